This design comes from an exercise in tuning for small area and a short achievable clock period on the open sky130 flow, not from production work. Where RTL was checked, it was by simulation tests only, not by an equivalence proof against the original. Runs are listed by start time; runs that overlapped did not see each other's results, and the first one shown may already differ from the original design. Not every run is shown, and edits may drop behaviour that the tests do not exercise. Function not checked in runs 2, 3 and 6: the RTL went through the layout flow alone.

--- run.sh ---
#!/bin/bash
# synth_recipe.tcl (not shown) runs the flow's synth.tcl, then flattens the netlist and writes it again
# the make line also repeats each setting of config.mk as NAME=value (left out here)
make -C /OpenROAD-flow-scripts/flow DESIGN_CONFIG=/design/flow/config.mk WORK_HOME=/design/flow/orfs CLKGATE_MAP_FILE= SYNTH_SCRIPT=/design/flow/synth_recipe.tcl finish
--- config.mk ---
export PLATFORM = sky130hd
export DESIGN_NAME = mul64_multi
export DESIGN_NICKNAME = mul64_multi
export VERILOG_FILES = /design/flow/design.v
export SDC_FILE = /design/flow/constraint.sdc
export NUM_CORES = 4
export LEC_CHECK = 0
export CAP_MARGIN = 20
export CORE_MARGIN = 2
export CORE_UTILIZATION = 40
export SETUP_SLACK_MARGIN = 0.4
export SLEW_MARGIN = 20
--- constraint.sdc ---
create_clock -name core_clock -period 12.0 [get_ports {clk}]
set_input_delay 2.4000 -clock core_clock [delete_from_list [all_inputs] [get_ports {clk}]]
set_output_delay 2.4000 -clock core_clock [all_outputs]
set_load 0.01 [all_outputs]
--- design.v ---
`timescale 1ns/100ps
module mul64_multi(input clk,input [63:0] A,B,output reg [127:0] Y,output done)
 ;
reg [4:0] enabler;
always@(posedge clk)
begin
	Y<=A*B;
end
reg [63:0] A_r,B_r;
always@(posedge clk)
begin
	A_r<=A;
	B_r<=B;
end
wire	changed;
assign changed = (A_r!=A) | (B_r!=B);
always@(posedge clk)
begin
	if(changed)
		enabler<=5'b10000;	
	else
		enabler<=(enabler>>1);
end
assign done=enabler[0];
endmodule
==> flow_metrics.tcl, run 1 <==
set metrics [dict create \
    fin_tns_setup_ns 0 \
    tightest_slew_ns 1.13 \
    worstPathRequired_ns 12.56 \
    cp_data_arrival_time_ns 11.98 \
    reg2reg_depth 8 \
    cts_buffers 44 \
    avgRoutedWirePerCell_um 23.2 \
    synth.distinct_cells 72 \
    die_area_um2 343000 \
    synth_ff_type "dfxtp_1" \
    drive_gt1_share_pct 6.48 \
    critPathMaxFanout 27 \
    cp-end-kind "flop" \
    die_w_um 586 \
    setup_violations 0 \
    firstDrtPassIters 7 \
    synth_edf_count 0 \
    synth_common_cells "fa_1, inv_1, nand2_1" \
    grt_usage_pct 27.0 \
    start_util_pct 40.2 \
    ant_nets 0 \
    hold_depth 1 \
    ios 258 \
    drc 0 \
    yosys-top-cells-area "fa_1, inv_1, and2_1" \
    relSlewSlack_pct 23.9 \
    yosysTopAreaCell "fa_1" \
    rows 213 \
    path_clk_slew_ns 0.05 \
    die_h_um 586 \
    rsz0062_at_grt "yes" \
    grt_pass1_wl_um 684000 \
    timing.fmax_mhz 87.6 \
    worst-setup-path-type "input pin to flop" \
    drt_iter0_markers 6770 \
    nFillCells 32800 \
    finClkSkew_ns 0.0481 \
    cts_setup_buffers 0 \
    status "no timing/DRC/antenna violations" \
    syn_area_um2 135000 \
    antenna_found_initial 50 \
    hold_path_class "flop to flop" \
    synth_most_common_cell "fa_1" \
    wl_um 448000 \
    overflow 0 \
    dpl-instance-area_um2 146000 \
    ys_ff_latch 261 \
    route.vias.total 98600 \
    syn_area_per_cell_um2 9.25 \
    cts_max_path_buffers 3 \
    cts_root_buf "clkbuf_16" \
    clk_latency_ns 0.71 \
    fin_util_pct 43.9 \
    ys_async_sr_fraction_pct 0 \
    maxSlewViolCount 0 \
    cap_violations 0 \
    crit_path_start_kind "input pin" \
    gp_congestion 0.960 \
    ys_seq_area_share_pct 3.86 \
    fin_area_um2 148000 \
    dp_hpwl_um 382000 \
    clock-sinks 261 \
    post-route-min-period_ns 11.42 \
    cts_tree "yes" \
    grt_pass1_vias 108000 \
    synth_warnings 1 \
    syn_inst 14600 \
    final_hold_viol_count 0 \
    post-route-period-util_pct 95.2 \
    viasPerCell 5.12 \
    layout.nets 19300 \
    cts.htree.levels 2 \
    cts_hold_buffers 0 \
    synth.top_cell.area_share_pct 56.8 \
    core_area_um2 337000 \
    area_growth_pct 9.25 \
    grt_max_degree 65 \
    io_buffers 257 \
]
-- critical path, stage by stage --
cell and delay (ns):
buf_2 0.40, buf_4 0.49, and2_1 0.22, fa_1 0.41, inv_1 0.08, fa_1 0.47, fa_1 0.58, fa_1 0.52
fa_1 0.55, fa_1 0.52, inv_1 0.08, fa_1 0.75, fa_1 0.51, fa_1 0.38, ha_1 0.31, ha_1 0.26
a21oi_1 0.16, o21ai_0 0.21, a221oi_1 0.35, buf_4 0.22, o211ai_1 0.13, a211o_1 0.28, o21ai_2 0.44, o311a_1 0.36
o31ai_2 0.08, buf_4 0.15, a21boi_0 0.31, xnor2_1 0.23
-- state kept, by name, summed over array words and instances (netlist names) --
register and count:
B_r 64, enabler 5, Y 128, A_r 64
-- cell usage in the layout (no fill, tap or decap), drive strengths merged, types with 4 or more instances in the layout --
master,n
fa,3837
inv,3560
nand2,2312
and2,1946
buf,839
ha,654
dfxtp,261
a21oi,211
xnor2,164
clkdlybuf4s50,129
nor2,103
o21ai,103
nand4,100
xor2,88
a21o,69
clkbuf,68
o21bai,45
nor4,25
diode,22
nor3,20
o21a,19
a31oi,11
nand3,11
o31ai,11
clkinv,10
o211ai,9
nor2b,9
nand2b,8
clkinvlp,8
a211oi,7
and3,7
or3,7
a21boi,7
and4,6
o31a,6
a221oi,5
o22ai,4
a41oi,4
-- path summary, 6_finish.rpt --
path | startpoint | slack [ns] | endpoint
hold reg to reg | enabler[3] | 0.43 | enabler[2]
hold / removal | enabler[3] | 0.43 | enabler[2]
setup reg to reg | B_r[15] | 8.85 | enabler[1]
setup / recovery | A[53] | 0.58 | Y[115]
-- per-layer routing --
metal	GRT usage (%)	vias to the layer above	wire length, um
met5	0	-	89
met4	15.8	14	31600
met3	5.12	1118	33800
met2	45.5	3668	219000
met1	32.3	52400	163000
li1	-	41300	-
-- per-stage QoR --
stage | cells | worst slack [ns] | hold WS [ns]
2_1_floorplan | 14600 | 1.09 | 0.406
3_3_place_gp | 19200 | -0.379 | 0.411
3_5_place_dp | 19200 | -0.327 | 0.420
4_1_cts | 19200 | 0.535 | 0.434
5_1_grt | 19300 | 0.349 | 0.443
6_report | 19300 | 0.581 | 0.426
-- cell families after synthesis --
family	Yosys count	synth area share [%]
simple gates	4562	16.6
buf+inv	4526	12.6
fa+ha+maj	4491	62.8
compound gates	543	2.53
flops	261	3.86
xor+xnor	252	1.63
-- area by class of cell --
cell class              count  area, um2  share of cell area, %
clock buffers              57       1240                  0.839
well taps                4515       5650                   3.82
diodes                     22       55.1                 0.0372
inverters                3556      13300                   9.03
repair buffers            979       8930                   6.04
clock inverters            24        250                  0.169
multi-input cells        9848     113000                   76.5
flip-flops and latches    261       5230                   3.53
-- what timing repair did --
| item | CTS | global route |
|---|---|---|
| hold endpoints to repair | 0 | 0 |
| gates resized for setup | 2 | 18 |
| setup endpoints to repair | 2 | 19 |
Power of run 1 is not shown: default switching activity piles up to over one toggle a cycle in this logic, so the estimate is an artifact.
==> run 2: changes to the inputs <==
==> design.v (replaced) <==
`timescale 1ns/100ps
module mul64_multi(input clk, input [63:0] A, B, output reg [127:0] Y, output done);
reg [63:0] A_r, B_r;
reg [4:0]  st;    
wire changed = (A_r != A) | (B_r != B);
always @(posedge clk) begin
	A_r <= A;
	B_r <= B;
	if (changed)
		st <= 5'b00001;
	else
		st <= {st[3:0], 1'b0};
end
assign done = st[4];
function [24:0] benc;    
	input [15:0] c;
	reg [16:0] x;
	integer k;
	begin
		x = {c, 1'b0};
		for (k = 0; k < 8; k = k + 1) begin
			benc[k]      = x[2*k+1] ^ x[2*k];
			benc[8+k]    = (x[2*k+2] & ~x[2*k+1] & ~x[2*k]) | (~x[2*k+2] & x[2*k+1] & x[2*k]);
			benc[16+k]   = x[2*k+2] & ~(x[2*k+1] & x[2*k]);
		end
		benc[24] = c[15];
	end
endfunction
wire [15:0] bnx = ({16{st[0]}} & B_r[31:16]) | ({16{st[1]}} & B_r[47:32]) | ({16{st[2]}} & B_r[63:48]);
reg  [24:0] ctl;
always @(posedge clk)
	ctl <= changed ? benc(B[15:0]) : benc(bnx);
wire [7:0] one  = ctl[7:0];
wire [7:0] two  = ctl[15:8];
wire [7:0] neg  = ctl[23:16];
wire [7:0] nneg = ~neg;
wire [16:0] bc  = {ctl[24], 16'b0};
genvar j, i;
wire [64:0] ax = {1'b0, A_r};
wire [64:0] ax2 = {A_r, 1'b0};
wire [64:0] pp0, pp1, pp2, pp3, pp4, pp5, pp6, pp7;
wire [64:0] ppa [0:7];
generate for (j = 0; j < 8; j = j + 1) begin : bsel
	assign ppa[j] = (({65{one[j]}} & ax) | ({65{two[j]}} & ax2)) ^ {65{neg[j]}};
end endgenerate
assign pp0 = ppa[0]; assign pp1 = ppa[1]; assign pp2 = ppa[2]; assign pp3 = ppa[3];
assign pp4 = ppa[4]; assign pp5 = ppa[5]; assign pp6 = ppa[6]; assign pp7 = ppa[7];
wire [63:0] pr8 = A_r & {64{bc[16]}};
wire [63:0] acc = {64{~st[0]}} & Y[127:64];
wire s1, c2;
ha us1(.a(acc[14]), .b(neg[7]), .s(s1), .co(c2));
wire s3, c4;
ha us3(.a(acc[15]), .b(pp0[15]), .s(s3), .co(c4));
wire s5, c6;
fa us5(.a(acc[16]), .b(pr8[0]), .c(pp0[16]), .s(s5), .co(c6));
wire s7, c8;
fa us7(.a(acc[17]), .b(pr8[1]), .c(pp0[17]), .s(s7), .co(c8));
wire s9, c10;
fa us9(.a(acc[18]), .b(pr8[2]), .c(pp0[18]), .s(s9), .co(c10));
wire s11, c12;
fa us11(.a(acc[19]), .b(pr8[3]), .c(pp0[19]), .s(s11), .co(c12));
wire s13, c14;
fa us13(.a(acc[20]), .b(pr8[4]), .c(pp0[20]), .s(s13), .co(c14));
wire s15, c16;
fa us15(.a(acc[21]), .b(pr8[5]), .c(pp0[21]), .s(s15), .co(c16));
wire s17, c18;
fa us17(.a(acc[22]), .b(pr8[6]), .c(pp0[22]), .s(s17), .co(c18));
wire s19, c20;
fa us19(.a(acc[23]), .b(pr8[7]), .c(pp0[23]), .s(s19), .co(c20));
wire s21, c22;
fa us21(.a(acc[24]), .b(pr8[8]), .c(pp0[24]), .s(s21), .co(c22));
wire s23, c24;
fa us23(.a(acc[25]), .b(pr8[9]), .c(pp0[25]), .s(s23), .co(c24));
wire s25, c26;
fa us25(.a(acc[26]), .b(pr8[10]), .c(pp0[26]), .s(s25), .co(c26));
wire s27, c28;
fa us27(.a(acc[27]), .b(pr8[11]), .c(pp0[27]), .s(s27), .co(c28));
wire s29, c30;
fa us29(.a(acc[28]), .b(pr8[12]), .c(pp0[28]), .s(s29), .co(c30));
wire s31, c32;
fa us31(.a(acc[29]), .b(pr8[13]), .c(pp0[29]), .s(s31), .co(c32));
wire s33, c34;
fa us33(.a(acc[30]), .b(pr8[14]), .c(pp0[30]), .s(s33), .co(c34));
wire s35, c36;
fa us35(.a(acc[31]), .b(pr8[15]), .c(pp0[31]), .s(s35), .co(c36));
wire s37, c38;
fa us37(.a(acc[32]), .b(pr8[16]), .c(pp0[32]), .s(s37), .co(c38));
wire s39, c40;
fa us39(.a(acc[33]), .b(pr8[17]), .c(pp0[33]), .s(s39), .co(c40));
wire s41, c42;
fa us41(.a(acc[34]), .b(pr8[18]), .c(pp0[34]), .s(s41), .co(c42));
wire s43, c44;
fa us43(.a(acc[35]), .b(pr8[19]), .c(pp0[35]), .s(s43), .co(c44));
wire s45, c46;
fa us45(.a(acc[36]), .b(pr8[20]), .c(pp0[36]), .s(s45), .co(c46));
wire s47, c48;
fa us47(.a(acc[37]), .b(pr8[21]), .c(pp0[37]), .s(s47), .co(c48));
wire s49, c50;
fa us49(.a(acc[38]), .b(pr8[22]), .c(pp0[38]), .s(s49), .co(c50));
wire s51, c52;
fa us51(.a(acc[39]), .b(pr8[23]), .c(pp0[39]), .s(s51), .co(c52));
wire s53, c54;
fa us53(.a(acc[40]), .b(pr8[24]), .c(pp0[40]), .s(s53), .co(c54));
wire s55, c56;
fa us55(.a(acc[41]), .b(pr8[25]), .c(pp0[41]), .s(s55), .co(c56));
wire s57, c58;
fa us57(.a(acc[42]), .b(pr8[26]), .c(pp0[42]), .s(s57), .co(c58));
wire s59, c60;
fa us59(.a(acc[43]), .b(pr8[27]), .c(pp0[43]), .s(s59), .co(c60));
wire s61, c62;
fa us61(.a(acc[44]), .b(pr8[28]), .c(pp0[44]), .s(s61), .co(c62));
wire s63, c64;
fa us63(.a(acc[45]), .b(pr8[29]), .c(pp0[45]), .s(s63), .co(c64));
wire s65, c66;
fa us65(.a(acc[46]), .b(pr8[30]), .c(pp0[46]), .s(s65), .co(c66));
wire s67, c68;
fa us67(.a(acc[47]), .b(pr8[31]), .c(pp0[47]), .s(s67), .co(c68));
wire s69, c70;
fa us69(.a(acc[48]), .b(pr8[32]), .c(pp0[48]), .s(s69), .co(c70));
wire s71, c72;
fa us71(.a(acc[49]), .b(pr8[33]), .c(pp0[49]), .s(s71), .co(c72));
wire s73, c74;
fa us73(.a(acc[50]), .b(pr8[34]), .c(pp0[50]), .s(s73), .co(c74));
wire s75, c76;
fa us75(.a(acc[51]), .b(pr8[35]), .c(pp0[51]), .s(s75), .co(c76));
wire s77, c78;
fa us77(.a(acc[52]), .b(pr8[36]), .c(pp0[52]), .s(s77), .co(c78));
wire s79, c80;
fa us79(.a(acc[53]), .b(pr8[37]), .c(pp0[53]), .s(s79), .co(c80));
wire s81, c82;
fa us81(.a(acc[54]), .b(pr8[38]), .c(pp0[54]), .s(s81), .co(c82));
wire s83, c84;
fa us83(.a(acc[55]), .b(pr8[39]), .c(pp0[55]), .s(s83), .co(c84));
wire s85, c86;
fa us85(.a(acc[56]), .b(pr8[40]), .c(pp0[56]), .s(s85), .co(c86));
wire s87, c88;
fa us87(.a(acc[57]), .b(pr8[41]), .c(pp0[57]), .s(s87), .co(c88));
wire s89, c90;
fa us89(.a(acc[58]), .b(pr8[42]), .c(pp0[58]), .s(s89), .co(c90));
wire s91, c92;
fa us91(.a(acc[59]), .b(pr8[43]), .c(pp0[59]), .s(s91), .co(c92));
wire s93, c94;
fa us93(.a(acc[60]), .b(pr8[44]), .c(pp0[60]), .s(s93), .co(c94));
wire s95, c96;
fa us95(.a(acc[61]), .b(pr8[45]), .c(pp0[61]), .s(s95), .co(c96));
wire s97, c98;
fa us97(.a(acc[62]), .b(pr8[46]), .c(pp0[62]), .s(s97), .co(c98));
wire s99, c100;
fa us99(.a(acc[63]), .b(pr8[47]), .c(pp0[63]), .s(s99), .co(c100));
wire s101, c102;
ha us101(.a(pr8[48]), .b(pp0[64]), .s(s101), .co(c102));
wire s103, c104;
fa us103(.a(1'b1), .b(nneg[0]), .c(pr8[49]), .s(s103), .co(c104));
wire s105, c106;
ha us105(.a(1'b1), .b(pr8[50]), .s(s105), .co(c106));
wire s107, c108;
ha us107(.a(acc[8]), .b(neg[4]), .s(s107), .co(c108));
wire s109, c110;
ha us109(.a(acc[9]), .b(pp0[9]), .s(s109), .co(c110));
wire s111, c112;
fa us111(.a(acc[10]), .b(neg[5]), .c(pp0[10]), .s(s111), .co(c112));
wire s113, c114;
ha us113(.a(pp1[8]), .b(pp2[6]), .s(s113), .co(c114));
wire s115, c116;
fa us115(.a(acc[11]), .b(pp0[11]), .c(pp1[9]), .s(s115), .co(c116));
wire s117, c118;
ha us117(.a(pp2[7]), .b(pp3[5]), .s(s117), .co(c118));
wire s119, c120;
fa us119(.a(acc[12]), .b(neg[6]), .c(pp0[12]), .s(s119), .co(c120));
wire s121, c122;
fa us121(.a(pp1[10]), .b(pp2[8]), .c(pp3[6]), .s(s121), .co(c122));
wire s123, c124;
ha us123(.a(pp4[4]), .b(pp5[2]), .s(s123), .co(c124));
wire s125, c126;
fa us125(.a(acc[13]), .b(pp0[13]), .c(pp1[11]), .s(s125), .co(c126));
wire s127, c128;
fa us127(.a(pp2[9]), .b(pp3[7]), .c(pp4[5]), .s(s127), .co(c128));
wire s129, c130;
ha us129(.a(pp5[3]), .b(pp6[1]), .s(s129), .co(c130));
wire s131, c132;
fa us131(.a(s1), .b(pp0[14]), .c(pp1[12]), .s(s131), .co(c132));
wire s133, c134;
fa us133(.a(pp2[10]), .b(pp3[8]), .c(pp4[6]), .s(s133), .co(c134));
wire s135, c136;
fa us135(.a(pp5[4]), .b(pp6[2]), .c(pp7[0]), .s(s135), .co(c136));
wire s137, c138;
fa us137(.a(c2), .b(pp1[13]), .c(pp2[11]), .s(s137), .co(c138));
wire s139, c140;
fa us139(.a(pp3[9]), .b(pp4[7]), .c(pp5[5]), .s(s139), .co(c140));
wire s141, c142;
fa us141(.a(pp6[3]), .b(pp7[1]), .c(s3), .s(s141), .co(c142));
wire s143, c144;
fa us143(.a(pp1[14]), .b(pp2[12]), .c(pp3[10]), .s(s143), .co(c144));
wire s145, c146;
fa us145(.a(pp4[8]), .b(pp5[6]), .c(pp6[4]), .s(s145), .co(c146));
wire s147, c148;
fa us147(.a(pp7[2]), .b(c4), .c(s5), .s(s147), .co(c148));
wire s149, c150;
fa us149(.a(pp1[15]), .b(pp2[13]), .c(pp3[11]), .s(s149), .co(c150));
wire s151, c152;
fa us151(.a(pp4[9]), .b(pp5[7]), .c(pp6[5]), .s(s151), .co(c152));
wire s153, c154;
fa us153(.a(pp7[3]), .b(c6), .c(s7), .s(s153), .co(c154));
wire s155, c156;
fa us155(.a(pp1[16]), .b(pp2[14]), .c(pp3[12]), .s(s155), .co(c156));
wire s157, c158;
fa us157(.a(pp4[10]), .b(pp5[8]), .c(pp6[6]), .s(s157), .co(c158));
wire s159, c160;
fa us159(.a(pp7[4]), .b(c8), .c(s9), .s(s159), .co(c160));
wire s161, c162;
fa us161(.a(pp1[17]), .b(pp2[15]), .c(pp3[13]), .s(s161), .co(c162));
wire s163, c164;
fa us163(.a(pp4[11]), .b(pp5[9]), .c(pp6[7]), .s(s163), .co(c164));
wire s165, c166;
fa us165(.a(pp7[5]), .b(c10), .c(s11), .s(s165), .co(c166));
wire s167, c168;
fa us167(.a(pp1[18]), .b(pp2[16]), .c(pp3[14]), .s(s167), .co(c168));
wire s169, c170;
fa us169(.a(pp4[12]), .b(pp5[10]), .c(pp6[8]), .s(s169), .co(c170));
wire s171, c172;
fa us171(.a(pp7[6]), .b(c12), .c(s13), .s(s171), .co(c172));
wire s173, c174;
fa us173(.a(pp1[19]), .b(pp2[17]), .c(pp3[15]), .s(s173), .co(c174));
wire s175, c176;
fa us175(.a(pp4[13]), .b(pp5[11]), .c(pp6[9]), .s(s175), .co(c176));
wire s177, c178;
fa us177(.a(pp7[7]), .b(c14), .c(s15), .s(s177), .co(c178));
wire s179, c180;
fa us179(.a(pp1[20]), .b(pp2[18]), .c(pp3[16]), .s(s179), .co(c180));
wire s181, c182;
fa us181(.a(pp4[14]), .b(pp5[12]), .c(pp6[10]), .s(s181), .co(c182));
wire s183, c184;
fa us183(.a(pp7[8]), .b(c16), .c(s17), .s(s183), .co(c184));
wire s185, c186;
fa us185(.a(pp1[21]), .b(pp2[19]), .c(pp3[17]), .s(s185), .co(c186));
wire s187, c188;
fa us187(.a(pp4[15]), .b(pp5[13]), .c(pp6[11]), .s(s187), .co(c188));
wire s189, c190;
fa us189(.a(pp7[9]), .b(c18), .c(s19), .s(s189), .co(c190));
wire s191, c192;
fa us191(.a(pp1[22]), .b(pp2[20]), .c(pp3[18]), .s(s191), .co(c192));
wire s193, c194;
fa us193(.a(pp4[16]), .b(pp5[14]), .c(pp6[12]), .s(s193), .co(c194));
wire s195, c196;
fa us195(.a(pp7[10]), .b(c20), .c(s21), .s(s195), .co(c196));
wire s197, c198;
fa us197(.a(pp1[23]), .b(pp2[21]), .c(pp3[19]), .s(s197), .co(c198));
wire s199, c200;
fa us199(.a(pp4[17]), .b(pp5[15]), .c(pp6[13]), .s(s199), .co(c200));
wire s201, c202;
fa us201(.a(pp7[11]), .b(c22), .c(s23), .s(s201), .co(c202));
wire s203, c204;
fa us203(.a(pp1[24]), .b(pp2[22]), .c(pp3[20]), .s(s203), .co(c204));
wire s205, c206;
fa us205(.a(pp4[18]), .b(pp5[16]), .c(pp6[14]), .s(s205), .co(c206));
wire s207, c208;
fa us207(.a(pp7[12]), .b(c24), .c(s25), .s(s207), .co(c208));
wire s209, c210;
fa us209(.a(pp1[25]), .b(pp2[23]), .c(pp3[21]), .s(s209), .co(c210));
wire s211, c212;
fa us211(.a(pp4[19]), .b(pp5[17]), .c(pp6[15]), .s(s211), .co(c212));
wire s213, c214;
fa us213(.a(pp7[13]), .b(c26), .c(s27), .s(s213), .co(c214));
wire s215, c216;
fa us215(.a(pp1[26]), .b(pp2[24]), .c(pp3[22]), .s(s215), .co(c216));
wire s217, c218;
fa us217(.a(pp4[20]), .b(pp5[18]), .c(pp6[16]), .s(s217), .co(c218));
wire s219, c220;
fa us219(.a(pp7[14]), .b(c28), .c(s29), .s(s219), .co(c220));
wire s221, c222;
fa us221(.a(pp1[27]), .b(pp2[25]), .c(pp3[23]), .s(s221), .co(c222));
wire s223, c224;
fa us223(.a(pp4[21]), .b(pp5[19]), .c(pp6[17]), .s(s223), .co(c224));
wire s225, c226;
fa us225(.a(pp7[15]), .b(c30), .c(s31), .s(s225), .co(c226));
wire s227, c228;
fa us227(.a(pp1[28]), .b(pp2[26]), .c(pp3[24]), .s(s227), .co(c228));
wire s229, c230;
fa us229(.a(pp4[22]), .b(pp5[20]), .c(pp6[18]), .s(s229), .co(c230));
wire s231, c232;
fa us231(.a(pp7[16]), .b(c32), .c(s33), .s(s231), .co(c232));
wire s233, c234;
fa us233(.a(pp1[29]), .b(pp2[27]), .c(pp3[25]), .s(s233), .co(c234));
wire s235, c236;
fa us235(.a(pp4[23]), .b(pp5[21]), .c(pp6[19]), .s(s235), .co(c236));
wire s237, c238;
fa us237(.a(pp7[17]), .b(c34), .c(s35), .s(s237), .co(c238));
wire s239, c240;
fa us239(.a(pp1[30]), .b(pp2[28]), .c(pp3[26]), .s(s239), .co(c240));
wire s241, c242;
fa us241(.a(pp4[24]), .b(pp5[22]), .c(pp6[20]), .s(s241), .co(c242));
wire s243, c244;
fa us243(.a(pp7[18]), .b(c36), .c(s37), .s(s243), .co(c244));
wire s245, c246;
fa us245(.a(pp1[31]), .b(pp2[29]), .c(pp3[27]), .s(s245), .co(c246));
wire s247, c248;
fa us247(.a(pp4[25]), .b(pp5[23]), .c(pp6[21]), .s(s247), .co(c248));
wire s249, c250;
fa us249(.a(pp7[19]), .b(c38), .c(s39), .s(s249), .co(c250));
wire s251, c252;
fa us251(.a(pp1[32]), .b(pp2[30]), .c(pp3[28]), .s(s251), .co(c252));
wire s253, c254;
fa us253(.a(pp4[26]), .b(pp5[24]), .c(pp6[22]), .s(s253), .co(c254));
wire s255, c256;
fa us255(.a(pp7[20]), .b(c40), .c(s41), .s(s255), .co(c256));
wire s257, c258;
fa us257(.a(pp1[33]), .b(pp2[31]), .c(pp3[29]), .s(s257), .co(c258));
wire s259, c260;
fa us259(.a(pp4[27]), .b(pp5[25]), .c(pp6[23]), .s(s259), .co(c260));
wire s261, c262;
fa us261(.a(pp7[21]), .b(c42), .c(s43), .s(s261), .co(c262));
wire s263, c264;
fa us263(.a(pp1[34]), .b(pp2[32]), .c(pp3[30]), .s(s263), .co(c264));
wire s265, c266;
fa us265(.a(pp4[28]), .b(pp5[26]), .c(pp6[24]), .s(s265), .co(c266));
wire s267, c268;
fa us267(.a(pp7[22]), .b(c44), .c(s45), .s(s267), .co(c268));
wire s269, c270;
fa us269(.a(pp1[35]), .b(pp2[33]), .c(pp3[31]), .s(s269), .co(c270));
wire s271, c272;
fa us271(.a(pp4[29]), .b(pp5[27]), .c(pp6[25]), .s(s271), .co(c272));
wire s273, c274;
fa us273(.a(pp7[23]), .b(c46), .c(s47), .s(s273), .co(c274));
wire s275, c276;
fa us275(.a(pp1[36]), .b(pp2[34]), .c(pp3[32]), .s(s275), .co(c276));
wire s277, c278;
fa us277(.a(pp4[30]), .b(pp5[28]), .c(pp6[26]), .s(s277), .co(c278));
wire s279, c280;
fa us279(.a(pp7[24]), .b(c48), .c(s49), .s(s279), .co(c280));
wire s281, c282;
fa us281(.a(pp1[37]), .b(pp2[35]), .c(pp3[33]), .s(s281), .co(c282));
wire s283, c284;
fa us283(.a(pp4[31]), .b(pp5[29]), .c(pp6[27]), .s(s283), .co(c284));
wire s285, c286;
fa us285(.a(pp7[25]), .b(c50), .c(s51), .s(s285), .co(c286));
wire s287, c288;
fa us287(.a(pp1[38]), .b(pp2[36]), .c(pp3[34]), .s(s287), .co(c288));
wire s289, c290;
fa us289(.a(pp4[32]), .b(pp5[30]), .c(pp6[28]), .s(s289), .co(c290));
wire s291, c292;
fa us291(.a(pp7[26]), .b(c52), .c(s53), .s(s291), .co(c292));
wire s293, c294;
fa us293(.a(pp1[39]), .b(pp2[37]), .c(pp3[35]), .s(s293), .co(c294));
wire s295, c296;
fa us295(.a(pp4[33]), .b(pp5[31]), .c(pp6[29]), .s(s295), .co(c296));
wire s297, c298;
fa us297(.a(pp7[27]), .b(c54), .c(s55), .s(s297), .co(c298));
wire s299, c300;
fa us299(.a(pp1[40]), .b(pp2[38]), .c(pp3[36]), .s(s299), .co(c300));
wire s301, c302;
fa us301(.a(pp4[34]), .b(pp5[32]), .c(pp6[30]), .s(s301), .co(c302));
wire s303, c304;
fa us303(.a(pp7[28]), .b(c56), .c(s57), .s(s303), .co(c304));
wire s305, c306;
fa us305(.a(pp1[41]), .b(pp2[39]), .c(pp3[37]), .s(s305), .co(c306));
wire s307, c308;
fa us307(.a(pp4[35]), .b(pp5[33]), .c(pp6[31]), .s(s307), .co(c308));
wire s309, c310;
fa us309(.a(pp7[29]), .b(c58), .c(s59), .s(s309), .co(c310));
wire s311, c312;
fa us311(.a(pp1[42]), .b(pp2[40]), .c(pp3[38]), .s(s311), .co(c312));
wire s313, c314;
fa us313(.a(pp4[36]), .b(pp5[34]), .c(pp6[32]), .s(s313), .co(c314));
wire s315, c316;
fa us315(.a(pp7[30]), .b(c60), .c(s61), .s(s315), .co(c316));
wire s317, c318;
fa us317(.a(pp1[43]), .b(pp2[41]), .c(pp3[39]), .s(s317), .co(c318));
wire s319, c320;
fa us319(.a(pp4[37]), .b(pp5[35]), .c(pp6[33]), .s(s319), .co(c320));
wire s321, c322;
fa us321(.a(pp7[31]), .b(c62), .c(s63), .s(s321), .co(c322));
wire s323, c324;
fa us323(.a(pp1[44]), .b(pp2[42]), .c(pp3[40]), .s(s323), .co(c324));
wire s325, c326;
fa us325(.a(pp4[38]), .b(pp5[36]), .c(pp6[34]), .s(s325), .co(c326));
wire s327, c328;
fa us327(.a(pp7[32]), .b(c64), .c(s65), .s(s327), .co(c328));
wire s329, c330;
fa us329(.a(pp1[45]), .b(pp2[43]), .c(pp3[41]), .s(s329), .co(c330));
wire s331, c332;
fa us331(.a(pp4[39]), .b(pp5[37]), .c(pp6[35]), .s(s331), .co(c332));
wire s333, c334;
fa us333(.a(pp7[33]), .b(c66), .c(s67), .s(s333), .co(c334));
wire s335, c336;
fa us335(.a(pp1[46]), .b(pp2[44]), .c(pp3[42]), .s(s335), .co(c336));
wire s337, c338;
fa us337(.a(pp4[40]), .b(pp5[38]), .c(pp6[36]), .s(s337), .co(c338));
wire s339, c340;
fa us339(.a(pp7[34]), .b(c68), .c(s69), .s(s339), .co(c340));
wire s341, c342;
fa us341(.a(pp1[47]), .b(pp2[45]), .c(pp3[43]), .s(s341), .co(c342));
wire s343, c344;
fa us343(.a(pp4[41]), .b(pp5[39]), .c(pp6[37]), .s(s343), .co(c344));
wire s345, c346;
fa us345(.a(pp7[35]), .b(c70), .c(s71), .s(s345), .co(c346));
wire s347, c348;
fa us347(.a(pp1[48]), .b(pp2[46]), .c(pp3[44]), .s(s347), .co(c348));
wire s349, c350;
fa us349(.a(pp4[42]), .b(pp5[40]), .c(pp6[38]), .s(s349), .co(c350));
wire s351, c352;
fa us351(.a(pp7[36]), .b(c72), .c(s73), .s(s351), .co(c352));
wire s353, c354;
fa us353(.a(pp1[49]), .b(pp2[47]), .c(pp3[45]), .s(s353), .co(c354));
wire s355, c356;
fa us355(.a(pp4[43]), .b(pp5[41]), .c(pp6[39]), .s(s355), .co(c356));
wire s357, c358;
fa us357(.a(pp7[37]), .b(c74), .c(s75), .s(s357), .co(c358));
wire s359, c360;
fa us359(.a(pp1[50]), .b(pp2[48]), .c(pp3[46]), .s(s359), .co(c360));
wire s361, c362;
fa us361(.a(pp4[44]), .b(pp5[42]), .c(pp6[40]), .s(s361), .co(c362));
wire s363, c364;
fa us363(.a(pp7[38]), .b(c76), .c(s77), .s(s363), .co(c364));
wire s365, c366;
fa us365(.a(pp1[51]), .b(pp2[49]), .c(pp3[47]), .s(s365), .co(c366));
wire s367, c368;
fa us367(.a(pp4[45]), .b(pp5[43]), .c(pp6[41]), .s(s367), .co(c368));
wire s369, c370;
fa us369(.a(pp7[39]), .b(c78), .c(s79), .s(s369), .co(c370));
wire s371, c372;
fa us371(.a(pp1[52]), .b(pp2[50]), .c(pp3[48]), .s(s371), .co(c372));
wire s373, c374;
fa us373(.a(pp4[46]), .b(pp5[44]), .c(pp6[42]), .s(s373), .co(c374));
wire s375, c376;
fa us375(.a(pp7[40]), .b(c80), .c(s81), .s(s375), .co(c376));
wire s377, c378;
fa us377(.a(pp1[53]), .b(pp2[51]), .c(pp3[49]), .s(s377), .co(c378));
wire s379, c380;
fa us379(.a(pp4[47]), .b(pp5[45]), .c(pp6[43]), .s(s379), .co(c380));
wire s381, c382;
fa us381(.a(pp7[41]), .b(c82), .c(s83), .s(s381), .co(c382));
wire s383, c384;
fa us383(.a(pp1[54]), .b(pp2[52]), .c(pp3[50]), .s(s383), .co(c384));
wire s385, c386;
fa us385(.a(pp4[48]), .b(pp5[46]), .c(pp6[44]), .s(s385), .co(c386));
wire s387, c388;
fa us387(.a(pp7[42]), .b(c84), .c(s85), .s(s387), .co(c388));
wire s389, c390;
fa us389(.a(pp1[55]), .b(pp2[53]), .c(pp3[51]), .s(s389), .co(c390));
wire s391, c392;
fa us391(.a(pp4[49]), .b(pp5[47]), .c(pp6[45]), .s(s391), .co(c392));
wire s393, c394;
fa us393(.a(pp7[43]), .b(c86), .c(s87), .s(s393), .co(c394));
wire s395, c396;
fa us395(.a(pp1[56]), .b(pp2[54]), .c(pp3[52]), .s(s395), .co(c396));
wire s397, c398;
fa us397(.a(pp4[50]), .b(pp5[48]), .c(pp6[46]), .s(s397), .co(c398));
wire s399, c400;
fa us399(.a(pp7[44]), .b(c88), .c(s89), .s(s399), .co(c400));
wire s401, c402;
fa us401(.a(pp1[57]), .b(pp2[55]), .c(pp3[53]), .s(s401), .co(c402));
wire s403, c404;
fa us403(.a(pp4[51]), .b(pp5[49]), .c(pp6[47]), .s(s403), .co(c404));
wire s405, c406;
fa us405(.a(pp7[45]), .b(c90), .c(s91), .s(s405), .co(c406));
wire s407, c408;
fa us407(.a(pp1[58]), .b(pp2[56]), .c(pp3[54]), .s(s407), .co(c408));
wire s409, c410;
fa us409(.a(pp4[52]), .b(pp5[50]), .c(pp6[48]), .s(s409), .co(c410));
wire s411, c412;
fa us411(.a(pp7[46]), .b(c92), .c(s93), .s(s411), .co(c412));
wire s413, c414;
fa us413(.a(pp1[59]), .b(pp2[57]), .c(pp3[55]), .s(s413), .co(c414));
wire s415, c416;
fa us415(.a(pp4[53]), .b(pp5[51]), .c(pp6[49]), .s(s415), .co(c416));
wire s417, c418;
fa us417(.a(pp7[47]), .b(c94), .c(s95), .s(s417), .co(c418));
wire s419, c420;
fa us419(.a(pp1[60]), .b(pp2[58]), .c(pp3[56]), .s(s419), .co(c420));
wire s421, c422;
fa us421(.a(pp4[54]), .b(pp5[52]), .c(pp6[50]), .s(s421), .co(c422));
wire s423, c424;
fa us423(.a(pp7[48]), .b(c96), .c(s97), .s(s423), .co(c424));
wire s425, c426;
fa us425(.a(pp1[61]), .b(pp2[59]), .c(pp3[57]), .s(s425), .co(c426));
wire s427, c428;
fa us427(.a(pp4[55]), .b(pp5[53]), .c(pp6[51]), .s(s427), .co(c428));
wire s429, c430;
fa us429(.a(pp7[49]), .b(c98), .c(s99), .s(s429), .co(c430));
wire s431, c432;
fa us431(.a(pp1[62]), .b(pp2[60]), .c(pp3[58]), .s(s431), .co(c432));
wire s433, c434;
fa us433(.a(pp4[56]), .b(pp5[54]), .c(pp6[52]), .s(s433), .co(c434));
wire s435, c436;
fa us435(.a(pp7[50]), .b(s101), .c(c100), .s(s435), .co(c436));
wire s437, c438;
fa us437(.a(pp1[63]), .b(pp2[61]), .c(pp3[59]), .s(s437), .co(c438));
wire s439, c440;
fa us439(.a(pp4[57]), .b(pp5[55]), .c(pp6[53]), .s(s439), .co(c440));
wire s441, c442;
fa us441(.a(pp7[51]), .b(c102), .c(s103), .s(s441), .co(c442));
wire s443, c444;
fa us443(.a(pp1[64]), .b(pp2[62]), .c(pp3[60]), .s(s443), .co(c444));
wire s445, c446;
fa us445(.a(pp4[58]), .b(pp5[56]), .c(pp6[54]), .s(s445), .co(c446));
wire s447, c448;
fa us447(.a(pp7[52]), .b(s105), .c(c104), .s(s447), .co(c448));
wire s449, c450;
fa us449(.a(nneg[1]), .b(pr8[51]), .c(c106), .s(s449), .co(c450));
wire s451, c452;
fa us451(.a(pp2[63]), .b(pp3[61]), .c(pp4[59]), .s(s451), .co(c452));
wire s453, c454;
fa us453(.a(pp5[57]), .b(pp6[55]), .c(pp7[53]), .s(s453), .co(c454));
wire s455, c456;
fa us455(.a(1'b1), .b(pr8[52]), .c(pp2[64]), .s(s455), .co(c456));
wire s457, c458;
fa us457(.a(pp3[62]), .b(pp4[60]), .c(pp5[58]), .s(s457), .co(c458));
wire s459, c460;
ha us459(.a(pp6[56]), .b(pp7[54]), .s(s459), .co(c460));
wire s461, c462;
fa us461(.a(nneg[2]), .b(pr8[53]), .c(pp3[63]), .s(s461), .co(c462));
wire s463, c464;
fa us463(.a(pp4[61]), .b(pp5[59]), .c(pp6[57]), .s(s463), .co(c464));
wire s465, c466;
fa us465(.a(1'b1), .b(pr8[54]), .c(pp3[64]), .s(s465), .co(c466));
wire s467, c468;
ha us467(.a(pp4[62]), .b(pp5[60]), .s(s467), .co(c468));
wire s469, c470;
fa us469(.a(nneg[3]), .b(pr8[55]), .c(pp4[63]), .s(s469), .co(c470));
wire s471, c472;
ha us471(.a(1'b1), .b(pr8[56]), .s(s471), .co(c472));
wire s473, c474;
ha us473(.a(acc[4]), .b(neg[2]), .s(s473), .co(c474));
wire s475, c476;
ha us475(.a(acc[5]), .b(pp0[5]), .s(s475), .co(c476));
wire s477, c478;
fa us477(.a(acc[6]), .b(neg[3]), .c(pp0[6]), .s(s477), .co(c478));
wire s479, c480;
ha us479(.a(pp1[4]), .b(pp2[2]), .s(s479), .co(c480));
wire s481, c482;
fa us481(.a(acc[7]), .b(pp0[7]), .c(pp1[5]), .s(s481), .co(c482));
wire s483, c484;
ha us483(.a(pp2[3]), .b(pp3[1]), .s(s483), .co(c484));
wire s485, c486;
fa us485(.a(s107), .b(pp0[8]), .c(pp1[6]), .s(s485), .co(c486));
wire s487, c488;
fa us487(.a(pp2[4]), .b(pp3[2]), .c(pp4[0]), .s(s487), .co(c488));
wire s489, c490;
fa us489(.a(c108), .b(pp1[7]), .c(pp2[5]), .s(s489), .co(c490));
wire s491, c492;
fa us491(.a(pp3[3]), .b(pp4[1]), .c(s109), .s(s491), .co(c492));
wire s493, c494;
fa us493(.a(pp3[4]), .b(pp4[2]), .c(pp5[0]), .s(s493), .co(c494));
wire s495, c496;
fa us495(.a(c110), .b(s113), .c(s111), .s(s495), .co(c496));
wire s497, c498;
fa us497(.a(pp4[3]), .b(pp5[1]), .c(c114), .s(s497), .co(c498));
wire s499, c500;
fa us499(.a(s117), .b(c112), .c(s115), .s(s499), .co(c500));
wire s501, c502;
fa us501(.a(pp6[0]), .b(c118), .c(s123), .s(s501), .co(c502));
wire s503, c504;
fa us503(.a(c116), .b(s119), .c(s121), .s(s503), .co(c504));
wire s505, c506;
fa us505(.a(c124), .b(s129), .c(c120), .s(s505), .co(c506));
wire s507, c508;
fa us507(.a(c122), .b(s125), .c(s127), .s(s507), .co(c508));
wire s509, c510;
fa us509(.a(c130), .b(c126), .c(c128), .s(s509), .co(c510));
wire s511, c512;
fa us511(.a(s131), .b(s133), .c(s135), .s(s511), .co(c512));
wire s513, c514;
fa us513(.a(c132), .b(c134), .c(c136), .s(s513), .co(c514));
wire s515, c516;
fa us515(.a(s137), .b(s139), .c(s141), .s(s515), .co(c516));
wire s517, c518;
fa us517(.a(c138), .b(c140), .c(s143), .s(s517), .co(c518));
wire s519, c520;
fa us519(.a(s145), .b(c142), .c(s147), .s(s519), .co(c520));
wire s521, c522;
fa us521(.a(c144), .b(c146), .c(s149), .s(s521), .co(c522));
wire s523, c524;
fa us523(.a(s151), .b(c148), .c(s153), .s(s523), .co(c524));
wire s525, c526;
fa us525(.a(c150), .b(c152), .c(s155), .s(s525), .co(c526));
wire s527, c528;
fa us527(.a(s157), .b(c154), .c(s159), .s(s527), .co(c528));
wire s529, c530;
fa us529(.a(c156), .b(c158), .c(s161), .s(s529), .co(c530));
wire s531, c532;
fa us531(.a(s163), .b(c160), .c(s165), .s(s531), .co(c532));
wire s533, c534;
fa us533(.a(c162), .b(c164), .c(s167), .s(s533), .co(c534));
wire s535, c536;
fa us535(.a(s169), .b(c166), .c(s171), .s(s535), .co(c536));
wire s537, c538;
fa us537(.a(c168), .b(c170), .c(s173), .s(s537), .co(c538));
wire s539, c540;
fa us539(.a(s175), .b(c172), .c(s177), .s(s539), .co(c540));
wire s541, c542;
fa us541(.a(c174), .b(c176), .c(s179), .s(s541), .co(c542));
wire s543, c544;
fa us543(.a(s181), .b(c178), .c(s183), .s(s543), .co(c544));
wire s545, c546;
fa us545(.a(c180), .b(c182), .c(s185), .s(s545), .co(c546));
wire s547, c548;
fa us547(.a(s187), .b(c184), .c(s189), .s(s547), .co(c548));
wire s549, c550;
fa us549(.a(c186), .b(c188), .c(s191), .s(s549), .co(c550));
wire s551, c552;
fa us551(.a(s193), .b(c190), .c(s195), .s(s551), .co(c552));
wire s553, c554;
fa us553(.a(c192), .b(c194), .c(s197), .s(s553), .co(c554));
wire s555, c556;
fa us555(.a(s199), .b(c196), .c(s201), .s(s555), .co(c556));
wire s557, c558;
fa us557(.a(c198), .b(c200), .c(s203), .s(s557), .co(c558));
wire s559, c560;
fa us559(.a(s205), .b(c202), .c(s207), .s(s559), .co(c560));
wire s561, c562;
fa us561(.a(c204), .b(c206), .c(s209), .s(s561), .co(c562));
wire s563, c564;
fa us563(.a(s211), .b(c208), .c(s213), .s(s563), .co(c564));
wire s565, c566;
fa us565(.a(c210), .b(c212), .c(s215), .s(s565), .co(c566));
wire s567, c568;
fa us567(.a(s217), .b(c214), .c(s219), .s(s567), .co(c568));
wire s569, c570;
fa us569(.a(c216), .b(c218), .c(s221), .s(s569), .co(c570));
wire s571, c572;
fa us571(.a(s223), .b(c220), .c(s225), .s(s571), .co(c572));
wire s573, c574;
fa us573(.a(c222), .b(c224), .c(s227), .s(s573), .co(c574));
wire s575, c576;
fa us575(.a(s229), .b(c226), .c(s231), .s(s575), .co(c576));
wire s577, c578;
fa us577(.a(c228), .b(c230), .c(s233), .s(s577), .co(c578));
wire s579, c580;
fa us579(.a(s235), .b(c232), .c(s237), .s(s579), .co(c580));
wire s581, c582;
fa us581(.a(c234), .b(c236), .c(s239), .s(s581), .co(c582));
wire s583, c584;
fa us583(.a(s241), .b(c238), .c(s243), .s(s583), .co(c584));
wire s585, c586;
fa us585(.a(c240), .b(c242), .c(s245), .s(s585), .co(c586));
wire s587, c588;
fa us587(.a(s247), .b(c244), .c(s249), .s(s587), .co(c588));
wire s589, c590;
fa us589(.a(c246), .b(c248), .c(s251), .s(s589), .co(c590));
wire s591, c592;
fa us591(.a(s253), .b(c250), .c(s255), .s(s591), .co(c592));
wire s593, c594;
fa us593(.a(c252), .b(c254), .c(s257), .s(s593), .co(c594));
wire s595, c596;
fa us595(.a(s259), .b(c256), .c(s261), .s(s595), .co(c596));
wire s597, c598;
fa us597(.a(c258), .b(c260), .c(s263), .s(s597), .co(c598));
wire s599, c600;
fa us599(.a(s265), .b(c262), .c(s267), .s(s599), .co(c600));
wire s601, c602;
fa us601(.a(c264), .b(c266), .c(s269), .s(s601), .co(c602));
wire s603, c604;
fa us603(.a(s271), .b(c268), .c(s273), .s(s603), .co(c604));
wire s605, c606;
fa us605(.a(c270), .b(c272), .c(s275), .s(s605), .co(c606));
wire s607, c608;
fa us607(.a(s277), .b(c274), .c(s279), .s(s607), .co(c608));
wire s609, c610;
fa us609(.a(c276), .b(c278), .c(s281), .s(s609), .co(c610));
wire s611, c612;
fa us611(.a(s283), .b(c280), .c(s285), .s(s611), .co(c612));
wire s613, c614;
fa us613(.a(c282), .b(c284), .c(s287), .s(s613), .co(c614));
wire s615, c616;
fa us615(.a(s289), .b(c286), .c(s291), .s(s615), .co(c616));
wire s617, c618;
fa us617(.a(c288), .b(c290), .c(s293), .s(s617), .co(c618));
wire s619, c620;
fa us619(.a(s295), .b(c292), .c(s297), .s(s619), .co(c620));
wire s621, c622;
fa us621(.a(c294), .b(c296), .c(s299), .s(s621), .co(c622));
wire s623, c624;
fa us623(.a(s301), .b(c298), .c(s303), .s(s623), .co(c624));
wire s625, c626;
fa us625(.a(c300), .b(c302), .c(s305), .s(s625), .co(c626));
wire s627, c628;
fa us627(.a(s307), .b(c304), .c(s309), .s(s627), .co(c628));
wire s629, c630;
fa us629(.a(c306), .b(c308), .c(s311), .s(s629), .co(c630));
wire s631, c632;
fa us631(.a(s313), .b(c310), .c(s315), .s(s631), .co(c632));
wire s633, c634;
fa us633(.a(c312), .b(c314), .c(s317), .s(s633), .co(c634));
wire s635, c636;
fa us635(.a(s319), .b(c316), .c(s321), .s(s635), .co(c636));
wire s637, c638;
fa us637(.a(c318), .b(c320), .c(s323), .s(s637), .co(c638));
wire s639, c640;
fa us639(.a(s325), .b(c322), .c(s327), .s(s639), .co(c640));
wire s641, c642;
fa us641(.a(c324), .b(c326), .c(s329), .s(s641), .co(c642));
wire s643, c644;
fa us643(.a(s331), .b(c328), .c(s333), .s(s643), .co(c644));
wire s645, c646;
fa us645(.a(c330), .b(c332), .c(s335), .s(s645), .co(c646));
wire s647, c648;
fa us647(.a(s337), .b(c334), .c(s339), .s(s647), .co(c648));
wire s649, c650;
fa us649(.a(c336), .b(c338), .c(s341), .s(s649), .co(c650));
wire s651, c652;
fa us651(.a(s343), .b(c340), .c(s345), .s(s651), .co(c652));
wire s653, c654;
fa us653(.a(c342), .b(c344), .c(s347), .s(s653), .co(c654));
wire s655, c656;
fa us655(.a(s349), .b(c346), .c(s351), .s(s655), .co(c656));
wire s657, c658;
fa us657(.a(c348), .b(c350), .c(s353), .s(s657), .co(c658));
wire s659, c660;
fa us659(.a(s355), .b(c352), .c(s357), .s(s659), .co(c660));
wire s661, c662;
fa us661(.a(c354), .b(c356), .c(s359), .s(s661), .co(c662));
wire s663, c664;
fa us663(.a(s361), .b(c358), .c(s363), .s(s663), .co(c664));
wire s665, c666;
fa us665(.a(c360), .b(c362), .c(s365), .s(s665), .co(c666));
wire s667, c668;
fa us667(.a(s367), .b(c364), .c(s369), .s(s667), .co(c668));
wire s669, c670;
fa us669(.a(c366), .b(c368), .c(s371), .s(s669), .co(c670));
wire s671, c672;
fa us671(.a(s373), .b(c370), .c(s375), .s(s671), .co(c672));
wire s673, c674;
fa us673(.a(c372), .b(c374), .c(s377), .s(s673), .co(c674));
wire s675, c676;
fa us675(.a(s379), .b(c376), .c(s381), .s(s675), .co(c676));
wire s677, c678;
fa us677(.a(c378), .b(c380), .c(s383), .s(s677), .co(c678));
wire s679, c680;
fa us679(.a(s385), .b(c382), .c(s387), .s(s679), .co(c680));
wire s681, c682;
fa us681(.a(c384), .b(c386), .c(s389), .s(s681), .co(c682));
wire s683, c684;
fa us683(.a(s391), .b(c388), .c(s393), .s(s683), .co(c684));
wire s685, c686;
fa us685(.a(c390), .b(c392), .c(s395), .s(s685), .co(c686));
wire s687, c688;
fa us687(.a(s397), .b(c394), .c(s399), .s(s687), .co(c688));
wire s689, c690;
fa us689(.a(c396), .b(c398), .c(s401), .s(s689), .co(c690));
wire s691, c692;
fa us691(.a(s403), .b(c400), .c(s405), .s(s691), .co(c692));
wire s693, c694;
fa us693(.a(c402), .b(c404), .c(s407), .s(s693), .co(c694));
wire s695, c696;
fa us695(.a(s409), .b(c406), .c(s411), .s(s695), .co(c696));
wire s697, c698;
fa us697(.a(c408), .b(c410), .c(s413), .s(s697), .co(c698));
wire s699, c700;
fa us699(.a(s415), .b(c412), .c(s417), .s(s699), .co(c700));
wire s701, c702;
fa us701(.a(c414), .b(c416), .c(s419), .s(s701), .co(c702));
wire s703, c704;
fa us703(.a(s421), .b(c418), .c(s423), .s(s703), .co(c704));
wire s705, c706;
fa us705(.a(c420), .b(c422), .c(s425), .s(s705), .co(c706));
wire s707, c708;
fa us707(.a(s427), .b(c424), .c(s429), .s(s707), .co(c708));
wire s709, c710;
fa us709(.a(c426), .b(c428), .c(s431), .s(s709), .co(c710));
wire s711, c712;
fa us711(.a(s433), .b(s435), .c(c430), .s(s711), .co(c712));
wire s713, c714;
fa us713(.a(c432), .b(c434), .c(s437), .s(s713), .co(c714));
wire s715, c716;
fa us715(.a(s439), .b(s441), .c(c436), .s(s715), .co(c716));
wire s717, c718;
fa us717(.a(c438), .b(c440), .c(s443), .s(s717), .co(c718));
wire s719, c720;
fa us719(.a(s445), .b(c442), .c(s447), .s(s719), .co(c720));
wire s721, c722;
fa us721(.a(c444), .b(c446), .c(s449), .s(s721), .co(c722));
wire s723, c724;
fa us723(.a(s451), .b(s453), .c(c448), .s(s723), .co(c724));
wire s725, c726;
fa us725(.a(s459), .b(c450), .c(c452), .s(s725), .co(c726));
wire s727, c728;
fa us727(.a(c454), .b(s455), .c(s457), .s(s727), .co(c728));
wire s729, c730;
fa us729(.a(pp7[55]), .b(c460), .c(c456), .s(s729), .co(c730));
wire s731, c732;
fa us731(.a(c458), .b(s461), .c(s463), .s(s731), .co(c732));
wire s733, c734;
fa us733(.a(pp6[58]), .b(pp7[56]), .c(s467), .s(s733), .co(c734));
wire s735, c736;
fa us735(.a(c462), .b(c464), .c(s465), .s(s735), .co(c736));
wire s737, c738;
fa us737(.a(pp5[61]), .b(pp6[59]), .c(pp7[57]), .s(s737), .co(c738));
wire s739, c740;
fa us739(.a(c468), .b(c466), .c(s469), .s(s739), .co(c740));
wire s741, c742;
fa us741(.a(pp4[64]), .b(pp5[62]), .c(pp6[60]), .s(s741), .co(c742));
wire s743, c744;
fa us743(.a(pp7[58]), .b(s471), .c(c470), .s(s743), .co(c744));
wire s745, c746;
fa us745(.a(nneg[4]), .b(pr8[57]), .c(c472), .s(s745), .co(c746));
wire s747, c748;
fa us747(.a(pp5[63]), .b(pp6[61]), .c(pp7[59]), .s(s747), .co(c748));
wire s749, c750;
fa us749(.a(1'b1), .b(pr8[58]), .c(pp5[64]), .s(s749), .co(c750));
wire s751, c752;
ha us751(.a(pp6[62]), .b(pp7[60]), .s(s751), .co(c752));
wire s753, c754;
fa us753(.a(nneg[5]), .b(pr8[59]), .c(pp6[63]), .s(s753), .co(c754));
wire s755, c756;
ha us755(.a(1'b1), .b(pr8[60]), .s(s755), .co(c756));
wire s757, c758;
ha us757(.a(acc[2]), .b(neg[1]), .s(s757), .co(c758));
wire s759, c760;
ha us759(.a(acc[3]), .b(pp0[3]), .s(s759), .co(c760));
wire s761, c762;
fa us761(.a(s473), .b(pp0[4]), .c(pp1[2]), .s(s761), .co(c762));
wire s763, c764;
fa us763(.a(c474), .b(pp1[3]), .c(pp2[1]), .s(s763), .co(c764));
wire s765, c766;
fa us765(.a(pp3[0]), .b(c476), .c(s479), .s(s765), .co(c766));
wire s767, c768;
fa us767(.a(c480), .b(s483), .c(c478), .s(s767), .co(c768));
wire s769, c770;
fa us769(.a(c484), .b(c482), .c(s485), .s(s769), .co(c770));
wire s771, c772;
fa us771(.a(c486), .b(c488), .c(s489), .s(s771), .co(c772));
wire s773, c774;
fa us773(.a(c490), .b(s493), .c(c492), .s(s773), .co(c774));
wire s775, c776;
fa us775(.a(c494), .b(s497), .c(c496), .s(s775), .co(c776));
wire s777, c778;
fa us777(.a(c498), .b(s501), .c(c500), .s(s777), .co(c778));
wire s779, c780;
fa us779(.a(c502), .b(s505), .c(c504), .s(s779), .co(c780));
wire s781, c782;
fa us781(.a(c506), .b(s509), .c(c508), .s(s781), .co(c782));
wire s783, c784;
fa us783(.a(c510), .b(s513), .c(c512), .s(s783), .co(c784));
wire s785, c786;
fa us785(.a(c514), .b(s517), .c(c516), .s(s785), .co(c786));
wire s787, c788;
fa us787(.a(c518), .b(s521), .c(c520), .s(s787), .co(c788));
wire s789, c790;
fa us789(.a(c522), .b(s525), .c(c524), .s(s789), .co(c790));
wire s791, c792;
fa us791(.a(c526), .b(s529), .c(c528), .s(s791), .co(c792));
wire s793, c794;
fa us793(.a(c530), .b(s533), .c(c532), .s(s793), .co(c794));
wire s795, c796;
fa us795(.a(c534), .b(s537), .c(c536), .s(s795), .co(c796));
wire s797, c798;
fa us797(.a(c538), .b(s541), .c(c540), .s(s797), .co(c798));
wire s799, c800;
fa us799(.a(c542), .b(s545), .c(c544), .s(s799), .co(c800));
wire s801, c802;
fa us801(.a(c546), .b(s549), .c(c548), .s(s801), .co(c802));
wire s803, c804;
fa us803(.a(c550), .b(s553), .c(c552), .s(s803), .co(c804));
wire s805, c806;
fa us805(.a(c554), .b(s557), .c(c556), .s(s805), .co(c806));
wire s807, c808;
fa us807(.a(c558), .b(s561), .c(c560), .s(s807), .co(c808));
wire s809, c810;
fa us809(.a(c562), .b(s565), .c(c564), .s(s809), .co(c810));
wire s811, c812;
fa us811(.a(c566), .b(s569), .c(c568), .s(s811), .co(c812));
wire s813, c814;
fa us813(.a(c570), .b(s573), .c(c572), .s(s813), .co(c814));
wire s815, c816;
fa us815(.a(c574), .b(s577), .c(c576), .s(s815), .co(c816));
wire s817, c818;
fa us817(.a(c578), .b(s581), .c(c580), .s(s817), .co(c818));
wire s819, c820;
fa us819(.a(c582), .b(s585), .c(c584), .s(s819), .co(c820));
wire s821, c822;
fa us821(.a(c586), .b(s589), .c(c588), .s(s821), .co(c822));
wire s823, c824;
fa us823(.a(c590), .b(s593), .c(c592), .s(s823), .co(c824));
wire s825, c826;
fa us825(.a(c594), .b(s597), .c(c596), .s(s825), .co(c826));
wire s827, c828;
fa us827(.a(c598), .b(s601), .c(c600), .s(s827), .co(c828));
wire s829, c830;
fa us829(.a(c602), .b(s605), .c(c604), .s(s829), .co(c830));
wire s831, c832;
fa us831(.a(c606), .b(s609), .c(c608), .s(s831), .co(c832));
wire s833, c834;
fa us833(.a(c610), .b(s613), .c(c612), .s(s833), .co(c834));
wire s835, c836;
fa us835(.a(c614), .b(s617), .c(c616), .s(s835), .co(c836));
wire s837, c838;
fa us837(.a(c618), .b(s621), .c(c620), .s(s837), .co(c838));
wire s839, c840;
fa us839(.a(c622), .b(s625), .c(c624), .s(s839), .co(c840));
wire s841, c842;
fa us841(.a(c626), .b(s629), .c(c628), .s(s841), .co(c842));
wire s843, c844;
fa us843(.a(c630), .b(s633), .c(c632), .s(s843), .co(c844));
wire s845, c846;
fa us845(.a(c634), .b(s637), .c(c636), .s(s845), .co(c846));
wire s847, c848;
fa us847(.a(c638), .b(s641), .c(c640), .s(s847), .co(c848));
wire s849, c850;
fa us849(.a(c642), .b(s645), .c(c644), .s(s849), .co(c850));
wire s851, c852;
fa us851(.a(c646), .b(s649), .c(c648), .s(s851), .co(c852));
wire s853, c854;
fa us853(.a(c650), .b(s653), .c(c652), .s(s853), .co(c854));
wire s855, c856;
fa us855(.a(c654), .b(s657), .c(c656), .s(s855), .co(c856));
wire s857, c858;
fa us857(.a(c658), .b(s661), .c(c660), .s(s857), .co(c858));
wire s859, c860;
fa us859(.a(c662), .b(s665), .c(c664), .s(s859), .co(c860));
wire s861, c862;
fa us861(.a(c666), .b(s669), .c(c668), .s(s861), .co(c862));
wire s863, c864;
fa us863(.a(c670), .b(s673), .c(c672), .s(s863), .co(c864));
wire s865, c866;
fa us865(.a(c674), .b(s677), .c(c676), .s(s865), .co(c866));
wire s867, c868;
fa us867(.a(c678), .b(s681), .c(c680), .s(s867), .co(c868));
wire s869, c870;
fa us869(.a(c682), .b(s685), .c(c684), .s(s869), .co(c870));
wire s871, c872;
fa us871(.a(c686), .b(s689), .c(c688), .s(s871), .co(c872));
wire s873, c874;
fa us873(.a(c690), .b(s693), .c(c692), .s(s873), .co(c874));
wire s875, c876;
fa us875(.a(c694), .b(s697), .c(c696), .s(s875), .co(c876));
wire s877, c878;
fa us877(.a(c698), .b(s701), .c(c700), .s(s877), .co(c878));
wire s879, c880;
fa us879(.a(c702), .b(s705), .c(c704), .s(s879), .co(c880));
wire s881, c882;
fa us881(.a(c706), .b(s709), .c(c708), .s(s881), .co(c882));
wire s883, c884;
fa us883(.a(c710), .b(s713), .c(c712), .s(s883), .co(c884));
wire s885, c886;
fa us885(.a(c714), .b(s717), .c(s719), .s(s885), .co(c886));
wire s887, c888;
fa us887(.a(c718), .b(s721), .c(c720), .s(s887), .co(c888));
wire s889, c890;
fa us889(.a(s725), .b(c722), .c(s727), .s(s889), .co(c890));
wire s891, c892;
fa us891(.a(c726), .b(s729), .c(c728), .s(s891), .co(c892));
wire s893, c894;
fa us893(.a(s733), .b(c730), .c(c732), .s(s893), .co(c894));
wire s895, c896;
fa us895(.a(s737), .b(c734), .c(c736), .s(s895), .co(c896));
wire s897, c898;
fa us897(.a(c738), .b(s741), .c(s743), .s(s897), .co(c898));
wire s899, c900;
fa us899(.a(c742), .b(s745), .c(s747), .s(s899), .co(c900));
wire s901, c902;
fa us901(.a(s751), .b(c746), .c(c748), .s(s901), .co(c902));
wire s903, c904;
fa us903(.a(pp7[61]), .b(c752), .c(c750), .s(s903), .co(c904));
wire s905, c906;
fa us905(.a(pp6[64]), .b(pp7[62]), .c(s755), .s(s905), .co(c906));
wire s907, c908;
fa us907(.a(nneg[6]), .b(pr8[61]), .c(c756), .s(s907), .co(c908));
wire s909, c910;
ha us909(.a(1'b1), .b(pr8[62]), .s(s909), .co(c910));
wire s911, c912;
ha us911(.a(acc[0]), .b(neg[0]), .s(s911), .co(c912));
wire s913, c914;
ha us913(.a(acc[1]), .b(pp0[1]), .s(s913), .co(c914));
wire s915, c916;
fa us915(.a(s757), .b(pp0[2]), .c(pp1[0]), .s(s915), .co(c916));
wire s917, c918;
fa us917(.a(c758), .b(pp1[1]), .c(s759), .s(s917), .co(c918));
wire s919, c920;
fa us919(.a(pp2[0]), .b(c760), .c(s761), .s(s919), .co(c920));
wire s921, c922;
fa us921(.a(s475), .b(c762), .c(s763), .s(s921), .co(c922));
wire s923, c924;
fa us923(.a(c764), .b(s477), .c(s765), .s(s923), .co(c924));
wire s925, c926;
fa us925(.a(s481), .b(c766), .c(s767), .s(s925), .co(c926));
wire s927, c928;
fa us927(.a(s487), .b(c768), .c(s769), .s(s927), .co(c928));
wire s929, c930;
fa us929(.a(s491), .b(c770), .c(s771), .s(s929), .co(c930));
wire s931, c932;
fa us931(.a(c772), .b(s495), .c(s773), .s(s931), .co(c932));
wire s933, c934;
fa us933(.a(s499), .b(c774), .c(s775), .s(s933), .co(c934));
wire s935, c936;
fa us935(.a(s503), .b(c776), .c(s777), .s(s935), .co(c936));
wire s937, c938;
fa us937(.a(s507), .b(c778), .c(s779), .s(s937), .co(c938));
wire s939, c940;
fa us939(.a(s511), .b(c780), .c(s781), .s(s939), .co(c940));
wire s941, c942;
fa us941(.a(s515), .b(c782), .c(s783), .s(s941), .co(c942));
wire s943, c944;
fa us943(.a(c784), .b(s519), .c(s785), .s(s943), .co(c944));
wire s945, c946;
fa us945(.a(s523), .b(c786), .c(s787), .s(s945), .co(c946));
wire s947, c948;
fa us947(.a(s527), .b(c788), .c(s789), .s(s947), .co(c948));
wire s949, c950;
fa us949(.a(s531), .b(c790), .c(s791), .s(s949), .co(c950));
wire s951, c952;
fa us951(.a(s535), .b(c792), .c(s793), .s(s951), .co(c952));
wire s953, c954;
fa us953(.a(s539), .b(c794), .c(s795), .s(s953), .co(c954));
wire s955, c956;
fa us955(.a(s543), .b(c796), .c(s797), .s(s955), .co(c956));
wire s957, c958;
fa us957(.a(s547), .b(c798), .c(s799), .s(s957), .co(c958));
wire s959, c960;
fa us959(.a(s551), .b(c800), .c(s801), .s(s959), .co(c960));
wire s961, c962;
fa us961(.a(s555), .b(c802), .c(s803), .s(s961), .co(c962));
wire s963, c964;
fa us963(.a(s559), .b(c804), .c(s805), .s(s963), .co(c964));
wire s965, c966;
fa us965(.a(s563), .b(c806), .c(s807), .s(s965), .co(c966));
wire s967, c968;
fa us967(.a(s567), .b(c808), .c(s809), .s(s967), .co(c968));
wire s969, c970;
fa us969(.a(s571), .b(c810), .c(s811), .s(s969), .co(c970));
wire s971, c972;
fa us971(.a(s575), .b(c812), .c(s813), .s(s971), .co(c972));
wire s973, c974;
fa us973(.a(s579), .b(c814), .c(s815), .s(s973), .co(c974));
wire s975, c976;
fa us975(.a(s583), .b(c816), .c(s817), .s(s975), .co(c976));
wire s977, c978;
fa us977(.a(s587), .b(c818), .c(s819), .s(s977), .co(c978));
wire s979, c980;
fa us979(.a(s591), .b(c820), .c(s821), .s(s979), .co(c980));
wire s981, c982;
fa us981(.a(s595), .b(c822), .c(s823), .s(s981), .co(c982));
wire s983, c984;
fa us983(.a(s599), .b(c824), .c(s825), .s(s983), .co(c984));
wire s985, c986;
fa us985(.a(s603), .b(c826), .c(s827), .s(s985), .co(c986));
wire s987, c988;
fa us987(.a(s607), .b(c828), .c(s829), .s(s987), .co(c988));
wire s989, c990;
fa us989(.a(s611), .b(c830), .c(s831), .s(s989), .co(c990));
wire s991, c992;
fa us991(.a(s615), .b(c832), .c(s833), .s(s991), .co(c992));
wire s993, c994;
fa us993(.a(s619), .b(c834), .c(s835), .s(s993), .co(c994));
wire s995, c996;
fa us995(.a(s623), .b(c836), .c(s837), .s(s995), .co(c996));
wire s997, c998;
fa us997(.a(s627), .b(c838), .c(s839), .s(s997), .co(c998));
wire s999, c1000;
fa us999(.a(s631), .b(c840), .c(s841), .s(s999), .co(c1000));
wire s1001, c1002;
fa us1001(.a(s635), .b(c842), .c(s843), .s(s1001), .co(c1002));
wire s1003, c1004;
fa us1003(.a(s639), .b(c844), .c(s845), .s(s1003), .co(c1004));
wire s1005, c1006;
fa us1005(.a(s643), .b(c846), .c(s847), .s(s1005), .co(c1006));
wire s1007, c1008;
fa us1007(.a(s647), .b(c848), .c(s849), .s(s1007), .co(c1008));
wire s1009, c1010;
fa us1009(.a(s651), .b(c850), .c(s851), .s(s1009), .co(c1010));
wire s1011, c1012;
fa us1011(.a(s655), .b(c852), .c(s853), .s(s1011), .co(c1012));
wire s1013, c1014;
fa us1013(.a(s659), .b(c854), .c(s855), .s(s1013), .co(c1014));
wire s1015, c1016;
fa us1015(.a(s663), .b(c856), .c(s857), .s(s1015), .co(c1016));
wire s1017, c1018;
fa us1017(.a(s667), .b(c858), .c(s859), .s(s1017), .co(c1018));
wire s1019, c1020;
fa us1019(.a(s671), .b(c860), .c(s861), .s(s1019), .co(c1020));
wire s1021, c1022;
fa us1021(.a(s675), .b(c862), .c(s863), .s(s1021), .co(c1022));
wire s1023, c1024;
fa us1023(.a(s679), .b(c864), .c(s865), .s(s1023), .co(c1024));
wire s1025, c1026;
fa us1025(.a(s683), .b(c866), .c(s867), .s(s1025), .co(c1026));
wire s1027, c1028;
fa us1027(.a(s687), .b(c868), .c(s869), .s(s1027), .co(c1028));
wire s1029, c1030;
fa us1029(.a(s691), .b(c870), .c(s871), .s(s1029), .co(c1030));
wire s1031, c1032;
fa us1031(.a(s695), .b(c872), .c(s873), .s(s1031), .co(c1032));
wire s1033, c1034;
fa us1033(.a(s699), .b(c874), .c(s875), .s(s1033), .co(c1034));
wire s1035, c1036;
fa us1035(.a(s703), .b(c876), .c(s877), .s(s1035), .co(c1036));
wire s1037, c1038;
fa us1037(.a(s707), .b(c878), .c(s879), .s(s1037), .co(c1038));
wire s1039, c1040;
fa us1039(.a(s711), .b(c880), .c(s881), .s(s1039), .co(c1040));
wire s1041, c1042;
fa us1041(.a(s715), .b(c882), .c(s883), .s(s1041), .co(c1042));
wire s1043, c1044;
fa us1043(.a(c716), .b(s885), .c(c884), .s(s1043), .co(c1044));
wire s1045, c1046;
fa us1045(.a(s723), .b(c886), .c(s887), .s(s1045), .co(c1046));
wire s1047, c1048;
fa us1047(.a(c724), .b(s889), .c(c888), .s(s1047), .co(c1048));
wire s1049, c1050;
fa us1049(.a(s731), .b(c890), .c(s891), .s(s1049), .co(c1050));
wire s1051, c1052;
fa us1051(.a(s735), .b(c892), .c(s893), .s(s1051), .co(c1052));
wire s1053, c1054;
fa us1053(.a(s739), .b(c894), .c(s895), .s(s1053), .co(c1054));
wire s1055, c1056;
fa us1055(.a(c740), .b(c896), .c(s897), .s(s1055), .co(c1056));
wire s1057, c1058;
fa us1057(.a(c744), .b(s899), .c(c898), .s(s1057), .co(c1058));
wire s1059, c1060;
fa us1059(.a(s749), .b(s901), .c(c900), .s(s1059), .co(c1060));
wire s1061, c1062;
fa us1061(.a(s753), .b(c902), .c(s903), .s(s1061), .co(c1062));
wire s1063, c1064;
fa us1063(.a(c754), .b(s905), .c(c904), .s(s1063), .co(c1064));
wire s1065, c1066;
fa us1065(.a(pp7[63]), .b(c906), .c(s907), .s(s1065), .co(c1066));
wire s1067, c1068;
fa us1067(.a(pp7[64]), .b(s909), .c(c908), .s(s1067), .co(c1068));
wire s1069, c1070;
fa us1069(.a(nneg[7]), .b(pr8[63]), .c(c910), .s(s1069), .co(c1070));
wire [79:0] r0 = {c1068, c1066, c1064, c1062, c1060, c1058, c1056, c1054, c1052, c1050, c1048, c1046, c1044, c1042, c1040, c1038, c1036, c1034, c1032, c1030, c1028, c1026, c1024, c1022, c1020, c1018, c1016, c1014, c1012, c1010, c1008, c1006, c1004, c1002, c1000, c998, c996, c994, c992, c990, c988, c986, c984, c982, c980, c978, c976, c974, c972, c970, c968, c966, c964, c962, c960, c958, c956, c954, c952, c950, c948, c946, c944, c942, c940, c938, c936, c934, c932, c930, c928, c926, c924, c922, c920, c918, c916, c914, c912, s911};
wire [79:0] r1 = {s1069, s1067, s1065, s1063, s1061, s1059, s1057, s1055, s1053, s1051, s1049, s1047, s1045, s1043, s1041, s1039, s1037, s1035, s1033, s1031, s1029, s1027, s1025, s1023, s1021, s1019, s1017, s1015, s1013, s1011, s1009, s1007, s1005, s1003, s1001, s999, s997, s995, s993, s991, s989, s987, s985, s983, s981, s979, s977, s975, s973, s971, s969, s967, s965, s963, s961, s959, s957, s955, s953, s951, s949, s947, s945, s943, s941, s939, s937, s935, s933, s931, s929, s927, s925, s923, s921, s919, s917, s915, s913, pp0[0]};
wire [79:0] s = r0 + r1;
always @(posedge clk)
	if (|st[3:0])
		Y <= {s, Y[63:16]};
endmodule
module fa(input a, b, c, output s, co);
assign s  = a ^ b ^ c;
assign co = (a & b) | (a & c) | (b & c);
endmodule
module ha(input a, b, output s, co);
assign s  = a ^ b;
assign co = a & b;
endmodule
--- a/config.mk
+++ b/config.mk
@@ -9,4 +9,5 @@
 export CORE_MARGIN = 2
-export CORE_UTILIZATION = 40
-export SETUP_SLACK_MARGIN = 0.4
+export CORE_UTILIZATION = 50
+export SETUP_SLACK_MARGIN = 5
 export SLEW_MARGIN = 20
+export SYNTH_HIERARCHICAL = 1
==> run 2 against run 1 <==
  * Hold slack improved by 0.021 ns
  * Count of clock-buffer cells in the layout is 8 lower
  * Wire length fell by 71%
  * Maximum frequency grew 65%
  * Synthesized cell count down 77%
  * First-iteration DRC count fell by 41%
  * Critical path type is now flop to flop
  * Final cell count down 77%
  * Final area decreased by 73%
  * Non-clock buffer count is 644 lower
  * Still clean on timing, DRC and antenna
==> flow_metrics.tcl, run 2 <==
set metrics [dict create \
    status "no timing/DRC/antenna violations" \
    relSlewSlack_pct 27.7 \
    worstPathRequired_ns 12.32 \
    grt_usage_pct 35.5 \
    cts_tree "yes" \
    overflow 0 \
    final_hold_viol_count 0 \
    synth_most_common_cell "xnor2_1" \
    core_area_um2 69900 \
    antenna_found_initial 2 \
    rows 97 \
    reg2reg_depth 18 \
    reg.largest.list "Y x128, A_r x64, B_r x64" \
    critPathMaxFanout 33 \
    synth-adder-area-share_pct 33.3 \
    post-route-period-util_pct 57.8 \
    maxSlewViolCount 0 \
    ios 258 \
    gp_congestion 1.13 \
    ys_async_sr_fraction_pct 0 \
    cts_max_path_buffers 3 \
    r2r_start "ctl[16]" \
    drive_gt1_share_pct 6.48 \
    synth_compound_area_share_pct 17.2 \
    die_area_um2 72500 \
    syn_inst 3361 \
    io_buffers 257 \
    grt_pass1_wl_um 194000 \
    cp-end-kind "flop" \
    rsz0062_at_grt "yes" \
    synth_ff_type "dfxtp_1" \
    grt_pass1_vias 29100 \
    synth.top_cell.area_share_pct 29.1 \
    synthMuxAreaShare_pct 0.256 \
    cts_root_buf "clkbuf_16" \
    drc 0 \
    rr_endpoint "Y[121]" \
    die_h_um 269 \
    cp_data_arrival_time_ns 7.25 \
    fin_tns_setup_ns 0 \
    synth_edf_count 128 \
    avgRoutedWirePerCell_um 30.3 \
    largest_reg_flops 128 \
    crit_path_start_kind "flop" \
    cts.htree.levels 2 \
    yosys.area_share.simple_pct 6.82 \
    worst-setup-path-type "flop to flop" \
    grt_max_degree 68 \
    hold_path_class "flop to flop" \
    start_util_pct 50.3 \
    ys_ff_latch 286 \
    ant_nets 0 \
    viasPerCell 6.53 \
    drt_iter0_markers 3967 \
    setup_violations 0 \
    reg2reg_slack_ns 5.06 \
    yosysTopAreaCell "fa_1" \
    finClkSkew_ns 0.0236 \
    cts_buffers 36 \
    route.vias.total 28400 \
    largest_register "Y" \
    clock-sinks 286 \
    critPathLaunch "ctl[16]" \
    timing.fmax_mhz 144 \
    synth.distinct_cells 77 \
    syn_area_um2 35200 \
    mostFrequentLayoutCell "xnor2_1" \
    final_cell_mix "xnor2_1, a22oi_1, fa_1, clkdlybuf4s50_1, edfxtp_1" \
    wl_um 132000 \
    firstDrtPassIters 10 \
    layout.nets 4139 \
    area_growth_pct 12.9 \
    endpoint "Y[121]" \
    die_w_um 269 \
    synth_top_family_by_area "adder cells" \
    yosys-top-cells-area "fa_1, xnor2_1, a22oi_1" \
    ys_seq_area_share_pct 19.9 \
    cap_violations 0 \
    path_clk_slew_ns 0.06 \
    tightest_slew_ns 1.07 \
    synth_common_cells "xnor2_1, a22oi_1, fa_1" \
    synth_warnings 7 \
    dp_hpwl_um 94500 \
    post-route-min-period_ns 6.94 \
    syn_area_per_cell_um2 10.5 \
    synth_xor_area_share_pct 17.9 \
    clk_latency_ns 0.59 \
]
==> run 2: cell count changes after synthesis, sizes merged, moves of 441 or more <==
cell    before  now
nand2     2312  123
ha         654  117
clkbuf     956  238
inv       3556   53
a22oi        2  512
fa        3837  512
xnor2      164  605
and2      1946   72
==> run 2: kinds of logic (layout without fill, tap and decap cells) <==
| group | count (synthesis) | count (layout) |
|---|---|---|
| simple gates | 464 | 464 |
| fa+ha+maj | 629 | 629 |
| flops | 286 | 286 |
| other cells | 1 | 10 |
| compound gates | 841 | 841 |
| buf+inv | 413 | 454 |
| xor+xnor | 719 | 719 |
| mux | 8 | 8 |
==> run 2: critical path, stage by stage (launching register included) <==
cell	delay, ns
dfxtp_4	0.62
buf_6	0.43
xnor2_1	0.25
fa_1	0.49
fa_1	0.46
fa_1	0.41
fa_1	0.56
fa_1	0.43
ha_1	0.41
a21oi_1	0.25
o21bai_1	0.09
a21o_1	0.20
a41o_1	0.30
and3b_1	0.24
nand3_1	0.35
a311o_1	0.51
a21boi_0	0.31
o21ai_0	0.14
xor2_1	0.16
==> run 2: worst min-delay path by stage <==
stage,startpoint,to,cells past startpoint
2_1_floorplan,st[3],st[4],2
3_3_place_gp,Y[19],Y[3],0
3_5_place_dp,Y[44],Y[28],0
4_1_cts,Y[44],Y[28],0
5_1_grt,Y[47],Y[31],0
6_report,Y[57],Y[41],0
==> run 2: cell type report <==
type | count | area (um2)
fillers | 6098 | 30200
multi-input cells | 2669 | 26600
flip-flops and latches | 286 | 7110
repair buffers | 335 | 3400
well taps | 940 | 1180
clock buffers | 49 | 1010
inverters | 53 | 199
clock inverters | 17 | 193
diodes | 2 | 5.00
==> run 2: what timing repair did <==
action / 4_1_cts / 5_1_grt
setup buffers: 3 / 13
hold buffers: 0 / 0
pin swaps: 1 / 2
resized for setup: 19 / 49
endpoints found under the setup margin: 21 / 22
==> run 2: per-stage QoR <==
step	cell area [um2]	util (%)	setup slack (ns)	hold WS, ns	instances
after global placement	38000	54.4	4.36	0.432	4267
after CTS	39400	56.3	4.99	0.446	4336
final	39700	56.8	5.06	0.446	4351
after detailed placement	38000	54.4	4.35	0.431	4267
after global routing	39700	56.8	4.88	0.460	4349
after floorplan	35200	-	5.90	0.416	3368
==> run 2: layer usage <==
| layer | vias to the layer above | GRT usage [%] | routed length (um) |
|---|---|---|---|
| met1 | 14400 | 44.5 | 48000 |
| met2 | 1967 | 57.3 | 61300 |
| met3 | 365 | 9.69 | 15400 |
| met4 | 0 | 15.7 | 7260 |
| li1 | 11700 | - | - |
| met5 | - | 0 | 0 |
==> run 2: Yosys stat by module (local to each module, per instance) <==
| module | cell area (um2) | flip-flops and latches | times used | cells |
|---|---|---|---|---|
| fa | 20.0 | 0 | 511 | 1 |
| ha | 12.5 | 0 | 24 | 1 |
| mul64_multi | 24700 | 286 | 1 | 2826 |
Power of run 2 is left out for the same reason.
==> run 3: changes to the inputs <==
==> flow/run.sh (new file) <==
#!/bin/bash
set -euo pipefail
bash standard.sh SETUP_SLACK_MARGIN=8 finish > flow_make.log 2>&1
==> standard.sh (new file) <==
#!/bin/bash
# synth_recipe.tcl (not shown) runs the flow's synth.tcl, then flattens the netlist and writes it again
# the make line also repeats each setting of config.mk as NAME=value (left out here)
make -C /OpenROAD-flow-scripts/flow DESIGN_CONFIG=/design/flow/config.mk WORK_HOME=/design/flow/orfs CLKGATE_MAP_FILE= SYNTH_SCRIPT=/design/flow/synth_recipe.tcl "${@:-finish}"
--- a/config.mk
+++ b/config.mk
@@ -10,3 +10,2 @@
 export CORE_UTILIZATION = 50
-export SETUP_SLACK_MARGIN = 5
 export SLEW_MARGIN = 20
removed: run.sh
==> run 3 against run 2 <==
  * Still clean
  * Core utilization is 8.0 points higher
  * Final area is 14% higher
  * Global-route usage is 4.5 points higher
  * Critical path depth is 3 higher
  * Non-clock buffer count is 170 higher
  * Synthesized cell count stayed put
  * Critical path type unchanged
  * Largest cell class unchanged
==> flow_metrics.tcl, run 3 <==
set metrics [dict create \
    grt_pass1_wl_um 216000 \
    ys_async_sr_fraction_pct 0 \
    cts.htree.levels 2 \
    die_w_um 269 \
    final_cell_mix "xnor2_1, fa_1, a22oi_1, clkdlybuf4s50_1, buf_4" \
    ys_seq_area_share_pct 19.9 \
    dp_hpwl_um 97600 \
    maxSlewViolCount 0 \
    synth_common_cells "xnor2_1, a22oi_1, fa_1" \
    synth.top_cell.area_share_pct 29.1 \
    finClkSkew_ns 0.0540 \
    wl_um 148000 \
    area_growth_pct 28.8 \
    relSlewSlack_pct 21.6 \
    worst-setup-path-type "flop to flop" \
    fin_util_pct 64.8 \
    timing.fmax_mhz 163 \
    cp_common_cell "fa_1" \
    fin_tns_setup_ns 0 \
    tightest_slew_ns 1.18 \
    nFillCells 5503 \
    ant_nets 0 \
    mostFrequentLayoutCell "xnor2_1" \
    io_buffers 257 \
    hold_path_class "flop to flop" \
    final_hold_viol_count 0 \
    clock-sinks 286 \
    path_clk_slew_ns 0.08 \
    crit_chain "a22oi_1, xnor2_1, fa_1, fa_1, fa_1, fa_1, fa_1, ha_4, a21oi_4, o21bai_1, a21oi_2, buf_6, a211oi_4, o2111ai_4, buf_4, buf_6, nand3_4, a21oi_4, o21a_4, o31ai_4, xor2_1" \
    rows 97 \
    gp_congestion 0.943 \
    grt_max_degree 65 \
    yosys.area_share.simple_pct 6.82 \
    post-route-period-util_pct 51.1 \
    yosysTopAreaCell "fa_1" \
    rsz0062_at_grt "yes" \
    ios 258 \
    worstPathRequired_ns 12.32 \
    crit_family "adder cells" \
    firstDrtPassIters 9 \
    avgRoutedWirePerCell_um 32.6 \
    drt_iter0_markers 3966 \
    overflow 0 \
    synth_most_common_cell "xnor2_1" \
    synth_top_family_by_area "adder cells" \
    drive_gt1_share_pct 23.8 \
    syn_inst 3361 \
    clk_latency_ns 0.61 \
    cts_tree "yes" \
    synth_warnings 7 \
    largest_register "Y" \
    synthMuxAreaShare_pct 0.256 \
    yosys-top-cells-area "fa_1, xnor2_1, a22oi_1" \
    synth_edf_count 128 \
    instances_no_fill 4524 \
    synth_ff_type "dfxtp_1" \
    die_area_um2 72500 \
    post-route-min-period_ns 6.13 \
    cts_max_path_buffers 3 \
    start_util_pct 50.3 \
    drc 0 \
    synth_compound_area_share_pct 17.2 \
    core_area_um2 69900 \
    slowest_delay_ns 0.60 \
    status "no timing/DRC/antenna violations" \
    cp-end-kind "flop" \
    largest_reg_flops 128 \
    antenna_found_initial 8 \
    cap_violations 0 \
    cp_data_arrival_time_ns 6.45 \
    setup_violations 0 \
    syn_area_um2 35200 \
    route.vias.total 30000 \
    cts_root_buf "clkbuf_16" \
    viasPerCell 6.62 \
    reg.largest.list "Y x128, A_r x64, B_r x64" \
    layout.nets 4310 \
    crit_path_start_kind "flop" \
    ys_ff_latch 286 \
    grt_pass1_vias 31700 \
    die_h_um 269 \
    synth-adder-area-share_pct 33.3 \
    synth_xor_area_share_pct 17.9 \
    slowest_stage "fa_1" \
    critical_path_buf_inv_count 3 \
    syn_area_per_cell_um2 10.5 \
    dp.cells 4260 \
    cts_buffers 37 \
    critPathMaxFanout 18 \
    grt_usage_pct 40.0 \
    synth.distinct_cells 77 \
]
-- run 3: changes by cell type in the layout (fill, tap and decap cells not counted), moves of 39 or more --
cell,change
a21oi_1,-53
buf_4,+90
clkdlybuf4s50_1,-115
dlygate4sd2_1,+54
ha_1,-57
ha_4,+49
xnor2_1,-40
xor2_1,-39
-- run 3: routing by layer --
metal  global-route usage [%]  wire length [um]
met5                        0                69
met2                     61.6             66300
met3                     12.6             17500
met4                     23.1             10100
met1                     49.6             53600
-- run 3: cells by family (layout without fill, tap and decap cells) --
family	Yosys count	after routing
xor+xnor	719	719
mux	8	8
flops	286	286
simple gates	464	464
fa+ha+maj	629	629
compound gates	841	841
buf+inv	413	626
other cells	1	11
-- run 3: final timing paths --
| path | from | end | slack, ns | cells past startpoint |
|---|---|---|---|---|
| worst max-delay path | A_r[23] | Y[125] | 5.87 | 21 |
| worst max register to register | A_r[23] | Y[125] | 5.87 | 21 |
| worst min-delay path | Y[58] | Y[42] | 0.44 | 0 |
| worst min register to register | Y[58] | Y[42] | 0.44 | 0 |
-- run 3: metrics by stage --
step | hold WS [ns] | setup WS (ns) | area (um2)
2_1_floorplan | 0.416 | 6.07 | 36300
3_3_place_gp | 0.429 | 4.49 | 38600
3_5_place_dp | 0.430 | 4.49 | 38600
4_1_cts | 0.448 | 5.94 | 44100
5_1_grt | 0.457 | 5.80 | 45300
6_report | 0.443 | 5.87 | 45300
-- run 3: worst register-to-register path, stage by stage (launching register included) --
cell       delay (ns)
dfxtp_4          0.56
a22oi_1          0.19
xnor2_1          0.21
fa_1             0.47
fa_1             0.48
fa_1             0.40
fa_1             0.45
fa_1             0.60
ha_4             0.21
a21oi_4          0.08
o21bai_1         0.21
a21oi_2          0.09
buf_6            0.14
a211oi_4         0.33
o2111ai_4        0.26
buf_4            0.21
buf_6            0.11
nand3_4          0.15
a21oi_4          0.10
o21a_4           0.26
o31ai_4          0.23
xor2_1           0.09
-- run 3: repair_timing --
action / in CTS / in global routing
hold buffers: 0 / 0
gates cloned: 16 / 5
setup buffers: 133 / 39
pin swaps: 135 / 81
endpoints found under the setup margin: 126 / 103
gates resized for setup: 621 / 240
-- run 3: area by class of cell --
class                           count  area, um2  share of cell area, %
Clock inverter                     16        211                  0.467
Antenna cell                        3       7.51                 0.0166
Tap cell                          940       1180                   2.60
Inverter                           53        199                  0.439
Multi-Input combinational cell   2669      29900                   65.9
Sequential cell                   286       7190                   15.9
Clock buffer                       52       1100                   2.43
Timing Repair Buffer              505       5570                   12.3
-- run 3: Yosys stat by module, one instance, submodules excluded --
module / times used / area, um2 / cells inside / flops+latches
fa: 511 / 20.0 / 1 / 0
ha: 24 / 12.5 / 1 / 0
mul64_multi: 1 / 24700 / 2826 / 286
Power of run 3 is left out for the same reason.
==> run 4: too many edits to list; what changed since run 3 <==
design.v: 1134 -> 1522 lines; modules unchanged: 2
  mul64_multi: edited, 1125 -> 1492 lines, shown in part
  pgc: new, 4 lines
  xr2: new, 3 lines
  opi: new, 4 lines
  opig: new, 3 lines
  opn: new, 4 lines
  opng: new, 3 lines
==> module mul64_multi, changes in run 4, first 60 of 2063 lines <==
@@ -2,3 +2,4 @@
 reg [63:0] A_r, B_r;
-reg [4:0]  st;    
+reg [4:0]  st;      
+reg [2:0]  Htop;    
 wire changed = (A_r != A) | (B_r != B);
@@ -13,20 +14,31 @@
 assign done = st[4];
-function [24:0] benc;    
-	input [15:0] c;
-	reg [16:0] x;
+function [2:0] bdig;
+	input [2:0] t;
+	begin
+		bdig[0] = t[1] ^ t[0];
+		bdig[1] = (t[2] & ~t[1] & ~t[0]) | (~t[2] & t[1] & t[0]);
+		bdig[2] = t[2] & ~(t[1] & t[0]);
+	end
+endfunction
+function [23:0] benc;
+	input [16:0] x;
 	integer k;
+	reg [2:0] d;
 	begin
-		x = {c, 1'b0};
 		for (k = 0; k < 8; k = k + 1) begin
-			benc[k]      = x[2*k+1] ^ x[2*k];
-			benc[8+k]    = (x[2*k+2] & ~x[2*k+1] & ~x[2*k]) | (~x[2*k+2] & x[2*k+1] & x[2*k]);
-			benc[16+k]   = x[2*k+2] & ~(x[2*k+1] & x[2*k]);
+			d = bdig(x[2*k+2 -: 3]);
+			benc[k]      = d[0];
+			benc[8+k]    = d[1];
+			benc[16+k]   = d[2];
 		end
-		benc[24] = c[15];
 	end
 endfunction
-wire [15:0] bnx = ({16{st[0]}} & B_r[31:16]) | ({16{st[1]}} & B_r[47:32]) | ({16{st[2]}} & B_r[63:48]);
-reg  [24:0] ctl;
-always @(posedge clk)
-	ctl <= changed ? benc(B[15:0]) : benc(bnx);
+wire [16:0] xnx = ({17{st[0]}} & B_r[33:17]) | ({17{st[1]}} & B_r[49:33]) |
+                  ({17{st[2]}} & {2'b00, B_r[63:49]});
+reg  [23:0] ctl;    
+reg  [2:0]  ctl0;   
+always @(posedge clk) begin
+	ctl  <= changed ? benc(B[17:1]) : benc(xnx);
+	ctl0 <= changed ? bdig({B[1:0], 1'b0}) : 3'b000;
+end
 wire [7:0] one  = ctl[7:0];
@@ -35,1091 +47,1446 @@
 wire [7:0] nneg = ~neg;
-wire [16:0] bc  = {ctl[24], 16'b0};
-genvar j, i;
-wire [64:0] ax = {1'b0, A_r};
+wire [64:0] ax  = {1'b0, A_r};
 wire [64:0] ax2 = {A_r, 1'b0};
 wire [64:0] pp0, pp1, pp2, pp3, pp4, pp5, pp6, pp7;
-wire [64:0] ppa [0:7];
-generate for (j = 0; j < 8; j = j + 1) begin : bsel
==> module pgc as of run 4 <==
module pgc(input a, b, output gn, pn);
assign gn = ~(a & b);
assign pn = ~(a | b);
endmodule
==> module xr2 as of run 4 <==
module xr2(input a, b, output x);
assign x = a ^ b;
endmodule
==> module opi as of run 4 <==
module opi(input g1, p1, g0, p0, output gn, pn);
assign gn = ~(g1 | (p1 & g0));
assign pn = ~(p1 & p0);
endmodule
==> module opig as of run 4 <==
module opig(input g1, p1, g0, output gn);
assign gn = ~(g1 | (p1 & g0));
endmodule
==> module opn as of run 4 <==
module opn(input gn1, pn1, gn0, pn0, output g, p);
assign g = ~(gn1 & (pn1 | gn0));
assign p = ~(pn1 | pn0);
endmodule
==> module opng as of run 4 <==
module opng(input gn1, pn1, gn0, output g);
assign g = ~(gn1 & (pn1 | gn0));
endmodule
==> flow/run.sh (replaced) <==
#!/bin/bash
set -euo pipefail
bash standard.sh SETUP_SLACK_MARGIN=7.5 finish > flow_make.log 2>&1
--- a/config.mk
+++ b/config.mk
@@ -9,3 +9,3 @@
 export CORE_MARGIN = 2
-export CORE_UTILIZATION = 50
+export CORE_UTILIZATION = 55
 export SLEW_MARGIN = 20
==> run 4 against run 3 <==
  * Hold slack is essentially flat
  * Highest routed layer unchanged
  * Still clean on timing, DRC and antenna
  * Clock skew fell by 0.035 ns
  * Count of clock-buffer cells in the layout shrank 4
  * Synthesized cell count is 6.5% higher
  * Non-clock buffer count rose by 66
  * Final area grew 2.8%
  * Largest cell class unchanged
==> flow_metrics.tcl, run 4 <==
set metrics [dict create \
    cts_root_buf "clkbuf_16" \
    crit_path_start_kind "flop" \
    synth_ff_type "dfxtp_1" \
    maxSlewViolCount 0 \
    dp_hpwl_um 98300 \
    rsz0062_at_grt "yes" \
    largest_reg_flops 128 \
    overflow 0 \
    cp_data_arrival_time_ns 5.64 \
    status "no timing/DRC/antenna violations" \
    final_hold_viol_count 0 \
    worst-setup-path-type "flop to flop" \
    timing.fmax_mhz 188 \
    core_area_um2 65500 \
    finClkSkew_ns 0.0188 \
    ys_seq_area_share_pct 19.7 \
    post-route-period-util_pct 44.3 \
    largest_register "Y" \
    route.vias.total 33300 \
    drive_gt1_share_pct 28.2 \
    start_util_pct 55.3 \
    cp-end-kind "flop" \
    synth.top_cell.area_share_pct 24.8 \
    post-route-min-period_ns 5.31 \
    firstDrtPassIters 9 \
    syn_area_per_cell_um2 10.1 \
    viasPerCell 7.09 \
    mostFrequentLayoutCell "xnor2_1" \
    die_h_um 261 \
    synth.distinct_cells 38 \
    clock-sinks 291 \
    nFillCells 4746 \
    cts_tree "yes" \
    relSlewSlack_pct 27.2 \
    drt_iter0_markers 5165 \
    ios 258 \
    antenna_found_initial 9 \
    avgRoutedWirePerCell_um 36.9 \
    grt_pass1_vias 33300 \
    instances_no_fill 4698 \
    yosys-top-cells-area "fa_1, xnor2_1, a22oi_1" \
    cts_hold_buffers 0 \
    setup_slack_ns 6.69 \
    synth_edf_count 131 \
    tightest_slew_ns 1.09 \
    critPathMaxFanout 8 \
    worstPathRequired_ns 12.33 \
    synth_warnings 7 \
    grt_usage_pct 49.7 \
    grt_max_degree 74 \
    reg.largest.list "Y x128, A_r x64, B_r x64" \
    grt_pass1_wl_um 239000 \
    area_growth_pct 28.6 \
    ys_ff_latch 291 \
    path_clk_slew_ns 0.06 \
    cts_max_path_buffers 3 \
    final_cell_mix "xnor2_1, a22oi_1, fa_1, xor2_1, clkdlybuf4s50_1" \
    ant_nets 0 \
    io_buffers 257 \
    syn_area_um2 36200 \
    ys_async_sr_fraction_pct 0 \
    wl_um 173000 \
    clk_latency_ns 0.60 \
    pre_cts_ws_ns 5.74 \
    cts_buffers 37 \
    dp.cells 4345 \
    synth_common_cells "xnor2_1, a22oi_1, fa_1" \
    layout.nets 4460 \
    gp_congestion 1.03 \
    synth_most_common_cell "xnor2_1" \
    syn_inst 3578 \
    hold_path_class "flop to flop" \
    fin_util_pct 71.1 \
    die_area_um2 67900 \
    drc 0 \
    die_w_um 261 \
    yosysTopAreaCell "fa_1" \
    cap_violations 0 \
    cts.htree.levels 2 \
    setup_violations 0 \
    rows 94 \
    fin_tns_setup_ns 0 \
]
run 4: cell types whose count changed after synthesis, sizes merged, moves of 27 or more:
| cell | change |
|---|---|
| clkbuf | -42 |
| and2 | -65 |
| xor2 | +155 |
| ha | -27 |
| nand4 | -29 |
| o21ai | +101 |
| a22oi | +64 |
| nor2 | +140 |
| nor2b | -66 |
| buf | +88 |
| fa | -63 |
| nand2 | +72 |
run 4: kinds of logic (layout without fill, tap and decap cells):
logic type	after synthesis	after routing	synth area share [%]
xor gates and xnor gates	874	874	21.1
other	2	22	0.0207
adders and majority gates	539	539	27.9
AOI/OAI and AO/OA	922	922	19.4
buffers and inverters	454	689	5.59
DFF	291	291	19.7
muxes	24	24	0.850
and+or+nand+nor	472	473	5.40
run 4: cell type report:
class	instances	area, um2	area share (%)
clock buffer	48	1010	2.17
tap	864	1080	2.32
multi-input combinational	2841	29900	64.2
timing repair buffer	571	6780	14.5
clock inverter	20	249	0.535
sequential	291	7340	15.8
antenna	13	32.5	0.0698
inverter	50	198	0.424
run 4: metrics by stage:
| step | hold WS (ns) | area, um2 |
|---|---|---|
| 2_1_floorplan | 0.416 | 37200 |
| 6_report | 0.442 | 46600 |
| 3_5_place_dp | 0.435 | 38800 |
| 4_1_cts | 0.449 | 44800 |
| 5_1_grt | 0.454 | 46500 |
| 3_3_place_gp | 0.429 | 38800 |
run 4: worst max-delay path, stage by stage, from the launching register on:
cell and delay [ns]:
dfxtp_4 0.48, buf_12 0.16, buf_16 0.17, buf_6 0.11, a22oi_2 0.05, xnor2_1 0.16, ha_1 0.31, fa_2 0.44
fa_2 0.36, fa_1 0.51, fa_2 0.66, nor2_4 0.08, nor2_4 0.23, nand2_4 0.13, nor2_4 0.17, buf_12 0.12
nand2_4 0.07, nor2_4 0.15, nand2_1 0.11, o21ai_2 0.20, inv_1 0.08, o21ai_1 0.20, xor2_1 0.09
run 4: routing by layer:
metal	vias to the layer above	wire (um)	global-route usage [%]
met5	-	80	0
met4	4	17700	41.4
met3	960	25700	18.6
met2	3138	70900	70.1
met1	16500	58900	60.3
li1	12700	-	-
run 4: worst paths after layout:
kind         startpoint      to  slack (ns)  depth (start not counted)
max              ctl[8]  Y[124]        6.69                         22
min               Y[48]   Y[32]        0.44                          0
max reg2reg      ctl[8]  Y[124]        6.69                         22
min reg2reg       Y[48]   Y[32]        0.44                          0
run 4: repair_timing:
action / in CTS / in global routing
setup buffers: 170 / 77
pin swaps: 108 / 170
endpoints found under the setup margin: 106 / 91
resized for setup: 507 / 219
cloned: 22 / 3
run 4: Yosys stat by module (local to each module, per instance):
module,area (um2),cells
xr2,8.76,1
fa,20.0,1
opn,12.5,2
opng,5.00,1
opi,12.5,2
mul64_multi,22300,2382
opig,8.76,1
pgc,7.51,2
ha,12.5,1
Power of run 4 is left out for the same reason.
==> run 5: changes to the inputs <==
==> flow/run.sh (replaced) <==
#!/bin/bash
set -euo pipefail
bash standard.sh SETUP_SLACK_MARGIN=6.5 finish > flow_make.log 2>&1
==> run 5 against run 4 <==
  * Register-to-register slack worse by 0.16 ns
  * Sequential share of layout area is 1.9 points higher
  * Clock skew is 0.015 ns higher
  * Sequential cell count stayed put
  * Maximum frequency is 2.9% lower
  * Final area is 10% lower
  * First-iteration DRC count is 22% lower
  * Hold slack better by 0.0016 ns
  * Non-clock buffer count is 183 lower
  * Core utilization is 7.5 points lower
  * Synthesized cell count stayed put
  * Final cell count is 4.2% lower
==> flow_metrics.tcl, run 5 <==
set metrics [dict create \
    status "no timing/DRC/antenna violations" \
    cp_data_arrival_time_ns 5.80 \
    io_buffers 257 \
    grt_pass1_wl_um 208000 \
    die_area_um2 67900 \
    syn_area_per_cell_um2 10.1 \
    rr_endpoint "Y[116]" \
    tightest_slew_ns 0.989 \
    critPathLaunch "ctl[19]" \
    synth.distinct_cells 38 \
    worstPathRequired_ns 12.34 \
    drt_iter0_markers 4045 \
    core_area_um2 65500 \
    nFillCells 5256 \
    final_hold_viol_count 0 \
    instances_no_fill 4501 \
    cts_buffers 37 \
    r2r_start "ctl[19]" \
    ys_async_sr_fraction_pct 0 \
    firstDrtPassIters 8 \
    layout.nets 4276 \
    reg2reg_depth 17 \
    worst-setup-path-type "flop to flop" \
    yosys-top-cells-area "fa_1, xnor2_1, a22oi_1" \
    cts_max_path_buffers 3 \
    timing.fmax_mhz 183 \
    die_w_um 261 \
    multi_input_area_um2 27400 \
    ant_nets 0 \
    drive_gt1_share_pct 15.1 \
    wl_um 146000 \
    die_h_um 261 \
    clk_latency_ns 0.60 \
    post-route-min-period_ns 5.47 \
    cts.htree.levels 2 \
    antenna_found_initial 8 \
    finClkSkew_ns 0.0337 \
    synth_common_cells "xnor2_1, a22oi_1, fa_1" \
    synth_warnings 7 \
    final_cell_mix "xnor2_1, a22oi_1, fa_1, xor2_1, clkdlybuf4s50_1" \
    synth_ff_type "dfxtp_1" \
    avgRoutedWirePerCell_um 32.5 \
    mostFrequentLayoutCell "xnor2_1" \
    setup_violations 0 \
    area_growth_pct 15.1 \
    min_from "Y[55]" \
    dp.cells 4351 \
    relSlewSlack_pct 33.8 \
    gp_congestion 0.956 \
    cp-end-kind "flop" \
    syn_inst 3578 \
    cts_tree "yes" \
    cap_violations 0 \
    rows 94 \
    viasPerCell 6.75 \
    ios 258 \
    post-route-period-util_pct 45.6 \
    reg2reg_slack_ns 6.53 \
    hold_path_class "flop to flop" \
    path_clk_slew_ns 0.07 \
    endpoint "Y[116]" \
    ys_ff_latch 291 \
    crit_path_start_kind "flop" \
    fin_tns_setup_ns 0 \
    rsz0062_at_grt "yes" \
    largest_reg_flops 128 \
    overflow 0 \
    grt_usage_pct 42.4 \
    seqCellArea_um2 7340 \
    cts_hold_buffers 0 \
    maxSlewViolCount 0 \
    yosysTopAreaCell "fa_1" \
    ys_seq_area_share_pct 19.7 \
    start_util_pct 55.3 \
    synth_most_common_cell "xnor2_1" \
    dp_hpwl_um 98100 \
    route.vias.total 30400 \
    synth.top_cell.area_share_pct 24.8 \
    reg.largest.list "Y x128, A_r x64, B_r x64" \
    grt_max_degree 67 \
    largest_register "Y" \
    syn_area_um2 36200 \
    clock-sinks 291 \
    drc 0 \
    grt_pass1_vias 30500 \
    cts_root_buf "clkbuf_16" \
    critPathMaxFanout 37 \
    synth_edf_count 131 \
]
## run 5: final cells by class
class                           count  share of cell area [%]
Timing Repair Buffer              388                    10.6
Multi-Input combinational cell   2840                    65.7
Clock buffer                       52                    2.50
Sequential cell                   291                    17.6
Antenna cell                        1                 0.00600
Inverter                           50                   0.468
Clock inverter                     15                   0.531
Tap cell                          864                    2.59
## run 5: per-layer routing
layer / vias to the layer above / share of wire, % / GRT usage, % / routed length [um]
met5: - / 0.031 / 0 / 45
met4: 8 / 6.9 / 24.8 / 10100
met3: 518 / 12 / 12.7 / 18200
met2: 2306 / 44 / 64.3 / 64700
met1: 15200 / 36 / 53.9 / 53000
li1: 12300 / - / - / -
## run 5: worst min path at each step
| stage | to | cells after the start |
|---|---|---|
| floorplan | st[4] | 2 |
| global placement | Y[4] | 0 |
| detailed placement | Y[3] | 0 |
| CTS | Y[3] | 0 |
| global route | Y[28] | 0 |
| finish | Y[39] | 0 |
## run 5: Yosys stat by module (local to each module, per instance)
module,flip-flops and latches,copies in the design
ha,0,72
opn,0,99
xr2,0,81
opig,0,21
mul64_multi,291,1
opng,0,59
pgc,0,80
opi,0,78
fa,0,449
## run 5: what timing repair did
| action | 4_1_cts | 5_1_grt |
|---|---|---|
| cloned | 0 | 2 |
| gates resized for setup | 148 | 98 |
| buffers inserted | 50 | 29 |
| endpoints found under the setup margin | 66 | 45 |
## run 5: worst max-delay path: stages (launching register included)
cell and delay, ns:
dfxtp_4 0.64, buf_12 0.34, xnor2_1 0.15, fa_1 0.55, fa_1 0.45, fa_1 0.49
fa_1 0.61, nor2_1 0.10, nor2_1 0.26, nand2_1 0.17, nor2_1 0.25, nand2_1 0.19
nor2_1 0.22, nand2_1 0.13, o21ai_4 0.25, inv_1 0.08, o21ai_1 0.17, xor2_1 0.09
## run 5: logic make-up after synthesis
| group | Yosys count | share of synthesized area [%] |
|---|---|---|
| AO/OA/AOI/OAI | 922 | 19.4 |
| XOR/XNOR | 874 | 21.1 |
| adder cells (fa/ha/maj) | 539 | 27.9 |
| AND/OR/NAND/NOR | 472 | 5.40 |
| buffers and inverters | 454 | 5.59 |
| flip-flops | 291 | 19.7 |
| multiplexers | 24 | 0.850 |
| other | 2 | 0.0207 |
## run 5: through the flow
step	instance area (um2)	hold slack (ns)	worst slack (ns)	utilization, %
floorplan	36300	0.416	5.99	-
global placement	38500	0.430	5.59	58.8
detailed placement	38500	0.433	5.47	58.8
CTS	41000	0.446	6.45	62.6
global route	41700	0.461	6.35	63.6
finish	41700	0.444	6.53	63.6
Power of run 5 is left out for the same reason.
==> run 6: changes to the inputs <==
--- a/design.v
+++ b/design.v
@@ -4,3 +4,3 @@
 reg [4:0]  st;      
-reg [2:0]  Htop;    
+reg [1:0]  Htop;    
 wire changed = (A_r != A) | (B_r != B);
@@ -15,54 +15,53 @@
 assign done = st[4];
-function [2:0] bdig;
-	input [2:0] t;
-	begin
-		bdig[0] = t[1] ^ t[0];
-		bdig[1] = (t[2] & ~t[1] & ~t[0]) | (~t[2] & t[1] & t[0]);
-		bdig[2] = t[2] & ~(t[1] & t[0]);
-	end
-endfunction
-function [23:0] benc;
-	input [16:0] x;
-	integer k;
-	reg [2:0] d;
-	begin
-		for (k = 0; k < 8; k = k + 1) begin
-			d = bdig(x[2*k+2 -: 3]);
-			benc[k]      = d[0];
-			benc[8+k]    = d[1];
-			benc[16+k]   = d[2];
-		end
-	end
-endfunction
 wire [16:0] xnx = ({17{st[0]}} & B_r[33:17]) | ({17{st[1]}} & B_r[49:33]) |
                   ({17{st[2]}} & {2'b00, B_r[63:49]});
-reg  [23:0] ctl;    
-reg  [2:0]  ctl0;   
+wire [26:0] cn0;
+ctlnext uc0(.b(B[17:0]), .x(xnx), .chg(changed), .c(cn0));
+reg  [26:0] ctl0;    
+wire [26:0] cn1;
+ctlnext uc1(.b(B[17:0]), .x(xnx), .chg(changed), .c(cn1));
+reg  [26:0] ctl1;    
 always @(posedge clk) begin
-	ctl  <= changed ? benc(B[17:1]) : benc(xnx);
-	ctl0 <= changed ? bdig({B[1:0], 1'b0}) : 3'b000;
+	ctl0 <= cn0;
+	ctl1 <= cn1;
 end
-wire [7:0] one  = ctl[7:0];
-wire [7:0] two  = ctl[15:8];
-wire [7:0] neg  = ctl[23:16];
-wire [7:0] nneg = ~neg;
 wire [64:0] ax  = {1'b0, A_r};
 wire [64:0] ax2 = {A_r, 1'b0};
-wire [64:0] pp0, pp1, pp2, pp3, pp4, pp5, pp6, pp7;
-assign pp0 = (({65{one[0]}} & ax) | ({65{two[0]}} & ax2)) ^ {65{neg[0]}};
-assign pp1 = (({65{one[1]}} & ax) | ({65{two[1]}} & ax2)) ^ {65{neg[1]}};
-assign pp2 = (({65{one[2]}} & ax) | ({65{two[2]}} & ax2)) ^ {65{neg[2]}};
-assign pp3 = (({65{one[3]}} & ax) | ({65{two[3]}} & ax2)) ^ {65{neg[3]}};
-assign pp4 = (({65{one[4]}} & ax) | ({65{two[4]}} & ax2)) ^ {65{neg[4]}};
-assign pp5 = (({65{one[5]}} & ax) | ({65{two[5]}} & ax2)) ^ {65{neg[5]}};
-assign pp6 = (({65{one[6]}} & ax) | ({65{two[6]}} & ax2)) ^ {65{neg[6]}};
-assign pp7 = (({65{one[7]}} & ax) | ({65{two[7]}} & ax2)) ^ {65{neg[7]}};
-wire [64:0] p0  = (({65{ctl0[0]}} & ax) | ({65{ctl0[1]}} & ax2)) ^ {65{ctl0[2]}};
-wire lo_c1 = p0[0] & ctl0[2];
-wire [1:0] lo = {p0[1] ^ lo_c1, p0[0] ^ ctl0[2]};
+wire [7:0] neg  = ctl0[23:16];
+wire [7:0] nneg = ~neg;
+wire c0neg = ctl0[26];
+wire [64:0] pp0;
+assign pp0[31:0] = (({32{ctl0[0]}} & ax[31:0]) | ({32{ctl0[8]}} & ax2[31:0])) ^ {32{ctl0[16]}};
+assign pp0[64:32] = (({33{ctl1[0]}} & ax[64:32]) | ({33{ctl1[8]}} & ax2[64:32])) ^ {33{ctl1[16]}};
+wire [64:0] pp1;
+assign pp1[31:0] = (({32{ctl0[1]}} & ax[31:0]) | ({32{ctl0[9]}} & ax2[31:0])) ^ {32{ctl0[17]}};
+assign pp1[64:32] = (({33{ctl1[1]}} & ax[64:32]) | ({33{ctl1[9]}} & ax2[64:32])) ^ {33{ctl1[17]}};
+wire [64:0] pp2;
+assign pp2[31:0] = (({32{ctl0[2]}} & ax[31:0]) | ({32{ctl0[10]}} & ax2[31:0])) ^ {32{ctl0[18]}};
+assign pp2[64:32] = (({33{ctl1[2]}} & ax[64:32]) | ({33{ctl1[10]}} & ax2[64:32])) ^ {33{ctl1[18]}};
+wire [64:0] pp3;
+assign pp3[31:0] = (({32{ctl0[3]}} & ax[31:0]) | ({32{ctl0[11]}} & ax2[31:0])) ^ {32{ctl0[19]}};
+assign pp3[64:32] = (({33{ctl1[3]}} & ax[64:32]) | ({33{ctl1[11]}} & ax2[64:32])) ^ {33{ctl1[19]}};
+wire [64:0] pp4;
+assign pp4[31:0] = (({32{ctl0[4]}} & ax[31:0]) | ({32{ctl0[12]}} & ax2[31:0])) ^ {32{ctl0[20]}};
+assign pp4[64:32] = (({33{ctl1[4]}} & ax[64:32]) | ({33{ctl1[12]}} & ax2[64:32])) ^ {33{ctl1[20]}};
+wire [64:0] pp5;
+assign pp5[31:0] = (({32{ctl0[5]}} & ax[31:0]) | ({32{ctl0[13]}} & ax2[31:0])) ^ {32{ctl0[21]}};
+assign pp5[64:32] = (({33{ctl1[5]}} & ax[64:32]) | ({33{ctl1[13]}} & ax2[64:32])) ^ {33{ctl1[21]}};
+wire [64:0] pp6;
+assign pp6[31:0] = (({32{ctl0[6]}} & ax[31:0]) | ({32{ctl0[14]}} & ax2[31:0])) ^ {32{ctl0[22]}};
+assign pp6[64:32] = (({33{ctl1[6]}} & ax[64:32]) | ({33{ctl1[14]}} & ax2[64:32])) ^ {33{ctl1[22]}};
+wire [64:0] pp7;
+assign pp7[31:0] = (({32{ctl0[7]}} & ax[31:0]) | ({32{ctl0[15]}} & ax2[31:0])) ^ {32{ctl0[23]}};
+assign pp7[64:32] = (({33{ctl1[7]}} & ax[64:32]) | ({33{ctl1[15]}} & ax2[64:32])) ^ {33{ctl1[23]}};
+wire [64:0] p0;
+assign p0[31:0] = (({32{ctl0[24]}} & ax[31:0]) | ({32{ctl0[25]}} & ax2[31:0])) ^ {32{ctl0[26]}};
+assign p0[64:32] = (({33{ctl1[24]}} & ax[64:32]) | ({33{ctl1[25]}} & ax2[64:32])) ^ {33{ctl1[26]}};
+wire lo_c1 = p0[0] & c0neg;
+wire [1:0] lo = {p0[1] ^ lo_c1, p0[0] ^ c0neg};
 wire lo_c2 = p0[1] & lo_c1;
-wire [64:0] H  = {Htop, Y[127:66]};
-wire [64:0] Hg = H & {65{~st[0]}};
-wire [64:0] sl = {ctl0[2] | Hg[64], ctl0[2] | Hg[63], p0[64:2] | Hg[62:0]};
-wire nsl64 = ~sl[64];
+wire [63:0] H  = {Htop, Y[127:66]};
+wire [63:0] Hg = H & {64{~st[0]}};
+wire [63:0] sl = {c0neg | Hg[63], p0[64:2] | Hg[62:0]};
+wire nsl63 = ~sl[63];
 wire s1, c2;
@@ -500,3 +499,3 @@
 wire s433, c434;
-fa us433(.a(sl[64]), .b(c100), .c(s101), .s(s433), .co(c434));
+fa us433(.a(sl[63]), .b(c100), .c(s101), .s(s433), .co(c434));
 wire s435, c436;
@@ -506,3 +505,3 @@
 wire s439, c440;
-fa us439(.a(nsl64), .b(c102), .c(s103), .s(s439), .co(c440));
+fa us439(.a(nsl63), .b(c102), .c(s103), .s(s439), .co(c440));
 wire s441, c442;
@@ -1109,4 +1108,4 @@
 ha us1041(.a(1'b1), .b(pp7[64]), .s(s1041), .co(c1042));
-wire [80:0] r0 = {1'b1, c1042, c1040, c1038, c1036, c1034, c1032, c1030, c1028, c1026, c1024, c1022, c1020, c1018, c1016, c1014, c1012, c1010, c1008, c1006, c1004, c1002, c1000, c998, c996, c994, c992, c990, c988, c986, c984, c982, c980, c978, c976, c974, c972, c970, c968, c966, c964, c962, c960, c958, c956, c954, c952, c950, c948, c946, c944, c942, c940, c938, c936, c934, c932, c930, c928, c926, c924, c922, c920, c918, c916, c914, c912, c910, c908, c906, c904, c902, c900, c898, c896, c894, c892, c890, c888, c886, s885};
-wire [80:0] r1 = {1'b0, nneg[7], s1041, s1039, s1037, s1035, s1033, s1031, s1029, s1027, s1025, s1023, s1021, s1019, s1017, s1015, s1013, s1011, s1009, s1007, s1005, s1003, s1001, s999, s997, s995, s993, s991, s989, s987, s985, s983, s981, s979, s977, s975, s973, s971, s969, s967, s965, s963, s961, s959, s957, s955, s953, s951, s949, s947, s945, s943, s941, s939, s937, s935, s933, s931, s929, s927, s925, s923, s921, s919, s917, s915, s913, s911, s909, s907, s905, s903, s901, s899, s897, s895, s893, s891, s889, s887, sl[0]};
+wire [79:0] r0 = {c1042, c1040, c1038, c1036, c1034, c1032, c1030, c1028, c1026, c1024, c1022, c1020, c1018, c1016, c1014, c1012, c1010, c1008, c1006, c1004, c1002, c1000, c998, c996, c994, c992, c990, c988, c986, c984, c982, c980, c978, c976, c974, c972, c970, c968, c966, c964, c962, c960, c958, c956, c954, c952, c950, c948, c946, c944, c942, c940, c938, c936, c934, c932, c930, c928, c926, c924, c922, c920, c918, c916, c914, c912, c910, c908, c906, c904, c902, c900, c898, c896, c894, c892, c890, c888, c886, s885};
+wire [79:0] r1 = {nneg[7], s1041, s1039, s1037, s1035, s1033, s1031, s1029, s1027, s1025, s1023, s1021, s1019, s1017, s1015, s1013, s1011, s1009, s1007, s1005, s1003, s1001, s999, s997, s995, s993, s991, s989, s987, s985, s983, s981, s979, s977, s975, s973, s971, s969, s967, s965, s963, s961, s959, s957, s955, s953, s951, s949, s947, s945, s943, s941, s939, s937, s935, s933, s931, s929, s927, s925, s923, s921, s919, s917, s915, s913, s911, s909, s907, s905, s903, s901, s899, s897, s895, s893, s891, s889, s887, sl[0]};
 wire q1, q2, q3; pgc uq1(.a(r0[0]), .b(r1[0]), .gn(q1), .pn(q2)); xr2 uq3(.a(r0[0]), .b(r1[0]), .x(q3));
@@ -1191,293 +1190,285 @@
 wire q238, q239, q240; pgc uq238(.a(r0[79]), .b(r1[79]), .gn(q238), .pn(q239)); xr2 uq240(.a(r0[79]), .b(r1[79]), .x(q240));
-wire q241, q242, q243; pgc uq241(.a(r0[80]), .b(r1[80]), .gn(q241), .pn(q242)); xr2 uq243(.a(r0[80]), .b(r1[80]), .x(q243));
-wire q244 = ~lo_c2;
-wire q245; opng uq245(.gn1(q1), .pn1(q2), .gn0(q244), .g(q245));
-wire q246, q247; opn uq246(.gn1(q7), .pn1(q8), .gn0(q4), .pn0(q5), .g(q246), .p(q247));
-wire q248, q249; opn uq248(.gn1(q13), .pn1(q14), .gn0(q10), .pn0(q11), .g(q248), .p(q249));
-wire q250, q251; opn uq250(.gn1(q19), .pn1(q20), .gn0(q16), .pn0(q17), .g(q250), .p(q251));
-wire q252, q253; opn uq252(.gn1(q25), .pn1(q26), .gn0(q22), .pn0(q23), .g(q252), .p(q253));
-wire q254, q255; opn uq254(.gn1(q31), .pn1(q32), .gn0(q28), .pn0(q29), .g(q254), .p(q255));
-wire q256, q257; opn uq256(.gn1(q37), .pn1(q38), .gn0(q34), .pn0(q35), .g(q256), .p(q257));
-wire q258, q259; opn uq258(.gn1(q43), .pn1(q44), .gn0(q40), .pn0(q41), .g(q258), .p(q259));
-wire q260, q261; opn uq260(.gn1(q49), .pn1(q50), .gn0(q46), .pn0(q47), .g(q260), .p(q261));
-wire q262, q263; opn uq262(.gn1(q55), .pn1(q56), .gn0(q52), .pn0(q53), .g(q262), .p(q263));
-wire q264, q265; opn uq264(.gn1(q61), .pn1(q62), .gn0(q58), .pn0(q59), .g(q264), .p(q265));
-wire q266, q267; opn uq266(.gn1(q67), .pn1(q68), .gn0(q64), .pn0(q65), .g(q266), .p(q267));
-wire q268, q269; opn uq268(.gn1(q73), .pn1(q74), .gn0(q70), .pn0(q71), .g(q268), .p(q269));
-wire q270, q271; opn uq270(.gn1(q79), .pn1(q80), .gn0(q76), .pn0(q77), .g(q270), .p(q271));
-wire q272, q273; opn uq272(.gn1(q85), .pn1(q86), .gn0(q82), .pn0(q83), .g(q272), .p(q273));
-wire q274, q275; opn uq274(.gn1(q91), .pn1(q92), .gn0(q88), .pn0(q89), .g(q274), .p(q275));
-wire q276, q277; opn uq276(.gn1(q97), .pn1(q98), .gn0(q94), .pn0(q95), .g(q276), .p(q277));
-wire q278, q279; opn uq278(.gn1(q103), .pn1(q104), .gn0(q100), .pn0(q101), .g(q278), .p(q279));
-wire q280, q281; opn uq280(.gn1(q109), .pn1(q110), .gn0(q106), .pn0(q107), .g(q280), .p(q281));
-wire q282, q283; opn uq282(.gn1(q115), .pn1(q116), .gn0(q112), .pn0(q113), .g(q282), .p(q283));
-wire q284, q285; opn uq284(.gn1(q121), .pn1(q122), .gn0(q118), .pn0(q119), .g(q284), .p(q285));
-wire q286, q287; opn uq286(.gn1(q127), .pn1(q128), .gn0(q124), .pn0(q125), .g(q286), .p(q287));
-wire q288, q289; opn uq288(.gn1(q133), .pn1(q134), .gn0(q130), .pn0(q131), .g(q288), .p(q289));
-wire q290, q291; opn uq290(.gn1(q139), .pn1(q140), .gn0(q136), .pn0(q137), .g(q290), .p(q291));
-wire q292, q293; opn uq292(.gn1(q145), .pn1(q146), .gn0(q142), .pn0(q143), .g(q292), .p(q293));
-wire q294, q295; opn uq294(.gn1(q151), .pn1(q152), .gn0(q148), .pn0(q149), .g(q294), .p(q295));
-wire q296, q297; opn uq296(.gn1(q157), .pn1(q158), .gn0(q154), .pn0(q155), .g(q296), .p(q297));
-wire q298, q299; opn uq298(.gn1(q163), .pn1(q164), .gn0(q160), .pn0(q161), .g(q298), .p(q299));
-wire q300, q301; opn uq300(.gn1(q169), .pn1(q170), .gn0(q166), .pn0(q167), .g(q300), .p(q301));
-wire q302, q303; opn uq302(.gn1(q175), .pn1(q176), .gn0(q172), .pn0(q173), .g(q302), .p(q303));
-wire q304, q305; opn uq304(.gn1(q181), .pn1(q182), .gn0(q178), .pn0(q179), .g(q304), .p(q305));
-wire q306, q307; opn uq306(.gn1(q187), .pn1(q188), .gn0(q184), .pn0(q185), .g(q306), .p(q307));
-wire q308, q309; opn uq308(.gn1(q193), .pn1(q194), .gn0(q190), .pn0(q191), .g(q308), .p(q309));
-wire q310, q311; opn uq310(.gn1(q199), .pn1(q200), .gn0(q196), .pn0(q197), .g(q310), .p(q311));
-wire q312, q313; opn uq312(.gn1(q205), .pn1(q206), .gn0(q202), .pn0(q203), .g(q312), .p(q313));
-wire q314, q315; opn uq314(.gn1(q211), .pn1(q212), .gn0(q208), .pn0(q209), .g(q314), .p(q315));
-wire q316, q317; opn uq316(.gn1(q217), .pn1(q218), .gn0(q214), .pn0(q215), .g(q316), .p(q317));
-wire q318, q319; opn uq318(.gn1(q223), .pn1(q224), .gn0(q220), .pn0(q221), .g(q318), .p(q319));
-wire q320, q321; opn uq320(.gn1(q229), .pn1(q230), .gn0(q226), .pn0(q227), .g(q320), .p(q321));
-wire q322, q323; opn uq322(.gn1(q235), .pn1(q236), .gn0(q232), .pn0(q233), .g(q322), .p(q323));
-wire q324, q325; opn uq324(.gn1(q241), .pn1(q242), .gn0(q238), .pn0(q239), .g(q324), .p(q325));
-wire q326, q327; opi uq326(.g1(q324), .p1(q325), .g0(q322), .p0(q323), .gn(q326), .pn(q327));
-wire q328, q329; opi uq328(.g1(q322), .p1(q323), .g0(q320), .p0(q321), .gn(q328), .pn(q329));
-wire q330, q331; opi uq330(.g1(q320), .p1(q321), .g0(q318), .p0(q319), .gn(q330), .pn(q331));
-wire q332, q333; opi uq332(.g1(q318), .p1(q319), .g0(q316), .p0(q317), .gn(q332), .pn(q333));
-wire q334, q335; opi uq334(.g1(q316), .p1(q317), .g0(q314), .p0(q315), .gn(q334), .pn(q335));
-wire q336, q337; opi uq336(.g1(q314), .p1(q315), .g0(q312), .p0(q313), .gn(q336), .pn(q337));
-wire q338, q339; opi uq338(.g1(q312), .p1(q313), .g0(q310), .p0(q311), .gn(q338), .pn(q339));
-wire q340, q341; opi uq340(.g1(q310), .p1(q311), .g0(q308), .p0(q309), .gn(q340), .pn(q341));
-wire q342, q343; opi uq342(.g1(q308), .p1(q309), .g0(q306), .p0(q307), .gn(q342), .pn(q343));
-wire q344, q345; opi uq344(.g1(q306), .p1(q307), .g0(q304), .p0(q305), .gn(q344), .pn(q345));
-wire q346, q347; opi uq346(.g1(q304), .p1(q305), .g0(q302), .p0(q303), .gn(q346), .pn(q347));
-wire q348, q349; opi uq348(.g1(q302), .p1(q303), .g0(q300), .p0(q301), .gn(q348), .pn(q349));
-wire q350, q351; opi uq350(.g1(q300), .p1(q301), .g0(q298), .p0(q299), .gn(q350), .pn(q351));
-wire q352, q353; opi uq352(.g1(q298), .p1(q299), .g0(q296), .p0(q297), .gn(q352), .pn(q353));
-wire q354, q355; opi uq354(.g1(q296), .p1(q297), .g0(q294), .p0(q295), .gn(q354), .pn(q355));
-wire q356, q357; opi uq356(.g1(q294), .p1(q295), .g0(q292), .p0(q293), .gn(q356), .pn(q357));
-wire q358, q359; opi uq358(.g1(q292), .p1(q293), .g0(q290), .p0(q291), .gn(q358), .pn(q359));
-wire q360, q361; opi uq360(.g1(q290), .p1(q291), .g0(q288), .p0(q289), .gn(q360), .pn(q361));
-wire q362, q363; opi uq362(.g1(q288), .p1(q289), .g0(q286), .p0(q287), .gn(q362), .pn(q363));
-wire q364, q365; opi uq364(.g1(q286), .p1(q287), .g0(q284), .p0(q285), .gn(q364), .pn(q365));
-wire q366, q367; opi uq366(.g1(q284), .p1(q285), .g0(q282), .p0(q283), .gn(q366), .pn(q367));
-wire q368, q369; opi uq368(.g1(q282), .p1(q283), .g0(q280), .p0(q281), .gn(q368), .pn(q369));
-wire q370, q371; opi uq370(.g1(q280), .p1(q281), .g0(q278), .p0(q279), .gn(q370), .pn(q371));
-wire q372, q373; opi uq372(.g1(q278), .p1(q279), .g0(q276), .p0(q277), .gn(q372), .pn(q373));
-wire q374, q375; opi uq374(.g1(q276), .p1(q277), .g0(q274), .p0(q275), .gn(q374), .pn(q375));
-wire q376, q377; opi uq376(.g1(q274), .p1(q275), .g0(q272), .p0(q273), .gn(q376), .pn(q377));
-wire q378, q379; opi uq378(.g1(q272), .p1(q273), .g0(q270), .p0(q271), .gn(q378), .pn(q379));
-wire q380, q381; opi uq380(.g1(q270), .p1(q271), .g0(q268), .p0(q269), .gn(q380), .pn(q381));
-wire q382, q383; opi uq382(.g1(q268), .p1(q269), .g0(q266), .p0(q267), .gn(q382), .pn(q383));
-wire q384, q385; opi uq384(.g1(q266), .p1(q267), .g0(q264), .p0(q265), .gn(q384), .pn(q385));
-wire q386, q387; opi uq386(.g1(q264), .p1(q265), .g0(q262), .p0(q263), .gn(q386), .pn(q387));
-wire q388, q389; opi uq388(.g1(q262), .p1(q263), .g0(q260), .p0(q261), .gn(q388), .pn(q389));
-wire q390, q391; opi uq390(.g1(q260), .p1(q261), .g0(q258), .p0(q259), .gn(q390), .pn(q391));
-wire q392, q393; opi uq392(.g1(q258), .p1(q259), .g0(q256), .p0(q257), .gn(q392), .pn(q393));
-wire q394, q395; opi uq394(.g1(q256), .p1(q257), .g0(q254), .p0(q255), .gn(q394), .pn(q395));
-wire q396, q397; opi uq396(.g1(q254), .p1(q255), .g0(q252), .p0(q253), .gn(q396), .pn(q397));
-wire q398, q399; opi uq398(.g1(q252), .p1(q253), .g0(q250), .p0(q251), .gn(q398), .pn(q399));
-wire q400, q401; opi uq400(.g1(q250), .p1(q251), .g0(q248), .p0(q249), .gn(q400), .pn(q401));
-wire q402, q403; opi uq402(.g1(q248), .p1(q249), .g0(q246), .p0(q247), .gn(q402), .pn(q403));
-wire q404; opig uq404(.g1(q246), .p1(q247), .g0(q245), .gn(q404));
-wire q405, q406; opn uq405(.gn1(q326), .pn1(q327), .gn0(q330), .pn0(q331), .g(q405), .p(q406));
-wire q407, q408; opn uq407(.gn1(q328), .pn1(q329), .gn0(q332), .pn0(q333), .g(q407), .p(q408));
-wire q409, q410; opn uq409(.gn1(q330), .pn1(q331), .gn0(q334), .pn0(q335), .g(q409), .p(q410));
-wire q411, q412; opn uq411(.gn1(q332), .pn1(q333), .gn0(q336), .pn0(q337), .g(q411), .p(q412));
-wire q413, q414; opn uq413(.gn1(q334), .pn1(q335), .gn0(q338), .pn0(q339), .g(q413), .p(q414));
-wire q415, q416; opn uq415(.gn1(q336), .pn1(q337), .gn0(q340), .pn0(q341), .g(q415), .p(q416));
-wire q417, q418; opn uq417(.gn1(q338), .pn1(q339), .gn0(q342), .pn0(q343), .g(q417), .p(q418));
-wire q419, q420; opn uq419(.gn1(q340), .pn1(q341), .gn0(q344), .pn0(q345), .g(q419), .p(q420));
-wire q421, q422; opn uq421(.gn1(q342), .pn1(q343), .gn0(q346), .pn0(q347), .g(q421), .p(q422));
-wire q423, q424; opn uq423(.gn1(q344), .pn1(q345), .gn0(q348), .pn0(q349), .g(q423), .p(q424));
-wire q425, q426; opn uq425(.gn1(q346), .pn1(q347), .gn0(q350), .pn0(q351), .g(q425), .p(q426));
-wire q427, q428; opn uq427(.gn1(q348), .pn1(q349), .gn0(q352), .pn0(q353), .g(q427), .p(q428));
-wire q429, q430; opn uq429(.gn1(q350), .pn1(q351), .gn0(q354), .pn0(q355), .g(q429), .p(q430));
-wire q431, q432; opn uq431(.gn1(q352), .pn1(q353), .gn0(q356), .pn0(q357), .g(q431), .p(q432));
-wire q433, q434; opn uq433(.gn1(q354), .pn1(q355), .gn0(q358), .pn0(q359), .g(q433), .p(q434));
-wire q435, q436; opn uq435(.gn1(q356), .pn1(q357), .gn0(q360), .pn0(q361), .g(q435), .p(q436));
-wire q437, q438; opn uq437(.gn1(q358), .pn1(q359), .gn0(q362), .pn0(q363), .g(q437), .p(q438));
-wire q439, q440; opn uq439(.gn1(q360), .pn1(q361), .gn0(q364), .pn0(q365), .g(q439), .p(q440));
-wire q441, q442; opn uq441(.gn1(q362), .pn1(q363), .gn0(q366), .pn0(q367), .g(q441), .p(q442));
-wire q443, q444; opn uq443(.gn1(q364), .pn1(q365), .gn0(q368), .pn0(q369), .g(q443), .p(q444));
-wire q445, q446; opn uq445(.gn1(q366), .pn1(q367), .gn0(q370), .pn0(q371), .g(q445), .p(q446));
-wire q447, q448; opn uq447(.gn1(q368), .pn1(q369), .gn0(q372), .pn0(q373), .g(q447), .p(q448));
-wire q449, q450; opn uq449(.gn1(q370), .pn1(q371), .gn0(q374), .pn0(q375), .g(q449), .p(q450));
-wire q451, q452; opn uq451(.gn1(q372), .pn1(q373), .gn0(q376), .pn0(q377), .g(q451), .p(q452));
-wire q453, q454; opn uq453(.gn1(q374), .pn1(q375), .gn0(q378), .pn0(q379), .g(q453), .p(q454));
-wire q455, q456; opn uq455(.gn1(q376), .pn1(q377), .gn0(q380), .pn0(q381), .g(q455), .p(q456));
-wire q457, q458; opn uq457(.gn1(q378), .pn1(q379), .gn0(q382), .pn0(q383), .g(q457), .p(q458));
-wire q459, q460; opn uq459(.gn1(q380), .pn1(q381), .gn0(q384), .pn0(q385), .g(q459), .p(q460));
-wire q461, q462; opn uq461(.gn1(q382), .pn1(q383), .gn0(q386), .pn0(q387), .g(q461), .p(q462));
-wire q463, q464; opn uq463(.gn1(q384), .pn1(q385), .gn0(q388), .pn0(q389), .g(q463), .p(q464));
-wire q465, q466; opn uq465(.gn1(q386), .pn1(q387), .gn0(q390), .pn0(q391), .g(q465), .p(q466));
-wire q467, q468; opn uq467(.gn1(q388), .pn1(q389), .gn0(q392), .pn0(q393), .g(q467), .p(q468));
-wire q469, q470; opn uq469(.gn1(q390), .pn1(q391), .gn0(q394), .pn0(q395), .g(q469), .p(q470));
-wire q471, q472; opn uq471(.gn1(q392), .pn1(q393), .gn0(q396), .pn0(q397), .g(q471), .p(q472));
-wire q473, q474; opn uq473(.gn1(q394), .pn1(q395), .gn0(q398), .pn0(q399), .g(q473), .p(q474));
-wire q475, q476; opn uq475(.gn1(q396), .pn1(q397), .gn0(q400), .pn0(q401), .g(q475), .p(q476));
-wire q477, q478; opn uq477(.gn1(q398), .pn1(q399), .gn0(q402), .pn0(q403), .g(q477), .p(q478));
-wire q479; opng uq479(.gn1(q400), .pn1(q401), .gn0(q404), .g(q479));
-wire q480 = ~q245;
-wire q481; opng uq481(.gn1(q402), .pn1(q403), .gn0(q480), .g(q481));
-wire q482, q483; opi uq482(.g1(q405), .p1(q406), .g0(q413), .p0(q414), .gn(q482), .pn(q483));
-wire q484, q485; opi uq484(.g1(q407), .p1(q408), .g0(q415), .p0(q416), .gn(q484), .pn(q485));
-wire q486, q487; opi uq486(.g1(q409), .p1(q410), .g0(q417), .p0(q418), .gn(q486), .pn(q487));
-wire q488, q489; opi uq488(.g1(q411), .p1(q412), .g0(q419), .p0(q420), .gn(q488), .pn(q489));
-wire q490, q491; opi uq490(.g1(q413), .p1(q414), .g0(q421), .p0(q422), .gn(q490), .pn(q491));
-wire q492, q493; opi uq492(.g1(q415), .p1(q416), .g0(q423), .p0(q424), .gn(q492), .pn(q493));
-wire q494, q495; opi uq494(.g1(q417), .p1(q418), .g0(q425), .p0(q426), .gn(q494), .pn(q495));
-wire q496, q497; opi uq496(.g1(q419), .p1(q420), .g0(q427), .p0(q428), .gn(q496), .pn(q497));
-wire q498, q499; opi uq498(.g1(q421), .p1(q422), .g0(q429), .p0(q430), .gn(q498), .pn(q499));
-wire q500, q501; opi uq500(.g1(q423), .p1(q424), .g0(q431), .p0(q432), .gn(q500), .pn(q501));
-wire q502, q503; opi uq502(.g1(q425), .p1(q426), .g0(q433), .p0(q434), .gn(q502), .pn(q503));
-wire q504, q505; opi uq504(.g1(q427), .p1(q428), .g0(q435), .p0(q436), .gn(q504), .pn(q505));
-wire q506, q507; opi uq506(.g1(q429), .p1(q430), .g0(q437), .p0(q438), .gn(q506), .pn(q507));
-wire q508, q509; opi uq508(.g1(q431), .p1(q432), .g0(q439), .p0(q440), .gn(q508), .pn(q509));
-wire q510, q511; opi uq510(.g1(q433), .p1(q434), .g0(q441), .p0(q442), .gn(q510), .pn(q511));
-wire q512, q513; opi uq512(.g1(q435), .p1(q436), .g0(q443), .p0(q444), .gn(q512), .pn(q513));
-wire q514, q515; opi uq514(.g1(q437), .p1(q438), .g0(q445), .p0(q446), .gn(q514), .pn(q515));
-wire q516, q517; opi uq516(.g1(q439), .p1(q440), .g0(q447), .p0(q448), .gn(q516), .pn(q517));
-wire q518, q519; opi uq518(.g1(q441), .p1(q442), .g0(q449), .p0(q450), .gn(q518), .pn(q519));
-wire q520, q521; opi uq520(.g1(q443), .p1(q444), .g0(q451), .p0(q452), .gn(q520), .pn(q521));
-wire q522, q523; opi uq522(.g1(q445), .p1(q446), .g0(q453), .p0(q454), .gn(q522), .pn(q523));
-wire q524, q525; opi uq524(.g1(q447), .p1(q448), .g0(q455), .p0(q456), .gn(q524), .pn(q525));
-wire q526, q527; opi uq526(.g1(q449), .p1(q450), .g0(q457), .p0(q458), .gn(q526), .pn(q527));
-wire q528, q529; opi uq528(.g1(q451), .p1(q452), .g0(q459), .p0(q460), .gn(q528), .pn(q529));
-wire q530, q531; opi uq530(.g1(q453), .p1(q454), .g0(q461), .p0(q462), .gn(q530), .pn(q531));
-wire q532, q533; opi uq532(.g1(q455), .p1(q456), .g0(q463), .p0(q464), .gn(q532), .pn(q533));
-wire q534, q535; opi uq534(.g1(q457), .p1(q458), .g0(q465), .p0(q466), .gn(q534), .pn(q535));
-wire q536, q537; opi uq536(.g1(q459), .p1(q460), .g0(q467), .p0(q468), .gn(q536), .pn(q537));
-wire q538, q539; opi uq538(.g1(q461), .p1(q462), .g0(q469), .p0(q470), .gn(q538), .pn(q539));
-wire q540, q541; opi uq540(.g1(q463), .p1(q464), .g0(q471), .p0(q472), .gn(q540), .pn(q541));
-wire q542, q543; opi uq542(.g1(q465), .p1(q466), .g0(q473), .p0(q474), .gn(q542), .pn(q543));
-wire q544, q545; opi uq544(.g1(q467), .p1(q468), .g0(q475), .p0(q476), .gn(q544), .pn(q545));
-wire q546, q547; opi uq546(.g1(q469), .p1(q470), .g0(q477), .p0(q478), .gn(q546), .pn(q547));
-wire q548; opig uq548(.g1(q471), .p1(q472), .g0(q479), .gn(q548));
-wire q549; opig uq549(.g1(q473), .p1(q474), .g0(q481), .gn(q549));
-wire q550 = ~q404;
-wire q551; opig uq551(.g1(q475), .p1(q476), .g0(q550), .gn(q551));
-wire q552; opig uq552(.g1(q477), .p1(q478), .g0(q245), .gn(q552));
-wire q553, q554; opn uq553(.gn1(q482), .pn1(q483), .gn0(q498), .pn0(q499), .g(q553), .p(q554));
-wire q555, q556; opn uq555(.gn1(q484), .pn1(q485), .gn0(q500), .pn0(q501), .g(q555), .p(q556));
-wire q557, q558; opn uq557(.gn1(q486), .pn1(q487), .gn0(q502), .pn0(q503), .g(q557), .p(q558));
-wire q559, q560; opn uq559(.gn1(q488), .pn1(q489), .gn0(q504), .pn0(q505), .g(q559), .p(q560));
-wire q561, q562; opn uq561(.gn1(q490), .pn1(q491), .gn0(q506), .pn0(q507), .g(q561), .p(q562));
-wire q563, q564; opn uq563(.gn1(q492), .pn1(q493), .gn0(q508), .pn0(q509), .g(q563), .p(q564));
-wire q565, q566; opn uq565(.gn1(q494), .pn1(q495), .gn0(q510), .pn0(q511), .g(q565), .p(q566));
-wire q567, q568; opn uq567(.gn1(q496), .pn1(q497), .gn0(q512), .pn0(q513), .g(q567), .p(q568));
-wire q569, q570; opn uq569(.gn1(q498), .pn1(q499), .gn0(q514), .pn0(q515), .g(q569), .p(q570));
-wire q571, q572; opn uq571(.gn1(q500), .pn1(q501), .gn0(q516), .pn0(q517), .g(q571), .p(q572));
-wire q573, q574; opn uq573(.gn1(q502), .pn1(q503), .gn0(q518), .pn0(q519), .g(q573), .p(q574));
-wire q575, q576; opn uq575(.gn1(q504), .pn1(q505), .gn0(q520), .pn0(q521), .g(q575), .p(q576));
-wire q577, q578; opn uq577(.gn1(q506), .pn1(q507), .gn0(q522), .pn0(q523), .g(q577), .p(q578));
-wire q579, q580; opn uq579(.gn1(q508), .pn1(q509), .gn0(q524), .pn0(q525), .g(q579), .p(q580));
-wire q581, q582; opn uq581(.gn1(q510), .pn1(q511), .gn0(q526), .pn0(q527), .g(q581), .p(q582));
-wire q583, q584; opn uq583(.gn1(q512), .pn1(q513), .gn0(q528), .pn0(q529), .g(q583), .p(q584));
-wire q585, q586; opn uq585(.gn1(q514), .pn1(q515), .gn0(q530), .pn0(q531), .g(q585), .p(q586));
-wire q587, q588; opn uq587(.gn1(q516), .pn1(q517), .gn0(q532), .pn0(q533), .g(q587), .p(q588));
-wire q589, q590; opn uq589(.gn1(q518), .pn1(q519), .gn0(q534), .pn0(q535), .g(q589), .p(q590));
-wire q591, q592; opn uq591(.gn1(q520), .pn1(q521), .gn0(q536), .pn0(q537), .g(q591), .p(q592));
-wire q593, q594; opn uq593(.gn1(q522), .pn1(q523), .gn0(q538), .pn0(q539), .g(q593), .p(q594));
-wire q595, q596; opn uq595(.gn1(q524), .pn1(q525), .gn0(q540), .pn0(q541), .g(q595), .p(q596));
-wire q597, q598; opn uq597(.gn1(q526), .pn1(q527), .gn0(q542), .pn0(q543), .g(q597), .p(q598));
-wire q599, q600; opn uq599(.gn1(q528), .pn1(q529), .gn0(q544), .pn0(q545), .g(q599), .p(q600));
-wire q601, q602; opn uq601(.gn1(q530), .pn1(q531), .gn0(q546), .pn0(q547), .g(q601), .p(q602));
-wire q603; opng uq603(.gn1(q532), .pn1(q533), .gn0(q548), .g(q603));
-wire q604; opng uq604(.gn1(q534), .pn1(q535), .gn0(q549), .g(q604));
-wire q605; opng uq605(.gn1(q536), .pn1(q537), .gn0(q551), .g(q605));
-wire q606; opng uq606(.gn1(q538), .pn1(q539), .gn0(q552), .g(q606));
-wire q607 = ~q479;
-wire q608; opng uq608(.gn1(q540), .pn1(q541), .gn0(q607), .g(q608));
-wire q609 = ~q481;
-wire q610; opng uq610(.gn1(q542), .pn1(q543), .gn0(q609), .g(q610));
-wire q611; opng uq611(.gn1(q544), .pn1(q545), .gn0(q404), .g(q611));
-wire q612; opng uq612(.gn1(q546), .pn1(q547), .gn0(q480), .g(q612));
-wire q613, q614; opi uq613(.g1(q553), .p1(q554), .g0(q585), .p0(q586), .gn(q613), .pn(q614));
-wire q615, q616; opi uq615(.g1(q555), .p1(q556), .g0(q587), .p0(q588), .gn(q615), .pn(q616));
-wire q617, q618; opi uq617(.g1(q557), .p1(q558), .g0(q589), .p0(q590), .gn(q617), .pn(q618));
-wire q619, q620; opi uq619(.g1(q559), .p1(q560), .g0(q591), .p0(q592), .gn(q619), .pn(q620));
-wire q621, q622; opi uq621(.g1(q561), .p1(q562), .g0(q593), .p0(q594), .gn(q621), .pn(q622));
-wire q623, q624; opi uq623(.g1(q563), .p1(q564), .g0(q595), .p0(q596), .gn(q623), .pn(q624));
-wire q625, q626; opi uq625(.g1(q565), .p1(q566), .g0(q597), .p0(q598), .gn(q625), .pn(q626));
-wire q627, q628; opi uq627(.g1(q567), .p1(q568), .g0(q599), .p0(q600), .gn(q627), .pn(q628));
-wire q629, q630; opi uq629(.g1(q569), .p1(q570), .g0(q601), .p0(q602), .gn(q629), .pn(q630));
-wire q631; opig uq631(.g1(q571), .p1(q572), .g0(q603), .gn(q631));
-wire q632; opig uq632(.g1(q573), .p1(q574), .g0(q604), .gn(q632));
-wire q633; opig uq633(.g1(q575), .p1(q576), .g0(q605), .gn(q633));
-wire q634; opig uq634(.g1(q577), .p1(q578), .g0(q606), .gn(q634));
-wire q635; opig uq635(.g1(q579), .p1(q580), .g0(q608), .gn(q635));
-wire q636; opig uq636(.g1(q581), .p1(q582), .g0(q610), .gn(q636));
-wire q637; opig uq637(.g1(q583), .p1(q584), .g0(q611), .gn(q637));
-wire q638; opig uq638(.g1(q585), .p1(q586), .g0(q612), .gn(q638));
-wire q639 = ~q548;
-wire q640; opig uq640(.g1(q587), .p1(q588), .g0(q639), .gn(q640));
-wire q641 = ~q549;
-wire q642; opig uq642(.g1(q589), .p1(q590), .g0(q641), .gn(q642));
-wire q643 = ~q551;
-wire q644; opig uq644(.g1(q591), .p1(q592), .g0(q643), .gn(q644));
-wire q645 = ~q552;
-wire q646; opig uq646(.g1(q593), .p1(q594), .g0(q645), .gn(q646));
-wire q647; opig uq647(.g1(q595), .p1(q596), .g0(q479), .gn(q647));
-wire q648; opig uq648(.g1(q597), .p1(q598), .g0(q481), .gn(q648));
-wire q649; opig uq649(.g1(q599), .p1(q600), .g0(q550), .gn(q649));
-wire q650; opig uq650(.g1(q601), .p1(q602), .g0(q245), .gn(q650));
-wire q651 = ~q612;
-wire q652; opng uq652(.gn1(q613), .pn1(q614), .gn0(q651), .g(q652));
-wire q653; opng uq653(.gn1(q615), .pn1(q616), .gn0(q548), .g(q653));
-wire q654; opng uq654(.gn1(q617), .pn1(q618), .gn0(q549), .g(q654));
-wire q655; opng uq655(.gn1(q619), .pn1(q620), .gn0(q551), .g(q655));
-wire q656; opng uq656(.gn1(q621), .pn1(q622), .gn0(q552), .g(q656));
-wire q657; opng uq657(.gn1(q623), .pn1(q624), .gn0(q607), .g(q657));
-wire q658; opng uq658(.gn1(q625), .pn1(q626), .gn0(q609), .g(q658));
-wire q659; opng uq659(.gn1(q627), .pn1(q628), .gn0(q404), .g(q659));
-wire q660; opng uq660(.gn1(q629), .pn1(q630), .gn0(q480), .g(q660));
-wire q661; opng uq661(.gn1(q4), .pn1(q5), .gn0(q480), .g(q661));
-wire q662; opng uq662(.gn1(q10), .pn1(q11), .gn0(q404), .g(q662));
-wire q663; opng uq663(.gn1(q16), .pn1(q17), .gn0(q609), .g(q663));
-wire q664; opng uq664(.gn1(q22), .pn1(q23), .gn0(q607), .g(q664));
-wire q665; opng uq665(.gn1(q28), .pn1(q29), .gn0(q552), .g(q665));
-wire q666; opng uq666(.gn1(q34), .pn1(q35), .gn0(q551), .g(q666));
-wire q667; opng uq667(.gn1(q40), .pn1(q41), .gn0(q549), .g(q667));
-wire q668; opng uq668(.gn1(q46), .pn1(q47), .gn0(q548), .g(q668));
-wire q669; opng uq669(.gn1(q52), .pn1(q53), .gn0(q651), .g(q669));
-wire q670 = ~q611;
-wire q671; opng uq671(.gn1(q58), .pn1(q59), .gn0(q670), .g(q671));
-wire q672 = ~q610;
-wire q673; opng uq673(.gn1(q64), .pn1(q65), .gn0(q672), .g(q673));
-wire q674 = ~q608;
-wire q675; opng uq675(.gn1(q70), .pn1(q71), .gn0(q674), .g(q675));
-wire q676 = ~q606;
-wire q677; opng uq677(.gn1(q76), .pn1(q77), .gn0(q676), .g(q677));
-wire q678 = ~q605;
-wire q679; opng uq679(.gn1(q82), .pn1(q83), .gn0(q678), .g(q679));
-wire q680 = ~q604;
-wire q681; opng uq681(.gn1(q88), .pn1(q89), .gn0(q680), .g(q681));
-wire q682 = ~q603;
-wire q683; opng uq683(.gn1(q94), .pn1(q95), .gn0(q682), .g(q683));
-wire q684; opng uq684(.gn1(q100), .pn1(q101), .gn0(q650), .g(q684));
-wire q685; opng uq685(.gn1(q106), .pn1(q107), .gn0(q649), .g(q685));
-wire q686; opng uq686(.gn1(q112), .pn1(q113), .gn0(q648), .g(q686));
-wire q687; opng uq687(.gn1(q118), .pn1(q119), .gn0(q647), .g(q687));
-wire q688; opng uq688(.gn1(q124), .pn1(q125), .gn0(q646), .g(q688));
-wire q689; opng uq689(.gn1(q130), .pn1(q131), .gn0(q644), .g(q689));
-wire q690; opng uq690(.gn1(q136), .pn1(q137), .gn0(q642), .g(q690));
-wire q691; opng uq691(.gn1(q142), .pn1(q143), .gn0(q640), .g(q691));
-wire q692; opng uq692(.gn1(q148), .pn1(q149), .gn0(q638), .g(q692));
-wire q693; opng uq693(.gn1(q154), .pn1(q155), .gn0(q637), .g(q693));
-wire q694; opng uq694(.gn1(q160), .pn1(q161), .gn0(q636), .g(q694));
-wire q695; opng uq695(.gn1(q166), .pn1(q167), .gn0(q635), .g(q695));
-wire q696; opng uq696(.gn1(q172), .pn1(q173), .gn0(q634), .g(q696));
-wire q697; opng uq697(.gn1(q178), .pn1(q179), .gn0(q633), .g(q697));
-wire q698; opng uq698(.gn1(q184), .pn1(q185), .gn0(q632), .g(q698));
-wire q699; opng uq699(.gn1(q190), .pn1(q191), .gn0(q631), .g(q699));
-wire q700 = ~q660;
-wire q701; opng uq701(.gn1(q196), .pn1(q197), .gn0(q700), .g(q701));
-wire q702 = ~q659;
-wire q703; opng uq703(.gn1(q202), .pn1(q203), .gn0(q702), .g(q703));
-wire q704 = ~q658;
-wire q705; opng uq705(.gn1(q208), .pn1(q209), .gn0(q704), .g(q705));
-wire q706 = ~q657;
-wire q707; opng uq707(.gn1(q214), .pn1(q215), .gn0(q706), .g(q707));
-wire q708 = ~q656;
-wire q709; opng uq709(.gn1(q220), .pn1(q221), .gn0(q708), .g(q709));
-wire q710 = ~q655;
-wire q711; opng uq711(.gn1(q226), .pn1(q227), .gn0(q710), .g(q711));
-wire q712 = ~q654;
-wire q713; opng uq713(.gn1(q232), .pn1(q233), .gn0(q712), .g(q713));
-wire q714 = ~q653;
-wire q715; opng uq715(.gn1(q238), .pn1(q239), .gn0(q714), .g(q715));
-wire [80:0] T = {(q243 ^ q715), (q240 ^ q653), (q237 ^ q713), (q234 ^ q654), (q231 ^ q711), (q228 ^ q655), (q225 ^ q709), (q222 ^ q656), (q219 ^ q707), (q216 ^ q657), (q213 ^ q705), (q210 ^ q658), (q207 ^ q703), (q204 ^ q659), (q201 ^ q701), (q198 ^ q660), (q195 ^ q699), ~(q192 ^ q631), (q189 ^ q698), ~(q186 ^ q632), (q183 ^ q697), ~(q180 ^ q633), (q177 ^ q696), ~(q174 ^ q634), (q171 ^ q695), ~(q168 ^ q635), (q165 ^ q694), ~(q162 ^ q636), (q159 ^ q693), ~(q156 ^ q637), (q153 ^ q692), ~(q150 ^ q638), (q147 ^ q691), ~(q144 ^ q640), (q141 ^ q690), ~(q138 ^ q642), (q135 ^ q689), ~(q132 ^ q644), (q129 ^ q688), ~(q126 ^ q646), (q123 ^ q687), ~(q120 ^ q647), (q117 ^ q686), ~(q114 ^ q648), (q111 ^ q685), ~(q108 ^ q649), (q105 ^ q684), ~(q102 ^ q650), (q99 ^ q683), (q96 ^ q603), (q93 ^ q681), (q90 ^ q604), (q87 ^ q679), (q84 ^ q605), (q81 ^ q677), (q78 ^ q606), (q75 ^ q675), (q72 ^ q608), (q69 ^ q673), (q66 ^ q610), (q63 ^ q671), (q60 ^ q611), (q57 ^ q669), (q54 ^ q612), (q51 ^ q668), ~(q48 ^ q548), (q45 ^ q667), ~(q42 ^ q549), (q39 ^ q666), ~(q36 ^ q551), (q33 ^ q665), ~(q30 ^ q552), (q27 ^ q664), (q24 ^ q479), (q21 ^ q663), (q18 ^ q481), (q15 ^ q662), ~(q12 ^ q404), (q9 ^ q661), (q6 ^ q245), (q3 ^ lo_c2)};
+wire q241 = ~lo_c2;
+wire q242; opng uq242(.gn1(q1), .pn1(q2), .gn0(q241), .g(q242));
+wire q243, q244; opn uq243(.gn1(q7), .pn1(q8), .gn0(q4), .pn0(q5), .g(q243), .p(q244));
+wire q245, q246; opn uq245(.gn1(q13), .pn1(q14), .gn0(q10), .pn0(q11), .g(q245), .p(q246));
+wire q247, q248; opn uq247(.gn1(q19), .pn1(q20), .gn0(q16), .pn0(q17), .g(q247), .p(q248));
+wire q249, q250; opn uq249(.gn1(q25), .pn1(q26), .gn0(q22), .pn0(q23), .g(q249), .p(q250));
+wire q251, q252; opn uq251(.gn1(q31), .pn1(q32), .gn0(q28), .pn0(q29), .g(q251), .p(q252));
+wire q253, q254; opn uq253(.gn1(q37), .pn1(q38), .gn0(q34), .pn0(q35), .g(q253), .p(q254));
+wire q255, q256; opn uq255(.gn1(q43), .pn1(q44), .gn0(q40), .pn0(q41), .g(q255), .p(q256));
+wire q257, q258; opn uq257(.gn1(q49), .pn1(q50), .gn0(q46), .pn0(q47), .g(q257), .p(q258));
+wire q259, q260; opn uq259(.gn1(q55), .pn1(q56), .gn0(q52), .pn0(q53), .g(q259), .p(q260));
+wire q261, q262; opn uq261(.gn1(q61), .pn1(q62), .gn0(q58), .pn0(q59), .g(q261), .p(q262));
+wire q263, q264; opn uq263(.gn1(q67), .pn1(q68), .gn0(q64), .pn0(q65), .g(q263), .p(q264));
+wire q265, q266; opn uq265(.gn1(q73), .pn1(q74), .gn0(q70), .pn0(q71), .g(q265), .p(q266));
+wire q267, q268; opn uq267(.gn1(q79), .pn1(q80), .gn0(q76), .pn0(q77), .g(q267), .p(q268));
+wire q269, q270; opn uq269(.gn1(q85), .pn1(q86), .gn0(q82), .pn0(q83), .g(q269), .p(q270));
+wire q271, q272; opn uq271(.gn1(q91), .pn1(q92), .gn0(q88), .pn0(q89), .g(q271), .p(q272));
+wire q273, q274; opn uq273(.gn1(q97), .pn1(q98), .gn0(q94), .pn0(q95), .g(q273), .p(q274));
+wire q275, q276; opn uq275(.gn1(q103), .pn1(q104), .gn0(q100), .pn0(q101), .g(q275), .p(q276));
+wire q277, q278; opn uq277(.gn1(q109), .pn1(q110), .gn0(q106), .pn0(q107), .g(q277), .p(q278));
+wire q279, q280; opn uq279(.gn1(q115), .pn1(q116), .gn0(q112), .pn0(q113), .g(q279), .p(q280));
+wire q281, q282; opn uq281(.gn1(q121), .pn1(q122), .gn0(q118), .pn0(q119), .g(q281), .p(q282));
+wire q283, q284; opn uq283(.gn1(q127), .pn1(q128), .gn0(q124), .pn0(q125), .g(q283), .p(q284));
+wire q285, q286; opn uq285(.gn1(q133), .pn1(q134), .gn0(q130), .pn0(q131), .g(q285), .p(q286));
+wire q287, q288; opn uq287(.gn1(q139), .pn1(q140), .gn0(q136), .pn0(q137), .g(q287), .p(q288));
+wire q289, q290; opn uq289(.gn1(q145), .pn1(q146), .gn0(q142), .pn0(q143), .g(q289), .p(q290));
+wire q291, q292; opn uq291(.gn1(q151), .pn1(q152), .gn0(q148), .pn0(q149), .g(q291), .p(q292));
+wire q293, q294; opn uq293(.gn1(q157), .pn1(q158), .gn0(q154), .pn0(q155), .g(q293), .p(q294));
+wire q295, q296; opn uq295(.gn1(q163), .pn1(q164), .gn0(q160), .pn0(q161), .g(q295), .p(q296));
+wire q297, q298; opn uq297(.gn1(q169), .pn1(q170), .gn0(q166), .pn0(q167), .g(q297), .p(q298));
+wire q299, q300; opn uq299(.gn1(q175), .pn1(q176), .gn0(q172), .pn0(q173), .g(q299), .p(q300));
+wire q301, q302; opn uq301(.gn1(q181), .pn1(q182), .gn0(q178), .pn0(q179), .g(q301), .p(q302));
+wire q303, q304; opn uq303(.gn1(q187), .pn1(q188), .gn0(q184), .pn0(q185), .g(q303), .p(q304));
+wire q305, q306; opn uq305(.gn1(q193), .pn1(q194), .gn0(q190), .pn0(q191), .g(q305), .p(q306));
+wire q307, q308; opn uq307(.gn1(q199), .pn1(q200), .gn0(q196), .pn0(q197), .g(q307), .p(q308));
+wire q309, q310; opn uq309(.gn1(q205), .pn1(q206), .gn0(q202), .pn0(q203), .g(q309), .p(q310));
+wire q311, q312; opn uq311(.gn1(q211), .pn1(q212), .gn0(q208), .pn0(q209), .g(q311), .p(q312));
+wire q313, q314; opn uq313(.gn1(q217), .pn1(q218), .gn0(q214), .pn0(q215), .g(q313), .p(q314));
+wire q315, q316; opn uq315(.gn1(q223), .pn1(q224), .gn0(q220), .pn0(q221), .g(q315), .p(q316));
+wire q317, q318; opn uq317(.gn1(q229), .pn1(q230), .gn0(q226), .pn0(q227), .g(q317), .p(q318));
+wire q319, q320; opn uq319(.gn1(q235), .pn1(q236), .gn0(q232), .pn0(q233), .g(q319), .p(q320));
+wire q321, q322; opi uq321(.g1(q319), .p1(q320), .g0(q317), .p0(q318), .gn(q321), .pn(q322));
+wire q323, q324; opi uq323(.g1(q317), .p1(q318), .g0(q315), .p0(q316), .gn(q323), .pn(q324));
+wire q325, q326; opi uq325(.g1(q315), .p1(q316), .g0(q313), .p0(q314), .gn(q325), .pn(q326));
+wire q327, q328; opi uq327(.g1(q313), .p1(q314), .g0(q311), .p0(q312), .gn(q327), .pn(q328));
+wire q329, q330; opi uq329(.g1(q311), .p1(q312), .g0(q309), .p0(q310), .gn(q329), .pn(q330));
+wire q331, q332; opi uq331(.g1(q309), .p1(q310), .g0(q307), .p0(q308), .gn(q331), .pn(q332));
+wire q333, q334; opi uq333(.g1(q307), .p1(q308), .g0(q305), .p0(q306), .gn(q333), .pn(q334));
+wire q335, q336; opi uq335(.g1(q305), .p1(q306), .g0(q303), .p0(q304), .gn(q335), .pn(q336));
+wire q337, q338; opi uq337(.g1(q303), .p1(q304), .g0(q301), .p0(q302), .gn(q337), .pn(q338));
+wire q339, q340; opi uq339(.g1(q301), .p1(q302), .g0(q299), .p0(q300), .gn(q339), .pn(q340));
+wire q341, q342; opi uq341(.g1(q299), .p1(q300), .g0(q297), .p0(q298), .gn(q341), .pn(q342));
+wire q343, q344; opi uq343(.g1(q297), .p1(q298), .g0(q295), .p0(q296), .gn(q343), .pn(q344));
+wire q345, q346; opi uq345(.g1(q295), .p1(q296), .g0(q293), .p0(q294), .gn(q345), .pn(q346));
+wire q347, q348; opi uq347(.g1(q293), .p1(q294), .g0(q291), .p0(q292), .gn(q347), .pn(q348));
+wire q349, q350; opi uq349(.g1(q291), .p1(q292), .g0(q289), .p0(q290), .gn(q349), .pn(q350));
+wire q351, q352; opi uq351(.g1(q289), .p1(q290), .g0(q287), .p0(q288), .gn(q351), .pn(q352));
+wire q353, q354; opi uq353(.g1(q287), .p1(q288), .g0(q285), .p0(q286), .gn(q353), .pn(q354));
+wire q355, q356; opi uq355(.g1(q285), .p1(q286), .g0(q283), .p0(q284), .gn(q355), .pn(q356));
+wire q357, q358; opi uq357(.g1(q283), .p1(q284), .g0(q281), .p0(q282), .gn(q357), .pn(q358));
+wire q359, q360; opi uq359(.g1(q281), .p1(q282), .g0(q279), .p0(q280), .gn(q359), .pn(q360));
+wire q361, q362; opi uq361(.g1(q279), .p1(q280), .g0(q277), .p0(q278), .gn(q361), .pn(q362));
+wire q363, q364; opi uq363(.g1(q277), .p1(q278), .g0(q275), .p0(q276), .gn(q363), .pn(q364));
+wire q365, q366; opi uq365(.g1(q275), .p1(q276), .g0(q273), .p0(q274), .gn(q365), .pn(q366));
+wire q367, q368; opi uq367(.g1(q273), .p1(q274), .g0(q271), .p0(q272), .gn(q367), .pn(q368));
+wire q369, q370; opi uq369(.g1(q271), .p1(q272), .g0(q269), .p0(q270), .gn(q369), .pn(q370));
+wire q371, q372; opi uq371(.g1(q269), .p1(q270), .g0(q267), .p0(q268), .gn(q371), .pn(q372));
+wire q373, q374; opi uq373(.g1(q267), .p1(q268), .g0(q265), .p0(q266), .gn(q373), .pn(q374));
+wire q375, q376; opi uq375(.g1(q265), .p1(q266), .g0(q263), .p0(q264), .gn(q375), .pn(q376));
+wire q377, q378; opi uq377(.g1(q263), .p1(q264), .g0(q261), .p0(q262), .gn(q377), .pn(q378));
+wire q379, q380; opi uq379(.g1(q261), .p1(q262), .g0(q259), .p0(q260), .gn(q379), .pn(q380));
+wire q381, q382; opi uq381(.g1(q259), .p1(q260), .g0(q257), .p0(q258), .gn(q381), .pn(q382));
+wire q383, q384; opi uq383(.g1(q257), .p1(q258), .g0(q255), .p0(q256), .gn(q383), .pn(q384));
+wire q385, q386; opi uq385(.g1(q255), .p1(q256), .g0(q253), .p0(q254), .gn(q385), .pn(q386));
+wire q387, q388; opi uq387(.g1(q253), .p1(q254), .g0(q251), .p0(q252), .gn(q387), .pn(q388));
+wire q389, q390; opi uq389(.g1(q251), .p1(q252), .g0(q249), .p0(q250), .gn(q389), .pn(q390));
+wire q391, q392; opi uq391(.g1(q249), .p1(q250), .g0(q247), .p0(q248), .gn(q391), .pn(q392));
+wire q393, q394; opi uq393(.g1(q247), .p1(q248), .g0(q245), .p0(q246), .gn(q393), .pn(q394));
+wire q395, q396; opi uq395(.g1(q245), .p1(q246), .g0(q243), .p0(q244), .gn(q395), .pn(q396));
+wire q397; opig uq397(.g1(q243), .p1(q244), .g0(q242), .gn(q397));
+wire q398, q399; opn uq398(.gn1(q321), .pn1(q322), .gn0(q325), .pn0(q326), .g(q398), .p(q399));
+wire q400, q401; opn uq400(.gn1(q323), .pn1(q324), .gn0(q327), .pn0(q328), .g(q400), .p(q401));
+wire q402, q403; opn uq402(.gn1(q325), .pn1(q326), .gn0(q329), .pn0(q330), .g(q402), .p(q403));
+wire q404, q405; opn uq404(.gn1(q327), .pn1(q328), .gn0(q331), .pn0(q332), .g(q404), .p(q405));
+wire q406, q407; opn uq406(.gn1(q329), .pn1(q330), .gn0(q333), .pn0(q334), .g(q406), .p(q407));
+wire q408, q409; opn uq408(.gn1(q331), .pn1(q332), .gn0(q335), .pn0(q336), .g(q408), .p(q409));
+wire q410, q411; opn uq410(.gn1(q333), .pn1(q334), .gn0(q337), .pn0(q338), .g(q410), .p(q411));
+wire q412, q413; opn uq412(.gn1(q335), .pn1(q336), .gn0(q339), .pn0(q340), .g(q412), .p(q413));
+wire q414, q415; opn uq414(.gn1(q337), .pn1(q338), .gn0(q341), .pn0(q342), .g(q414), .p(q415));
+wire q416, q417; opn uq416(.gn1(q339), .pn1(q340), .gn0(q343), .pn0(q344), .g(q416), .p(q417));
+wire q418, q419; opn uq418(.gn1(q341), .pn1(q342), .gn0(q345), .pn0(q346), .g(q418), .p(q419));
+wire q420, q421; opn uq420(.gn1(q343), .pn1(q344), .gn0(q347), .pn0(q348), .g(q420), .p(q421));
+wire q422, q423; opn uq422(.gn1(q345), .pn1(q346), .gn0(q349), .pn0(q350), .g(q422), .p(q423));
+wire q424, q425; opn uq424(.gn1(q347), .pn1(q348), .gn0(q351), .pn0(q352), .g(q424), .p(q425));
+wire q426, q427; opn uq426(.gn1(q349), .pn1(q350), .gn0(q353), .pn0(q354), .g(q426), .p(q427));
+wire q428, q429; opn uq428(.gn1(q351), .pn1(q352), .gn0(q355), .pn0(q356), .g(q428), .p(q429));
+wire q430, q431; opn uq430(.gn1(q353), .pn1(q354), .gn0(q357), .pn0(q358), .g(q430), .p(q431));
+wire q432, q433; opn uq432(.gn1(q355), .pn1(q356), .gn0(q359), .pn0(q360), .g(q432), .p(q433));
+wire q434, q435; opn uq434(.gn1(q357), .pn1(q358), .gn0(q361), .pn0(q362), .g(q434), .p(q435));
+wire q436, q437; opn uq436(.gn1(q359), .pn1(q360), .gn0(q363), .pn0(q364), .g(q436), .p(q437));
+wire q438, q439; opn uq438(.gn1(q361), .pn1(q362), .gn0(q365), .pn0(q366), .g(q438), .p(q439));
+wire q440, q441; opn uq440(.gn1(q363), .pn1(q364), .gn0(q367), .pn0(q368), .g(q440), .p(q441));
+wire q442, q443; opn uq442(.gn1(q365), .pn1(q366), .gn0(q369), .pn0(q370), .g(q442), .p(q443));
+wire q444, q445; opn uq444(.gn1(q367), .pn1(q368), .gn0(q371), .pn0(q372), .g(q444), .p(q445));
+wire q446, q447; opn uq446(.gn1(q369), .pn1(q370), .gn0(q373), .pn0(q374), .g(q446), .p(q447));
+wire q448, q449; opn uq448(.gn1(q371), .pn1(q372), .gn0(q375), .pn0(q376), .g(q448), .p(q449));
+wire q450, q451; opn uq450(.gn1(q373), .pn1(q374), .gn0(q377), .pn0(q378), .g(q450), .p(q451));
+wire q452, q453; opn uq452(.gn1(q375), .pn1(q376), .gn0(q379), .pn0(q380), .g(q452), .p(q453));
+wire q454, q455; opn uq454(.gn1(q377), .pn1(q378), .gn0(q381), .pn0(q382), .g(q454), .p(q455));
+wire q456, q457; opn uq456(.gn1(q379), .pn1(q380), .gn0(q383), .pn0(q384), .g(q456), .p(q457));
+wire q458, q459; opn uq458(.gn1(q381), .pn1(q382), .gn0(q385), .pn0(q386), .g(q458), .p(q459));
+wire q460, q461; opn uq460(.gn1(q383), .pn1(q384), .gn0(q387), .pn0(q388), .g(q460), .p(q461));
+wire q462, q463; opn uq462(.gn1(q385), .pn1(q386), .gn0(q389), .pn0(q390), .g(q462), .p(q463));
+wire q464, q465; opn uq464(.gn1(q387), .pn1(q388), .gn0(q391), .pn0(q392), .g(q464), .p(q465));
+wire q466, q467; opn uq466(.gn1(q389), .pn1(q390), .gn0(q393), .pn0(q394), .g(q466), .p(q467));
+wire q468, q469; opn uq468(.gn1(q391), .pn1(q392), .gn0(q395), .pn0(q396), .g(q468), .p(q469));
+wire q470; opng uq470(.gn1(q393), .pn1(q394), .gn0(q397), .g(q470));
+wire q471 = ~q242;
+wire q472; opng uq472(.gn1(q395), .pn1(q396), .gn0(q471), .g(q472));
+wire q473, q474; opi uq473(.g1(q398), .p1(q399), .g0(q406), .p0(q407), .gn(q473), .pn(q474));
+wire q475, q476; opi uq475(.g1(q400), .p1(q401), .g0(q408), .p0(q409), .gn(q475), .pn(q476));
+wire q477, q478; opi uq477(.g1(q402), .p1(q403), .g0(q410), .p0(q411), .gn(q477), .pn(q478));
+wire q479, q480; opi uq479(.g1(q404), .p1(q405), .g0(q412), .p0(q413), .gn(q479), .pn(q480));
+wire q481, q482; opi uq481(.g1(q406), .p1(q407), .g0(q414), .p0(q415), .gn(q481), .pn(q482));
+wire q483, q484; opi uq483(.g1(q408), .p1(q409), .g0(q416), .p0(q417), .gn(q483), .pn(q484));
+wire q485, q486; opi uq485(.g1(q410), .p1(q411), .g0(q418), .p0(q419), .gn(q485), .pn(q486));
+wire q487, q488; opi uq487(.g1(q412), .p1(q413), .g0(q420), .p0(q421), .gn(q487), .pn(q488));
+wire q489, q490; opi uq489(.g1(q414), .p1(q415), .g0(q422), .p0(q423), .gn(q489), .pn(q490));
+wire q491, q492; opi uq491(.g1(q416), .p1(q417), .g0(q424), .p0(q425), .gn(q491), .pn(q492));
+wire q493, q494; opi uq493(.g1(q418), .p1(q419), .g0(q426), .p0(q427), .gn(q493), .pn(q494));
+wire q495, q496; opi uq495(.g1(q420), .p1(q421), .g0(q428), .p0(q429), .gn(q495), .pn(q496));
+wire q497, q498; opi uq497(.g1(q422), .p1(q423), .g0(q430), .p0(q431), .gn(q497), .pn(q498));
+wire q499, q500; opi uq499(.g1(q424), .p1(q425), .g0(q432), .p0(q433), .gn(q499), .pn(q500));
+wire q501, q502; opi uq501(.g1(q426), .p1(q427), .g0(q434), .p0(q435), .gn(q501), .pn(q502));
+wire q503, q504; opi uq503(.g1(q428), .p1(q429), .g0(q436), .p0(q437), .gn(q503), .pn(q504));
+wire q505, q506; opi uq505(.g1(q430), .p1(q431), .g0(q438), .p0(q439), .gn(q505), .pn(q506));
+wire q507, q508; opi uq507(.g1(q432), .p1(q433), .g0(q440), .p0(q441), .gn(q507), .pn(q508));
+wire q509, q510; opi uq509(.g1(q434), .p1(q435), .g0(q442), .p0(q443), .gn(q509), .pn(q510));
+wire q511, q512; opi uq511(.g1(q436), .p1(q437), .g0(q444), .p0(q445), .gn(q511), .pn(q512));
+wire q513, q514; opi uq513(.g1(q438), .p1(q439), .g0(q446), .p0(q447), .gn(q513), .pn(q514));
+wire q515, q516; opi uq515(.g1(q440), .p1(q441), .g0(q448), .p0(q449), .gn(q515), .pn(q516));
+wire q517, q518; opi uq517(.g1(q442), .p1(q443), .g0(q450), .p0(q451), .gn(q517), .pn(q518));
+wire q519, q520; opi uq519(.g1(q444), .p1(q445), .g0(q452), .p0(q453), .gn(q519), .pn(q520));
+wire q521, q522; opi uq521(.g1(q446), .p1(q447), .g0(q454), .p0(q455), .gn(q521), .pn(q522));
+wire q523, q524; opi uq523(.g1(q448), .p1(q449), .g0(q456), .p0(q457), .gn(q523), .pn(q524));
+wire q525, q526; opi uq525(.g1(q450), .p1(q451), .g0(q458), .p0(q459), .gn(q525), .pn(q526));
+wire q527, q528; opi uq527(.g1(q452), .p1(q453), .g0(q460), .p0(q461), .gn(q527), .pn(q528));
+wire q529, q530; opi uq529(.g1(q454), .p1(q455), .g0(q462), .p0(q463), .gn(q529), .pn(q530));
+wire q531, q532; opi uq531(.g1(q456), .p1(q457), .g0(q464), .p0(q465), .gn(q531), .pn(q532));
+wire q533, q534; opi uq533(.g1(q458), .p1(q459), .g0(q466), .p0(q467), .gn(q533), .pn(q534));
+wire q535, q536; opi uq535(.g1(q460), .p1(q461), .g0(q468), .p0(q469), .gn(q535), .pn(q536));
+wire q537; opig uq537(.g1(q462), .p1(q463), .g0(q470), .gn(q537));
+wire q538; opig uq538(.g1(q464), .p1(q465), .g0(q472), .gn(q538));
+wire q539 = ~q397;
+wire q540; opig uq540(.g1(q466), .p1(q467), .g0(q539), .gn(q540));
+wire q541; opig uq541(.g1(q468), .p1(q469), .g0(q242), .gn(q541));
+wire q542, q543; opn uq542(.gn1(q473), .pn1(q474), .gn0(q489), .pn0(q490), .g(q542), .p(q543));
+wire q544, q545; opn uq544(.gn1(q475), .pn1(q476), .gn0(q491), .pn0(q492), .g(q544), .p(q545));
+wire q546, q547; opn uq546(.gn1(q477), .pn1(q478), .gn0(q493), .pn0(q494), .g(q546), .p(q547));
+wire q548, q549; opn uq548(.gn1(q479), .pn1(q480), .gn0(q495), .pn0(q496), .g(q548), .p(q549));
+wire q550, q551; opn uq550(.gn1(q481), .pn1(q482), .gn0(q497), .pn0(q498), .g(q550), .p(q551));
+wire q552, q553; opn uq552(.gn1(q483), .pn1(q484), .gn0(q499), .pn0(q500), .g(q552), .p(q553));
+wire q554, q555; opn uq554(.gn1(q485), .pn1(q486), .gn0(q501), .pn0(q502), .g(q554), .p(q555));
+wire q556, q557; opn uq556(.gn1(q487), .pn1(q488), .gn0(q503), .pn0(q504), .g(q556), .p(q557));
+wire q558, q559; opn uq558(.gn1(q489), .pn1(q490), .gn0(q505), .pn0(q506), .g(q558), .p(q559));
+wire q560, q561; opn uq560(.gn1(q491), .pn1(q492), .gn0(q507), .pn0(q508), .g(q560), .p(q561));
+wire q562, q563; opn uq562(.gn1(q493), .pn1(q494), .gn0(q509), .pn0(q510), .g(q562), .p(q563));
+wire q564, q565; opn uq564(.gn1(q495), .pn1(q496), .gn0(q511), .pn0(q512), .g(q564), .p(q565));
+wire q566, q567; opn uq566(.gn1(q497), .pn1(q498), .gn0(q513), .pn0(q514), .g(q566), .p(q567));
+wire q568, q569; opn uq568(.gn1(q499), .pn1(q500), .gn0(q515), .pn0(q516), .g(q568), .p(q569));
+wire q570, q571; opn uq570(.gn1(q501), .pn1(q502), .gn0(q517), .pn0(q518), .g(q570), .p(q571));
+wire q572, q573; opn uq572(.gn1(q503), .pn1(q504), .gn0(q519), .pn0(q520), .g(q572), .p(q573));
+wire q574, q575; opn uq574(.gn1(q505), .pn1(q506), .gn0(q521), .pn0(q522), .g(q574), .p(q575));
+wire q576, q577; opn uq576(.gn1(q507), .pn1(q508), .gn0(q523), .pn0(q524), .g(q576), .p(q577));
+wire q578, q579; opn uq578(.gn1(q509), .pn1(q510), .gn0(q525), .pn0(q526), .g(q578), .p(q579));
+wire q580, q581; opn uq580(.gn1(q511), .pn1(q512), .gn0(q527), .pn0(q528), .g(q580), .p(q581));
+wire q582, q583; opn uq582(.gn1(q513), .pn1(q514), .gn0(q529), .pn0(q530), .g(q582), .p(q583));
+wire q584, q585; opn uq584(.gn1(q515), .pn1(q516), .gn0(q531), .pn0(q532), .g(q584), .p(q585));
+wire q586, q587; opn uq586(.gn1(q517), .pn1(q518), .gn0(q533), .pn0(q534), .g(q586), .p(q587));
+wire q588, q589; opn uq588(.gn1(q519), .pn1(q520), .gn0(q535), .pn0(q536), .g(q588), .p(q589));
+wire q590; opng uq590(.gn1(q521), .pn1(q522), .gn0(q537), .g(q590));
+wire q591; opng uq591(.gn1(q523), .pn1(q524), .gn0(q538), .g(q591));
+wire q592; opng uq592(.gn1(q525), .pn1(q526), .gn0(q540), .g(q592));
+wire q593; opng uq593(.gn1(q527), .pn1(q528), .gn0(q541), .g(q593));
+wire q594 = ~q470;
+wire q595; opng uq595(.gn1(q529), .pn1(q530), .gn0(q594), .g(q595));
+wire q596 = ~q472;
+wire q597; opng uq597(.gn1(q531), .pn1(q532), .gn0(q596), .g(q597));
+wire q598; opng uq598(.gn1(q533), .pn1(q534), .gn0(q397), .g(q598));
+wire q599; opng uq599(.gn1(q535), .pn1(q536), .gn0(q471), .g(q599));
+wire q600, q601; opi uq600(.g1(q542), .p1(q543), .g0(q574), .p0(q575), .gn(q600), .pn(q601));
+wire q602, q603; opi uq602(.g1(q544), .p1(q545), .g0(q576), .p0(q577), .gn(q602), .pn(q603));
+wire q604, q605; opi uq604(.g1(q546), .p1(q547), .g0(q578), .p0(q579), .gn(q604), .pn(q605));
+wire q606, q607; opi uq606(.g1(q548), .p1(q549), .g0(q580), .p0(q581), .gn(q606), .pn(q607));
+wire q608, q609; opi uq608(.g1(q550), .p1(q551), .g0(q582), .p0(q583), .gn(q608), .pn(q609));
+wire q610, q611; opi uq610(.g1(q552), .p1(q553), .g0(q584), .p0(q585), .gn(q610), .pn(q611));
+wire q612, q613; opi uq612(.g1(q554), .p1(q555), .g0(q586), .p0(q587), .gn(q612), .pn(q613));
+wire q614, q615; opi uq614(.g1(q556), .p1(q557), .g0(q588), .p0(q589), .gn(q614), .pn(q615));
+wire q616; opig uq616(.g1(q558), .p1(q559), .g0(q590), .gn(q616));
+wire q617; opig uq617(.g1(q560), .p1(q561), .g0(q591), .gn(q617));
+wire q618; opig uq618(.g1(q562), .p1(q563), .g0(q592), .gn(q618));
+wire q619; opig uq619(.g1(q564), .p1(q565), .g0(q593), .gn(q619));
+wire q620; opig uq620(.g1(q566), .p1(q567), .g0(q595), .gn(q620));
+wire q621; opig uq621(.g1(q568), .p1(q569), .g0(q597), .gn(q621));
+wire q622; opig uq622(.g1(q570), .p1(q571), .g0(q598), .gn(q622));
+wire q623; opig uq623(.g1(q572), .p1(q573), .g0(q599), .gn(q623));
+wire q624 = ~q537;
+wire q625; opig uq625(.g1(q574), .p1(q575), .g0(q624), .gn(q625));
+wire q626 = ~q538;
+wire q627; opig uq627(.g1(q576), .p1(q577), .g0(q626), .gn(q627));
+wire q628 = ~q540;
+wire q629; opig uq629(.g1(q578), .p1(q579), .g0(q628), .gn(q629));
+wire q630 = ~q541;
+wire q631; opig uq631(.g1(q580), .p1(q581), .g0(q630), .gn(q631));
+wire q632; opig uq632(.g1(q582), .p1(q583), .g0(q470), .gn(q632));
+wire q633; opig uq633(.g1(q584), .p1(q585), .g0(q472), .gn(q633));
+wire q634; opig uq634(.g1(q586), .p1(q587), .g0(q539), .gn(q634));
+wire q635; opig uq635(.g1(q588), .p1(q589), .g0(q242), .gn(q635));
+wire q636; opng uq636(.gn1(q600), .pn1(q601), .gn0(q537), .g(q636));
+wire q637; opng uq637(.gn1(q602), .pn1(q603), .gn0(q538), .g(q637));
+wire q638; opng uq638(.gn1(q604), .pn1(q605), .gn0(q540), .g(q638));
+wire q639; opng uq639(.gn1(q606), .pn1(q607), .gn0(q541), .g(q639));
+wire q640; opng uq640(.gn1(q608), .pn1(q609), .gn0(q594), .g(q640));
+wire q641; opng uq641(.gn1(q610), .pn1(q611), .gn0(q596), .g(q641));
+wire q642; opng uq642(.gn1(q612), .pn1(q613), .gn0(q397), .g(q642));
+wire q643; opng uq643(.gn1(q614), .pn1(q615), .gn0(q471), .g(q643));
+wire q644; opng uq644(.gn1(q4), .pn1(q5), .gn0(q471), .g(q644));
+wire q645; opng uq645(.gn1(q10), .pn1(q11), .gn0(q397), .g(q645));
+wire q646; opng uq646(.gn1(q16), .pn1(q17), .gn0(q596), .g(q646));
+wire q647; opng uq647(.gn1(q22), .pn1(q23), .gn0(q594), .g(q647));
+wire q648; opng uq648(.gn1(q28), .pn1(q29), .gn0(q541), .g(q648));
+wire q649; opng uq649(.gn1(q34), .pn1(q35), .gn0(q540), .g(q649));
+wire q650; opng uq650(.gn1(q40), .pn1(q41), .gn0(q538), .g(q650));
+wire q651; opng uq651(.gn1(q46), .pn1(q47), .gn0(q537), .g(q651));
+wire q652 = ~q599;
+wire q653; opng uq653(.gn1(q52), .pn1(q53), .gn0(q652), .g(q653));
+wire q654 = ~q598;
+wire q655; opng uq655(.gn1(q58), .pn1(q59), .gn0(q654), .g(q655));
+wire q656 = ~q597;
+wire q657; opng uq657(.gn1(q64), .pn1(q65), .gn0(q656), .g(q657));
+wire q658 = ~q595;
+wire q659; opng uq659(.gn1(q70), .pn1(q71), .gn0(q658), .g(q659));
+wire q660 = ~q593;
+wire q661; opng uq661(.gn1(q76), .pn1(q77), .gn0(q660), .g(q661));
+wire q662 = ~q592;
+wire q663; opng uq663(.gn1(q82), .pn1(q83), .gn0(q662), .g(q663));
+wire q664 = ~q591;
+wire q665; opng uq665(.gn1(q88), .pn1(q89), .gn0(q664), .g(q665));
+wire q666 = ~q590;
+wire q667; opng uq667(.gn1(q94), .pn1(q95), .gn0(q666), .g(q667));
+wire q668; opng uq668(.gn1(q100), .pn1(q101), .gn0(q635), .g(q668));
+wire q669; opng uq669(.gn1(q106), .pn1(q107), .gn0(q634), .g(q669));
+wire q670; opng uq670(.gn1(q112), .pn1(q113), .gn0(q633), .g(q670));
+wire q671; opng uq671(.gn1(q118), .pn1(q119), .gn0(q632), .g(q671));
+wire q672; opng uq672(.gn1(q124), .pn1(q125), .gn0(q631), .g(q672));
+wire q673; opng uq673(.gn1(q130), .pn1(q131), .gn0(q629), .g(q673));
+wire q674; opng uq674(.gn1(q136), .pn1(q137), .gn0(q627), .g(q674));
+wire q675; opng uq675(.gn1(q142), .pn1(q143), .gn0(q625), .g(q675));
+wire q676; opng uq676(.gn1(q148), .pn1(q149), .gn0(q623), .g(q676));
+wire q677; opng uq677(.gn1(q154), .pn1(q155), .gn0(q622), .g(q677));
+wire q678; opng uq678(.gn1(q160), .pn1(q161), .gn0(q621), .g(q678));
+wire q679; opng uq679(.gn1(q166), .pn1(q167), .gn0(q620), .g(q679));
+wire q680; opng uq680(.gn1(q172), .pn1(q173), .gn0(q619), .g(q680));
+wire q681; opng uq681(.gn1(q178), .pn1(q179), .gn0(q618), .g(q681));
+wire q682; opng uq682(.gn1(q184), .pn1(q185), .gn0(q617), .g(q682));
+wire q683; opng uq683(.gn1(q190), .pn1(q191), .gn0(q616), .g(q683));
+wire q684 = ~q643;
+wire q685; opng uq685(.gn1(q196), .pn1(q197), .gn0(q684), .g(q685));
+wire q686 = ~q642;
+wire q687; opng uq687(.gn1(q202), .pn1(q203), .gn0(q686), .g(q687));
+wire q688 = ~q641;
+wire q689; opng uq689(.gn1(q208), .pn1(q209), .gn0(q688), .g(q689));
+wire q690 = ~q640;
+wire q691; opng uq691(.gn1(q214), .pn1(q215), .gn0(q690), .g(q691));
+wire q692 = ~q639;
+wire q693; opng uq693(.gn1(q220), .pn1(q221), .gn0(q692), .g(q693));
+wire q694 = ~q638;
+wire q695; opng uq695(.gn1(q226), .pn1(q227), .gn0(q694), .g(q695));
+wire q696 = ~q637;
+wire q697; opng uq697(.gn1(q232), .pn1(q233), .gn0(q696), .g(q697));
+wire q698 = ~q636;
+wire q699; opng uq699(.gn1(q238), .pn1(q239), .gn0(q698), .g(q699));
+wire [79:0] T = {(q240 ^ q636), (q237 ^ q697), (q234 ^ q637), (q231 ^ q695), (q228 ^ q638), (q225 ^ q693), (q222 ^ q639), (q219 ^ q691), (q216 ^ q640), (q213 ^ q689), (q210 ^ q641), (q207 ^ q687), (q204 ^ q642), (q201 ^ q685), (q198 ^ q643), (q195 ^ q683), ~(q192 ^ q616), (q189 ^ q682), ~(q186 ^ q617), (q183 ^ q681), ~(q180 ^ q618), (q177 ^ q680), ~(q174 ^ q619), (q171 ^ q679), ~(q168 ^ q620), (q165 ^ q678), ~(q162 ^ q621), (q159 ^ q677), ~(q156 ^ q622), (q153 ^ q676), ~(q150 ^ q623), (q147 ^ q675), ~(q144 ^ q625), (q141 ^ q674), ~(q138 ^ q627), (q135 ^ q673), ~(q132 ^ q629), (q129 ^ q672), ~(q126 ^ q631), (q123 ^ q671), ~(q120 ^ q632), (q117 ^ q670), ~(q114 ^ q633), (q111 ^ q669), ~(q108 ^ q634), (q105 ^ q668), ~(q102 ^ q635), (q99 ^ q667), (q96 ^ q590), (q93 ^ q665), (q90 ^ q591), (q87 ^ q663), (q84 ^ q592), (q81 ^ q661), (q78 ^ q593), (q75 ^ q659), (q72 ^ q595), (q69 ^ q657), (q66 ^ q597), (q63 ^ q655), (q60 ^ q598), (q57 ^ q653), (q54 ^ q599), (q51 ^ q651), ~(q48 ^ q537), (q45 ^ q650), ~(q42 ^ q538), (q39 ^ q649), ~(q36 ^ q540), (q33 ^ q648), ~(q30 ^ q541), (q27 ^ q647), (q24 ^ q470), (q21 ^ q646), (q18 ^ q472), (q15 ^ q645), ~(q12 ^ q397), (q9 ^ q644), (q6 ^ q242), (q3 ^ lo_c2)};
 always @(posedge clk) begin
@@ -1485,3 +1476,3 @@
 		Y[127:66] <= T[77:16];
-		Htop      <= T[80:78];
+		Htop      <= T[79:78];
 		Y[65:50]  <= T[15:0];
@@ -1501,2 +1492,22 @@
 endmodule
+module bdig(input [2:0] t, output [2:0] d);
+assign d[0] = t[1] ^ t[0];
+assign d[1] = (t[2] & ~t[1] & ~t[0]) | (~t[2] & t[1] & t[0]);
+assign d[2] = t[2] & ~(t[1] & t[0]);
+endmodule
+module ctlnext(input [17:0] b, input [16:0] x, input chg, output [26:0] c);
+wire [2:0] dn [0:7];
+wire [2:0] dx [0:7];
+wire [2:0] d0;
+genvar k;
+generate for (k = 0; k < 8; k = k + 1) begin : g
+	bdig un(.t(b[2*k+3 -: 3]), .d(dn[k]));
+	bdig ux(.t(x[2*k+2 -: 3]), .d(dx[k]));
+	assign c[k]    = chg ? dn[k][0] : dx[k][0];
+	assign c[8+k]  = chg ? dn[k][1] : dx[k][1];
+	assign c[16+k] = chg ? dn[k][2] : dx[k][2];
+end endgenerate
+bdig u0(.t({b[1:0], 1'b0}), .d(d0));
+assign c[26:24] = chg ? d0 : 3'b000;
+endmodule
 module pgc(input a, b, output gn, pn);
==> run 6 against run 5 <==
  * Register-to-register slack gained 0.08 ns
  * Synthesized cell count grew 3.3%
  * Wire length shrank 6.2%
  * Clock skew shrank 0.0043 ns
  * Final area grew 1.4%
  * Die area grew 5.4%
  * Final cell count grew 2.7%
  * Count of clock-buffer cells in the layout shrank 5
  * Hold slack gained 0.0012 ns
  * Critical path type is now input pin to flop
  * Still clean
  * Critical path depth shrank 9
==> flow_metrics.tcl, run 6 <==
set metrics [dict create \
    status "no timing/DRC/antenna violations" \
    dp_hpwl_um 100000 \
    ios 258 \
    die_h_um 268 \
    cts_tree "yes" \
    synth_common_cells "xnor2_1, a22oi_1, fa_1" \
    endpoint "ctl0[16]" \
    grt_usage_pct 38.1 \
    cap_violations 0 \
    synth.top_cell.area_share_pct 23.5 \
    grt_pass1_wl_um 202000 \
    yosysTopAreaCell "fa_1" \
    die_area_um2 71600 \
    synth.distinct_cells 38 \
    avgRoutedWirePerCell_um 29.6 \
    grt_pass1_vias 31400 \
    cts_root_buf "clkbuf_16" \
    io_buffers 257 \
    rr_endpoint "Y[114]" \
    setup_violations 0 \
    ys_async_sr_fraction_pct 0 \
    r2r_start "ctl0[3]" \
    cp_data_arrival_time_ns 5.89 \
    antenna_found_initial 1 \
    wl_um 137000 \
    nFillCells 5731 \
    fin_tns_setup_ns 0 \
    rows 96 \
    grt_max_degree 79 \
    overflow 0 \
    timing.fmax_mhz 184 \
    hold_path_class "flop to flop" \
    ant_nets 0 \
    synth_most_common_cell "xnor2_1" \
    die_w_um 268 \
    fin_util_pct 61.5 \
    relSlewSlack_pct 29.2 \
    reg2reg_depth 16 \
    rsz0062_at_grt "yes" \
    drt_iter0_markers 3648 \
    tightest_slew_ns 1.05 \
    post-route-period-util_pct 45.3 \
    final_hold_viol_count 0 \
    crit_path_start_kind "input pin" \
    clk_latency_ns 0.60 \
    reg.largest.list "Y x128, A_r x64, B_r x64" \
    synth_ff_type "dfxtp_1" \
    start_util_pct 55.6 \
    worst-setup-path-type "input pin to flop" \
    finClkSkew_ns 0.0294 \
    min_from "Y[24]" \
    largest_reg_flops 128 \
    syn_inst 3695 \
    synth_warnings 8 \
    cts_buffers 38 \
    largest_register "Y" \
    post-route-min-period_ns 5.43 \
    cp-end-kind "flop" \
    core_area_um2 68700 \
    maxSlewViolCount 0 \
    cts_max_path_buffers 3 \
    route.vias.total 30400 \
    drive_gt1_share_pct 14.6 \
    yosys-top-cells-area "fa_1, xnor2_1, a22oi_1" \
    layout.nets 4350 \
    cts.htree.levels 2 \
    gp_congestion 1.02 \
    ys_ff_latch 317 \
    path_clk_slew_ns 0.06 \
    seqCellArea_um2 7890 \
    area_growth_pct 10.7 \
    ys_seq_area_share_pct 20.0 \
    reg2reg_slack_ns 6.61 \
    syn_area_um2 38200 \
    viasPerCell 6.57 \
    critPathMaxFanout 55 \
    multi_input_area_um2 28500 \
    drc 0 \
    final_cell_mix "xnor2_1, a22oi_1, fa_1, clkdlybuf4s50_1, nand2_1" \
    syn_area_per_cell_um2 10.3 \
    critPathLaunch "B[11]" \
    clock-sinks 317 \
    synth_edf_count 130 \
    worstPathRequired_ns 12.46 \
    firstDrtPassIters 6 \
    mostFrequentLayoutCell "xnor2_1" \
]
-- run 6: changes by cell type in the layout (fill, tap and decap cells not counted), sizes merged, moves of 18 or more --
| cell | delta |
|---|---|
| buf | -70 |
| dfxtp | +27 |
| ha | +18 |
| mux2 | +33 |
| nand2b | +32 |
| nand4 | +26 |
| nor2 | -29 |
| nor2b | +27 |
| nor4 | -26 |
| o22ai | +34 |
| xnor2 | +128 |
| xor2 | -130 |
-- run 6: repair_timing --
item                       in CTS  in global routing
hold buffers                    0                  0
buffers inserted                0                  1
pin swaps                       0                  0
setup endpoints to repair     106                 36
gates resized for setup        91                139
-- run 6: stage by stage --
stage                     worst slack, ns  instances  area [um2]  hold slack [ns]
after global routing                 6.47       4623       42300            0.457
after global placement               5.52       4552       40300            0.429
after CTS                            6.51       4622       41900            0.449
final                                6.57       4624       42300            0.445
after floorplan                      6.18       3705       38300            0.424
after detailed placement             5.54       4554       40400            0.435
-- run 6: how the worst min path moves through the flow --
| stage | depth (start not counted) | endpoint |
|---|---|---|
| floorplan | 2 | st[4] |
| global placement | 0 | Y[9] |
| detailed placement | 0 | Y[3] |
| CTS | 0 | Y[8] |
| global route | 0 | Y[11] |
| finish | 0 | Y[8] |
-- run 6: modules after synthesis, one instance, submodules excluded, excerpt --
module / area, um2 / flip-flops and latches / cells inside
opng: 5.00 / 0 / 1
xr2: 8.76 / 0 / 1
opig: 8.76 / 0 / 1
mul64_multi: 22100 / 317 / 2271
fa: 20.0 / 0 / 1
opi: 12.5 / 0 / 2
bdig: 41.3 / 0 / 5
opn: 12.5 / 0 / 2
ctlnext: 399 / 0 / 31
-- run 6: logic make-up after synthesis --
family                     synth area share (%)
and+or+nand+nor                            5.81
muxes                                      1.75
DFF                                        20.0
other                                    0.0295
xor gates and xnor gates                   20.1
AOI/OAI and AO/OA                          19.3
adders and majority gates                  27.1
buffers and inverters                      5.99
-- run 6: per-layer routing --
metal  global-route usage [%]  share of wire, %  vias to the layer above
met1                     48.8                38                    15300
met4                     20.4               6.1                        0
li1                         -                 -                    12600
met2                     60.4                46                     2007
met3                     8.03                10                      410
met5                        0                 0                        -
-- run 6: cell type report --
cell class	count	area share (%)
diodes	1	0.00592
clock buffers	47	2.38
clock inverters	21	0.615
inverters	52	0.500
multi-input cells	2938	67.4
flip-flops and latches	317	18.7
well taps	931	2.75
repair buffers	317	7.68
-- run 6: critical path: stages --
cell and delay, ns:
clkdlybuf4s50_1 0.78, xnor2_1 0.40, nand4_1 0.16, nor4_1 0.62, nand4_1 0.35, or2_2 0.37
buf_4 0.39, mux2_4 0.40
Power of run 6 is left out for the same reason.
==> run 7: changes to the inputs <==
--- a/design.v
+++ b/design.v
@@ -4,3 +4,3 @@
 reg [4:0]  st;      
-reg [1:0]  Htop;    
+reg        Htop;    
 wire changed = (A_r != A) | (B_r != B);
@@ -15,13 +15,9 @@
 assign done = st[4];
-wire [16:0] xnx = ({17{st[0]}} & B_r[33:17]) | ({17{st[1]}} & B_r[49:33]) |
-                  ({17{st[2]}} & {2'b00, B_r[63:49]});
-wire [26:0] cn0;
-ctlnext uc0(.b(B[17:0]), .x(xnx), .chg(changed), .c(cn0));
-reg  [26:0] ctl0;    
-wire [26:0] cn1;
-ctlnext uc1(.b(B[17:0]), .x(xnx), .chg(changed), .c(cn1));
-reg  [26:0] ctl1;    
+wire [16:0] xnx = ({17{st[0]}} & B_r[32:16]) | ({17{st[1]}} & B_r[48:32]) |
+                  ({17{st[2]}} & {1'b0, B_r[63:48]});
+wire [24:0] cn0;
+ctlnext uc0(.b(B[16:0]), .x(xnx), .chg(changed), .c(cn0));
+reg  [24:0] ctl0;    
 always @(posedge clk) begin
 	ctl0 <= cn0;
-	ctl1 <= cn1;
 end
@@ -31,36 +27,22 @@
 wire [7:0] nneg = ~neg;
-wire c0neg = ctl0[26];
+wire b0 = ctl0[24];
 wire [64:0] pp0;
-assign pp0[31:0] = (({32{ctl0[0]}} & ax[31:0]) | ({32{ctl0[8]}} & ax2[31:0])) ^ {32{ctl0[16]}};
-assign pp0[64:32] = (({33{ctl1[0]}} & ax[64:32]) | ({33{ctl1[8]}} & ax2[64:32])) ^ {33{ctl1[16]}};
+assign pp0[64:0] = (({65{ctl0[0]}} & ax[64:0]) | ({65{ctl0[8]}} & ax2[64:0])) ^ {65{ctl0[16]}};
 wire [64:0] pp1;
-assign pp1[31:0] = (({32{ctl0[1]}} & ax[31:0]) | ({32{ctl0[9]}} & ax2[31:0])) ^ {32{ctl0[17]}};
-assign pp1[64:32] = (({33{ctl1[1]}} & ax[64:32]) | ({33{ctl1[9]}} & ax2[64:32])) ^ {33{ctl1[17]}};
+assign pp1[64:0] = (({65{ctl0[1]}} & ax[64:0]) | ({65{ctl0[9]}} & ax2[64:0])) ^ {65{ctl0[17]}};
 wire [64:0] pp2;
-assign pp2[31:0] = (({32{ctl0[2]}} & ax[31:0]) | ({32{ctl0[10]}} & ax2[31:0])) ^ {32{ctl0[18]}};
-assign pp2[64:32] = (({33{ctl1[2]}} & ax[64:32]) | ({33{ctl1[10]}} & ax2[64:32])) ^ {33{ctl1[18]}};
+assign pp2[64:0] = (({65{ctl0[2]}} & ax[64:0]) | ({65{ctl0[10]}} & ax2[64:0])) ^ {65{ctl0[18]}};
 wire [64:0] pp3;
-assign pp3[31:0] = (({32{ctl0[3]}} & ax[31:0]) | ({32{ctl0[11]}} & ax2[31:0])) ^ {32{ctl0[19]}};
-assign pp3[64:32] = (({33{ctl1[3]}} & ax[64:32]) | ({33{ctl1[11]}} & ax2[64:32])) ^ {33{ctl1[19]}};
+assign pp3[64:0] = (({65{ctl0[3]}} & ax[64:0]) | ({65{ctl0[11]}} & ax2[64:0])) ^ {65{ctl0[19]}};
 wire [64:0] pp4;
-assign pp4[31:0] = (({32{ctl0[4]}} & ax[31:0]) | ({32{ctl0[12]}} & ax2[31:0])) ^ {32{ctl0[20]}};
-assign pp4[64:32] = (({33{ctl1[4]}} & ax[64:32]) | ({33{ctl1[12]}} & ax2[64:32])) ^ {33{ctl1[20]}};
+assign pp4[64:0] = (({65{ctl0[4]}} & ax[64:0]) | ({65{ctl0[12]}} & ax2[64:0])) ^ {65{ctl0[20]}};
 wire [64:0] pp5;
-assign pp5[31:0] = (({32{ctl0[5]}} & ax[31:0]) | ({32{ctl0[13]}} & ax2[31:0])) ^ {32{ctl0[21]}};
-assign pp5[64:32] = (({33{ctl1[5]}} & ax[64:32]) | ({33{ctl1[13]}} & ax2[64:32])) ^ {33{ctl1[21]}};
+assign pp5[64:0] = (({65{ctl0[5]}} & ax[64:0]) | ({65{ctl0[13]}} & ax2[64:0])) ^ {65{ctl0[21]}};
 wire [64:0] pp6;
-assign pp6[31:0] = (({32{ctl0[6]}} & ax[31:0]) | ({32{ctl0[14]}} & ax2[31:0])) ^ {32{ctl0[22]}};
-assign pp6[64:32] = (({33{ctl1[6]}} & ax[64:32]) | ({33{ctl1[14]}} & ax2[64:32])) ^ {33{ctl1[22]}};
+assign pp6[64:0] = (({65{ctl0[6]}} & ax[64:0]) | ({65{ctl0[14]}} & ax2[64:0])) ^ {65{ctl0[22]}};
 wire [64:0] pp7;
-assign pp7[31:0] = (({32{ctl0[7]}} & ax[31:0]) | ({32{ctl0[15]}} & ax2[31:0])) ^ {32{ctl0[23]}};
-assign pp7[64:32] = (({33{ctl1[7]}} & ax[64:32]) | ({33{ctl1[15]}} & ax2[64:32])) ^ {33{ctl1[23]}};
-wire [64:0] p0;
-assign p0[31:0] = (({32{ctl0[24]}} & ax[31:0]) | ({32{ctl0[25]}} & ax2[31:0])) ^ {32{ctl0[26]}};
-assign p0[64:32] = (({33{ctl1[24]}} & ax[64:32]) | ({33{ctl1[25]}} & ax2[64:32])) ^ {33{ctl1[26]}};
-wire lo_c1 = p0[0] & c0neg;
-wire [1:0] lo = {p0[1] ^ lo_c1, p0[0] ^ c0neg};
-wire lo_c2 = p0[1] & lo_c1;
-wire [63:0] H  = {Htop, Y[127:66]};
+assign pp7[64:0] = (({65{ctl0[7]}} & ax[64:0]) | ({65{ctl0[15]}} & ax2[64:0])) ^ {65{ctl0[23]}};
+wire [63:0] H  = {Htop, Y[127:65]};
 wire [63:0] Hg = H & {64{~st[0]}};
-wire [63:0] sl = {c0neg | Hg[63], p0[64:2] | Hg[62:0]};
+wire [63:0] sl = {Hg[63], (A_r[63:1] & {63{b0}}) | Hg[62:0]};
 wire nsl63 = ~sl[63];
@@ -951,161 +933,157 @@
 wire s885, c886;
-ha us885(.a(neg[0]), .b(pp0[0]), .s(s885), .co(c886));
+ha us885(.a(pp1[0]), .b(sl[2]), .s(s885), .co(c886));
 wire s887, c888;
-ha us887(.a(pp0[1]), .b(sl[1]), .s(s887), .co(c888));
+fa us887(.a(sl[3]), .b(c736), .c(s737), .s(s887), .co(c888));
 wire s889, c890;
-fa us889(.a(pp1[0]), .b(sl[2]), .c(s735), .s(s889), .co(c890));
+fa us889(.a(c738), .b(s459), .c(s739), .s(s889), .co(c890));
 wire s891, c892;
-fa us891(.a(sl[3]), .b(c736), .c(s737), .s(s891), .co(c892));
+fa us891(.a(s461), .b(c740), .c(s741), .s(s891), .co(c892));
 wire s893, c894;
-fa us893(.a(c738), .b(s459), .c(s739), .s(s893), .co(c894));
+fa us893(.a(s463), .b(c742), .c(s743), .s(s893), .co(c894));
 wire s895, c896;
-fa us895(.a(s461), .b(c740), .c(s741), .s(s895), .co(c896));
+fa us895(.a(s467), .b(c744), .c(s745), .s(s895), .co(c896));
 wire s897, c898;
-fa us897(.a(s463), .b(c742), .c(s743), .s(s897), .co(c898));
+fa us897(.a(s473), .b(c746), .c(s747), .s(s897), .co(c898));
 wire s899, c900;
-fa us899(.a(s467), .b(c744), .c(s745), .s(s899), .co(c900));
+fa us899(.a(s477), .b(c748), .c(s749), .s(s899), .co(c900));
 wire s901, c902;
-fa us901(.a(s473), .b(c746), .c(s747), .s(s901), .co(c902));
+fa us901(.a(s481), .b(c750), .c(s751), .s(s901), .co(c902));
 wire s903, c904;
-fa us903(.a(s477), .b(c748), .c(s749), .s(s903), .co(c904));
+fa us903(.a(s485), .b(c752), .c(s753), .s(s903), .co(c904));
 wire s905, c906;
-fa us905(.a(s481), .b(c750), .c(s751), .s(s905), .co(c906));
+fa us905(.a(s489), .b(c754), .c(s755), .s(s905), .co(c906));
 wire s907, c908;
-fa us907(.a(s485), .b(c752), .c(s753), .s(s907), .co(c908));
+fa us907(.a(s493), .b(c756), .c(s757), .s(s907), .co(c908));
 wire s909, c910;
-fa us909(.a(s489), .b(c754), .c(s755), .s(s909), .co(c910));
+fa us909(.a(s497), .b(c758), .c(s759), .s(s909), .co(c910));
 wire s911, c912;
-fa us911(.a(s493), .b(c756), .c(s757), .s(s911), .co(c912));
+fa us911(.a(s501), .b(c760), .c(s761), .s(s911), .co(c912));
 wire s913, c914;
-fa us913(.a(s497), .b(c758), .c(s759), .s(s913), .co(c914));
+fa us913(.a(s505), .b(c762), .c(s763), .s(s913), .co(c914));
 wire s915, c916;
-fa us915(.a(s501), .b(c760), .c(s761), .s(s915), .co(c916));
+fa us915(.a(s509), .b(c764), .c(s765), .s(s915), .co(c916));
 wire s917, c918;
-fa us917(.a(s505), .b(c762), .c(s763), .s(s917), .co(c918));
+fa us917(.a(s513), .b(c766), .c(s767), .s(s917), .co(c918));
 wire s919, c920;
-fa us919(.a(s509), .b(c764), .c(s765), .s(s919), .co(c920));
+fa us919(.a(s517), .b(c768), .c(s769), .s(s919), .co(c920));
 wire s921, c922;
-fa us921(.a(s513), .b(c766), .c(s767), .s(s921), .co(c922));
+fa us921(.a(s521), .b(c770), .c(s771), .s(s921), .co(c922));
 wire s923, c924;
-fa us923(.a(s517), .b(c768), .c(s769), .s(s923), .co(c924));
+fa us923(.a(s525), .b(c772), .c(s773), .s(s923), .co(c924));
 wire s925, c926;
-fa us925(.a(s521), .b(c770), .c(s771), .s(s925), .co(c926));
+fa us925(.a(s529), .b(c774), .c(s775), .s(s925), .co(c926));
 wire s927, c928;
-fa us927(.a(s525), .b(c772), .c(s773), .s(s927), .co(c928));
+fa us927(.a(s533), .b(c776), .c(s777), .s(s927), .co(c928));
 wire s929, c930;
-fa us929(.a(s529), .b(c774), .c(s775), .s(s929), .co(c930));
+fa us929(.a(s537), .b(c778), .c(s779), .s(s929), .co(c930));
 wire s931, c932;
-fa us931(.a(s533), .b(c776), .c(s777), .s(s931), .co(c932));
+fa us931(.a(s541), .b(c780), .c(s781), .s(s931), .co(c932));
 wire s933, c934;
-fa us933(.a(s537), .b(c778), .c(s779), .s(s933), .co(c934));
+fa us933(.a(s545), .b(c782), .c(s783), .s(s933), .co(c934));
 wire s935, c936;
-fa us935(.a(s541), .b(c780), .c(s781), .s(s935), .co(c936));
+fa us935(.a(s549), .b(c784), .c(s785), .s(s935), .co(c936));
 wire s937, c938;
-fa us937(.a(s545), .b(c782), .c(s783), .s(s937), .co(c938));
+fa us937(.a(s553), .b(c786), .c(s787), .s(s937), .co(c938));
 wire s939, c940;
-fa us939(.a(s549), .b(c784), .c(s785), .s(s939), .co(c940));
+fa us939(.a(s557), .b(c788), .c(s789), .s(s939), .co(c940));
 wire s941, c942;
-fa us941(.a(s553), .b(c786), .c(s787), .s(s941), .co(c942));
+fa us941(.a(s561), .b(c790), .c(s791), .s(s941), .co(c942));
 wire s943, c944;
-fa us943(.a(s557), .b(c788), .c(s789), .s(s943), .co(c944));
+fa us943(.a(s565), .b(c792), .c(s793), .s(s943), .co(c944));
 wire s945, c946;
-fa us945(.a(s561), .b(c790), .c(s791), .s(s945), .co(c946));
+fa us945(.a(s569), .b(c794), .c(s795), .s(s945), .co(c946));
 wire s947, c948;
-fa us947(.a(s565), .b(c792), .c(s793), .s(s947), .co(c948));
+fa us947(.a(s573), .b(c796), .c(s797), .s(s947), .co(c948));
 wire s949, c950;
-fa us949(.a(s569), .b(c794), .c(s795), .s(s949), .co(c950));
+fa us949(.a(s577), .b(c798), .c(s799), .s(s949), .co(c950));
 wire s951, c952;
-fa us951(.a(s573), .b(c796), .c(s797), .s(s951), .co(c952));
+fa us951(.a(s581), .b(c800), .c(s801), .s(s951), .co(c952));
 wire s953, c954;
-fa us953(.a(s577), .b(c798), .c(s799), .s(s953), .co(c954));
+fa us953(.a(s585), .b(c802), .c(s803), .s(s953), .co(c954));
 wire s955, c956;
-fa us955(.a(s581), .b(c800), .c(s801), .s(s955), .co(c956));
+fa us955(.a(s589), .b(c804), .c(s805), .s(s955), .co(c956));
 wire s957, c958;
-fa us957(.a(s585), .b(c802), .c(s803), .s(s957), .co(c958));
+fa us957(.a(s593), .b(c806), .c(s807), .s(s957), .co(c958));
 wire s959, c960;
-fa us959(.a(s589), .b(c804), .c(s805), .s(s959), .co(c960));
+fa us959(.a(s597), .b(c808), .c(s809), .s(s959), .co(c960));
 wire s961, c962;
-fa us961(.a(s593), .b(c806), .c(s807), .s(s961), .co(c962));
+fa us961(.a(s601), .b(c810), .c(s811), .s(s961), .co(c962));
 wire s963, c964;
-fa us963(.a(s597), .b(c808), .c(s809), .s(s963), .co(c964));
+fa us963(.a(s605), .b(c812), .c(s813), .s(s963), .co(c964));
 wire s965, c966;
-fa us965(.a(s601), .b(c810), .c(s811), .s(s965), .co(c966));
+fa us965(.a(s609), .b(c814), .c(s815), .s(s965), .co(c966));
 wire s967, c968;
-fa us967(.a(s605), .b(c812), .c(s813), .s(s967), .co(c968));
+fa us967(.a(s613), .b(c816), .c(s817), .s(s967), .co(c968));
 wire s969, c970;
-fa us969(.a(s609), .b(c814), .c(s815), .s(s969), .co(c970));
+fa us969(.a(s617), .b(c818), .c(s819), .s(s969), .co(c970));
 wire s971, c972;
-fa us971(.a(s613), .b(c816), .c(s817), .s(s971), .co(c972));
+fa us971(.a(s621), .b(c820), .c(s821), .s(s971), .co(c972));
 wire s973, c974;
-fa us973(.a(s617), .b(c818), .c(s819), .s(s973), .co(c974));
+fa us973(.a(s625), .b(c822), .c(s823), .s(s973), .co(c974));
 wire s975, c976;
-fa us975(.a(s621), .b(c820), .c(s821), .s(s975), .co(c976));
+fa us975(.a(s629), .b(c824), .c(s825), .s(s975), .co(c976));
 wire s977, c978;
-fa us977(.a(s625), .b(c822), .c(s823), .s(s977), .co(c978));
+fa us977(.a(s633), .b(c826), .c(s827), .s(s977), .co(c978));
 wire s979, c980;
-fa us979(.a(s629), .b(c824), .c(s825), .s(s979), .co(c980));
+fa us979(.a(s637), .b(c828), .c(s829), .s(s979), .co(c980));
 wire s981, c982;
-fa us981(.a(s633), .b(c826), .c(s827), .s(s981), .co(c982));
+fa us981(.a(s641), .b(c830), .c(s831), .s(s981), .co(c982));
 wire s983, c984;
-fa us983(.a(s637), .b(c828), .c(s829), .s(s983), .co(c984));
+fa us983(.a(s645), .b(c832), .c(s833), .s(s983), .co(c984));
 wire s985, c986;
-fa us985(.a(s641), .b(c830), .c(s831), .s(s985), .co(c986));
+fa us985(.a(s649), .b(c834), .c(s835), .s(s985), .co(c986));
 wire s987, c988;
-fa us987(.a(s645), .b(c832), .c(s833), .s(s987), .co(c988));
+fa us987(.a(s653), .b(c836), .c(s837), .s(s987), .co(c988));
 wire s989, c990;
-fa us989(.a(s649), .b(c834), .c(s835), .s(s989), .co(c990));
+fa us989(.a(s657), .b(c838), .c(s839), .s(s989), .co(c990));
 wire s991, c992;
-fa us991(.a(s653), .b(c836), .c(s837), .s(s991), .co(c992));
+fa us991(.a(s661), .b(c840), .c(s841), .s(s991), .co(c992));
 wire s993, c994;
-fa us993(.a(s657), .b(c838), .c(s839), .s(s993), .co(c994));
+fa us993(.a(s665), .b(c842), .c(s843), .s(s993), .co(c994));
 wire s995, c996;
-fa us995(.a(s661), .b(c840), .c(s841), .s(s995), .co(c996));
+fa us995(.a(s669), .b(c844), .c(s845), .s(s995), .co(c996));
 wire s997, c998;
-fa us997(.a(s665), .b(c842), .c(s843), .s(s997), .co(c998));
+fa us997(.a(s673), .b(c846), .c(s847), .s(s997), .co(c998));
 wire s999, c1000;
-fa us999(.a(s669), .b(c844), .c(s845), .s(s999), .co(c1000));
+fa us999(.a(s677), .b(c848), .c(s849), .s(s999), .co(c1000));
 wire s1001, c1002;
-fa us1001(.a(s673), .b(c846), .c(s847), .s(s1001), .co(c1002));
+fa us1001(.a(s681), .b(c850), .c(s851), .s(s1001), .co(c1002));
 wire s1003, c1004;
-fa us1003(.a(s677), .b(c848), .c(s849), .s(s1003), .co(c1004));
+fa us1003(.a(s685), .b(c852), .c(s853), .s(s1003), .co(c1004));
 wire s1005, c1006;
-fa us1005(.a(s681), .b(c850), .c(s851), .s(s1005), .co(c1006));
+fa us1005(.a(s689), .b(c854), .c(s855), .s(s1005), .co(c1006));
 wire s1007, c1008;
-fa us1007(.a(s685), .b(c852), .c(s853), .s(s1007), .co(c1008));
+fa us1007(.a(s693), .b(c856), .c(s857), .s(s1007), .co(c1008));
 wire s1009, c1010;
-fa us1009(.a(s689), .b(c854), .c(s855), .s(s1009), .co(c1010));
+fa us1009(.a(s697), .b(c858), .c(s859), .s(s1009), .co(c1010));
 wire s1011, c1012;
-fa us1011(.a(s693), .b(c856), .c(s857), .s(s1011), .co(c1012));
+fa us1011(.a(s701), .b(c860), .c(s861), .s(s1011), .co(c1012));
 wire s1013, c1014;
-fa us1013(.a(s697), .b(c858), .c(s859), .s(s1013), .co(c1014));
+fa us1013(.a(s705), .b(c862), .c(s863), .s(s1013), .co(c1014));
 wire s1015, c1016;
-fa us1015(.a(s701), .b(c860), .c(s861), .s(s1015), .co(c1016));
+fa us1015(.a(s709), .b(c864), .c(s865), .s(s1015), .co(c1016));
 wire s1017, c1018;
-fa us1017(.a(s705), .b(c862), .c(s863), .s(s1017), .co(c1018));
+fa us1017(.a(c710), .b(s867), .c(c866), .s(s1017), .co(c1018));
 wire s1019, c1020;
-fa us1019(.a(s709), .b(c864), .c(s865), .s(s1019), .co(c1020));
+fa us1019(.a(s717), .b(c868), .c(s869), .s(s1019), .co(c1020));
 wire s1021, c1022;
-fa us1021(.a(c710), .b(s867), .c(c866), .s(s1021), .co(c1022));
+fa us1021(.a(c718), .b(c870), .c(s871), .s(s1021), .co(c1022));
 wire s1023, c1024;
-fa us1023(.a(s717), .b(c868), .c(s869), .s(s1023), .co(c1024));
+fa us1023(.a(c722), .b(s873), .c(c872), .s(s1023), .co(c1024));
 wire s1025, c1026;
-fa us1025(.a(c718), .b(c870), .c(s871), .s(s1025), .co(c1026));
+fa us1025(.a(c726), .b(s875), .c(c874), .s(s1025), .co(c1026));
 wire s1027, c1028;
-fa us1027(.a(c722), .b(s873), .c(c872), .s(s1027), .co(c1028));
+fa us1027(.a(s731), .b(s877), .c(c876), .s(s1027), .co(c1028));
 wire s1029, c1030;
-fa us1029(.a(c726), .b(s875), .c(c874), .s(s1029), .co(c1030));
+fa us1029(.a(c732), .b(s879), .c(c878), .s(s1029), .co(c1030));
 wire s1031, c1032;
-fa us1031(.a(s731), .b(s877), .c(c876), .s(s1031), .co(c1032));
+fa us1031(.a(c734), .b(s881), .c(c880), .s(s1031), .co(c1032));
 wire s1033, c1034;
-fa us1033(.a(c732), .b(s879), .c(c878), .s(s1033), .co(c1034));
+fa us1033(.a(pp7[62]), .b(s883), .c(c882), .s(s1033), .co(c1034));
 wire s1035, c1036;
-fa us1035(.a(c734), .b(s881), .c(c880), .s(s1035), .co(c1036));
+fa us1035(.a(nneg[6]), .b(pp7[63]), .c(c884), .s(s1035), .co(c1036));
 wire s1037, c1038;
-fa us1037(.a(pp7[62]), .b(s883), .c(c882), .s(s1037), .co(c1038));
-wire s1039, c1040;
-fa us1039(.a(nneg[6]), .b(pp7[63]), .c(c884), .s(s1039), .co(c1040));
-wire s1041, c1042;
-ha us1041(.a(1'b1), .b(pp7[64]), .s(s1041), .co(c1042));
-wire [79:0] r0 = {c1042, c1040, c1038, c1036, c1034, c1032, c1030, c1028, c1026, c1024, c1022, c1020, c1018, c1016, c1014, c1012, c1010, c1008, c1006, c1004, c1002, c1000, c998, c996, c994, c992, c990, c988, c986, c984, c982, c980, c978, c976, c974, c972, c970, c968, c966, c964, c962, c960, c958, c956, c954, c952, c950, c948, c946, c944, c942, c940, c938, c936, c934, c932, c930, c928, c926, c924, c922, c920, c918, c916, c914, c912, c910, c908, c906, c904, c902, c900, c898, c896, c894, c892, c890, c888, c886, s885};
-wire [79:0] r1 = {nneg[7], s1041, s1039, s1037, s1035, s1033, s1031, s1029, s1027, s1025, s1023, s1021, s1019, s1017, s1015, s1013, s1011, s1009, s1007, s1005, s1003, s1001, s999, s997, s995, s993, s991, s989, s987, s985, s983, s981, s979, s977, s975, s973, s971, s969, s967, s965, s963, s961, s959, s957, s955, s953, s951, s949, s947, s945, s943, s941, s939, s937, s935, s933, s931, s929, s927, s925, s923, s921, s919, s917, s915, s913, s911, s909, s907, s905, s903, s901, s899, s897, s895, s893, s891, s889, s887, sl[0]};
+ha us1037(.a(1'b1), .b(pp7[64]), .s(s1037), .co(c1038));
+wire [79:0] r0 = {c1038, c1036, c1034, c1032, c1030, c1028, c1026, c1024, c1022, c1020, c1018, c1016, c1014, c1012, c1010, c1008, c1006, c1004, c1002, c1000, c998, c996, c994, c992, c990, c988, c986, c984, c982, c980, c978, c976, c974, c972, c970, c968, c966, c964, c962, c960, c958, c956, c954, c952, c950, c948, c946, c944, c942, c940, c938, c936, c934, c932, c930, c928, c926, c924, c922, c920, c918, c916, c914, c912, c910, c908, c906, c904, c902, c900, c898, c896, c894, c892, c890, c888, c886, s885, pp0[1], pp0[0]};
+wire [79:0] r1 = {nneg[7], s1037, s1035, s1033, s1031, s1029, s1027, s1025, s1023, s1021, s1019, s1017, s1015, s1013, s1011, s1009, s1007, s1005, s1003, s1001, s999, s997, s995, s993, s991, s989, s987, s985, s983, s981, s979, s977, s975, s973, s971, s969, s967, s965, s963, s961, s959, s957, s955, s953, s951, s949, s947, s945, s943, s941, s939, s937, s935, s933, s931, s929, s927, s925, s923, s921, s919, s917, s915, s913, s911, s909, s907, s905, s903, s901, s899, s897, s895, s893, s891, s889, s887, s735, sl[1], sl[0]};
 wire q1, q2, q3; pgc uq1(.a(r0[0]), .b(r1[0]), .gn(q1), .pn(q2)); xr2 uq3(.a(r0[0]), .b(r1[0]), .x(q3));
@@ -1190,3 +1168,3 @@
 wire q238, q239, q240; pgc uq238(.a(r0[79]), .b(r1[79]), .gn(q238), .pn(q239)); xr2 uq240(.a(r0[79]), .b(r1[79]), .x(q240));
-wire q241 = ~lo_c2;
+wire q241 = ~neg[0];
 wire q242; opng uq242(.gn1(q1), .pn1(q2), .gn0(q241), .g(q242));
@@ -1472,12 +1450,12 @@
 wire q699; opng uq699(.gn1(q238), .pn1(q239), .gn0(q698), .g(q699));
-wire [79:0] T = {(q240 ^ q636), (q237 ^ q697), (q234 ^ q637), (q231 ^ q695), (q228 ^ q638), (q225 ^ q693), (q222 ^ q639), (q219 ^ q691), (q216 ^ q640), (q213 ^ q689), (q210 ^ q641), (q207 ^ q687), (q204 ^ q642), (q201 ^ q685), (q198 ^ q643), (q195 ^ q683), ~(q192 ^ q616), (q189 ^ q682), ~(q186 ^ q617), (q183 ^ q681), ~(q180 ^ q618), (q177 ^ q680), ~(q174 ^ q619), (q171 ^ q679), ~(q168 ^ q620), (q165 ^ q678), ~(q162 ^ q621), (q159 ^ q677), ~(q156 ^ q622), (q153 ^ q676), ~(q150 ^ q623), (q147 ^ q675), ~(q144 ^ q625), (q141 ^ q674), ~(q138 ^ q627), (q135 ^ q673), ~(q132 ^ q629), (q129 ^ q672), ~(q126 ^ q631), (q123 ^ q671), ~(q120 ^ q632), (q117 ^ q670), ~(q114 ^ q633), (q111 ^ q669), ~(q108 ^ q634), (q105 ^ q668), ~(q102 ^ q635), (q99 ^ q667), (q96 ^ q590), (q93 ^ q665), (q90 ^ q591), (q87 ^ q663), (q84 ^ q592), (q81 ^ q661), (q78 ^ q593), (q75 ^ q659), (q72 ^ q595), (q69 ^ q657), (q66 ^ q597), (q63 ^ q655), (q60 ^ q598), (q57 ^ q653), (q54 ^ q599), (q51 ^ q651), ~(q48 ^ q537), (q45 ^ q650), ~(q42 ^ q538), (q39 ^ q649), ~(q36 ^ q540), (q33 ^ q648), ~(q30 ^ q541), (q27 ^ q647), (q24 ^ q470), (q21 ^ q646), (q18 ^ q472), (q15 ^ q645), ~(q12 ^ q397), (q9 ^ q644), (q6 ^ q242), (q3 ^ lo_c2)};
+wire [79:0] T = {(q240 ^ q636), (q237 ^ q697), (q234 ^ q637), (q231 ^ q695), (q228 ^ q638), (q225 ^ q693), (q222 ^ q639), (q219 ^ q691), (q216 ^ q640), (q213 ^ q689), (q210 ^ q641), (q207 ^ q687), (q204 ^ q642), (q201 ^ q685), (q198 ^ q643), (q195 ^ q683), ~(q192 ^ q616), (q189 ^ q682), ~(q186 ^ q617), (q183 ^ q681), ~(q180 ^ q618), (q177 ^ q680), ~(q174 ^ q619), (q171 ^ q679), ~(q168 ^ q620), (q165 ^ q678), ~(q162 ^ q621), (q159 ^ q677), ~(q156 ^ q622), (q153 ^ q676), ~(q150 ^ q623), (q147 ^ q675), ~(q144 ^ q625), (q141 ^ q674), ~(q138 ^ q627), (q135 ^ q673), ~(q132 ^ q629), (q129 ^ q672), ~(q126 ^ q631), (q123 ^ q671), ~(q120 ^ q632), (q117 ^ q670), ~(q114 ^ q633), (q111 ^ q669), ~(q108 ^ q634), (q105 ^ q668), ~(q102 ^ q635), (q99 ^ q667), (q96 ^ q590), (q93 ^ q665), (q90 ^ q591), (q87 ^ q663), (q84 ^ q592), (q81 ^ q661), (q78 ^ q593), (q75 ^ q659), (q72 ^ q595), (q69 ^ q657), (q66 ^ q597), (q63 ^ q655), (q60 ^ q598), (q57 ^ q653), (q54 ^ q599), (q51 ^ q651), ~(q48 ^ q537), (q45 ^ q650), ~(q42 ^ q538), (q39 ^ q649), ~(q36 ^ q540), (q33 ^ q648), ~(q30 ^ q541), (q27 ^ q647), (q24 ^ q470), (q21 ^ q646), (q18 ^ q472), (q15 ^ q645), ~(q12 ^ q397), (q9 ^ q644), (q6 ^ q242), (q3 ^ neg[0])};
 always @(posedge clk) begin
 	if (|st[3:0]) begin
-		Y[127:66] <= T[77:16];
-		Htop      <= T[79:78];
-		Y[65:50]  <= T[15:0];
-		Y[49:2]   <= Y[65:18];
+		Y[127:65] <= T[78:16];
+		Htop      <= T[79];
+		Y[64:49]  <= T[15:0];
+		Y[48:1]   <= Y[64:17];
 	end
 	if (st[0])
-		Y[1:0] <= lo;
+		Y[0] <= A_r[0] & b0;
 end
@@ -1497,16 +1475,15 @@
 endmodule
-module ctlnext(input [17:0] b, input [16:0] x, input chg, output [26:0] c);
-wire [2:0] dn [0:7];
+module ctlnext(input [16:0] b, input [16:0] x, input chg, output [24:0] c);
+wire [16:0] yb = {b[16:1], 1'b0};
+wire [2:0] db [0:7];
 wire [2:0] dx [0:7];
-wire [2:0] d0;
 genvar k;
 generate for (k = 0; k < 8; k = k + 1) begin : g
-	bdig un(.t(b[2*k+3 -: 3]), .d(dn[k]));
+	bdig ub(.t(yb[2*k+2 -: 3]), .d(db[k]));
 	bdig ux(.t(x[2*k+2 -: 3]), .d(dx[k]));
-	assign c[k]    = chg ? dn[k][0] : dx[k][0];
-	assign c[8+k]  = chg ? dn[k][1] : dx[k][1];
-	assign c[16+k] = chg ? dn[k][2] : dx[k][2];
+	assign c[k]    = chg ? db[k][0] : dx[k][0];
+	assign c[8+k]  = chg ? db[k][1] : dx[k][1];
+	assign c[16+k] = chg ? db[k][2] : dx[k][2];
 end endgenerate
-bdig u0(.t({b[1:0], 1'b0}), .d(d0));
-assign c[26:24] = chg ? d0 : 3'b000;
+assign c[24] = chg & b[0];
 endmodule
==> flow/run.sh (replaced) <==
#!/bin/bash
set -euo pipefail
bash standard.sh SETUP_SLACK_MARGIN=6.0 finish > flow_make.log 2>&1
--- a/config.mk
+++ b/config.mk
@@ -9,3 +9,3 @@
 export CORE_MARGIN = 2
-export CORE_UTILIZATION = 55
+export CORE_UTILIZATION = 60
 export SLEW_MARGIN = 20
==> run 7 against run 6 <==
  * Die area decreased by 16%
  * Critical path depth increased by 10
  * Global-route usage up 4.1 points
  * Hold slack worse by 0.0062 ns
  * Wire length is 1.6% lower
  * Count of clock-buffer cells in the layout grew 7
  * Synthesized cell count shrank 9.6%
  * Clock skew is 0.028 ns higher
  * Critical endpoint is now Y[127]
  * Largest cell class unchanged
==> flow_metrics.tcl, run 7 <==
set metrics [dict create \
    status "no timing/DRC/antenna violations" \
    syn_area_per_cell_um2 10.5 \
    hold_path_class "flop to flop" \
    die_area_um2 60200 \
    synth_most_common_cell "xnor2_1" \
    cts_tree "yes" \
    crit_path_start_kind "flop" \
    worst-setup-path-type "flop to flop" \
    rows 88 \
    worstPathRequired_ns 12.35 \
    grt_pass1_wl_um 188000 \
    clock-sinks 287 \
    synth_ff_type "dfxtp_1" \
    post-route-period-util_pct 49.3 \
    grt_max_degree 73 \
    cp_data_arrival_time_ns 6.27 \
    cts_buffers 36 \
    rsz0062_at_grt "no" \
    antenna_found_initial 2 \
    syn_area_um2 34900 \
    start_util_pct 60.7 \
    ant_nets 0 \
    timing.fmax_mhz 169 \
    drc 0 \
    tightest_slew_ns 1.01 \
    wl_um 135000 \
    synth.distinct_cells 34 \
    maxSlewViolCount 0 \
    syn_inst 3341 \
    cts.htree.levels 2 \
    cts_hold_buffers 0 \
    yosys-top-cells-area "fa_1, xnor2_1, edfxtp_1" \
    grt_usage_pct 42.1 \
    holdPathEnd "Y[26]" \
    grt_pass1_vias 29800 \
    final_hold_viol_count 0 \
    reg2reg_slack_ns 6.08 \
    critPathMaxFanout 18 \
    reg.largest.list "Y x128, A_r x64, B_r x64" \
    rr_endpoint "Y[127]" \
    clk_latency_ns 0.61 \
    relSlewSlack_pct 31.9 \
    drt_iter0_markers 3384 \
    gp_congestion 0.993 \
    ios 258 \
    synth_edf_count 129 \
    largest_reg_flops 128 \
    synth.top_cell.area_share_pct 25.7 \
    r2r_start "A_r[33]" \
    synth_common_cells "xnor2_1, a22oi_1, fa_1" \
    firstDrtPassIters 7 \
    hold_depth 0 \
    io_buffers 257 \
    layout.nets 4037 \
    mostFrequentLayoutCell "xnor2_1" \
    largest_register "Y" \
    ys_ff_latch 287 \
    synth_warnings 8 \
    min_from "Y[42]" \
    setup_violations 0 \
    final_cell_mix "xnor2_1, a22oi_1, fa_1, clkdlybuf4s50_1, nand2_1" \
    viasPerCell 6.96 \
    die_h_um 245 \
    yosysTopAreaCell "fa_1" \
    core_area_um2 57600 \
    avgRoutedWirePerCell_um 32.3 \
    reg2reg_depth 18 \
    cp-end-kind "flop" \
    ys_seq_area_share_pct 20.1 \
    cap_violations 0 \
    post-route-min-period_ns 5.92 \
    hold_slack_ns 0.439 \
    cts_root_buf "clkbuf_16" \
    route.vias.total 29000 \
    finClkSkew_ns 0.0571 \
    cts_max_path_buffers 3 \
    ys_async_sr_fraction_pct 0 \
    drive_gt1_share_pct 12.7 \
    die_w_um 245 \
    path_clk_slew_ns 0.06 \
    area_growth_pct 12.3 \
    fin_tns_setup_ns 0 \
    overflow 0 \
    dp_hpwl_um 88700 \
]
## run 7: cell types whose count changed in the layout (fill, tap and decap cells not counted), moves of 21 or more
| cell | previous run | this run |
|---|---|---|
| a21o_1 | 63 | 0 |
| a22o_1 | 2 | 64 |
| a22oi_1 | 567 | 504 |
| buf_6 | 37 | 4 |
| dfxtp_1 | 111 | 87 |
| dfxtp_2 | 16 | 49 |
| dfxtp_4 | 60 | 22 |
| ha_1 | 108 | 87 |
| nor2_1 | 137 | 178 |
| nor2_2 | 41 | 0 |
| xnor2_1 | 726 | 663 |
## run 7: kinds of logic (layout without fill, tap and decap cells)
kind of cell / Yosys count / count (layout) / share of synthesized area (%)
AO/OA/AOI/OAI: 856 / 856 / 19.3
XOR/XNOR: 808 / 808 / 20.4
adder cells (fa/ha/maj): 535 / 535 / 28.8
AND/OR/NAND/NOR: 450 / 450 / 5.43
buffers and inverters: 379 / 431 / 5.01
flip-flops: 287 / 287 / 20.1
multiplexers: 24 / 24 / 0.978
other: 2 / 14 / 0.0215
## run 7: worst max-delay path, stage by stage (launching register included)
cell and delay [ns]:
dfxtp_1 0.99, a22oi_1 0.25, xnor2_1 0.19, ha_1 0.31
fa_1 0.46, fa_1 0.39, fa_1 0.45, fa_1 0.57
nor2_1 0.10, nor2_1 0.32, nand2_1 0.20, nor2_1 0.28
nand2_1 0.14, nor2_1 0.21, nand2_1 0.08, o21ai_1 0.37
inv_1 0.12, o21ai_1 0.18, xor2_1 0.09
## run 7: area by class of cell
| cell class | instances | area [um2] |
|---|---|---|
| clock buffers | 54 | 1080 |
| fillers | 4437 | 18400 |
| repair buffers | 313 | 3470 |
| inverters | 52 | 198 |
| well taps | 765 | 957 |
| clock inverters | 12 | 148 |
| multi-input cells | 2683 | 26200 |
| diodes | 4 | 10.0 |
| flip-flops and latches | 287 | 7180 |
## run 7: routing by layer
metal | GRT usage [%] | share of wire, % | routed length, um
met5 | 0 | 0.0096 | 13
met4 | 25.2 | 7.8 | 10500
met3 | 11.2 | 14 | 18500
met2 | 64.7 | 44 | 58800
met1 | 53.5 | 35 | 47100
## run 7: how the worst max path moves through the flow
stage | from | endpoint | slack (ns) | cells after the start
final | A_r[33] | Y[127] | 6.08 | 18
after global routing | ctl0[5] | Y[115] | 5.99 | 18
after CTS | A_r[54] | Y[125] | 6.00 | 18
after detailed placement | ctl0[16] | Y[125] | 5.73 | 18
after global placement | ctl0[16] | Y[125] | 5.81 | 18
after floorplan | st[0] | Htop | 6.06 | 4
## run 7: modules after synthesis (local to each module, per instance)
module | flip-flops and latches | cell area [um2] | cells
opn | 0 | 12.5 | 2
opng | 0 | 5.00 | 1
ctlnext | 0 | 403 | 29
fa | 0 | 20.0 | 1
bdig | 0 | 41.3 | 5
xr2 | 0 | 8.76 | 1
ha | 0 | 12.5 | 1
mul64_multi | 287 | 20000 | 2042
pgc | 0 | 7.51 | 2
opig | 0 | 8.76 | 1
opi | 0 | 12.5 | 2
## run 7: per-stage QoR
step | cells | utilization, % | instance area (um2) | setup slack, ns
final | 4170 | 68.1 | 39200 | 6.08
after global routing | 4166 | 68.1 | 39200 | 5.99
after detailed placement | 4075 | 64.7 | 37300 | 5.73
after global placement | 4075 | 64.7 | 37300 | 5.81
after floorplan | 3349 | - | 35000 | 6.06
after CTS | 4144 | 67.0 | 38600 | 6.00
## run 7: what timing repair did
item                                    4_1_cts  5_1_grt
cloned                                        0        0
endpoints found under the setup margin       15       18
gates resized for setup                      13       76
setup buffers                                 3       21
Power of run 7 is left out for the same reason.
==> run 8: changes to the inputs <==
==> flow/run.sh (replaced) <==
#!/bin/bash
set -euo pipefail
bash standard.sh SETUP_SLACK_MARGIN=6.5 finish > flow_make.log 2>&1
==> run 8 against run 7 <==
  * Die area is the same
  * Register-to-register slack gained 0.38 ns
  * Largest cell class unchanged
  * Wire length up 3.9%
  * Final area increased by 2.4%
==> flow_metrics.tcl, run 8 <==
set metrics [dict create \
    status "no timing/DRC/antenna violations" \
    crit_path_start_kind "flop" \
    fin_tns_setup_ns 0 \
    worstPathRequired_ns 12.34 \
    tightest_slew_ns 1.12 \
    syn_area_um2 34900 \
    yosysTopAreaCell "fa_1" \
    antenna_found_initial 7 \
    layout.nets 4076 \
    cp-end-kind "flop" \
    timing.fmax_mhz 180 \
    ant_nets 0 \
    syn_area_per_cell_um2 10.5 \
    largest_register "Y" \
    maxSlewViolCount 0 \
    path_clk_slew_ns 0.07 \
    rows 88 \
    cts_tree "yes" \
    synth.distinct_cells 34 \
    ys_seq_area_share_pct 20.1 \
    yosys-top-cells-area "fa_1, xnor2_1, edfxtp_1" \
    cp_data_arrival_time_ns 5.88 \
    cap_violations 0 \
    worst-setup-path-type "flop to flop" \
    ios 258 \
    firstDrtPassIters 8 \
    drc 0 \
    synth_ff_type "dfxtp_1" \
    ys_ff_latch 287 \
    finClkSkew_ns 0.0171 \
    final_hold_viol_count 0 \
    synth.top_cell.area_share_pct 25.7 \
    rsz0062_at_grt "yes" \
    die_area_um2 60200 \
    final_cell_mix "xnor2_1, a22oi_1, fa_1, clkdlybuf4s50_1, nand2_1" \
    setup_violations 0 \
    cts.htree.levels 2 \
    area_growth_pct 15.0 \
    critPathMaxFanout 64 \
    fin_area_um2 40200 \
    synth_warnings 8 \
    crit_chain "buf_12, a22oi_1, xnor2_1, ha_1, fa_1, fa_1, fa_1, fa_1, nor2_1, nor2_2, nand2_1, nor2_1, nand2_1, nor2_2, nand2_1, o21ai_1, inv_1, o21ai_1, xor2_1" \
    largest_reg_flops 128 \
    route.vias.total 29500 \
    syn_inst 3341 \
    post-route-min-period_ns 5.54 \
    cts_max_path_buffers 3 \
    clock-sinks 287 \
    gp_congestion 1.00 \
    cts_buffers 38 \
    grt_pass1_wl_um 201000 \
    cts_hold_buffers 0 \
    slowest_delay_ns 0.64 \
    dp_hpwl_um 90000 \
    dpl-instance-area_um2 37300 \
    viasPerCell 6.99 \
    grt_pass1_vias 29900 \
    post-route-period-util_pct 46.2 \
    relSlewSlack_pct 24.8 \
    ys_async_sr_fraction_pct 0 \
    drt_iter0_markers 3994 \
    start_util_pct 60.7 \
    hold_path_class "flop to flop" \
    grt_max_degree 78 \
    synth_edf_count 129 \
    grt_usage_pct 46.3 \
    die_h_um 245 \
    cts_root_buf "clkbuf_16" \
    cp_common_cell "fa_1" \
    synth_common_cells "xnor2_1, a22oi_1, fa_1" \
    mostFrequentLayoutCell "xnor2_1" \
    die_w_um 245 \
    synth_most_common_cell "xnor2_1" \
    drive_gt1_share_pct 15.4 \
    reg.largest.list "Y x128, A_r x64, B_r x64" \
    slowest_stage "fa_1" \
    io_buffers 257 \
    avgRoutedWirePerCell_um 33.2 \
    clk_latency_ns 0.60 \
    overflow 0 \
    core_area_um2 57600 \
    wl_um 140000 \
]
## run 8: cell types whose count changed in the layout (fill, tap and decap cells not counted), moves of 11 or more
cell / before / now
buf_4: 15 / 28
dfxtp_1: 87 / 76
dfxtp_4: 22 / 35
nor2_1: 178 / 146
buf_12: 19 / 50
nor2_2: 0 / 32
## run 8: logic make-up (layout without fill, tap and decap cells)
| logic type | after synthesis | count (layout) | synth area share (%) |
|---|---|---|---|
| AOI/OAI and AO/OA | 856 | 856 | 19.3 |
| xor gates and xnor gates | 808 | 808 | 20.4 |
| DFF | 287 | 287 | 20.1 |
| and+or+nand+nor | 450 | 450 | 5.43 |
| muxes | 24 | 24 | 0.978 |
| other | 2 | 16 | 0.0215 |
| adders and majority gates | 535 | 535 | 28.8 |
| buffers and inverters | 379 | 472 | 5.01 |
## run 8: area by class of cell
class | count | area [um2]
multi-input combinational | 2683 | 26300
fill | 4257 | 17400
sequential | 287 | 7230
timing repair buffer | 350 | 4100
clock buffer | 51 | 1150
tap | 765 | 957
clock inverter | 19 | 219
inverter | 52 | 203
antenna | 6 | 15.0
## run 8: Yosys stat by module (local to each module, per instance)
module	cell area [um2]	flip-flops and latches	times used	cells
bdig	41.3	0	16	5
ctlnext	403	0	1	29
fa	20.0	0	448	1
ha	12.5	0	71	1
mul64_multi	20000	287	1	2042
opi	12.5	0	78	2
opig	8.76	0	21	1
opn	12.5	0	99	2
opng	5.00	0	58	1
pgc	7.51	0	79	2
xr2	8.76	0	80	1
## run 8: through the flow
| stage | worst slack, ns | hold WS [ns] | util (%) | cells |
|---|---|---|---|---|
| final | 6.46 | 0.446 | 69.8 | 4213 |
| after global routing | 6.40 | 0.451 | 69.7 | 4209 |
| after CTS | 6.48 | 0.447 | 69.2 | 4196 |
| after detailed placement | 5.82 | 0.434 | 64.7 | 4074 |
| after global placement | 5.81 | 0.427 | 64.7 | 4074 |
| after floorplan | 6.19 | 0.424 | - | 3349 |
## run 8: layer usage
metal	up-vias	wire length [um]	GRT usage, %
met1	14600	48100	56.8
met3	613	19000	14.6
li1	11700	-	-
met5	-	36	0
met2	2566	60700	68.7
met4	4	12100	34.1
## run 8: timing repair
item                                   4_1_cts  5_1_grt
resized for setup                          109       54
setup endpoints to repair                   63       40
setup buffers                               52       11
endpoints found under the hold margin        0        0
## run 8: critical path: cells and delay by family, from the launching register on
| family | cells | cell delay (ns) |
|---|---|---|
| simple gates | 7 | 1.28 |
| fa+ha+maj | 5 | 2.26 |
| flops | 1 | 0.34 |
| compound gates | 3 | 0.65 |
| buf+inv | 2 | 0.37 |
| xor+xnor | 2 | 0.26 |
## run 8: final timing paths
check	start	end	slack [ns]	cells past startpoint
worst min-delay path	Y[49]	Y[33]	0.45	0
worst min register to register	Y[49]	Y[33]	0.45	0
worst max-delay path	ctl0[1]	Y[121]	6.46	19
worst max register to register	ctl0[1]	Y[121]	6.46	19
Power of run 8 is left out for the same reason.
==> run 9: changes to the inputs <==
==> flow/run.sh (replaced) <==
#!/bin/bash
set -euo pipefail
bash standard.sh SETUP_SLACK_MARGIN=7.0 finish > flow_make.log 2>&1
==> run 9 against run 8 <==
  * Still clean
  * Die area did not move
  * Sequential share of layout area is 0.99 points lower
  * Non-clock buffer count is 91 higher
==> flow_metrics.tcl, run 9 <==
set metrics [dict create \
    hold_path_class "flop to flop" \
    firstDrtPassIters 7 \
    grt_usage_pct 47.6 \
    synth_common_cells "xnor2_1, a22oi_1, fa_1" \
    synth-adder-area-share_pct 28.8 \
    maxSlewViolCount 0 \
    crit_path_start_kind "flop" \
    cts_max_path_buffers 3 \
    yosys.area_share.simple_pct 5.43 \
    critPathMaxFanout 8 \
    cts.htree.levels 2 \
    clock-sinks 287 \
    synth_most_common_cell "xnor2_1" \
    tightest_slew_ns 1.13 \
    ios 258 \
    synth_warnings 8 \
    worstPathRequired_ns 12.36 \
    synth_compound_area_share_pct 19.3 \
    post-route-min-period_ns 5.24 \
    syn_inst 3341 \
    path_clk_slew_ns 0.07 \
    final_hold_viol_count 0 \
    drc 0 \
    nFillCells 3919 \
    ys_seq_area_share_pct 20.1 \
    grt_max_degree 78 \
    synth_xor_area_share_pct 20.4 \
    reg.largest.list "Y x128, A_r x64, B_r x64" \
    core_area_um2 57600 \
    syn_area_per_cell_um2 10.5 \
    area_growth_pct 22.6 \
    gp_congestion 1.00 \
    drt_iter0_markers 4473 \
    grt_pass1_wl_um 206000 \
    start_util_pct 60.7 \
    synth_ff_type "dfxtp_1" \
    route.vias.total 30600 \
    viasPerCell 7.11 \
    wl_um 151000 \
    cp_data_arrival_time_ns 5.60 \
    final_cell_mix "xnor2_1, a22oi_1, fa_1, clkdlybuf4s50_1, nand2_1" \
    synthMuxAreaShare_pct 0.978 \
    synth_top_family_by_area "adder cells" \
    largest_reg_flops 128 \
    die_w_um 245 \
    overflow 0 \
    die_area_um2 60200 \
    timing.fmax_mhz 191 \
    ys_ff_latch 287 \
    synth.top_cell.area_share_pct 25.7 \
    largest_register "Y" \
    cts_buffers 38 \
    io_buffers 257 \
    post-route-period-util_pct 43.7 \
    grt_pass1_vias 30400 \
    die_h_um 245 \
    ys_async_sr_fraction_pct 0 \
    drive_gt1_share_pct 23.6 \
    finClkSkew_ns 0.0263 \
    syn_area_um2 34900 \
    dp_hpwl_um 90000 \
    yosysTopAreaCell "fa_1" \
    rsz0062_at_grt "yes" \
    cts_hold_buffers 0 \
    antenna_found_initial 7 \
    cts_tree "yes" \
    cap_violations 0 \
    synth_edf_count 129 \
    status "no timing/DRC/antenna violations" \
    layout.nets 4167 \
    yosys-top-cells-area "fa_1, xnor2_1, edfxtp_1" \
    cts_root_buf "clkbuf_16" \
    avgRoutedWirePerCell_um 35.0 \
    relSlewSlack_pct 24.9 \
    synth.distinct_cells 34 \
    clk_latency_ns 0.61 \
    fin_tns_setup_ns 0 \
    mostFrequentLayoutCell "xnor2_1" \
    fin_util_pct 74.4 \
    cp-end-kind "flop" \
    ant_nets 0 \
    rows 88 \
    setup_violations 0 \
    worst-setup-path-type "flop to flop" \
]
[run 9: cell counts after synthesis]
No cell type changed its count.
[run 9: per-stage QoR]
step                      hold slack, ns  setup slack, ns  instance area, um2  instances
after detailed placement           0.434             5.82               37300       4074
after CTS                          0.447             6.88               40800       4215
after global placement             0.427             5.81               37300       4074
after floorplan                    0.424             6.19               35000       3349
after global routing               0.451             6.70               42800       4301
final                              0.446             6.76               42800       4303
[run 9: path summary, 6_finish.rpt]
kind	from	to	slack, ns	cells after the start
setup / recovery	ctl0[0]	Y[127]	6.76	20
hold / removal	Y[49]	Y[33]	0.45	0
setup reg to reg	ctl0[0]	Y[127]	6.76	20
hold reg to reg	Y[49]	Y[33]	0.45	0
[run 9: final cells by class]
cell class,count,area (um2),area share [%]
Tap cell,765,957,2.23
Clock inverter,19,219,0.511
Multi-Input combinational cell,2683,27800,64.9
Clock buffer,51,1150,2.68
Sequential cell,287,7280,17.0
Inverter,52,203,0.473
Antenna cell,5,12.5,0.0292
Timing Repair Buffer,441,5210,12.2
[run 9: logic make-up (layout without fill, tap and decap cells)]
kind of cell	after synthesis	after routing
compound gates	856	856
xor+xnor	808	808
fa+ha+maj	535	535
simple gates	450	450
buf+inv	379	563
flops	287	287
mux	24	24
other cells	2	15
[run 9: routing by layer]
| layer | track usage [%] | up-vias | part of all wire (%) |
|---|---|---|---|
| met2 | 70.4 | 2795 | 42 |
| li1 | - | 11900 | - |
| met3 | 14.6 | 768 | 14 |
| met4 | 36.4 | 4 | 9.9 |
| met1 | 58.4 | 15100 | 33 |
| met5 | 0 | - | 0.038 |
[run 9: worst max-delay path, cell delays in order, from the launching register on]
cell and delay (ns):
dfxtp_4 0.38, buf_12 0.16, clkbuf_16 0.18, a22oi_1 0.24, xnor2_1 0.11, ha_1 0.34, fa_1 0.46, fa_1 0.40
fa_1 0.49, fa_2 0.61, nor2_4 0.06, nor2_4 0.19, nand2_2 0.16, nor2_4 0.20, nand2_2 0.15, nor2_4 0.16
nand2_1 0.12, o21ai_4 0.25, inv_1 0.07, o21ai_1 0.16, xor2_1 0.08
[run 9: repair_timing]
item | in CTS | in global routing
setup endpoints to repair | 93 | 76
pin swaps | 12 | 71
resized for setup | 286 | 265
buffers inserted | 66 | 70
cloned | 5 | 13
[run 9: Yosys stat by module (local to each module, per instance)]
module	area [um2]	times used	flip-flops and latches	cells
mul64_multi	20000	1	287	2042
ctlnext	403	1	0	29
bdig	41.3	16	0	5
fa	20.0	448	0	1
ha	12.5	71	0	1
opi	12.5	78	0	2
opn	12.5	99	0	2
opig	8.76	21	0	1
xr2	8.76	80	0	1
pgc	7.51	79	0	2
opng	5.00	58	0	1
Power of run 9 is left out for the same reason.
==> run 10: changes to the inputs <==
==> flow/run.sh (replaced) <==
#!/bin/bash
set -euo pipefail
bash standard.sh SETUP_SLACK_MARGIN=6.5 finish > flow_make.log 2>&1
--- a/config.mk
+++ b/config.mk
@@ -9,3 +9,4 @@
 export CORE_MARGIN = 2
-export CORE_UTILIZATION = 60
+export CORE_UTILIZATION = 70
+export CTS_BUF_LIST = sky130_fd_sc_hd__clkbuf_4 sky130_fd_sc_hd__clkbuf_8
 export SLEW_MARGIN = 20
==> run 10 against run 9 <==
  * Non-clock buffer count decreased by 75
  * Wire length decreased by 6.2%
  * Register-to-register slack got worse by 0.24 ns
  * Die area decreased by 14%
  * Sequential share of layout area increased by 1.1 points
  * Critical path depth decreased by 1
  * First-iteration DRC count increased by 17%
  * Clock skew increased by 0.075 ns
  * Via count increased by 2.6%
  * Core utilization increased by 6.9 points
  * Worst setup slack got worse by 0.24 ns
  * Critical path type unchanged
  * Critical endpoint unchanged
==> flow_metrics.tcl, run 10 <==
set metrics [dict create \
    drc 0 \
    worst-setup-path-type "flop to flop" \
    firstDrtPassIters 11 \
    fin_tns_setup_ns 0 \
    critPathMaxFanout 32 \
    synth_ff_type "dfxtp_1" \
    finClkSkew_ns 0.101 \
    layout.nets 4107 \
    ant_nets 0 \
    ys_async_sr_fraction_pct 0 \
    multi_input_area_um2 26400 \
    syn_area_um2 34900 \
    wl_um 141000 \
    route.vias.total 31400 \
    status "no timing/DRC/antenna violations" \
    syn_area_per_cell_um2 10.5 \
    mostFrequentLayoutCell "xnor2_1" \
    synth.distinct_cells 34 \
    yosysTopAreaCell "fa_1" \
    syn_inst 3341 \
    dp_hpwl_um 86500 \
    drive_gt1_share_pct 16.8 \
    worstPathRequired_ns 12.49 \
    synth_warnings 8 \
    path_clk_slew_ns 0.06 \
    final_cell_mix "xnor2_1, a22oi_1, fa_1, clkdlybuf4s50_1, nand2_1" \
    largest_register "Y" \
    synth_common_cells "xnor2_1, a22oi_1, fa_1" \
    ys_ff_latch 287 \
    cts_max_path_buffers 3 \
    maxSlewViolCount 0 \
    grt_max_degree 70 \
    yosys-top-cells-area "fa_1, xnor2_1, edfxtp_1" \
    cts_buffers 53 \
    hold_path_class "flop to flop" \
    clk_latency_ns 0.76 \
    die_area_um2 51700 \
    cap_violations 0 \
    ios 258 \
    crit_path_start_kind "flop" \
    start_util_pct 71.1 \
    die_h_um 227 \
    grt_pass1_vias 31200 \
    rows 81 \
    grt_pass1_wl_um 198000 \
    timing.fmax_mhz 182 \
    antenna_found_initial 10 \
    rsz0062_at_grt "yes" \
    drt_iter0_markers 5232 \
    setup_violations 0 \
    die_w_um 227 \
    io_buffers 257 \
    post-route-min-period_ns 5.48 \
    cp_data_arrival_time_ns 5.97 \
    gp_congestion 1.06 \
    overflow 0 \
    nFillCells 2964 \
    synth.top_cell.area_share_pct 25.7 \
    relSlewSlack_pct 18.1 \
    cp-end-kind "flop" \
    cts_tree "yes" \
    cts_root_buf "clkbuf_8" \
    core_area_um2 49200 \
    hold_slack_ns 0.450 \
    largest_reg_flops 128 \
    post-route-period-util_pct 45.7 \
    viasPerCell 7.55 \
    grt_usage_pct 53.0 \
    synth_edf_count 129 \
    clock-sinks 287 \
    area_growth_pct 14.4 \
    final_hold_viol_count 0 \
    cts_hold_buffers 0 \
    fin_util_pct 81.3 \
    seqCellArea_um2 7230 \
    avgRoutedWirePerCell_um 34.0 \
    reg.largest.list "Y x128, A_r x64, B_r x64" \
    cts.htree.levels 2 \
    ys_seq_area_share_pct 20.1 \
    synth_most_common_cell "xnor2_1" \
    tightest_slew_ns 1.22 \
]
## run 10: cell counts after synthesis
No cell type changed its count.
## run 10: path summary, 6_finish.rpt
check | start | end | slack (ns) | depth (start not counted)
worst max-delay path | ctl0[0] | Y[127] | 6.52 | 19
worst min-delay path | Y[45] | Y[29] | 0.45 | 0
worst max register to register | ctl0[0] | Y[127] | 6.52 | 19
worst min register to register | Y[45] | Y[29] | 0.45 | 0
## run 10: per-stage QoR
stage / setup slack, ns / cells / cell area (um2)
after floorplan: 6.19 / 3349 / 35000
after global placement: 5.85 / 3974 / 37100
after detailed placement: 5.70 / 3974 / 37100
after CTS: 6.48 / 4119 / 39300
after global routing: 6.43 / 4152 / 40000
final: 6.52 / 4158 / 40000
## run 10: cell type report
cell class	instances	share of cell area, %
antenna	6	0.0376
timing repair buffer	366	10.5
inverter	52	0.507
tap	664	2.08
multi-input combinational	2683	66.0
sequential	287	18.1
clock inverter	18	0.347
clock buffer	82	2.53
## run 10: critical path: stages (launching register included)
cell and delay (ns):
dfxtp_4 0.44, buf_16 0.25, a22oi_1 0.14, xnor2_1 0.29
ha_1 0.32, fa_1 0.40, fa_1 0.43, fa_1 0.48
fa_1 0.59, nor2_1 0.10, nor2_2 0.22, nand2_1 0.24
nor2_2 0.24, nand2_1 0.14, nor2_1 0.23, nand2_1 0.09
o21ai_2 0.27, inv_1 0.10, o21ai_1 0.17, xor2_1 0.08
## run 10: metal layers
metal | wire [um] | part of all wire [%] | GRT usage, % | up-vias
met5 | 101 | 0.072 | 0 | -
met4 | 15500 | 11 | 42.0 | 11
met3 | 24000 | 17 | 23.6 | 1149
met2 | 58100 | 41 | 75.7 | 3452
met1 | 43600 | 31 | 61.9 | 15000
li1 | - | - | - | 11800
## run 10: Yosys stat by module (local to each module, per instance)
module,flops+latches,cells inside,cell area (um2)
fa,0,1,20.0
opng,0,1,5.00
mul64_multi,287,2042,20000
ha,0,1,12.5
opn,0,2,12.5
opig,0,1,8.76
opi,0,2,12.5
pgc,0,2,7.51
bdig,0,5,41.3
xr2,0,1,8.76
ctlnext,0,29,403
## run 10: cells by family (layout without fill, tap and decap cells)
kind of cell / count (synthesis) / after routing / share of synthesized area, %
compound gates: 856 / 856 / 19.3
xor+xnor: 808 / 808 / 20.4
fa+ha+maj: 535 / 535 / 28.8
buf+inv: 379 / 518 / 5.01
flops: 287 / 287 / 20.1
mux: 24 / 24 / 0.978
other cells: 2 / 16 / 0.0215
simple gates: 450 / 450 / 5.43
## run 10: repair_timing
item                       in CTS  in global routing
buffers inserted               45                 28
setup endpoints to repair      63                 43
gates resized for setup       117                 81
pin swaps                       0                  1
cloned                          0                  5
Power of run 10 is left out for the same reason.
==> run 11: changes to the inputs <==
==> flow/run.sh (replaced) <==
#!/bin/bash
set -euo pipefail
K=(SETUP_SLACK_MARGIN=6.8 "BUFFER_PORTS_ARGS=-buffer_cell sky130_fd_sc_hd__buf_1")
bash standard.sh "${K[@]}" synth > flow_synth.log 2>&1
N=orfs/results/sky130hd/mul64_multi/base/1_2_yosys.v
sed -i -E 's/sky130_fd_sc_hd__(a21oi|o21ai|o22ai|a22oi|mux2|xnor2|xor2|nor4|nand4|and2b|and2)_[2-8] /sky130_fd_sc_hd__\1_1 /g' $N
bash standard.sh "${K[@]}" finish > flow_make.log 2>&1
--- a/config.mk
+++ b/config.mk
@@ -10,3 +10,2 @@
 export CORE_UTILIZATION = 70
-export CTS_BUF_LIST = sky130_fd_sc_hd__clkbuf_4 sky130_fd_sc_hd__clkbuf_8
 export SLEW_MARGIN = 20
==> run 11 against run 10 <==
  * Synthesized cell count stayed put
  * Register-to-register slack better by 0.097 ns
  * Count of clock-buffer cells in the layout is 39 lower
  * Area after synthesis is 2.8% lower
  * Critical path depth is 1 lower
  * Still clean
  * Sequential cell count stayed put
  * Clock skew is 0.060 ns lower
==> flow_metrics.tcl, run 11 <==
set metrics [dict create \
    crit_path_start_kind "flop" \
    rows 80 \
    syn_inst 3341 \
    setup_slack_ns 6.61 \
    mostFrequentLayoutCell "xnor2_1" \
    cp_data_arrival_time_ns 5.74 \
    die_h_um 224 \
    cp-end-kind "flop" \
    antenna_found_initial 10 \
    maxSlewViolCount 0 \
    drc 0 \
    syn_area_um2 34000 \
    die_w_um 224 \
    reg.largest.list "Y x128, A_r x64, B_r x64" \
    grt_pass1_vias 30800 \
    grt_usage_pct 52.7 \
    rsz0062_at_grt "yes" \
    clk_latency_ns 0.62 \
    worst-setup-path-type "flop to flop" \
    cts_buffers 35 \
    avgRoutedWirePerCell_um 35.0 \
    gp_congestion 1.03 \
    final_cell_mix "xnor2_1, a22oi_1, fa_1, buf_1, nand2_1" \
    cts_tree "yes" \
    cts_root_buf "clkbuf_16" \
    hold_depth 0 \
    layout.nets 4104 \
    grt_max_degree 67 \
    clock-sinks 287 \
    wl_um 143000 \
    route.vias.total 31500 \
    syn_area_per_cell_um2 10.2 \
    cap_violations 0 \
    grtUsageMet1_pct 62.6 \
    largest_reg_flops 128 \
    fin_tns_setup_ns 0 \
    status "no timing/DRC/antenna violations" \
    cts_max_path_buffers 3 \
    drive_gt1_share_pct 14.0 \
    largest_register "Y" \
    instances_no_fill 4090 \
    relSlewSlack_pct 25.8 \
    dp_hpwl_um 85900 \
    use_met3_pct 22.9 \
    ios 258 \
    nFillCells 2990 \
    reg2reg_depth 18 \
    dp.cells 3933 \
    path_clk_slew_ns 0.06 \
    overflow 0 \
    post-route-min-period_ns 5.39 \
    cts.htree.levels 2 \
    fin_util_pct 80.5 \
    grt-busiest-layer "met2" \
    tightest_slew_ns 1.11 \
    critPathMaxFanout 18 \
    post-route-period-util_pct 44.9 \
    viasPerCell 7.71 \
    die_area_um2 50300 \
    synth_warnings 8 \
    firstDrtPassIters 11 \
    area_growth_pct 13.3 \
    finClkSkew_ns 0.0405 \
    ant_nets 0 \
    hold_path_class "flop to flop" \
    final_hold_viol_count 0 \
    core_area_um2 47800 \
    timing.fmax_mhz 186 \
    start_util_pct 71.0 \
    worstPathRequired_ns 12.36 \
    use_met2_pct 76.2 \
    drt_iter0_markers 5413 \
    setup_violations 0 \
    grt_pass1_wl_um 194000 \
    pre_cts_ws_ns 5.77 \
    io_buffers 257 \
]
run 11: path summary, 6_finish.rpt:
check / end / slack [ns] / from
max: Y[121] / 6.61 / A_r[45]
min: Y[18] / 0.44 / Y[34]
max reg2reg: Y[121] / 6.61 / A_r[45]
min reg2reg: Y[18] / 0.44 / Y[34]
run 11: worst max-delay path: stages (launching register included):
cell	delay, ns
dfxtp_2	0.65
a22oi_1	0.22
xnor2_1	0.27
ha_1	0.30
fa_2	0.40
fa_1	0.43
fa_1	0.49
fa_1	0.59
nor2_1	0.10
nor2_2	0.28
nand2_2	0.18
nor2_2	0.18
nand2_1	0.16
nor2_2	0.16
nand2_1	0.11
o21ai_4	0.21
inv_1	0.08
o21ai_1	0.22
xor2_1	0.10
run 11: per-stage QoR:
stage	area (um2)	hold slack [ns]
after floorplan	34100	0.424
after global placement	34500	0.430
after detailed placement	34500	0.433
after CTS	36900	0.447
after global routing	38500	0.451
final	38500	0.445
run 11: area by class of cell:
type | instances | area (um2) | area share (%)
multi-input combinational | 2683 | 26200 | 68.0
tap | 615 | 769 | 2.00
inverter | 52 | 198 | 0.514
sequential | 287 | 7270 | 18.9
clock inverter | 21 | 216 | 0.562
clock buffer | 43 | 946 | 2.46
timing repair buffer | 381 | 2910 | 7.56
antenna | 8 | 20.0 | 0.0520
run 11: layer usage:
| metal | up-vias | routed length, um |
|---|---|---|
| met1 | 15000 | 44100 |
| met3 | 1178 | 25900 |
| met4 | 12 | 15900 |
| met5 | - | 149 |
| li1 | 11800 | - |
| met2 | 3625 | 57000 |
run 11: repair_timing:
action,4_1_cts,5_1_grt
gates cloned,1,18
buffers inserted,43,23
pin swaps,0,32
hold buffers,0,0
setup endpoints to repair,89,61
resized for setup,173,271
Power of run 11 is left out for the same reason.
==> run 12: changes to the inputs <==
--- a/design.v
+++ b/design.v
@@ -1394,59 +1394,81 @@
 wire q643; opng uq643(.gn1(q614), .pn1(q615), .gn0(q471), .g(q643));
-wire q644; opng uq644(.gn1(q4), .pn1(q5), .gn0(q471), .g(q644));
-wire q645; opng uq645(.gn1(q10), .pn1(q11), .gn0(q397), .g(q645));
-wire q646; opng uq646(.gn1(q16), .pn1(q17), .gn0(q596), .g(q646));
-wire q647; opng uq647(.gn1(q22), .pn1(q23), .gn0(q594), .g(q647));
-wire q648; opng uq648(.gn1(q28), .pn1(q29), .gn0(q541), .g(q648));
-wire q649; opng uq649(.gn1(q34), .pn1(q35), .gn0(q540), .g(q649));
-wire q650; opng uq650(.gn1(q40), .pn1(q41), .gn0(q538), .g(q650));
-wire q651; opng uq651(.gn1(q46), .pn1(q47), .gn0(q537), .g(q651));
-wire q652 = ~q599;
-wire q653; opng uq653(.gn1(q52), .pn1(q53), .gn0(q652), .g(q653));
-wire q654 = ~q598;
-wire q655; opng uq655(.gn1(q58), .pn1(q59), .gn0(q654), .g(q655));
-wire q656 = ~q597;
-wire q657; opng uq657(.gn1(q64), .pn1(q65), .gn0(q656), .g(q657));
-wire q658 = ~q595;
-wire q659; opng uq659(.gn1(q70), .pn1(q71), .gn0(q658), .g(q659));
-wire q660 = ~q593;
-wire q661; opng uq661(.gn1(q76), .pn1(q77), .gn0(q660), .g(q661));
-wire q662 = ~q592;
-wire q663; opng uq663(.gn1(q82), .pn1(q83), .gn0(q662), .g(q663));
-wire q664 = ~q591;
-wire q665; opng uq665(.gn1(q88), .pn1(q89), .gn0(q664), .g(q665));
-wire q666 = ~q590;
-wire q667; opng uq667(.gn1(q94), .pn1(q95), .gn0(q666), .g(q667));
-wire q668; opng uq668(.gn1(q100), .pn1(q101), .gn0(q635), .g(q668));
-wire q669; opng uq669(.gn1(q106), .pn1(q107), .gn0(q634), .g(q669));
-wire q670; opng uq670(.gn1(q112), .pn1(q113), .gn0(q633), .g(q670));
-wire q671; opng uq671(.gn1(q118), .pn1(q119), .gn0(q632), .g(q671));
-wire q672; opng uq672(.gn1(q124), .pn1(q125), .gn0(q631), .g(q672));
-wire q673; opng uq673(.gn1(q130), .pn1(q131), .gn0(q629), .g(q673));
-wire q674; opng uq674(.gn1(q136), .pn1(q137), .gn0(q627), .g(q674));
-wire q675; opng uq675(.gn1(q142), .pn1(q143), .gn0(q625), .g(q675));
-wire q676; opng uq676(.gn1(q148), .pn1(q149), .gn0(q623), .g(q676));
-wire q677; opng uq677(.gn1(q154), .pn1(q155), .gn0(q622), .g(q677));
-wire q678; opng uq678(.gn1(q160), .pn1(q161), .gn0(q621), .g(q678));
-wire q679; opng uq679(.gn1(q166), .pn1(q167), .gn0(q620), .g(q679));
-wire q680; opng uq680(.gn1(q172), .pn1(q173), .gn0(q619), .g(q680));
-wire q681; opng uq681(.gn1(q178), .pn1(q179), .gn0(q618), .g(q681));
-wire q682; opng uq682(.gn1(q184), .pn1(q185), .gn0(q617), .g(q682));
-wire q683; opng uq683(.gn1(q190), .pn1(q191), .gn0(q616), .g(q683));
-wire q684 = ~q643;
-wire q685; opng uq685(.gn1(q196), .pn1(q197), .gn0(q684), .g(q685));
-wire q686 = ~q642;
-wire q687; opng uq687(.gn1(q202), .pn1(q203), .gn0(q686), .g(q687));
-wire q688 = ~q641;
-wire q689; opng uq689(.gn1(q208), .pn1(q209), .gn0(q688), .g(q689));
-wire q690 = ~q640;
-wire q691; opng uq691(.gn1(q214), .pn1(q215), .gn0(q690), .g(q691));
-wire q692 = ~q639;
-wire q693; opng uq693(.gn1(q220), .pn1(q221), .gn0(q692), .g(q693));
-wire q694 = ~q638;
-wire q695; opng uq695(.gn1(q226), .pn1(q227), .gn0(q694), .g(q695));
-wire q696 = ~q637;
-wire q697; opng uq697(.gn1(q232), .pn1(q233), .gn0(q696), .g(q697));
-wire q698 = ~q636;
-wire q699; opng uq699(.gn1(q238), .pn1(q239), .gn0(q698), .g(q699));
-wire [79:0] T = {(q240 ^ q636), (q237 ^ q697), (q234 ^ q637), (q231 ^ q695), (q228 ^ q638), (q225 ^ q693), (q222 ^ q639), (q219 ^ q691), (q216 ^ q640), (q213 ^ q689), (q210 ^ q641), (q207 ^ q687), (q204 ^ q642), (q201 ^ q685), (q198 ^ q643), (q195 ^ q683), ~(q192 ^ q616), (q189 ^ q682), ~(q186 ^ q617), (q183 ^ q681), ~(q180 ^ q618), (q177 ^ q680), ~(q174 ^ q619), (q171 ^ q679), ~(q168 ^ q620), (q165 ^ q678), ~(q162 ^ q621), (q159 ^ q677), ~(q156 ^ q622), (q153 ^ q676), ~(q150 ^ q623), (q147 ^ q675), ~(q144 ^ q625), (q141 ^ q674), ~(q138 ^ q627), (q135 ^ q673), ~(q132 ^ q629), (q129 ^ q672), ~(q126 ^ q631), (q123 ^ q671), ~(q120 ^ q632), (q117 ^ q670), ~(q114 ^ q633), (q111 ^ q669), ~(q108 ^ q634), (q105 ^ q668), ~(q102 ^ q635), (q99 ^ q667), (q96 ^ q590), (q93 ^ q665), (q90 ^ q591), (q87 ^ q663), (q84 ^ q592), (q81 ^ q661), (q78 ^ q593), (q75 ^ q659), (q72 ^ q595), (q69 ^ q657), (q66 ^ q597), (q63 ^ q655), (q60 ^ q598), (q57 ^ q653), (q54 ^ q599), (q51 ^ q651), ~(q48 ^ q537), (q45 ^ q650), ~(q42 ^ q538), (q39 ^ q649), ~(q36 ^ q540), (q33 ^ q648), ~(q30 ^ q541), (q27 ^ q647), (q24 ^ q470), (q21 ^ q646), (q18 ^ q472), (q15 ^ q645), ~(q12 ^ q397), (q9 ^ q644), (q6 ^ q242), (q3 ^ neg[0])};
+wire q644 = ~q4;
+wire q645 = ~q5;
+wire q646; opig uq646(.g1(q644), .p1(q645), .g0(q242), .gn(q646));
+wire q647; opng uq647(.gn1(q10), .pn1(q11), .gn0(q397), .g(q647));
+wire q648 = ~q16;
+wire q649 = ~q17;
+wire q650; opig uq650(.g1(q648), .p1(q649), .g0(q472), .gn(q650));
+wire q651 = ~q22;
+wire q652 = ~q23;
+wire q653; opig uq653(.g1(q651), .p1(q652), .g0(q470), .gn(q653));
+wire q654; opng uq654(.gn1(q28), .pn1(q29), .gn0(q541), .g(q654));
+wire q655; opng uq655(.gn1(q34), .pn1(q35), .gn0(q540), .g(q655));
+wire q656; opng uq656(.gn1(q40), .pn1(q41), .gn0(q538), .g(q656));
+wire q657; opng uq657(.gn1(q46), .pn1(q47), .gn0(q537), .g(q657));
+wire q658 = ~q52;
+wire q659 = ~q53;
+wire q660; opig uq660(.g1(q658), .p1(q659), .g0(q599), .gn(q660));
+wire q661 = ~q58;
+wire q662 = ~q59;
+wire q663; opig uq663(.g1(q661), .p1(q662), .g0(q598), .gn(q663));
+wire q664 = ~q64;
+wire q665 = ~q65;
+wire q666; opig uq666(.g1(q664), .p1(q665), .g0(q597), .gn(q666));
+wire q667 = ~q70;
+wire q668 = ~q71;
+wire q669; opig uq669(.g1(q667), .p1(q668), .g0(q595), .gn(q669));
+wire q670 = ~q76;
+wire q671 = ~q77;
+wire q672; opig uq672(.g1(q670), .p1(q671), .g0(q593), .gn(q672));
+wire q673 = ~q82;
+wire q674 = ~q83;
+wire q675; opig uq675(.g1(q673), .p1(q674), .g0(q592), .gn(q675));
+wire q676 = ~q88;
+wire q677 = ~q89;
+wire q678; opig uq678(.g1(q676), .p1(q677), .g0(q591), .gn(q678));
+wire q679 = ~q94;
+wire q680 = ~q95;
+wire q681; opig uq681(.g1(q679), .p1(q680), .g0(q590), .gn(q681));
+wire q682; opng uq682(.gn1(q100), .pn1(q101), .gn0(q635), .g(q682));
+wire q683; opng uq683(.gn1(q106), .pn1(q107), .gn0(q634), .g(q683));
+wire q684; opng uq684(.gn1(q112), .pn1(q113), .gn0(q633), .g(q684));
+wire q685; opng uq685(.gn1(q118), .pn1(q119), .gn0(q632), .g(q685));
+wire q686; opng uq686(.gn1(q124), .pn1(q125), .gn0(q631), .g(q686));
+wire q687; opng uq687(.gn1(q130), .pn1(q131), .gn0(q629), .g(q687));
+wire q688; opng uq688(.gn1(q136), .pn1(q137), .gn0(q627), .g(q688));
+wire q689; opng uq689(.gn1(q142), .pn1(q143), .gn0(q625), .g(q689));
+wire q690; opng uq690(.gn1(q148), .pn1(q149), .gn0(q623), .g(q690));
+wire q691; opng uq691(.gn1(q154), .pn1(q155), .gn0(q622), .g(q691));
+wire q692; opng uq692(.gn1(q160), .pn1(q161), .gn0(q621), .g(q692));
+wire q693; opng uq693(.gn1(q166), .pn1(q167), .gn0(q620), .g(q693));
+wire q694; opng uq694(.gn1(q172), .pn1(q173), .gn0(q619), .g(q694));
+wire q695; opng uq695(.gn1(q178), .pn1(q179), .gn0(q618), .g(q695));
+wire q696; opng uq696(.gn1(q184), .pn1(q185), .gn0(q617), .g(q696));
+wire q697; opng uq697(.gn1(q190), .pn1(q191), .gn0(q616), .g(q697));
+wire q698 = ~q196;
+wire q699 = ~q197;
+wire q700; opig uq700(.g1(q698), .p1(q699), .g0(q643), .gn(q700));
+wire q701 = ~q202;
+wire q702 = ~q203;
+wire q703; opig uq703(.g1(q701), .p1(q702), .g0(q642), .gn(q703));
+wire q704 = ~q208;
+wire q705 = ~q209;
+wire q706; opig uq706(.g1(q704), .p1(q705), .g0(q641), .gn(q706));
+wire q707 = ~q214;
+wire q708 = ~q215;
+wire q709; opig uq709(.g1(q707), .p1(q708), .g0(q640), .gn(q709));
+wire q710 = ~q220;
+wire q711 = ~q221;
+wire q712; opig uq712(.g1(q710), .p1(q711), .g0(q639), .gn(q712));
+wire q713 = ~q226;
+wire q714 = ~q227;
+wire q715; opig uq715(.g1(q713), .p1(q714), .g0(q638), .gn(q715));
+wire q716 = ~q232;
+wire q717 = ~q233;
+wire q718; opig uq718(.g1(q716), .p1(q717), .g0(q637), .gn(q718));
+wire q719 = ~q238;
+wire q720 = ~q239;
+wire q721; opig uq721(.g1(q719), .p1(q720), .g0(q636), .gn(q721));
+wire [79:0] T = {(q240 ^ q636), ~(q237 ^ q718), (q234 ^ q637), ~(q231 ^ q715), (q228 ^ q638), ~(q225 ^ q712), (q222 ^ q639), ~(q219 ^ q709), (q216 ^ q640), ~(q213 ^ q706), (q210 ^ q641), ~(q207 ^ q703), (q204 ^ q642), ~(q201 ^ q700), (q198 ^ q643), (q195 ^ q697), ~(q192 ^ q616), (q189 ^ q696), ~(q186 ^ q617), (q183 ^ q695), ~(q180 ^ q618), (q177 ^ q694), ~(q174 ^ q619), (q171 ^ q693), ~(q168 ^ q620), (q165 ^ q692), ~(q162 ^ q621), (q159 ^ q691), ~(q156 ^ q622), (q153 ^ q690), ~(q150 ^ q623), (q147 ^ q689), ~(q144 ^ q625), (q141 ^ q688), ~(q138 ^ q627), (q135 ^ q687), ~(q132 ^ q629), (q129 ^ q686), ~(q126 ^ q631), (q123 ^ q685), ~(q120 ^ q632), (q117 ^ q684), ~(q114 ^ q633), (q111 ^ q683), ~(q108 ^ q634), (q105 ^ q682), ~(q102 ^ q635), ~(q99 ^ q681), (q96 ^ q590), ~(q93 ^ q678), (q90 ^ q591), ~(q87 ^ q675), (q84 ^ q592), ~(q81 ^ q672), (q78 ^ q593), ~(q75 ^ q669), (q72 ^ q595), ~(q69 ^ q666), (q66 ^ q597), ~(q63 ^ q663), (q60 ^ q598), ~(q57 ^ q660), (q54 ^ q599), (q51 ^ q657), ~(q48 ^ q537), (q45 ^ q656), ~(q42 ^ q538), (q39 ^ q655), ~(q36 ^ q540), (q33 ^ q654), ~(q30 ^ q541), ~(q27 ^ q653), (q24 ^ q470), ~(q21 ^ q650), (q18 ^ q472), (q15 ^ q647), ~(q12 ^ q397), ~(q9 ^ q646), (q6 ^ q242), (q3 ^ neg[0])};
 always @(posedge clk) begin
==> run 12 against run 11 <==
  * Hold slack better by 0.00060 ns
  * Highest routed layer unchanged
  * Global-route usage down 0.12 points
  * Critical path type unchanged
  * Wire length down 3.9%
  * Critical endpoint is now Y[123]
  * Synthesized cell count up 0.63%
  * Largest cell class unchanged
  * Area after synthesis up 0.23%
==> flow_metrics.tcl, run 12 <==
set metrics [dict create \
    crit_path_start_kind "flop" \
    core_area_um2 47800 \
    overflow 0 \
    rows 80 \
    area_growth_pct 13.9 \
    relSlewSlack_pct 13.1 \
    mostFrequentLayoutCell "xnor2_1" \
    cts_root_buf "clkbuf_16" \
    synth_warnings 8 \
    hold_path_class "flop to flop" \
    syn_inst 3362 \
    tightest_slew_ns 1.29 \
    worst-setup-path-type "flop to flop" \
    hold_slack_ns 0.445 \
    finClkSkew_ns 0.0534 \
    ant_nets 0 \
    path_clk_slew_ns 0.06 \
    die_h_um 225 \
    largest_register "Y" \
    start_util_pct 71.2 \
    status "no timing/DRC/antenna violations" \
    slowest_stage "fa_1" \
    slowest_delay_ns 0.57 \
    timing.fmax_mhz 186 \
    maxSlewViolCount 0 \
    drt_iter0_markers 5433 \
    grt_pass1_wl_um 195000 \
    drive_gt1_share_pct 15.3 \
    worstPathRequired_ns 12.35 \
    hold_depth 0 \
    fin_tns_setup_ns 0 \
    grt_pass1_vias 31300 \
    syn_area_per_cell_um2 10.1 \
    die_area_um2 50400 \
    viasPerCell 7.62 \
    route.vias.total 31200 \
    post-route-min-period_ns 5.36 \
    layout.nets 4104 \
    min_from "Y[43]" \
    syn_area_um2 34100 \
    reg.largest.list "Y x128, A_r x64, B_r x64" \
    reg2reg_slack_ns 6.64 \
    crit_chain "clkbuf_16, a22oi_1, xnor2_1, ha_1, fa_1, fa_1, fa_1, fa_1, nor2_2, nor2_2, nand2_2, nor2_2, nand2_1, nor2_2, nand2_1, o21ai_4, a21oi_1, xnor2_1" \
    crit_family "adder cells" \
    avgRoutedWirePerCell_um 33.6 \
    rsz0062_at_grt "yes" \
    antenna_found_initial 9 \
    final_cell_mix "xnor2_1, a22oi_1, fa_1, buf_1, nand2_1" \
    ios 258 \
    die_w_um 225 \
    cts_hold_buffers 0 \
    final_hold_viol_count 0 \
    critical_path_buf_inv_count 1 \
    r2r_start "ctl0[1]" \
    setup_violations 0 \
    cts_buffers 36 \
    cp-end-kind "flop" \
    io_buffers 257 \
    clock-sinks 287 \
    wl_um 138000 \
    grt_usage_pct 52.6 \
    clk_latency_ns 0.61 \
    grt_max_degree 129 \
    cts.htree.levels 2 \
    drc 0 \
    rr_endpoint "Y[123]" \
    holdPathEnd "Y[27]" \
    gp_congestion 1.03 \
    dp_hpwl_um 85300 \
    largest_reg_flops 128 \
    critPathMaxFanout 10 \
    cap_violations 0 \
    firstDrtPassIters 10 \
    cts_tree "yes" \
    cp_data_arrival_time_ns 5.71 \
    post-route-period-util_pct 44.7 \
    reg2reg_depth 18 \
    cts_max_path_buffers 3 \
]
[run 12: worst max path at each step]
stage,to,startpoint,depth (start not counted),slack (ns)
detailed placement,Y[105],ctl0[16],16,5.80
floorplan,Htop,st[0],4,6.19
CTS,Y[99],ctl0[8],17,6.74
global route,Y[123],ctl0[1],18,6.59
finish,Y[123],ctl0[1],18,6.64
global placement,Y[105],ctl0[16],16,5.85
[run 12: metrics by stage]
stage	util, %	instances	setup slack (ns)	area [um2]
floorplan	-	3370	6.19	34100
global placement	72.3	3949	5.85	34600
detailed placement	72.3	3949	5.80	34600
CTS	77.7	4044	6.74	37200
global route	81.0	4084	6.59	38800
finish	81.0	4092	6.64	38800
[run 12: layout make-up]
cell class | count | area [um2]
Multi-Input combinational cell | 2683 | 26600
Fill cell | 2856 | 9070
Sequential cell | 287 | 7210
Timing Repair Buffer | 359 | 2610
Clock buffer | 52 | 1020
Tap cell | 615 | 769
Inverter | 73 | 282
Clock inverter | 14 | 251
Antenna cell | 9 | 22.5
[run 12: timing repair]
item | CTS | global route
buffers inserted | 23 | 32
gates resized for setup | 238 | 284
pin swaps | 4 | 43
endpoints found under the setup margin | 70 | 80
cloned | 6 | 7
[run 12: layer usage]
layer	up-vias	share of wire (%)	global-route usage, %
li1	11800	-	-
met1	15000	32	62.6
met2	3372	42	75.6
met3	1078	17	23.2
met4	4	9.6	38.9
met5	-	0.11	0
[run 12: worst register-to-register path, stage by stage, from the launching register on]
cell and delay, ns:
dfxtp_4 0.56, clkbuf_16 0.30, a22oi_1 0.12, xnor2_1 0.22
ha_1 0.31, fa_1 0.46, fa_1 0.41, fa_1 0.47
fa_1 0.57, nor2_2 0.07, nor2_2 0.22, nand2_2 0.15
nor2_2 0.18, nand2_1 0.16, nor2_2 0.19, nand2_1 0.11
o21ai_4 0.29, a21oi_1 0.15, xnor2_1 0.16
Power of run 12 is left out for the same reason.
==> run 13: changes to the inputs <==
--- a/flow/run.sh
+++ b/flow/run.sh
@@ -2,3 +2,3 @@
 set -euo pipefail
-K=(SETUP_SLACK_MARGIN=6.8 "BUFFER_PORTS_ARGS=-buffer_cell sky130_fd_sc_hd__buf_1")
+K=(SETUP_SLACK_MARGIN=7.0 "BUFFER_PORTS_ARGS=-buffer_cell sky130_fd_sc_hd__buf_1")
 bash standard.sh "${K[@]}" synth > flow_synth.log 2>&1
--- a/config.mk
+++ b/config.mk
@@ -9,3 +9,3 @@
 export CORE_MARGIN = 2
-export CORE_UTILIZATION = 70
+export CORE_UTILIZATION = 65
 export SLEW_MARGIN = 20
==> run 13 against run 12 <==
  * Final cell count up 2.3%
  * Maximum frequency up 1.6%
  * Count of clock-buffer cells in the layout up 2
  * Critical path type unchanged
  * First-iteration DRC count down 6.7%
  * Area after synthesis unchanged
  * Highest routed layer unchanged
  * Via count about the same
==> flow_metrics.tcl, run 13 <==
set metrics [dict create \
    wl_um 147000 \
    layout.nets 4136 \
    clock-sinks 287 \
    cp_data_arrival_time_ns 5.61 \
    cts_tree "yes" \
    reg2reg_depth 19 \
    crit_chain "buf_12, clkbuf_16, a22oi_2, xnor2_1, ha_1, fa_1, fa_1, fa_1, fa_2, nor2_1, nor2_2, nand2_2, nor2_4, nand2_2, nor2_4, nand2_1, o21ai_4, a21oi_2, xnor2_1" \
    io_buffers 257 \
    rows 83 \
    r2r_start "ctl0[1]" \
    drive_gt1_share_pct 19.0 \
    final_hold_viol_count 0 \
    dp_hpwl_um 88000 \
    finClkSkew_ns 0.0360 \
    avgRoutedWirePerCell_um 35.0 \
    hold_depth 0 \
    slowest_stage "fa_2" \
    viasPerCell 7.46 \
    start_util_pct 66.1 \
    syn_area_um2 34100 \
    overflow 0 \
    firstDrtPassIters 7 \
    syn_area_per_cell_um2 10.1 \
    clk_latency_ns 0.60 \
    tightest_slew_ns 1.39 \
    crit_family "adder cells" \
    slowest_delay_ns 0.62 \
    cts_buffers 36 \
    critical_path_buf_inv_count 2 \
    rr_endpoint "Y[123]" \
    cap_violations 0 \
    syn_inst 3362 \
    post-route-period-util_pct 44.0 \
    area_growth_pct 17.2 \
    status "no timing/DRC/antenna violations" \
    drc 0 \
    reg2reg_slack_ns 6.72 \
    holdPathEnd "Y[36]" \
    fin_util_pct 77.5 \
    grt_pass1_vias 31200 \
    cts_hold_buffers 0 \
    fin_tns_setup_ns 0 \
    nFillCells 3411 \
    cp_common_cell "fa_1" \
    timing.fmax_mhz 190 \
    relSlewSlack_pct 7.31 \
    post-route-min-period_ns 5.28 \
    seqCellArea_um2 7250 \
    setup_violations 0 \
    largest_reg_flops 128 \
    grt_pass1_wl_um 205000 \
    synth_warnings 8 \
    hold_path_class "flop to flop" \
    antenna_found_initial 9 \
    cts_root_buf "clkbuf_16" \
    largest_register "Y" \
    mostFrequentLayoutCell "xnor2_1" \
    crit_path_start_kind "flop" \
    critPathMaxFanout 9 \
    die_w_um 233 \
    rsz0062_at_grt "yes" \
    reg.largest.list "Y x128, A_r x64, B_r x64" \
    gp_congestion 1.04 \
    ios 258 \
    drt_iter0_markers 5067 \
    path_clk_slew_ns 0.06 \
    die_h_um 233 \
    cts.htree.levels 2 \
    grt_max_degree 72 \
    cts_max_path_buffers 3 \
    worstPathRequired_ns 12.34 \
    final_cell_mix "xnor2_1, a22oi_1, fa_1, buf_1, nand2_1" \
    grt_usage_pct 52.6 \
    ant_nets 0 \
    cp-end-kind "flop" \
    route.vias.total 31200 \
    min_from "Y[52]" \
    die_area_um2 54200 \
    maxSlewViolCount 0 \
    worst-setup-path-type "flop to flop" \
    multi_input_area_um2 27300 \
    core_area_um2 51500 \
]
## run 13: timing repair
item	in CTS	in global routing
setup endpoints to repair	96	89
cloned	14	5
buffers inserted	54	25
pin swaps	19	61
resized for setup	349	363
## run 13: worst max-delay path by stage
stage,start,end,slack [ns],cells after the start
floorplan,st[0],Htop,6.19,4
global placement,ctl0[19],Y[113],5.70,15
detailed placement,ctl0[19],Y[113],5.71,15
CTS,ctl0[0],Y[113],6.90,17
global route,ctl0[1],Y[123],6.73,19
finish,ctl0[1],Y[123],6.72,19
## run 13: through the flow
stage / setup slack, ns / cells / hold WS, ns / cell area [um2]
final: 6.72 / 4186 / 0.444 / 39900
after global routing: 6.73 / 4183 / 0.457 / 39900
after CTS: 6.90 / 4150 / 0.445 / 38100
after detailed placement: 5.71 / 4016 / 0.431 / 34700
after global placement: 5.70 / 4016 / 0.427 / 34700
after floorplan: 6.19 / 3370 / 0.424 / 34100
## run 13: routing by layer
| layer | part of all wire (%) | routed length, um | GRT usage [%] |
|---|---|---|---|
| met5 | 0.0089 | 13 | 0 |
| met4 | 11 | 15800 | 43.3 |
| met3 | 17 | 24200 | 22.0 |
| met2 | 41 | 59800 | 74.8 |
| met1 | 32 | 46800 | 62.0 |
## run 13: area by class of cell
type                            count  area share [%]
Inverter                           73           0.705
Multi-Input combinational cell   2683            68.4
Timing Repair Buffer              391            7.61
Clock inverter                     12           0.326
Tap cell                          680            2.13
Sequential cell                   287            18.2
Clock buffer                       54            2.60
Antenna cell                        6          0.0376
Power of run 13 is left out for the same reason.
==> run 14: changes to the inputs <==
--- a/flow/run.sh
+++ b/flow/run.sh
@@ -2,3 +2,3 @@
 set -euo pipefail
-K=(SETUP_SLACK_MARGIN=7.0 "BUFFER_PORTS_ARGS=-buffer_cell sky130_fd_sc_hd__buf_1")
+K=(SETUP_SLACK_MARGIN=6.4 "BUFFER_PORTS_ARGS=-buffer_cell sky130_fd_sc_hd__buf_1")
 bash standard.sh "${K[@]}" synth > flow_synth.log 2>&1
==> run 14 against run 13 <==
  * Still clean on timing, DRC and antenna
  * Clock skew about the same
  * Global-route usage is 4.3 points lower
  * Die area stayed put
  * Non-clock buffer count fell by 46
  * Worst setup slack worse by 0.36 ns
  * Wire length fell by 9.1%
  * Maximum frequency shrank 6.4%
  * Hold slack barely moved
  * Sequential share of layout area grew 1.3 points
  * Highest routed layer unchanged
==> flow_metrics.tcl, run 14 <==
set metrics [dict create \
    cts_hold_buffers 0 \
    crit_chain "buf_8, a22oi_1, xnor2_1, fa_1, fa_1, fa_1, fa_1, nor2_1, nor2_1, nand2_1, nor2_2, nand2_1, o21ai_4, a21oi_1, o21ai_1, xor2_1" \
    min_from "Y[52]" \
    use_met2_pct 71.4 \
    r2r_start "ctl0[6]" \
    reg.largest.list "Y x128, A_r x64, B_r x64" \
    clk_latency_ns 0.60 \
    crit_family "adder cells" \
    hold_slack_ns 0.444 \
    start_util_pct 66.1 \
    nFillCells 3887 \
    tightest_slew_ns 1.21 \
    firstDrtPassIters 8 \
    drc 0 \
    cts_root_buf "clkbuf_16" \
    cts_buffers 36 \
    ant_nets 0 \
    final_cell_mix "xnor2_1, a22oi_1, fa_1, buf_1, nand2_1" \
    io_buffers 257 \
    finClkSkew_ns 0.0360 \
    grtUsageMet1_pct 59.4 \
    crit_path_start_kind "flop" \
    final_hold_viol_count 0 \
    overflow 0 \
    post-route-min-period_ns 5.64 \
    status "no timing/DRC/antenna violations" \
    largest_register "Y" \
    viasPerCell 7.20 \
    syn_area_per_cell_um2 10.1 \
    cts_tree "yes" \
    slowest_delay_ns 0.59 \
    rsz0062_at_grt "yes" \
    cp-end-kind "flop" \
    largest_reg_flops 128 \
    clock-sinks 287 \
    drive_gt1_share_pct 7.35 \
    grt_pass1_wl_um 192000 \
    core_area_um2 51500 \
    gp_congestion 1.04 \
    fin_tns_setup_ns 0 \
    die_h_um 233 \
    grt-busiest-layer "met2" \
    critical_path_buf_inv_count 1 \
    cts.htree.levels 2 \
    layout.nets 4090 \
    mostFrequentLayoutCell "xnor2_1" \
    grt_max_degree 72 \
    path_clk_slew_ns 0.06 \
    die_area_um2 54200 \
    worstPathRequired_ns 12.35 \
    avgRoutedWirePerCell_um 32.2 \
    ios 258 \
    critPathLaunch "ctl0[6]" \
    syn_area_um2 34100 \
    grt_pass1_vias 30300 \
    setup_violations 0 \
    worst-setup-path-type "flop to flop" \
    die_w_um 233 \
    synth_warnings 8 \
    dp_hpwl_um 88000 \
    wl_um 133000 \
    hold_path_class "flop to flop" \
    antenna_found_initial 4 \
    rows 83 \
    area_growth_pct 8.59 \
    critPathMaxFanout 64 \
    relSlewSlack_pct 19.7 \
    cts_max_path_buffers 3 \
    syn_inst 3362 \
    maxSlewViolCount 0 \
    cp_data_arrival_time_ns 5.99 \
    cp_common_cell "fa_1" \
    timing.fmax_mhz 177 \
    use_met3_pct 16.8 \
    grt_usage_pct 48.3 \
    drt_iter0_markers 4420 \
    route.vias.total 29800 \
    slowest_stage "fa_1" \
    post-route-period-util_pct 47.0 \
    cap_violations 0 \
]
run 14: changes by cell type in the layout (fill, tap and decap cells not counted), sizes merged:
cell | previous run | this run
clkbuf | 59 | 55
bufbuf | 2 | 0
buf | 384 | 344
inv | 75 | 74
bufinv | 0 | 1
diode | 6 | 2
run 14: per-layer routing:
| layer | up-vias | wire (um) |
|---|---|---|
| met5 | - | 28 |
| met2 | 2833 | 56800 |
| li1 | 11700 | - |
| met4 | 4 | 11500 |
| met1 | 14500 | 44800 |
| met3 | 737 | 20200 |
run 14: metrics by stage:
stage,cells,utilization [%],cell area [um2],setup WS [ns]
5_1_grt,4135,71.8,37000,6.34
2_1_floorplan,3370,-,34100,6.19
3_5_place_dp,4016,67.3,34700,5.71
6_report,4136,71.8,37000,6.36
3_3_place_gp,4016,67.3,34700,5.70
4_1_cts,4091,70.4,36300,6.32
run 14: final timing paths:
path	endpoint	slack [ns]	cells past startpoint
max	Y[113]	6.36	16
max reg2reg	Y[113]	6.36	16
min reg2reg	Y[36]	0.44	0
min	Y[36]	0.44	0
run 14: repair_timing:
| action | in CTS | in global routing |
|---|---|---|
| endpoints found under the setup margin | 58 | 43 |
| buffers inserted | 9 | 43 |
| pin swaps | 0 | 2 |
| gates resized for setup | 85 | 91 |
run 14: layout make-up:
class	count	area, um2	share of cell area, %
Antenna cell	2	5.00	0.0135
Clock buffer	54	1040	2.81
Clock inverter	12	130	0.352
Inverter	73	288	0.778
Multi-Input combinational cell	2683	25400	68.6
Sequential cell	287	7190	19.4
Tap cell	680	851	2.30
Timing Repair Buffer	345	2090	5.65
Power of run 14 is left out for the same reason.
==> run 15: changes to the inputs <==
--- a/flow/run.sh
+++ b/flow/run.sh
@@ -2,3 +2,3 @@
 set -euo pipefail
-K=(SETUP_SLACK_MARGIN=6.4 "BUFFER_PORTS_ARGS=-buffer_cell sky130_fd_sc_hd__buf_1")
+K=(SETUP_SLACK_MARGIN=6.0 "BUFFER_PORTS_ARGS=-buffer_cell sky130_fd_sc_hd__buf_1")
 bash standard.sh "${K[@]}" synth > flow_synth.log 2>&1
==> run 15 against run 14 <==
  * Still clean
  * Critical path depth rose by 1
  * Register-to-register slack got worse by 0.35 ns
  * Sequential share of layout area rose by 0.26 points
  * Worst setup slack got worse by 0.35 ns
  * Clock skew rose by 0.010 ns
  * Core utilization fell by 1.5 points
  * Hold slack improved by 0.0029 ns
  * Final cell count fell by 1.2%
  * Synthesized cell count did not move
  * First-iteration DRC count fell by 4.3%
  * Sequential cell count did not move
  * Critical path type unchanged
  * Critical endpoint is now Y[121]
==> flow_metrics.tcl, run 15 <==
set metrics [dict create \
    status "no timing/DRC/antenna violations" \
    synth_warnings 8 \
    relSlewSlack_pct 21.1 \
    hold_depth 0 \
    clock-sinks 287 \
    rsz0062_at_grt "yes" \
    critPathMaxFanout 38 \
    finClkSkew_ns 0.0462 \
    grtUsageMet1_pct 58.6 \
    hold_path_class "flop to flop" \
    post-route-period-util_pct 49.9 \
    setup_slack_ns 6.01 \
    cts_buffers 35 \
    start_util_pct 66.1 \
    grt-busiest-layer "met2" \
    worst-setup-path-type "flop to flop" \
    crit_path_start_kind "flop" \
    syn_inst 3362 \
    avgRoutedWirePerCell_um 31.4 \
    overflow 0 \
    rr_endpoint "Y[121]" \
    reg.largest.list "Y x128, A_r x64, B_r x64" \
    hold_slack_ns 0.447 \
    area_growth_pct 6.33 \
    wl_um 128000 \
    cts_tree "yes" \
    grt_usage_pct 47.1 \
    nFillCells 3946 \
    fin_tns_setup_ns 0 \
    die_area_um2 54200 \
    dp_hpwl_um 89400 \
    gp_congestion 1.02 \
    post-route-min-period_ns 5.99 \
    tightest_slew_ns 1.17 \
    largest_register "Y" \
    layout.nets 4043 \
    clk_latency_ns 0.59 \
    r2r_start "ctl0[13]" \
    grt_pass1_vias 29900 \
    cts.htree.levels 2 \
    antenna_found_initial 1 \
    firstDrtPassIters 9 \
    grt_max_degree 67 \
    pre_cts_ws_ns 5.72 \
    cts_max_path_buffers 3 \
    antenna_cells 0 \
    die_w_um 233 \
    final_hold_viol_count 0 \
    min_from "Y[47]" \
    cp-end-kind "flop" \
    setup_violations 0 \
    reg2reg_slack_ns 6.01 \
    largest_reg_flops 128 \
    maxSlewViolCount 0 \
    cap_violations 0 \
    ant_nets 0 \
    cp_data_arrival_time_ns 6.32 \
    core_area_um2 51500 \
    grt_pass1_wl_um 188000 \
    drc 0 \
    io_buffers 257 \
    use_met2_pct 69.1 \
    ios 258 \
    path_clk_slew_ns 0.06 \
    use_met3_pct 15.2 \
    worstPathRequired_ns 12.33 \
    route.vias.total 29100 \
    die_h_um 233 \
    reg2reg_depth 17 \
    syn_area_um2 34100 \
    holdPathEnd "Y[31]" \
    rows 83 \
    cts_root_buf "clkbuf_16" \
    viasPerCell 7.12 \
    final_cell_mix "xnor2_1, a22oi_1, fa_1, buf_1, nand2_1" \
    syn_area_per_cell_um2 10.1 \
    mostFrequentLayoutCell "xnor2_1" \
    drt_iter0_markers 4232 \
    drive_gt1_share_pct 4.67 \
    timing.fmax_mhz 167 \
    fin_util_pct 70.3 \
]
==> run 15: cell count changes in the layout (fill, tap and decap cells not counted), moves of 6 or more <==
cell	before	now
a21oi_1	103	109
buf_4	49	14
dfxtp_1	79	112
nor2_1	172	178
clkbuf_1	12	4
nor2_2	6	0
buf_6	3	19
buf_12	27	3
dfxtp_2	57	29
==> run 15: routing by layer <==
| layer | vias up | share of wire (%) |
|---|---|---|
| li1 | 11600 | - |
| met1 | 14100 | 35 |
| met2 | 2688 | 43 |
| met3 | 642 | 15 |
| met4 | 0 | 8.0 |
| met5 | - | 0 |
==> run 15: how the worst max path moves through the flow <==
stage	depth (start not counted)	end	slack, ns	from
final	17	Y[121]	6.01	ctl0[13]
after detailed placement	16	Y[113]	5.72	ctl0[0]
after CTS	15	Y[107]	6.00	A_r[14]
after floorplan	4	Htop	6.07	st[0]
after global routing	18	Y[121]	5.88	ctl0[9]
after global placement	16	Y[113]	5.72	ctl0[0]
==> run 15: worst max-delay path, stage by stage, from the launching register on <==
cell and delay (ns):
dfxtp_4 0.73, buf_6 0.48, a22oi_1 0.16, xnor2_1 0.20, fa_1 0.49, fa_1 0.55, fa_1 0.44, fa_1 0.63
nor2_1 0.10, nor2_1 0.33, nand2_1 0.15, nor2_1 0.32, nand2_1 0.17, nor2_1 0.19, nand2_1 0.10, o21ai_2 0.36
a21oi_1 0.14, xnor2_1 0.16
==> run 15: through the flow <==
stage | cell area (um2) | instances
2_1_floorplan | 34100 | 3370
3_3_place_gp | 34700 | 4019
3_5_place_dp | 34700 | 4019
4_1_cts | 36000 | 4084
5_1_grt | 36200 | 4086
6_report | 36200 | 4086
==> run 15: area by class of cell <==
type | count | area [um2] | share of cell area, %
Clock buffer | 43 | 946 | 2.61
Clock inverter | 21 | 299 | 0.826
Inverter | 73 | 277 | 0.764
Multi-Input combinational cell | 2683 | 25300 | 69.8
Sequential cell | 287 | 7140 | 19.7
Tap cell | 680 | 851 | 2.35
Timing Repair Buffer | 299 | 1430 | 3.96
==> run 15: what timing repair did <==
item / in CTS / in global routing
hold buffers: 0 / 0
buffers inserted: 1 / 2
resized for setup: 29 / 50
setup endpoints to repair: 22 / 27
Power of run 15 is left out for the same reason.
==> run 16: changes to the inputs <==
--- a/flow/run.sh
+++ b/flow/run.sh
@@ -2,3 +2,3 @@
 set -euo pipefail
-K=(SETUP_SLACK_MARGIN=6.0 "BUFFER_PORTS_ARGS=-buffer_cell sky130_fd_sc_hd__buf_1")
+K=(SETUP_SLACK_MARGIN=5.6 "BUFFER_PORTS_ARGS=-buffer_cell sky130_fd_sc_hd__buf_1")
 bash standard.sh "${K[@]}" synth > flow_synth.log 2>&1
==> run 16 against run 15 <==
  * Final cell count rose by 0.15%
  * Synthesized cell count did not move
  * Non-clock buffer count rose by 5
  * Critical path type unchanged
  * Core utilization fell by 0.53 points
  * Maximum frequency fell by 6.0%
==> flow_metrics.tcl, run 16 <==
set metrics [dict create \
    status "no timing/DRC/antenna violations" \
    setup_violations 0 \
    start_util_pct 66.1 \
    hold_depth 0 \
    cts_tree "yes" \
    final_cell_mix "xnor2_1, a22oi_1, fa_1, buf_1, nand2_1" \
    cts_root_buf "clkbuf_16" \
    slowest_stage "dfxtp_2" \
    cp-end-kind "flop" \
    grt_max_degree 67 \
    cp_data_arrival_time_ns 6.71 \
    hold_path_class "flop to flop" \
    syn_area_um2 34100 \
    nFillCells 3949 \
    ant_nets 0 \
    die_h_um 233 \
    die_w_um 233 \
    path_clk_slew_ns 0.07 \
    worstPathRequired_ns 12.34 \
    instances_no_fill 4092 \
    synth_warnings 8 \
    maxSlewViolCount 0 \
    reg2reg_slack_ns 5.63 \
    route.vias.total 29000 \
    dp.cells 4027 \
    cts_setup_buffers 0 \
    crit_family "compound AO/OA/AOI/OAI gates" \
    overflow 0 \
    worst-setup-path-type "flop to flop" \
    grt_pass1_wl_um 187000 \
    fin_area_um2 35900 \
    viasPerCell 7.09 \
    critPathMaxFanout 35 \
    ios 258 \
    crit_chain "buf_4, a22o_1, fa_1, fa_1, fa_1, fa_1, nor2_1, o21ai_1, a21oi_1, o21ai_1, a21oi_1, o21ai_1, a21oi_1, o21ai_1, xor2_1" \
    grt-busiest-layer "met2" \
    antenna_found_initial 1 \
    drt_iter0_markers 4505 \
    r2r_start "ctl0[24]" \
    grt_usage_pct 46.7 \
    dp_hpwl_um 88600 \
    clk_latency_ns 0.60 \
    crit_path_start_kind "flop" \
    drive_gt1_share_pct 3.75 \
    drc 0 \
    reg2reg_depth 15 \
    clock-sinks 287 \
    holdPathEnd "Y[19]" \
    rows 83 \
    cts.htree.levels 2 \
    area_growth_pct 5.54 \
    cap_violations 0 \
    multi_input_area_um2 25200 \
    slowest_delay_ns 0.84 \
    wl_um 126000 \
    post-route-min-period_ns 6.37 \
    critical_path_buf_inv_count 1 \
    mostFrequentLayoutCell "xnor2_1" \
    fin_tns_setup_ns 0 \
    cts_max_path_buffers 3 \
    syn_area_per_cell_um2 10.1 \
    cts_hold_buffers 0 \
    syn_inst 3362 \
    die_area_um2 54200 \
    rr_endpoint "Y[105]" \
    largest_reg_flops 128 \
    timing.fmax_mhz 157 \
    seqCellArea_um2 7100 \
    rsz0062_at_grt "yes" \
    layout.nets 4048 \
    reg.largest.list "Y x128, A_r x64, B_r x64" \
    firstDrtPassIters 9 \
    gp_congestion 1.04 \
    grt_pass1_vias 29600 \
    final_hold_viol_count 0 \
    core_area_um2 51500 \
    post-route-period-util_pct 53.1 \
    use_met2_pct 70.3 \
    relSlewSlack_pct 23.5 \
    use_met3_pct 14.6 \
    io_buffers 257 \
    fin_util_pct 69.8 \
    finClkSkew_ns 0.0487 \
    dpl-instance-area_um2 34700 \
    tightest_slew_ns 1.14 \
    cts_buffers 35 \
    min_from "Y[35]" \
    largest_register "Y" \
    grtUsageMet1_pct 58.7 \
    avgRoutedWirePerCell_um 30.8 \
]
-- run 16: metrics by stage --
stage | worst slack [ns] | hold WS, ns
after detailed placement | 5.76 | 0.435
after global placement | 5.81 | 0.428
after global routing | 5.60 | 0.457
final | 5.63 | 0.447
after CTS | 5.72 | 0.447
after floorplan | 5.95 | 0.424
-- run 16: worst max path at each step --
stage / from / to / depth (start not counted) / slack, ns
floorplan: st[0] / Htop / 4 / 5.95
global placement: ctl0[9] / Y[111] / 16 / 5.81
detailed placement: ctl0[9] / Y[111] / 16 / 5.76
CTS: ctl0[9] / Y[111] / 16 / 5.72
global route: ctl0[24] / Y[121] / 16 / 5.60
finish: ctl0[24] / Y[105] / 15 / 5.63
-- run 16: final cells by class --
cell class,count,share of cell area (%)
inverters,73,0.763
clock buffers,44,2.62
multi-input cells,2683,70.2
diodes,1,0.00696
repair buffers,304,3.73
clock inverters,20,0.588
well taps,680,2.37
flip-flops and latches,287,19.8
-- run 16: layer usage --
| layer | wire length [um] | vias to the layer above |
|---|---|---|
| met3 | 17400 | 558 |
| met2 | 55600 | 2575 |
| met1 | 44200 | 14300 |
| met5 | 104 | - |
| li1 | - | 11600 |
| met4 | 8790 | 2 |
-- run 16: what timing repair did --
action,CTS,global route
endpoints found under the setup margin,0,12
hold endpoints to repair,0,0
resized for setup,0,10
Power of run 16 is left out for the same reason.
==> run 17: changes to the inputs <==
--- a/flow/run.sh
+++ b/flow/run.sh
@@ -2,3 +2,3 @@
 set -euo pipefail
-K=(SETUP_SLACK_MARGIN=5.6 "BUFFER_PORTS_ARGS=-buffer_cell sky130_fd_sc_hd__buf_1")
+K=(SETUP_SLACK_MARGIN=6.6 "BUFFER_PORTS_ARGS=-buffer_cell sky130_fd_sc_hd__buf_1")
 bash standard.sh "${K[@]}" synth > flow_synth.log 2>&1
==> run 17 against run 16 <==
  * Still clean
  * Final area rose by 4.3%
  * First-iteration DRC count is 1.0% higher
  * Clock skew shrank 0.014 ns
  * Critical endpoint is now Y[113]
==> flow_metrics.tcl, run 17 <==
set metrics [dict create \
    overflow 0 \
    cp-end-kind "flop" \
    ant_nets 0 \
    viasPerCell 7.22 \
    io_buffers 257 \
    cts.htree.levels 2 \
    grt_usage_pct 49.3 \
    clock-sinks 287 \
    final_hold_viol_count 0 \
    tightest_slew_ns 1.37 \
    syn_inst 3362 \
    crit_chain "buf_6, a22o_1, fa_1, fa_1, fa_1, fa_1, nor2_2, o21ai_1, a21oi_2, o21ai_1, a21oi_2, o21ai_4, a21oi_2, o21ai_1, xor2_1" \
    relSlewSlack_pct 8.94 \
    worst-setup-path-type "flop to flop" \
    die_h_um 233 \
    cts_root_buf "clkbuf_16" \
    slowest_delay_ns 0.65 \
    synth_warnings 8 \
    rsz0062_at_grt "yes" \
    layout.nets 4096 \
    dp_hpwl_um 88000 \
    hold_path_class "flop to flop" \
    avgRoutedWirePerCell_um 32.9 \
    post-route-period-util_pct 45.2 \
    cts_buffers 36 \
    grt_max_degree 72 \
    crit_family "adder cells" \
    grt_pass1_vias 30400 \
    cp_data_arrival_time_ns 5.78 \
    drc 0 \
    drt_iter0_markers 4551 \
    dp.cells 4016 \
    syn_area_per_cell_um2 10.1 \
    die_area_um2 54200 \
    maxSlewViolCount 0 \
    ios 258 \
    syn_area_um2 34100 \
    rows 83 \
    worstPathRequired_ns 12.36 \
    wl_um 136000 \
    largest_reg_flops 128 \
    setup_violations 0 \
    path_clk_slew_ns 0.06 \
    start_util_pct 66.1 \
    gp_congestion 1.04 \
    mostFrequentLayoutCell "xnor2_1" \
    die_w_um 233 \
    cap_violations 0 \
    fin_util_pct 72.8 \
    firstDrtPassIters 8 \
    reg.largest.list "Y x128, A_r x64, B_r x64" \
    cp_common_cell "fa_1" \
    grt_pass1_wl_um 195000 \
    crit_path_start_kind "flop" \
    slowest_stage "dfxtp_4" \
    post-route-min-period_ns 5.43 \
    route.vias.total 29900 \
    status "no timing/DRC/antenna violations" \
    largest_register "Y" \
    timing.fmax_mhz 184 \
    finClkSkew_ns 0.0345 \
    clk_latency_ns 0.59 \
    cts_max_path_buffers 3 \
    instances_no_fill 4142 \
    final_cell_mix "xnor2_1, a22oi_1, fa_1, buf_1, nand2_1" \
    drive_gt1_share_pct 9.25 \
    core_area_um2 51500 \
    area_growth_pct 10.1 \
    nFillCells 3811 \
    critical_path_buf_inv_count 1 \
    reg2reg_slack_ns 6.57 \
    antenna_found_initial 2 \
    fin_tns_setup_ns 0 \
    critPathMaxFanout 36 \
    cts_tree "yes" \
    hold_slack_ns 0.444 \
]
run 17: timing repair:
action                                  in CTS  in global routing
pin swaps                                    1                  8
buffers inserted                            31                 23
hold buffers                                 0                  0
endpoints found under the setup margin      66                 49
gates resized for setup                    145                107
gates cloned                                 0                  4
run 17: cell type report:
cell class / count / area (um2) / area share (%)
clock buffer: 54 / 1040 / 2.77
inverter: 73 / 282 / 0.751
timing repair buffer: 351 / 2330 / 6.21
multi-input combinational: 2683 / 25700 / 68.4
tap: 680 / 851 / 2.27
sequential: 287 / 7200 / 19.2
clock inverter: 12 / 130 / 0.347
antenna: 2 / 5.00 / 0.0133
run 17: final timing paths:
check	from	to	cells after the start
setup / recovery	ctl0[24]	Y[113]	15
hold / removal	Y[52]	Y[36]	0
setup reg to reg	ctl0[24]	Y[113]	15
hold reg to reg	Y[52]	Y[36]	0
run 17: through the flow:
step / instance area (um2) / worst slack (ns)
finish: 37500 / 6.57
global route: 37500 / 6.45
CTS: 36700 / 6.53
detailed placement: 34700 / 5.71
global placement: 34700 / 5.70
floorplan: 34100 / 6.19
run 17: per-layer routing:
layer / global-route usage (%) / share of wire, % / up-vias
li1: - / - / 11700
met1: 60.0 / 34 / 14700
met2: 72.6 / 43 / 2767
met3: 18.4 / 15 / 704
met4: 34.2 / 8.3 / 2
met5: 0 / 0.0095 / -
Power of run 17 is left out for the same reason.
==> run 18: changes to the inputs <==
--- a/flow/run.sh
+++ b/flow/run.sh
@@ -2,3 +2,3 @@
 set -euo pipefail
-K=(SETUP_SLACK_MARGIN=6.6 "BUFFER_PORTS_ARGS=-buffer_cell sky130_fd_sc_hd__buf_1")
+K=(SETUP_SLACK_MARGIN=6.2 "BUFFER_PORTS_ARGS=-buffer_cell sky130_fd_sc_hd__buf_1")
 bash standard.sh "${K[@]}" synth > flow_synth.log 2>&1
==> run 18 against run 17 <==
  * Final area is 2.2% lower
  * Critical path depth unchanged
  * Wire length decreased by 2.7%
  * Critical path type unchanged
  * Global-route usage shrank 1.5 points
  * Non-clock buffer count shrank 25
  * Worst setup slack worse by 0.34 ns
  * Synthesized cell count stayed put
==> flow_metrics.tcl, run 18 <==
set metrics [dict create \
    status "no timing/DRC/antenna violations" \
    grt_pass1_vias 30100 \
    cp_common_cell "fa_1" \
    gp_congestion 1.04 \
    finClkSkew_ns 0.0309 \
    cp_data_arrival_time_ns 6.11 \
    slowest_stage "dfxtp_2" \
    syn_area_um2 34100 \
    die_h_um 233 \
    reg2reg_depth 15 \
    drt_iter0_markers 4306 \
    grt_usage_pct 47.8 \
    grt_max_degree 72 \
    overflow 0 \
    slowest_delay_ns 0.80 \
    largest_reg_flops 128 \
    cts_hold_buffers 0 \
    ios 258 \
    antenna_found_initial 2 \
    die_area_um2 54200 \
    cts_buffers 36 \
    clk_latency_ns 0.59 \
    grt_pass1_wl_um 190000 \
    maxSlewViolCount 0 \
    post-route-period-util_pct 48.1 \
    min_from "Y[52]" \
    r2r_start "A_r[10]" \
    ant_nets 0 \
    final_hold_viol_count 0 \
    crit_path_start_kind "flop" \
    cts.htree.levels 2 \
    start_util_pct 66.1 \
    die_w_um 233 \
    nFillCells 3914 \
    area_growth_pct 7.67 \
    route.vias.total 29400 \
    reg2reg_slack_ns 6.23 \
    clock-sinks 287 \
    hold_depth 0 \
    io_buffers 257 \
    rows 83 \
    post-route-min-period_ns 5.77 \
    critical_path_buf_inv_count 0 \
    tightest_slew_ns 1.14 \
    cts_max_path_buffers 3 \
    avgRoutedWirePerCell_um 32.2 \
    critPathMaxFanout 18 \
    worst-setup-path-type "flop to flop" \
    cts_tree "yes" \
    dp_hpwl_um 88000 \
    crit_chain "a22oi_1, xnor2_1, fa_1, fa_1, fa_1, fa_1, nor2_1, nor2_1, nand2_1, nor2_1, a21oi_2, o21ai_2, a21oi_1, o21ai_1, xor2_1" \
    drc 0 \
    timing.fmax_mhz 173 \
    setup_violations 0 \
    reg.largest.list "Y x128, A_r x64, B_r x64" \
    cp-end-kind "flop" \
    core_area_um2 51500 \
    rsz0062_at_grt "no" \
    crit_family "adder cells" \
    largest_register "Y" \
    fin_tns_setup_ns 0 \
    cts_root_buf "clkbuf_16" \
    cap_violations 0 \
    rr_endpoint "Y[113]" \
    wl_um 132000 \
    hold_path_class "flop to flop" \
    final_cell_mix "xnor2_1, a22oi_1, fa_1, buf_1, nand2_1" \
    worstPathRequired_ns 12.35 \
    mostFrequentLayoutCell "xnor2_1" \
    relSlewSlack_pct 24.0 \
    viasPerCell 7.14 \
    path_clk_slew_ns 0.06 \
    layout.nets 4071 \
    syn_inst 3362 \
    synth_warnings 8 \
    drive_gt1_share_pct 6.11 \
    firstDrtPassIters 10 \
    syn_area_per_cell_um2 10.1 \
    holdPathEnd "Y[36]" \
]
[run 18: how the worst max path moves through the flow]
stage                         from     end  slack, ns  cells after the start
after floorplan              st[0]    Htop       6.19                      4
after global placement    ctl0[19]  Y[113]       5.70                     15
after detailed placement  ctl0[19]  Y[113]       5.71                     15
after CTS                  ctl0[0]  Y[109]       6.20                     17
after global routing       ctl0[8]  Y[101]       6.17                     17
final                      A_r[10]  Y[113]       6.23                     15
[run 18: area by class of cell]
class / count / area (um2) / share of cell area, %
diodes: 2 / 5.00 / 0.0137
clock buffers: 54 / 1040 / 2.84
clock inverters: 12 / 130 / 0.355
inverters: 73 / 288 / 0.785
multi-input cells: 2683 / 25300 / 69.0
flip-flops and latches: 287 / 7170 / 19.6
well taps: 680 / 851 / 2.32
repair buffers: 326 / 1890 / 5.15
[run 18: stage by stage]
step                utilization, %  instance area (um2)  hold slack [ns]  cells  setup slack (ns)
global route                  71.2                36700            0.457   4116              6.17
floorplan                        -                34100            0.424   3370              6.19
finish                        71.2                36700            0.445   4117              6.23
global placement              67.3                34700            0.427   4016              5.70
CTS                           70.0                36100            0.445   4087              6.20
detailed placement            67.3                34700            0.431   4016              5.71
[run 18: worst register-to-register path: cells and delay by family (launching register included)]
family / cells / cell delay, ns
flops: 1 / 0.80
compound gates: 5 / 1.25
simple gates: 4 / 0.76
xor+xnor: 2 / 0.75
fa+ha+maj: 4 / 1.99
[run 18: per-layer routing]
metal  wire length, um  part of all wire [%]  vias up  track usage (%)
met5                 0                     0        -                0
met4             10800                   8.2        0             32.0
met3             19700                    15      666             16.0
met2             56800                    43     2669             70.9
met1             45100                    34    14400             59.4
li1                  -                     -    11700                -
[run 18: repair_timing]
action	4_1_cts	5_1_grt
gates resized for setup	45	98
buffers inserted	5	28
setup endpoints to repair	43	38
hold endpoints to repair	0	0
Power of run 18 is left out for the same reason.

port drivers added, routing unchanged:
The flow's constraints put no driver on any port. The routed layouts listed below were extracted and timed again, unchanged, in two steps.
Step 1 sets driving cells, clkbuf_16 on the clock port and buf_2 on the other inputs (assumed; they add their load-dependent delay and slew).
Step 2 adds t to the input delays and takes it off the output delays; t is the mean of the earliest and latest rising clock arrival at the registers after step 1. Input paths then give back, and output paths get back, about the clock's delay inside the block.
Three values: ideal, step 1, step 2; two values: the first two.
run | t (ns) | slack for setup (ns) | worst setup path at the end | latest minus earliest clock arrival (ns)
run 1 | 0.778 | 0.581 / 0.564 / -0.214 | input to register | 0.053 / 0.052
run 2 | 0.642 | 5.065 / 5.065 / 5.065 | register to register | 0.023 / 0.024
run 3 | 0.648 | 5.869 / 5.869 / 5.869 | register to register | 0.054 / 0.054
run 4 | 0.649 | 6.690 / 6.690 / 6.690 | register to register | 0.019 / 0.019
run 5 | 0.645 | 6.533 / 6.533 / 6.093 | input to register | 0.034 / 0.033
run 6 | 0.655 | 6.566 / 6.607 / 5.955 | input to register | 0.029 / 0.029
run 7 | 0.647 | 6.079 / 6.079 / 5.731 | input to register | 0.057 / 0.057
run 8 | 0.659 | 6.458 / 6.458 / 5.895 | input to register | 0.019 / 0.019
run 9 | 0.663 | 6.760 / 6.760 / 6.248 | input to register | 0.030 / 0.029
run 10 | 0.772 | 6.516 / 6.516 / 5.915 | input to register | 0.101 / 0.101
run 11 | 0.663 | 6.613 / 6.613 / 6.230 | input to register | 0.041 / 0.041
run 12 | 0.647 | 6.637 / 6.637 / 6.204 | input to register | 0.053 / 0.053
run 13 | 0.653 | 6.723 / 6.723 / 6.508 | input to register | 0.036 / 0.036
run 14 | 0.645 | 6.363 / 6.363 / 5.846 | input to register | 0.036 / 0.036
run 15 | 0.628 | 6.009 / 6.009 / 6.009 | register to register | 0.047 / 0.046
run 16 | 0.637 | 5.626 / 5.626 / 5.626 | register to register | 0.049 / 0.049
run 17 | 0.642 | 6.573 / 6.573 / 6.063 | input to register | 0.034 / 0.034
run 18 | 0.641 | 6.232 / 6.232 / 5.987 | input to register | 0.031 / 0.031
Met with ideal ports but missed after step 2: setup timing in run 1. For run 1, which loses most, drivers alone change the setup slack by -0.017 ns; drivers and shift together by -0.795 ns.
